This is an optimization exercise on Yosys and OpenROAD, whose aim is small area, not a production implementation. Where RTL was checked, it was by simulation tests only, not by an equivalence proof against the original. Order is by start time. A run may have started before the one above it ended, and the first run may already hold edits. The series may have gaps, and a smaller design here may also do less where the tests do not look. For runs 10, 11, 13, 20, 22 to 24, 28 and 30, only the layout was checked, not whether the RTL still works. The clock cells of runs 17 to 31 come from the design's own scripts or RTL, not from TritonCTS. The flow treats the clock pin as an ideal source. Dropping or thinning the clock tree relies on that and would not hold on a real chip. No activity file was given, so power comes from the tool's default toggle rates.

==> flow/design.v <==
module alu_design #(parameter W = 8)(
    input clk, rst, mode, ce, cin,
    input [1:0] inp_valid,
    input [7:0] opa, opb,
    input [3:0] cmd,
    output reg err, ov, cout, g, l, e,
    output reg [15:0] res
);
parameter INV_INP = 2'b00, OPA_VALID = 2'b01, OPB_VALID = 2'b10, OPA_AND_OPB_VALID = 2'b11;
reg [7:0] opa_p, opb_p;
reg [3:0] cmd_p;
reg [1:0] valid_p;
reg mode_p, cin_p;
reg [15:0] res_p;
reg cout_p, ov_p, g_p, l_p, e_p, err_p;
always @(posedge clk or posedge rst) begin
    if (rst) begin
        opa_p <= 0;
        opb_p <= 0;
        cmd_p <= 0;
        valid_p <= 0;
        cin_p <= 0;
        mode_p <= 0;
    end else if (ce) begin
        opa_p <= opa;
        opb_p <= opb;
        cmd_p <= cmd;
        valid_p <= inp_valid;
        cin_p <= cin;
        mode_p <= mode;
    end
end
always @(*) begin
    res_p = 0;
    err_p = 0;
    cout_p = 0;
    ov_p = 0;
    g_p = 0;
    l_p = 0;
    e_p = 0;
    if (ce) begin
        if (mode_p == 1) begin
            case (valid_p)
                INV_INP: begin
                    res_p = 0;
                    err_p = 1;
                end
                OPA_VALID: begin
                    case (cmd_p)
                        4'b0100: begin
                            res_p = opa_p + 1;
                            cout_p = res_p[8];
                        end
                        4'b0101: begin
                            res_p = opa_p - 1;
                            ov_p = res_p[8];
                        end
                        default: err_p = 1;
                    endcase
                end
                OPB_VALID: begin
                    case (cmd_p)
                        4'b0110: begin
                            res_p = opb_p + 1;
                            cout_p = res_p[8];
                        end
                        4'b0111: begin
                            res_p = opb_p - 1;
                            ov_p = res_p[8];
                        end
                        default: err_p = 1;
                    endcase
                end
                OPA_AND_OPB_VALID: begin
                    case (cmd_p)
                        4'b0000: begin
                            res_p = opa_p + opb_p;
                            cout_p = res_p[8];
                        end
                        4'b0001: begin
                            res_p = opa_p - opb_p;
                            ov_p = res_p[8];
                        end
                        4'b0010: begin
                            res_p = opa_p + opb_p + cin_p;
                            cout_p = res_p[8];
                        end
                        4'b0011: begin
                            res_p = opa_p - opb_p - cin_p;
                            ov_p = res_p[8];
                        end
                        4'b1000: begin
                            g_p = (opa_p > opb_p);
                            l_p = (opa_p < opb_p);
                            e_p = (opa_p == opb_p);
                        end
                        4'b1001: begin
                            res_p = (opa_p + 1) * (opb_p + 1);
                        end
                        4'b1010: begin
                            res_p = (opa_p << 1) * opb_p;
                        end
                        4'b1011: begin
                            res_p = $signed(opa_p) + $signed(opb_p);
                            ov_p = (($signed(opa_p) > 0) && ($signed(opb_p) > 0) && ($signed(res_p[7:0]) < 0)) ||
                                   (($signed(opa_p) < 0) && ($signed(opb_p) < 0) && ($signed(res_p[7:0]) > 0));
                        end
                        4'b1100: begin
                            res_p = $signed(opa_p) - $signed(opb_p);
                            ov_p = (($signed(opa_p) > 0) && ($signed(opb_p) < 0) && ($signed(res_p[7:0]) < 0)) ||
                                   (($signed(opa_p) < 0) && ($signed(opb_p) > 0) && ($signed(res_p[7:0]) > 0));
                        end
                        default: err_p = 1;
                    endcase
                end
                default: err_p = 1;
            endcase
        end else begin
            case (valid_p)
                INV_INP: begin
                    res_p = 0;
                    err_p = 1;
                end
                OPA_VALID: begin
                    case (cmd_p)
                        4'b0110: res_p = ~opa_p;
                        4'b1000: res_p = opa_p >> 1;
                        4'b1001: res_p = opa_p << 1;
                        default: err_p = 1;
                    endcase
                end
                OPB_VALID: begin
                    case (cmd_p)
                        4'b0111: res_p = ~opb_p;
                        4'b1010: res_p = opb_p >> 1;
                        4'b1011: res_p = opb_p << 1;
                        default: err_p = 1;
                    endcase
                end
                OPA_AND_OPB_VALID: begin
                    case (cmd_p)
                        4'b0000: res_p = opa_p & opb_p;
                        4'b0010: res_p = opa_p | opb_p;
                        4'b0001: res_p = ~(opa_p & opb_p);
                        4'b0011: res_p = ~(opa_p | opb_p);
                        4'b0100: res_p = opa_p ^ opb_p;
                        4'b0101: res_p = ~(opa_p ^ opb_p);
                        4'b1100: begin
                            if (|opb_p[7:4]) err_p = 1;
                            else res_p = (opa_p << opb_p[2:0]) | (opa_p >> (8 - opb_p[2:0]));
                        end
                        4'b1101: begin
                            if (|opb_p[7:4]) err_p = 1;
                            else res_p = (opa_p >> opb_p[2:0]) | (opa_p << (8 - opb_p[2:0]));
                        end
                        default: err_p = 1;
                    endcase
                end
                default: err_p = 1;
            endcase
        end
    end
end
always @(posedge clk or posedge rst) begin
    if (rst) begin
        res <= 0;
        cout <= 0;
        ov <= 0;
        g <= 0;
        l <= 0;
        e <= 0;
        err <= 0;
    end else if (ce) begin
        res <= res_p;
        cout <= cout_p;
        ov <= ov_p;
        g <= g_p;
        l <= l_p;
        e <= e_p;
        err <= err_p;
    end
end
endmodule
==> flow/run.sh <==
#!/bin/bash
# synth_recipe.tcl (not shown) runs the flow's synth.tcl, then flattens the netlist and writes it again
# the make line also repeats each setting of config.mk as NAME=value (left out here)
make -C /OpenROAD-flow-scripts/flow DESIGN_CONFIG=/design/flow/config.mk WORK_HOME=/design/flow/orfs CLKGATE_MAP_FILE= SYNTH_SCRIPT=/design/flow/synth_recipe.tcl finish
==> flow/config.mk <==
export PLATFORM = sky130hd
export DESIGN_NAME = alu_design
export DESIGN_NICKNAME = alu_design
export VERILOG_FILES = /design/flow/design.v
export SDC_FILE = /design/flow/constraint.sdc
export NUM_CORES = 4
export LEC_CHECK = 0
export CAP_MARGIN = 20
export CORE_MARGIN = 2
export CORE_UTILIZATION = 40
export SLEW_MARGIN = 20
==> flow/constraint.sdc <==
create_clock -name core_clock -period 7.0 [get_ports {clk}]
set_input_delay 1.4000 -clock core_clock [delete_from_list [all_inputs] [get_ports {clk}]]
set_output_delay 1.4000 -clock core_clock [all_outputs]
set_load 0.01 [all_outputs]
==> results of run 1 <==
[flip-flops by register name, indices dropped and copies added, names as in the netlist]
register	cells
opa_p	8
mode_p	1
err	1
ov	1
res	16
cin_p	1
valid_p	2
cout	1
g	1
l	1
opb_p	8
e	1
cmd_p	4
[final cells by class]
cell class | instances | area (um^2) | share of cell area [%]
inverters | 166 | 623 | 5.14
flip-flops and latches | 46 | 1150 | 9.49
clock inverters | 1 | 8.76 | 0.0722
repair buffers | 90 | 791 | 6.52
well taps | 372 | 465 | 3.84
multi-input cells | 1160 | 8940 | 73.8
clock buffers | 7 | 143 | 1.18
[kinds of logic after synthesis]
group                    Yosys count  synth area share [%]
AND/OR/NAND/NOR                  499                  20.9
adder cells (fa/ha/maj)          186                  26.8
buffers and inverters            257                  8.97
XOR/XNOR                          77                  6.21
AO/OA/AOI/OAI                    357                  22.4
flip-flops                        46                  10.4
multiplexers                      41                  4.31
[per-layer routing]
metal	GRT usage (%)	vias up	routed length [um]
met3	5.86	155	4670
met2	49.2	756	19800
met5	0	-	0
li1	-	5111	-
met4	16.0	0	2600
met1	42.0	5544	18100
[synth_stat cells (all sizes together), types with 9 or more instances]
cell      n
and3      9
nand4     9
ha      100
a221oi   20
a211oi   15
o211ai   10
o22ai    27
nand2   141
clkbuf   64
inv     159
buf      27
a21oi    66
xnor2    54
xor2     22
mux2     14
or2      15
nor2    176
nand2b   23
a31oi    14
nand3    36
nor3     29
nor2b    16
a22oi    15
o21ai    76
fa       86
mux2i    23
dfrtp    46
or3      10
[through the flow]
step | util (%) | instance area (um^2) | worst slack [ps] | total power [mW]
after floorplan | - | 11100 | 501 | 1.87
after global placement | 44.2 | 12000 | 954 | 2.59
after detailed placement | 44.2 | 12000 | 825 | 2.60
after CTS | 44.7 | 12100 | 792 | 2.88
after global routing | 44.7 | 12100 | 425 | 3.15
final | 44.7 | 12100 | 645 | 2.91
[worst reg2reg max path: stages (launching register included)]
cell	delay, ps
dfrtp_1	510
inv_1	420
nor3_1	140
xnor2_1	800
or2_2	260
fa_1	460
fa_1	550
inv_1	50
fa_1	520
inv_1	50
fa_1	530
inv_1	40
ha_1	370
nand3_1	120
o211ai_1	130
o41ai_1	540
xor2_1	210
o22ai_1	100
nor3_1	130
o21ai_0	90
a22o_1	210
[power breakdown]
part	leakage (nW)	switching, mW	total, mW	internal (mW)
Sequential	0.584	0.0483	0.339	0.291
Combinational	4.64	1.46	2.30	0.832
Clock	0.0745	0.126	0.270	0.144
Total	5.30	1.64	2.91	1.27
[final timing paths]
path                               start  endpoint  slack, ps
worst max-delay path            opb_p[4]   res[12]        640
worst min-delay path             res[14]   res[14]        490
worst max register to register  opb_p[4]   res[12]        640
worst min register to register   res[14]   res[14]        490
max in group asynchronous            rst   res[10]       4960
min in group asynchronous            rst        ov       1580
==> summary.txt, run 1 <==
status=finished clean; die height=170 um; Synth Flop Type=dfrtp_1; initial antenna violation count=1; io pins=between 40 and 50; Layout Cells excl Fill=1842; clock latency on the worst-skew pair=roughly 330 ps; htree depth=2; crit-path leading delay family=adder cells; register area share after synthesis=10.4%; hold crit path type=reg2reg; maxcap violations=0; DRC violations left=0; final critical-path required period=6360 ps; number of synthesized register bits=46; Crit Path Class=reg2reg; Worst-Margin Slew=1070 ps; nature of the critical path startpoint=flop; power density cells=240 nW/um^2; commonest non-fill, non-tap cells in the layout=nor2_1, inv_1, nand2_1, ha_1, fa_1; Cells after Synth=between 1000 and 1500; # nets final=~1700; Post-Place Cells=1834; final setup fails=0; Global Route Usage Sum=between 30% and 40%; fmax=157 MHz; hold path depth=1; setup TNS=0 ps; CTS root buffer=clkbuf_16; Synth area leaders=fa_1, ha_1, dfrtp_1; Fillers=2767; Die Area=29100 um^2; first-pass GRT wire length=68600 um; Post-synth EDFFs=0; type of destination of the critical path=flop; CTS resizes=0; Max stage delay on crit path=800 ps; DRT Pass-1 Iters=6; CTS tree=yes; largest area contributor in the netlist=fa_1; commonest non-fill, non-tap cell in the layout=nor2_1; total number of vias=about 12000; share of the synthesized area in the top cell type=roughly 16%; final wirelength=45100 um; Setup Skew=~18 ps; detailed-route vias per instance=6.28; area of the mapped netlist=11100 um^2; Setup Fix Bufs, Post-CTS=0; Final Slew Violations=0; Critical Path Slowest Stage Cell=xnor2_1; starting density of the core=40.9%; vias in the first global route=11178; reg2reg path depth=20; Slew HR=28.9%; Buffers on Ports=48; Layout area overhead=9.39%; Peak VDD IR=between 0.1 and 0.15 mV; final hold vios=0; remaining global-route overflow=0; Crit Path Max Fanout=12; crit path DAT=6550 ps; Async SR Flop Fraction=100%; post-synthesis average cell area=7.58 um^2; die width=170 um; core area=27100 um^2; DRT iter0 DRCs=around 1600; Num CTS Buffers=5; Tcrit/Tclk final=90.8%; Placer Congestion=~1.0; fraction of layout cells with a size suffix above 1=6.46%; syn_nets=1676; number of hold buffers added after CTS=0; Rows=60; stages on the worst setup path=20; largest net degree at the start of global routing=between 50 and 60; synth unique cells=86; Hold Worst Slack=495 ps; clock sink count=46; RSZ-0062 raised after global routing=false; Syn. warnings=1; WP buf/inv=4; Clk pin slew, worst setup/hold paths=roughly 70 ps; post-route ant nets=0; Worst EP required=7200 ps; Detail Placement HPWL=approximately 35000 um; diode count=0; routed len/inst=24.5 um; Leak=5.30 nW; Critical Path, Cell by Cell=inv_1, nor3_1, xnor2_1, or2_2, fa_1, fa_1, inv_1, fa_1, inv_1, fa_1, inv_1, ha_1, nand3_1, o211ai_1, o41ai_1, xor2_1, o22ai_1, nor3_1, o21ai_0, a22o_1; CTS Buffer Depth=2
==> run 2: changes to the inputs <==
==> flow/design.v (replaced) <==
module alu_design #(parameter W = 8)(
    input clk, rst, mode, ce, cin,
    input [1:0] inp_valid,
    input [7:0] opa, opb,
    input [3:0] cmd,
    output err, ov, cout, g, l, e,
    output reg [15:0] res
);
localparam F_NONE = 3'd0, F_COUT = 3'd1, F_OV = 3'd2, F_G = 3'd3,
           F_L = 3'd4, F_E = 3'd5, F_ERR = 3'd6;
wire [7:0] a = opa, b = opb;
wire v01 = ~inp_valid[1] &  inp_valid[0];
wire v10 =  inp_valid[1] & ~inp_valid[0];
wire v11 =  inp_valid[1] &  inp_valid[0];
wire [3:0] k = cmd;
wire kc0 = k == 4'd0,  kc1 = k == 4'd1,  kc2 = k == 4'd2,  kc3 = k == 4'd3;
wire kc4 = k == 4'd4,  kc5 = k == 4'd5,  kc6 = k == 4'd6,  kc7 = k == 4'd7;
wire kc8 = k == 4'd8,  kc9 = k == 4'd9,  kc10 = k == 4'd10, kc11 = k == 4'd11;
wire kc12 = k == 4'd12, kc13 = k == 4'd13;
wire o_inc  = mode & ((v01 & kc4) | (v10 & kc6));
wire o_dec  = mode & ((v01 & kc5) | (v10 & kc7));
wire o_add  = mode & v11 & (kc0 | kc2);
wire o_sub  = mode & v11 & (kc1 | kc3);
wire o_cmp  = mode & v11 & kc8;
wire o_minc = mode & v11 & kc9;
wire o_mshl = mode & v11 & kc10;
wire o_sadd = mode & v11 & kc11;
wire o_ssub = mode & v11 & kc12;
wire rot_ok = ~|b[7:4];
wire o_lnorm = ~mode & v11 & (k <= 4'd5);           
wire o_nota = ~mode & v01 & kc6;
wire o_notb = ~mode & v10 & kc7;
wire o_shr  = ~mode & ((v01 & kc8) | (v10 & kc10));
wire o_shl  = ~mode & ((v01 & kc9) | (v10 & kc11));
wire o_rol  = ~mode & v11 & kc12 & rot_ok;
wire o_ror  = ~mode & v11 & kc13 & rot_ok;
wire o_err  = ~(o_inc | o_dec | o_add | o_sub | o_cmp | o_minc | o_mshl | o_sadd |
                o_ssub | o_lnorm | o_nota | o_notb | o_shr | o_shl | o_rol | o_ror);
wire       q_inv  = (k[0] & ~k[3]) | (k[3] & ~k[1] & ~k[0]);    
wire       q_zero = k[3] & (k[1] ^ k[0]);                         
wire [7:0] p = inp_valid[0] ? a : {8{k[0]}};
wire [7:0] q = inp_valid[1] ? ((b & {8{~q_zero}}) ^ {8{q_inv & inp_valid[0]}}) : {8{k[0]}};
wire       ci = ~(inp_valid[1] & inp_valid[0]) ? ~k[0] :
                k[3] ? ~k[1] : (k[1] ? (cin ^ k[0]) : k[0]);
wire [8:0] c;
wire [7:0] sum;
assign c[0] = ci;
genvar i;
generate
    for (i = 0; i < 8; i = i + 1) begin : add
        alu_fa u_fa (.a(p[i]), .b(q[i]), .c(c[i]), .s(sum[i]), .co(c[i+1]));
    end
endgenerate
wire c8 = c[8];
wire sum_zero = ~|sum;
reg [3:0] tt;
always @(*) begin
    case ({inp_valid, k})
        6'b11_0000: tt = 4'b1000;    
        6'b11_0001: tt = 4'b0111;    
        6'b11_0010: tt = 4'b1110;    
        6'b11_0011: tt = 4'b0001;    
        6'b11_0100: tt = 4'b0110;    
        6'b11_0101: tt = 4'b1001;    
        6'b01_0110: tt = 4'b0011;    
        6'b10_0111: tt = 4'b0101;    
        6'b10_1011: tt = 4'b1010;    
        default:    tt = 4'b1100;    
    endcase
end
wire [7:0] lgc;
generate
    for (i = 0; i < 8; i = i + 1) begin : lg
        assign lgc[i] = tt[{a[i], b[i]}];
    end
endgenerate
wire [7:0] shr = inp_valid[0] ? {1'b0, a[7:1]} : {1'b0, b[7:1]};
wire [8:0] binc = {1'b0, b} + {8'd0, o_minc};
wire [2:0] n_rot = b[2:0] ^ {3{k[0]}};               
wire [7:0] oh = 8'd1 << n_rot;
wire y_b   = o_minc | o_mshl;
wire y_oh  = o_rol | o_ror;
wire y_one = ~(o_err | o_cmp | y_b | y_oh);
wire [7:0] n_y = ({8{y_b}} & (binc[7:0] | {binc[8], 7'd0})) |
                 ({8{y_oh}} & oh) | {7'd0, y_one};
wire [7:0] n_x = (mode ? sum : (o_shr ? shr : lgc)) |
                 {o_minc & c8 & ~binc[8], 7'd0};
wire n_s    = o_mshl | o_shl | o_ror | (o_minc & (c8 | binc[8]));
wire n_fold = o_rol | o_ror;
wire ovs = o_sadd ? ((a[7] & b[7] & ~sum[7] & ~sum_zero) | (~a[7] & ~b[7] & sum[7])) :
                    ((~a[7] & (|a) & b[7] & sum[7]) | (a[7] & ~b[7] & ~sum[7]));
wire n_hiff = (o_dec | o_sub) & ~c8 |
              (o_sadd | o_ssub) & (a[7] ^ b[7] ^ o_ssub ^ c8) |
              (o_lnorm & k[0]) | o_nota | o_notb;
wire [2:0] n_fc = o_err ? F_ERR :
                  o_cmp ? (sum_zero ? F_E : (c8 ? F_G : F_L)) :
                  ((o_inc | o_add) & c8) ? F_COUT :
                  (((o_dec | o_sub) & ~c8) | ((o_sadd | o_ssub) & ovs)) ? F_OV : F_NONE;
reg [7:0] x;
reg [7:0] y;
reg       s, fold, hiff;
reg [2:0] fc;
always @(posedge clk)
    if (ce) x <= n_x;
always @(posedge clk or posedge rst) begin
    if (rst) begin
        y <= 0; s <= 0; fold <= 0; hiff <= 0; fc <= F_ERR;
    end else if (ce) begin
        y <= n_y; s <= n_s; fold <= n_fold; hiff <= n_hiff; fc <= n_fc;
    end
end
wire [15:0] m;
  wire pp0_0 = ~(x[0] & y[0]);
  wire pp0_1 = ~(x[1] & y[0]);
  wire pp0_2 = ~(x[2] & y[0]);
  wire pp0_3 = ~(x[3] & y[0]);
  wire pp0_4 = ~(x[4] & y[0]);
  wire pp0_5 = ~(x[5] & y[0]);
  wire pp0_6 = ~(x[6] & y[0]);
  wire pp0_7 = ~(x[7] & y[0]);
  wire pp1_0 = ~(x[0] & y[1]);
  wire pp1_1 = ~(x[1] & y[1]);
  wire pp1_2 = ~(x[2] & y[1]);
  wire pp1_3 = ~(x[3] & y[1]);
  wire pp1_4 = ~(x[4] & y[1]);
  wire pp1_5 = ~(x[5] & y[1]);
  wire pp1_6 = ~(x[6] & y[1]);
  wire pp1_7 = ~(x[7] & y[1]);
  wire pp2_0 = ~(x[0] & y[2]);
  wire pp2_1 = ~(x[1] & y[2]);
  wire pp2_2 = ~(x[2] & y[2]);
  wire pp2_3 = ~(x[3] & y[2]);
  wire pp2_4 = ~(x[4] & y[2]);
  wire pp2_5 = ~(x[5] & y[2]);
  wire pp2_6 = ~(x[6] & y[2]);
  wire pp2_7 = ~(x[7] & y[2]);
  wire pp3_0 = ~(x[0] & y[3]);
  wire pp3_1 = ~(x[1] & y[3]);
  wire pp3_2 = ~(x[2] & y[3]);
  wire pp3_3 = ~(x[3] & y[3]);
  wire pp3_4 = ~(x[4] & y[3]);
  wire pp3_5 = ~(x[5] & y[3]);
  wire pp3_6 = ~(x[6] & y[3]);
  wire pp3_7 = ~(x[7] & y[3]);
  wire pp4_0 = ~(x[0] & y[4]);
  wire pp4_1 = ~(x[1] & y[4]);
  wire pp4_2 = ~(x[2] & y[4]);
  wire pp4_3 = ~(x[3] & y[4]);
  wire pp4_4 = ~(x[4] & y[4]);
  wire pp4_5 = ~(x[5] & y[4]);
  wire pp4_6 = ~(x[6] & y[4]);
  wire pp4_7 = ~(x[7] & y[4]);
  wire pp5_0 = ~(x[0] & y[5]);
  wire pp5_1 = ~(x[1] & y[5]);
  wire pp5_2 = ~(x[2] & y[5]);
  wire pp5_3 = ~(x[3] & y[5]);
  wire pp5_4 = ~(x[4] & y[5]);
  wire pp5_5 = ~(x[5] & y[5]);
  wire pp5_6 = ~(x[6] & y[5]);
  wire pp5_7 = ~(x[7] & y[5]);
  wire pp6_0 = ~(x[0] & y[6]);
  wire pp6_1 = ~(x[1] & y[6]);
  wire pp6_2 = ~(x[2] & y[6]);
  wire pp6_3 = ~(x[3] & y[6]);
  wire pp6_4 = ~(x[4] & y[6]);
  wire pp6_5 = ~(x[5] & y[6]);
  wire pp6_6 = ~(x[6] & y[6]);
  wire pp6_7 = ~(x[7] & y[6]);
  wire pp7_0 = ~(x[0] & y[7]);
  wire pp7_1 = ~(x[1] & y[7]);
  wire pp7_2 = ~(x[2] & y[7]);
  wire pp7_3 = ~(x[3] & y[7]);
  wire pp7_4 = ~(x[4] & y[7]);
  wire pp7_5 = ~(x[5] & y[7]);
  wire pp7_6 = ~(x[6] & y[7]);
  wire pp7_7 = ~(x[7] & y[7]);
  wire hs0 = ~(pp0_6 ^ pp1_5);
  wire hc0 = pp0_6 | pp1_5;
  wire fs1, fc1;
  alu_fa u_fs1 (.a(pp0_7), .b(pp1_6), .c(pp2_5), .s(fs1), .co(fc1));
  wire hs2 = ~(pp3_4 ^ pp4_3);
  wire hc2 = pp3_4 | pp4_3;
  wire fs3, fc3;
  alu_fa u_fs3 (.a(pp1_7), .b(pp2_6), .c(pp3_5), .s(fs3), .co(fc3));
  wire hs4 = ~(pp4_4 ^ pp5_3);
  wire hc4 = pp4_4 | pp5_3;
  wire fs5, fc5;
  alu_fa u_fs5 (.a(pp2_7), .b(pp3_6), .c(pp4_5), .s(fs5), .co(fc5));
  wire hs6 = ~(pp0_4 ^ pp1_3);
  wire hc6 = pp0_4 | pp1_3;
  wire fs7, fc7;
  alu_fa u_fs7 (.a(pp0_5), .b(pp1_4), .c(pp2_3), .s(fs7), .co(fc7));
  wire hs8 = ~(pp3_2 ^ pp4_1);
  wire hc8 = pp3_2 | pp4_1;
  wire fs9, fc9;
  alu_fa u_fs9 (.a(hs0), .b(pp2_4), .c(pp3_3), .s(fs9), .co(fc9));
  wire fs10, fc10;
  alu_fa u_fs10 (.a(pp4_2), .b(pp5_1), .c(pp6_0), .s(fs10), .co(fc10));
  wire fs11, fc11;
  alu_fa u_fs11 (.a(hc0), .b(fs1), .c(hs2), .s(fs11), .co(fc11));
  wire fs12, fc12;
  alu_fa u_fs12 (.a(pp5_2), .b(pp6_1), .c(pp7_0), .s(fs12), .co(fc12));
  wire fs13, fc13;
  alu_fa u_fs13 (.a(fc1), .b(hc2), .c(fs3), .s(fs13), .co(fc13));
  wire fs14, fc14;
  alu_fa u_fs14 (.a(hs4), .b(pp6_2), .c(pp7_1), .s(fs14), .co(fc14));
  wire fs15, fc15;
  alu_fa u_fs15 (.a(fc3), .b(hc4), .c(fs5), .s(fs15), .co(fc15));
  wire fs16, fc16;
  alu_fa u_fs16 (.a(pp5_4), .b(pp6_3), .c(pp7_2), .s(fs16), .co(fc16));
  wire fs17, fc17;
  alu_fa u_fs17 (.a(fc5), .b(pp3_7), .c(pp4_6), .s(fs17), .co(fc17));
  wire fs18, fc18;
  alu_fa u_fs18 (.a(pp5_5), .b(pp6_4), .c(pp7_3), .s(fs18), .co(fc18));
  wire fs19, fc19;
  alu_fa u_fs19 (.a(pp4_7), .b(pp5_6), .c(pp6_5), .s(fs19), .co(fc19));
  wire hs20 = ~(pp0_3 ^ pp1_2);
  wire hc20 = pp0_3 | pp1_2;
  wire fs21, fc21;
  alu_fa u_fs21 (.a(hs6), .b(pp2_2), .c(pp3_1), .s(fs21), .co(fc21));
  wire fs22, fc22;
  alu_fa u_fs22 (.a(hc6), .b(fs7), .c(hs8), .s(fs22), .co(fc22));
  wire fs23, fc23;
  alu_fa u_fs23 (.a(fc7), .b(hc8), .c(fs9), .s(fs23), .co(fc23));
  wire fs24, fc24;
  alu_fa u_fs24 (.a(fc9), .b(fc10), .c(fs11), .s(fs24), .co(fc24));
  wire fs25, fc25;
  alu_fa u_fs25 (.a(fc11), .b(fc12), .c(fs13), .s(fs25), .co(fc25));
  wire fs26, fc26;
  alu_fa u_fs26 (.a(fc13), .b(fc14), .c(fs15), .s(fs26), .co(fc26));
  wire fs27, fc27;
  alu_fa u_fs27 (.a(fc15), .b(fc16), .c(fs17), .s(fs27), .co(fc27));
  wire fs28, fc28;
  alu_fa u_fs28 (.a(fc17), .b(fc18), .c(fs19), .s(fs28), .co(fc28));
  wire fs29, fc29;
  alu_fa u_fs29 (.a(fc19), .b(pp5_7), .c(pp6_6), .s(fs29), .co(fc29));
  wire hs30 = ~(pp0_2 ^ pp1_1);
  wire hc30 = pp0_2 | pp1_1;
  wire fs31, fc31;
  alu_fa u_fs31 (.a(hs20), .b(pp2_1), .c(pp3_0), .s(fs31), .co(fc31));
  wire fs32, fc32;
  alu_fa u_fs32 (.a(hc20), .b(fs21), .c(pp4_0), .s(fs32), .co(fc32));
  wire fs33, fc33;
  alu_fa u_fs33 (.a(fc21), .b(fs22), .c(pp5_0), .s(fs33), .co(fc33));
  wire fs34, fc34;
  alu_fa u_fs34 (.a(fc22), .b(fs23), .c(fs10), .s(fs34), .co(fc34));
  wire fs35, fc35;
  alu_fa u_fs35 (.a(fc23), .b(fs24), .c(fs12), .s(fs35), .co(fc35));
  wire fs36, fc36;
  alu_fa u_fs36 (.a(fc24), .b(fs25), .c(fs14), .s(fs36), .co(fc36));
  wire fs37, fc37;
  alu_fa u_fs37 (.a(fc25), .b(fs26), .c(fs16), .s(fs37), .co(fc37));
  wire fs38, fc38;
  alu_fa u_fs38 (.a(fc26), .b(fs27), .c(fs18), .s(fs38), .co(fc38));
  wire fs39, fc39;
  alu_fa u_fs39 (.a(fc27), .b(fs28), .c(pp7_4), .s(fs39), .co(fc39));
  wire fs40, fc40;
  alu_fa u_fs40 (.a(fc28), .b(fs29), .c(pp7_5), .s(fs40), .co(fc40));
  wire fs41, fc41;
  alu_fa u_fs41 (.a(fc29), .b(pp6_7), .c(pp7_6), .s(fs41), .co(fc41));
  wire hs42 = ~(pp0_1 ^ pp1_0);
  wire hc42 = pp0_1 | pp1_0;
  wire fs43, fc43;
  alu_fa u_fs43 (.a(hs30), .b(pp2_0), .c(hc42), .s(fs43), .co(fc43));
  wire fs44, fc44;
  alu_fa u_fs44 (.a(hc30), .b(fs31), .c(fc43), .s(fs44), .co(fc44));
  wire fs45, fc45;
  alu_fa u_fs45 (.a(fc31), .b(fs32), .c(fc44), .s(fs45), .co(fc45));
  wire fs46, fc46;
  alu_fa u_fs46 (.a(fc32), .b(fs33), .c(fc45), .s(fs46), .co(fc46));
  wire fs47, fc47;
  alu_fa u_fs47 (.a(fc33), .b(fs34), .c(fc46), .s(fs47), .co(fc47));
  wire fs48, fc48;
  alu_fa u_fs48 (.a(fc34), .b(fs35), .c(fc47), .s(fs48), .co(fc48));
  wire fs49, fc49;
  alu_fa u_fs49 (.a(fc35), .b(fs36), .c(fc48), .s(fs49), .co(fc49));
  wire fs50, fc50;
  alu_fa u_fs50 (.a(fc36), .b(fs37), .c(fc49), .s(fs50), .co(fc50));
  wire fs51, fc51;
  alu_fa u_fs51 (.a(fc37), .b(fs38), .c(fc50), .s(fs51), .co(fc51));
  wire fs52, fc52;
  alu_fa u_fs52 (.a(fc38), .b(fs39), .c(fc51), .s(fs52), .co(fc52));
  wire fs53, fc53;
  alu_fa u_fs53 (.a(fc39), .b(fs40), .c(fc52), .s(fs53), .co(fc53));
  wire fs54, fc54;
  alu_fa u_fs54 (.a(fc40), .b(fs41), .c(fc53), .s(fs54), .co(fc54));
  wire fs55, fc55;
  alu_fa u_fs55 (.a(fc41), .b(pp7_7), .c(fc54), .s(fs55), .co(fc55));
  assign m = ~{fc55, fs55, fs54, fs53, fs52, fs51, fs50, fs49, fs48, fs47, fs46, fs45, fs44, fs43, hs42, pp0_0};
wire [15:0] ms = s ? {m[14:0], 1'b0} : m;
wire [7:0]  hi = (hiff ? 8'hFF : ms[15:8]) | {7'd0, fc == F_COUT};
wire [7:0]  lo = fold ? (ms[7:0] | ms[15:8]) : ms[7:0];
reg [2:0] fc2;
always @(posedge clk or posedge rst) begin
    if (rst) begin
        res <= 0; fc2 <= F_NONE;
    end else if (ce) begin
        res <= {hi, lo}; fc2 <= fc;
    end
end
assign cout = fc2 == F_COUT;
assign ov   = fc2 == F_OV;
assign g    = fc2 == F_G;
assign l    = fc2 == F_L;
assign e    = fc2 == F_E;
assign err  = fc2 == F_ERR;
endmodule
module alu_fa (input a, b, c, output s, co);
    assign s = a ^ b ^ c;
    assign co = (a & b) | (c & (a ^ b));
endmodule
==> summary.txt, run 2 <==
commonest non-fill, non-tap cell in the layout=nand2_1; post-synthesis average cell area=8.76 um^2; Final Slew Violations=0; Gate power share=59.4%; CTS root buffer=clkbuf_16; CP most frequent cell=fa_1; Buffers on Ports=48; setup TNS=0 ps; Num CTS Buffers=5; status=finished clean; type of destination of the critical path=flop; core area=13100 um^2; routed len/inst=17.2 um; io pins=49; diode count=0; met2 WL=7040 um; worst hold endpoint=res[0]; Top reg by flops=res; commonest non-fill, non-tap cells in the layout=nand2_1, fa_1, inv_1, clkdlybuf4s50_1, nor2_1; Placer Congestion=0.948; max layer used=met4; Power Internal=between 800 and 900 uW; cell with the most instances after synthesis=nand2_1; Clk network pwr share=17.6%; fmax=149 MHz; final hold vios=0; die height=~120 um; DRT Pass-1 Iters=5; Core Util, Final=47.6%; starting density of the core=40.7%; synth cell count leaders=nand2_1, fa_1, inv_1; initial antenna violation count=0; Sw Ratio=41.3%; CTS Buffer Depth=2; Setup Skew=6.04 ps; clock sink count=41; reg2reg path depth=19; origin of the worst setup path=x[6]; Syn. warnings=1; syn_nets=around 700; hold path depth=1; Layout area overhead=16.9%; Critical Path Slowest Stage Cell=fa_1; Crit Path Class=reg2reg; Post-synth EDFFs=8; vias in the first global route=4660; Worst-Margin Slew=roughly 850 ps; power density cells=243 nW/um^2; CTS tree=yes; Synth Flop Type=dfrtp_1; Die Area=14300 um^2; Clk pin slew, worst setup/hold paths=~60 ps; synth unique cells=66; Leak=2.55 nW; max FFs per register=16; total number of vias=4575; Met3 Wirelength=about 650 um; Switch Pwr=628 uW; area of the mapped netlist=5350 um^2; Peak VDD IR=0.128 mV; Fillers=between 1000 and 1500; r2r startpoint=x[6]; first-pass GRT wire length=23500 um; DRT met1 WL=6220 um; FF-to-FF setup slack=280 ps; final critical-path required period=6720 ps; biggest regs=res x16, x x8, y x8; Reg power frac=23.0%; register area share after synthesis=20.0%; maxcap violations=0; Detail Placement HPWL=11600 um; DRC violations left=0; die width=120 um; crit-path leading delay family=adder cells; share of the synthesized area in the top cell type=21.0%; WP buf/inv=2; Setup Fix Bufs, Post-CTS=0; Cells after Synth=611; fraction of layout cells with a size suffix above 1=10.4%; hold crit path type=reg2reg; Async SR Flop Fraction=80.5%; nature of the critical path startpoint=flop; # nets final=roughly 760; Rows=42; Worst EP required=7170 ps; Max stage delay on crit path=approximately 600 ps; cell area after layout=6250 um^2; Crit Path Max Fanout=4; detailed-route vias per instance=roughly 5.5; worst r2r dst=res[6]; remaining global-route overflow=0; Synth area leaders=fa_1, dfrtp_1, nand2_1; Critical Path, Cell by Cell=and2_1, ha_1, fa_1, fa_1, fa_1, fa_1, inv_1, fa_1, fa_1, fa_1, fa_1, fa_1, fa_1, fa_1, inv_1, fa_1, a21oi_2, mux2i_1, mux2_2; largest area contributor in the netlist=fa_1; largest net degree at the start of global routing=66; htree depth=2; crit path DAT=6890 ps; placed cell areas=6070 um^2; HP Start=res[0]; number of synthesized register bits=41; final setup fails=0; Global Route Usage Sum=20.7%; clock latency on the worst-skew pair=290 ps; final wirelength=~14000 um; Tcrit/Tclk final=96.0%; Slew HR=43.1%; DRT iter0 DRCs=315; post-route ant nets=0
run 2: how the worst max path moves through the flow:
stage	end	slack (ps)	depth (start not counted)
floorplan	res[6]	510	20
global placement	fc[1]	290	24
detailed placement	fc[1]	60	24
CTS	res[6]	250	19
global route	res[6]	-10	23
finish	res[6]	280	19
run 2: final cells by class:
cell class	instances	area, um^2	area share, %
Sequential cell	41	1070	17.1
Tap cell	176	220	3.52
Timing Repair Buffer	74	673	10.8
Multi-Input combinational cell	481	3920	62.7
Clock buffer	5	125	2.00
Clock inverter	3	45.0	0.720
Inverter	53	199	3.18
run 2: timing repair:
item                       in CTS  in global routing
hold buffers                    0                  0
setup endpoints to repair       0                  3
resized for setup               0                  3
run 2: power by group through the flow:
stage	registers (mW)	clock network, mW	logic (mW)
finish	0.350	0.267	0.902
global route	0.358	0.284	0.999
CTS	0.350	0.274	0.907
detailed placement	0.355	0	0.903
global placement	0.353	0	0.885
floorplan	0.354	0	0.570
run 2: routing by layer:
layer / up-vias / GRT usage [%]
met1: 2220 / 27.3
li1: 2180 / -
met4: 0 / 7.43
met5: - / 0
met2: 141 / 35.0
met3: 34 / 2.76
run 2: cells by family after synthesis:
group                      share of synthesized area, %
muxes                                              8.26
DFF                                                20.0
AOI/OAI and AO/OA                                  14.2
xor gates and xnor gates                           2.46
and+or+nand+nor                                    23.1
buffers and inverters                              6.88
adders and majority gates                          25.2
run 2: per-stage QoR:
| stage | hold WS [ps] | total power [mW] | std cells | worst slack (ps) |
|---|---|---|---|---|
| finish | 489 | 1.52 | 833 | 280 |
| detailed placement | 478 | 1.26 | 825 | 61.6 |
| global placement | 466 | 1.24 | 825 | 292 |
| floorplan | 472 | 0.924 | 611 | 511 |
| global route | 496 | 1.64 | 833 | -11.4 |
| CTS | 495 | 1.53 | 833 | 253 |
==> run 3: changes to the inputs <==
--- a/flow/config.mk
+++ b/flow/config.mk
@@ -9,3 +9,4 @@
 export CORE_MARGIN = 2
 export CORE_UTILIZATION = 40
 export SLEW_MARGIN = 20
+export SYNTH_HIERARCHICAL = 1
==> summary.txt, run 3 <==
status=finished clean; initial antenna violation count=0; largest area contributor in the netlist=fa_1; Max stage delay on crit path=530 ps; CTS root buffer=clkbuf_16; # nets final=749; maxcap violations=0; Post-Synth XOR/XNOR Area=2.89%; fmax=147 MHz; crit path DAT=6990 ps; setup TNS=0 ps; Rows=41; Crit Path Max Fanout=5; Global Route Usage Sum=21.7%; Setup Skew=8.26 ps; simple-gate share of the synthesized area=approximately 21%; routed len/inst=17.2 um; Detail Placement HPWL=11400 um; Post-synth EDFFs=8; post-route ant nets=0; Async SR Flop Fraction=between 80% and 90%; Buffers on Ports=48; Tcrit/Tclk final=97.4%; Worst-Margin Slew=~860 ps; Final Slew Violations=0; Compound-Gate Fraction of Synth Area=17.3%; CP most frequent cell=fa_1; DRC violations left=0; remaining global-route overflow=0; Synth area leaders=fa_1, dfrtp_1, nand2_1; WP buf/inv=1; post-synthesis mux area share=5.92%; Syn. warnings=7; power density cells=about 250 nW/um^2; io pins=49; Top reg by flops=res; Synth Flop Type=dfrtp_1; die height=between 100 and 150 um; worst r2r dst=res[6]; final setup fails=0; clock latency on the worst-skew pair=280 ps; RSZ-0062 raised after global routing=false; setup ws final=179 ps; Slew HR=42.2%; starting density of the core=40.7%; diode count=0; crit-path leading delay family=adder cells; hold crit path type=reg2reg; Die Area=roughly 14000 um^2; largest net degree at the start of global routing=61; Critical Path, Cell by Cell=and2_1, ha_1, inv_1, fa_1, fa_1, fa_2, fa_2, fa_2, fa_1, fa_1, fa_1, fa_1, fa_1, fa_2, fa_1, fa_1, o21ai_1, nor2_1, a21oi_1, mux2_2; synth unique cells=67; worst hold endpoint=res[0]; share of the synthesized area in the top cell type=21.9%; clock sink count=41; final hold vios=0; Leak=roughly 2.4 nW; commonest non-fill, non-tap cells in the layout=nand2_1, fa_1, clkdlybuf4s50_1, nor2_1, o21ai_0; vias in the first global route=~4700; total number of vias=4559; Num CTS Buffers=5; synth cell count leaders=nand2_1, fa_1, nor2_1; largest family of logic cells by synthesized area=adder cells; hold path depth=1; CTS tree=yes; post-synthesis adder-cell area fraction=26.3%; Layout area overhead=19.3%; DRT Pass-1 Iters=5; Placer Congestion=just over 0.9; DRT iter0 DRCs=304; fraction of layout cells with a size suffix above 1=11.2%; Peak VDD IR=0.118 mV; register area share after synthesis=20.9%; core area=12600 um^2; r2r startpoint=y[0]; type of destination of the critical path=flop; FF-to-FF setup slack=180 ps; Critical Path Slowest Stage Cell=fa_1; reg2reg path depth=20; cell with the most instances after synthesis=nand2_1; syn_nets=697; Core Util, Final=48.5%; Cells after Synth=596; Clk pin slew, worst setup/hold paths=70 ps; nature of the critical path startpoint=flop; detailed-route vias per instance=~5.6; Worst EP required=7170 ps; number of synthesized register bits=41; biggest regs=res x16, x x8, y x8; CTS Buffer Depth=2; commonest non-fill, non-tap cell in the layout=nand2_1; Crit Path Class=reg2reg; htree depth=2; final critical-path required period=6820 ps; first-pass GRT wire length=23400 um; area of the mapped netlist=5110 um^2; die width=approximately 120 um; max FFs per register=16; HP Start=res[0]; Hold Worst Slack=479 ps; post-synthesis average cell area=8.58 um^2; Setup WS pre-CTS=-74.5 ps; final wirelength=14100 um
-- run 3: cell types whose count changed after synthesis, sizes merged, moves of 5 or more --
cell / change
mux2i: -6
inv: -18
and3: -5
a31oi: +5
o21ai: +23
or3: +5
clkbuf: +11
buf: -7
nand2: +23
mux4: -5
nand3: -6
and2: -12
-- run 3: how the worst max path moves through the flow --
| stage | cells past startpoint | from | slack (ps) | end |
|---|---|---|---|---|
| after global routing | 20 | x[3] | 4 | res[6] |
| after detailed placement | 20 | y[0] | -70 | res[6] |
| after floorplan | 19 | cmd[0] | 120 | fc[1] |
| final | 20 | y[0] | 180 | res[6] |
| after CTS | 20 | x[4] | 20 | res[6] |
| after global placement | 20 | cmd[0] | 30 | fc[1] |
-- run 3: kinds of logic after synthesis --
logic type | Yosys count
AO/OA/AOI/OAI | 135
XOR/XNOR | 16
adder cells (fa/ha/maj) | 74
buffers and inverters | 76
flip-flops | 41
multiplexers | 29
AND/OR/NAND/NOR | 225
-- run 3: per-module statistics from Yosys (local to each module, per instance) --
module | cells inside | area [um^2] | flops+latches | copies in the design
alu_design | 540 | 3990 | 41 | 1
alu_fa | 1 | 20.0 | 0 | 56
-- run 3: stage by stage --
stage	power (mW)	cell area, um^2	std cells
after floorplan	0.913	5110	596
after global placement	1.24	5910	812
after detailed placement	1.26	5910	812
after CTS	1.53	6090	821
after global routing	1.65	6100	821
final	1.52	6100	821
-- run 3: cell type report --
cell class                 instances  area, um^2
clock inverter                     3        43.8
clock buffer                       5         125
tap                              172         215
inverter                          36         135
sequential                        41        1070
fill                            1197        6470
multi-input combinational        479        3760
timing repair buffer              85         753
-- run 3: repair_timing --
item	in CTS	in global routing
setup buffers	1	0
endpoints found under the setup margin	1	5
hold buffers	0	0
pin swaps	1	3
gates resized for setup	1	5
-- run 3: where the power goes --
part           switching, mW  leakage (nW)  total, mW  internal [mW]
clock network         0.0942        0.0842      0.263          0.169
registers             0.0443         0.469      0.346          0.302
logic                  0.478          1.80      0.915          0.437
-- run 3: per-layer routing --
metal  vias to the layer above  routed length (um)  global-route usage (%)
met4                         0                 425                    7.22
met5                         -                   0                       0
met3                        37                 705                    2.21
met1                      2213                6100                    28.4
li1                       2148                   -                       -
met2                       161                6900                    37.9
==> run 4: changes to the inputs <==
--- a/flow/config.mk
+++ b/flow/config.mk
@@ -8,5 +8,7 @@
 export CAP_MARGIN = 20
 export CORE_MARGIN = 2
 export CORE_UTILIZATION = 40
+export CTS_BUF_LIST = sky130_fd_sc_hd__clkbuf_8
+export GPL_TIMING_DRIVEN = 0
 export SLEW_MARGIN = 20
 export SYNTH_HIERARCHICAL = 1
==> summary.txt, run 4 <==
Max stage delay on crit path=just over 600 ps; total number of vias=4555; clock sink count=41; final wirelength=about 14000 um; die height=about 120 um; CTS root buffer=clkbuf_8; DRC violations left=0; largest net degree at the start of global routing=34; first-pass GRT wire length=roughly 24000 um; Tot Pwr=1.43 mW; share of the synthesized area in the top cell type=21.9%; max FFs per register=16; Async SR Flop Fraction=80.5%; cell with the most instances after synthesis=nand2_1; setup ws final=147 ps; crit-path leading delay family=adder cells; stages on the worst setup path=17; diode count=0; Layout area overhead=17.4%; Synth area leaders=fa_1, dfrtp_1, nand2_1; Fillers=1226; post-synthesis average cell area=approximately 8.6 um^2; number of synthesized register bits=41; Buffers on Ports=44; starting density of the core=40.7%; CTS tree=yes; Detail Placement HPWL=approximately 11000 um; Final Slew Violations=0; initial antenna violation count=0; status=finished clean; Peak VDD IR=0.0979 mV; final hold vios=0; WP buf/inv=3; worst r2r dst=res[6]; post-route ant nets=0; detailed-route vias per instance=between 5 and 6; multi-input logic area=approximately 3800 um^2; hold crit path type=reg2reg; vias in the first global route=between 4000 and 5000; power density cells=239 nW/um^2; Top reg by flops=res; synth unique cells=67; syn_nets=697; hold path depth=1; Slew HR=38.1%; # nets final=752; Post-synth EDFFs=8; reg2reg path depth=20; CP most frequent cell=fa_1; fraction of layout cells with a size suffix above 1=9.51%; die width=117 um; fmax=between 100 and 150 MHz; FF-to-FF setup slack=260 ps; r2r startpoint=x[3]; synth cell count leaders=nand2_1, fa_1, nor2_1; DRT iter0 DRCs=303; Clk pin slew, worst setup/hold paths=80 ps; Cells after Synth=596; Core Util, Final=a little under half; htree depth=2; Crit Path Class=in2reg; CTS Buffer Depth=2; commonest non-fill, non-tap cells in the layout=nand2_1, fa_1, clkdlybuf4s50_1, nor2_1, o21ai_0; Syn. warnings=7; Leak=~2.3 nW; maxcap violations=0; Tcrit/Tclk final=a little over nine tenths; Critical Path, Cell by Cell=clkdlybuf4s50_1, buf_2, clkbuf_1, nor2_1, a21oi_1, fa_1, fa_1, fa_1, fa_1, fa_1, fa_1, fa_2, fa_2, mux2i_1, o32ai_1, o2bb2ai_1, o32a_1; Setup Skew=approximately 5.4 ps; DRT Pass-1 Iters=5; Critical Path Slowest Stage Cell=fa_2; core area=approximately 13000 um^2; Worst-Margin Slew=approximately 900 ps; remaining global-route overflow=0; commonest non-fill, non-tap cell in the layout=nand2_1; clock latency on the worst-skew pair=around 300 ps; routed len/inst=around 17 um; type of destination of the critical path=flop; Crit Path Max Fanout=10; Rows=41; Synth Flop Type=dfrtp_1; register area share after synthesis=between 20% and 30%; Global Route Usage Sum=between 20 and 25%; final setup fails=0; number of hold buffers added after CTS=0; largest area contributor in the netlist=fa_1; Register Area=1070 um^2; origin of the worst setup path=inp_valid[1]; Setup WS pre-CTS=-1300 ps; area of the mapped netlist=about 5000 um^2; HP Start=res[0]; crit path DAT=7080 ps; Worst setup endpoint=fc[1]; io pins=49; Num CTS Buffers=5; biggest regs=res x16, x x8, y x8; final critical-path required period=6850 ps; Worst EP required=7230 ps; nature of the critical path startpoint=primary input; Placer Congestion=a little over 0.9; Die Area=about 14000 um^2
[run 4: kinds of logic after synthesis]
logic type | after synthesis | synth area share (%)
AND/OR/NAND/NOR | 225 | 20.7
multiplexers | 29 | 5.92
buffers and inverters | 76 | 5.90
XOR/XNOR | 16 | 2.89
flip-flops | 41 | 20.9
AO/OA/AOI/OAI | 135 | 17.3
adder cells (fa/ha/maj) | 74 | 26.3
[run 4: worst register-to-register path: stages (launching register included)]
cell      delay (ps)
edfxtp_1         470
buf_4            170
buf_4            150
nand2_1           80
fa_1             430
fa_1             530
fa_1             450
fa_1             410
fa_1             380
fa_1             380
fa_1             390
fa_2             350
fa_2             340
fa_2             350
fa_2             350
fa_2             340
fa_1             520
o21ai_1           80
nor2_1           110
a21oi_1           60
mux2_2           280
[run 4: timing repair]
item                       CTS  global route
setup buffers                6             2
gates resized for setup     17             9
gates cloned                 0             0
pin swaps                    5             7
setup endpoints to repair    9             8
[run 4: worst min-delay path by stage]
stage,to,slack (ps)
after global routing,res[0],520
after global placement,res[4],480
after detailed placement,res[0],490
after CTS,res[0],500
final,res[0],500
after floorplan,fc2[0],500
[run 4: where the power goes]
part / leakage [nW] / switching (mW) / internal, mW
Combinational: 1.73 / 0.483 / 0.434
Sequential: 0.466 / 0.0374 / 0.302
Clock: 0.0549 / 0.0849 / 0.0911
[run 4: final cells by class]
type,count,area share (%)
Tap cell,172,3.58
Timing Repair Buffer,52,8.38
Sequential cell,41,17.8
Inverter,36,2.33
Buffer,36,2.77
Multi-Input combinational cell,479,63.3
Clock buffer,7,1.60
Clock inverter,1,0.146
[run 4: routing by layer]
| layer | routed length (um) | GRT usage [%] | vias to the layer above |
|---|---|---|---|
| met5 | 0 | 0 | - |
| met4 | 200 | 5.02 | 0 |
| met3 | 771 | 1.91 | 15 |
| met2 | 7050 | 38.0 | 152 |
| met1 | 6240 | 30.6 | 2239 |
| li1 | - | - | 2149 |
[run 4: metrics by stage]
step	std cells	hold slack (ps)	setup TNS, ps	cell area, um^2
2_1_floorplan	596	503	0	5110
3_3_place_gp	812	476	-6350	5770
3_5_place_dp	812	485	-7050	5770
4_1_cts	824	504	0	5970
5_1_grt	824	517	-2.69	6000
6_report	824	504	0	6000
[run 4: modules after synthesis, one instance, submodules excluded]
module	cells inside	flops+latches	times used	area, um^2
alu_design	540	41	1	3990
alu_fa	1	0	56	20.0
==> run 5: changes to the inputs <==
==> flow/flow/run.sh (new file) <==
#!/bin/bash
# Standard ORFS layout with two changes:
#  - synthesis maps logic with an area-oriented ABC script (flow/synth.tcl)
#  - port buffers use the smallest buffer cell
set -euo pipefail
F="$PWD/flow"
bash standard.sh SYNTH_SCRIPT="$F/synth.tcl" \
  "BUFFER_PORTS_ARGS=-buffer_cell sky130_fd_sc_hd__buf_1" finish > standard.log 2>&1
==> flow/flow/area.abc (new file) <==
strash
dch -f
amap
topo
stime -c
dnsize -c
==> flow/flow/synth.tcl (new file) <==
# synth_recipe.tcl with one change: the final technology mapping uses the
# area-oriented ABC script beside this file instead of ORFS's speed script.
proc synth {args} { yosys synth -nofsm -noshare {*}$args }
set ::area_abc_script [file join [file dirname [file normalize [info script]]] area.abc]
proc abc {args} {
  set i [lsearch $args -script]
  if {$i >= 0} { lset args [expr {$i + 1}] $::area_abc_script }
  yosys abc {*}$args
}
source $::env(SCRIPTS_DIR)/synth.tcl
# left out here: clear keep_hierarchy, flatten, clean up, hide names made inside functions, write 1_2_yosys.v
==> flow/standard.sh (new file) <==
#!/bin/bash
# synth_recipe.tcl (not shown) runs the flow's synth.tcl, then flattens the netlist and writes it again
# the make line also repeats each setting of config.mk as NAME=value (left out here)
make -C /OpenROAD-flow-scripts/flow DESIGN_CONFIG=/design/flow/config.mk WORK_HOME=/design/flow/orfs CLKGATE_MAP_FILE= SYNTH_SCRIPT=/design/flow/synth_recipe.tcl "${@:-finish}"
removed: flow/run.sh
==> summary.txt, run 5 <==
status=finished clean; Crit Path Class=in2reg; largest net degree at the start of global routing=38; number of hold buffers added after CTS=0; biggest regs=res x16, x x8, y x8; Max stage delay on crit path=460 ps; Clk pin slew, worst setup/hold paths=80 ps; Core Util, Final=a little under half; Critical Path, Cell by Cell=buf_6, clkinv_8, ha_1, nor2b_4, or3_1, a31o_1, fa_1, fa_1, fa_2, fa_2, fa_2, fa_2, fa_2, or4_4, nor4_4, nor2_1, a21oi_1, a211oi_1, o31a_1, o32a_1; post-synthesis average cell area=8.65 um^2; htree depth=2; Die Area=12500 um^2; number of synthesized register bits=41; Final Slew Violations=0; DRT iter0 DRCs=269; Sw Ratio=40.9%; final setup fails=0; die height=between 100 and 150 um; clock latency on the worst-skew pair=roughly 290 ps; Synth area leaders=fa_1, dfrtp_1, clkinv_1; crit path DAT=7090 ps; detailed-route vias per instance=5.99; final wirelength=13200 um; area of the mapped netlist=between 4000 and 5000 um^2; remaining global-route overflow=0; Layout area overhead=14.7%; Rows=39; CTS Buffer Depth=2; commonest non-fill, non-tap cell in the layout=nand2_1; max FFs per register=16; Worst EP required=7220 ps; largest area contributor in the netlist=fa_1; starting density of the core=40.8%; syn_nets=637; DRT Pass-1 Iters=4; Async SR Flop Fraction=just over 80%; Num CTS Buffers=5; power density cells=between 150 and 200 nW/um^2; Power Internal=~570 uW; nature of the critical path startpoint=primary input; Global Route Usage Sum=22.0%; synth unique cells=37; clock sink count=41; Buffers on Ports=48; fraction of layout cells with a size suffix above 1=under 10%; share of the synthesized area in the top cell type=24.2%; Leak=between 1.5 and 2 nW; Reg power frac=34.4%; Clk network pwr share=~16%; Worst-Margin Slew=1110 ps; RSZ-0062 raised after global routing=false; initial antenna violation count=0; Post-synth EDFFs=8; synth cell count leaders=clkinv_1, nand2_1, nor2_1; Synth Flop Type=dfrtp_1; total number of vias=between 4000 and 5000; die width=112 um; type of destination of the critical path=flop; register area share after synthesis=23.0%; commonest non-fill, non-tap cells in the layout=nand2_1, clkinv_1, nor2_1, buf_1, fa_1; Slew HR=around 25%; core area=roughly 11000 um^2; Peak VDD IR=0.111 mV; setup ws final=between 100 and 150 ps; Cells after Synth=between 500 and 600; Setup WS pre-CTS=-990 ps; Switch Pwr=391 uW; CP most frequent cell=fa_2; Syn. warnings=7; Setup Skew=7.59 ps; # nets final=706; CTS root buffer=clkbuf_8; routed len/inst=17.6 um; Top reg by flops=res; diode count=0; Tcrit/Tclk final=98.0%; CTS tree=yes; first-pass GRT wire length=between 20000 and 25000 um; hold crit path type=reg2reg; Hold Worst Slack=490 ps; io pins=49; cell with the most instances after synthesis=clkinv_1; final hold vios=0; vias in the first global route=between 4000 and 5000; Gate power share=49.4%; Critical Path Slowest Stage Cell=or4_4; Crit Path Max Fanout=16; final critical-path required period=6860 ps; DRC violations left=0; fmax=146 MHz; Placer Congestion=approximately 0.88; Detail Placement HPWL=10300 um; maxcap violations=0; post-route ant nets=0
-- run 5: changes by cell type after synthesis, moves of 19 or more --
cell,previous run,this run
mux2i_1,19,0
and2_1,20,0
o22ai_1,1,41
nor3_1,6,26
clkbuf_1,33,0
a21oi_1,36,15
inv_1,34,0
nand2_1,104,70
clkinv_1,1,72
-- run 5: through the flow --
stage          std cells  total power, mW  cell area (um^2)  setup TNS [ps]
2_1_floorplan        536            0.632              4650               0
3_3_place_gp         727            0.757              5010           -3080
3_5_place_dp         727            0.767              5010           -3620
4_1_cts              741            0.940              5210               0
5_1_grt              749             1.03              5320               0
6_report             749            0.956              5320               0
-- run 5: power groups by stage --
| stage | Combinational (mW) | Clock, mW | Sequential, mW |
|---|---|---|---|
| 2_1_floorplan | 0.295 | 0 | 0.337 |
| 3_3_place_gp | 0.422 | 0 | 0.335 |
| 3_5_place_dp | 0.430 | 0 | 0.337 |
| 4_1_cts | 0.452 | 0.159 | 0.330 |
| 5_1_grt | 0.529 | 0.169 | 0.335 |
| 6_report | 0.473 | 0.154 | 0.329 |
-- run 5: final cells by class --
type | instances | area, um^2
repair buffers | 62 | 298
clock inverters | 3 | 16.3
fillers | 1134 | 6050
clock buffers | 5 | 68.8
well taps | 143 | 179
multi-input cells | 423 | 3390
inverters | 72 | 293
flip-flops and latches | 41 | 1070
-- run 5: worst paths after layout --
kind | to | slack, ps | start | depth (start not counted)
min reg2reg | res[1] | 490 | res[1] | 2
min | res[1] | 490 | res[1] | 2
min in group asynchronous | res[2] | 1110 | rst | 2
max | fc[1] | 140 | cmd[0] | 20
max reg2reg | res[6] | 250 | x[2] | 20
max in group asynchronous | fc[2] | 5510 | rst | 2
-- run 5: logic make-up (layout without fill, tap and decap cells) --
kind of cell,Yosys count,after routing,share of synthesized area (%)
flip-flops,41,41,23.0
buffers and inverters,72,142,5.83
adder cells (fa/ha/maj),74,74,29.0
AND/OR/NAND/NOR,193,193,18.3
AO/OA/AOI/OAI,156,156,23.8
-- run 5: critical path: cells and delay by family --
kind,cells,cell delay [ps]
simple gates,5,1390
compound gates,5,1060
buf+inv,2,230
fa+ha+maj,8,2980
-- run 5: layer usage --
layer / share of wire (%) / up-vias / wire length, um / track usage, %
met2: 49 / 171 / 6400 / 36.2
li1: - / 2092 / - / -
met1: 42 / 2191 / 5570 / 29.6
met5: 0 / - / 0 / 0
met4: 3.6 / 0 / 476 / 9.88
met3: 5.6 / 31 / 735 / 2.18
-- run 5: what timing repair did --
action | CTS | global route
pin swaps | 4 | 7
hold endpoints to repair | 0 | 0
gates resized for setup | 21 | 17
endpoints found under the setup margin | 9 | 5
setup buffers | 6 | 8
-- run 5: Yosys stat by module (local to each module, per instance) --
| module | flip-flops and latches | cell area (um^2) |
|---|---|---|
| alu_fa | 0 | 20.0 |
| alu_design | 41 | 3520 |
==> run 6: changes to the inputs <==
--- a/flow/design.v
+++ b/flow/design.v
@@ -13,39 +13,75 @@
 wire v10 =  inp_valid[1] & ~inp_valid[0];
 wire v11 =  inp_valid[1] &  inp_valid[0];
 wire [3:0] k = cmd;
-wire kc0 = k == 4'd0,  kc1 = k == 4'd1,  kc2 = k == 4'd2,  kc3 = k == 4'd3;
-wire kc4 = k == 4'd4,  kc5 = k == 4'd5,  kc6 = k == 4'd6,  kc7 = k == 4'd7;
-wire kc8 = k == 4'd8,  kc9 = k == 4'd9,  kc10 = k == 4'd10, kc11 = k == 4'd11;
-wire kc12 = k == 4'd12, kc13 = k == 4'd13;
-wire o_inc  = mode & ((v01 & kc4) | (v10 & kc6));
-wire o_dec  = mode & ((v01 & kc5) | (v10 & kc7));
-wire o_add  = mode & v11 & (kc0 | kc2);
-wire o_sub  = mode & v11 & (kc1 | kc3);
-wire o_cmp  = mode & v11 & kc8;
-wire o_minc = mode & v11 & kc9;
-wire o_mshl = mode & v11 & kc10;
-wire o_sadd = mode & v11 & kc11;
-wire o_ssub = mode & v11 & kc12;
+wire o_inc  = mode & ((v01 & k == 4'd4) | (v10 & k == 4'd6));
+wire o_dec  = mode & ((v01 & k == 4'd5) | (v10 & k == 4'd7));
+wire o_add  = mode & v11 & (k == 4'd0 | k == 4'd2);
+wire o_sub  = mode & v11 & (k == 4'd1 | k == 4'd3);
+wire o_cmp  = mode & v11 & k == 4'd8;
+wire o_minc = mode & v11 & k == 4'd9;
+wire o_mshl = mode & v11 & k == 4'd10;
+wire o_sadd = mode & v11 & k == 4'd11;
+wire o_ssub = mode & v11 & k == 4'd12;
 wire rot_ok = ~|b[7:4];
 wire o_lnorm = ~mode & v11 & (k <= 4'd5);           
-wire o_nota = ~mode & v01 & kc6;
-wire o_notb = ~mode & v10 & kc7;
-wire o_shr  = ~mode & ((v01 & kc8) | (v10 & kc10));
-wire o_shl  = ~mode & ((v01 & kc9) | (v10 & kc11));
-wire o_rol  = ~mode & v11 & kc12 & rot_ok;
-wire o_ror  = ~mode & v11 & kc13 & rot_ok;
+wire o_nota = ~mode & v01 & k == 4'd6;
+wire o_notb = ~mode & v10 & k == 4'd7;
+wire o_shr  = ~mode & ((v01 & k == 4'd8) | (v10 & k == 4'd10));
+wire o_shl  = ~mode & ((v01 & k == 4'd9) | (v10 & k == 4'd11));
+wire o_rol  = ~mode & v11 & k == 4'd12 & rot_ok;
+wire o_ror  = ~mode & v11 & k == 4'd13 & rot_ok;
 wire o_err  = ~(o_inc | o_dec | o_add | o_sub | o_cmp | o_minc | o_mshl | o_sadd |
                 o_ssub | o_lnorm | o_nota | o_notb | o_shr | o_shl | o_rol | o_ror);
-wire       q_inv  = (k[0] & ~k[3]) | (k[3] & ~k[1] & ~k[0]);    
-wire       q_zero = k[3] & (k[1] ^ k[0]);                         
-wire [7:0] p = inp_valid[0] ? a : {8{k[0]}};
-wire [7:0] q = inp_valid[1] ? ((b & {8{~q_zero}}) ^ {8{q_inv & inp_valid[0]}}) : {8{k[0]}};
-wire       ci = ~(inp_valid[1] & inp_valid[0]) ? ~k[0] :
+reg [3:0] tt;
+always @(*) begin
+    if (mode) begin
+        case ({inp_valid, k})
+            6'b01_0100: tt = 4'b0000;    
+            6'b01_0101: tt = 4'b1111;    
+            6'b10_0110: tt = 4'b1010;    
+            6'b10_0111: tt = 4'b1010;    
+            6'b11_0001, 6'b11_0011, 6'b11_1000, 6'b11_1100:
+                        tt = 4'b0101;    
+            6'b11_1001, 6'b11_1010:
+                        tt = 4'b0000;    
+            default:    tt = 4'b1010;    
+        endcase
+    end else begin
+        case ({inp_valid, k})
+            6'b11_0000: tt = 4'b1000;    
+            6'b11_0001: tt = 4'b0111;    
+            6'b11_0010: tt = 4'b1110;    
+            6'b11_0011: tt = 4'b0001;    
+            6'b11_0100: tt = 4'b0110;    
+            6'b11_0101: tt = 4'b1001;    
+            6'b01_0110: tt = 4'b0011;    
+            6'b10_0111: tt = 4'b0101;    
+            6'b10_1010, 6'b10_1011:
+                        tt = 4'b1010;    
+            default:    tt = 4'b1100;    
+        endcase
+    end
+end
+wire [7:0] q;
+genvar i;
+generate
+    for (i = 0; i < 8; i = i + 1) begin : lg
+        if (i == 0) begin : b0
+            assign q[i] = tt[{a[i], b[i]}] & ~o_shr;
+        end else begin : bn
+            assign q[i] = tt[{a[i], b[i]}];
+        end
+    end
+endgenerate
+wire       p_a  = mode & inp_valid[0];
+wire       p_ff = mode & ~inp_valid[0] & k[0];          
+wire [7:0] p = ({8{p_a}} & a) | {8{p_ff}};
+wire       ci = ~mode ? 1'b0 :
+                ~(inp_valid[1] & inp_valid[0]) ? ~k[0] :
                 k[3] ? ~k[1] : (k[1] ? (cin ^ k[0]) : k[0]);
 wire [8:0] c;
 wire [7:0] sum;
 assign c[0] = ci;
-genvar i;
 generate
     for (i = 0; i < 8; i = i + 1) begin : add
         alu_fa u_fa (.a(p[i]), .b(q[i]), .c(c[i]), .s(sum[i]), .co(c[i+1]));
@@ -53,45 +89,22 @@
 endgenerate
 wire c8 = c[8];
 wire sum_zero = ~|sum;
-reg [3:0] tt;
-always @(*) begin
-    case ({inp_valid, k})
-        6'b11_0000: tt = 4'b1000;    
-        6'b11_0001: tt = 4'b0111;    
-        6'b11_0010: tt = 4'b1110;    
-        6'b11_0011: tt = 4'b0001;    
-        6'b11_0100: tt = 4'b0110;    
-        6'b11_0101: tt = 4'b1001;    
-        6'b01_0110: tt = 4'b0011;    
-        6'b10_0111: tt = 4'b0101;    
-        6'b10_1011: tt = 4'b1010;    
-        default:    tt = 4'b1100;    
-    endcase
-end
-wire [7:0] lgc;
-generate
-    for (i = 0; i < 8; i = i + 1) begin : lg
-        assign lgc[i] = tt[{a[i], b[i]}];
-    end
-endgenerate
-wire [7:0] shr = inp_valid[0] ? {1'b0, a[7:1]} : {1'b0, b[7:1]};
 wire [8:0] binc = {1'b0, b} + {8'd0, o_minc};
 wire [2:0] n_rot = b[2:0] ^ {3{k[0]}};               
 wire [7:0] oh = 8'd1 << n_rot;
 wire y_b   = o_minc | o_mshl;
 wire y_oh  = o_rol | o_ror;
-wire y_one = ~(o_err | o_cmp | y_b | y_oh);
+wire y_one = ~(o_err | o_cmp | y_b | y_oh | o_shr);
 wire [7:0] n_y = ({8{y_b}} & (binc[7:0] | {binc[8], 7'd0})) |
-                 ({8{y_oh}} & oh) | {7'd0, y_one};
-wire [7:0] n_x = (mode ? sum : (o_shr ? shr : lgc)) |
-                 {o_minc & c8 & ~binc[8], 7'd0};
+                 ({8{y_oh}} & oh) | {o_shr, 6'd0, y_one};
+wire [7:0] n_x = sum | {o_minc & c8 & ~binc[8], 7'd0};
 wire n_s    = o_mshl | o_shl | o_ror | (o_minc & (c8 | binc[8]));
-wire n_fold = o_rol | o_ror;
+wire n_fold = o_rol | o_ror | o_shr;
 wire ovs = o_sadd ? ((a[7] & b[7] & ~sum[7] & ~sum_zero) | (~a[7] & ~b[7] & sum[7])) :
                     ((~a[7] & (|a) & b[7] & sum[7]) | (a[7] & ~b[7] & ~sum[7]));
 wire n_hiff = (o_dec | o_sub) & ~c8 |
               (o_sadd | o_ssub) & (a[7] ^ b[7] ^ o_ssub ^ c8) |
-              (o_lnorm & k[0]) | o_nota | o_notb;
+              (o_lnorm & k[0]) | o_nota | o_notb | o_shr;
 wire [2:0] n_fc = o_err ? F_ERR :
                   o_cmp ? (sum_zero ? F_E : (c8 ? F_G : F_L)) :
                   ((o_inc | o_add) & c8) ? F_COUT :
@@ -288,7 +301,7 @@
   alu_fa u_fs55 (.a(fc41), .b(pp7_7), .c(fc54), .s(fs55), .co(fc55));
   assign m = ~{fc55, fs55, fs54, fs53, fs52, fs51, fs50, fs49, fs48, fs47, fs46, fs45, fs44, fs43, hs42, pp0_0};
 wire [15:0] ms = s ? {m[14:0], 1'b0} : m;
-wire [7:0]  hi = (hiff ? 8'hFF : ms[15:8]) | {7'd0, fc == F_COUT};
+wire [7:0]  hi = (hiff ? {8{~fold}} : ms[15:8]) | {7'd0, fc == F_COUT};
 wire [7:0]  lo = fold ? (ms[7:0] | ms[15:8]) : ms[7:0];
 reg [2:0] fc2;
 always @(posedge clk or posedge rst) begin
==> flow/flow/area.abc (replaced) <==
strash
dc2
dch -f
amap
topo
stime -c
dnsize -c
==> summary.txt, run 6 <==
routed len/inst=16.6 um; Setup WS pre-CTS=-1290 ps; Synth Flop Type=dfrtp_1; Tot Pwr=797 uW; Top reg by flops=res; setup TNS=0 ps; die height=about 110 um; Critical Path, Cell by Cell=clkinv_2, nor2_1, ha_1, clkinv_1, fa_1, fa_1, fa_2, fa_1, fa_2, fa_2, fa_2, fa_2, fa_1, fa_2, fa_2, fa_2, fa_1, clkinv_1, o22ai_2, nor2_1, o32a_1; Tcrit/Tclk final=97.4%; Slew HR=49.5%; final critical-path required period=between 6000 and 7000 ps; Register Area=approximately 1100 um^2; Setup Skew=roughly 11 ps; Final Slew Violations=0; maxcap violations=0; remaining global-route overflow=0; Cells after Synth=518; crit path DAT=6990 ps; Clk pin slew, worst setup/hold paths=80 ps; CTS root buffer=clkbuf_8; post-synthesis average cell area=8.38 um^2; starting density of the core=roughly 41%; CTS tree=yes; Peak VDD IR=around 0.11 mV; Max stage delay on crit path=between 500 and 600 ps; final wirelength=12200 um; initial antenna violation count=0; nature of the critical path startpoint=flop; Synth area leaders=fa_1, dfrtp_1, clkinv_1; share of the synthesized area in the top cell type=25.8%; Num CTS Buffers=5; number of hold buffers added after CTS=0; DRT Pass-1 Iters=6; vias in the first global route=4083; max FFs per register=16; final setup fails=0; Crit Path Class=reg2reg; clock latency on the worst-skew pair=290 ps; hold crit path type=reg2reg; total number of vias=4143; area of the mapped netlist=around 4300 um^2; Fillers=1048; htree depth=2; commonest non-fill, non-tap cell in the layout=nor2_1; largest net degree at the start of global routing=34; Leak=1.65 nW; synth unique cells=36; multi-input logic area=roughly 3200 um^2; Crit Path Max Fanout=4; fraction of layout cells with a size suffix above 1=around 15%; diode count=0; DRT iter0 DRCs=280; Buffers on Ports=48; type of destination of the critical path=flop; biggest regs=res x16, x x8, y x8; Syn. warnings=7; cell with the most instances after synthesis=clkinv_1; placed cell areas=4730 um^2; Worst EP required=7170 ps; largest area contributor in the netlist=fa_1; syn_nets=just over 600; post-route ant nets=0; fmax=147 MHz; die width=108 um; Rows=38; synth cell count leaders=clkinv_1, nor2_1, nand2_1; # nets final=689; power density cells=153 nW/um^2; Die Area=11700 um^2; Async SR Flop Fraction=80.5%; Global Route Usage Sum=21.4%; final hold vios=0; Critical Path Slowest Stage Cell=fa_1; number of synthesized register bits=41; Placer Congestion=0.932; Layout area overhead=20.3%; cell area after layout=5220 um^2; Layout Cells excl Fill=about 730; Post-Place Cells=around 710; Worst-Margin Slew=~750 ps; Post-synth EDFFs=8; commonest non-fill, non-tap cells in the layout=nor2_1, clkinv_1, nand2_1, fa_1, buf_1; setup ws final=185 ps; status=finished clean; detailed-route vias per instance=5.64; CTS Buffer Depth=2; clock sink count=41; first-pass GRT wire length=around 20000 um; register area share after synthesis=about a quarter; Detail Placement HPWL=9670 um; CP most frequent cell=fa_2; DRC violations left=0; io pins=49; core area=10700 um^2
-- run 6: changes by cell type after synthesis, moves of 8 or more --
cell      delta
a31o_1       -8
clkinv_1    +10
nor2_1      +23
o21ai_0     +10
o22a_1      -11
o22ai_1     -14
-- run 6: critical path, delay by kind of cell (launching register included) --
kind	cells	cell delay, ps
AOI/OAI and AO/OA	2	410
DFF	1	440
buffers and inverters	3	290
and+or+nand+nor	2	140
adders and majority gates	14	5430
-- run 6: layout make-up --
type	instances	area share [%]
tap	140	3.35
clock buffer	6	1.58
multi-input combinational	395	61.0
sequential	41	20.5
timing repair buffer	68	6.95
clock inverter	2	0.216
inverter	82	6.44
-- run 6: Yosys stat by module (local to each module, per instance) --
module | area (um^2) | cells inside | flip-flops and latches | times used
alu_design | 3220 | 462 | 41 | 1
alu_fa | 20.0 | 1 | 0 | 56
-- run 6: where the power goes --
group          leakage, nW  switching, mW  internal (mW)  total [mW]
Clock               0.0486         0.0786         0.0786       0.157
Sequential           0.484         0.0333          0.282       0.315
Combinational         1.11          0.189          0.135       0.324
Total                 1.65          0.301          0.496       0.797
-- run 6: worst paths after layout --
| path | startpoint | endpoint | slack [ps] | depth (start not counted) |
|---|---|---|---|---|
| min in group asynchronous | rst | hiff | 1120 | 2 |
| hold reg to reg | fc[2] | fc[2] | 480 | 2 |
| hold / removal | fc[2] | fc[2] | 480 | 2 |
| setup reg to reg | x[3] | res[6] | 190 | 21 |
| setup / recovery | x[3] | res[6] | 190 | 21 |
| max in group asynchronous | rst | res[0] | 5510 | 2 |
-- run 6: cells by family after synthesis --
group,count (synthesis),share of synthesized area (%)
buf+inv,82,7.09
flops,41,24.6
compound gates,129,19.7
fa+ha+maj,69,29.6
simple gates,197,19.0
-- run 6: timing repair --
action,4_1_cts,5_1_grt
setup endpoints to repair,11,9
pin swaps,10,12
setup buffers,8,11
resized for setup,44,41
-- run 6: metal layers --
metal	GRT usage (%)	vias up	share of wire, %
met5	0	-	0
met4	6.04	0	1.6
met3	1.99	16	5.4
met2	36.6	147	50
met1	29.2	2025	43
li1	-	1955	-
-- run 6: stage by stage --
step / hold WS, ps / util [%]
floorplan: 451 / -
global placement: 465 / 43.9
detailed placement: 470 / 44.2
CTS: 483 / 46.7
global route: 507 / 48.8
finish: 482 / 48.8
==> run 7: changes to the inputs <==
--- a/flow/config.mk
+++ b/flow/config.mk
@@ -7,7 +7,7 @@
 export LEC_CHECK = 0
 export CAP_MARGIN = 20
 export CORE_MARGIN = 2
-export CORE_UTILIZATION = 40
+export CORE_UTILIZATION = 60
 export CTS_BUF_LIST = sky130_fd_sc_hd__clkbuf_8
 export GPL_TIMING_DRIVEN = 0
 export SLEW_MARGIN = 20
==> summary.txt, run 7 <==
post-route ant nets=0; status=finished clean; DRC violations left=0; cell area after layout=5090 um^2; Setup Skew=7.38 ps; Buffers on Ports=48; final critical-path required period=6800 ps; Top reg by flops=res; Register Area=1070 um^2; DRT Pass-1 Iters=5; first-pass GRT wire length=approximately 19000 um; Synth area leaders=fa_1, dfrtp_1, clkinv_1; post-synthesis average cell area=8.38 um^2; final hold vios=0; Tcrit/Tclk final=slightly below 100%; Gate power share=~40%; final wirelength=11400 um; number of hold buffers added after CTS=0; Cells after Synth=518; commonest non-fill, non-tap cell in the layout=nor2_1; commonest non-fill, non-tap cells in the layout=nor2_1, nand2_1, clkinv_1, fa_1, buf_1; htree depth=2; Reg power frac=39.4%; Hold Worst Slack=between 400 and 500 ps; Post-synth EDFFs=8; die height=just under 90 um; initial antenna violation count=0; cell with the most instances after synthesis=clkinv_1; Switch Pwr=between 300 and 400 uW; number of synthesized register bits=slightly above 40; share of the synthesized area in the top cell type=25.8%; remaining global-route overflow=0; Num CTS Buffers=5; Worst EP required=7230 ps; fraction of layout cells with a size suffix above 1=approximately 15%; die width=89.1 um; Detail Placement HPWL=9010 um; Async SR Flop Fraction=80.5%; Peak VDD IR=0.0818 mV; register area share after synthesis=24.6%; Layout area overhead=17.3%; synth cell count leaders=clkinv_1, nor2_1, nand2_1; Rows=31; routed len/inst=around 17 um; Crit Path Max Fanout=6; detailed-route vias per instance=between 5 and 6; largest net degree at the start of global routing=39; CTS tree=yes; Syn. warnings=7; crit path DAT=7030 ps; Max stage delay on crit path=590 ps; hold crit path type=reg2reg; type of destination of the critical path=flop; biggest regs=res x16, x x8, y x8; Clk network pwr share=21.0%; Fillers=606; Core Util, Final=a little under three quarters; CP most frequent cell=fa_2; maxcap violations=0; Die Area=7930 um^2; clock sink count=41; Final Slew Violations=0; Synth Flop Type=dfrtp_1; Worst-Margin Slew=632 ps; placed cell areas=4670 um^2; Clk pin slew, worst setup/hold paths=around 80 ps; DRT iter0 DRCs=230; Placer Congestion=around 0.93; syn_nets=614; vias in the first global route=4111; area of the mapped netlist=4340 um^2; nature of the critical path startpoint=primary input; RSZ-0062 raised after global routing=true; Slew HR=between 50% and 60%; Global Route Usage Sum=between 30% and 40%; Power Internal=between 400 and 500 uW; max FFs per register=16; clock latency on the worst-skew pair=about 290 ps; Leak=1.62 nW; largest area contributor in the netlist=fa_1; io pins=slightly below 50; multi-input logic area=3140 um^2; diode count=0; starting density of the core=60.8%; Crit Path Class=in2reg; Sw Ratio=38.2%; fmax=around 150 MHz; WP buf/inv=4; final setup fails=0; total number of vias=4121; crit-path leading delay family=adder cells; power density cells=~160 nW/um^2; CTS Buffer Depth=2; CTS root buffer=clkbuf_8; core area=7140 um^2; Critical Path Slowest Stage Cell=fa_2; # nets final=685; synth unique cells=36
run 7: cell counts after synthesis:
Identical to the previous run, type by type.
run 7: cell families (layout without fill, tap and decap cells):
kind of cell	Yosys count	after routing	synth area share [%]
and+or+nand+nor	197	197	19.0
buffers and inverters	82	154	7.09
AOI/OAI and AO/OA	129	129	19.7
DFF	41	41	24.6
adders and majority gates	69	69	29.6
run 7: layer usage:
| metal | vias to the layer above | share of wire, % | track usage [%] |
|---|---|---|---|
| li1 | 1945 | - | - |
| met1 | 1995 | 40 | 37.3 |
| met2 | 145 | 52 | 57.2 |
| met3 | 36 | 4.4 | 3.88 |
| met4 | 0 | 3.4 | 11.8 |
| met5 | - | 0 | 0 |
run 7: final cells by class:
type	count	share of cell area (%)
multi-input combinational	395	61.7
sequential	41	21.0
timing repair buffer	64	6.39
inverter	82	6.64
tap	99	2.43
clock inverter	2	0.270
clock buffer	6	1.62
run 7: final timing paths:
path | start | to | slack [ps] | depth (start not counted)
worst min register to register | fc[2] | fc[2] | 480 | 2
worst max-delay path | inp_valid[1] | fc[1] | 200 | 26
worst max register to register | y[1] | res[6] | 300 | 21
min in group asynchronous | rst | res[4] | 1120 | 2
worst min-delay path | fc[2] | fc[2] | 480 | 2
max in group asynchronous | rst | fc[1] | 5520 | 2
run 7: per-module statistics from Yosys (local to each module, per instance):
| module | cell area, um^2 | flip-flops and latches |
|---|---|---|
| alu_design | 3220 | 41 |
| alu_fa | 20.0 | 0 |
run 7: timing repair:
| item | 4_1_cts | 5_1_grt |
|---|---|---|
| endpoints found under the setup margin | 10 | 9 |
| buffers inserted | 10 | 5 |
| resized for setup | 56 | 22 |
| pin swaps | 8 | 12 |
run 7: power groups by stage:
stage	Clock, mW	Combinational (mW)	Sequential (mW)
2_1_floorplan	0	0.172	0.322
3_3_place_gp	0	0.260	0.324
3_5_place_dp	0	0.269	0.326
4_1_cts	0.170	0.299	0.316
5_1_grt	0.178	0.352	0.317
6_report	0.166	0.314	0.313
run 7: worst min-delay path: stages (launching register included):
cell and delay [ps]:
dfstp_2 380, clkinv_1 50, a21oi_1 60
run 7: metrics by stage:
| stage | power [mW] | setup TNS (ps) | std cells | worst slack (ps) |
|---|---|---|---|---|
| finish | 0.793 | 0 | 689 | 198 |
| global route | 0.847 | -4.93 | 689 | -4.93 |
| CTS | 0.785 | 0 | 684 | 28.4 |
| detailed placement | 0.594 | -7590 | 666 | -1340 |
| global placement | 0.584 | -6600 | 665 | -1220 |
| floorplan | 0.494 | 0 | 518 | 105 |
==> run 8: changes to the inputs <==
--- a/flow/config.mk
+++ b/flow/config.mk
@@ -7,7 +7,7 @@
 export LEC_CHECK = 0
 export CAP_MARGIN = 20
 export CORE_MARGIN = 2
-export CORE_UTILIZATION = 60
+export CORE_UTILIZATION = 75
 export CTS_BUF_LIST = sky130_fd_sc_hd__clkbuf_8
 export GPL_TIMING_DRIVEN = 0
 export SLEW_MARGIN = 20
==> summary.txt, run 8 <==
status=finished with violations; layout check failures=negative setup slack; final wirelength=~18000 um; Worst-Margin Slew=around 980 ps; die width=80.1 um; setup ws final=-280 ps; fmax=137 MHz; total number of vias=5319; Num CTS Buffers=5; detailed-route vias per instance=7.99; Die Area=around 6400 um^2; type of destination of the critical path=flop; number of hold buffers added after CTS=0; met2 WL=7520 um; clock latency on the worst-skew pair=~310 ps; hold crit path type=reg2reg; register area share after synthesis=between 20% and 30%; Placer Congestion=0.975; htree depth=2; DRC violations left=0; first-pass GRT wire length=between 20000 and 25000 um; largest area contributor in the netlist=fa_1; DRT met1 WL=between 5000 and 6000 um; clock sink count=41; Global Route Usage Sum=46.1%; syn_nets=approximately 610; power density cells=between 150 and 200 nW/um^2; Post-synth EDFFs=8; Critical Path Slowest Stage Cell=fa_2; Clk pin slew, worst setup/hold paths=100 ps; CP most frequent cell=fa_2; Hold Worst Slack=around 500 ps; routed len/inst=26.8 um; Tot Pwr=~930 uW; remaining global-route overflow=0; area of the mapped netlist=4340 um^2; Cells after Synth=518; cell with the most instances after synthesis=clkinv_1; max FFs per register=16; CTS tree=yes; Fillers=around 170; initial antenna violation count=1; Tcrit/Tclk final=104%; post-route ant nets=0; Buffers on Ports=between 40 and 50; synth cell count leaders=clkinv_1, nor2_1, nand2_1; DRT Pass-1 Iters=11; fraction of layout cells with a size suffix above 1=17.3%; CTS root buffer=clkbuf_8; DRT iter0 DRCs=1493; share of the synthesized area in the top cell type=roughly 26%; biggest regs=res x16, x x8, y x8; Worst EP required=roughly 7200 ps; vias in the first global route=4631; commonest non-fill, non-tap cell in the layout=nor2_1; final setup fails=5; final critical-path required period=about 7300 ps; synth unique cells=36; largest net degree at the start of global routing=34; # nets final=689; Top reg by flops=res; commonest non-fill, non-tap cells in the layout=nor2_1, nand2_1, clkinv_1, fa_1, buf_1; crit path DAT=7510 ps; Leak=1.67 nW; io pins=49; Final Slew Violations=0; Crit Path Class=in2reg; maxcap violations=0; Peak VDD IR=0.164 mV; Setup Skew=18.8 ps; number of synthesized register bits=41; nature of the critical path startpoint=primary input; Detail Placement HPWL=9140 um; diode count=0; CTS Buffer Depth=2; Rows=27; Async SR Flop Fraction=80.5%; Layout area overhead=19.8%; max layer used=met4; die height=80.1 um; Synth Flop Type=dfrtp_1; Max stage delay on crit path=600 ps; Syn. warnings=7; Crit Path Max Fanout=7; Synth area leaders=fa_1, dfrtp_1, clkinv_1; Slew HR=33.8%; Met3 Wirelength=between 2000 and 3000 um; Critical Path, Cell by Cell=buf_1, clkinv_2, nand2_1, o21ai_0, nor2b_2, a21oi_1, clkinv_1, a221oi_1, nor2_1, nor2_1, fa_2, fa_1, fa_2, fa_1, fa_1, fa_2, fa_2, fa_2, nor4_2, nand2_1, a32oi_2, a221oi_2, nor3_2, o21ai_1; starting density of the core=~78%; final hold vios=0; post-synthesis average cell area=8.38 um^2; setup TNS=-702 ps; core area=5540 um^2
==> run 8: cell counts after synthesis <==
Identical to the previous run, type by type.
==> run 8: stage by stage <==
stage          cells  util (%)  instance area [um^2]  worst slack, ps
2_1_floorplan    518         -                  4340              105
3_3_place_gp     638      83.2                  4610            -1070
3_5_place_dp     639      83.8                  4640            -1230
4_1_cts          659      90.4                  5010             15.9
5_1_grt          666      93.9                  5200             -445
6_report         666      93.9                  5200             -280
==> run 8: power breakdown <==
part           internal, mW  switching (mW)  total [mW]
clock                 0.144          0.0942       0.238
sequential            0.282          0.0424       0.324
combinational         0.138           0.227       0.365
total                 0.564           0.363       0.927
==> run 8: timing repair <==
action | 4_1_cts | 5_1_grt
setup endpoints to repair | 10 | 10
buffers inserted | 12 | 7
pin swaps | 14 | 14
gates resized for setup | 51 | 43
gates cloned | 0 | 0
==> run 8: per-layer routing <==
metal / global-route usage, % / vias to the layer above
li1: - / 1952
met1: 52.8 / 2302
met2: 75.8 / 757
met3: 11.5 / 308
met4: 31.5 / 0
met5: 0 / -
==> run 8: cell families (layout without fill, tap and decap cells) <==
family / Yosys count / after routing / synth area share (%)
adder cells (fa/ha/maj): 69 / 69 / 29.6
AO/OA/AOI/OAI: 129 / 129 / 19.7
flip-flops: 41 / 41 / 24.6
buffers and inverters: 82 / 158 / 7.09
AND/OR/NAND/NOR: 197 / 197 / 19.0
==> run 8: critical path: cells and delay by family <==
family / cells / cell delay (ps)
adder cells (fa/ha/maj): 8 / 3250
AO/OA/AOI/OAI: 6 / 1270
buffers and inverters: 3 / 540
AND/OR/NAND/NOR: 7 / 1050
==> run 8: layout make-up <==
cell class	instances	area (um^2)	area share, %
sequential	41	1070	20.5
inverter	82	333	6.40
multi-input combinational	395	3200	61.6
timing repair buffer	68	368	7.07
clock buffer	5	68.8	1.32
clock inverter	3	68.8	1.32
tap	72	90.1	1.73
==> run 8: modules after synthesis (local to each module, per instance) <==
| module | area (um^2) | cells | copies in the design |
|---|---|---|---|
| alu_design | 3220 | 462 | 1 |
| alu_fa | 20.0 | 1 | 56 |
==> run 8: final timing paths <==
kind,slack [ps],start,cells past startpoint,end
worst max-delay path,-280,inp_valid[1],24,fc[1]
worst min register to register,500,res[9],1,res[9]
worst max register to register,-30,y[0],22,res[14]
max in group asynchronous,5520,rst,2,fc[1]
worst min-delay path,500,res[9],1,res[9]
min in group asynchronous,1090,rst,2,res[12]
==> run 9: changes to the inputs <==
==> flow/flow/area.abc (replaced) <==
strash
&get -n
&deepsyn -I 10 -J 50
&put
dch -f
amap
topo
stime -c
dnsize -c
--- a/flow/config.mk
+++ b/flow/config.mk
@@ -7,7 +7,7 @@
 export LEC_CHECK = 0
 export CAP_MARGIN = 20
 export CORE_MARGIN = 2
-export CORE_UTILIZATION = 75
+export CORE_UTILIZATION = 40
 export CTS_BUF_LIST = sky130_fd_sc_hd__clkbuf_8
 export GPL_TIMING_DRIVEN = 0
 export SLEW_MARGIN = 20
==> summary.txt, run 9 <==
status=finished clean; largest area contributor in the netlist=fa_1; Final Slew Violations=0; number of synthesized register bits=41; Crit Path Max Fanout=7; starting density of the core=roughly two fifths; remaining global-route overflow=0; final wirelength=about 12000 um; Tot Pwr=slightly below 800 uW; commonest non-fill, non-tap cells in the layout=clkinv_1, nand2_1, nor2_1, fa_1, buf_1; r2r startpoint=x[3]; Fillers=slightly above 1000; syn_nets=about 580; Peak VDD IR=between 0.07 and 0.08 mV; initial antenna violation count=0; Rows=37; synth cell count leaders=clkinv_1, nor2_1, nand2_1; FF-to-FF setup slack=290 ps; Tcrit/Tclk final=97.0%; fmax=147 MHz; Num CTS Buffers=5; Detail Placement HPWL=9420 um; Die Area=11300 um^2; Syn. warnings=7; Worst EP required=just over 7000 ps; die width=106 um; die height=106 um; crit path DAT=roughly 7000 ps; maxcap violations=0; total number of vias=3949; Setup Skew=12.0 ps; Worst-Margin Slew=861 ps; final setup fails=0; Leak=1.58 nW; nature of the critical path startpoint=primary input; Synth Flop Type=dfrtp_1; clock sink count=41; CTS tree=yes; diode count=0; setup ws final=212 ps; origin of the worst setup path=inp_valid[0]; routed len/inst=about 17 um; io pins=49; cell with the most instances after synthesis=clkinv_1; reg2reg path depth=19; Clk pin slew, worst setup/hold paths=90 ps; DRC violations left=0; Crit Path Class=in2reg; first-pass GRT wire length=19600 um; power density cells=approximately 160 nW/um^2; setup TNS=0 ps; Async SR Flop Fraction=a little over 80%; hold crit path type=reg2reg; vias in the first global route=3891; Slew HR=between 40 and 50%; worst r2r dst=res[7]; Synth area leaders=fa_1, dfrtp_1, clkinv_1; DRT Pass-1 Iters=5; Post-synth EDFFs=8; detailed-route vias per instance=between 5 and 6; worst hold endpoint=res[7]; type of destination of the critical path=flop; Setup WS pre-CTS=-1470 ps; largest net degree at the start of global routing=34; hold path depth=2; Buffers on Ports=48; final critical-path required period=6790 ps; commonest non-fill, non-tap cell in the layout=clkinv_1; Global Route Usage Sum=21.9%; final hold vios=0; biggest regs=res x16, x x8, y x8; DRT iter0 DRCs=274; core area=roughly 10000 um^2; share of the synthesized area in the top cell type=a little over a quarter; Placer Congestion=0.915; max FFs per register=16; register area share after synthesis=about a quarter; post-route ant nets=0; fraction of layout cells with a size suffix above 1=13.9%; area of the mapped netlist=4190 um^2; post-synthesis average cell area=8.72 um^2; Top reg by flops=res; synth unique cells=42; CTS Buffer Depth=2; Post-Place Cells=665; clock latency on the worst-skew pair=about 300 ps; Layout area overhead=18.1%; HP Start=res[7]; # nets final=649; htree depth=2; Cells after Synth=just under 500; Layout Cells excl Fill=690; CTS root buffer=clkbuf_8
[run 9: routing by layer]
metal  global-route usage [%]  wire [um]  share of wire, %
met1                     29.9       5240                44
met2                     36.8       5790                48
met3                     2.94        668               5.6
met4                     5.36        251               2.1
met5                        0          0                 0
[run 9: what timing repair did]
item	CTS	global route
setup endpoints to repair	8	8
gates resized for setup	46	12
setup buffers	11	6
hold buffers	0	0
pin swaps	8	10
[run 9: cell type report]
class	count	area (um^2)	area share [%]
Sequential cell	41	1070	21.6
Tap cell	136	170	3.44
Inverter	77	310	6.27
Multi-Input combinational cell	363	2970	60.0
Timing Repair Buffer	65	328	6.62
Clock inverter	1	8.76	0.177
Clock buffer	7	96.3	1.95
[run 9: cells by family after synthesis]
| family | after synthesis | synth area share [%] |
|---|---|---|
| flops | 41 | 25.5 |
| simple gates | 174 | 17.5 |
| compound gates | 120 | 19.5 |
| buf+inv | 77 | 6.89 |
| fa+ha+maj | 69 | 30.6 |
[run 9: worst max path at each step]
stage	end	depth (start not counted)
2_1_floorplan	fc[1]	24
3_3_place_gp	fc[1]	22
3_5_place_dp	fc[1]	22
4_1_cts	fc[1]	25
5_1_grt	fc[0]	28
6_report	fc[1]	27
[run 9: power by group]
part	total [mW]	leakage (nW)	switching, mW	internal, mW
clock	0.176	0.0549	0.0845	0.0911
sequential	0.320	0.489	0.0377	0.282
combinational	0.287	1.03	0.176	0.112
total	0.783	1.58	0.298	0.485
[run 9: critical path, stage by stage]
cell	delay, ps
buf_2	120
clkinv_2	100
nor2_4	150
clkinv_2	90
nor2_4	110
nand2_2	110
nor2_4	150
nand2_4	90
o211ai_1	120
buf_4	160
nor2_2	80
o221a_1	240
nor2_1	90
nor2_1	80
fa_2	380
fa_2	350
fa_2	360
fa_2	350
fa_2	350
fa_2	340
fa_2	380
fa_2	600
buf_4	140
clkinv_1	90
a32oi_1	220
o221ai_1	160
o22a_1	180
[run 9: modules after synthesis, one instance, submodules excluded]
module / copies in the design / cells inside / flip-flops and latches
alu_design: 1 / 425 / 41
alu_fa: 56 / 1 / 0
[run 9: per-stage QoR]
step,cell area (um^2),utilization (%),hold slack [ps]
2_1_floorplan,4210,-,496
3_3_place_gp,4560,44.6,486
3_5_place_dp,4560,44.6,499
4_1_cts,4880,47.7,524
5_1_grt,4950,48.4,551
6_report,4950,48.4,529
==> run 10: changes to the inputs <==
--- a/flow/design.v
+++ b/flow/design.v
@@ -6,8 +6,8 @@
     output err, ov, cout, g, l, e,
     output reg [15:0] res
 );
-localparam F_NONE = 3'd0, F_COUT = 3'd1, F_OV = 3'd2, F_G = 3'd3,
-           F_L = 3'd4, F_E = 3'd5, F_ERR = 3'd6;
+localparam F_NONE = 3'd0, F_COUT = 3'd1, F_OV = 3'd2, F_ERR = 3'd3,
+           F_L = 3'd4, F_G = 3'd5, F_E = 3'd6;
 wire [7:0] a = opa, b = opb;
 wire v01 = ~inp_valid[1] &  inp_valid[0];
 wire v10 =  inp_valid[1] & ~inp_valid[0];
@@ -100,15 +100,15 @@
 wire [7:0] n_x = sum | {o_minc & c8 & ~binc[8], 7'd0};
 wire n_s    = o_mshl | o_shl | o_ror | (o_minc & (c8 | binc[8]));
 wire n_fold = o_rol | o_ror | o_shr;
-wire ovs = o_sadd ? ((a[7] & b[7] & ~sum[7] & ~sum_zero) | (~a[7] & ~b[7] & sum[7])) :
+wire ovs = o_sadd ? ((a[7] & b[7] & ~sum[7] & |{a[6:0], b[6:0]}) | (~a[7] & ~b[7] & sum[7])) :
                     ((~a[7] & (|a) & b[7] & sum[7]) | (a[7] & ~b[7] & ~sum[7]));
 wire n_hiff = (o_dec | o_sub) & ~c8 |
               (o_sadd | o_ssub) & (a[7] ^ b[7] ^ o_ssub ^ c8) |
               (o_lnorm & k[0]) | o_nota | o_notb | o_shr;
-wire [2:0] n_fc = o_err ? F_ERR :
-                  o_cmp ? (sum_zero ? F_E : (c8 ? F_G : F_L)) :
-                  ((o_inc | o_add) & c8) ? F_COUT :
-                  (((o_dec | o_sub) & ~c8) | ((o_sadd | o_ssub) & ovs)) ? F_OV : F_NONE;
+wire [2:0] n_fc = {o_cmp,
+                   o_cmp ? sum_zero :
+                       (o_err | ((o_dec | o_sub) & ~c8) | ((o_sadd | o_ssub) & ovs)),
+                   o_cmp ? c8 & ~sum_zero : (o_err | ((o_inc | o_add) & c8))};
 reg [7:0] x;
 reg [7:0] y;
 reg       s, fold, hiff;
@@ -302,7 +302,7 @@
   assign m = ~{fc55, fs55, fs54, fs53, fs52, fs51, fs50, fs49, fs48, fs47, fs46, fs45, fs44, fs43, hs42, pp0_0};
 wire [15:0] ms = s ? {m[14:0], 1'b0} : m;
 wire [7:0]  hi = (hiff ? {8{~fold}} : ms[15:8]) | {7'd0, fc == F_COUT};
-wire [7:0]  lo = fold ? (ms[7:0] | ms[15:8]) : ms[7:0];
+wire [7:0]  lo = ms[7:0] | ({8{fold}} & {s & m[14], ms[14:8]});
 reg [2:0] fc2;
 always @(posedge clk or posedge rst) begin
     if (rst) begin
==> flow/flow/run.sh (replaced) <==
#!/bin/bash
# Standard ORFS layout with these changes:
#  - synthesis maps logic with an area-oriented ABC script (flow/synth.tcl)
#  - port buffers use the smallest buffer cell
#  - clock tree: large sink clusters and no dummy loads
set -euo pipefail
F="$PWD/flow"
bash standard.sh SYNTH_SCRIPT="$F/synth.tcl" \
  "BUFFER_PORTS_ARGS=-buffer_cell sky130_fd_sc_hd__buf_1" \
  "CTS_ARGS=-sink_clustering_enable -repair_clock_nets -dont_use_dummy_load -buf_list sky130_fd_sc_hd__clkbuf_8 -sink_clustering_size 50 -sink_clustering_max_diameter 300" \
  finish > standard.log 2>&1
--- a/flow/config.mk
+++ b/flow/config.mk
@@ -7,7 +7,7 @@
 export LEC_CHECK = 0
 export CAP_MARGIN = 20
 export CORE_MARGIN = 2
-export CORE_UTILIZATION = 40
+export CORE_UTILIZATION = 60
 export CTS_BUF_LIST = sky130_fd_sc_hd__clkbuf_8
 export GPL_TIMING_DRIVEN = 0
 export SLEW_MARGIN = 20
==> summary.txt, run 10 <==
status=finished clean; Rows=30; post-synthesis adder-cell area fraction=30.7%; Crit Path Max Fanout=14; Num CTS Buffers=5; largest family of logic cells by synthesized area=adder cells; max FFs per register=16; Setup Skew=30.7 ps; DRT Pass-1 Iters=5; Worst-Margin Slew=691 ps; Async SR Flop Fraction=80.5%; register area share after synthesis=25.5%; htree depth=2; DRT iter0 DRCs=roughly 220; final setup fails=0; Die Area=7660 um^2; setup ws final=187 ps; detailed-route vias per instance=6.33; cell area after layout=4820 um^2; Worst EP required=7220 ps; Post-synth EDFFs=8; DRC violations left=0; CP most frequent cell=fa_2; remaining global-route overflow=0; Setup WS pre-CTS=-1340 ps; stages on the worst setup path=22; share of the synthesized area in the top cell type=26.8%; Reg power frac=44.3%; Peak VDD IR=0.0739 mV; CTS tree=yes; type of destination of the critical path=flop; area of the mapped netlist=4190 um^2; maxcap violations=0; final critical-path required period=6810 ps; Layout area overhead=15.1%; Post-Synth XOR/XNOR Area=0%; Synth area leaders=fa_1, dfrtp_1, clkinv_1; final wirelength=about 11000 um; initial antenna violation count=0; biggest regs=res x16, x x8, y x8; Gate power share=36.8%; Global Route Usage Sum=29.8%; final hold vios=0; Clk pin slew, worst setup/hold paths=about 80 ps; Sw Ratio=37.5%; die height=87.5 um; vias in the first global route=3881; Crit Path Class=in2reg; core area=about 6800 um^2; Critical Path Slowest Stage Cell=fa_2; power density cells=around 150 nW/um^2; total number of vias=3961; hold crit path type=reg2reg; syn_nets=579; Detail Placement HPWL=8480 um; io pins=slightly below 50; hold path depth=1; post-route ant nets=0; Max stage delay on crit path=approximately 500 ps; nature of the critical path startpoint=primary input; WP buf/inv=2; largest area contributor in the netlist=fa_1; Final Slew Violations=0; Cells after Synth=483; cell with the most instances after synthesis=clkinv_1; simple-gate share of the synthesized area=18.1%; Top reg by flops=res; Syn. warnings=7; starting density of the core=a little over 60%; Compound-Gate Fraction of Synth Area=a little under a fifth; routed len/inst=about 17 um; fmax=147 MHz; commonest non-fill, non-tap cells in the layout=clkinv_1, nand2_1, nor2_1, buf_1, fa_1; crit path DAT=about 7000 ps; placed cell areas=about 4500 um^2; reg2reg path depth=19; # nets final=644; post-synthesis average cell area=a little under 9 um^2; number of synthesized register bits=41; synth unique cells=35; HP Start=res[8]; post-synthesis mux area share=0%; Fillers=558; Clk network pwr share=roughly a fifth; Power Internal=451 uW; fraction of layout cells with a size suffix above 1=13.2%; die width=just under 90 um; CTS Buffer Depth=2; Placer Congestion=0.998; number of hold buffers added after CTS=0; first-pass GRT wire length=17700 um; Synth Flop Type=dfrtp_1; Buffers on Ports=48; Tcrit/Tclk final=~100%; Slew HR=53.9%; largest net degree at the start of global routing=42; Critical Path, Cell by Cell=buf_4, nor2_1, clkinv_1, nor2_1, a221oi_1, o21ai_1, nor2_2, a221oi_2, nor3_2, fa_2, fa_2, fa_2, fa_2, fa_2, fa_2, fa_2, fa_2, nor4_2, nand2_1, o22ai_2, a221oi_2, a22oi_1; origin of the worst setup path=cmd[0]; commonest non-fill, non-tap cell in the layout=clkinv_1; clock latency on the worst-skew pair=300 ps; CTS root buffer=clkbuf_8; clock sink count=41; Switch Pwr=271 uW; crit-path leading delay family=adder cells; Leak=about 1.5 nW; r2r startpoint=y[1]; diode count=0; synth cell count leaders=clkinv_1, nand2_1, nor2_1
-- run 10: cell types whose count changed in the layout (fill, tap and decap cells not counted), moves of 4 or more --
cell      delta
a221oi_1     +7
buf_1        +5
a21oi_1     -15
clkinv_2     -4
clkinv_1     +7
buf_4       -10
inv_4        +5
o221ai_1     -4
nand2_1      +9
-- run 10: cell type report --
class                      count  area, um^2  area share, %
tap                           80         100           2.08
clock buffer                   5        68.8           1.43
multi-input combinational    361        2990           62.1
sequential                    41        1070           22.2
inverter                      81         323           6.70
timing repair buffer          58         262           5.43
-- run 10: logic make-up after synthesis --
logic type / count (synthesis)
AO/OA/AOI/OAI: 112
adder cells (fa/ha/maj): 69
buffers and inverters: 81
flip-flops: 41
AND/OR/NAND/NOR: 180
-- run 10: per-stage QoR --
step	total power [mW]	std cells	utilization, %	hold slack (ps)	TNS [ps]
after global routing	0.767	626	71.3	490	-34.9
after global placement	0.546	611	66.1	459	-5740
after floorplan	0.465	483	-	480	0
after detailed placement	0.553	611	66.1	469	-6060
after CTS	0.705	619	69.2	486	-26.0
final	0.722	626	71.3	484	0
-- run 10: power groups by stage --
stage | combinational [mW] | sequential, mW | clock [mW]
after floorplan | 0.141 | 0.324 | 0
after global placement | 0.221 | 0.325 | 0
after detailed placement | 0.226 | 0.327 | 0
after CTS | 0.247 | 0.320 | 0.138
after global routing | 0.295 | 0.324 | 0.147
final | 0.265 | 0.320 | 0.137
-- run 10: modules after synthesis (local to each module, per instance) --
module | cells | cell area, um^2 | flops+latches | times used
alu_design | 427 | 3060 | 41 | 1
alu_fa | 1 | 20.0 | 0 | 56
-- run 10: path summary, 6_finish.rpt --
check / end / slack (ps)
worst max-delay path: fc[1] / 190
worst min-delay path: res[8] / 480
worst max register to register: res[6] / 220
worst min register to register: res[8] / 480
max in group asynchronous: y[0] / 5480
min in group asynchronous: res[3] / 1100
-- run 10: routing by layer --
metal	global-route usage [%]	vias to the layer above	wire length (um)
met1	37.9	1935	4490
met2	49.9	185	5320
met3	3.89	38	570
met4	15.0	0	475
met5	0	-	0
li1	-	1803	-
-- run 10: repair_timing --
action | CTS | global route
setup endpoints to repair | 7 | 7
gates resized for setup | 39 | 30
pin swaps | 9 | 9
buffers inserted | 3 | 7
-- run 10: worst register-to-register path: stages (launching register included) --
cell,delay [ps]
dfrtp_2,440
inv_4,100
nor2_1,60
ha_1,270
clkinv_1,70
fa_1,470
fa_1,520
fa_2,380
fa_1,400
fa_2,360
fa_1,390
fa_2,350
fa_2,360
fa_1,390
fa_2,350
fa_1,380
fa_2,350
fa_1,560
o21ai_1,110
a221o_1,360
==> run 11: changes to the inputs <==
==> flow/design.v (replaced) <==
module alu_design #(parameter W = 8)(
    input clk, rst, mode, ce, cin,
    input [1:0] inp_valid,
    input [7:0] opa, opb,
    input [3:0] cmd,
    output err, ov, cout, g, l, e,
    output reg [15:0] res
);
localparam F_NONE = 3'd0, F_COUT = 3'd1, F_OV = 3'd2, F_ERR = 3'd3,
           F_L = 3'd4, F_G = 3'd5, F_E = 3'd6;
wire [7:0] a = opa, b = opb;
wire v01 = ~inp_valid[1] &  inp_valid[0];
wire v10 =  inp_valid[1] & ~inp_valid[0];
wire v11 =  inp_valid[1] &  inp_valid[0];
wire [3:0] k = cmd;
wire o_inc  = mode & ((v01 & k == 4'd4) | (v10 & k == 4'd6));
wire o_dec  = mode & ((v01 & k == 4'd5) | (v10 & k == 4'd7));
wire o_add  = mode & v11 & (k == 4'd0 | k == 4'd2);
wire o_sub  = mode & v11 & (k == 4'd1 | k == 4'd3);
wire o_cmp  = mode & v11 & k == 4'd8;
wire o_minc = mode & v11 & k == 4'd9;
wire o_mshl = mode & v11 & k == 4'd10;
wire o_sadd = mode & v11 & k == 4'd11;
wire o_ssub = mode & v11 & k == 4'd12;
wire rot_ok = ~|b[7:4];
wire o_lnorm = ~mode & v11 & (k <= 4'd5);           
wire o_nota = ~mode & v01 & k == 4'd6;
wire o_notb = ~mode & v10 & k == 4'd7;
wire o_shr  = ~mode & ((v01 & k == 4'd8) | (v10 & k == 4'd10));
wire o_shl  = ~mode & ((v01 & k == 4'd9) | (v10 & k == 4'd11));
wire o_rol  = ~mode & v11 & k == 4'd12 & rot_ok;
wire o_ror  = ~mode & v11 & k == 4'd13 & rot_ok;
wire o_err  = ~(o_inc | o_dec | o_add | o_sub | o_cmp | o_minc | o_mshl | o_sadd |
                o_ssub | o_lnorm | o_nota | o_notb | o_shr | o_shl | o_rol | o_ror);
reg [3:0] tt;
always @(*) begin
    if (mode) begin
        case ({inp_valid, k})
            6'b01_0100: tt = 4'b0000;    
            6'b01_0101: tt = 4'b1111;    
            6'b10_0110: tt = 4'b1010;    
            6'b10_0111: tt = 4'b1010;    
            6'b11_0001, 6'b11_0011, 6'b11_1000, 6'b11_1100:
                        tt = 4'b0101;    
            6'b11_1001, 6'b11_1010:
                        tt = 4'b0000;    
            default:    tt = 4'b1010;    
        endcase
    end else begin
        case ({inp_valid, k})
            6'b11_0000: tt = 4'b1000;    
            6'b11_0001: tt = 4'b0111;    
            6'b11_0010: tt = 4'b1110;    
            6'b11_0011: tt = 4'b0001;    
            6'b11_0100: tt = 4'b0110;    
            6'b11_0101: tt = 4'b1001;    
            6'b01_0110: tt = 4'b0011;    
            6'b10_0111: tt = 4'b0101;    
            6'b10_1010, 6'b10_1011:
                        tt = 4'b1010;    
            default:    tt = 4'b1100;    
        endcase
    end
end
wire [7:0] q;
genvar i;
generate
    for (i = 0; i < 8; i = i + 1) begin : lg
        if (i == 0) begin : b0
            assign q[i] = tt[{a[i], b[i]}] & ~o_shr;
        end else begin : bn
            assign q[i] = tt[{a[i], b[i]}];
        end
    end
endgenerate
wire       p_a  = mode & inp_valid[0];
wire       p_ff = mode & ~inp_valid[0] & k[0];          
wire [7:0] p = ({8{p_a}} & a) | {8{p_ff}};
wire       ci = ~mode ? 1'b0 :
                ~(inp_valid[1] & inp_valid[0]) ? ~k[0] :
                k[3] ? ~k[1] : (k[1] ? (cin ^ k[0]) : k[0]);
wire [8:0] c;
wire [7:0] sum;
assign c[0] = ci;
generate
    for (i = 0; i < 8; i = i + 1) begin : add
        alu_fa u_fa (.a(p[i]), .b(q[i]), .c(c[i]), .s(sum[i]), .co(c[i+1]));
    end
endgenerate
wire c8 = c[8];
wire sum_zero = ~|sum;
wire [8:0] binc = {1'b0, b} + {8'd0, o_minc};
wire [2:0] n_rot = b[2:0] ^ {3{k[0]}};               
wire [7:0] oh = 8'd1 << n_rot;
wire y_b   = o_minc | o_mshl;
wire y_oh  = o_rol | o_ror;
wire y_one = ~(o_err | o_cmp | y_b | y_oh | o_shr);
wire [7:0] n_y = ({8{y_b}} & (binc[7:0] | {binc[8], 7'd0})) |
                 ({8{y_oh}} & oh) | {o_shr, 6'd0, y_one};
wire [7:0] n_x = sum | {o_minc & c8 & ~binc[8], 7'd0};
wire n_s    = o_mshl | o_shl | o_ror | (o_minc & (c8 | binc[8]));
wire n_fold = o_rol | o_ror | o_shr;
wire ovs = o_sadd ? ((a[7] & b[7] & ~sum[7] & |{a[6:0], b[6:0]}) | (~a[7] & ~b[7] & sum[7])) :
                    ((~a[7] & (|a) & b[7] & sum[7]) | (a[7] & ~b[7] & ~sum[7]));
wire n_hiff = (o_dec | o_sub) & ~c8 |
              (o_sadd | o_ssub) & (a[7] ^ b[7] ^ o_ssub ^ c8) |
              (o_lnorm & k[0]) | o_nota | o_notb | o_shr;
wire [2:0] n_fc = {o_cmp,
                   o_cmp ? sum_zero :
                       (o_err | ((o_dec | o_sub) & ~c8) | ((o_sadd | o_ssub) & ovs)),
                   o_cmp ? c8 & ~sum_zero : (o_err | ((o_inc | o_add) & c8))};
reg [7:0] x;
reg [7:0] y;
reg       s, fold, hiff;
reg [2:0] fc;
always @(posedge clk)
    if (ce) x <= n_x;
always @(posedge clk or posedge rst) begin
    if (rst) begin
        y <= 0; s <= 0; fold <= 0; hiff <= 0; fc <= F_ERR;
    end else if (ce) begin
        y <= n_y; s <= n_s; fold <= n_fold; hiff <= n_hiff; fc <= n_fc;
    end
end
wire [15:0] m;
  wire mu_pp0_0 = ~(x[0] & y[0]);
  wire mu_pp0_1 = ~(x[1] & y[0]);
  wire mu_pp0_2 = ~(x[2] & y[0]);
  wire mu_pp0_3 = ~(x[3] & y[0]);
  wire mu_pp0_4 = ~(x[4] & y[0]);
  wire mu_pp0_5 = ~(x[5] & y[0]);
  wire mu_pp0_6 = ~(x[6] & y[0]);
  wire mu_pp0_7 = ~(x[7] & y[0]);
  wire mu_pp1_0 = ~(x[0] & y[1]);
  wire mu_pp1_1 = ~(x[1] & y[1]);
  wire mu_pp1_2 = ~(x[2] & y[1]);
  wire mu_pp1_3 = ~(x[3] & y[1]);
  wire mu_pp1_4 = ~(x[4] & y[1]);
  wire mu_pp1_5 = ~(x[5] & y[1]);
  wire mu_pp1_6 = ~(x[6] & y[1]);
  wire mu_pp1_7 = ~(x[7] & y[1]);
  wire mu_pp2_0 = ~(x[0] & y[2]);
  wire mu_pp2_1 = ~(x[1] & y[2]);
  wire mu_pp2_2 = ~(x[2] & y[2]);
  wire mu_pp2_3 = ~(x[3] & y[2]);
  wire mu_pp2_4 = ~(x[4] & y[2]);
  wire mu_pp2_5 = ~(x[5] & y[2]);
  wire mu_pp2_6 = ~(x[6] & y[2]);
  wire mu_pp2_7 = ~(x[7] & y[2]);
  wire mu_pp3_0 = ~(x[0] & y[3]);
  wire mu_pp3_1 = ~(x[1] & y[3]);
  wire mu_pp3_2 = ~(x[2] & y[3]);
  wire mu_pp3_3 = ~(x[3] & y[3]);
  wire mu_pp3_4 = ~(x[4] & y[3]);
  wire mu_pp3_5 = ~(x[5] & y[3]);
  wire mu_pp3_6 = ~(x[6] & y[3]);
  wire mu_pp3_7 = ~(x[7] & y[3]);
  wire mu_pp4_0 = ~(x[0] & y[4]);
  wire mu_pp4_1 = ~(x[1] & y[4]);
  wire mu_pp4_2 = ~(x[2] & y[4]);
  wire mu_pp4_3 = ~(x[3] & y[4]);
  wire mu_pp4_4 = ~(x[4] & y[4]);
  wire mu_pp4_5 = ~(x[5] & y[4]);
  wire mu_pp4_6 = ~(x[6] & y[4]);
  wire mu_pp4_7 = ~(x[7] & y[4]);
  wire mu_pp5_0 = ~(x[0] & y[5]);
  wire mu_pp5_1 = ~(x[1] & y[5]);
  wire mu_pp5_2 = ~(x[2] & y[5]);
  wire mu_pp5_3 = ~(x[3] & y[5]);
  wire mu_pp5_4 = ~(x[4] & y[5]);
  wire mu_pp5_5 = ~(x[5] & y[5]);
  wire mu_pp5_6 = ~(x[6] & y[5]);
  wire mu_pp5_7 = ~(x[7] & y[5]);
  wire mu_pp6_0 = ~(x[0] & y[6]);
  wire mu_pp6_1 = ~(x[1] & y[6]);
  wire mu_pp6_2 = ~(x[2] & y[6]);
  wire mu_pp6_3 = ~(x[3] & y[6]);
  wire mu_pp6_4 = ~(x[4] & y[6]);
  wire mu_pp6_5 = ~(x[5] & y[6]);
  wire mu_pp6_6 = ~(x[6] & y[6]);
  wire mu_pp6_7 = ~(x[7] & y[6]);
  wire mu_pp7_0 = ~(x[0] & y[7]);
  wire mu_pp7_1 = ~(x[1] & y[7]);
  wire mu_pp7_2 = ~(x[2] & y[7]);
  wire mu_pp7_3 = ~(x[3] & y[7]);
  wire mu_pp7_4 = ~(x[4] & y[7]);
  wire mu_pp7_5 = ~(x[5] & y[7]);
  wire mu_pp7_6 = ~(x[6] & y[7]);
  wire mu_pp7_7 = ~(x[7] & y[7]);
  wire mu_fs0, mu_fc0;
  alu_fa u_mu_fs0 (.a(mu_pp0_2), .b(mu_pp1_1), .c(mu_pp2_0), .s(mu_fs0), .co(mu_fc0));
  wire mu_fs1, mu_fc1;
  alu_fa u_mu_fs1 (.a(mu_pp0_3), .b(mu_pp1_2), .c(mu_pp2_1), .s(mu_fs1), .co(mu_fc1));
  wire mu_fs2, mu_fc2;
  alu_fa u_mu_fs2 (.a(mu_pp3_0), .b(mu_fc0), .c(mu_fs1), .s(mu_fs2), .co(mu_fc2));
  wire mu_fs3, mu_fc3;
  alu_fa u_mu_fs3 (.a(mu_pp0_4), .b(mu_pp1_3), .c(mu_pp2_2), .s(mu_fs3), .co(mu_fc3));
  wire mu_fs4, mu_fc4;
  alu_fa u_mu_fs4 (.a(mu_pp3_1), .b(mu_pp4_0), .c(mu_fc1), .s(mu_fs4), .co(mu_fc4));
  wire mu_fs5, mu_fc5;
  alu_fa u_mu_fs5 (.a(mu_fs3), .b(mu_fs4), .c(mu_fc2), .s(mu_fs5), .co(mu_fc5));
  wire mu_fs6, mu_fc6;
  alu_fa u_mu_fs6 (.a(mu_pp0_5), .b(mu_pp1_4), .c(mu_pp2_3), .s(mu_fs6), .co(mu_fc6));
  wire mu_fs7, mu_fc7;
  alu_fa u_mu_fs7 (.a(mu_pp3_2), .b(mu_pp4_1), .c(mu_pp5_0), .s(mu_fs7), .co(mu_fc7));
  wire mu_fs8, mu_fc8;
  alu_fa u_mu_fs8 (.a(mu_fc3), .b(mu_fs6), .c(mu_fs7), .s(mu_fs8), .co(mu_fc8));
  wire mu_fs9, mu_fc9;
  alu_fa u_mu_fs9 (.a(mu_fc4), .b(mu_fs8), .c(mu_fc5), .s(mu_fs9), .co(mu_fc9));
  wire mu_fs10, mu_fc10;
  alu_fa u_mu_fs10 (.a(mu_pp0_6), .b(mu_pp1_5), .c(mu_pp2_4), .s(mu_fs10), .co(mu_fc10));
  wire mu_fs11, mu_fc11;
  alu_fa u_mu_fs11 (.a(mu_pp3_3), .b(mu_pp4_2), .c(mu_pp5_1), .s(mu_fs11), .co(mu_fc11));
  wire mu_fs12, mu_fc12;
  alu_fa u_mu_fs12 (.a(mu_pp6_0), .b(mu_fc6), .c(mu_fc7), .s(mu_fs12), .co(mu_fc12));
  wire mu_fs13, mu_fc13;
  alu_fa u_mu_fs13 (.a(mu_fs10), .b(mu_fs11), .c(mu_fc8), .s(mu_fs13), .co(mu_fc13));
  wire mu_fs14, mu_fc14;
  alu_fa u_mu_fs14 (.a(mu_fs12), .b(mu_fs13), .c(mu_fc9), .s(mu_fs14), .co(mu_fc14));
  wire mu_fs15, mu_fc15;
  alu_fa u_mu_fs15 (.a(mu_pp0_7), .b(mu_pp1_6), .c(mu_pp2_5), .s(mu_fs15), .co(mu_fc15));
  wire mu_fs16, mu_fc16;
  alu_fa u_mu_fs16 (.a(mu_pp3_4), .b(mu_pp4_3), .c(mu_pp5_2), .s(mu_fs16), .co(mu_fc16));
  wire mu_fs17, mu_fc17;
  alu_fa u_mu_fs17 (.a(mu_pp6_1), .b(mu_pp7_0), .c(mu_fc10), .s(mu_fs17), .co(mu_fc17));
  wire mu_fs18, mu_fc18;
  alu_fa u_mu_fs18 (.a(mu_fc11), .b(mu_fs15), .c(mu_fs16), .s(mu_fs18), .co(mu_fc18));
  wire mu_fs19, mu_fc19;
  alu_fa u_mu_fs19 (.a(mu_fc12), .b(mu_fs17), .c(mu_fs18), .s(mu_fs19), .co(mu_fc19));
  wire mu_fs20, mu_fc20;
  alu_fa u_mu_fs20 (.a(mu_fc13), .b(mu_fs19), .c(mu_fc14), .s(mu_fs20), .co(mu_fc20));
  wire mu_fs21, mu_fc21;
  alu_fa u_mu_fs21 (.a(mu_pp1_7), .b(mu_pp2_6), .c(mu_pp3_5), .s(mu_fs21), .co(mu_fc21));
  wire mu_fs22, mu_fc22;
  alu_fa u_mu_fs22 (.a(mu_pp4_4), .b(mu_pp5_3), .c(mu_pp6_2), .s(mu_fs22), .co(mu_fc22));
  wire mu_fs23, mu_fc23;
  alu_fa u_mu_fs23 (.a(mu_pp7_1), .b(mu_fc15), .c(mu_fc16), .s(mu_fs23), .co(mu_fc23));
  wire mu_fs24, mu_fc24;
  alu_fa u_mu_fs24 (.a(mu_fs21), .b(mu_fs22), .c(mu_fc17), .s(mu_fs24), .co(mu_fc24));
  wire mu_fs25, mu_fc25;
  alu_fa u_mu_fs25 (.a(mu_fc18), .b(mu_fs23), .c(mu_fs24), .s(mu_fs25), .co(mu_fc25));
  wire mu_fs26, mu_fc26;
  alu_fa u_mu_fs26 (.a(mu_fc19), .b(mu_fs25), .c(mu_fc20), .s(mu_fs26), .co(mu_fc26));
  wire mu_fs27, mu_fc27;
  alu_fa u_mu_fs27 (.a(mu_pp2_7), .b(mu_pp3_6), .c(mu_pp4_5), .s(mu_fs27), .co(mu_fc27));
  wire mu_fs28, mu_fc28;
  alu_fa u_mu_fs28 (.a(mu_pp5_4), .b(mu_pp6_3), .c(mu_pp7_2), .s(mu_fs28), .co(mu_fc28));
  wire mu_fs29, mu_fc29;
  alu_fa u_mu_fs29 (.a(mu_fc21), .b(mu_fc22), .c(mu_fs27), .s(mu_fs29), .co(mu_fc29));
  wire mu_fs30, mu_fc30;
  alu_fa u_mu_fs30 (.a(mu_fs28), .b(mu_fc23), .c(mu_fs29), .s(mu_fs30), .co(mu_fc30));
  wire mu_fs31, mu_fc31;
  alu_fa u_mu_fs31 (.a(mu_fc24), .b(mu_fs30), .c(mu_fc25), .s(mu_fs31), .co(mu_fc31));
  wire mu_fs32, mu_fc32;
  alu_fa u_mu_fs32 (.a(mu_pp3_7), .b(mu_pp4_6), .c(mu_pp5_5), .s(mu_fs32), .co(mu_fc32));
  wire mu_fs33, mu_fc33;
  alu_fa u_mu_fs33 (.a(mu_pp6_4), .b(mu_pp7_3), .c(mu_fc27), .s(mu_fs33), .co(mu_fc33));
  wire mu_fs34, mu_fc34;
  alu_fa u_mu_fs34 (.a(mu_fc28), .b(mu_fs32), .c(mu_fs33), .s(mu_fs34), .co(mu_fc34));
  wire mu_fs35, mu_fc35;
  alu_fa u_mu_fs35 (.a(mu_fc29), .b(mu_fs34), .c(mu_fc30), .s(mu_fs35), .co(mu_fc35));
  wire mu_fs36, mu_fc36;
  alu_fa u_mu_fs36 (.a(mu_pp4_7), .b(mu_pp5_6), .c(mu_pp6_5), .s(mu_fs36), .co(mu_fc36));
  wire mu_fs37, mu_fc37;
  alu_fa u_mu_fs37 (.a(mu_pp7_4), .b(mu_fc32), .c(mu_fs36), .s(mu_fs37), .co(mu_fc37));
  wire mu_fs38, mu_fc38;
  alu_fa u_mu_fs38 (.a(mu_fc33), .b(mu_fs37), .c(mu_fc34), .s(mu_fs38), .co(mu_fc38));
  wire mu_fs39, mu_fc39;
  alu_fa u_mu_fs39 (.a(mu_pp5_7), .b(mu_pp6_6), .c(mu_pp7_5), .s(mu_fs39), .co(mu_fc39));
  wire mu_fs40, mu_fc40;
  alu_fa u_mu_fs40 (.a(mu_fc36), .b(mu_fs39), .c(mu_fc37), .s(mu_fs40), .co(mu_fc40));
  wire mu_fs41, mu_fc41;
  alu_fa u_mu_fs41 (.a(mu_pp6_7), .b(mu_pp7_6), .c(mu_fc39), .s(mu_fs41), .co(mu_fc41));
  wire mu_hs42 = ~(mu_pp0_1 ^ mu_pp1_0);
  wire mu_hc42 = mu_pp0_1 | mu_pp1_0;
  wire mu_hs43 = ~(mu_fs0 ^ mu_hc42);
  wire mu_hc43 = mu_fs0 | mu_hc42;
  wire mu_hs44 = ~(mu_fs2 ^ mu_hc43);
  wire mu_hc44 = mu_fs2 | mu_hc43;
  wire mu_hs45 = ~(mu_fs5 ^ mu_hc44);
  wire mu_hc45 = mu_fs5 | mu_hc44;
  wire mu_hs46 = ~(mu_fs9 ^ mu_hc45);
  wire mu_hc46 = mu_fs9 | mu_hc45;
  wire mu_hs47 = ~(mu_fs14 ^ mu_hc46);
  wire mu_hc47 = mu_fs14 | mu_hc46;
  wire mu_hs48 = ~(mu_fs20 ^ mu_hc47);
  wire mu_hc48 = mu_fs20 | mu_hc47;
  wire mu_hs49 = ~(mu_fs26 ^ mu_hc48);
  wire mu_hc49 = mu_fs26 | mu_hc48;
  wire mu_fs50, mu_fc50;
  alu_fa u_mu_fs50 (.a(mu_fs31), .b(mu_fc26), .c(mu_hc49), .s(mu_fs50), .co(mu_fc50));
  wire mu_fs51, mu_fc51;
  alu_fa u_mu_fs51 (.a(mu_fs35), .b(mu_fc31), .c(mu_fc50), .s(mu_fs51), .co(mu_fc51));
  wire mu_fs52, mu_fc52;
  alu_fa u_mu_fs52 (.a(mu_fs38), .b(mu_fc35), .c(mu_fc51), .s(mu_fs52), .co(mu_fc52));
  wire mu_fs53, mu_fc53;
  alu_fa u_mu_fs53 (.a(mu_fs40), .b(mu_fc38), .c(mu_fc52), .s(mu_fs53), .co(mu_fc53));
  wire mu_fs54, mu_fc54;
  alu_fa u_mu_fs54 (.a(1'b1), .b(mu_fs41), .c(mu_fc40), .s(mu_fs54), .co(mu_fc54));
  wire mu_fs55, mu_fc55;
  alu_fa u_mu_fs55 (.a(mu_pp7_7), .b(mu_fc41), .c(mu_fc54), .s(mu_fs55), .co(mu_fc55));
  wire mu_fs56, mu_fc56;
  alu_fa u_mu_fs56 (.a(1'b0), .b(mu_fs41), .c(mu_fc40), .s(mu_fs56), .co(mu_fc56));
  wire mu_fs57, mu_fc57;
  alu_fa u_mu_fs57 (.a(mu_pp7_7), .b(mu_fc41), .c(mu_fc56), .s(mu_fs57), .co(mu_fc57));
  wire mu_cs13 = mu_fc53 ? mu_fs54 : mu_fs56;
  wire mu_cs14 = mu_fc53 ? mu_fs55 : mu_fs57;
  wire mu_cs15 = mu_fc53 ? mu_fc55 : mu_fc57;
  assign m = ~{mu_cs15, mu_cs14, mu_cs13, mu_fs53, mu_fs52, mu_fs51, mu_fs50, mu_hs49, mu_hs48, mu_hs47, mu_hs46, mu_hs45, mu_hs44, mu_hs43, mu_hs42, mu_pp0_0};
wire [15:0] ms = s ? {m[14:0], 1'b0} : m;
wire [7:0]  hi = (hiff ? {8{~fold}} : ms[15:8]) | {7'd0, fc == F_COUT};
wire [7:0]  lo = ms[7:0] | ({8{fold}} & {s & m[14], ms[14:8]});
reg [2:0] fc2;
always @(posedge clk or posedge rst) begin
    if (rst) begin
        res <= 0; fc2 <= F_NONE;
    end else if (ce) begin
        res <= {hi, lo}; fc2 <= fc;
    end
end
assign cout = fc2 == F_COUT;
assign ov   = fc2 == F_OV;
assign g    = fc2 == F_G;
assign l    = fc2 == F_L;
assign e    = fc2 == F_E;
assign err  = fc2 == F_ERR;
endmodule
module alu_fa (input a, b, c, output s, co);
    assign s = a ^ b ^ c;
    assign co = (a & b) | (c & (a ^ b));
endmodule
==> summary.txt, run 11 <==
status=finished clean; synth cell count leaders=nand2_1, clkinv_1, nor2_1; DRT iter0 DRCs=220; htree depth=2; Top reg by flops=res; fmax=147 MHz; Critical Path, Cell by Cell=buf_1, clkinv_1, a21oi_1, o21ai_1, o211ai_1, buf_4, a31oi_4, a22oi_2, o22a_1, nor2_1, fa_2, fa_2, fa_1, fa_2, fa_2, fa_2, fa_2, fa_2, nor4_2, nand2_1, a31o_1, nand3_1, a21oi_1; vias in the first global route=a little over 4000; post-synthesis average cell area=8.63 um^2; multi-input logic area=3070 um^2; cell with the most instances after synthesis=nand2_1; biggest regs=res x16, x x8, y x8; CTS root buffer=clkbuf_8; Synth Flop Type=dfrtp_1; CTS tree=yes; number of synthesized register bits=41; DRC violations left=0; largest area contributor in the netlist=fa_1; detailed-route vias per instance=6.12; Worst EP required=7210 ps; die height=~88 um; post-route ant nets=0; synth unique cells=41; commonest non-fill, non-tap cell in the layout=nand2_1; core area=6830 um^2; Tcrit/Tclk final=97.5%; syn_nets=593; io pins=49; Crit Path Class=in2reg; commonest non-fill, non-tap cells in the layout=nand2_1, clkinv_1, nor2_1, fa_1, buf_1; Slew HR=about two fifths; Fillers=583; FF-to-FF setup slack=560 ps; Async SR Flop Fraction=80.5%; Cells after Synth=495; Leak=1.50 nW; final hold vios=0; max FFs per register=16; Buffers on Ports=48; Register Area=1070 um^2; initial antenna violation count=0; Clk pin slew, worst setup/hold paths=70 ps; CP most frequent cell=fa_2; largest net degree at the start of global routing=39; Placer Congestion=0.974; final critical-path required period=about 6800 ps; first-pass GRT wire length=18700 um; area of the mapped netlist=around 4300 um^2; power density cells=154 nW/um^2; Setup WS pre-CTS=-958 ps; number of hold buffers added after CTS=0; routed len/inst=17.5 um; setup ws final=between 150 and 200 ps; total number of vias=3971; clock latency on the worst-skew pair=300 ps; Rows=30; Critical Path Slowest Stage Cell=fa_2; # nets final=653; nature of the critical path startpoint=primary input; die width=about 88 um; Die Area=7810 um^2; Synth area leaders=fa_1, dfrtp_1, nand2_1; Setup Skew=25.7 ps; Global Route Usage Sum=31.1%; Crit Path Max Fanout=8; Num CTS Buffers=5; diode count=0; Hold Worst Slack=479 ps; Syn. warnings=7; Peak VDD IR=0.0912 mV; register area share after synthesis=25.0%; Post-synth EDFFs=8; maxcap violations=0; clock sink count=41; final wirelength=around 11000 um; Layout area overhead=13.1%; CTS Buffer Depth=2; final setup fails=0; share of the synthesized area in the top cell type=27.2%; starting density of the core=62.5%; crit path DAT=7040 ps; Worst-Margin Slew=898 ps; remaining global-route overflow=0; Final Slew Violations=0; hold crit path type=reg2reg; type of destination of the critical path=flop; DRT Pass-1 Iters=5; fraction of layout cells with a size suffix above 1=9.40%; Detail Placement HPWL=8770 um; Max stage delay on crit path=roughly 500 ps
run 11: cell count changes after synthesis, sizes merged, moves of 7 or more:
cell,before,now
a21oi,7,14
o21a,9,1
nand2,67,92
o22ai,17,8
clkinv,81,69
a221oi,14,2
o21ai,30,19
run 11: modules after synthesis (local to each module, per instance):
module      times used  cells  area (um^2)  flip-flops and latches
alu_design           1    437         3110                      41
alu_fa              58      1         20.0                       0
run 11: cells by family after synthesis:
family | Yosys count | synth area share (%)
buffers and inverters | 69 | 6.06
other | 2 | 0.176
AOI/OAI and AO/OA | 107 | 17.9
and+or+nand+nor | 205 | 19.9
adders and majority gates | 71 | 31.0
DFF | 41 | 25.0
run 11: report_power, final:
group | leakage, nW | internal, mW | switching (mW) | total [mW]
logic | 0.980 | 0.104 | 0.172 | 0.276
registers | 0.487 | 0.285 | 0.0460 | 0.331
clock network | 0.0359 | 0.0642 | 0.0704 | 0.135
total | 1.50 | 0.453 | 0.289 | 0.742
run 11: cell type report:
type	count	area share (%)
clock buffers	5	1.42
inverters	69	5.75
flip-flops and latches	41	22.1
repair buffers	53	4.71
well taps	96	2.49
multi-input cells	385	63.5
run 11: metal layers:
| layer | GRT usage [%] | wire length (um) | part of all wire (%) |
|---|---|---|---|
| met1 | 39.1 | 4680 | 41 |
| met2 | 54.7 | 5740 | 51 |
| met3 | 4.20 | 541 | 4.8 |
| met4 | 12.0 | 372 | 3.3 |
| met5 | 0 | 0 | 0 |
run 11: stage by stage:
step	util, %	TNS (ps)	area [um^2]	std cells	power [mW]
global placement	66.9	-3680	4570	639	0.584
CTS	70.1	0	4790	648	0.737
global route	70.7	-68.5	4830	649	0.794
floorplan	-	0	4270	495	0.494
detailed placement	67.0	-3830	4570	639	0.592
finish	70.7	0	4830	649	0.742
run 11: worst max-delay path: cells and delay by family:
family	cells	cell delay [ps]
adder cells (fa/ha/maj)	8	3050
buffers and inverters	3	710
AND/OR/NAND/NOR	4	500
AO/OA/AOI/OAI	8	1350
run 11: timing repair:
action / 4_1_cts / 5_1_grt
gates resized for setup: 37 / 16
pin swaps: 5 / 7
buffers inserted: 4 / 1
endpoints found under the setup margin: 5 / 4
run 11: worst paths after layout:
| path | start | to | cells after the start |
|---|---|---|---|
| setup / recovery | mode | fc[0] | 23 |
| hold / removal | fc[1] | fc[1] | 2 |
| setup reg to reg | x[3] | res[6] | 20 |
| hold reg to reg | fc[1] | fc[1] | 2 |
| max in group asynchronous | rst | fold | 2 |
| min in group asynchronous | rst | res[1] | 2 |
==> run 12: changes to the inputs <==
--- a/flow/design.v
+++ b/flow/design.v
@@ -79,15 +79,29 @@
 wire       ci = ~mode ? 1'b0 :
                 ~(inp_valid[1] & inp_valid[0]) ? ~k[0] :
                 k[3] ? ~k[1] : (k[1] ? (cin ^ k[0]) : k[0]);
-wire [8:0] c;
+localparam SPLIT = 4;
+wire [SPLIT:0] c;
 wire [7:0] sum;
 assign c[0] = ci;
 generate
-    for (i = 0; i < 8; i = i + 1) begin : add
+    for (i = 0; i < SPLIT; i = i + 1) begin : add
         alu_fa u_fa (.a(p[i]), .b(q[i]), .c(c[i]), .s(sum[i]), .co(c[i+1]));
     end
 endgenerate
-wire c8 = c[8];
+wire [8:SPLIT+1] z0, z1;
+wire [7:SPLIT]   s0, s1;
+assign s0[SPLIT] = p[SPLIT] ^ q[SPLIT];
+assign z0[SPLIT+1] = p[SPLIT] & q[SPLIT];
+assign s1[SPLIT] = ~(p[SPLIT] ^ q[SPLIT]);
+assign z1[SPLIT+1] = p[SPLIT] | q[SPLIT];
+generate
+    for (i = SPLIT + 1; i < 8; i = i + 1) begin : addh
+        alu_fa u_fa0 (.a(p[i]), .b(q[i]), .c(z0[i]), .s(s0[i]), .co(z0[i+1]));
+        alu_fa u_fa1 (.a(p[i]), .b(q[i]), .c(z1[i]), .s(s1[i]), .co(z1[i+1]));
+    end
+endgenerate
+assign sum[7:SPLIT] = c[SPLIT] ? s1 : s0;
+wire c8 = c[SPLIT] ? z1[8] : z0[8];
 wire sum_zero = ~|sum;
 wire [8:0] binc = {1'b0, b} + {8'd0, o_minc};
 wire [2:0] n_rot = b[2:0] ^ {3{k[0]}};               
==> summary.txt, run 12 <==
Detail Placement HPWL=8650 um; max layer used=met4; CTS tree=yes; fmax=152 MHz; final wirelength=10800 um; Global Route Usage Sum=29.3%; Die Area=7940 um^2; fraction of layout cells with a size suffix above 1=2.74%; nature of the critical path startpoint=primary input; Sw Ratio=40.2%; Top reg by flops=res; Post-synth EDFFs=8; Async SR Flop Fraction=80.5%; routed len/inst=16.7 um; FF-to-FF setup slack=540 ps; stages on the worst setup path=20; Worst EP required=7120 ps; synth cell count leaders=nand2_1, clkinv_1, fa_1; clock latency on the worst-skew pair=300 ps; Switch Pwr=approximately 320 uW; die width=89.1 um; Clk network pwr share=16.9%; DRC violations left=0; Final Slew Violations=0; detailed-route vias per instance=6.09; syn_nets=597; DRT Pass-1 Iters=6; DRT iter0 DRCs=~220; HP Start=fc[1]; post-route ant nets=0; htree depth=2; Setup Skew=around 33 ps; first-pass GRT wire length=17900 um; hold path depth=2; Tot Pwr=797 uW; biggest regs=res x16, x x8, y x8; Slew HR=around half; r2r startpoint=y[0]; crit-path leading delay family=compound AO/OA/AOI/OAI gates; WP buf/inv=5; Core Util, Final=66.7%; final critical-path required period=between 6000 and 7000 ps; commonest non-fill, non-tap cells in the layout=nand2_1, clkinv_1, fa_1, buf_1, nor2_1; final setup fails=0; Clk pin slew, worst setup/hold paths=70 ps; remaining global-route overflow=0; post-synthesis average cell area=8.78 um^2; worst r2r dst=res[6]; Worst-Margin Slew=754 ps; initial antenna violation count=0; Critical Path Slowest Stage Cell=a2111oi_4; die height=between 80 and 90 um; Layout area overhead=9.47%; reg2reg path depth=19; Met3 Wirelength=around 530 um; Synth area leaders=fa_1, dfrtp_1, nand2_1; Buffers on Ports=48; max FFs per register=16; Rows=31; largest net degree at the start of global routing=34; hold crit path type=reg2reg; Crit Path Max Fanout=5; Power Internal=477 uW; vias in the first global route=3783; worst hold endpoint=fc[1]; io pins=49; Fillers=621; power density cells=167 nW/um^2; RSZ-0062 raised after global routing=false; total number of vias=3940; Reg power frac=42.5%; maxcap violations=0; Max stage delay on crit path=500 ps; Crit Path Class=in2reg; number of hold buffers added after CTS=0; CTS Buffer Depth=2; # nets final=652; Placer Congestion=slightly below 1; register area share after synthesis=24.6%; synth unique cells=42; Leak=1.52 nW; met2 WL=5270 um; Num CTS Buffers=5; cell with the most instances after synthesis=nand2_1; Peak VDD IR=0.0757 mV; share of the synthesized area in the top cell type=27.6%; final hold vios=0; status=finished clean; number of synthesized register bits=41; clock sink count=41; DRT met1 WL=4620 um; Cells after Synth=495; commonest non-fill, non-tap cell in the layout=nand2_1; Tcrit/Tclk final=94.2%; Critical Path, Cell by Cell=buf_1, clkinv_1, nor2_2, clkinv_1, a2111oi_4, a21boi_0, o21ai_0, clkinv_1, a221oi_1, nor3_1, fa_1, fa_1, fa_1, fa_1, o22ai_1, clkinv_1, a21oi_1, o22ai_1, nor3_1, a21oi_1; largest area contributor in the netlist=fa_1; CTS root buffer=clkbuf_8; type of destination of the critical path=flop; Syn. warnings=7; starting density of the core=60.9%; area of the mapped netlist=roughly 4300 um^2; Setup Fix Bufs, Post-CTS=0; crit path DAT=6720 ps; diode count=0; Gate power share=40.6%; core area=slightly above 7000 um^2; Synth Flop Type=dfrtp_1
## run 12: cell types whose count changed in the layout (fill, tap and decap cells not counted), moves of 5 or more
cell	before	now
o22ai_1	8	24
clkinv_1	59	72
o211ai_1	7	2
fa_2	7	0
nor3_1	19	13
fa_1	51	60
o221ai_1	16	10
nor2_1	57	45
nor2_4	5	0
o21ai_0	16	21
buf_4	5	0
## run 12: metrics by stage
stage / setup WS [ps] / hold slack, ps / instance area (um^2) / setup TNS, ps / std cells
2_1_floorplan: 796 / 458 / 4350 / 0 / 495
3_3_place_gp: -576 / 481 / 4650 / -2050 / 642
3_5_place_dp: -525 / 482 / 4650 / -1780 / 642
4_1_cts: 200 / 493 / 4730 / 0 / 647
5_1_grt: 78.0 / 517 / 4760 / 0 / 647
6_report: 405 / 491 / 4760 / 0 / 647
## run 12: Yosys stat by module (local to each module, per instance)
module	cells	flip-flops and latches
alu_fa	1	0
alu_design	435	41
## run 12: final cells by class
class / instances / area, um^2 / share of cell area [%]
Clock buffer: 5 / 68.8 / 1.45
Multi-Input combinational cell: 380 / 3030 / 63.7
Inverter: 74 / 283 / 5.94
Sequential cell: 41 / 1070 / 22.4
Timing Repair Buffer: 48 / 183 / 3.84
Tap cell: 99 / 124 / 2.60
## run 12: worst max-delay path by stage
| stage | startpoint | endpoint | slack [ps] |
|---|---|---|---|
| after global placement | inp_valid[0] | fc[1] | -580 |
| after global routing | cmd[1] | hiff | 80 |
| after floorplan | inp_valid[0] | fc[1] | 800 |
| final | inp_valid[0] | hiff | 400 |
| after CTS | inp_valid[0] | hiff | 200 |
| after detailed placement | inp_valid[0] | fc[1] | -530 |
## run 12: tightest hold or removal path: cells and delay by family, from the launching register on
| kind | cells | cell delay (ps) |
|---|---|---|
| flops | 1 | 360 |
| buf+inv | 1 | 60 |
| compound gates | 1 | 60 |
## run 12: logic make-up (layout without fill, tap and decap cells)
family,count (synthesis),after routing,share of synthesized area (%)
AOI/OAI and AO/OA,123,123,19.5
adders and majority gates,75,75,31.9
buffers and inverters,74,127,6.39
DFF,41,41,24.6
other,2,2,0.173
and+or+nand+nor,180,180,17.5
## run 12: power groups by stage
stage               clock (mW)  sequential (mW)  combinational, mW
floorplan                    0            0.338              0.212
global placement             0            0.341              0.315
detailed placement           0            0.342              0.321
CTS                      0.138            0.338              0.323
global route             0.149            0.345              0.373
finish                   0.135            0.338              0.323
## run 12: repair_timing
item | 4_1_cts | 5_1_grt
resized for setup | 2 | 7
pin swaps | 0 | 0
endpoints found under the setup margin | 3 | 3
## run 12: routing by layer
layer	track usage [%]	vias up
li1	-	1853
met1	39.2	1910
met2	48.5	148
met3	2.86	29
met4	13.6	0
met5	0	-
==> run 13: changes to the inputs <==
--- a/flow/design.v
+++ b/flow/design.v
@@ -79,7 +79,7 @@
 wire       ci = ~mode ? 1'b0 :
                 ~(inp_valid[1] & inp_valid[0]) ? ~k[0] :
                 k[3] ? ~k[1] : (k[1] ? (cin ^ k[0]) : k[0]);
-localparam SPLIT = 4;
+localparam SPLIT = 5;
 wire [SPLIT:0] c;
 wire [7:0] sum;
 assign c[0] = ci;
==> summary.txt, run 13 <==
Synth Flop Type=dfrtp_1; Final Slew Violations=0; post-synthesis average cell area=8.86 um^2; final wirelength=11300 um; fmax=147 MHz; Layout area overhead=15.7%; register area share after synthesis=24.9%; die height=88.6 um; Leak=between 1.5 and 2 nW; Buffers on Ports=48; Crit Path Class=in2reg; synth cell count leaders=nand2_1, clkinv_1, fa_1; nature of the critical path startpoint=primary input; diode count=0; crit path DAT=6990 ps; Post-synth EDFFs=8; type of destination of the critical path=flop; Switch Pwr=between 300 and 400 uW; initial antenna violation count=0; CTS Buffer Depth=2; remaining global-route overflow=0; Sw Ratio=39.8%; Clk network pwr share=17.3%; final critical-path required period=6790 ps; total number of vias=4044; Worst-Margin Slew=778 ps; Setup Skew=36.8 ps; max FFs per register=16; number of synthesized register bits=between 40 and 50; setup ws final=211 ps; area of the mapped netlist=4300 um^2; Die Area=just under 8000 um^2; Reg power frac=41.9%; CP most frequent cell=fa_1; Cells after Synth=485; fraction of layout cells with a size suffix above 1=11.3%; io pins=49; largest area contributor in the netlist=fa_1; commonest non-fill, non-tap cells in the layout=nand2_1, clkinv_1, fa_1, nor2_1, buf_1; post-route ant nets=0; core area=6870 um^2; commonest non-fill, non-tap cell in the layout=nand2_1; Synth area leaders=fa_1, dfrtp_1, nand2_1; detailed-route vias per instance=6.25; clock sink count=a little over 40; Critical Path Slowest Stage Cell=fa_2; Rows=30; clock latency on the worst-skew pair=between 300 and 400 ps; share of the synthesized area in the top cell type=27.5%; Core Util, Final=72.3%; synth unique cells=35; number of hold buffers added after CTS=0; maxcap violations=0; starting density of the core=approximately 63%; Crit Path Max Fanout=6; Syn. warnings=7; Num CTS Buffers=5; DRT iter0 DRCs=around 300; cell with the most instances after synthesis=nand2_1; die width=88.6 um; final setup fails=0; Gate power share=40.8%; Slew HR=47.7%; Clk pin slew, worst setup/hold paths=70 ps; DRT Pass-1 Iters=5; Setup WS pre-CTS=-1530 ps; syn_nets=586; Detail Placement HPWL=8800 um; largest net degree at the start of global routing=34; routed len/inst=between 15 and 20 um; Async SR Flop Fraction=80.5%; Global Route Usage Sum=30.1%; first-pass GRT wire length=18100 um; Tcrit/Tclk final=97.0%; vias in the first global route=3926; Top reg by flops=res; Placer Congestion=0.955; power density cells=around 160 nW/um^2; status=finished clean; CTS root buffer=clkbuf_8; final hold vios=0; Power Internal=477 uW; htree depth=2; Max stage delay on crit path=460 ps; # nets final=654; Peak VDD IR=a little over 0.1 mV; CTS tree=yes; DRC violations left=0; hold crit path type=reg2reg; biggest regs=res x16, x x8, y x8; Worst EP required=7200 ps
-- run 13: final cells by class --
cell class	count	area, um^2
clock buffer	5	68.8
sequential	41	1070
inverter	67	267
fill	549	1900
multi-input combinational	377	3160
tap	96	120
timing repair buffer	61	287
-- run 13: repair_timing --
item                                    in CTS  in global routing
pin swaps                                    5                 12
buffers inserted                             6                  7
endpoints found under the setup margin       8                  5
gates cloned                                 0                  0
resized for setup                           23                 33
-- run 13: power by group through the flow --
stage | logic, mW | clock network [mW] | registers [mW]
after detailed placement | 0.275 | 0 | 0.336
after global routing | 0.360 | 0.145 | 0.337
after CTS | 0.294 | 0.139 | 0.331
after floorplan | 0.180 | 0 | 0.331
after global placement | 0.268 | 0 | 0.334
final | 0.323 | 0.137 | 0.332
-- run 13: through the flow --
stage,TNS [ps],hold WS [ps],instances,power [mW],cell area (um^2)
after detailed placement,-8170,480,629,0.611,4610
after global routing,-132,520,647,0.843,4970
final,0,491,647,0.792,4970
after CTS,0,491,640,0.764,4790
after global placement,-8190,472,629,0.602,4600
after floorplan,0,459,485,0.511,4300
-- run 13: final timing paths --
| check | start | to | slack (ps) | depth (start not counted) |
|---|---|---|---|---|
| setup / recovery | inp_valid[0] | fc[1] | 210 | 31 |
| hold / removal | hiff | hiff | 490 | 1 |
| setup reg to reg | y[1] | res[6] | 660 | 20 |
| hold reg to reg | hiff | hiff | 490 | 1 |
| max in group asynchronous | rst | y[3] | 5520 | 2 |
| min in group asynchronous | rst | res[6] | 1090 | 2 |
-- run 13: cells by family (layout without fill, tap and decap cells) --
family	count (synthesis)	count (layout)	synth area share, %
adder cells (fa/ha/maj)	74	74	31.9
other	2	2	0.175
AND/OR/NAND/NOR	179	179	17.6
buffers and inverters	67	133	5.85
flip-flops	41	41	24.9
AO/OA/AOI/OAI	122	122	19.6
-- run 13: layer usage --
| metal | vias to the layer above | wire [um] | track usage, % | part of all wire [%] |
|---|---|---|---|---|
| met3 | 34 | 673 | 2.89 | 6.0 |
| met2 | 204 | 5600 | 51.0 | 50 |
| met4 | 0 | 391 | 14.9 | 3.5 |
| li1 | 1865 | - | - | - |
| met5 | - | 0 | 0 | 0 |
| met1 | 1941 | 4620 | 38.8 | 41 |
-- run 13: worst max-delay path: cells and delay by family --
kind | cells | cell delay (ps)
and+or+nand+nor | 7 | 770
buffers and inverters | 7 | 830
AOI/OAI and AO/OA | 12 | 1950
adders and majority gates | 5 | 2030
-- run 13: per-module statistics from Yosys (local to each module, per instance) --
module      copies in the design  cell area, um^2
alu_design                     1             3120
alu_fa                        59             20.0
==> run 14: changes to the inputs <==
--- a/flow/design.v
+++ b/flow/design.v
@@ -79,7 +79,7 @@
 wire       ci = ~mode ? 1'b0 :
                 ~(inp_valid[1] & inp_valid[0]) ? ~k[0] :
                 k[3] ? ~k[1] : (k[1] ? (cin ^ k[0]) : k[0]);
-localparam SPLIT = 5;
+localparam SPLIT = 4;
 wire [SPLIT:0] c;
 wire [7:0] sum;
 assign c[0] = ci;
@@ -310,17 +310,14 @@
   wire mu_fs53, mu_fc53;
   alu_fa u_mu_fs53 (.a(mu_fs40), .b(mu_fc38), .c(mu_fc52), .s(mu_fs53), .co(mu_fc53));
   wire mu_fs54, mu_fc54;
-  alu_fa u_mu_fs54 (.a(1'b1), .b(mu_fs41), .c(mu_fc40), .s(mu_fs54), .co(mu_fc54));
+  alu_fa u_mu_fs54 (.a(mu_fs41), .b(mu_fc40), .c(mu_fc53), .s(mu_fs54), .co(mu_fc54));
   wire mu_fs55, mu_fc55;
-  alu_fa u_mu_fs55 (.a(mu_pp7_7), .b(mu_fc41), .c(mu_fc54), .s(mu_fs55), .co(mu_fc55));
+  alu_fa u_mu_fs55 (.a(1'b1), .b(mu_pp7_7), .c(mu_fc41), .s(mu_fs55), .co(mu_fc55));
   wire mu_fs56, mu_fc56;
-  alu_fa u_mu_fs56 (.a(1'b0), .b(mu_fs41), .c(mu_fc40), .s(mu_fs56), .co(mu_fc56));
-  wire mu_fs57, mu_fc57;
-  alu_fa u_mu_fs57 (.a(mu_pp7_7), .b(mu_fc41), .c(mu_fc56), .s(mu_fs57), .co(mu_fc57));
-  wire mu_cs13 = mu_fc53 ? mu_fs54 : mu_fs56;
-  wire mu_cs14 = mu_fc53 ? mu_fs55 : mu_fs57;
-  wire mu_cs15 = mu_fc53 ? mu_fc55 : mu_fc57;
-  assign m = ~{mu_cs15, mu_cs14, mu_cs13, mu_fs53, mu_fs52, mu_fs51, mu_fs50, mu_hs49, mu_hs48, mu_hs47, mu_hs46, mu_hs45, mu_hs44, mu_hs43, mu_hs42, mu_pp0_0};
+  alu_fa u_mu_fs56 (.a(1'b0), .b(mu_pp7_7), .c(mu_fc41), .s(mu_fs56), .co(mu_fc56));
+  wire mu_cs14 = mu_fc54 ? mu_fs55 : mu_fs56;
+  wire mu_cs15 = mu_fc54 ? mu_fc55 : mu_fc56;
+  assign m = ~{mu_cs15, mu_cs14, mu_fs54, mu_fs53, mu_fs52, mu_fs51, mu_fs50, mu_hs49, mu_hs48, mu_hs47, mu_hs46, mu_hs45, mu_hs44, mu_hs43, mu_hs42, mu_pp0_0};
 wire [15:0] ms = s ? {m[14:0], 1'b0} : m;
 wire [7:0]  hi = (hiff ? {8{~fold}} : ms[15:8]) | {7'd0, fc == F_COUT};
 wire [7:0]  lo = ms[7:0] | ({8{fold}} & {s & m[14], ms[14:8]});
==> summary.txt, run 14 <==
max FFs per register=16; final hold vios=0; htree depth=2; Post-synth EDFFs=8; DRC violations left=0; Crit Path Class=in2reg; post-synthesis average cell area=8.77 um^2; biggest regs=res x16, x x8, y x8; syn_nets=between 500 and 600; clock latency on the worst-skew pair=290 ps; nature of the critical path startpoint=primary input; RSZ-0062 raised after global routing=false; crit path DAT=roughly 7000 ps; die width=roughly 90 um; remaining global-route overflow=0; synth cell count leaders=nand2_1, fa_1, nor2_1; Die Area=7890 um^2; Setup Skew=31.0 ps; detailed-route vias per instance=6.12; diode count=0; cell with the most instances after synthesis=nand2_1; DRT Pass-1 Iters=5; CTS resizes=1; largest area contributor in the netlist=fa_1; reg2reg path depth=20; total number of vias=3920; starting density of the core=62.8%; Placer Congestion=0.904; routed len/inst=16.5 um; Layout area overhead=8.90%; Worst-Margin Slew=784 ps; register area share after synthesis=about a quarter; Worst EP required=7220 ps; Synth Flop Type=dfrtp_1; status=finished clean; CTS root buffer=clkbuf_8; Final Slew Violations=0; CTS Buffer Depth=2; hold path depth=2; Crit Path Max Fanout=8; area of the mapped netlist=4320 um^2; power density cells=157 nW/um^2; Detail Placement HPWL=approximately 8600 um; origin of the worst setup path=cmd[1]; worst hold endpoint=res[7]; final wirelength=10600 um; share of the synthesized area in the top cell type=27.4%; Setup WS pre-CTS=-388 ps; die height=88.8 um; Hold Worst Slack=around 510 ps; Async SR Flop Fraction=between 80% and 90%; Clk pin slew, worst setup/hold paths=~80 ps; Cells after Synth=~500; post-route ant nets=0; setup TNS=0 ps; Peak VDD IR=0.0863 mV; io pins=49; commonest non-fill, non-tap cells in the layout=nand2_1, fa_1, nor2_1, clkinv_1, buf_1; Synth area leaders=fa_1, dfrtp_1, nand2_1; Num CTS Buffers=5; maxcap violations=0; # nets final=648; Global Route Usage Sum=29.1%; final critical-path required period=6750 ps; clock sink count=41; Leak=1.46 nW; CTS tree=yes; Setup Fix Bufs, Post-CTS=0; fraction of layout cells with a size suffix above 1=2.20%; vias in the first global route=roughly 3800; type of destination of the critical path=flop; setup ws final=250 ps; core area=6870 um^2; number of hold buffers added after CTS=0; largest net degree at the start of global routing=35; Tcrit/Tclk final=between 90% and 100%; cell area after layout=between 4000 and 5000 um^2; initial antenna violation count=0; Slew HR=47.2%; DRT iter0 DRCs=300; Top reg by flops=res; Syn. warnings=7; final setup fails=0; commonest non-fill, non-tap cell in the layout=nand2_1; number of synthesized register bits=41; placed cell areas=around 4600 um^2; hold crit path type=reg2reg; Rows=30; worst r2r dst=res[6]; Buffers on Ports=48; fmax=148 MHz; FF-to-FF setup slack=approximately 330 ps; synth unique cells=37; Fillers=595; first-pass GRT wire length=17600 um; HP Start=res[7]; r2r startpoint=x[3]
run 14: changes by cell type after synthesis, moves of 6 or more:
cell and delta:
clkinv_1 -11, nand2_1 +9, nor2_1 +13, nor3_1 -8, o211ai_1 +12, o221ai_1 -7
or2_0 +6
run 14: worst max path at each step:
stage             end  cells past startpoint
3_3_place_gp    fc[1]                     21
6_report        fc[1]                     23
4_1_cts         fc[1]                     21
5_1_grt        res[6]                     20
2_1_floorplan  res[6]                     20
3_5_place_dp    fc[1]                     21
run 14: layout make-up:
type	count	area, um^2	share of cell area, %
Clock buffer	5	68.8	1.46
Inverter	56	211	4.50
Multi-Input combinational cell	395	3050	64.9
Sequential cell	41	1070	22.7
Tap cell	96	120	2.56
Timing Repair Buffer	48	181	3.86
run 14: stage by stage:
stage | util [%] | power (mW) | cells
after floorplan | - | 0.511 | 492
after global placement | 67.2 | 0.600 | 636
after detailed placement | 67.2 | 0.610 | 636
after CTS | 68.3 | 0.743 | 641
after global routing | 68.4 | 0.800 | 641
final | 68.4 | 0.739 | 641
run 14: cell families (layout without fill, tap and decap cells):
family                     Yosys count  in the layout  share of synthesized area (%)
DFF                                 41             41                           24.8
adders and majority gates           74             74                           31.7
buffers and inverters               56            109                           4.87
AOI/OAI and AO/OA                  119            119                           18.7
other                                2              2                          0.174
and+or+nand+nor                    200            200                           19.8
run 14: routing by layer:
metal | global-route usage, % | vias up | wire [um]
li1 | - | 1837 | -
met1 | 37.8 | 1901 | 4450
met2 | 49.5 | 154 | 5240
met3 | 3.73 | 28 | 511
met4 | 11.6 | 0 | 384
met5 | 0 | - | 0
run 14: power by group:
part | leakage [nW] | switching [mW] | total [mW] | internal [mW]
sequential | 0.489 | 0.0464 | 0.333 | 0.287
clock | 0.0359 | 0.0672 | 0.131 | 0.0640
combinational | 0.932 | 0.169 | 0.274 | 0.105
total | 1.46 | 0.283 | 0.739 | 0.456
run 14: per-module statistics from Yosys (local to each module, per instance):
module      times used  cells  flip-flops and latches  cell area [um^2]
alu_design           1    433                      41              3140
alu_fa              59      1                       0              20.0
run 14: worst max-delay path, cell delays in order:
cell and delay, ps:
buf_1 260, clkinv_1 270, o22a_1 260, nor3_1 210, nand2_1 100, a31oi_1 260
o211ai_1 190, a31oi_1 210, nor2_1 150, nor2_1 130, o32a_1 180, nor2_1 70
fa_1 420, fa_1 410, fa_1 420, fa_1 480, o22ai_2 280, clkinv_1 200
or3_1 350, nor4b_2 390, a21oi_1 70, o21ai_0 100, o32a_1 170
==> run 15: changes to the inputs <==
==> flow/flow/area.abc (replaced) <==
strash
&get -n
&deepsyn -I 10 -J 50
&put
dch -f
amap -m
topo
stime -c
dnsize -c
==> summary.txt, run 15 <==
max FFs per register=16; syn_nets=594; Core Util, Final=69.0%; GRT met1 Usage=37.3%; Max stage delay on crit path=490 ps; synth cell count leaders=nand2_1, fa_1, nor2_1; area of the mapped netlist=4320 um^2; remaining global-route overflow=0; grt met2 use=50.7%; io pins=49; type of destination of the critical path=flop; maxcap violations=0; nature of the critical path startpoint=primary input; RSZ-0062 raised after global routing=false; Setup WS pre-CTS=-582 ps; FF-to-FF setup slack=between 300 and 400 ps; Rows=30; Synth Flop Type=dfrtp_1; vias in the first global route=3957; Critical Path Slowest Stage Cell=fa_1; diode count=0; die height=approximately 89 um; routed len/inst=16.9 um; largest net degree at the start of global routing=35; CTS root buffer=clkbuf_8; cell area after layout=4740 um^2; Buffers on Ports=48; final setup fails=0; DRC violations left=0; final hold vios=0; core area=6870 um^2; Layout area overhead=9.79%; final wirelength=about 11000 um; first-pass GRT wire length=between 15000 and 20000 um; Async SR Flop Fraction=80.5%; Critical Path, Cell by Cell=buf_1, clkinv_2, a31oi_1, a31oi_1, o211ai_1, nor2_1, or2_1, o21ai_0, o32a_1, nor2_1, fa_1, fa_1, fa_1, fa_1, o22ai_2, clkinv_1, or3_1, nor4b_4, a21oi_1, o21ai_0, o32a_1; Leak=1.49 nW; Num CTS Buffers=5; multi-input logic area=3070 um^2; post-synthesis average cell area=roughly 9 um^2; CTS Buffer Depth=2; power density cells=roughly 160 nW/um^2; Cells after Synth=493; cell with the most instances after synthesis=nand2_1; grt peak-use layer=met2; CP most frequent cell=fa_1; Fillers=580; number of hold buffers added after CTS=0; Global Route Usage Sum=about 30%; Crit Path Class=in2reg; CTS tree=yes; DRT iter0 DRCs=between 200 and 300; total number of vias=3990; hold crit path type=reg2reg; die width=about 90 um; Final Slew Violations=0; Synth area leaders=fa_1, dfrtp_1, nand2_1; synth unique cells=38; number of synthesized register bits=41; Worst EP required=a little over 7000 ps; largest area contributor in the netlist=fa_1; detailed-route vias per instance=6.19; DRT Pass-1 Iters=5; status=finished clean; Crit Path Max Fanout=12; starting density of the core=a little over three fifths; Die Area=7890 um^2; fmax=roughly 150 MHz; clock sink count=41; placed cell areas=roughly 4600 um^2; Setup Skew=between 20 and 30 ps; post-route ant nets=0; final critical-path required period=just under 7000 ps; clock latency on the worst-skew pair=~300 ps; # nets final=652; biggest regs=res x16, x x8, y x8; setup ws final=236 ps; met3 Use GR=4.76%; Clk pin slew, worst setup/hold paths=90 ps; Worst-Margin Slew=763 ps; Detail Placement HPWL=between 8000 and 9000 um; Peak VDD IR=0.105 mV; Slew HR=48.6%; share of the synthesized area in the top cell type=27.3%; commonest non-fill, non-tap cell in the layout=nand2_1; htree depth=2; fraction of layout cells with a size suffix above 1=3.28%; commonest non-fill, non-tap cells in the layout=nand2_1, nor2_1, fa_1, clkinv_1, buf_1; crit path DAT=6990 ps; Placer Congestion=0.937; initial antenna violation count=0; Post-synth EDFFs=8; register area share after synthesis=24.7%; Syn. warnings=7; Register Area=1070 um^2; Tcrit/Tclk final=a little over nine tenths; Top reg by flops=res; Hold Worst Slack=503 ps
run 15: timing repair:
item                       4_1_cts  5_1_grt
pin swaps                        0        0
hold endpoints to repair         0        0
gates resized for setup          2        6
cloned                           0        0
setup endpoints to repair        2        3
setup buffers                    0        3
run 15: Yosys stat by module, one instance, submodules excluded:
module      flip-flops and latches  copies in the design  area, um^2  cells inside
alu_design                      41                     1        3140           434
alu_fa                           0                    59        20.0             1
run 15: final timing paths:
kind                             start      to  depth (start not counted)
worst max-delay path            cmd[0]   fc[1]                         21
worst min-delay path            res[7]  res[7]                          2
worst max register to register    y[0]  res[6]                         20
worst min register to register  res[7]  res[7]                          2
max in group asynchronous          rst    y[2]                          2
min in group asynchronous          rst  res[2]                          2
run 15: cell families after synthesis:
logic type	share of synthesized area [%]
buffers and inverters	4.78
adders and majority gates	31.7
other	0.174
muxes	0.232
AOI/OAI and AO/OA	18.5
DFF	24.7
and+or+nand+nor	19.9
run 15: where the power goes:
group	switching (mW)	internal [mW]	total [mW]	leakage, nW
Combinational	0.175	0.110	0.285	0.964
Sequential	0.0462	0.287	0.333	0.489
Clock	0.0687	0.0642	0.133	0.0359
Total	0.290	0.461	0.751	1.49
run 15: per-stage QoR:
stage,setup TNS [ps],power [mW],std cells
after detailed placement,-1090,0.611,637
after global routing,0,0.810,645
after CTS,0,0.744,642
final,0,0.751,645
after global placement,-909,0.602,637
after floorplan,0,0.511,493
run 15: worst max-delay path, delay by kind of cell:
| kind | cells | cell delay, ps |
|---|---|---|
| adders and majority gates | 4 | 1690 |
| AOI/OAI and AO/OA | 9 | 1690 |
| buffers and inverters | 3 | 920 |
| and+or+nand+nor | 5 | 1270 |
run 15: final cells by class:
cell class	instances	share of cell area [%]
Inverter	55	4.41
Tap cell	96	2.53
Timing Repair Buffer	51	4.30
Clock buffer	5	1.45
Multi-Input combinational cell	397	64.8
Sequential cell	41	22.5
run 15: routing by layer:
layer	up-vias	part of all wire, %
li1	1837	-
met2	183	50
met4	0	3.8
met1	1937	40
met5	-	0
met3	33	6.1
==> run 16: changes to the inputs <==
--- a/flow/flow/run.sh
+++ b/flow/flow/run.sh
@@ -7,5 +7,5 @@
 F="$PWD/flow"
 bash standard.sh SYNTH_SCRIPT="$F/synth.tcl" \
   "BUFFER_PORTS_ARGS=-buffer_cell sky130_fd_sc_hd__buf_1" \
-  "CTS_ARGS=-sink_clustering_enable -repair_clock_nets -dont_use_dummy_load -buf_list sky130_fd_sc_hd__clkbuf_8 -sink_clustering_size 50 -sink_clustering_max_diameter 300" \
+  "CTS_ARGS=-sink_clustering_enable -repair_clock_nets -dont_use_dummy_load -root_buf sky130_fd_sc_hd__clkbuf_8 -buf_list sky130_fd_sc_hd__clkbuf_4 -sink_clustering_size 50 -sink_clustering_max_diameter 300" \
   finish > standard.log 2>&1
==> summary.txt, run 16 <==
commonest non-fill, non-tap cell in the layout=nand2_1; Slew HR=48.6%; die width=88.8 um; share of the synthesized area in the top cell type=27.3%; Hold Worst Slack=503 ps; type of destination of the critical path=flop; final setup fails=0; Worst-Margin Slew=763 ps; starting density of the core=62.9%; Buffers on Ports=48; Crit Path Class=in2reg; number of hold buffers added after CTS=0; met3 Use GR=under 10%; commonest non-fill, non-tap cells in the layout=nand2_1, nor2_1, fa_1, clkinv_1, buf_1; Clk pin slew, worst setup/hold paths=90 ps; status=finished clean; Post-Place Cells=637; max FFs per register=16; DRC violations left=0; DRT Pass-1 Iters=5; Global Route Usage Sum=between 20 and 30%; synth cell count leaders=nand2_1, fa_1, nor2_1; Rows=30; Post-synth EDFFs=8; RSZ-0062 raised after global routing=false; Syn. warnings=7; Placer Congestion=0.937; Setup Skew=28.6 ps; setup TNS=0 ps; placed cell areas=4620 um^2; power density cells=158 nW/um^2; crit path DAT=between 6000 and 7000 ps; post-synthesis average cell area=8.76 um^2; final hold vios=0; register area share after synthesis=24.7%; Async SR Flop Fraction=80.5%; Fillers=580; Synth Flop Type=dfrtp_1; Layout Cells excl Fill=645; Leak=1.49 nW; diode count=0; remaining global-route overflow=0; DRT iter0 DRCs=266; largest area contributor in the netlist=fa_1; initial antenna violation count=0; Worst EP required=7220 ps; # nets final=652; Layout area overhead=9.79%; Critical Path, Cell by Cell=buf_1, clkinv_2, a31oi_1, a31oi_1, o211ai_1, nor2_1, or2_1, o21ai_0, o32a_1, nor2_1, fa_1, fa_1, fa_1, fa_1, o22ai_2, clkinv_1, or3_1, nor4b_4, a21oi_1, o21ai_0, o32a_1; clock latency on the worst-skew pair=300 ps; Crit Path Max Fanout=12; Die Area=7890 um^2; number of synthesized register bits=41; total number of vias=3990; area of the mapped netlist=4320 um^2; Tcrit/Tclk final=between 90% and 100%; routed len/inst=approximately 17 um; Top reg by flops=res; Max stage delay on crit path=490 ps; CTS tree=yes; CTS root buffer=clkbuf_8; Critical Path Slowest Stage Cell=fa_1; largest net degree at the start of global routing=35; biggest regs=res x16, x x8, y x8; core area=6870 um^2; fraction of layout cells with a size suffix above 1=3.28%; hold crit path type=reg2reg; die height=88.8 um; first-pass GRT wire length=18200 um; syn_nets=between 500 and 600; GRT met1 Usage=37.3%; cell with the most instances after synthesis=nand2_1; htree depth=2; CP most frequent cell=fa_1; final critical-path required period=6760 ps; vias in the first global route=~4000; Num CTS Buffers=5; Synth area leaders=fa_1, dfrtp_1, nand2_1; Final Slew Violations=0; CTS Buffer Depth=2; Peak VDD IR=roughly 0.11 mV; post-route ant nets=0; Cells after Synth=between 400 and 500; grt peak-use layer=met2; detailed-route vias per instance=6.19; final wirelength=10900 um; synth unique cells=38; nature of the critical path startpoint=primary input; fmax=148 MHz; grt met2 use=50.7%; Detail Placement HPWL=8850 um; cell area after layout=4740 um^2; maxcap violations=0; io pins=49; clock sink count=41
run 16: cell counts after synthesis:
No cell type changed its count.
run 16: worst max-delay path, delay by kind of cell:
kind,cells,cell delay [ps]
simple gates,5,1270
buf+inv,3,920
fa+ha+maj,4,1690
compound gates,9,1690
run 16: per-module statistics from Yosys, one instance, submodules excluded:
module / area (um^2) / cells inside / times used / flip-flops and latches
alu_fa: 20.0 / 1 / 59 / 0
alu_design: 3140 / 434 / 1 / 41
run 16: worst paths after layout:
check | from | endpoint | slack [ps] | depth (start not counted)
setup / recovery | cmd[0] | fc[1] | 240 | 21
hold / removal | res[7] | res[7] | 500 | 2
setup reg to reg | y[0] | res[6] | 380 | 20
hold reg to reg | res[7] | res[7] | 500 | 2
max in group asynchronous | rst | y[2] | 5490 | 2
min in group asynchronous | rst | res[2] | 1110 | 2
run 16: power breakdown:
group          switching, mW  internal [mW]  total [mW]  leakage [nW]
clock                 0.0687         0.0642       0.133        0.0359
combinational          0.175          0.110       0.285         0.964
sequential            0.0462          0.287       0.333         0.489
total                  0.290          0.461       0.751          1.49
run 16: final cells by class:
| type | instances | area, um^2 | area share, % |
|---|---|---|---|
| Timing Repair Buffer | 51 | 204 | 4.30 |
| Inverter | 55 | 209 | 4.41 |
| Tap cell | 96 | 120 | 2.53 |
| Multi-Input combinational cell | 397 | 3070 | 64.8 |
| Sequential cell | 41 | 1070 | 22.5 |
| Clock buffer | 5 | 68.8 | 1.45 |
run 16: cell families (layout without fill, tap and decap cells):
| family | count (synthesis) | after routing | share of synthesized area, % |
|---|---|---|---|
| AND/OR/NAND/NOR | 202 | 202 | 19.9 |
| AO/OA/AOI/OAI | 118 | 118 | 18.5 |
| adder cells (fa/ha/maj) | 74 | 74 | 31.7 |
| buffers and inverters | 55 | 111 | 4.78 |
| flip-flops | 41 | 41 | 24.7 |
| other | 2 | 2 | 0.174 |
| multiplexers | 1 | 1 | 0.232 |
run 16: stage by stage:
step / util (%) / power, mW / worst slack [ps]
after global placement: 67.2 / 0.602 / -479
after CTS: 68.4 / 0.744 / 57.2
final: 69.0 / 0.751 / 236
after detailed placement: 67.3 / 0.611 / -582
after global routing: 69.0 / 0.810 / 34.7
after floorplan: - / 0.511 / 759
run 16: layer usage:
metal | up-vias | wire (um)
met2 | 183 | 5500
met4 | 0 | 411
met5 | - | 0
met3 | 33 | 660
li1 | 1837 | -
met1 | 1937 | 4340
run 16: what timing repair did:
item	CTS	global route
pin swaps	0	0
setup buffers	0	3
gates resized for setup	2	6
endpoints found under the setup margin	2	3
gates cloned	0	0
==> run 17: changes to the inputs <==
==> flow/flow/run.sh (replaced) <==
#!/bin/bash
# Standard ORFS layout with these changes:
#  - synthesis maps logic with an area-oriented ABC script (flow/synth.tcl)
#  - port buffers use the smallest buffer cell
#  - clock: flow/pre_cts.tcl replaces TritonCTS by one clock buffer per group
#    of nearby registers (three groups), each driven by the clock port
set -euo pipefail
F="$PWD/flow"
export PRE_CTS_TCL="$F/pre_cts.tcl"
export ALU_CLOCK_BUFFER=sky130_fd_sc_hd__clkbuf_8
export ALU_CLOCK_GROUPS=3
bash standard.sh SYNTH_SCRIPT="$F/synth.tcl" \
  "BUFFER_PORTS_ARGS=-buffer_cell sky130_fd_sc_hd__buf_1" \
  finish > standard.log 2>&1
==> flow/flow/area.abc (replaced) <==
strash
&get -n
&deepsyn -I 10 -J 50
&put
dch -f
amap
topo
stime -c
dnsize -c
==> flow/flow/pre_cts.tcl (new file) <==
# Clock distribution: instead of TritonCTS's tree (a root buffer, four leaf
# buffers and dummy loads), the registers are split into a few groups by
# position and each group gets one clock buffer, placed at the group's centre
# and driven by the clock port.  The port then drives only those buffers.
proc clock_tree_synthesis {args} {
  set cell $::env(ALU_CLOCK_BUFFER)
  set ngroups $::env(ALU_CLOCK_GROUPS)
  set block [ord::get_db_block]
  set dbu [$block getDbUnitsPerMicron]
  set regs {}
  foreach pin [get_pins -of_objects [get_nets clk]] {
    set inst [sta::sta_to_db_inst [get_cells -of_objects $pin]]
    set bb [$inst getBBox]
    lappend regs [list $pin \
      [expr {([$bb xMin] + [$bb xMax]) / 2.0 / $dbu}] \
      [expr {([$bb yMin] + [$bb yMax]) / 2.0 / $dbu}]]
  }
  # k-means on the register positions, started from groups of equal size
  # taken in order of x
  set regs [lsort -real -index 1 $regs]
  set n [llength $regs]
  set centres {}
  for {set g 0} {$g < $ngroups} {incr g} {
    set part [lrange $regs [expr {$g * $n / $ngroups}] [expr {($g + 1) * $n / $ngroups - 1}]]
    set sx 0.0; set sy 0.0
    foreach r $part { set sx [expr {$sx + [lindex $r 1]}]; set sy [expr {$sy + [lindex $r 2]}] }
    lappend centres [list [expr {$sx / [llength $part]}] [expr {$sy / [llength $part]}]]
  }
  for {set it 0} {$it < 20} {incr it} {
    set members [lrepeat $ngroups {}]
    foreach r $regs {
      set best 0; set bd 1e30
      for {set g 0} {$g < $ngroups} {incr g} {
        set c [lindex $centres $g]
        set d [expr {abs([lindex $r 1] - [lindex $c 0]) + abs([lindex $r 2] - [lindex $c 1])}]
        if { $d < $bd } { set bd $d; set best $g }
      }
      lset members $best [concat [lindex $members $best] [list $r]]
    }
    set centres {}
    for {set g 0} {$g < $ngroups} {incr g} {
      set part [lindex $members $g]
      set sx 0.0; set sy 0.0
      foreach r $part { set sx [expr {$sx + [lindex $r 1]}]; set sy [expr {$sy + [lindex $r 2]}] }
      set k [expr {max(1, [llength $part])}]
      lappend centres [list [expr {$sx / $k}] [expr {$sy / $k}]]
    }
  }
  for {set g 0} {$g < $ngroups} {incr g} {
    set part [lindex $members $g]
    if { [llength $part] == 0 } { continue }
    set pins {}
    foreach r $part { lappend pins [lindex $r 0] }
    insert_buffer -buffer_cell $cell -net [get_nets clk] -load_pins $pins \
      -location [lindex $centres $g] -buffer_name clkbuf_g$g -net_name clknet_g$g
    puts "clock group $g: [llength $part] registers, buffer at [lindex $centres $g]"
  }
  set_propagated_clock [all_clocks]
}
==> summary.txt, run 17 <==
fmax=about 150 MHz; Top reg by flops=res; core area=6870 um^2; Global Route Usage Sum=28.1%; fraction of layout cells with a size suffix above 1=just over 2%; Crit Path Max Fanout=8; RSZ-0062 raised after global routing=false; Slew HR=between 40% and 50%; DRT iter0 DRCs=roughly 280; Synth Flop Type=dfrtp_1; Synth area leaders=fa_1, dfrtp_1, nand2_1; number of synthesized register bits=slightly above 40; Async SR Flop Fraction=80.5%; DRC violations left=0; HP Start=res[7]; Max stage delay on crit path=480 ps; final wirelength=10600 um; Setup Fix Bufs, Post-CTS=0; Crit Path Class=in2reg; crit path DAT=6910 ps; starting density of the core=about 63%; commonest non-fill, non-tap cells in the layout=nand2_1, fa_1, nor2_1, clkinv_1, buf_1; worst r2r dst=res[6]; area of the mapped netlist=around 4300 um^2; Setup WS pre-CTS=-388 ps; detailed-route vias per instance=between 6 and 7; clock latency on the worst-skew pair=160 ps; Setup Skew=approximately 35 ps; Peak VDD IR=0.0872 mV; register area share after synthesis=24.8%; die width=88.8 um; Detail Placement HPWL=~8600 um; remaining global-route overflow=0; hold path depth=2; Post-Place Cells=around 640; post-synthesis average cell area=8.77 um^2; Syn. warnings=7; Critical Path Slowest Stage Cell=fa_1; routed len/inst=about 17 um; Tcrit/Tclk final=~97%; largest area contributor in the netlist=fa_1; CTS resizes=2; Hold Worst Slack=511 ps; final hold vios=0; DRT Pass-1 Iters=5; io pins=49; hold crit path type=reg2reg; Clk pin slew, worst setup/hold paths=100 ps; setup ws final=193 ps; type of destination of the critical path=flop; biggest regs=res x16, x x8, y x8; Final Slew Violations=0; synth unique cells=37; Rows=30; Placer Congestion=0.904; nature of the critical path startpoint=primary input; status=finished clean; Die Area=between 7000 and 8000 um^2; Leak=1.45 nW; Layout area overhead=8.52%; CP most frequent cell=fa_1; power density cells=150 nW/um^2; Critical Path, Cell by Cell=buf_1, clkinv_1, o22a_1, nor3_1, nand2_1, a31oi_1, o211ai_1, a31oi_1, nor2_1, nor2_1, o32a_1, nor2_1, fa_1, fa_1, fa_1, fa_1, o22ai_2, clkinv_1, or3_1, nor4b_4, a21oi_1, o21ai_0, o32a_1; syn_nets=593; Cells after Synth=between 400 and 500; maxcap violations=0; # nets final=646; post-route ant nets=0; largest net degree at the start of global routing=35; diode count=0; Post-synth EDFFs=8; total number of vias=3946; max FFs per register=16; share of the synthesized area in the top cell type=27.4%; r2r startpoint=y[1]; synth cell count leaders=nand2_1, fa_1, nor2_1; Worst-Margin Slew=~760 ps; first-pass GRT wire length=17500 um; cell with the most instances after synthesis=nand2_1; Layout Cells excl Fill=between 600 and 700; commonest non-fill, non-tap cell in the layout=nand2_1; final critical-path required period=just under 7000 ps; die height=roughly 89 um; final setup fails=0; reg2reg path depth=20; worst hold endpoint=res[7]; Worst EP required=around 7100 ps; number of hold buffers added after CTS=0; vias in the first global route=around 3800; FF-to-FF setup slack=320 ps; Buffers on Ports=48; initial antenna violation count=0
run 17: cell families after synthesis:
family,synth area share [%]
AND/OR/NAND/NOR,19.8
buffers and inverters,4.87
AO/OA/AOI/OAI,18.7
other,0.174
adder cells (fa/ha/maj),31.7
flip-flops,24.8
run 17: critical path, delay by kind of cell:
family / cells / cell delay, ps
buffers and inverters: 3 / 720
adders and majority gates: 4 / 1720
AOI/OAI and AO/OA: 9 / 1680
and+or+nand+nor: 7 / 1380
run 17: per-module statistics from Yosys, one instance, submodules excluded:
module	cells	flops+latches	cell area, um^2
alu_design	433	41	3140
alu_fa	1	0	20.0
run 17: power breakdown:
| part | switching (mW) | total, mW | leakage, nW | internal, mW |
|---|---|---|---|---|
| sequential | 0.0466 | 0.334 | 0.488 | 0.287 |
| combinational | 0.171 | 0.277 | 0.941 | 0.106 |
| clock | 0.0548 | 0.0941 | 0.0216 | 0.0393 |
| total | 0.272 | 0.704 | 1.45 | 0.432 |
run 17: per-stage QoR:
step / utilization (%) / total power [mW] / cell area, um^2 / setup TNS [ps]
final: 68.2 / 0.704 / 4680 / 0
after global routing: 68.2 / 0.760 / 4680 / 0
after CTS: 68.0 / 0.704 / 4670 / 0
after detailed placement: 67.2 / 0.610 / 4620 / -738
after global placement: 67.2 / 0.600 / 4620 / -800
after floorplan: - / 0.511 / 4320 / 0
run 17: worst max-delay path by stage:
| stage | from | endpoint | slack (ps) | depth (start not counted) |
|---|---|---|---|---|
| 2_1_floorplan | x[3] | res[6] | 760 | 20 |
| 3_3_place_gp | cmd[0] | fc[1] | -420 | 21 |
| 3_5_place_dp | cmd[0] | fc[1] | -390 | 21 |
| 4_1_cts | cmd[1] | fc[1] | 90 | 23 |
| 5_1_grt | mode | fc[1] | 9 | 22 |
| 6_report | cmd[1] | fc[1] | 190 | 23 |
run 17: metal layers:
layer	up-vias	track usage, %	share of wire (%)
li1	1832	-	-
met2	160	48.9	50
met4	0	9.64	3.1
met3	22	1.77	5.0
met1	1932	37.6	42
met5	-	0	0
run 17: final cells by class, without the clock buffers:
type | instances | area (um^2)
timing repair buffer | 48 | 183
sequential | 41 | 1070
multi-input combinational | 395 | 3060
tap | 96 | 120
inverter | 56 | 211
fill | 591 | 2180
==> run 18: changes to the inputs <==
==> flow/flow/area.abc (replaced) <==
strash
&get -n
&deepsyn -I 10 -J 50
&put
dch -f
amap -m
topo
stime -c
dnsize -c
--- a/flow/flow/synth.tcl
+++ b/flow/flow/synth.tcl
@@ -7,5 +7,7 @@
   if {$i >= 0} { lset args [expr {$i + 1}] $::area_abc_script }
   yosys abc {*}$args
 }
+# half adders are left as plain logic (only full adders become adder cells)
+proc extract_fa {args} { yosys extract_fa -fa {*}$args }
 source $::env(SCRIPTS_DIR)/synth.tcl
 # left out here: clear keep_hierarchy, flatten, clean up, hide names made inside functions, write 1_2_yosys.v
==> summary.txt, run 18 <==
status=finished clean; Critical Path Slowest Stage Cell=edfxtp_1; clock latency on the worst-skew pair=150 ps; CP most frequent cell=fa_1; Tcrit/Tclk final=95.9%; area of the mapped netlist=just over 4000 um^2; Synth area leaders=fa_1, dfrtp_1, nand2_1; number of hold buffers added after CTS=0; DRT iter0 DRCs=289; reg2reg path depth=19; commonest non-fill, non-tap cells in the layout=nand2_1, clkinv_1, fa_1, nor2_1, buf_1; synth cell count leaders=nand2_1, clkinv_1, nor2_1; Post-Synth XOR/XNOR Area=0%; largest net degree at the start of global routing=34; commonest non-fill, non-tap cell in the layout=nand2_1; remaining global-route overflow=0; nature of the critical path startpoint=flop; final critical-path required period=6720 ps; Syn. warnings=7; Rows=30; largest family of logic cells by synthesized area=adder cells; Final Slew Violations=0; Cells after Synth=484; setup TNS=0 ps; power density cells=between 100 and 150 nW/um^2; Async SR Flop Fraction=80.5%; post-synthesis average cell area=8.55 um^2; Leak=1.45 nW; Crit Path Max Fanout=8; simple-gate share of the synthesized area=18.6%; max FFs per register=16; final hold vios=0; Tot Pwr=699 uW; detailed-route vias per instance=6.50; fmax=149 MHz; placed cell areas=4420 um^2; type of destination of the critical path=flop; initial antenna violation count=0; first-pass GRT wire length=17600 um; Top reg by flops=res; io pins=49; final wirelength=~11000 um; Synth Flop Type=dfrtp_1; Post-Place Cells=612; Layout area overhead=14.7%; Slew HR=47.5%; Die Area=between 7000 and 8000 um^2; post-synthesis adder-cell area fraction=28.5%; hold path depth=2; fraction of layout cells with a size suffix above 1=10.8%; synth unique cells=38; WP buf/inv=1; DRT Pass-1 Iters=6; Worst-Margin Slew=783 ps; Fillers=544; core area=6720 um^2; cell area after layout=4740 um^2; Placer Congestion=0.968; # nets final=634; register area share after synthesis=25.8%; diode count=0; routed len/inst=17.9 um; Crit Path Class=reg2reg; DRC violations left=0; crit-path leading delay family=adder cells; Max stage delay on crit path=~540 ps; Global Route Usage Sum=about 29%; RSZ-0062 raised after global routing=false; hold crit path type=reg2reg; Peak VDD IR=0.0885 mV; starting density of the core=61.6%; Post-synth EDFFs=8; number of synthesized register bits=41; post-route ant nets=0; Layout Cells excl Fill=626; stages on the worst setup path=19; Setup Skew=~6.8 ps; Critical Path, Cell by Cell=nand2_1, fa_1, fa_1, fa_1, fa_1, fa_1, fa_1, fa_1, clkinv_1, nand2_1, fa_1, fa_1, fa_1, fa_1, fa_1, a22o_1, o21ai_0, nor2_1, nor3_1; Clk pin slew, worst setup/hold paths=90 ps; Buffers on Ports=48; final setup fails=0; Compound-Gate Fraction of Synth Area=approximately a fifth; Detail Placement HPWL=8640 um; cell with the most instances after synthesis=nand2_1; vias in the first global route=3730; Worst EP required=slightly above 7000 ps; share of the synthesized area in the top cell type=about 29%; post-synthesis mux area share=0%; total number of vias=4071; crit path DAT=6780 ps; largest area contributor in the netlist=fa_1; die width=87.0 um; maxcap violations=0; Hold Worst Slack=499 ps; syn_nets=570; die height=87.0 um; biggest regs=res x16, x x8, y x8
run 18: changes by cell type after synthesis, moves of 5 or more:
cell,before,now
ha_1,15,0
a21oi_1,12,24
clkinv_1,56,64
o221ai_1,11,4
o211ai_1,13,7
nor2b_1,5,0
run 18: kinds of logic (layout without fill, tap and decap cells):
family	count (synthesis)	count (layout)
other	2	2
buffers and inverters	64	126
AND/OR/NAND/NOR	187	187
AO/OA/AOI/OAI	131	131
adder cells (fa/ha/maj)	59	59
flip-flops	41	41
run 18: layout make-up, without the clock buffers:
type / instances / area, um^2 / share of cell area [%]
multi-input combinational: 379 / 3010 / 63.4
sequential: 41 / 1070 / 22.6
timing repair buffer: 59 / 269 / 5.67
inverter: 64 / 254 / 5.35
tap: 80 / 100 / 2.11
run 18: modules after synthesis, one instance, submodules excluded:
module | cell area [um^2] | copies in the design
alu_fa | 20.0 | 59
alu_design | 2960 | 1
run 18: final timing paths:
kind / to / slack [ps] / start
max in group asynchronous: y[1] / 5360 / rst
min reg2reg: fc[0] / 500 / fc[0]
max reg2reg: res[6] / 280 / x[2]
min in group asynchronous: res[0] / 1260 / rst
min: fc[0] / 500 / fc[0]
max: res[6] / 280 / x[2]
run 18: report_power, final:
part / internal [mW] / switching [mW]
clock: 0.0394 / 0.0562
sequential: 0.281 / 0.0409
combinational: 0.106 / 0.175
run 18: repair_timing:
item	in CTS	in global routing
gates resized for setup	33	26
hold endpoints to repair	0	0
pin swaps	2	5
setup buffers	1	10
endpoints found under the setup margin	7	7
run 18: per-layer routing:
metal	GRT usage (%)	vias to the layer above	wire length [um]
li1	-	1820	-
met1	38.8	2004	4520
met2	52.2	212	5720
met3	1.61	35	668
met4	6.53	0	285
met5	0	-	0
run 18: worst reg2reg max path, cell delays in order (launching register included):
cell      delay [ps]
edfxtp_1         540
nand2_1          130
fa_1             420
fa_1             470
fa_1             420
fa_1             390
fa_1             380
fa_1             380
fa_1             480
clkinv_1          90
nand2_1           90
fa_1             390
fa_1             400
fa_1             400
fa_1             390
fa_1             420
a22o_1           290
o21ai_0          270
nor2_1           100
nor3_1           180
run 18: metrics by stage:
stage	setup slack [ps]	utilization, %
2_1_floorplan	145	-
3_3_place_gp	-1270	65.8
3_5_place_dp	-1290	65.8
4_1_cts	25.8	68.2
5_1_grt	5.13	70.6
6_report	284	70.6
==> run 19: changes to the inputs <==
==> flow/flow/area.abc (replaced) <==
strash
dc2
dch -f
amap
topo
stime -c
dnsize -c
==> summary.txt, run 19 <==
synth unique cells=38; Final Slew Violations=0; commonest non-fill, non-tap cell in the layout=nand2_1; largest area contributor in the netlist=fa_1; vias in the first global route=4098; commonest non-fill, non-tap cells in the layout=nand2_1, clkinv_1, fa_1, nor2_1, buf_1; crit path DAT=6810 ps; Layout Cells excl Fill=663; synth cell count leaders=nand2_1, clkinv_1, fa_1; routed len/inst=about 17 um; maxcap violations=0; clock latency on the worst-skew pair=150 ps; CP most frequent cell=fa_1; Clk pin slew, worst setup/hold paths=around 90 ps; Top reg by flops=res; register area share after synthesis=24.6%; Slew HR=57.1%; Die Area=7930 um^2; Async SR Flop Fraction=80.5%; Switch Pwr=between 500 and 600 uW; die width=89.0 um; Sw Ratio=46.7%; die height=89.0 um; syn_nets=601; total number of vias=4174; Gate power share=between 60% and 70%; biggest regs=res x16, x x8, y x8; Synth Flop Type=dfrtp_1; Fillers=slightly above 600; Layout area overhead=8.94%; r2r startpoint=y[1]; HP Start=res[12]; starting density of the core=a little over three fifths; detailed-route vias per instance=6.30; Rows=30; number of synthesized register bits=~40; fmax=approximately 150 MHz; final setup fails=0; final wirelength=11400 um; Clk network pwr share=under 10%; # nets final=around 660; RSZ-0062 raised after global routing=false; Buffers on Ports=48; DRT Pass-1 Iters=6; Worst EP required=~7100 ps; final hold vios=0; share of the synthesized area in the top cell type=27.2%; remaining global-route overflow=0; Critical Path, Cell by Cell=nand2_1, fa_1, fa_1, fa_1, fa_1, fa_1, fa_1, fa_1, clkinv_1, nand2_1, fa_1, fa_1, fa_1, fa_1, fa_1, o22ai_1, o22ai_1, o21ai_0, a21oi_1, a21oi_1; hold crit path type=reg2reg; Post-synth EDFFs=8; Max stage delay on crit path=570 ps; max FFs per register=16; Global Route Usage Sum=a little under a third; type of destination of the critical path=flop; Tot Pwr=1.25 mW; largest net degree at the start of global routing=34; Worst-Margin Slew=644 ps; Power Internal=approximately 670 uW; status=finished clean; origin of the worst setup path=y[1]; power density cells=about 260 nW/um^2; Synth area leaders=fa_1, dfrtp_1, nand2_1; nature of the critical path startpoint=flop; Syn. warnings=7; Placer Congestion=0.977; Crit Path Class=reg2reg; Tcrit/Tclk final=96.1%; Setup Skew=16.2 ps; Leak=~1.5 nW; Detail Placement HPWL=between 9000 and 10000 um; final critical-path required period=6730 ps; first-pass GRT wire length=~19000 um; Critical Path Slowest Stage Cell=dfrtp_1; area of the mapped netlist=4340 um^2; post-synthesis average cell area=8.42 um^2; Crit Path Max Fanout=9; DRC violations left=0; DRT iter0 DRCs=281; post-route ant nets=0; Cells after Synth=515; Peak VDD IR=0.140 mV; fraction of layout cells with a size suffix above 1=2.29%; io pins=a little under 50; core area=6910 um^2; cell with the most instances after synthesis=nand2_1; initial antenna violation count=0; Post-Place Cells=660; Reg power frac=29.2%; diode count=0
[run 19: worst max-delay path, delay by kind of cell, from the launching register on]
family / cells / cell delay [ps]
buffers and inverters: 1 / 70
DFF: 1 / 570
AOI/OAI and AO/OA: 5 / 860
adders and majority gates: 12 / 4980
and+or+nand+nor: 2 / 200
[run 19: area by class of cell, without the clock buffers]
| class | instances | area, um^2 | area share (%) |
|---|---|---|---|
| multi-input combinational | 413 | 3050 | 64.6 |
| tap | 96 | 120 | 2.54 |
| sequential | 41 | 1070 | 22.6 |
| inverter | 61 | 231 | 4.90 |
| timing repair buffer | 49 | 211 | 4.47 |
[run 19: modules after synthesis (local to each module, per instance)]
| module | cells | copies in the design |
|---|---|---|
| alu_design | 456 | 1 |
| alu_fa | 1 | 59 |
[run 19: metrics by stage]
stage | util [%] | setup TNS [ps] | worst slack, ps | hold WS (ps) | cell area [um^2]
after floorplan | - | 0 | 818 | 455 | 4340
after global placement | 67.2 | -1320 | -442 | 462 | 4640
after detailed placement | 67.6 | -885 | -327 | 466 | 4670
after CTS | 68.2 | 0 | 187 | 487 | 4710
after global routing | 68.4 | 0 | 14.6 | 499 | 4730
final | 68.4 | 0 | 275 | 484 | 4730
[run 19: kinds of logic after synthesis]
family	after synthesis	share of synthesized area (%)
other	2	0.173
adder cells (fa/ha/maj)	59	27.2
AND/OR/NAND/NOR	210	20.7
buffers and inverters	61	5.28
flip-flops	41	24.6
AO/OA/AOI/OAI	142	22.0
[run 19: routing by layer]
metal / routed length (um) / global-route usage, % / vias to the layer above
li1: - / - / 1935
met1: 4510 / 38.3 / 1983
met2: 5690 / 54.5 / 216
met3: 792 / 1.85 / 40
met4: 418 / 10.7 / 0
met5: 0 / 0 / -
[run 19: what timing repair did]
action,CTS,global route
hold buffers,0,0
gates resized for setup,2,3
buffers inserted,0,0
endpoints found under the setup margin,3,4
pin swaps,0,0
[run 19: worst paths after layout]
kind	end	slack, ps	cells past startpoint
min reg2reg	res[12]	480	1
max	res[6]	270	20
min	res[12]	480	1
max in group asynchronous	fc[1]	5390	2
min in group asynchronous	res[14]	1250	2
max reg2reg	res[6]	270	20
[run 19: power by group through the flow]
stage                     clock network [mW]  logic [mW]  registers [mW]
after floorplan                            0       0.550           0.368
after global placement                     0       0.764           0.366
after detailed placement                   0       0.790           0.368
after CTS                             0.0975       0.792           0.363
after global routing                   0.107       0.900           0.374
final                                 0.0967       0.790           0.365
==> run 20: changes to the inputs <==
--- a/flow/design.v
+++ b/flow/design.v
@@ -32,53 +32,10 @@
 wire o_ror  = ~mode & v11 & k == 4'd13 & rot_ok;
 wire o_err  = ~(o_inc | o_dec | o_add | o_sub | o_cmp | o_minc | o_mshl | o_sadd |
                 o_ssub | o_lnorm | o_nota | o_notb | o_shr | o_shl | o_rol | o_ror);
-reg [3:0] tt;
-always @(*) begin
-    if (mode) begin
-        case ({inp_valid, k})
-            6'b01_0100: tt = 4'b0000;    
-            6'b01_0101: tt = 4'b1111;    
-            6'b10_0110: tt = 4'b1010;    
-            6'b10_0111: tt = 4'b1010;    
-            6'b11_0001, 6'b11_0011, 6'b11_1000, 6'b11_1100:
-                        tt = 4'b0101;    
-            6'b11_1001, 6'b11_1010:
-                        tt = 4'b0000;    
-            default:    tt = 4'b1010;    
-        endcase
-    end else begin
-        case ({inp_valid, k})
-            6'b11_0000: tt = 4'b1000;    
-            6'b11_0001: tt = 4'b0111;    
-            6'b11_0010: tt = 4'b1110;    
-            6'b11_0011: tt = 4'b0001;    
-            6'b11_0100: tt = 4'b0110;    
-            6'b11_0101: tt = 4'b1001;    
-            6'b01_0110: tt = 4'b0011;    
-            6'b10_0111: tt = 4'b0101;    
-            6'b10_1010, 6'b10_1011:
-                        tt = 4'b1010;    
-            default:    tt = 4'b1100;    
-        endcase
-    end
-end
-wire [7:0] q;
+wire [7:0] p, q;
+wire       ci;
+alu_opnd u_opnd (.mode(mode), .k(k), .cin(cin), .a(a), .b(b), .p(p), .q(q), .ci(ci));
 genvar i;
-generate
-    for (i = 0; i < 8; i = i + 1) begin : lg
-        if (i == 0) begin : b0
-            assign q[i] = tt[{a[i], b[i]}] & ~o_shr;
-        end else begin : bn
-            assign q[i] = tt[{a[i], b[i]}];
-        end
-    end
-endgenerate
-wire       p_a  = mode & inp_valid[0];
-wire       p_ff = mode & ~inp_valid[0] & k[0];          
-wire [7:0] p = ({8{p_a}} & a) | {8{p_ff}};
-wire       ci = ~mode ? 1'b0 :
-                ~(inp_valid[1] & inp_valid[0]) ? ~k[0] :
-                k[3] ? ~k[1] : (k[1] ? (cin ^ k[0]) : k[0]);
 localparam SPLIT = 4;
 wire [SPLIT:0] c;
 wire [7:0] sum;
@@ -340,3 +297,52 @@
     assign s = a ^ b ^ c;
     assign co = (a & b) | (c & (a ^ b));
 endmodule
+module alu_opnd (input mode, input [3:0] k, input cin, input [7:0] a, b,
+                 output [7:0] p, output [7:0] q, output reg ci);
+genvar i;
+reg [3:0] tt;
+always @(*) begin
+    case ({mode, k})
+        5'b1_0100: tt = 4'b0000;         
+        5'b1_0101: tt = 4'b1111;         
+        5'b1_0001, 5'b1_0011, 5'b1_1000, 5'b1_1100:
+                   tt = 4'b0101;         
+        5'b1_1001, 5'b1_1010:
+                   tt = 4'b0000;         
+        5'b0_0000: tt = 4'b1000;         
+        5'b0_0001: tt = 4'b0111;         
+        5'b0_0010: tt = 4'b1110;         
+        5'b0_0011: tt = 4'b0001;         
+        5'b0_0100: tt = 4'b0110;         
+        5'b0_0101: tt = 4'b1001;         
+        5'b0_0110: tt = 4'b0011;         
+        5'b0_0111: tt = 4'b0101;         
+        5'b0_1000, 5'b0_1001, 5'b0_1100, 5'b0_1101:
+                   tt = 4'b1100;         
+        default:   tt = 4'b1010;         
+    endcase
+end
+wire shr_k = ~mode & k[3] & ~k[2] & ~k[0];       
+generate
+    for (i = 0; i < 8; i = i + 1) begin : lg
+        if (i == 0) begin : b0
+            assign q[i] = tt[{a[i], b[i]}] & ~shr_k;
+        end else begin : bn
+            assign q[i] = tt[{a[i], b[i]}];
+        end
+    end
+endgenerate
+wire       p_b  = ~k[3] & k[2] & k[1];           
+wire       p_a  = mode & ~p_b;
+wire       p_ff = mode & p_b & k[0];
+assign p = ({8{p_a}} & a) | {8{p_ff}};
+always @(*) begin
+    case ({mode, k})
+        5'b1_0100, 5'b1_0110, 5'b1_0001, 5'b1_1000, 5'b1_1001, 5'b1_1100:
+                   ci = 1'b1;            
+        5'b1_0010: ci = cin;             
+        5'b1_0011: ci = ~cin;            
+        default:   ci = 1'b0;
+    endcase
+end
+endmodule
--- a/flow/flow/run.sh
+++ b/flow/flow/run.sh
@@ -1,6 +1,6 @@
 #!/bin/bash
 # Standard ORFS layout with these changes:
-#  - synthesis maps logic with an area-oriented ABC script (flow/synth.tcl)
+#  - synthesis maps logic with area-oriented ABC scripts (flow/synth.tcl)
 #  - port buffers use the smallest buffer cell
 #  - clock: flow/pre_cts.tcl replaces TritonCTS by one clock buffer per group
 #    of nearby registers (three groups), each driven by the clock port
==> flow/flow/area.abc (replaced) <==
strash
&get -n
&deepsyn -I 10 -J 50
&put
dch -f
amap -m
topo
stime -c
dnsize -c
==> flow/flow/opnd.abc (new file) <==
strash
dc2
dch -f
amap
topo
stime -c
dnsize -c
==> flow/flow/synth.tcl (replaced) <==
# synth_recipe.tcl with these changes:
#  - the final technology mapping uses ABC scripts beside this file instead
#    of ORFS's speed script: opnd.abc (no deep restructuring, which keeps the
#    operand decode shallow) for module alu_opnd, area.abc for the rest
#  - half adders are left as plain logic (only full adders become adder cells)
proc synth {args} { yosys synth -nofsm -noshare {*}$args }
set ::flow_dir [file dirname [file normalize [info script]]]
proc abc {args} {
  set i [lsearch $args -script]
  set a1 $args
  lset a1 [expr {$i + 1}] [file join $::flow_dir opnd.abc]
  set a2 $args
  lset a2 [expr {$i + 1}] [file join $::flow_dir area.abc]
  yosys abc {*}$a1 alu_opnd
  yosys abc {*}$a2 alu_design alu_fa
}
proc extract_fa {args} { yosys extract_fa -fa {*}$args }
source $::env(SCRIPTS_DIR)/synth.tcl
# left out here: clear keep_hierarchy, flatten, clean up, hide names made inside functions, write 1_2_yosys.v
==> summary.txt, run 20 <==
status=finished clean; Top reg by flops=res; largest net degree at the start of global routing=34; Synth area leaders=fa_1, dfrtp_1, nand2_1; die height=between 80 and 90 um; initial antenna violation count=0; final hold vios=0; Placer Congestion=0.927; starting density of the core=roughly 62%; Power Internal=433 uW; area of the mapped netlist=4250 um^2; routed len/inst=15.8 um; vias in the first global route=between 3000 and 4000; nature of the critical path startpoint=flop; Peak VDD IR=0.0966 mV; largest area contributor in the netlist=fa_1; multi-input logic area=2970 um^2; Global Route Usage Sum=28.2%; Fillers=595; Post-synth EDFFs=8; hold crit path type=reg2reg; number of synthesized register bits=between 40 and 50; Clk network pwr share=13.8%; Clk pin slew, worst setup/hold paths=around 100 ps; type of destination of the critical path=flop; Switch Pwr=271 uW; maxcap violations=0; register area share after synthesis=25.2%; power density cells=151 nW/um^2; Layout area overhead=10.1%; Syn. warnings=8; DRT Pass-1 Iters=4; DRT iter0 DRCs=253; Final Slew Violations=0; Buffers on Ports=48; Worst-Margin Slew=787 ps; fmax=roughly 150 MHz; final setup fails=0; Reg power frac=45.9%; Register Area=1070 um^2; fraction of layout cells with a size suffix above 1=between 3 and 4%; diode count=0; total number of vias=3956; final critical-path required period=6790 ps; crit path DAT=6870 ps; Crit Path Max Fanout=9; commonest non-fill, non-tap cell in the layout=nand2_1; DRC violations left=0; Sw Ratio=38.5%; first-pass GRT wire length=17500 um; die width=88.1 um; number of hold buffers added after CTS=0; Gate power share=40.3%; Crit Path Class=reg2reg; Die Area=around 7800 um^2; clock latency on the worst-skew pair=150 ps; syn_nets=594; Leak=1.44 nW; post-synthesis average cell area=~8.4 um^2; RSZ-0062 raised after global routing=false; # nets final=between 600 and 700; Synth Flop Type=dfrtp_1; post-route ant nets=0; Detail Placement HPWL=8350 um; Rows=30; share of the synthesized area in the top cell type=27.8%; Layout Cells excl Fill=665; biggest regs=res x16, x x8, y x8; max FFs per register=16; remaining global-route overflow=0; cell with the most instances after synthesis=nand2_1; synth unique cells=41; commonest non-fill, non-tap cells in the layout=nand2_1, nor2_1, fa_1, clkinv_1, buf_1; FF-to-FF setup slack=210 ps; io pins=49; detailed-route vias per instance=5.95; synth cell count leaders=nand2_1, nor2_1, fa_1; Setup Skew=~29 ps; setup TNS=0 ps; final wirelength=about 11000 um; Cells after Synth=508; Worst EP required=7080 ps; core area=6830 um^2; Tcrit/Tclk final=97.1%; Slew HR=between 40% and 50%; Post-Place Cells=652; Async SR Flop Fraction=80.5%
==> run 20: cell count changes in the layout (fill, tap and decap cells not counted), sizes merged, moves of 7 or more <==
cell and delta:
nor2 +18, o22ai -17, buf +10, o32a -9
o211ai +8, a211oi -7, nand3 -7
==> run 20: through the flow <==
step	total power, mW	hold WS (ps)	worst slack [ps]	cell area [um^2]	utilization [%]
3_3_place_gp	0.585	462	45.5	4550	66.6
6_report	0.704	488	206	4680	68.5
4_1_cts	0.691	489	15.6	4590	67.2
5_1_grt	0.758	507	0.120	4680	68.5
3_5_place_dp	0.596	469	4.73	4550	66.6
2_1_floorplan	0.501	446	537	4250	-
==> run 20: final cells by class, without the clock buffers <==
| class | instances | share of cell area (%) |
|---|---|---|
| Timing Repair Buffer | 58 | 5.48 |
| Tap cell | 96 | 2.57 |
| Inverter | 57 | 4.60 |
| Sequential cell | 41 | 22.9 |
| Multi-Input combinational cell | 410 | 63.5 |
==> run 20: logic make-up (layout without fill, tap and decap cells) <==
| logic type | after synthesis | in the layout | share of synthesized area (%) |
|---|---|---|---|
| and+or+nand+nor | 229 | 229 | 22.9 |
| adders and majority gates | 59 | 59 | 27.8 |
| AOI/OAI and AO/OA | 120 | 120 | 18.9 |
| buffers and inverters | 57 | 118 | 5.04 |
| DFF | 41 | 41 | 25.2 |
| other | 2 | 2 | 0.177 |
==> run 20: metal layers <==
layer | track usage (%) | up-vias | wire length (um)
li1 | - | 1893 | -
met5 | 0 | - | 0
met1 | 38.0 | 1886 | 4320
met2 | 50.4 | 156 | 5310
met4 | 6.34 | 0 | 258
met3 | 1.98 | 21 | 640
==> run 20: modules after synthesis, one instance, submodules excluded <==
module	times used	cell area, um^2	flip-flops and latches
alu_opnd	1	440	0
alu_design	1	2630	41
alu_fa	59	20.0	0
==> run 20: power by group through the flow <==
| stage | clock network [mW] | registers, mW | logic (mW) |
|---|---|---|---|
| 2_1_floorplan | 0 | 0.327 | 0.174 |
| 3_3_place_gp | 0 | 0.331 | 0.255 |
| 3_5_place_dp | 0 | 0.332 | 0.264 |
| 4_1_cts | 0.0993 | 0.327 | 0.265 |
| 5_1_grt | 0.107 | 0.328 | 0.322 |
| 6_report | 0.0973 | 0.324 | 0.283 |
==> run 20: path summary, 6_finish.rpt <==
path                       start      to  depth (start not counted)
max                         y[2]  res[6]                         18
min                        fc[1]   fc[1]                          2
max reg2reg                 y[2]  res[6]                         18
min reg2reg                fc[1]   fc[1]                          2
max in group asynchronous    rst    y[5]                          2
min in group asynchronous    rst  res[2]                          2
==> run 20: critical path, cell delays in order, from the launching register on <==
cell     delay, ps
dfrtp_2        510
nand2_1        110
fa_1           390
fa_1           470
fa_1           410
fa_1           390
fa_1           390
fa_1           390
fa_1           510
or3_1          410
fa_1           410
fa_1           410
fa_1           390
fa_1           400
fa_1           420
a22o_1         290
o21ai_1        200
nor2_1          60
nor3_1         170
==> run 20: what timing repair did <==
| action | CTS | global route |
|---|---|---|
| gates resized for setup | 1 | 4 |
| setup buffers | 0 | 10 |
| pin swaps | 0 | 0 |
| endpoints found under the setup margin | 2 | 5 |
| cloned | 0 | 0 |
==> run 21: changes to the inputs <==
--- a/flow/design.v
+++ b/flow/design.v
@@ -326,9 +326,11 @@
 generate
     for (i = 0; i < 8; i = i + 1) begin : lg
         if (i == 0) begin : b0
-            assign q[i] = tt[{a[i], b[i]}] & ~shr_k;
+            wire q0;
+            alu_lut2 u_lut (.a(a[i]), .b(b[i]), .tt(tt), .q(q0));
+            assign q[i] = q0 & ~shr_k;
         end else begin : bn
-            assign q[i] = tt[{a[i], b[i]}];
+            alu_lut2 u_lut (.a(a[i]), .b(b[i]), .tt(tt), .q(q[i]));
         end
     end
 endgenerate
@@ -346,3 +348,6 @@
     endcase
 end
 endmodule
+module alu_lut2 (input a, b, input [3:0] tt, output q);
+    assign q = tt[{a, b}];
+endmodule
==> flow/flow/lut.abc (new file) <==
strash
&get -n
&nf -R 1000
&put
==> flow/flow/synth.tcl (replaced) <==
# synth_recipe.tcl with these changes:
#  - the final technology mapping uses ABC scripts beside this file instead
#    of ORFS's speed script: lut.abc (maps the 2-input function unit alu_lut2
#    to one 4:1 mux), opnd.abc (no deep restructuring, which keeps the operand
#    decode shallow) for module alu_opnd, area.abc for the rest
#  - half adders are left as plain logic (only full adders become adder cells)
proc synth {args} { yosys synth -nofsm -noshare {*}$args }
set ::flow_dir [file dirname [file normalize [info script]]]
proc abc {args} {
  set i [lsearch $args -script]
  set a0 $args
  lset a0 [expr {$i + 1}] [file join $::flow_dir lut.abc]
  set a1 $args
  lset a1 [expr {$i + 1}] [file join $::flow_dir opnd.abc]
  set a2 $args
  lset a2 [expr {$i + 1}] [file join $::flow_dir area.abc]
  yosys abc {*}$a0 alu_lut2
  yosys abc {*}$a1 alu_opnd
  yosys abc {*}$a2 alu_design alu_fa
}
proc extract_fa {args} { yosys extract_fa -fa {*}$args }
source $::env(SCRIPTS_DIR)/synth.tcl
# left out here: clear keep_hierarchy, flatten, clean up, hide names made inside functions, write 1_2_yosys.v
==> summary.txt, run 21 <==
Register Area=1070 um^2; Clk network pwr share=13.2%; Gate power share=40.6%; routed len/inst=15.8 um; Tcrit/Tclk final=roughly 97%; commonest non-fill, non-tap cell in the layout=nand2_1; die height=88.0 um; detailed-route vias per instance=6.02; setup TNS=0 ps; Post-synth EDFFs=8; Setup Skew=between 30 and 40 ps; Top reg by flops=res; Peak VDD IR=0.0961 mV; Leak=1.41 nW; post-route ant nets=0; Switch Pwr=approximately 280 uW; clock latency on the worst-skew pair=approximately 160 ps; nature of the critical path startpoint=flop; Rows=30; final wirelength=10000 um; power density cells=between 150 and 200 nW/um^2; hold crit path type=reg2reg; core area=6830 um^2; multi-input logic area=2970 um^2; number of synthesized register bits=roughly 40; register area share after synthesis=25.2%; # nets final=627; number of hold buffers added after CTS=0; Global Route Usage Sum=between 20% and 30%; final hold vios=0; fraction of layout cells with a size suffix above 1=a little over 5%; synth cell count leaders=nand2_1, nor2_1, fa_1; vias in the first global route=about 3600; Worst EP required=7070 ps; commonest non-fill, non-tap cells in the layout=nand2_1, nor2_1, fa_1, clkinv_1, buf_1; hold path depth=1; max FFs per register=16; Slew HR=45.3%; Power Internal=442 uW; first-pass GRT wire length=16500 um; Detail Placement HPWL=approximately 8100 um; Crit Path Max Fanout=8; Fillers=607; Layout area overhead=9.45%; Clk pin slew, worst setup/hold paths=80 ps; starting density of the core=62.0%; cell with the most instances after synthesis=nand2_1; crit path DAT=6820 ps; die width=88.0 um; total number of vias=3823; Syn. warnings=8; Worst-Margin Slew=816 ps; Die Area=just under 8000 um^2; remaining global-route overflow=0; Buffers on Ports=48; Final Slew Violations=0; post-synthesis average cell area=8.75 um^2; area of the mapped netlist=4240 um^2; r2r startpoint=x[3]; DRT Pass-1 Iters=5; synth unique cells=40; Cells after Synth=484; Placer Congestion=0.958; final critical-path required period=6760 ps; maxcap violations=0; Reg power frac=46.3%; DRC violations left=0; share of the synthesized area in the top cell type=27.9%; biggest regs=res x16, x x8, y x8; DRT iter0 DRCs=231; reg2reg path depth=18; HP Start=res[1]; Crit Path Class=reg2reg; diode count=0; final setup fails=0; Sw Ratio=approximately two fifths; fmax=148 MHz; syn_nets=570; largest net degree at the start of global routing=34; Core Util, Final=67.9%; largest area contributor in the netlist=fa_1; type of destination of the critical path=flop; Layout Cells excl Fill=635; io pins=49; Synth area leaders=fa_1, dfrtp_1, nand2_1; Synth Flop Type=dfrtp_1; initial antenna violation count=0; origin of the worst setup path=x[3]; Post-Place Cells=628; status=finished clean; Async SR Flop Fraction=80.5%
==> run 21: per-stage QoR <==
step / total power, mW / instance area [um^2] / setup slack (ps) / hold slack, ps
finish: 0.719 / 4640 / 245 / 482
global route: 0.775 / 4640 / -19.6 / 507
CTS: 0.710 / 4580 / 40.0 / 484
detailed placement: 0.616 / 4540 / -350 / 462
global placement: 0.607 / 4540 / -237 / 462
floorplan: 0.519 / 4240 / 537 / 446
==> run 21: worst max-delay path: stages (launching register included) <==
cell and delay, ps:
edfxtp_1 510, nand2_1 130, fa_1 450, fa_1 470, fa_1 420, fa_1 390, fa_1 400, fa_1 390
fa_1 520, or3_4 390, fa_1 380, fa_1 390, fa_1 400, fa_1 400, fa_2 370, a22o_1 280
o21ai_2 160, nor2_1 60, nor3_1 170
==> run 21: cells by family after synthesis <==
family,synth area share (%)
fa+ha+maj,27.9
buf+inv,5.14
simple gates,21.6
flops,25.2
mux,4.25
compound gates,15.8
other cells,0.177
==> run 21: Yosys stat by module, one instance, submodules excluded <==
module | flops+latches | cells inside | times used
alu_design | 41 | 366 | 1
alu_fa | 0 | 1 | 59
alu_lut2 | 0 | 1 | 8
alu_opnd | 0 | 51 | 1
==> run 21: area by class of cell, without the clock buffers <==
type                       count  area share, %
multi-input combinational    385           64.1
sequential                    41           23.1
inverter                      58           4.72
timing repair buffer          52           4.59
tap                           96           2.59
==> run 21: path summary, 6_finish.rpt <==
| check | slack, ps | endpoint |
|---|---|---|
| max | 240 | res[6] |
| min | 480 | res[1] |
| max reg2reg | 240 | res[6] |
| min reg2reg | 480 | res[1] |
| max in group asynchronous | 5370 | y[6] |
| min in group asynchronous | 1240 | res[8] |
==> run 21: routing by layer <==
layer  routed length (um)  vias to the layer above  track usage (%)
met3                  491                       30             1.51
met2                 5050                      151             47.3
met4                  370                        0             8.82
met1                 4110                     1843             35.4
li1                     -                     1799                -
met5                    0                        -                0
==> run 21: repair_timing <==
item	4_1_cts	5_1_grt
buffers inserted	0	4
resized for setup	4	8
endpoints found under the setup margin	4	6
==> run 21: power groups by stage <==
stage / sequential [mW] / combinational, mW / clock (mW)
after floorplan: 0.332 / 0.186 / 0
after global placement: 0.337 / 0.270 / 0
after detailed placement: 0.336 / 0.280 / 0
after CTS: 0.332 / 0.280 / 0.0983
after global routing: 0.338 / 0.330 / 0.108
final: 0.332 / 0.292 / 0.0946
==> run 22: changes to the inputs <==
--- a/flow/design.v
+++ b/flow/design.v
@@ -267,14 +267,17 @@
   wire mu_fs53, mu_fc53;
   alu_fa u_mu_fs53 (.a(mu_fs40), .b(mu_fc38), .c(mu_fc52), .s(mu_fs53), .co(mu_fc53));
   wire mu_fs54, mu_fc54;
-  alu_fa u_mu_fs54 (.a(mu_fs41), .b(mu_fc40), .c(mu_fc53), .s(mu_fs54), .co(mu_fc54));
+  alu_fa u_mu_fs54 (.a(1'b1), .b(mu_fs41), .c(mu_fc40), .s(mu_fs54), .co(mu_fc54));
   wire mu_fs55, mu_fc55;
-  alu_fa u_mu_fs55 (.a(1'b1), .b(mu_pp7_7), .c(mu_fc41), .s(mu_fs55), .co(mu_fc55));
+  alu_fa u_mu_fs55 (.a(mu_pp7_7), .b(mu_fc41), .c(mu_fc54), .s(mu_fs55), .co(mu_fc55));
   wire mu_fs56, mu_fc56;
-  alu_fa u_mu_fs56 (.a(1'b0), .b(mu_pp7_7), .c(mu_fc41), .s(mu_fs56), .co(mu_fc56));
-  wire mu_cs14 = mu_fc54 ? mu_fs55 : mu_fs56;
-  wire mu_cs15 = mu_fc54 ? mu_fc55 : mu_fc56;
-  assign m = ~{mu_cs15, mu_cs14, mu_fs54, mu_fs53, mu_fs52, mu_fs51, mu_fs50, mu_hs49, mu_hs48, mu_hs47, mu_hs46, mu_hs45, mu_hs44, mu_hs43, mu_hs42, mu_pp0_0};
+  alu_fa u_mu_fs56 (.a(1'b0), .b(mu_fs41), .c(mu_fc40), .s(mu_fs56), .co(mu_fc56));
+  wire mu_fs57, mu_fc57;
+  alu_fa u_mu_fs57 (.a(mu_pp7_7), .b(mu_fc41), .c(mu_fc56), .s(mu_fs57), .co(mu_fc57));
+  wire mu_cs13 = mu_fc53 ? mu_fs54 : mu_fs56;
+  wire mu_cs14 = mu_fc53 ? mu_fs55 : mu_fs57;
+  wire mu_cs15 = mu_fc53 ? mu_fc55 : mu_fc57;
+  assign m = ~{mu_cs15, mu_cs14, mu_cs13, mu_fs53, mu_fs52, mu_fs51, mu_fs50, mu_hs49, mu_hs48, mu_hs47, mu_hs46, mu_hs45, mu_hs44, mu_hs43, mu_hs42, mu_pp0_0};
 wire [15:0] ms = s ? {m[14:0], 1'b0} : m;
 wire [7:0]  hi = (hiff ? {8{~fold}} : ms[15:8]) | {7'd0, fc == F_COUT};
 wire [7:0]  lo = ms[7:0] | ({8{fold}} & {s & m[14], ms[14:8]});
==> summary.txt, run 22 <==
nature of the critical path startpoint=primary input; Fillers=586; DRT Pass-1 Iters=5; Synth Flop Type=dfrtp_1; DRT iter0 DRCs=177; worst hold endpoint=fc[1]; Core Util, Final=67.9%; DRC violations left=0; Cells after Synth=about 470; vias in the first global route=3552; Setup Skew=around 14 ps; syn_nets=560; final wirelength=10400 um; Async SR Flop Fraction=80.5%; Top reg by flops=res; Global Route Usage Sum=27.5%; Tot Pwr=713 uW; Post-synth EDFFs=8; Crit Path Class=in2reg; worst r2r dst=res[6]; post-route ant nets=0; first-pass GRT wire length=16900 um; initial antenna violation count=0; r2r startpoint=y[0]; Detail Placement HPWL=8310 um; core area=6830 um^2; biggest regs=res x16, x x8, y x8; final hold vios=0; maxcap violations=0; reg2reg path depth=18; detailed-route vias per instance=slightly above 6; number of hold buffers added after CTS=0; CP most frequent cell=fa_1; Crit Path Max Fanout=11; Hold Worst Slack=488 ps; routed len/inst=16.8 um; share of the synthesized area in the top cell type=28.2%; cell with the most instances after synthesis=nand2_1; HP Start=fc[1]; commonest non-fill, non-tap cells in the layout=nand2_1, clkinv_1, fa_1, nor2_1, buf_1; Syn. warnings=8; Layout area overhead=8.71%; synth unique cells=41; register area share after synthesis=25.1%; Buffers on Ports=48; max FFs per register=16; fmax=153 MHz; clock latency on the worst-skew pair=about 150 ps; multi-input logic area=2960 um^2; status=finished clean; Worst EP required=just over 7000 ps; total number of vias=~3800; Slew HR=47.5%; type of destination of the critical path=flop; hold crit path type=reg2reg; Worst-Margin Slew=just under 800 ps; Critical Path, Cell by Cell=buf_1, nand2_1, o21ai_2, clkinv_1, o221ai_1, o21ai_0, mux4_2, clkinv_1, a31oi_1, fa_1, fa_1, fa_1, fa_1, o22ai_2, clkinv_1, nor3_1, nor4bb_4, nand2_1, o31ai_1, a311oi_1, a32oi_1; starting density of the core=62.4%; hold path depth=2; fraction of layout cells with a size suffix above 1=3.82%; post-synthesis average cell area=9.01 um^2; diode count=0; # nets final=613; Rows=30; Leak=1.39 nW; Synth area leaders=fa_1, dfrtp_1, nand2_1; die height=88.3 um; Die Area=approximately 8000 um^2; Peak VDD IR=around 0.1 mV; number of synthesized register bits=41; FF-to-FF setup slack=roughly 690 ps; RSZ-0062 raised after global routing=false; io pins=between 40 and 50; Tcrit/Tclk final=93.1%; final setup fails=0; Critical Path Slowest Stage Cell=mux4_2; Clk pin slew, worst setup/hold paths=about 90 ps; synth cell count leaders=nand2_1, clkinv_1, fa_1; Setup Fix Bufs, Post-CTS=0; final critical-path required period=6520 ps; area of the mapped netlist=4260 um^2; die width=between 80 and 90 um; setup TNS=0 ps; Max stage delay on crit path=540 ps; commonest non-fill, non-tap cell in the layout=nand2_1; power density cells=approximately 150 nW/um^2; largest area contributor in the netlist=fa_1; remaining global-route overflow=0; crit path DAT=6580 ps; Placer Congestion=between 0.8 and 0.9; largest net degree at the start of global routing=34; Final Slew Violations=0; Register Area=between 1000 and 1500 um^2
[run 22: changes by cell type after synthesis, moves of 4 or more]
cell	change
nor2_1	-27
nor4_1	-5
clkinv_1	+11
o221ai_1	+10
o22ai_1	+4
o31ai_1	+5
a21oi_1	-6
o211ai_1	-7
nor3_1	-4
a22oi_1	+6
[run 22: per-module statistics from Yosys, one instance, submodules excluded]
module      cell area [um^2]  flip-flops and latches  cells
alu_design              2630                      41    354
alu_fa                  20.0                       0      1
alu_lut2                22.5                       0      1
alu_opnd                 249                       0     51
[run 22: metrics by stage]
stage | area (um^2) | setup WS, ps | std cells
after floorplan | 4260 | 1140 | 473
after global placement | 4560 | -478 | 617
after detailed placement | 4570 | -523 | 617
after CTS | 4610 | 37.5 | 620
after global routing | 4640 | 55.4 | 620
final | 4640 | 483 | 620
[run 22: logic make-up after synthesis]
logic type	count (synthesis)	synth area share [%]
compound gates	112	18.2
buf+inv	69	6.07
other cells	2	0.176
fa+ha+maj	60	28.2
mux	8	4.23
simple gates	181	18.1
flops	41	25.1
[run 22: repair_timing]
item,4_1_cts,5_1_grt
endpoints found under the hold margin,0,0
setup endpoints to repair,2,2
gates resized for setup,2,5
[run 22: metal layers]
metal / vias up / track usage [%] / wire, um
li1: 1775 / - / -
met1: 1818 / 38.0 / 4310
met2: 156 / 48.3 / 5270
met3: 13 / 2.71 / 635
met4: 0 / 4.68 / 177
met5: - / 0 / 0
[run 22: worst max path at each step]
stage               slack [ps]   start  depth (start not counted)     to
floorplan                 1140  cmd[3]                         21  fc[1]
global placement          -480  cmd[1]                         21  fc[1]
finish                     480  cmd[2]                         21  fc[1]
detailed placement        -520  cmd[1]                         21  fc[1]
global route                60  cmd[2]                         21  fc[1]
CTS                         40  cmd[1]                         21  fc[1]
[run 22: final cells by class, without the clock buffers]
type / instances / area share, %
inverter: 69 / 5.61
timing repair buffer: 48 / 3.97
multi-input combinational: 363 / 63.9
tap: 96 / 2.59
sequential: 41 / 23.0
[run 22: power breakdown]
group          internal (mW)  leakage [nW]  total [mW]  switching [mW]
logic                  0.110         0.874       0.282           0.172
clock network         0.0394        0.0216      0.0956          0.0562
registers              0.286         0.500       0.335          0.0494
total                  0.435          1.39       0.713           0.278
[run 22: worst max-delay path: cells and delay by family]
kind / cells / cell delay (ps)
buffers and inverters: 4 / 670
AOI/OAI and AO/OA: 8 / 1430
muxes: 1 / 540
and+or+nand+nor: 4 / 810
adders and majority gates: 4 / 1700
==> run 23: changes to the inputs <==
--- a/flow/design.v
+++ b/flow/design.v
@@ -36,7 +36,7 @@
 wire       ci;
 alu_opnd u_opnd (.mode(mode), .k(k), .cin(cin), .a(a), .b(b), .p(p), .q(q), .ci(ci));
 genvar i;
-localparam SPLIT = 4;
+localparam SPLIT = 6;
 wire [SPLIT:0] c;
 wire [7:0] sum;
 assign c[0] = ci;
@@ -267,17 +267,14 @@
   wire mu_fs53, mu_fc53;
   alu_fa u_mu_fs53 (.a(mu_fs40), .b(mu_fc38), .c(mu_fc52), .s(mu_fs53), .co(mu_fc53));
   wire mu_fs54, mu_fc54;
-  alu_fa u_mu_fs54 (.a(1'b1), .b(mu_fs41), .c(mu_fc40), .s(mu_fs54), .co(mu_fc54));
+  alu_fa u_mu_fs54 (.a(mu_fs41), .b(mu_fc40), .c(mu_fc53), .s(mu_fs54), .co(mu_fc54));
   wire mu_fs55, mu_fc55;
-  alu_fa u_mu_fs55 (.a(mu_pp7_7), .b(mu_fc41), .c(mu_fc54), .s(mu_fs55), .co(mu_fc55));
+  alu_fa u_mu_fs55 (.a(1'b1), .b(mu_pp7_7), .c(mu_fc41), .s(mu_fs55), .co(mu_fc55));
   wire mu_fs56, mu_fc56;
-  alu_fa u_mu_fs56 (.a(1'b0), .b(mu_fs41), .c(mu_fc40), .s(mu_fs56), .co(mu_fc56));
-  wire mu_fs57, mu_fc57;
-  alu_fa u_mu_fs57 (.a(mu_pp7_7), .b(mu_fc41), .c(mu_fc56), .s(mu_fs57), .co(mu_fc57));
-  wire mu_cs13 = mu_fc53 ? mu_fs54 : mu_fs56;
-  wire mu_cs14 = mu_fc53 ? mu_fs55 : mu_fs57;
-  wire mu_cs15 = mu_fc53 ? mu_fc55 : mu_fc57;
-  assign m = ~{mu_cs15, mu_cs14, mu_cs13, mu_fs53, mu_fs52, mu_fs51, mu_fs50, mu_hs49, mu_hs48, mu_hs47, mu_hs46, mu_hs45, mu_hs44, mu_hs43, mu_hs42, mu_pp0_0};
+  alu_fa u_mu_fs56 (.a(1'b0), .b(mu_pp7_7), .c(mu_fc41), .s(mu_fs56), .co(mu_fc56));
+  wire mu_cs14 = mu_fc54 ? mu_fs55 : mu_fs56;
+  wire mu_cs15 = mu_fc54 ? mu_fc55 : mu_fc56;
+  assign m = ~{mu_cs15, mu_cs14, mu_fs54, mu_fs53, mu_fs52, mu_fs51, mu_fs50, mu_hs49, mu_hs48, mu_hs47, mu_hs46, mu_hs45, mu_hs44, mu_hs43, mu_hs42, mu_pp0_0};
 wire [15:0] ms = s ? {m[14:0], 1'b0} : m;
 wire [7:0]  hi = (hiff ? {8{~fold}} : ms[15:8]) | {7'd0, fc == F_COUT};
 wire [7:0]  lo = ms[7:0] | ({8{fold}} & {s & m[14], ms[14:8]});
==> summary.txt, run 23 <==
status=finished clean; Critical Path Slowest Stage Cell=mux4_2; Leak=~1.4 nW; Peak VDD IR=0.0826 mV; power density cells=159 nW/um^2; nature of the critical path startpoint=primary input; Synth area leaders=fa_1, dfrtp_1, nand2_1; final hold vios=0; RSZ-0062 raised after global routing=false; largest area contributor in the netlist=fa_1; Layout Cells excl Fill=601; Post-Place Cells=597; final wirelength=10400 um; total number of vias=3737; final setup fails=0; worst hold endpoint=res[2]; Hold Worst Slack=501 ps; die width=87.2 um; DRT iter0 DRCs=between 200 and 300; cell area after layout=4540 um^2; final critical-path required period=6740 ps; Post-synth EDFFs=8; fraction of layout cells with a size suffix above 1=5.57%; type of destination of the critical path=flop; Max stage delay on crit path=roughly 480 ps; Top reg by flops=res; HP Start=res[2]; register area share after synthesis=25.7%; Fillers=579; Crit Path Max Fanout=10; Clk pin slew, worst setup/hold paths=90 ps; Placer Congestion=0.955; # nets final=607; area of the mapped netlist=4150 um^2; maxcap violations=0; diode count=0; reg2reg path depth=19; Syn. warnings=8; Global Route Usage Sum=approximately 29%; fmax=148 MHz; Setup Skew=between 10 and 15 ps; Worst-Margin Slew=751 ps; routed len/inst=around 17 um; syn_nets=approximately 550; Register Area=1070 um^2; die height=just under 90 um; starting density of the core=61.5%; multi-input logic area=2930 um^2; FF-to-FF setup slack=290 ps; Cells after Synth=469; hold crit path type=reg2reg; crit path DAT=6750 ps; Tcrit/Tclk final=96.4%; Rows=30; io pins=just under 50; max FFs per register=16; worst r2r dst=res[7]; commonest non-fill, non-tap cell in the layout=nand2_1; DRC violations left=0; DRT Pass-1 Iters=5; placed cell areas=around 4400 um^2; number of hold buffers added after CTS=0; commonest non-fill, non-tap cells in the layout=nand2_1, nor2_1, fa_1, clkinv_1, buf_1; Slew HR=49.6%; share of the synthesized area in the top cell type=27.5%; biggest regs=res x16, x x8, y x8; Die Area=7600 um^2; Crit Path Class=in2reg; largest net degree at the start of global routing=34; cell with the most instances after synthesis=nand2_1; post-route ant nets=0; first-pass GRT wire length=17400 um; Final Slew Violations=0; remaining global-route overflow=0; detailed-route vias per instance=approximately 6.2; Detail Placement HPWL=8240 um; Tot Pwr=722 uW; setup TNS=0 ps; initial antenna violation count=0; Layout area overhead=9.37%; hold path depth=2; synth unique cells=40; Buffers on Ports=48; origin of the worst setup path=cmd[1]; clock latency on the worst-skew pair=150 ps; Worst EP required=approximately 7000 ps; post-synthesis average cell area=8.85 um^2; synth cell count leaders=nand2_1, fa_1, nor2_1; Synth Flop Type=dfrtp_1; number of synthesized register bits=41; core area=6760 um^2; r2r startpoint=y[1]; Critical Path, Cell by Cell=buf_2, clkinv_1, o22ai_2, nor3_1, o41a_1, mux4_2, clkinv_1, a31oi_1, fa_1, fa_1, fa_1, fa_1, fa_1, fa_1, clkinv_1, o22a_1, nand2_1, o21ai_1, nor2_1, a2111oi_2, a22oi_1; Async SR Flop Fraction=80.5%; vias in the first global route=3668; CP most frequent cell=fa_1
## run 23: kinds of logic (layout without fill, tap and decap cells)
| family | after synthesis | after routing | synth area share [%] |
|---|---|---|---|
| other | 2 | 2 | 0.181 |
| buffers and inverters | 54 | 106 | 4.88 |
| muxes | 8 | 8 | 4.34 |
| adders and majority gates | 57 | 57 | 27.5 |
| and+or+nand+nor | 200 | 200 | 20.3 |
| AOI/OAI and AO/OA | 107 | 107 | 17.1 |
| DFF | 41 | 41 | 25.7 |
## run 23: per-stage QoR
step / util [%] / setup slack (ps)
floorplan: - / 529
global placement: 65.6 / -855
detailed placement: 65.6 / -918
CTS: 66.5 / 14.3
global route: 67.2 / 7.04
finish: 67.2 / 255
## run 23: cell type report, without the clock buffers
class / instances / share of cell area [%]
multi-input combinational: 374 / 64.5
sequential: 41 / 23.5
inverter: 54 / 4.49
timing repair buffer: 49 / 4.33
tap: 80 / 2.20
## run 23: worst max path at each step
stage	cells past startpoint	slack [ps]	to
2_1_floorplan	20	530	hiff
3_3_place_gp	21	-850	fc[1]
3_5_place_dp	21	-920	fc[1]
4_1_cts	19	10	hiff
5_1_grt	21	7	hiff
6_report	21	260	hiff
## run 23: layer usage
layer | up-vias | share of wire (%) | GRT usage [%]
li1 | 1744 | - | -
met1 | 1822 | 42 | 39.0
met2 | 144 | 51 | 51.5
met3 | 27 | 5.1 | 1.71
met4 | 0 | 2.3 | 5.87
met5 | - | 0 | 0
## run 23: timing repair
| item | in CTS | in global routing |
|---|---|---|
| buffers inserted | 0 | 1 |
| pin swaps | 0 | 1 |
| resized for setup | 8 | 13 |
| hold endpoints to repair | 0 | 0 |
| endpoints found under the setup margin | 5 | 3 |
## run 23: critical path, delay by kind of cell
kind	cells	cell delay, ps
fa+ha+maj	6	2510
compound gates	7	1530
buf+inv	4	600
mux	1	480
simple gates	3	230
## run 23: report_power, final
part	switching [mW]	total, mW	internal, mW
sequential	0.0478	0.336	0.288
combinational	0.173	0.286	0.113
clock	0.0607	0.100	0.0395
total	0.282	0.722	0.440
## run 23: per-module statistics from Yosys (local to each module, per instance)
module | cells inside | flip-flops and latches | cell area [um^2]
alu_fa | 1 | 0 | 20.0
alu_opnd | 51 | 0 | 249
alu_design | 353 | 41 | 2580
alu_lut2 | 1 | 0 | 22.5
==> run 24: changes to the inputs <==
--- a/flow/design.v
+++ b/flow/design.v
@@ -269,12 +269,8 @@
   wire mu_fs54, mu_fc54;
   alu_fa u_mu_fs54 (.a(mu_fs41), .b(mu_fc40), .c(mu_fc53), .s(mu_fs54), .co(mu_fc54));
   wire mu_fs55, mu_fc55;
-  alu_fa u_mu_fs55 (.a(1'b1), .b(mu_pp7_7), .c(mu_fc41), .s(mu_fs55), .co(mu_fc55));
-  wire mu_fs56, mu_fc56;
-  alu_fa u_mu_fs56 (.a(1'b0), .b(mu_pp7_7), .c(mu_fc41), .s(mu_fs56), .co(mu_fc56));
-  wire mu_cs14 = mu_fc54 ? mu_fs55 : mu_fs56;
-  wire mu_cs15 = mu_fc54 ? mu_fc55 : mu_fc56;
-  assign m = ~{mu_cs15, mu_cs14, mu_fs54, mu_fs53, mu_fs52, mu_fs51, mu_fs50, mu_hs49, mu_hs48, mu_hs47, mu_hs46, mu_hs45, mu_hs44, mu_hs43, mu_hs42, mu_pp0_0};
+  alu_fa u_mu_fs55 (.a(mu_pp7_7), .b(mu_fc41), .c(mu_fc54), .s(mu_fs55), .co(mu_fc55));
+  assign m = ~{mu_fc55, mu_fs55, mu_fs54, mu_fs53, mu_fs52, mu_fs51, mu_fs50, mu_hs49, mu_hs48, mu_hs47, mu_hs46, mu_hs45, mu_hs44, mu_hs43, mu_hs42, mu_pp0_0};
 wire [15:0] ms = s ? {m[14:0], 1'b0} : m;
 wire [7:0]  hi = (hiff ? {8{~fold}} : ms[15:8]) | {7'd0, fc == F_COUT};
 wire [7:0]  lo = ms[7:0] | ({8{fold}} & {s & m[14], ms[14:8]});
==> summary.txt, run 24 <==
status=finished clean; Crit Path Class=reg2reg; Top reg by flops=res; area of the mapped netlist=slightly above 4000 um^2; Fillers=around 600; vias in the first global route=around 3600; initial antenna violation count=0; fraction of layout cells with a size suffix above 1=about 5.6%; starting density of the core=61.3%; max FFs per register=16; commonest non-fill, non-tap cells in the layout=nand2_1, fa_1, nor2_1, clkinv_1, buf_1; origin of the worst setup path=x[2]; DRT iter0 DRCs=200; total number of vias=3650; synth cell count leaders=nand2_1, fa_1, clkinv_1, nor2_1, dfrtp_1; power density cells=167 nW/um^2; DRC violations left=0; die width=around 87 um; FF-to-FF setup slack=250 ps; crit path DAT=about 6800 ps; max layer used=met4; Slew HR=46.7%; worst r2r dst=res[6]; Detail Placement HPWL=between 7000 and 8000 um; Synth Flop Type=dfrtp_1; core area=approximately 6700 um^2; synth unique cells=40; Crit Path Max Fanout=8; detailed-route vias per instance=6.10; DRT Pass-1 Iters=5; Worst EP required=7090 ps; Post-synth EDFFs=8; Buffers on Ports=48; r2r startpoint=x[2]; Layout area overhead=9.66%; io pins=49; met2 WL=4990 um; Final Slew Violations=0; final hold vios=0; number of hold buffers added after CTS=0; reg2reg path depth=19; register area share after synthesis=a little over a quarter; Worst setup endpoint=res[6]; largest area contributor in the netlist=fa_1; Syn. warnings=8; remaining global-route overflow=0; Synth area leaders=fa_1, dfrtp_1, nand2_1; Core Util, Final=between 60% and 70%; final setup fails=0; Met3 Wirelength=497 um; post-synthesis average cell area=8.80 um^2; multi-input logic area=2870 um^2; biggest regs=res x16, x x8, y x8; first-pass GRT wire length=between 15000 and 20000 um; Rows=30; Die Area=7500 um^2; diode count=0; share of the synthesized area in the top cell type=27.4%; Tcrit/Tclk final=96.4%; # nets final=603; routed len/inst=16.3 um; number of synthesized register bits=~40; type of destination of the critical path=flop; largest net degree at the start of global routing=34; Worst-Margin Slew=roughly 780 ps; DRT met1 WL=4090 um; Setup Skew=9.63 ps; Peak VDD IR=0.110 mV; die height=86.6 um; Cells after Synth=about 470; post-route ant nets=0; Clk pin slew, worst setup/hold paths=about 90 ps; cell with the most instances after synthesis=nand2_1; final critical-path required period=6750 ps; clock latency on the worst-skew pair=150 ps; hold crit path type=reg2reg; Placer Congestion=roughly 0.94; Global Route Usage Sum=27.7%; commonest non-fill, non-tap cell in the layout=nand2_1; Async SR Flop Fraction=80.5%; Register Area=roughly 1100 um^2; syn_nets=548; final wirelength=slightly below 10000 um; Tot Pwr=749 uW; Leak=1.37 nW; Hold Worst Slack=487 ps; nature of the critical path startpoint=flop; fmax=roughly 150 MHz; maxcap violations=0
-- run 24: worst max-delay path, cell delays in order (launching register included) --
cell and delay, ps:
edfxtp_1 540, nand2_1 120, fa_1 420, fa_1 470
fa_1 420, fa_1 390, fa_1 390, fa_1 400
fa_1 460, clkinv_1 90, nand2_1 70, fa_1 380
fa_1 390, fa_1 380, fa_1 380, fa_1 380
fa_1 460, o21a_1 220, o22ai_1 170, o21a_1 140
-- run 24: how the worst min path moves through the flow --
stage,startpoint,end,slack [ps],depth (start not counted)
after global routing,fc[1],fc[1],500,2
after global placement,res[6],res[6],460,1
after detailed placement,res[6],res[6],470,1
after floorplan,fc[1],fc[1],460,2
final,res[6],res[6],490,1
after CTS,res[6],res[6],490,1
-- run 24: cell type report, without the clock buffers --
cell class	count	share of cell area, %
inverters	55	4.63
multi-input cells	369	63.8
well taps	80	2.23
repair buffers	50	4.54
flip-flops and latches	41	23.9
-- run 24: per-layer routing --
layer	GRT usage, %	up-vias
met5	0	-
met4	3.41	0
met3	1.33	13
met2	49.9	123
met1	38.6	1784
li1	-	1730
-- run 24: timing repair --
item,CTS,global route
resized for setup,10,8
pin swaps,0,1
setup buffers,0,2
endpoints found under the hold margin,0,0
cloned,0,0
setup endpoints to repair,4,4
-- run 24: where the power goes --
group,switching [mW],total [mW],internal (mW)
Sequential,0.0484,0.339,0.291
Combinational,0.191,0.313,0.122
Clock,0.0573,0.0967,0.0394
-- run 24: per-module statistics from Yosys (local to each module, per instance) --
module / cell area (um^2) / cells / flip-flops and latches / copies in the design
alu_lut2: 22.5 / 1 / 0 / 8
alu_opnd: 249 / 51 / 0 / 1
alu_design: 2540 / 350 / 41 / 1
alu_fa: 20.0 / 1 / 0 / 56
-- run 24: through the flow --
step                setup TNS (ps)  cells  instance area [um^2]  worst slack [ps]
global placement             -2510    593                  4370              -924
CTS                              0    596                  4440               143
floorplan                        0    465                  4090               547
finish                           0    598                  4490               251
global route                 -38.4    598                  4490             -38.4
detailed placement           -2730    593                  4380              -943
-- run 24: logic make-up after synthesis --
logic type / Yosys count / synth area share, %
simple gates: 204 / 21.2
compound gates: 99 / 15.4
xor+xnor: 1 / 0.214
flops: 41 / 26.1
mux: 9 / 4.65
fa+ha+maj: 56 / 27.4
buf+inv: 55 / 5.04
==> run 25: changes to the inputs <==
--- a/flow/design.v
+++ b/flow/design.v
@@ -36,7 +36,7 @@
 wire       ci;
 alu_opnd u_opnd (.mode(mode), .k(k), .cin(cin), .a(a), .b(b), .p(p), .q(q), .ci(ci));
 genvar i;
-localparam SPLIT = 6;
+localparam SPLIT = 5;
 wire [SPLIT:0] c;
 wire [7:0] sum;
 assign c[0] = ci;
==> summary.txt, run 25 <==
status=finished clean; final wirelength=9910 um; maxcap violations=0; biggest regs=res x16, x x8, y x8; Clk pin slew, worst setup/hold paths=100 ps; Placer Congestion=0.880; DRT met1 WL=4110 um; total number of vias=3674; fraction of layout cells with a size suffix above 1=4.72%; Tcrit/Tclk final=96.1%; detailed-route vias per instance=6.25; Synth area leaders=fa_1, dfrtp_1, nand2_1; diode count=0; Cells after Synth=457; io pins=around 50; met2 WL=between 4000 and 5000 um; Synth Flop Type=dfrtp_1; Crit Path Class=reg2reg; synth cell count leaders=nand2_1, fa_1, clkinv_1; Setup Fix Bufs, Post-CTS=0; Global Route Usage Sum=27.8%; largest net degree at the start of global routing=34; die width=86.8 um; starting density of the core=between 60% and 70%; largest area contributor in the netlist=fa_1; max FFs per register=16; max layer used=met4; first-pass GRT wire length=16700 um; setup ws final=272 ps; cell with the most instances after synthesis=nand2_1; Setup WS pre-CTS=-532 ps; synth unique cells=38; Rows=30; die height=86.8 um; Core Util, Final=about two thirds; Worst EP required=7060 ps; share of the synthesized area in the top cell type=27.7%; remaining global-route overflow=0; Crit Path Max Fanout=9; final critical-path required period=6730 ps; Die Area=7540 um^2; Fillers=565; post-synthesis average cell area=approximately 9 um^2; Detail Placement HPWL=7880 um; Async SR Flop Fraction=between 80% and 90%; Final Slew Violations=0; type of destination of the critical path=flop; area of the mapped netlist=just over 4000 um^2; number of hold buffers added after CTS=0; syn_nets=approximately 540; initial antenna violation count=0; DRT Pass-1 Iters=6; Buffers on Ports=48; power density cells=165 nW/um^2; # nets final=between 500 and 600; Syn. warnings=8; Slew HR=37.4%; routed len/inst=16.9 um; Worst-Margin Slew=roughly 930 ps; core area=between 6000 and 7000 um^2; vias in the first global route=3605; commonest non-fill, non-tap cell in the layout=nand2_1; commonest non-fill, non-tap cells in the layout=nand2_1, fa_1, clkinv_1, nor2_1, buf_1; hold crit path type=reg2reg; Met3 Wirelength=535 um; nature of the critical path startpoint=flop; DRC violations left=0; Leak=1.35 nW; final setup fails=0; register area share after synthesis=about a quarter; crit path DAT=slightly below 7000 ps; Post-synth EDFFs=8; Peak VDD IR=approximately 0.12 mV; Layout area overhead=8.63%; number of synthesized register bits=just over 40; Setup Skew=~30 ps; fmax=between 100 and 150 MHz; Hold Worst Slack=500 ps; final hold vios=0; DRT iter0 DRCs=around 260; RSZ-0062 raised after global routing=false; Top reg by flops=res; post-route ant nets=0; clock latency on the worst-skew pair=160 ps
run 25: changes by cell type in the layout (fill, tap and decap cells not counted), sizes merged, moves of 5 or more:
cell | before | now
o221ai | 4 | 11
o22ai | 16 | 8
buf | 49 | 44
clkinv | 55 | 50
nor2 | 55 | 49
run 25: metal layers:
layer	up-vias	GRT usage, %
li1	1722	-
met1	1774	37.3
met2	155	49.2
met3	23	1.52
met4	0	8.24
met5	-	0
run 25: Yosys stat by module, one instance, submodules excluded:
module	cells	times used	cell area, um^2	flip-flops and latches
alu_opnd	51	1	249	0
alu_design	341	1	2550	41
alu_fa	1	57	20.0	0
alu_lut2	1	8	22.5	0
run 25: final timing paths:
check	from	endpoint	slack, ps	cells past startpoint
worst max-delay path	y[2]	res[6]	270	18
max in group asynchronous	rst	y[4]	5370	2
worst max register to register	y[2]	res[6]	270	18
worst min-delay path	fc[0]	fc[0]	500	2
worst min register to register	fc[0]	fc[0]	500	2
min in group asynchronous	rst	fc2[1]	1250	2
run 25: area by class of cell, without the clock buffers:
| cell class | count | area [um^2] | share of cell area [%] |
|---|---|---|---|
| flip-flops and latches | 41 | 1070 | 23.9 |
| repair buffers | 48 | 186 | 4.17 |
| inverters | 50 | 189 | 4.22 |
| multi-input cells | 366 | 2890 | 64.5 |
| well taps | 80 | 100 | 2.24 |
run 25: kinds of logic after synthesis:
family                     after synthesis  synth area share (%)
buffers and inverters                   50                  4.56
DFF                                     41                  25.9
AOI/OAI and AO/OA                      104                  17.1
adders and majority gates               57                  27.7
and+or+nand+nor                        197                  20.3
muxes                                    8                  4.38
run 25: per-stage QoR:
stage | cells | instance area (um^2) | total power [mW] | setup TNS [ps]
floorplan | 457 | 4120 | 0.537 | 0
global placement | 585 | 4400 | 0.633 | -1350
detailed placement | 585 | 4400 | 0.642 | -1970
CTS | 588 | 4450 | 0.736 | 0
global route | 588 | 4470 | 0.799 | 0
finish | 588 | 4470 | 0.740 | 0
run 25: power breakdown:
group	internal [mW]	leakage [nW]	switching, mW
logic	0.119	0.840	0.184
registers	0.290	0.490	0.0504
clock network	0.0394	0.0216	0.0577
run 25: timing repair:
item	in CTS	in global routing
endpoints found under the setup margin	5	7
resized for setup	2	12
hold endpoints to repair	0	0
cloned	0	0
run 25: critical path: stages, from the launching register on:
cell and delay (ps):
dfrtp_1 590, nand2_1 130, fa_1 410, fa_1 470, fa_1 410, fa_1 380, fa_1 390, fa_1 390
fa_1 450, clkinv_1 80, nand2_1 80, fa_1 390, fa_1 390, fa_1 420, fa_1 400, fa_1 390
fa_1 490, o21a_1 210, o221ai_1 170
==> run 26: changes to the inputs <==
--- a/flow/config.mk
+++ b/flow/config.mk
@@ -7,7 +7,7 @@
 export LEC_CHECK = 0
 export CAP_MARGIN = 20
 export CORE_MARGIN = 2
-export CORE_UTILIZATION = 60
+export CORE_UTILIZATION = 68
 export CTS_BUF_LIST = sky130_fd_sc_hd__clkbuf_8
 export GPL_TIMING_DRIVEN = 0
 export SLEW_MARGIN = 20
==> summary.txt, run 26 <==
Synth Flop Type=dfrtp_1; Clk network pwr share=roughly an eighth; CP most frequent cell=fa_1; final wirelength=9890 um; clock latency on the worst-skew pair=~160 ps; Power Internal=447 uW; Worst-Margin Slew=957 ps; met2 WL=5010 um; diode count=0; first-pass GRT wire length=between 15000 and 20000 um; register area share after synthesis=25.9%; Final Slew Violations=0; final critical-path required period=6700 ps; Critical Path Slowest Stage Cell=dfrtp_1; max layer used=met4; Syn. warnings=8; starting density of the core=70.0%; Layout area overhead=8.17%; Global Route Usage Sum=31.4%; placed cell areas=4390 um^2; DRT iter0 DRCs=between 200 and 300; core area=5890 um^2; largest area contributor in the netlist=fa_1; hold crit path type=reg2reg; max FFs per register=16; vias in the first global route=3503; post-route ant nets=0; Hold Worst Slack=approximately 510 ps; Sw Ratio=39.4%; Layout Cells excl Fill=583; maxcap violations=0; Switch Pwr=290 uW; synth unique cells=38; Cells after Synth=457; type of destination of the critical path=flop; Setup Fix Bufs, Post-CTS=0; Met3 Wirelength=616 um; Async SR Flop Fraction=80.5%; Slew HR=35.7%; Buffers on Ports=48; initial antenna violation count=0; Post-Place Cells=580; Rows=28; Placer Congestion=0.905; fraction of layout cells with a size suffix above 1=4.13%; syn_nets=541; synth cell count leaders=nand2_1, fa_1, clkinv_1; crit-path leading delay family=adder cells; die width=81.8 um; routed len/inst=17.0 um; Detail Placement HPWL=between 7000 and 8000 um; commonest non-fill, non-tap cells in the layout=nand2_1, fa_1, clkinv_1, nor2_1, buf_1; Crit Path Class=reg2reg; io pins=49; share of the synthesized area in the top cell type=27.7%; r2r startpoint=y[2]; setup TNS=0 ps; Tcrit/Tclk final=95.7%; Post-synth EDFFs=8; status=finished clean; Worst EP required=7070 ps; area of the mapped netlist=4120 um^2; # nets final=a little under 600; DRC violations left=0; cell area after layout=4450 um^2; largest net degree at the start of global routing=34; Leak=1.34 nW; biggest regs=res x16, x x8, y x8; WP buf/inv=1; Reg power frac=46.3%; Tot Pwr=737 uW; crit path DAT=between 6000 and 7000 ps; DRT met1 WL=3960 um; Clk pin slew, worst setup/hold paths=around 110 ps; cell with the most instances after synthesis=nand2_1; Top reg by flops=res; Critical Path, Cell by Cell=nand2_1, fa_1, fa_1, fa_1, fa_1, fa_1, fa_1, fa_1, clkinv_1, nand2_1, fa_1, fa_1, fa_1, fa_1, fa_1, fa_1, o21a_1, o221ai_1; post-synthesis average cell area=9.01 um^2; Setup Skew=42.3 ps; HP Start=res[6]; nature of the critical path startpoint=flop; number of hold buffers added after CTS=0; number of synthesized register bits=41; fmax=149 MHz; die height=slightly above 80 um; total number of vias=3734; detailed-route vias per instance=6.40; Max stage delay on crit path=slightly above 600 ps; Gate power share=40.5%; Peak VDD IR=0.187 mV; Crit Path Max Fanout=9; final hold vios=0; origin of the worst setup path=y[2]; Die Area=6690 um^2; Fillers=425; commonest non-fill, non-tap cell in the layout=nand2_1; power density cells=around 170 nW/um^2; DRT Pass-1 Iters=5; final setup fails=0; remaining global-route overflow=0; Synth area leaders=fa_1, dfrtp_1, nand2_1
## run 26: cells by family after synthesis
family	Yosys count	share of synthesized area, %
AOI/OAI and AO/OA	104	17.1
adders and majority gates	57	27.7
buffers and inverters	50	4.56
DFF	41	25.9
muxes	8	4.38
and+or+nand+nor	197	20.3
## run 26: routing by layer
metal,track usage (%),up-vias
li1,-,1718
met1,40.6,1803
met2,57.5,185
met3,1.76,28
met4,8.67,0
met5,0,-
## run 26: what timing repair did
action / 4_1_cts / 5_1_grt
pin swaps: 0 / 0
endpoints found under the setup margin: 4 / 7
resized for setup: 2 / 9
## run 26: path summary, 6_finish.rpt
path,cells after the start,slack [ps],endpoint
max,18,300,res[6]
max in group asynchronous,2,5390,y[5]
min in group asynchronous,2,1230,res[15]
min reg2reg,2,510,res[6]
min,2,510,res[6]
max reg2reg,18,300,res[6]
## run 26: worst register-to-register path, stage by stage, from the launching register on
cell and delay [ps]:
dfrtp_1 610, nand2_1 130, fa_1 390, fa_1 460
fa_1 420, fa_1 400, fa_1 390, fa_1 380
fa_1 440, clkinv_1 80, nand2_1 70, fa_1 380
fa_1 400, fa_1 410, fa_1 390, fa_1 390
fa_1 490, o21a_1 210, o221ai_1 160
## run 26: final cells by class, without the clock buffers
class / instances / area [um^2] / share of cell area, %
tap: 75 / 93.8 / 2.11
sequential: 41 / 1070 / 24.0
timing repair buffer: 48 / 185 / 4.16
inverter: 50 / 189 / 4.24
multi-input combinational: 366 / 2870 / 64.5
## run 26: power groups by stage
stage | registers [mW] | logic (mW) | clock network [mW]
floorplan | 0.338 | 0.199 | 0
global placement | 0.341 | 0.288 | 0
detailed placement | 0.344 | 0.297 | 0
CTS | 0.339 | 0.298 | 0.0959
global route | 0.347 | 0.341 | 0.106
finish | 0.341 | 0.299 | 0.0974
## run 26: modules after synthesis, one instance, submodules excluded
| module | flops+latches | copies in the design |
|---|---|---|
| alu_design | 41 | 1 |
| alu_lut2 | 0 | 8 |
| alu_fa | 0 | 57 |
| alu_opnd | 0 | 1 |
## run 26: metrics by stage
stage,util [%],worst slack [ps]
after floorplan,-,661
after global placement,74.6,-304
after detailed placement,74.7,-457
after CTS,75.4,125
after global routing,75.7,-11.1
final,75.7,299
==> run 27: changes to the inputs <==
--- a/flow/config.mk
+++ b/flow/config.mk
@@ -7,7 +7,7 @@
 export LEC_CHECK = 0
 export CAP_MARGIN = 20
 export CORE_MARGIN = 2
-export CORE_UTILIZATION = 68
+export CORE_UTILIZATION = 52
 export CTS_BUF_LIST = sky130_fd_sc_hd__clkbuf_8
 export GPL_TIMING_DRIVEN = 0
 export SLEW_MARGIN = 20
==> summary.txt, run 27 <==
clock latency on the worst-skew pair=160 ps; initial antenna violation count=0; status=finished clean; power density cells=164 nW/um^2; biggest regs=res x16, x x8, y x8; Setup Skew=~34 ps; final wirelength=10100 um; DRT Pass-1 Iters=4; Rows=32; Power Internal=447 uW; CP most frequent cell=fa_1; Setup Fix Bufs, Post-CTS=0; Sw Ratio=39.4%; Synth Flop Type=dfrtp_1; fraction of layout cells with a size suffix above 1=4.13%; Detail Placement HPWL=8260 um; r2r startpoint=y[1]; nature of the critical path startpoint=flop; DRT iter0 DRCs=167; type of destination of the critical path=flop; Synth area leaders=fa_1, dfrtp_1, nand2_1; DRC violations left=0; crit-path leading delay family=adder cells; final critical-path required period=6720 ps; Fillers=~770; vias in the first global route=3552; first-pass GRT wire length=~17000 um; synth cell count leaders=nand2_1, fa_1, clkinv_1; Tcrit/Tclk final=96.0%; register area share after synthesis=25.9%; Worst EP required=7070 ps; origin of the worst setup path=y[1]; area of the mapped netlist=4120 um^2; Placer Congestion=roughly 0.87; diode count=0; hold crit path type=reg2reg; Layout area overhead=8.99%; Critical Path, Cell by Cell=nand2_1, fa_1, fa_1, fa_1, fa_1, fa_1, fa_1, fa_1, clkinv_1, nand2_1, fa_1, fa_1, fa_1, fa_1, fa_1, fa_1, o21a_1, o221ai_1; final hold vios=0; die width=93.0 um; Switch Pwr=a little under 300 uW; Leak=1.35 nW; largest area contributor in the netlist=fa_1; HP Start=res[6]; Async SR Flop Fraction=between 80% and 90%; final setup fails=0; routed len/inst=16.6 um; core area=7690 um^2; total number of vias=3631; detailed-route vias per instance=5.95; Die Area=~8600 um^2; synth unique cells=38; Critical Path Slowest Stage Cell=dfrtp_1; Final Slew Violations=0; Syn. warnings=8; Hold Worst Slack=501 ps; Post-synth EDFFs=8; Worst-Margin Slew=972 ps; maxcap violations=0; Slew HR=34.7%; share of the synthesized area in the top cell type=roughly 28%; setup TNS=0 ps; syn_nets=541; post-synthesis average cell area=between 9 and 10 um^2; # nets final=594; Crit Path Max Fanout=9; Reg power frac=between 40% and 50%; die height=93.0 um; commonest non-fill, non-tap cell in the layout=nand2_1; Clk pin slew, worst setup/hold paths=100 ps; Global Route Usage Sum=23.9%; cell with the most instances after synthesis=nand2_1; Crit Path Class=reg2reg; starting density of the core=between 50 and 60%; largest net degree at the start of global routing=34; crit path DAT=roughly 6800 ps; Clk network pwr share=13.0%; Buffers on Ports=48; number of synthesized register bits=41; fmax=149 MHz; Cells after Synth=457; Max stage delay on crit path=570 ps; RSZ-0062 raised after global routing=false; commonest non-fill, non-tap cells in the layout=nand2_1, fa_1, clkinv_1, nor2_1, buf_1; io pins=between 40 and 50; post-route ant nets=0; max FFs per register=16; remaining global-route overflow=0; WP buf/inv=1; Top reg by flops=res; Peak VDD IR=0.101 mV; Gate power share=40.7%
run 27: changes by cell type in the layout (fill, tap and decap cells not counted):
cell      delta
buf_1        -1
clkbuf_2     +1
dfrtp_1      +1
dfrtp_2      -1
run 27: metrics by stage:
step	total power [mW]	instance area [um^2]	instances	worst slack [ps]	utilization (%)
finish	0.737	4490	610	279	58.4
global route	0.791	4490	610	14.6	58.4
detailed placement	0.647	4430	607	-470	57.6
CTS	0.741	4470	610	45.6	58.2
global placement	0.638	4430	607	-431	57.6
floorplan	0.537	4120	457	661	-
run 27: power groups by stage:
stage | registers, mW | clock network (mW) | logic, mW
after floorplan | 0.338 | 0 | 0.199
after global placement | 0.344 | 0 | 0.295
after detailed placement | 0.345 | 0 | 0.302
after CTS | 0.340 | 0.0973 | 0.303
after global routing | 0.346 | 0.105 | 0.340
final | 0.341 | 0.0960 | 0.300
run 27: path summary, 6_finish.rpt:
check / to / depth (start not counted) / slack [ps]
max in group asynchronous: y[6] / 2 / 5360
min: res[6] / 2 / 500
min reg2reg: res[6] / 2 / 500
max reg2reg: res[6] / 18 / 280
max: res[6] / 18 / 280
min in group asynchronous: s / 2 / 1240
run 27: cell families after synthesis:
logic type                 Yosys count  synth area share, %
and+or+nand+nor                    197                 20.3
DFF                                 41                 25.9
buffers and inverters               50                 4.56
adders and majority gates           57                 27.7
muxes                                8                 4.38
AOI/OAI and AO/OA                  104                 17.1
run 27: timing repair:
| item | CTS | global route |
|---|---|---|
| endpoints found under the hold margin | 0 | 0 |
| endpoints found under the setup margin | 5 | 7 |
| gates resized for setup | 2 | 9 |
| hold buffers | 0 | 0 |
run 27: final cells by class, without the clock buffers:
type                    instances  area (um^2)  area share, %
multi-input cells             366         2870           64.0
well taps                     102          128           2.84
flip-flops and latches         41         1070           23.8
repair buffers                 48          186           4.15
inverters                      50          189           4.21
run 27: worst min-delay path: cells and delay by family, from the launching register on:
family | cells | cell delay (ps)
AOI/OAI and AO/OA | 1 | 60
DFF | 1 | 350
and+or+nand+nor | 1 | 60
run 27: routing by layer:
| layer | vias to the layer above | track usage (%) | part of all wire, % |
|---|---|---|---|
| li1 | 1715 | - | - |
| met1 | 1794 | 31.8 | 43 |
| met2 | 107 | 44.3 | 50 |
| met3 | 15 | 0.645 | 4.0 |
| met4 | 0 | 4.53 | 2.3 |
| met5 | - | 0 | 0 |
run 27: Yosys stat by module, one instance, submodules excluded:
module	copies in the design	cells inside	flip-flops and latches
alu_design	1	341	41
alu_opnd	1	51	0
alu_lut2	8	1	0
alu_fa	57	1	0
==> run 28: changes to the inputs <==
--- a/flow/design.v
+++ b/flow/design.v
@@ -32,10 +32,58 @@
 wire o_ror  = ~mode & v11 & k == 4'd13 & rot_ok;
 wire o_err  = ~(o_inc | o_dec | o_add | o_sub | o_cmp | o_minc | o_mshl | o_sadd |
                 o_ssub | o_lnorm | o_nota | o_notb | o_shr | o_shl | o_rol | o_ror);
-wire [7:0] p, q;
+wire [7:0] q;
 wire       ci;
-alu_opnd u_opnd (.mode(mode), .k(k), .cin(cin), .a(a), .b(b), .p(p), .q(q), .ci(ci));
 genvar i;
+reg [3:0] tt;
+always @(*) begin
+    case ({mode, k})
+        5'b1_0100: tt = 4'b0000;         
+        5'b1_0101: tt = 4'b1111;         
+        5'b1_0001, 5'b1_0011, 5'b1_1000, 5'b1_1100:
+                   tt = 4'b0101;         
+        5'b1_1001, 5'b1_1010:
+                   tt = 4'b0000;         
+        5'b0_0000: tt = 4'b1000;         
+        5'b0_0001: tt = 4'b0111;         
+        5'b0_0010: tt = 4'b1110;         
+        5'b0_0011: tt = 4'b0001;         
+        5'b0_0100: tt = 4'b0110;         
+        5'b0_0101: tt = 4'b1001;         
+        5'b0_0110: tt = 4'b0011;         
+        5'b0_0111: tt = 4'b0101;         
+        5'b0_1000, 5'b0_1001, 5'b0_1100, 5'b0_1101:
+                   tt = 4'b1100;         
+        default:   tt = 4'b1010;         
+    endcase
+end
+wire shr_k = ~mode & k[3] & ~k[2] & ~k[0];       
+generate
+    for (i = 0; i < 8; i = i + 1) begin : lg
+        if (i == 0) begin : b0
+            wire q0;
+            alu_lut2 u_lut (.a(a[i]), .b(b[i]), .tt(tt), .q(q0));
+            assign q[i] = q0 & ~shr_k;
+        end else begin : bn
+            alu_lut2 u_lut (.a(a[i]), .b(b[i]), .tt(tt), .q(q[i]));
+        end
+    end
+endgenerate
+wire       p_b  = ~k[3] & k[2] & k[1];           
+wire       p_a  = mode & ~p_b;
+wire       p_ff = mode & p_b & k[0];
+wire [7:0] p = ({8{p_a}} & a) | {8{p_ff}};
+reg ci_r;
+always @(*) begin
+    case ({mode, k})
+        5'b1_0100, 5'b1_0110, 5'b1_0001, 5'b1_1000, 5'b1_1001, 5'b1_1100:
+                   ci_r = 1'b1;            
+        5'b1_0010: ci_r = cin;             
+        5'b1_0011: ci_r = ~cin;            
+        default:   ci_r = 1'b0;
+    endcase
+end
+assign ci = ci_r;
 localparam SPLIT = 5;
 wire [SPLIT:0] c;
 wire [7:0] sum;
@@ -293,57 +341,6 @@
     assign s = a ^ b ^ c;
     assign co = (a & b) | (c & (a ^ b));
 endmodule
-module alu_opnd (input mode, input [3:0] k, input cin, input [7:0] a, b,
-                 output [7:0] p, output [7:0] q, output reg ci);
-genvar i;
-reg [3:0] tt;
-always @(*) begin
-    case ({mode, k})
-        5'b1_0100: tt = 4'b0000;         
-        5'b1_0101: tt = 4'b1111;         
-        5'b1_0001, 5'b1_0011, 5'b1_1000, 5'b1_1100:
-                   tt = 4'b0101;         
-        5'b1_1001, 5'b1_1010:
-                   tt = 4'b0000;         
-        5'b0_0000: tt = 4'b1000;         
-        5'b0_0001: tt = 4'b0111;         
-        5'b0_0010: tt = 4'b1110;         
-        5'b0_0011: tt = 4'b0001;         
-        5'b0_0100: tt = 4'b0110;         
-        5'b0_0101: tt = 4'b1001;         
-        5'b0_0110: tt = 4'b0011;         
-        5'b0_0111: tt = 4'b0101;         
-        5'b0_1000, 5'b0_1001, 5'b0_1100, 5'b0_1101:
-                   tt = 4'b1100;         
-        default:   tt = 4'b1010;         
-    endcase
-end
-wire shr_k = ~mode & k[3] & ~k[2] & ~k[0];       
-generate
-    for (i = 0; i < 8; i = i + 1) begin : lg
-        if (i == 0) begin : b0
-            wire q0;
-            alu_lut2 u_lut (.a(a[i]), .b(b[i]), .tt(tt), .q(q0));
-            assign q[i] = q0 & ~shr_k;
-        end else begin : bn
-            alu_lut2 u_lut (.a(a[i]), .b(b[i]), .tt(tt), .q(q[i]));
-        end
-    end
-endgenerate
-wire       p_b  = ~k[3] & k[2] & k[1];           
-wire       p_a  = mode & ~p_b;
-wire       p_ff = mode & p_b & k[0];
-assign p = ({8{p_a}} & a) | {8{p_ff}};
-always @(*) begin
-    case ({mode, k})
-        5'b1_0100, 5'b1_0110, 5'b1_0001, 5'b1_1000, 5'b1_1001, 5'b1_1100:
-                   ci = 1'b1;            
-        5'b1_0010: ci = cin;             
-        5'b1_0011: ci = ~cin;            
-        default:   ci = 1'b0;
-    endcase
-end
-endmodule
 module alu_lut2 (input a, b, input [3:0] tt, output q);
     assign q = tt[{a, b}];
 endmodule
==> flow/flow/synth.tcl (replaced) <==
# synth_recipe.tcl with these changes:
#  - the final technology mapping uses ABC scripts beside this file instead
#    of ORFS's speed script: lut.abc (maps the 2-input function unit alu_lut2
#    to one 4:1 mux) for module alu_lut2, area.abc for the rest
#  - half adders are left as plain logic (only full adders become adder cells)
proc synth {args} { yosys synth -nofsm -noshare {*}$args }
set ::flow_dir [file dirname [file normalize [info script]]]
proc abc {args} {
  set i [lsearch $args -script]
  set a0 $args
  lset a0 [expr {$i + 1}] [file join $::flow_dir lut.abc]
  set a2 $args
  lset a2 [expr {$i + 1}] [file join $::flow_dir area.abc]
  yosys abc {*}$a0 alu_lut2
  yosys abc {*}$a2 alu_design alu_fa
}
proc extract_fa {args} { yosys extract_fa -fa {*}$args }
source $::env(SCRIPTS_DIR)/synth.tcl
# left out here: clear keep_hierarchy, flatten, clean up, hide names made inside functions, write 1_2_yosys.v
--- a/flow/config.mk
+++ b/flow/config.mk
@@ -7,7 +7,7 @@
 export LEC_CHECK = 0
 export CAP_MARGIN = 20
 export CORE_MARGIN = 2
-export CORE_UTILIZATION = 52
+export CORE_UTILIZATION = 60
 export CTS_BUF_LIST = sky130_fd_sc_hd__clkbuf_8
 export GPL_TIMING_DRIVEN = 0
 export SLEW_MARGIN = 20
removed: flow/flow/opnd.abc
==> summary.txt, run 28 <==
status=finished clean; Slew HR=34.7%; starting density of the core=60.9%; Post-Synth XOR/XNOR Area=0%; Detail Placement HPWL=between 8000 and 9000 um; Layout Cells excl Fill=585; share of the synthesized area in the top cell type=~28%; number of hold buffers added after CTS=0; Post-Place Cells=579; Worst-Margin Slew=between 900 and 1000 ps; area of the mapped netlist=roughly 4100 um^2; synth unique cells=39; Setup WS pre-CTS=-1070 ps; commonest non-fill, non-tap cells in the layout=nand2_1, nor2_1, fa_1, buf_1, clkinv_1; Syn. warnings=7; Compound-Gate Fraction of Synth Area=16.6%; final setup fails=0; Tot Pwr=699 uW; final critical-path required period=6780 ps; routed len/inst=~17 um; final hold vios=0; post-synthesis adder-cell area fraction=28.0%; DRT Pass-1 Iters=5; Cells after Synth=around 450; Crit Path Max Fanout=10; Synth area leaders=fa_1, dfrtp_1, nand2_1; detailed-route vias per instance=roughly 6.3; Global Route Usage Sum=28.0%; Top reg by flops=res; Layout area overhead=10.2%; syn_nets=535; fmax=147 MHz; Post-synth EDFFs=8; Crit Path Class=in2reg; type of destination of the critical path=flop; commonest non-fill, non-tap cell in the layout=nand2_1; Peak VDD IR=0.108 mV; cell with the most instances after synthesis=nand2_1; DRT iter0 DRCs=257; Tcrit/Tclk final=between 90% and 100%; # nets final=591; setup TNS=0 ps; Clk pin slew, worst setup/hold paths=100 ps; max FFs per register=16; die width=86.4 um; setup ws final=~220 ps; total number of vias=3685; nature of the critical path startpoint=primary input; number of synthesized register bits=41; largest area contributor in the netlist=fa_1; Buffers on Ports=48; simple-gate share of the synthesized area=~21%; Rows=30; placed cell areas=4350 um^2; Die Area=7460 um^2; first-pass GRT wire length=16800 um; diode count=0; biggest regs=res x16, x x8, y x8; crit path DAT=6790 ps; post-route ant nets=0; Placer Congestion=0.995; Final Slew Violations=0; hold crit path type=reg2reg; Async SR Flop Fraction=about four fifths; initial antenna violation count=0; remaining global-route overflow=0; DRC violations left=0; Synth Flop Type=dfrtp_1; core area=6680 um^2; fraction of layout cells with a size suffix above 1=6.53%; final wirelength=10000 um; power density cells=156 nW/um^2; Setup Skew=22.4 ps; largest family of logic cells by synthesized area=adder cells; vias in the first global route=3572; die height=roughly 86 um; largest net degree at the start of global routing=39; register area share after synthesis=26.3%; io pins=49; maxcap violations=0; cell area after layout=4480 um^2; post-synthesis mux area share=4.43%; clock latency on the worst-skew pair=150 ps; Worst EP required=7010 ps; post-synthesis average cell area=9.02 um^2; Leak=between 1 and 1.5 nW; synth cell count leaders=nand2_1, nor2_1, fa_1
==> run 28: where the power goes <==
part / switching [mW] / internal, mW / total (mW)
clock network: 0.0582 / 0.0395 / 0.0976
registers: 0.0450 / 0.285 / 0.330
logic: 0.165 / 0.107 / 0.272
total: 0.268 / 0.431 / 0.699
==> run 28: area by class of cell, without the clock buffers <==
| cell class | count | area [um^2] |
|---|---|---|
| multi-input combinational | 365 | 2890 |
| fill | 569 | 2200 |
| sequential | 41 | 1070 |
| timing repair buffer | 51 | 206 |
| inverter | 45 | 174 |
| tap | 80 | 100 |
==> run 28: critical path, stage by stage <==
cell       delay (ps)
buf_1             200
clkinv_1          300
nor2_1            230
nor2_1             80
o221ai_2          400
a31oi_1           300
mux4_2            500
o21a_1            130
fa_1              440
fa_1              400
fa_1              390
fa_1              390
fa_2              420
o22ai_4           200
clkinv_1          200
o21ai_2           210
nor2_1             70
a2111oi_2         390
a22oi_1           110
==> run 28: kinds of logic (layout without fill, tap and decap cells) <==
family / after synthesis / after routing
DFF: 41 / 41
AOI/OAI and AO/OA: 100 / 100
adders and majority gates: 57 / 57
and+or+nand+nor: 200 / 200
muxes: 8 / 8
buffers and inverters: 45 / 99
==> run 28: through the flow <==
stage | utilization [%] | hold WS (ps)
final | 67.1 | 510
after global routing | 67.1 | 535
after detailed placement | 65.1 | 488
after floorplan | - | 474
after global placement | 65.1 | 488
after CTS | 66.1 | 507
==> run 28: per-layer routing <==
metal	vias up	wire (um)	share of wire [%]	track usage [%]
met5	-	0	0	0
met4	0	246	2.5	7.24
met3	21	493	4.9	1.43
met2	152	5050	51	49.9
met1	1801	4210	42	37.8
li1	1711	-	-	-
==> run 28: final timing paths <==
path                       slack, ps      to  cells past startpoint   start
setup / recovery                 220    hiff                     19  cmd[1]
hold / removal                   510  res[0]                      2  res[0]
setup reg to reg                 250  res[6]                     19    x[3]
hold reg to reg                  510  res[0]                      2  res[0]
max in group asynchronous       5380    y[4]                      2     rst
min in group asynchronous       1250  res[9]                      2     rst
==> run 28: what timing repair did <==
item | 4_1_cts | 5_1_grt
hold endpoints to repair | 0 | 0
setup buffers | 0 | 3
gates cloned | 0 | 0
setup endpoints to repair | 6 | 6
resized for setup | 10 | 12
==> run 28: per-module statistics from Yosys (local to each module, per instance) <==
module	flops+latches	cells	copies in the design
alu_design	41	386	1
alu_lut2	0	1	8
alu_fa	0	1	57
==> run 29: changes to the inputs <==
--- a/flow/design.v
+++ b/flow/design.v
@@ -32,58 +32,10 @@
 wire o_ror  = ~mode & v11 & k == 4'd13 & rot_ok;
 wire o_err  = ~(o_inc | o_dec | o_add | o_sub | o_cmp | o_minc | o_mshl | o_sadd |
                 o_ssub | o_lnorm | o_nota | o_notb | o_shr | o_shl | o_rol | o_ror);
-wire [7:0] q;
+wire [7:0] p, q;
 wire       ci;
+alu_opnd u_opnd (.mode(mode), .k(k), .cin(cin), .a(a), .b(b), .p(p), .q(q), .ci(ci));
 genvar i;
-reg [3:0] tt;
-always @(*) begin
-    case ({mode, k})
-        5'b1_0100: tt = 4'b0000;         
-        5'b1_0101: tt = 4'b1111;         
-        5'b1_0001, 5'b1_0011, 5'b1_1000, 5'b1_1100:
-                   tt = 4'b0101;         
-        5'b1_1001, 5'b1_1010:
-                   tt = 4'b0000;         
-        5'b0_0000: tt = 4'b1000;         
-        5'b0_0001: tt = 4'b0111;         
-        5'b0_0010: tt = 4'b1110;         
-        5'b0_0011: tt = 4'b0001;         
-        5'b0_0100: tt = 4'b0110;         
-        5'b0_0101: tt = 4'b1001;         
-        5'b0_0110: tt = 4'b0011;         
-        5'b0_0111: tt = 4'b0101;         
-        5'b0_1000, 5'b0_1001, 5'b0_1100, 5'b0_1101:
-                   tt = 4'b1100;         
-        default:   tt = 4'b1010;         
-    endcase
-end
-wire shr_k = ~mode & k[3] & ~k[2] & ~k[0];       
-generate
-    for (i = 0; i < 8; i = i + 1) begin : lg
-        if (i == 0) begin : b0
-            wire q0;
-            alu_lut2 u_lut (.a(a[i]), .b(b[i]), .tt(tt), .q(q0));
-            assign q[i] = q0 & ~shr_k;
-        end else begin : bn
-            alu_lut2 u_lut (.a(a[i]), .b(b[i]), .tt(tt), .q(q[i]));
-        end
-    end
-endgenerate
-wire       p_b  = ~k[3] & k[2] & k[1];           
-wire       p_a  = mode & ~p_b;
-wire       p_ff = mode & p_b & k[0];
-wire [7:0] p = ({8{p_a}} & a) | {8{p_ff}};
-reg ci_r;
-always @(*) begin
-    case ({mode, k})
-        5'b1_0100, 5'b1_0110, 5'b1_0001, 5'b1_1000, 5'b1_1001, 5'b1_1100:
-                   ci_r = 1'b1;            
-        5'b1_0010: ci_r = cin;             
-        5'b1_0011: ci_r = ~cin;            
-        default:   ci_r = 1'b0;
-    endcase
-end
-assign ci = ci_r;
 localparam SPLIT = 5;
 wire [SPLIT:0] c;
 wire [7:0] sum;
@@ -341,6 +293,57 @@
     assign s = a ^ b ^ c;
     assign co = (a & b) | (c & (a ^ b));
 endmodule
+module alu_opnd (input mode, input [3:0] k, input cin, input [7:0] a, b,
+                 output [7:0] p, output [7:0] q, output reg ci);
+genvar i;
+reg [3:0] tt;
+always @(*) begin
+    case ({mode, k})
+        5'b1_0100: tt = 4'b0000;         
+        5'b1_0101: tt = 4'b1111;         
+        5'b1_0001, 5'b1_0011, 5'b1_1000, 5'b1_1100:
+                   tt = 4'b0101;         
+        5'b1_1001, 5'b1_1010:
+                   tt = 4'b0000;         
+        5'b0_0000: tt = 4'b1000;         
+        5'b0_0001: tt = 4'b0111;         
+        5'b0_0010: tt = 4'b1110;         
+        5'b0_0011: tt = 4'b0001;         
+        5'b0_0100: tt = 4'b0110;         
+        5'b0_0101: tt = 4'b1001;         
+        5'b0_0110: tt = 4'b0011;         
+        5'b0_0111: tt = 4'b0101;         
+        5'b0_1000, 5'b0_1001, 5'b0_1100, 5'b0_1101:
+                   tt = 4'b1100;         
+        default:   tt = 4'b1010;         
+    endcase
+end
+wire shr_k = ~mode & k[3] & ~k[2] & ~k[0];       
+generate
+    for (i = 0; i < 8; i = i + 1) begin : lg
+        if (i == 0) begin : b0
+            wire q0;
+            alu_lut2 u_lut (.a(a[i]), .b(b[i]), .tt(tt), .q(q0));
+            assign q[i] = q0 & ~shr_k;
+        end else begin : bn
+            alu_lut2 u_lut (.a(a[i]), .b(b[i]), .tt(tt), .q(q[i]));
+        end
+    end
+endgenerate
+wire       p_b  = ~k[3] & k[2] & k[1];           
+wire       p_a  = mode & ~p_b;
+wire       p_ff = mode & p_b & k[0];
+assign p = ({8{p_a}} & a) | {8{p_ff}};
+always @(*) begin
+    case ({mode, k})
+        5'b1_0100, 5'b1_0110, 5'b1_0001, 5'b1_1000, 5'b1_1001, 5'b1_1100:
+                   ci = 1'b1;            
+        5'b1_0010: ci = cin;             
+        5'b1_0011: ci = ~cin;            
+        default:   ci = 1'b0;
+    endcase
+end
+endmodule
 module alu_lut2 (input a, b, input [3:0] tt, output q);
-    assign q = tt[{a, b}];
+    assign q = b ? (a ? tt[3] : tt[1]) : (a ? tt[2] : tt[0]);
 endmodule
==> flow/flow/opnd.abc (new file) <==
strash
dc2
dch -f
amap
topo
stime -c
dnsize -c
==> flow/flow/synth.tcl (replaced) <==
# synth_recipe.tcl with these changes:
#  - the final technology mapping uses ABC scripts beside this file instead
#    of ORFS's speed script: lut.abc (maps the 2-input function unit alu_lut2
#    to one 4:1 mux), opnd.abc (no deep restructuring, which keeps the operand
#    decode shallow) for module alu_opnd, area.abc for the rest
#  - half adders are left as plain logic (only full adders become adder cells)
proc synth {args} { yosys synth -nofsm -noshare {*}$args }
set ::flow_dir [file dirname [file normalize [info script]]]
proc abc {args} {
  set i [lsearch $args -script]
  set a0 $args
  lset a0 [expr {$i + 1}] [file join $::flow_dir lut.abc]
  set a1 $args
  lset a1 [expr {$i + 1}] [file join $::flow_dir opnd.abc]
  set a2 $args
  lset a2 [expr {$i + 1}] [file join $::flow_dir area.abc]
  yosys abc {*}$a0 alu_lut2
  yosys abc {*}$a1 alu_opnd
  yosys abc {*}$a2 alu_design alu_fa
}
proc extract_fa {args} { yosys extract_fa -fa {*}$args }
source $::env(SCRIPTS_DIR)/synth.tcl
# left out here: clear keep_hierarchy, flatten, clean up, hide names made inside functions, write 1_2_yosys.v
==> summary.txt, run 29 <==
area of the mapped netlist=4120 um^2; post-route ant nets=0; type of destination of the critical path=flop; Top reg by flops=res; DRT iter0 DRCs=223; # nets final=602; diode count=0; Setup Skew=between 30 and 40 ps; number of hold buffers added after CTS=0; maxcap violations=0; commonest non-fill, non-tap cell in the layout=nand2_1; Die Area=around 7500 um^2; cell with the most instances after synthesis=nand2_1; Leak=1.39 nW; synth unique cells=38; reg2reg path depth=18; Crit Path Class=reg2reg; die height=86.8 um; Clk pin slew, worst setup/hold paths=100 ps; initial antenna violation count=0; Peak VDD IR=0.118 mV; Synth area leaders=fa_1, dfrtp_1, nand2_1; DRT Pass-1 Iters=5; Detail Placement HPWL=7990 um; hold crit path type=reg2reg; cell area after layout=4530 um^2; worst r2r dst=res[6]; Layout Cells excl Fill=596; hold path depth=2; vias in the first global route=~3500; Global Route Usage Sum=27.5%; Max stage delay on crit path=580 ps; final critical-path required period=6730 ps; largest area contributor in the netlist=fa_1; routed len/inst=16.9 um; Fillers=577; CP most frequent cell=fa_1; commonest non-fill, non-tap cells in the layout=nand2_1, fa_1, clkinv_1, nor2_1, buf_1; Setup WS pre-CTS=-620 ps; final wirelength=10100 um; syn_nets=around 540; largest net degree at the start of global routing=34; nature of the critical path startpoint=flop; Placer Congestion=~0.90; setup ws final=266 ps; clock latency on the worst-skew pair=approximately 160 ps; power density cells=166 nW/um^2; register area share after synthesis=25.9%; post-synthesis average cell area=9.01 um^2; final hold vios=0; r2r startpoint=x[3]; Slew HR=37.5%; HP Start=fc[0]; Final Slew Violations=0; Worst EP required=7020 ps; core area=6720 um^2; synth cell count leaders=nand2_1, fa_1, clkinv_1; Post-synth EDFFs=8; number of synthesized register bits=41; Post-Place Cells=585; Cells after Synth=around 460; final setup fails=0; remaining global-route overflow=0; Rows=30; Core Util, Final=67.4%; worst hold endpoint=fc[0]; die width=86.8 um; biggest regs=res x16, x x8, y x8; Tcrit/Tclk final=96.2%; share of the synthesized area in the top cell type=27.7%; Critical Path Slowest Stage Cell=fa_2; status=finished clean; io pins=between 40 and 50; crit path DAT=6750 ps; Worst-Margin Slew=930 ps; Async SR Flop Fraction=between 80% and 90%; fraction of layout cells with a size suffix above 1=6.40%; placed cell areas=4400 um^2; Syn. warnings=8; Layout area overhead=10.0%; Synth Flop Type=dfrtp_1; Critical Path, Cell by Cell=nand2_1, fa_1, fa_1, fa_1, fa_1, fa_1, fa_1, fa_1, clkinv_1, nand2_1, fa_1, fa_1, fa_1, fa_1, fa_1, fa_2, o21a_1, o221ai_1; first-pass GRT wire length=16600 um; max FFs per register=16; fmax=approximately 150 MHz; Buffers on Ports=48; FF-to-FF setup slack=between 200 and 300 ps; total number of vias=3664; Crit Path Max Fanout=7; starting density of the core=61.3%; DRC violations left=0; detailed-route vias per instance=approximately 6.1
## run 29: repair_timing
action,CTS,global route
buffers inserted,0,8
gates resized for setup,3,11
setup endpoints to repair,5,7
hold endpoints to repair,0,0
## run 29: metal layers
metal  global-route usage [%]  up-vias  part of all wire, %
met4                     8.66        0                  2.8
li1                         -     1728                    -
met3                     1.14       18                  4.7
met5                        0        -                    0
met2                     48.1      142                   51
met1                     37.4     1776                   42
## run 29: final cells by class, without the clock buffers
cell class | instances | area (um^2) | area share (%)
multi-input cells | 366 | 2880 | 63.6
flip-flops and latches | 41 | 1070 | 23.7
repair buffers | 56 | 246 | 5.44
inverters | 50 | 189 | 4.17
well taps | 80 | 100 | 2.21
## run 29: Yosys stat by module, one instance, submodules excluded
| module | cells | flops+latches | times used |
|---|---|---|---|
| alu_design | 341 | 41 | 1 |
| alu_fa | 1 | 0 | 57 |
| alu_lut2 | 1 | 0 | 8 |
| alu_opnd | 51 | 0 | 1 |
## run 29: per-stage QoR
stage	TNS [ps]	power (mW)	hold slack, ps
final	0	0.752	502
after CTS	0	0.739	500
after global placement	-1570	0.633	477
after detailed placement	-2230	0.644	480
after global routing	-17.5	0.808	526
after floorplan	0	0.537	474
## run 29: logic make-up after synthesis
group	Yosys count	synth area share, %
adder cells (fa/ha/maj)	57	27.7
buffers and inverters	50	4.56
multiplexers	8	4.38
AND/OR/NAND/NOR	197	20.3
flip-flops	41	25.9
AO/OA/AOI/OAI	104	17.1
## run 29: worst max-delay path by stage
stage,startpoint,endpoint,slack [ps]
global placement,cmd[1],fc[1],-430
floorplan,y[0],res[6],660
CTS,cmd[1],hiff,80
detailed placement,cmd[1],hiff,-620
global route,x[3],res[6],-20
finish,x[3],res[6],270
## run 29: worst max-delay path: cells and delay by family, from the launching register on
kind / cells / cell delay (ps)
flip-flops: 1 / 520
buffers and inverters: 1 / 80
AND/OR/NAND/NOR: 2 / 210
AO/OA/AOI/OAI: 2 / 270
adder cells (fa/ha/maj): 13 / 5540
## run 29: where the power goes
group          leakage, nW  internal [mW]  switching (mW)  total (mW)
clock network       0.0216         0.0394          0.0570      0.0964
logic                0.877          0.128           0.187       0.316
registers            0.488          0.290          0.0504       0.340
==> run 30: changes to the inputs <==
--- a/flow/design.v
+++ b/flow/design.v
@@ -269,8 +269,12 @@
   wire mu_fs54, mu_fc54;
   alu_fa u_mu_fs54 (.a(mu_fs41), .b(mu_fc40), .c(mu_fc53), .s(mu_fs54), .co(mu_fc54));
   wire mu_fs55, mu_fc55;
-  alu_fa u_mu_fs55 (.a(mu_pp7_7), .b(mu_fc41), .c(mu_fc54), .s(mu_fs55), .co(mu_fc55));
-  assign m = ~{mu_fc55, mu_fs55, mu_fs54, mu_fs53, mu_fs52, mu_fs51, mu_fs50, mu_hs49, mu_hs48, mu_hs47, mu_hs46, mu_hs45, mu_hs44, mu_hs43, mu_hs42, mu_pp0_0};
+  alu_fa u_mu_fs55 (.a(1'b1), .b(mu_pp7_7), .c(mu_fc41), .s(mu_fs55), .co(mu_fc55));
+  wire mu_fs56, mu_fc56;
+  alu_fa u_mu_fs56 (.a(1'b0), .b(mu_pp7_7), .c(mu_fc41), .s(mu_fs56), .co(mu_fc56));
+  wire mu_cs14 = mu_fc54 ? mu_fs55 : mu_fs56;
+  wire mu_cs15 = mu_fc54 ? mu_fc55 : mu_fc56;
+  assign m = ~{mu_cs15, mu_cs14, mu_fs54, mu_fs53, mu_fs52, mu_fs51, mu_fs50, mu_hs49, mu_hs48, mu_hs47, mu_hs46, mu_hs45, mu_hs44, mu_hs43, mu_hs42, mu_pp0_0};
 wire [15:0] ms = s ? {m[14:0], 1'b0} : m;
 wire [7:0]  hi = (hiff ? {8{~fold}} : ms[15:8]) | {7'd0, fc == F_COUT};
 wire [7:0]  lo = ms[7:0] | ({8{fold}} & {s & m[14], ms[14:8]});
==> summary.txt, run 30 <==
synth unique cells=39; total number of vias=3780; Detail Placement HPWL=8190 um; Slew HR=50.9%; die width=87.6 um; nature of the critical path startpoint=primary input; Peak VDD IR=0.107 mV; Global Route Usage Sum=around 28%; Synth area leaders=fa_1, dfrtp_1, nand2_1; initial antenna violation count=0; Async SR Flop Fraction=about four fifths; biggest regs=res x16, x x8, y x8; Crit Path Class=in2reg; Tcrit/Tclk final=slightly below 100%; number of synthesized register bits=41; Crit Path Max Fanout=9; diode count=0; maxcap violations=0; final setup fails=0; vias in the first global route=3773; Fillers=576; power density cells=158 nW/um^2; Hold Worst Slack=between 500 and 600 ps; synth cell count leaders=nand2_1, clkinv_1, fa_1; setup ws final=250 ps; Die Area=7680 um^2; hold crit path type=reg2reg; Top reg by flops=res; routed len/inst=16.2 um; syn_nets=565; core area=6790 um^2; clock latency on the worst-skew pair=150 ps; final critical-path required period=6750 ps; Worst-Margin Slew=about 730 ps; share of the synthesized area in the top cell type=roughly 28%; Worst EP required=7090 ps; Post-synth EDFFs=8; origin of the worst setup path=cmd[1]; largest net degree at the start of global routing=34; crit path DAT=6840 ps; Core Util, Final=67.8%; Post-Place Cells=between 600 and 700; commonest non-fill, non-tap cells in the layout=nand2_1, fa_1, clkinv_1, nor2_1, buf_1; cell with the most instances after synthesis=nand2_1; # nets final=620; RSZ-0062 raised after global routing=false; starting density of the core=between 60% and 70%; detailed-route vias per instance=6.01; Leak=about 1.4 nW; fmax=148 MHz; number of hold buffers added after CTS=0; DRC violations left=0; Layout Cells excl Fill=629; post-synthesis average cell area=8.74 um^2; largest area contributor in the netlist=fa_1; register area share after synthesis=between 20% and 30%; Cells after Synth=480; Synth Flop Type=dfrtp_1; die height=roughly 90 um; HP Start=res[14]; final wirelength=10200 um; DRT iter0 DRCs=around 150; Syn. warnings=8; status=finished clean; Setup Skew=11.5 ps; final hold vios=0; remaining global-route overflow=0; fraction of layout cells with a size suffix above 1=5.44%; r2r startpoint=y[0]; DRT Pass-1 Iters=5; io pins=49; max FFs per register=16; Placer Congestion=0.913; Rows=30; Clk pin slew, worst setup/hold paths=90 ps; Setup WS pre-CTS=-1300 ps; post-route ant nets=0; area of the mapped netlist=4200 um^2; type of destination of the critical path=flop; first-pass GRT wire length=17400 um; Buffers on Ports=48; commonest non-fill, non-tap cell in the layout=nand2_1; Final Slew Violations=0; Layout area overhead=9.78%
==> run 30: area by class of cell, without the clock buffers <==
type | count | area [um^2] | area share (%)
inverters | 58 | 220 | 4.78
repair buffers | 50 | 204 | 4.43
flip-flops and latches | 41 | 1070 | 23.2
multi-input cells | 381 | 2950 | 64.1
well taps | 96 | 120 | 2.61
==> run 30: through the flow <==
stage / power, mW / TNS (ps) / cell area [um^2]
final: 0.729 / 0 / 4610
after floorplan: 0.522 / 0 / 4200
after detailed placement: 0.625 / -2990 / 4500
after global routing: 0.788 / 0 / 4610
after global placement: 0.617 / -2830 / 4500
after CTS: 0.733 / 0 / 4580
==> run 30: worst paths after layout <==
check / to / depth (start not counted) / slack, ps
setup / recovery: fc[0] / 21 / 250
hold / removal: res[14] / 2 / 520
setup reg to reg: res[6] / 19 / 330
hold reg to reg: res[14] / 2 / 520
max in group asynchronous: fc[0] / 2 / 5370
min in group asynchronous: res[9] / 2 / 1260
==> run 30: kinds of logic after synthesis <==
| logic type | synth area share [%] |
|---|---|
| simple gates | 20.1 |
| compound gates | 17.1 |
| buf+inv | 5.19 |
| fa+ha+maj | 27.7 |
| flops | 25.5 |
| mux | 4.29 |
| other cells | 0.179 |
==> run 30: report_power, final <==
part | total [mW] | switching, mW | leakage (nW) | internal (mW)
logic | 0.297 | 0.182 | 0.884 | 0.115
registers | 0.333 | 0.0456 | 0.494 | 0.288
clock network | 0.0987 | 0.0592 | 0.0216 | 0.0395
total | 0.729 | 0.287 | 1.40 | 0.442
==> run 30: per-layer routing <==
metal | track usage, % | up-vias | share of wire (%)
li1 | - | 1788 | -
met1 | 38.5 | 1850 | 42
met2 | 51.1 | 126 | 51
met3 | 1.51 | 16 | 4.7
met4 | 5.17 | 0 | 2.0
met5 | 0 | - | 0
==> run 30: worst max-delay path, cell delays in order <==
cell and delay, ps:
buf_2 190, clkinv_1 180, o22ai_1 180, nor3_1 80, o41a_1 430, mux4_2 490
clkinv_1 50, a31oi_1 50, fa_1 430, fa_1 430, fa_1 400, fa_1 390
fa_2 410, o22ai_2 260, inv_2 100, or4_1 530, nor4_4 270, buf_4 170
o21ai_0 60, a31o_1 220, o21a_1 100
==> run 30: Yosys stat by module, one instance, submodules excluded <==
module / flip-flops and latches / cell area [um^2] / cells / times used
alu_design: 41 / 2610 / 363 / 1
alu_opnd: 0 / 249 / 51 / 1
alu_lut2: 0 / 22.5 / 1 / 8
alu_fa: 0 / 20.0 / 1 / 58
==> run 30: what timing repair did <==
action	in CTS	in global routing
pin swaps	1	2
resized for setup	15	3
setup endpoints to repair	4	2
buffers inserted	0	2
==> run 31: changes to the inputs <==
--- a/flow/design.v
+++ b/flow/design.v
@@ -269,12 +269,8 @@
   wire mu_fs54, mu_fc54;
   alu_fa u_mu_fs54 (.a(mu_fs41), .b(mu_fc40), .c(mu_fc53), .s(mu_fs54), .co(mu_fc54));
   wire mu_fs55, mu_fc55;
-  alu_fa u_mu_fs55 (.a(1'b1), .b(mu_pp7_7), .c(mu_fc41), .s(mu_fs55), .co(mu_fc55));
-  wire mu_fs56, mu_fc56;
-  alu_fa u_mu_fs56 (.a(1'b0), .b(mu_pp7_7), .c(mu_fc41), .s(mu_fs56), .co(mu_fc56));
-  wire mu_cs14 = mu_fc54 ? mu_fs55 : mu_fs56;
-  wire mu_cs15 = mu_fc54 ? mu_fc55 : mu_fc56;
-  assign m = ~{mu_cs15, mu_cs14, mu_fs54, mu_fs53, mu_fs52, mu_fs51, mu_fs50, mu_hs49, mu_hs48, mu_hs47, mu_hs46, mu_hs45, mu_hs44, mu_hs43, mu_hs42, mu_pp0_0};
+  alu_fa u_mu_fs55 (.a(mu_pp7_7), .b(mu_fc41), .c(mu_fc54), .s(mu_fs55), .co(mu_fc55));
+  assign m = ~{mu_fc55, mu_fs55, mu_fs54, mu_fs53, mu_fs52, mu_fs51, mu_fs50, mu_hs49, mu_hs48, mu_hs47, mu_hs46, mu_hs45, mu_hs44, mu_hs43, mu_hs42, mu_pp0_0};
 wire [15:0] ms = s ? {m[14:0], 1'b0} : m;
 wire [7:0]  hi = (hiff ? {8{~fold}} : ms[15:8]) | {7'd0, fc == F_COUT};
 wire [7:0]  lo = ms[7:0] | ({8{fold}} & {s & m[14], ms[14:8]});
--- a/flow/config.mk
+++ b/flow/config.mk
@@ -7,7 +7,7 @@
 export LEC_CHECK = 0
 export CAP_MARGIN = 20
 export CORE_MARGIN = 2
-export CORE_UTILIZATION = 60
+export CORE_UTILIZATION = 52
 export CTS_BUF_LIST = sky130_fd_sc_hd__clkbuf_8
 export GPL_TIMING_DRIVEN = 0
 export SLEW_MARGIN = 20
==> summary.txt, run 31 <==
status=finished clean; Gate power share=40.9%; Final Slew Violations=0; DRT Pass-1 Iters=4; share of the synthesized area in the top cell type=roughly 28%; Switch Pwr=293 uW; origin of the worst setup path=cmd[1]; die width=93.0 um; hold path depth=2; synth unique cells=38; Hold Worst Slack=495 ps; Global Route Usage Sum=24.6%; Layout area overhead=9.15%; largest net degree at the start of global routing=34; Syn. warnings=8; starting density of the core=53.6%; power density cells=165 nW/um^2; fraction of layout cells with a size suffix above 1=4.53%; Reg power frac=46.0%; worst r2r dst=res[6]; vias in the first global route=3550; Synth Flop Type=dfrtp_1; DRC violations left=0; Crit Path Class=in2reg; die height=93.0 um; Max stage delay on crit path=540 ps; Detail Placement HPWL=about 8300 um; number of synthesized register bits=41; placed cell areas=4430 um^2; nature of the critical path startpoint=primary input; diode count=0; first-pass GRT wire length=17000 um; Buffers on Ports=48; crit path DAT=6830 ps; final setup fails=0; Worst EP required=7090 ps; Clk network pwr share=between 10% and 20%; Tcrit/Tclk final=between 90% and 100%; Worst setup endpoint=fc[1]; Sw Ratio=roughly two fifths; Cells after Synth=457; Critical Path, Cell by Cell=clkbuf_2, clkinv_1, o21ai_4, clkinv_1, o221ai_1, o21ai_0, mux4_2, clkinv_1, a31oi_1, fa_1, fa_1, fa_1, fa_1, fa_1, o22ai_1, clkinv_1, a22oi_1, nor3_1, a211oi_1, o21ai_0, o22a_1; Rows=32; Core Util, Final=between 50% and 60%; largest area contributor in the netlist=fa_1; number of hold buffers added after CTS=0; post-synthesis average cell area=approximately 9.0 um^2; biggest regs=res x16, x x8, y x8; Power Internal=448 uW; Slew HR=39.6%; Critical Path Slowest Stage Cell=mux4_2; area of the mapped netlist=4120 um^2; max FFs per register=16; routed len/inst=16.9 um; final wirelength=between 10000 and 15000 um; Post-synth EDFFs=8; Leak=1.35 nW; final hold vios=0; core area=~7700 um^2; hold crit path type=reg2reg; type of destination of the critical path=flop; r2r startpoint=y[2]; Placer Congestion=around 0.86; FF-to-FF setup slack=approximately 260 ps; RSZ-0062 raised after global routing=false; initial antenna violation count=0; syn_nets=541; register area share after synthesis=between 20% and 30%; Layout Cells excl Fill=610; clock latency on the worst-skew pair=around 150 ps; Setup Skew=22.4 ps; DRT iter0 DRCs=237; # nets final=roughly 600; io pins=49; commonest non-fill, non-tap cell in the layout=nand2_1; total number of vias=3574; Peak VDD IR=0.0716 mV; Synth area leaders=fa_1, dfrtp_1, nand2_1; Die Area=approximately 8600 um^2; Crit Path Max Fanout=10; Fillers=around 740; Clk pin slew, worst setup/hold paths=about 90 ps; reg2reg path depth=18; fmax=between 100 and 150 MHz; Async SR Flop Fraction=80.5%; maxcap violations=0; detailed-route vias per instance=5.86; remaining global-route overflow=0; synth cell count leaders=nand2_1, fa_1, clkinv_1; final critical-path required period=6740 ps; Worst-Margin Slew=approximately 900 ps; cell area after layout=4490 um^2; commonest non-fill, non-tap cells in the layout=nand2_1, fa_1, clkinv_1, nor2_1, buf_1; cell with the most instances after synthesis=nand2_1; post-route ant nets=0; Top reg by flops=res; CP most frequent cell=fa_1; setup TNS=0 ps; Post-Place Cells=607
## run 31: cell types whose count changed in the layout (fill, tap and decap cells not counted), moves of 4 or more
cell      delta
nor3_1       +4
nor2_1       -6
clkbuf_2     +4
clkinv_1     -6
o21ai_0      -9
o221ai_1     +8
o211ai_1     -5
a21oi_1      -5
a221o_1      +4
## run 31: power by group through the flow
stage          sequential (mW)  clock, mW  combinational [mW]
2_1_floorplan            0.338          0               0.199
3_3_place_gp             0.343          0               0.295
3_5_place_dp             0.345          0               0.303
4_1_cts                  0.340     0.0999               0.304
5_1_grt                  0.346      0.104               0.343
6_report                 0.341     0.0970               0.303
## run 31: worst min-delay path by stage
| stage | from | end |
|---|---|---|
| 2_1_floorplan | fc[0] | fc[0] |
| 3_3_place_gp | res[6] | res[6] |
| 3_5_place_dp | res[7] | res[7] |
| 4_1_cts | fc[0] | fc[0] |
| 5_1_grt | res[7] | res[7] |
| 6_report | fc[0] | fc[0] |
## run 31: critical path, delay by kind of cell
family | cells | cell delay (ps)
fa+ha+maj | 5 | 2090
compound gates | 9 | 1910
buf+inv | 5 | 790
mux | 1 | 540
simple gates | 1 | 80
## run 31: logic make-up (layout without fill, tap and decap cells)
kind of cell             Yosys count  after routing  synth area share, %
AO/OA/AOI/OAI                    104            104                 17.1
multiplexers                       8              8                 4.38
flip-flops                        41             41                 25.9
buffers and inverters             50            101                 4.56
AND/OR/NAND/NOR                  197            197                 20.3
adder cells (fa/ha/maj)           57             57                 27.7
## run 31: metrics by stage
stage / setup slack [ps] / total power, mW
floorplan: 661 / 0.537
global placement: -494 / 0.638
detailed placement: -562 / 0.649
CTS: 37.5 / 0.745
global route: 22.1 / 0.794
finish: 257 / 0.741
## run 31: per-module statistics from Yosys (local to each module, per instance)
module / cells / flops+latches / times used
alu_fa: 1 / 0 / 57
alu_design: 341 / 41 / 1
alu_opnd: 51 / 0 / 1
alu_lut2: 1 / 0 / 8
## run 31: final cells by class, without the clock buffers
type	count	area (um^2)	area share [%]
tap	102	128	2.84
sequential	41	1070	23.8
inverter	50	189	4.20
timing repair buffer	48	186	4.15
multi-input combinational	366	2880	64.1
## run 31: timing repair
| action | CTS | global route |
|---|---|---|
| setup buffers | 0 | 0 |
| setup endpoints to repair | 5 | 6 |
| pin swaps | 0 | 0 |
| gates resized for setup | 2 | 10 |
## run 31: per-layer routing
metal	track usage, %	vias up	routed length (um)
met5	0	-	0
met4	2.94	0	116
met3	0.967	8	394
met2	46.6	98	5320
met1	32.4	1748	4460
li1	-	1720	-

-- static timing again, ports no longer ideal --
The flow's constraints put no driver on any port. The routed layouts listed below were extracted and timed again, unchanged, in two steps.
Step 1: set_driving_cell puts a clkbuf_16 on clk and a buf_2 on each other input, an assumption about the parent block.
Step 2, shift: input delay + t, output delay - t, t = (earliest + latest rising clock arrival at the registers) / 2. This alone moves slack from input paths to output paths.
Slacks: ideal / step 1 / step 2; pairs: ideal / step 1.
| run | t (ns) | setup slack, ns | clock arrival spread, ns | worst data-port slew with drivers (ns) |
|---|---|---|---|---|
| run 1 | 0.364 | 0.645 / 0.645 / 0.645 | 0.019 / 0.019 | 0.04 |
| run 2 | 0.318 | 0.280 / 0.280 / 0.133 | 0.007 / 0.006 | 0.04 |
| run 3 | 0.317 | 0.179 / 0.179 / -0.084 | 0.008 / 0.009 | 0.04 |
| run 4 | 0.329 | 0.147 / 0.161 / -0.168 | 0.006 / 0.006 | 0.03 |
| run 5 | 0.320 | 0.138 / 0.129 / -0.191 | 0.008 / 0.008 | 0.04 |
| run 6 | 0.317 | 0.185 / 0.185 / -0.096 | 0.012 / 0.011 | 0.04 |
| run 7 | 0.323 | 0.198 / 0.207 / -0.115 | 0.009 / 0.009 | 0.03 |
| run 8 | 0.332 | -0.280 / -0.276 / -0.608 | 0.019 / 0.018 | 0.05 |
| run 9 | 0.321 | 0.212 / 0.221 / -0.100 | 0.012 / 0.012 | 0.03 |
| run 10 | 0.318 | 0.187 / 0.195 / -0.123 | 0.031 / 0.031 | 0.03 |
| run 11 | 0.309 | 0.176 / 0.180 / -0.130 | 0.026 / 0.025 | 0.03 |
| run 12 | 0.310 | 0.405 / 0.414 / 0.104 | 0.033 / 0.033 | 0.03 |
| run 13 | 0.318 | 0.211 / 0.220 / -0.097 | 0.037 / 0.037 | 0.03 |
| run 14 | 0.304 | 0.250 / 0.257 / -0.048 | 0.031 / 0.031 | 0.03 |
| run 15 | 0.314 | 0.236 / 0.242 / -0.071 | 0.028 / 0.029 | 0.03 |
| run 16 | 0.314 | 0.236 / 0.242 / -0.071 | 0.028 / 0.029 | 0.03 |
| run 17 | 0.191 | 0.193 / 0.218 / 0.028 | 0.035 / 0.035 | 0.03 |
| run 18 | 0.194 | 0.284 / 0.284 / 0.130 | 0.007 / 0.007 | 0.03 |
| run 19 | 0.196 | 0.275 / 0.275 / 0.185 | 0.016 / 0.017 | 0.03 |
| run 20 | 0.191 | 0.206 / 0.206 / 0.202 | 0.029 / 0.029 | 0.03 |
| run 21 | 0.192 | 0.245 / 0.245 / 0.245 | 0.031 / 0.031 | 0.03 |
| run 22 | 0.193 | 0.483 / 0.510 / 0.317 | 0.015 / 0.015 | 0.03 |
| run 23 | 0.200 | 0.255 / 0.289 / 0.089 | 0.014 / 0.015 | 0.03 |
| run 24 | 0.195 | 0.251 / 0.251 / 0.094 | 0.010 / 0.011 | 0.03 |
| run 25 | 0.195 | 0.272 / 0.272 / 0.249 | 0.032 / 0.033 | 0.04 |
| run 26 | 0.198 | 0.299 / 0.299 / 0.157 | 0.042 / 0.043 | 0.03 |
| run 27 | 0.190 | 0.279 / 0.279 / 0.233 | 0.034 / 0.034 | 0.03 |
| run 28 | 0.193 | 0.218 / 0.245 / 0.053 | 0.023 / 0.023 | 0.03 |
| run 29 | 0.192 | 0.266 / 0.266 / 0.192 | 0.031 / 0.031 | 0.03 |
| run 30 | 0.197 | 0.250 / 0.280 / 0.084 | 0.011 / 0.011 | 0.03 |
| run 31 | 0.190 | 0.257 / 0.263 / 0.092 | 0.022 / 0.022 | 0.03 |
With both steps, setup timing fails in 12 of these runs, where it was met with ideal ports. For run 5, which loses most, drivers alone change the setup slack by -0.009 ns; drivers and shift together by -0.329 ns.
